Source: an optimization exercise on an open RTL-to-GDS flow (aim: small area, a short achievable clock period and few clock cycles). Production flows keep margins and buffers that such runs may drop.
Only simulation tests tie the RTL to the original design; equivalence was not proved.
The runs stand in the order in which they began. Some may have run side by side, so a run need not build on the results above it, and the first need not be the original design.
Not every run is shown, and edits may drop behaviour that the tests do not exercise.

==> design.v <==
module JAM (
input CLK,
input RST,
output reg [2:0] W,
output reg [2:0] J,
input [6:0] Cost,
output reg [3:0] MatchCount,
output reg [9:0] MinCost,
output reg Valid );
reg [6:0] C;         
reg [2:0] row, t;    
reg pv;              
wire [7:0] rsel = pv ? (8'd1 << row) : 8'd0;
wire [7:0] tle;      
genvar gi;
generate for (gi=0; gi<8; gi=gi+1) begin : g_tle assign tle[gi] = (t <= gi); end endgenerate
reg [9:0] ac0; reg [3:0] an0;
reg [9:0] ac1; reg [3:0] an1;
reg [9:0] ac2; reg [3:0] an2;
reg [9:0] ac3; reg [3:0] an3;
reg [9:0] ac4; reg [3:0] an4;
reg [9:0] ac5; reg [3:0] an5;
reg [9:0] ac6; reg [3:0] an6;
reg [9:0] ac7; reg [3:0] an7;
reg [8:0] ac8; reg [3:0] an8;
reg [8:0] ac9; reg [3:0] an9;
reg [8:0] ac10; reg [3:0] an10;
reg [8:0] ac11; reg [3:0] an11;
reg [8:0] ac12; reg [3:0] an12;
reg [8:0] ac13; reg [3:0] an13;
reg [8:0] ac14; reg [3:0] an14;
reg [8:0] ac15; reg [3:0] an15;
reg [9:0] ac16; reg [3:0] an16;
reg [9:0] ac17; reg [3:0] an17;
reg [9:0] ac18; reg [3:0] an18;
reg [9:0] ac19; reg [3:0] an19;
reg [9:0] ac20; reg [3:0] an20;
reg [9:0] ac21; reg [3:0] an21;
reg [9:0] ac22; reg [3:0] an22;
reg [9:0] ac23; reg [3:0] an23;
reg [9:0] ac24; reg [3:0] an24;
reg [9:0] ac25; reg [3:0] an25;
reg [9:0] ac26; reg [3:0] an26;
reg [9:0] ac27; reg [3:0] an27;
reg [9:0] ac28; reg [3:0] an28;
reg [9:0] ac29; reg [3:0] an29;
reg [9:0] ac30; reg [3:0] an30;
reg [9:0] ac31; reg [3:0] an31;
reg [8:0] ac32; reg [3:0] an32;
reg [8:0] ac33; reg [3:0] an33;
reg [8:0] ac34; reg [3:0] an34;
reg [8:0] ac35; reg [3:0] an35;
reg [8:0] ac36; reg [3:0] an36;
reg [8:0] ac37; reg [3:0] an37;
reg [8:0] ac38; reg [3:0] an38;
reg [8:0] ac39; reg [3:0] an39;
reg [8:0] ac40; reg [3:0] an40;
reg [8:0] ac41; reg [3:0] an41;
reg [8:0] ac42; reg [3:0] an42;
reg [8:0] ac43; reg [3:0] an43;
reg [8:0] ac44; reg [3:0] an44;
reg [8:0] ac45; reg [3:0] an45;
reg [8:0] ac46; reg [3:0] an46;
reg [8:0] ac47; reg [3:0] an47;
reg [8:0] ac48; reg [3:0] an48;
reg [8:0] ac49; reg [3:0] an49;
reg [8:0] ac50; reg [3:0] an50;
reg [8:0] ac51; reg [3:0] an51;
reg [8:0] ac52; reg [3:0] an52;
reg [8:0] ac53; reg [3:0] an53;
reg [8:0] ac54; reg [3:0] an54;
reg [8:0] ac55; reg [3:0] an55;
reg [8:0] ac56; reg [3:0] an56;
reg [8:0] ac57; reg [3:0] an57;
reg [8:0] ac58; reg [3:0] an58;
reg [8:0] ac59; reg [3:0] an59;
reg [8:0] ac60; reg [3:0] an60;
reg [8:0] ac61; reg [3:0] an61;
reg [8:0] ac62; reg [3:0] an62;
reg [8:0] ac63; reg [3:0] an63;
reg [9:0] ac64; reg [3:0] an64;
reg [9:0] ac65; reg [3:0] an65;
reg [9:0] ac66; reg [3:0] an66;
reg [9:0] ac67; reg [3:0] an67;
reg [8:0] ac68; reg [3:0] an68;
reg [8:0] ac69; reg [3:0] an69;
reg [9:0] bc0; reg [3:0] bn0;
reg [9:0] bc1; reg [3:0] bn1;
reg [9:0] bc2; reg [3:0] bn2;
reg [9:0] bc3; reg [3:0] bn3;
reg [9:0] bc4; reg [3:0] bn4;
reg [9:0] bc5; reg [3:0] bn5;
reg [9:0] bc6; reg [3:0] bn6;
reg [9:0] bc7; reg [3:0] bn7;
reg [9:0] bc8; reg [3:0] bn8;
reg [9:0] bc9; reg [3:0] bn9;
reg [9:0] bc10; reg [3:0] bn10;
reg [9:0] bc11; reg [3:0] bn11;
reg [9:0] bc12; reg [3:0] bn12;
reg [9:0] bc13; reg [3:0] bn13;
reg [9:0] bc14; reg [3:0] bn14;
reg [9:0] bc15; reg [3:0] bn15;
reg [9:0] bc16; reg [3:0] bn16;
reg [9:0] bc17; reg [3:0] bn17;
reg [9:0] bc18; reg [3:0] bn18;
reg [9:0] bc19; reg [3:0] bn19;
reg [9:0] bc20; reg [3:0] bn20;
reg [9:0] bc21; reg [3:0] bn21;
reg [9:0] bc22; reg [3:0] bn22;
reg [9:0] bc23; reg [3:0] bn23;
reg [9:0] bc24; reg [3:0] bn24;
reg [9:0] bc25; reg [3:0] bn25;
reg [9:0] bc26; reg [3:0] bn26;
reg [9:0] bc27; reg [3:0] bn27;
reg [9:0] bc28; reg [3:0] bn28;
reg [9:0] bc29; reg [3:0] bn29;
reg [9:0] bc30; reg [3:0] bn30;
reg [9:0] bc31; reg [3:0] bn31;
reg [9:0] bc32; reg [3:0] bn32;
reg [9:0] bc33; reg [3:0] bn33;
reg [9:0] bc34; reg [3:0] bn34;
reg [9:0] bc35; reg [3:0] bn35;
reg [9:0] bc36; reg [3:0] bn36;
reg [9:0] bc37; reg [3:0] bn37;
reg [9:0] bc38; reg [3:0] bn38;
reg [9:0] bc39; reg [3:0] bn39;
reg [9:0] bc40; reg [3:0] bn40;
reg [9:0] bc41; reg [3:0] bn41;
reg [9:0] bc42; reg [3:0] bn42;
reg [9:0] bc43; reg [3:0] bn43;
reg [9:0] bc44; reg [3:0] bn44;
reg [9:0] bc45; reg [3:0] bn45;
reg [9:0] bc46; reg [3:0] bn46;
reg [9:0] bc47; reg [3:0] bn47;
reg [9:0] bc48; reg [3:0] bn48;
reg [9:0] bc49; reg [3:0] bn49;
reg [9:0] bc50; reg [3:0] bn50;
reg [9:0] bc51; reg [3:0] bn51;
reg [9:0] bc52; reg [3:0] bn52;
reg [9:0] bc53; reg [3:0] bn53;
reg [9:0] bc54; reg [3:0] bn54;
reg [9:0] bc55; reg [3:0] bn55;
reg [9:0] sc_a0; reg [3:0] sn_a0; reg act_a0, fst_a0;
always @* begin
  sc_a0 = 10'd0; sn_a0 = 4'd0; act_a0 = 1'b0; fst_a0 = 1'b0;
  if (rsel[5]) begin sc_a0 = bc21; sn_a0 = bn21; end
  if (rsel[5]) begin act_a0 = 1'b1; fst_a0 = tle[0]; end
end
wire [9:0] sum_a0 = sc_a0 + C;
wire lt_a0 = sum_a0 < ac0;
wire eq_a0 = sum_a0 == ac0;
wire tk_a0 = act_a0 & (fst_a0 | lt_a0);
wire [9:0] nc_a0 = tk_a0 ? sum_a0 : ac0;
wire [3:0] nn_a0 = tk_a0 ? sn_a0 : (act_a0 & eq_a0) ? an0 + sn_a0 : an0;
reg [9:0] sc_a1; reg [3:0] sn_a1; reg act_a1, fst_a1;
always @* begin
  sc_a1 = 10'd0; sn_a1 = 4'd0; act_a1 = 1'b0; fst_a1 = 1'b0;
  if (rsel[1] | rsel[3] | rsel[5]) begin sc_a1 = bc36; sn_a1 = bn36; end
  if (rsel[1]) begin act_a1 = 1'b1; fst_a1 = tle[2]; end
  if (rsel[3]) begin act_a1 = 1'b1; fst_a1 = tle[1]; end
  if (rsel[5]) begin act_a1 = 1'b1; fst_a1 = tle[0]; end
end
wire [9:0] sum_a1 = sc_a1 + C;
wire lt_a1 = sum_a1 < ac1;
wire eq_a1 = sum_a1 == ac1;
wire tk_a1 = act_a1 & (fst_a1 | lt_a1);
wire [9:0] nc_a1 = tk_a1 ? sum_a1 : ac1;
wire [3:0] nn_a1 = tk_a1 ? sn_a1 : (act_a1 & eq_a1) ? an1 + sn_a1 : an1;
reg [9:0] sc_a3; reg [3:0] sn_a3; reg act_a3, fst_a3;
always @* begin
  sc_a3 = 10'd0; sn_a3 = 4'd0; act_a3 = 1'b0; fst_a3 = 1'b0;
  if (rsel[3] | rsel[5]) begin sc_a3 = bc50; sn_a3 = bn50; end
  if (rsel[3]) begin act_a3 = 1'b1; fst_a3 = tle[1]; end
  if (rsel[5]) begin act_a3 = 1'b1; fst_a3 = tle[1]; end
end
wire [9:0] sum_a3 = sc_a3 + C;
wire lt_a3 = sum_a3 < ac3;
wire eq_a3 = sum_a3 == ac3;
wire tk_a3 = act_a3 & (fst_a3 | lt_a3);
wire [9:0] nc_a3 = tk_a3 ? sum_a3 : ac3;
wire [3:0] nn_a3 = tk_a3 ? sn_a3 : (act_a3 & eq_a3) ? an3 + sn_a3 : an3;
reg [9:0] sc_a4; reg [3:0] sn_a4; reg act_a4, fst_a4;
always @* begin
  sc_a4 = 10'd0; sn_a4 = 4'd0; act_a4 = 1'b0; fst_a4 = 1'b0;
  if (rsel[5]) begin sc_a4 = bc1; sn_a4 = bn1; end
  if (rsel[5]) begin act_a4 = 1'b1; fst_a4 = tle[0]; end
end
wire [9:0] sum_a4 = sc_a4 + C;
wire lt_a4 = sum_a4 < ac4;
wire eq_a4 = sum_a4 == ac4;
wire tk_a4 = act_a4 & (fst_a4 | lt_a4);
wire [9:0] nc_a4 = tk_a4 ? sum_a4 : ac4;
wire [3:0] nn_a4 = tk_a4 ? sn_a4 : (act_a4 & eq_a4) ? an4 + sn_a4 : an4;
reg [9:0] sc_a6; reg [3:0] sn_a6; reg act_a6, fst_a6;
always @* begin
  sc_a6 = 10'd0; sn_a6 = 4'd0; act_a6 = 1'b0; fst_a6 = 1'b0;
  if (rsel[1]) begin sc_a6 = bc38; sn_a6 = bn38; end
  if (rsel[3] | rsel[5]) begin sc_a6 = bc9; sn_a6 = bn9; end
  if (rsel[1]) begin act_a6 = 1'b1; fst_a6 = tle[4]; end
  if (rsel[3]) begin act_a6 = 1'b1; fst_a6 = tle[2]; end
  if (rsel[5]) begin act_a6 = 1'b1; fst_a6 = tle[1]; end
end
wire [9:0] sum_a6 = sc_a6 + C;
wire lt_a6 = sum_a6 < ac6;
wire eq_a6 = sum_a6 == ac6;
wire tk_a6 = act_a6 & (fst_a6 | lt_a6);
wire [9:0] nc_a6 = tk_a6 ? sum_a6 : ac6;
wire [3:0] nn_a6 = tk_a6 ? sn_a6 : (act_a6 & eq_a6) ? an6 + sn_a6 : an6;
reg [9:0] sc_a7; reg [3:0] sn_a7; reg act_a7, fst_a7;
always @* begin
  sc_a7 = 10'd0; sn_a7 = 4'd0; act_a7 = 1'b0; fst_a7 = 1'b0;
  if (rsel[3] | rsel[5]) begin sc_a7 = bc23; sn_a7 = bn23; end
  if (rsel[3]) begin act_a7 = 1'b1; fst_a7 = tle[0]; end
  if (rsel[5]) begin act_a7 = 1'b1; fst_a7 = tle[0]; end
end
wire [9:0] sum_a7 = sc_a7 + C;
wire lt_a7 = sum_a7 < ac7;
wire eq_a7 = sum_a7 == ac7;
wire tk_a7 = act_a7 & (fst_a7 | lt_a7);
wire [9:0] nc_a7 = tk_a7 ? sum_a7 : ac7;
wire [3:0] nn_a7 = tk_a7 ? sn_a7 : (act_a7 & eq_a7) ? an7 + sn_a7 : an7;
reg [9:0] sc_a11; reg [3:0] sn_a11; reg act_a11, fst_a11;
always @* begin
  sc_a11 = 10'd0; sn_a11 = 4'd0; act_a11 = 1'b0; fst_a11 = 1'b0;
  if (rsel[3]) begin sc_a11 = bc2; sn_a11 = bn2; end
  if (rsel[3]) begin act_a11 = 1'b1; fst_a11 = tle[3]; end
end
wire [9:0] sum_a11 = sc_a11 + C;
wire lt_a11 = sum_a11 < ac11;
wire eq_a11 = sum_a11 == ac11;
wire tk_a11 = act_a11 & (fst_a11 | lt_a11);
wire [9:0] nc_a11 = tk_a11 ? sum_a11 : ac11;
wire [3:0] nn_a11 = tk_a11 ? sn_a11 : (act_a11 & eq_a11) ? an11 + sn_a11 : an11;
reg [9:0] sc_a12; reg [3:0] sn_a12; reg act_a12, fst_a12;
always @* begin
  sc_a12 = 10'd0; sn_a12 = 4'd0; act_a12 = 1'b0; fst_a12 = 1'b0;
  if (rsel[3]) begin sc_a12 = bc39; sn_a12 = bn39; end
  if (rsel[3]) begin act_a12 = 1'b1; fst_a12 = tle[0]; end
end
wire [9:0] sum_a12 = sc_a12 + C;
wire lt_a12 = sum_a12 < ac12;
wire eq_a12 = sum_a12 == ac12;
wire tk_a12 = act_a12 & (fst_a12 | lt_a12);
wire [9:0] nc_a12 = tk_a12 ? sum_a12 : ac12;
wire [3:0] nn_a12 = tk_a12 ? sn_a12 : (act_a12 & eq_a12) ? an12 + sn_a12 : an12;
reg [9:0] sc_a14; reg [3:0] sn_a14; reg act_a14, fst_a14;
always @* begin
  sc_a14 = 10'd0; sn_a14 = 4'd0; act_a14 = 1'b0; fst_a14 = 1'b0;
  if (rsel[3]) begin sc_a14 = bc44; sn_a14 = bn44; end
  if (rsel[3]) begin act_a14 = 1'b1; fst_a14 = tle[1]; end
end
wire [9:0] sum_a14 = sc_a14 + C;
wire lt_a14 = sum_a14 < ac14;
wire eq_a14 = sum_a14 == ac14;
wire tk_a14 = act_a14 & (fst_a14 | lt_a14);
wire [9:0] nc_a14 = tk_a14 ? sum_a14 : ac14;
wire [3:0] nn_a14 = tk_a14 ? sn_a14 : (act_a14 & eq_a14) ? an14 + sn_a14 : an14;
reg [9:0] sc_a15; reg [3:0] sn_a15; reg act_a15, fst_a15;
always @* begin
  sc_a15 = 10'd0; sn_a15 = 4'd0; act_a15 = 1'b0; fst_a15 = 1'b0;
  if (rsel[3]) begin sc_a15 = bc49; sn_a15 = bn49; end
  if (rsel[3]) begin act_a15 = 1'b1; fst_a15 = tle[0]; end
end
wire [9:0] sum_a15 = sc_a15 + C;
wire lt_a15 = sum_a15 < ac15;
wire eq_a15 = sum_a15 == ac15;
wire tk_a15 = act_a15 & (fst_a15 | lt_a15);
wire [9:0] nc_a15 = tk_a15 ? sum_a15 : ac15;
wire [3:0] nn_a15 = tk_a15 ? sn_a15 : (act_a15 & eq_a15) ? an15 + sn_a15 : an15;
reg [9:0] sc_a16; reg [3:0] sn_a16; reg act_a16, fst_a16;
always @* begin
  sc_a16 = 10'd0; sn_a16 = 4'd0; act_a16 = 1'b0; fst_a16 = 1'b0;
  if (rsel[1]) begin sc_a16 = bc39; sn_a16 = bn39; end
  if (rsel[3] | rsel[5]) begin sc_a16 = bc40; sn_a16 = bn40; end
  if (rsel[1]) begin act_a16 = 1'b1; fst_a16 = tle[5]; end
  if (rsel[3]) begin act_a16 = 1'b1; fst_a16 = tle[2]; end
  if (rsel[5]) begin act_a16 = 1'b1; fst_a16 = tle[0]; end
end
wire [9:0] sum_a16 = sc_a16 + C;
wire lt_a16 = sum_a16 < ac16;
wire eq_a16 = sum_a16 == ac16;
wire tk_a16 = act_a16 & (fst_a16 | lt_a16);
wire [9:0] nc_a16 = tk_a16 ? sum_a16 : ac16;
wire [3:0] nn_a16 = tk_a16 ? sn_a16 : (act_a16 & eq_a16) ? an16 + sn_a16 : an16;
reg [9:0] sc_a17; reg [3:0] sn_a17; reg act_a17, fst_a17;
always @* begin
  sc_a17 = 10'd0; sn_a17 = 4'd0; act_a17 = 1'b0; fst_a17 = 1'b0;
  if (rsel[3] | rsel[5]) begin sc_a17 = bc18; sn_a17 = bn18; end
  if (rsel[3]) begin act_a17 = 1'b1; fst_a17 = tle[0]; end
  if (rsel[5]) begin act_a17 = 1'b1; fst_a17 = tle[0]; end
end
wire [9:0] sum_a17 = sc_a17 + C;
wire lt_a17 = sum_a17 < ac17;
wire eq_a17 = sum_a17 == ac17;
wire tk_a17 = act_a17 & (fst_a17 | lt_a17);
wire [9:0] nc_a17 = tk_a17 ? sum_a17 : ac17;
wire [3:0] nn_a17 = tk_a17 ? sn_a17 : (act_a17 & eq_a17) ? an17 + sn_a17 : an17;
reg [9:0] sc_a18; reg [3:0] sn_a18; reg act_a18, fst_a18;
always @* begin
  sc_a18 = 10'd0; sn_a18 = 4'd0; act_a18 = 1'b0; fst_a18 = 1'b0;
  if (rsel[1] | rsel[3]) begin sc_a18 = bc35; sn_a18 = bn35; end
  if (rsel[5]) begin sc_a18 = bc44; sn_a18 = bn44; end
  if (rsel[1]) begin act_a18 = 1'b1; fst_a18 = tle[1]; end
  if (rsel[3]) begin act_a18 = 1'b1; fst_a18 = tle[0]; end
  if (rsel[5]) begin act_a18 = 1'b1; fst_a18 = tle[0]; end
end
wire [9:0] sum_a18 = sc_a18 + C;
wire lt_a18 = sum_a18 < ac18;
wire eq_a18 = sum_a18 == ac18;
wire tk_a18 = act_a18 & (fst_a18 | lt_a18);
wire [9:0] nc_a18 = tk_a18 ? sum_a18 : ac18;
wire [3:0] nn_a18 = tk_a18 ? sn_a18 : (act_a18 & eq_a18) ? an18 + sn_a18 : an18;
reg [9:0] sc_a19; reg [3:0] sn_a19; reg act_a19, fst_a19;
always @* begin
  sc_a19 = 10'd0; sn_a19 = 4'd0; act_a19 = 1'b0; fst_a19 = 1'b0;
  if (rsel[5]) begin sc_a19 = bc49; sn_a19 = bn49; end
  if (rsel[5]) begin act_a19 = 1'b1; fst_a19 = tle[0]; end
end
wire [9:0] sum_a19 = sc_a19 + C;
wire lt_a19 = sum_a19 < ac19;
wire eq_a19 = sum_a19 == ac19;
wire tk_a19 = act_a19 & (fst_a19 | lt_a19);
wire [9:0] nc_a19 = tk_a19 ? sum_a19 : ac19;
wire [3:0] nn_a19 = tk_a19 ? sn_a19 : (act_a19 & eq_a19) ? an19 + sn_a19 : an19;
reg [9:0] sc_a21; reg [3:0] sn_a21; reg act_a21, fst_a21;
always @* begin
  sc_a21 = 10'd0; sn_a21 = 4'd0; act_a21 = 1'b0; fst_a21 = 1'b0;
  if (rsel[3] | rsel[5]) begin sc_a21 = bc28; sn_a21 = bn28; end
  if (rsel[3]) begin act_a21 = 1'b1; fst_a21 = tle[2]; end
  if (rsel[5]) begin act_a21 = 1'b1; fst_a21 = tle[1]; end
end
wire [9:0] sum_a21 = sc_a21 + C;
wire lt_a21 = sum_a21 < ac21;
wire eq_a21 = sum_a21 == ac21;
wire tk_a21 = act_a21 & (fst_a21 | lt_a21);
wire [9:0] nc_a21 = tk_a21 ? sum_a21 : ac21;
wire [3:0] nn_a21 = tk_a21 ? sn_a21 : (act_a21 & eq_a21) ? an21 + sn_a21 : an21;
reg [9:0] sc_a23; reg [3:0] sn_a23; reg act_a23, fst_a23;
always @* begin
  sc_a23 = 10'd0; sn_a23 = 4'd0; act_a23 = 1'b0; fst_a23 = 1'b0;
  if (rsel[5]) begin sc_a23 = bc2; sn_a23 = bn2; end
  if (rsel[5]) begin act_a23 = 1'b1; fst_a23 = tle[1]; end
end
wire [9:0] sum_a23 = sc_a23 + C;
wire lt_a23 = sum_a23 < ac23;
wire eq_a23 = sum_a23 == ac23;
wire tk_a23 = act_a23 & (fst_a23 | lt_a23);
wire [9:0] nc_a23 = tk_a23 ? sum_a23 : ac23;
wire [3:0] nn_a23 = tk_a23 ? sn_a23 : (act_a23 & eq_a23) ? an23 + sn_a23 : an23;
reg [9:0] sc_a24; reg [3:0] sn_a24; reg act_a24, fst_a24;
always @* begin
  sc_a24 = 10'd0; sn_a24 = 4'd0; act_a24 = 1'b0; fst_a24 = 1'b0;
  if (rsel[3] | rsel[5]) begin sc_a24 = bc7; sn_a24 = bn7; end
  if (rsel[3]) begin act_a24 = 1'b1; fst_a24 = tle[0]; end
  if (rsel[5]) begin act_a24 = 1'b1; fst_a24 = tle[0]; end
end
wire [9:0] sum_a24 = sc_a24 + C;
wire lt_a24 = sum_a24 < ac24;
wire eq_a24 = sum_a24 == ac24;
wire tk_a24 = act_a24 & (fst_a24 | lt_a24);
wire [9:0] nc_a24 = tk_a24 ? sum_a24 : ac24;
wire [3:0] nn_a24 = tk_a24 ? sn_a24 : (act_a24 & eq_a24) ? an24 + sn_a24 : an24;
reg [9:0] sc_a25; reg [3:0] sn_a25; reg act_a25, fst_a25;
always @* begin
  sc_a25 = 10'd0; sn_a25 = 4'd0; act_a25 = 1'b0; fst_a25 = 1'b0;
  if (rsel[5]) begin sc_a25 = bc27; sn_a25 = bn27; end
  if (rsel[5]) begin act_a25 = 1'b1; fst_a25 = tle[0]; end
end
wire [9:0] sum_a25 = sc_a25 + C;
wire lt_a25 = sum_a25 < ac25;
wire eq_a25 = sum_a25 == ac25;
wire tk_a25 = act_a25 & (fst_a25 | lt_a25);
wire [9:0] nc_a25 = tk_a25 ? sum_a25 : ac25;
wire [3:0] nn_a25 = tk_a25 ? sn_a25 : (act_a25 & eq_a25) ? an25 + sn_a25 : an25;
reg [9:0] sc_a28; reg [3:0] sn_a28; reg act_a28, fst_a28;
always @* begin
  sc_a28 = 10'd0; sn_a28 = 4'd0; act_a28 = 1'b0; fst_a28 = 1'b0;
  if (rsel[3] | rsel[5]) begin sc_a28 = bc29; sn_a28 = bn29; end
  if (rsel[3]) begin act_a28 = 1'b1; fst_a28 = tle[3]; end
  if (rsel[5]) begin act_a28 = 1'b1; fst_a28 = tle[2]; end
end
wire [9:0] sum_a28 = sc_a28 + C;
wire lt_a28 = sum_a28 < ac28;
wire eq_a28 = sum_a28 == ac28;
wire tk_a28 = act_a28 & (fst_a28 | lt_a28);
wire [9:0] nc_a28 = tk_a28 ? sum_a28 : ac28;
wire [3:0] nn_a28 = tk_a28 ? sn_a28 : (act_a28 & eq_a28) ? an28 + sn_a28 : an28;
reg [9:0] sc_a29; reg [3:0] sn_a29; reg act_a29, fst_a29;
always @* begin
  sc_a29 = 10'd0; sn_a29 = 4'd0; act_a29 = 1'b0; fst_a29 = 1'b0;
  if (rsel[5]) begin sc_a29 = bc52; sn_a29 = bn52; end
  if (rsel[5]) begin act_a29 = 1'b1; fst_a29 = tle[0]; end
end
wire [9:0] sum_a29 = sc_a29 + C;
wire lt_a29 = sum_a29 < ac29;
wire eq_a29 = sum_a29 == ac29;
wire tk_a29 = act_a29 & (fst_a29 | lt_a29);
wire [9:0] nc_a29 = tk_a29 ? sum_a29 : ac29;
wire [3:0] nn_a29 = tk_a29 ? sn_a29 : (act_a29 & eq_a29) ? an29 + sn_a29 : an29;
reg [9:0] sc_a30; reg [3:0] sn_a30; reg act_a30, fst_a30;
always @* begin
  sc_a30 = 10'd0; sn_a30 = 4'd0; act_a30 = 1'b0; fst_a30 = 1'b0;
  if (rsel[1] | rsel[3] | rsel[5]) begin sc_a30 = bc32; sn_a30 = bn32; end
  if (rsel[1]) begin act_a30 = 1'b1; fst_a30 = tle[6]; end
  if (rsel[3]) begin act_a30 = 1'b1; fst_a30 = tle[1]; end
  if (rsel[5]) begin act_a30 = 1'b1; fst_a30 = tle[0]; end
end
wire [9:0] sum_a30 = sc_a30 + C;
wire lt_a30 = sum_a30 < ac30;
wire eq_a30 = sum_a30 == ac30;
wire tk_a30 = act_a30 & (fst_a30 | lt_a30);
wire [9:0] nc_a30 = tk_a30 ? sum_a30 : ac30;
wire [3:0] nn_a30 = tk_a30 ? sn_a30 : (act_a30 & eq_a30) ? an30 + sn_a30 : an30;
reg [9:0] sc_a31; reg [3:0] sn_a31; reg act_a31, fst_a31;
always @* begin
  sc_a31 = 10'd0; sn_a31 = 4'd0; act_a31 = 1'b0; fst_a31 = 1'b0;
  if (rsel[1]) begin sc_a31 = bc34; sn_a31 = bn34; end
  if (rsel[3] | rsel[5]) begin sc_a31 = bc13; sn_a31 = bn13; end
  if (rsel[1]) begin act_a31 = 1'b1; fst_a31 = tle[0]; end
  if (rsel[3]) begin act_a31 = 1'b1; fst_a31 = tle[0]; end
  if (rsel[5]) begin act_a31 = 1'b1; fst_a31 = tle[0]; end
end
wire [9:0] sum_a31 = sc_a31 + C;
wire lt_a31 = sum_a31 < ac31;
wire eq_a31 = sum_a31 == ac31;
wire tk_a31 = act_a31 & (fst_a31 | lt_a31);
wire [9:0] nc_a31 = tk_a31 ? sum_a31 : ac31;
wire [3:0] nn_a31 = tk_a31 ? sn_a31 : (act_a31 & eq_a31) ? an31 + sn_a31 : an31;
reg [9:0] sc_a32; reg [3:0] sn_a32; reg act_a32, fst_a32;
always @* begin
  sc_a32 = 10'd0; sn_a32 = 4'd0; act_a32 = 1'b0; fst_a32 = 1'b0;
  if (rsel[3]) begin sc_a32 = bc16; sn_a32 = bn16; end
  if (rsel[3]) begin act_a32 = 1'b1; fst_a32 = tle[1]; end
end
wire [9:0] sum_a32 = sc_a32 + C;
wire lt_a32 = sum_a32 < ac32;
wire eq_a32 = sum_a32 == ac32;
wire tk_a32 = act_a32 & (fst_a32 | lt_a32);
wire [9:0] nc_a32 = tk_a32 ? sum_a32 : ac32;
wire [3:0] nn_a32 = tk_a32 ? sn_a32 : (act_a32 & eq_a32) ? an32 + sn_a32 : an32;
reg [9:0] sc_a33; reg [3:0] sn_a33; reg act_a33, fst_a33;
always @* begin
  sc_a33 = 10'd0; sn_a33 = 4'd0; act_a33 = 1'b0; fst_a33 = 1'b0;
  if (rsel[3]) begin sc_a33 = bc20; sn_a33 = bn20; end
  if (rsel[3]) begin act_a33 = 1'b1; fst_a33 = tle[0]; end
end
wire [9:0] sum_a33 = sc_a33 + C;
wire lt_a33 = sum_a33 < ac33;
wire eq_a33 = sum_a33 == ac33;
wire tk_a33 = act_a33 & (fst_a33 | lt_a33);
wire [9:0] nc_a33 = tk_a33 ? sum_a33 : ac33;
wire [3:0] nn_a33 = tk_a33 ? sn_a33 : (act_a33 & eq_a33) ? an33 + sn_a33 : an33;
reg [9:0] sc_a35; reg [3:0] sn_a35; reg act_a35, fst_a35;
always @* begin
  sc_a35 = 10'd0; sn_a35 = 4'd0; act_a35 = 1'b0; fst_a35 = 1'b0;
  if (rsel[3]) begin sc_a35 = bc0; sn_a35 = bn0; end
  if (rsel[3]) begin act_a35 = 1'b1; fst_a35 = tle[1]; end
end
wire [9:0] sum_a35 = sc_a35 + C;
wire lt_a35 = sum_a35 < ac35;
wire eq_a35 = sum_a35 == ac35;
wire tk_a35 = act_a35 & (fst_a35 | lt_a35);
wire [9:0] nc_a35 = tk_a35 ? sum_a35 : ac35;
wire [3:0] nn_a35 = tk_a35 ? sn_a35 : (act_a35 & eq_a35) ? an35 + sn_a35 : an35;
reg [9:0] sc_a38; reg [3:0] sn_a38; reg act_a38, fst_a38;
always @* begin
  sc_a38 = 10'd0; sn_a38 = 4'd0; act_a38 = 1'b0; fst_a38 = 1'b0;
  if (rsel[3]) begin sc_a38 = bc51; sn_a38 = bn51; end
  if (rsel[3]) begin act_a38 = 1'b1; fst_a38 = tle[2]; end
end
wire [9:0] sum_a38 = sc_a38 + C;
wire lt_a38 = sum_a38 < ac38;
wire eq_a38 = sum_a38 == ac38;
wire tk_a38 = act_a38 & (fst_a38 | lt_a38);
wire [9:0] nc_a38 = tk_a38 ? sum_a38 : ac38;
wire [3:0] nn_a38 = tk_a38 ? sn_a38 : (act_a38 & eq_a38) ? an38 + sn_a38 : an38;
reg [9:0] sc_a40; reg [3:0] sn_a40; reg act_a40, fst_a40;
always @* begin
  sc_a40 = 10'd0; sn_a40 = 4'd0; act_a40 = 1'b0; fst_a40 = 1'b0;
  if (rsel[3]) begin sc_a40 = bc26; sn_a40 = bn26; end
  if (rsel[3]) begin act_a40 = 1'b1; fst_a40 = tle[0]; end
end
wire [9:0] sum_a40 = sc_a40 + C;
wire lt_a40 = sum_a40 < ac40;
wire eq_a40 = sum_a40 == ac40;
wire tk_a40 = act_a40 & (fst_a40 | lt_a40);
wire [9:0] nc_a40 = tk_a40 ? sum_a40 : ac40;
wire [3:0] nn_a40 = tk_a40 ? sn_a40 : (act_a40 & eq_a40) ? an40 + sn_a40 : an40;
reg [9:0] sc_a45; reg [3:0] sn_a45; reg act_a45, fst_a45;
always @* begin
  sc_a45 = 10'd0; sn_a45 = 4'd0; act_a45 = 1'b0; fst_a45 = 1'b0;
  if (rsel[3]) begin sc_a45 = bc30; sn_a45 = bn30; end
  if (rsel[3]) begin act_a45 = 1'b1; fst_a45 = tle[4]; end
end
wire [9:0] sum_a45 = sc_a45 + C;
wire lt_a45 = sum_a45 < ac45;
wire eq_a45 = sum_a45 == ac45;
wire tk_a45 = act_a45 & (fst_a45 | lt_a45);
wire [9:0] nc_a45 = tk_a45 ? sum_a45 : ac45;
wire [3:0] nn_a45 = tk_a45 ? sn_a45 : (act_a45 & eq_a45) ? an45 + sn_a45 : an45;
reg [9:0] sc_a46; reg [3:0] sn_a46; reg act_a46, fst_a46;
always @* begin
  sc_a46 = 10'd0; sn_a46 = 4'd0; act_a46 = 1'b0; fst_a46 = 1'b0;
  if (rsel[3]) begin sc_a46 = bc4; sn_a46 = bn4; end
  if (rsel[3]) begin act_a46 = 1'b1; fst_a46 = tle[0]; end
end
wire [9:0] sum_a46 = sc_a46 + C;
wire lt_a46 = sum_a46 < ac46;
wire eq_a46 = sum_a46 == ac46;
wire tk_a46 = act_a46 & (fst_a46 | lt_a46);
wire [9:0] nc_a46 = tk_a46 ? sum_a46 : ac46;
wire [3:0] nn_a46 = tk_a46 ? sn_a46 : (act_a46 & eq_a46) ? an46 + sn_a46 : an46;
reg [9:0] sc_a47; reg [3:0] sn_a47; reg act_a47, fst_a47;
always @* begin
  sc_a47 = 10'd0; sn_a47 = 4'd0; act_a47 = 1'b0; fst_a47 = 1'b0;
  if (rsel[3]) begin sc_a47 = bc55; sn_a47 = bn55; end
  if (rsel[3]) begin act_a47 = 1'b1; fst_a47 = tle[0]; end
end
wire [9:0] sum_a47 = sc_a47 + C;
wire lt_a47 = sum_a47 < ac47;
wire eq_a47 = sum_a47 == ac47;
wire tk_a47 = act_a47 & (fst_a47 | lt_a47);
wire [9:0] nc_a47 = tk_a47 ? sum_a47 : ac47;
wire [3:0] nn_a47 = tk_a47 ? sn_a47 : (act_a47 & eq_a47) ? an47 + sn_a47 : an47;
reg [9:0] sc_a49; reg [3:0] sn_a49; reg act_a49, fst_a49;
always @* begin
  sc_a49 = 10'd0; sn_a49 = 4'd0; act_a49 = 1'b0; fst_a49 = 1'b0;
  if (rsel[3]) begin sc_a49 = bc52; sn_a49 = bn52; end
  if (rsel[3]) begin act_a49 = 1'b1; fst_a49 = tle[3]; end
end
wire [9:0] sum_a49 = sc_a49 + C;
wire lt_a49 = sum_a49 < ac49;
wire eq_a49 = sum_a49 == ac49;
wire tk_a49 = act_a49 & (fst_a49 | lt_a49);
wire [9:0] nc_a49 = tk_a49 ? sum_a49 : ac49;
wire [3:0] nn_a49 = tk_a49 ? sn_a49 : (act_a49 & eq_a49) ? an49 + sn_a49 : an49;
reg [9:0] sc_a50; reg [3:0] sn_a50; reg act_a50, fst_a50;
always @* begin
  sc_a50 = 10'd0; sn_a50 = 4'd0; act_a50 = 1'b0; fst_a50 = 1'b0;
  if (rsel[3]) begin sc_a50 = bc11; sn_a50 = bn11; end
  if (rsel[3]) begin act_a50 = 1'b1; fst_a50 = tle[0]; end
end
wire [9:0] sum_a50 = sc_a50 + C;
wire lt_a50 = sum_a50 < ac50;
wire eq_a50 = sum_a50 == ac50;
wire tk_a50 = act_a50 & (fst_a50 | lt_a50);
wire [9:0] nc_a50 = tk_a50 ? sum_a50 : ac50;
wire [3:0] nn_a50 = tk_a50 ? sn_a50 : (act_a50 & eq_a50) ? an50 + sn_a50 : an50;
reg [9:0] sc_a51; reg [3:0] sn_a51; reg act_a51, fst_a51;
always @* begin
  sc_a51 = 10'd0; sn_a51 = 4'd0; act_a51 = 1'b0; fst_a51 = 1'b0;
  if (rsel[3]) begin sc_a51 = bc43; sn_a51 = bn43; end
  if (rsel[3]) begin act_a51 = 1'b1; fst_a51 = tle[0]; end
end
wire [9:0] sum_a51 = sc_a51 + C;
wire lt_a51 = sum_a51 < ac51;
wire eq_a51 = sum_a51 == ac51;
wire tk_a51 = act_a51 & (fst_a51 | lt_a51);
wire [9:0] nc_a51 = tk_a51 ? sum_a51 : ac51;
wire [3:0] nn_a51 = tk_a51 ? sn_a51 : (act_a51 & eq_a51) ? an51 + sn_a51 : an51;
reg [9:0] sc_a53; reg [3:0] sn_a53; reg act_a53, fst_a53;
always @* begin
  sc_a53 = 10'd0; sn_a53 = 4'd0; act_a53 = 1'b0; fst_a53 = 1'b0;
  if (rsel[3]) begin sc_a53 = bc27; sn_a53 = bn27; end
  if (rsel[3]) begin act_a53 = 1'b1; fst_a53 = tle[1]; end
end
wire [9:0] sum_a53 = sc_a53 + C;
wire lt_a53 = sum_a53 < ac53;
wire eq_a53 = sum_a53 == ac53;
wire tk_a53 = act_a53 & (fst_a53 | lt_a53);
wire [9:0] nc_a53 = tk_a53 ? sum_a53 : ac53;
wire [3:0] nn_a53 = tk_a53 ? sn_a53 : (act_a53 & eq_a53) ? an53 + sn_a53 : an53;
reg [9:0] sc_a57; reg [3:0] sn_a57; reg act_a57, fst_a57;
always @* begin
  sc_a57 = 10'd0; sn_a57 = 4'd0; act_a57 = 1'b0; fst_a57 = 1'b0;
  if (rsel[3]) begin sc_a57 = bc47; sn_a57 = bn47; end
  if (rsel[3]) begin act_a57 = 1'b1; fst_a57 = tle[1]; end
end
wire [9:0] sum_a57 = sc_a57 + C;
wire lt_a57 = sum_a57 < ac57;
wire eq_a57 = sum_a57 == ac57;
wire tk_a57 = act_a57 & (fst_a57 | lt_a57);
wire [9:0] nc_a57 = tk_a57 ? sum_a57 : ac57;
wire [3:0] nn_a57 = tk_a57 ? sn_a57 : (act_a57 & eq_a57) ? an57 + sn_a57 : an57;
reg [9:0] sc_a59; reg [3:0] sn_a59; reg act_a59, fst_a59;
always @* begin
  sc_a59 = 10'd0; sn_a59 = 4'd0; act_a59 = 1'b0; fst_a59 = 1'b0;
  if (rsel[3]) begin sc_a59 = bc21; sn_a59 = bn21; end
  if (rsel[3]) begin act_a59 = 1'b1; fst_a59 = tle[1]; end
end
wire [9:0] sum_a59 = sc_a59 + C;
wire lt_a59 = sum_a59 < ac59;
wire eq_a59 = sum_a59 == ac59;
wire tk_a59 = act_a59 & (fst_a59 | lt_a59);
wire [9:0] nc_a59 = tk_a59 ? sum_a59 : ac59;
wire [3:0] nn_a59 = tk_a59 ? sn_a59 : (act_a59 & eq_a59) ? an59 + sn_a59 : an59;
reg [9:0] sc_a60; reg [3:0] sn_a60; reg act_a60, fst_a60;
always @* begin
  sc_a60 = 10'd0; sn_a60 = 4'd0; act_a60 = 1'b0; fst_a60 = 1'b0;
  if (rsel[3]) begin sc_a60 = bc15; sn_a60 = bn15; end
  if (rsel[3]) begin act_a60 = 1'b1; fst_a60 = tle[0]; end
end
wire [9:0] sum_a60 = sc_a60 + C;
wire lt_a60 = sum_a60 < ac60;
wire eq_a60 = sum_a60 == ac60;
wire tk_a60 = act_a60 & (fst_a60 | lt_a60);
wire [9:0] nc_a60 = tk_a60 ? sum_a60 : ac60;
wire [3:0] nn_a60 = tk_a60 ? sn_a60 : (act_a60 & eq_a60) ? an60 + sn_a60 : an60;
reg [9:0] sc_a63; reg [3:0] sn_a63; reg act_a63, fst_a63;
always @* begin
  sc_a63 = 10'd0; sn_a63 = 4'd0; act_a63 = 1'b0; fst_a63 = 1'b0;
  if (rsel[3]) begin sc_a63 = bc1; sn_a63 = bn1; end
  if (rsel[3]) begin act_a63 = 1'b1; fst_a63 = tle[2]; end
end
wire [9:0] sum_a63 = sc_a63 + C;
wire lt_a63 = sum_a63 < ac63;
wire eq_a63 = sum_a63 == ac63;
wire tk_a63 = act_a63 & (fst_a63 | lt_a63);
wire [9:0] nc_a63 = tk_a63 ? sum_a63 : ac63;
wire [3:0] nn_a63 = tk_a63 ? sn_a63 : (act_a63 & eq_a63) ? an63 + sn_a63 : an63;
reg [9:0] sc_a64; reg [3:0] sn_a64; reg act_a64, fst_a64;
always @* begin
  sc_a64 = 10'd0; sn_a64 = 4'd0; act_a64 = 1'b0; fst_a64 = 1'b0;
  if (rsel[1] | rsel[3] | rsel[5]) begin sc_a64 = bc37; sn_a64 = bn37; end
  if (rsel[1]) begin act_a64 = 1'b1; fst_a64 = tle[3]; end
  if (rsel[3]) begin act_a64 = 1'b1; fst_a64 = tle[2]; end
  if (rsel[5]) begin act_a64 = 1'b1; fst_a64 = tle[1]; end
end
wire [9:0] sum_a64 = sc_a64 + C;
wire lt_a64 = sum_a64 < ac64;
wire eq_a64 = sum_a64 == ac64;
wire tk_a64 = act_a64 & (fst_a64 | lt_a64);
wire [9:0] nc_a64 = tk_a64 ? sum_a64 : ac64;
wire [3:0] nn_a64 = tk_a64 ? sn_a64 : (act_a64 & eq_a64) ? an64 + sn_a64 : an64;
reg [9:0] sc_a65; reg [3:0] sn_a65; reg act_a65, fst_a65;
always @* begin
  sc_a65 = 10'd0; sn_a65 = 4'd0; act_a65 = 1'b0; fst_a65 = 1'b0;
  if (rsel[3] | rsel[5]) begin sc_a65 = bc46; sn_a65 = bn46; end
  if (rsel[3]) begin act_a65 = 1'b1; fst_a65 = tle[0]; end
  if (rsel[5]) begin act_a65 = 1'b1; fst_a65 = tle[0]; end
end
wire [9:0] sum_a65 = sc_a65 + C;
wire lt_a65 = sum_a65 < ac65;
wire eq_a65 = sum_a65 == ac65;
wire tk_a65 = act_a65 & (fst_a65 | lt_a65);
wire [9:0] nc_a65 = tk_a65 ? sum_a65 : ac65;
wire [3:0] nn_a65 = tk_a65 ? sn_a65 : (act_a65 & eq_a65) ? an65 + sn_a65 : an65;
reg [9:0] sc_a66; reg [3:0] sn_a66; reg act_a66, fst_a66;
always @* begin
  sc_a66 = 10'd0; sn_a66 = 4'd0; act_a66 = 1'b0; fst_a66 = 1'b0;
  if (rsel[5]) begin sc_a66 = bc8; sn_a66 = bn8; end
  if (rsel[5]) begin act_a66 = 1'b1; fst_a66 = tle[0]; end
end
wire [9:0] sum_a66 = sc_a66 + C;
wire lt_a66 = sum_a66 < ac66;
wire eq_a66 = sum_a66 == ac66;
wire tk_a66 = act_a66 & (fst_a66 | lt_a66);
wire [9:0] nc_a66 = tk_a66 ? sum_a66 : ac66;
wire [3:0] nn_a66 = tk_a66 ? sn_a66 : (act_a66 & eq_a66) ? an66 + sn_a66 : an66;
reg [9:0] sc_a68; reg [3:0] sn_a68; reg act_a68, fst_a68;
always @* begin
  sc_a68 = 10'd0; sn_a68 = 4'd0; act_a68 = 1'b0; fst_a68 = 1'b0;
  if (rsel[3]) begin sc_a68 = bc8; sn_a68 = bn8; end
  if (rsel[3]) begin act_a68 = 1'b1; fst_a68 = tle[1]; end
end
wire [9:0] sum_a68 = sc_a68 + C;
wire lt_a68 = sum_a68 < ac68;
wire eq_a68 = sum_a68 == ac68;
wire tk_a68 = act_a68 & (fst_a68 | lt_a68);
wire [9:0] nc_a68 = tk_a68 ? sum_a68 : ac68;
wire [3:0] nn_a68 = tk_a68 ? sn_a68 : (act_a68 & eq_a68) ? an68 + sn_a68 : an68;
reg [9:0] sc_b0; reg [3:0] sn_b0; reg act_b0, fst_b0;
always @* begin
  sc_b0 = 10'd0; sn_b0 = 4'd0; act_b0 = 1'b0; fst_b0 = 1'b0;
  if (rsel[4]) begin sc_b0 = {1'd0,ac42}; sn_b0 = an42; end
  if (rsel[4]) begin act_b0 = 1'b1; fst_b0 = tle[1]; end
end
wire [9:0] sum_b0 = sc_b0 + C;
wire lt_b0 = sum_b0 < bc0;
wire eq_b0 = sum_b0 == bc0;
wire tk_b0 = act_b0 & (fst_b0 | lt_b0);
wire [9:0] nc_b0 = tk_b0 ? sum_b0 : bc0;
wire [3:0] nn_b0 = tk_b0 ? sn_b0 : (act_b0 & eq_b0) ? bn0 + sn_b0 : bn0;
reg [9:0] sc_b3; reg [3:0] sn_b3; reg act_b3, fst_b3;
always @* begin
  sc_b3 = 10'd0; sn_b3 = 4'd0; act_b3 = 1'b0; fst_b3 = 1'b0;
  if (rsel[2]) begin sc_b3 = ac28; sn_b3 = an28; end
  if (rsel[4]) begin sc_b3 = {1'd0,ac48}; sn_b3 = an48; end
  if (rsel[2]) begin act_b3 = 1'b1; fst_b3 = tle[4]; end
  if (rsel[4]) begin act_b3 = 1'b1; fst_b3 = tle[2]; end
end
wire [9:0] sum_b3 = sc_b3 + C;
wire lt_b3 = sum_b3 < bc3;
wire eq_b3 = sum_b3 == bc3;
wire tk_b3 = act_b3 & (fst_b3 | lt_b3);
wire [9:0] nc_b3 = tk_b3 ? sum_b3 : bc3;
wire [3:0] nn_b3 = tk_b3 ? sn_b3 : (act_b3 & eq_b3) ? bn3 + sn_b3 : bn3;
reg [9:0] sc_b4; reg [3:0] sn_b4; reg act_b4, fst_b4;
always @* begin
  sc_b4 = 10'd0; sn_b4 = 4'd0; act_b4 = 1'b0; fst_b4 = 1'b0;
  if (rsel[4]) begin sc_b4 = {1'd0,ac39}; sn_b4 = an39; end
  if (rsel[4]) begin act_b4 = 1'b1; fst_b4 = tle[0]; end
end
wire [9:0] sum_b4 = sc_b4 + C;
wire lt_b4 = sum_b4 < bc4;
wire eq_b4 = sum_b4 == bc4;
wire tk_b4 = act_b4 & (fst_b4 | lt_b4);
wire [9:0] nc_b4 = tk_b4 ? sum_b4 : bc4;
wire [3:0] nn_b4 = tk_b4 ? sn_b4 : (act_b4 & eq_b4) ? bn4 + sn_b4 : bn4;
reg [9:0] sc_b5; reg [3:0] sn_b5; reg act_b5, fst_b5;
always @* begin
  sc_b5 = 10'd0; sn_b5 = 4'd0; act_b5 = 1'b0; fst_b5 = 1'b0;
  if (rsel[2] | rsel[4]) begin sc_b5 = ac0; sn_b5 = an0; end
  if (rsel[2]) begin act_b5 = 1'b1; fst_b5 = tle[1]; end
  if (rsel[4]) begin act_b5 = 1'b1; fst_b5 = tle[0]; end
end
wire [9:0] sum_b5 = sc_b5 + C;
wire lt_b5 = sum_b5 < bc5;
wire eq_b5 = sum_b5 == bc5;
wire tk_b5 = act_b5 & (fst_b5 | lt_b5);
wire [9:0] nc_b5 = tk_b5 ? sum_b5 : bc5;
wire [3:0] nn_b5 = tk_b5 ? sn_b5 : (act_b5 & eq_b5) ? bn5 + sn_b5 : bn5;
reg [9:0] sc_b6; reg [3:0] sn_b6; reg act_b6, fst_b6;
always @* begin
  sc_b6 = 10'd0; sn_b6 = 4'd0; act_b6 = 1'b0; fst_b6 = 1'b0;
  if (rsel[2] | rsel[4]) begin sc_b6 = ac19; sn_b6 = an19; end
  if (rsel[2]) begin act_b6 = 1'b1; fst_b6 = tle[0]; end
  if (rsel[4]) begin act_b6 = 1'b1; fst_b6 = tle[0]; end
end
wire [9:0] sum_b6 = sc_b6 + C;
wire lt_b6 = sum_b6 < bc6;
wire eq_b6 = sum_b6 == bc6;
wire tk_b6 = act_b6 & (fst_b6 | lt_b6);
wire [9:0] nc_b6 = tk_b6 ? sum_b6 : bc6;
wire [3:0] nn_b6 = tk_b6 ? sn_b6 : (act_b6 & eq_b6) ? bn6 + sn_b6 : bn6;
reg [9:0] sc_b10; reg [3:0] sn_b10; reg act_b10, fst_b10;
always @* begin
  sc_b10 = 10'd0; sn_b10 = 4'd0; act_b10 = 1'b0; fst_b10 = 1'b0;
  if (rsel[2]) begin sc_b10 = ac22; sn_b10 = an22; end
  if (rsel[4]) begin sc_b10 = {1'd0,ac10}; sn_b10 = an10; end
  if (rsel[2]) begin act_b10 = 1'b1; fst_b10 = tle[3]; end
  if (rsel[4]) begin act_b10 = 1'b1; fst_b10 = tle[2]; end
end
wire [9:0] sum_b10 = sc_b10 + C;
wire lt_b10 = sum_b10 < bc10;
wire eq_b10 = sum_b10 == bc10;
wire tk_b10 = act_b10 & (fst_b10 | lt_b10);
wire [9:0] nc_b10 = tk_b10 ? sum_b10 : bc10;
wire [3:0] nn_b10 = tk_b10 ? sn_b10 : (act_b10 & eq_b10) ? bn10 + sn_b10 : bn10;
reg [9:0] sc_b11; reg [3:0] sn_b11; reg act_b11, fst_b11;
always @* begin
  sc_b11 = 10'd0; sn_b11 = 4'd0; act_b11 = 1'b0; fst_b11 = 1'b0;
  if (rsel[4]) begin sc_b11 = {1'd0,ac56}; sn_b11 = an56; end
  if (rsel[4]) begin act_b11 = 1'b1; fst_b11 = tle[0]; end
end
wire [9:0] sum_b11 = sc_b11 + C;
wire lt_b11 = sum_b11 < bc11;
wire eq_b11 = sum_b11 == bc11;
wire tk_b11 = act_b11 & (fst_b11 | lt_b11);
wire [9:0] nc_b11 = tk_b11 ? sum_b11 : bc11;
wire [3:0] nn_b11 = tk_b11 ? sn_b11 : (act_b11 & eq_b11) ? bn11 + sn_b11 : bn11;
reg [9:0] sc_b12; reg [3:0] sn_b12; reg act_b12, fst_b12;
always @* begin
  sc_b12 = 10'd0; sn_b12 = 4'd0; act_b12 = 1'b0; fst_b12 = 1'b0;
  if (rsel[2] | rsel[4]) begin sc_b12 = ac66; sn_b12 = an66; end
  if (rsel[2]) begin act_b12 = 1'b1; fst_b12 = tle[1]; end
  if (rsel[4]) begin act_b12 = 1'b1; fst_b12 = tle[0]; end
end
wire [9:0] sum_b12 = sc_b12 + C;
wire lt_b12 = sum_b12 < bc12;
wire eq_b12 = sum_b12 == bc12;
wire tk_b12 = act_b12 & (fst_b12 | lt_b12);
wire [9:0] nc_b12 = tk_b12 ? sum_b12 : bc12;
wire [3:0] nn_b12 = tk_b12 ? sn_b12 : (act_b12 & eq_b12) ? bn12 + sn_b12 : bn12;
reg [9:0] sc_b14; reg [3:0] sn_b14; reg act_b14, fst_b14;
always @* begin
  sc_b14 = 10'd0; sn_b14 = 4'd0; act_b14 = 1'b0; fst_b14 = 1'b0;
  if (rsel[2] | rsel[4]) begin sc_b14 = ac20; sn_b14 = an20; end
  if (rsel[2]) begin act_b14 = 1'b1; fst_b14 = tle[1]; end
  if (rsel[4]) begin act_b14 = 1'b1; fst_b14 = tle[1]; end
end
wire [9:0] sum_b14 = sc_b14 + C;
wire lt_b14 = sum_b14 < bc14;
wire eq_b14 = sum_b14 == bc14;
wire tk_b14 = act_b14 & (fst_b14 | lt_b14);
wire [9:0] nc_b14 = tk_b14 ? sum_b14 : bc14;
wire [3:0] nn_b14 = tk_b14 ? sn_b14 : (act_b14 & eq_b14) ? bn14 + sn_b14 : bn14;
reg [9:0] sc_b15; reg [3:0] sn_b15; reg act_b15, fst_b15;
always @* begin
  sc_b15 = 10'd0; sn_b15 = 4'd0; act_b15 = 1'b0; fst_b15 = 1'b0;
  if (rsel[4]) begin sc_b15 = {1'd0,ac54}; sn_b15 = an54; end
  if (rsel[4]) begin act_b15 = 1'b1; fst_b15 = tle[0]; end
end
wire [9:0] sum_b15 = sc_b15 + C;
wire lt_b15 = sum_b15 < bc15;
wire eq_b15 = sum_b15 == bc15;
wire tk_b15 = act_b15 & (fst_b15 | lt_b15);
wire [9:0] nc_b15 = tk_b15 ? sum_b15 : bc15;
wire [3:0] nn_b15 = tk_b15 ? sn_b15 : (act_b15 & eq_b15) ? bn15 + sn_b15 : bn15;
reg [9:0] sc_b16; reg [3:0] sn_b16; reg act_b16, fst_b16;
always @* begin
  sc_b16 = 10'd0; sn_b16 = 4'd0; act_b16 = 1'b0; fst_b16 = 1'b0;
  if (rsel[4]) begin sc_b16 = {1'd0,ac37}; sn_b16 = an37; end
  if (rsel[4]) begin act_b16 = 1'b1; fst_b16 = tle[1]; end
end
wire [9:0] sum_b16 = sc_b16 + C;
wire lt_b16 = sum_b16 < bc16;
wire eq_b16 = sum_b16 == bc16;
wire tk_b16 = act_b16 & (fst_b16 | lt_b16);
wire [9:0] nc_b16 = tk_b16 ? sum_b16 : bc16;
wire [3:0] nn_b16 = tk_b16 ? sn_b16 : (act_b16 & eq_b16) ? bn16 + sn_b16 : bn16;
reg [9:0] sc_b17; reg [3:0] sn_b17; reg act_b17, fst_b17;
always @* begin
  sc_b17 = 10'd0; sn_b17 = 4'd0; act_b17 = 1'b0; fst_b17 = 1'b0;
  if (rsel[2] | rsel[4]) begin sc_b17 = ac4; sn_b17 = an4; end
  if (rsel[2]) begin act_b17 = 1'b1; fst_b17 = tle[2]; end
  if (rsel[4]) begin act_b17 = 1'b1; fst_b17 = tle[0]; end
end
wire [9:0] sum_b17 = sc_b17 + C;
wire lt_b17 = sum_b17 < bc17;
wire eq_b17 = sum_b17 == bc17;
wire tk_b17 = act_b17 & (fst_b17 | lt_b17);
wire [9:0] nc_b17 = tk_b17 ? sum_b17 : bc17;
wire [3:0] nn_b17 = tk_b17 ? sn_b17 : (act_b17 & eq_b17) ? bn17 + sn_b17 : bn17;
reg [9:0] sc_b19; reg [3:0] sn_b19; reg act_b19, fst_b19;
always @* begin
  sc_b19 = 10'd0; sn_b19 = 4'd0; act_b19 = 1'b0; fst_b19 = 1'b0;
  if (rsel[2]) begin sc_b19 = ac3; sn_b19 = an3; end
  if (rsel[4]) begin sc_b19 = {1'd0,ac62}; sn_b19 = an62; end
  if (rsel[2]) begin act_b19 = 1'b1; fst_b19 = tle[1]; end
  if (rsel[4]) begin act_b19 = 1'b1; fst_b19 = tle[1]; end
end
wire [9:0] sum_b19 = sc_b19 + C;
wire lt_b19 = sum_b19 < bc19;
wire eq_b19 = sum_b19 == bc19;
wire tk_b19 = act_b19 & (fst_b19 | lt_b19);
wire [9:0] nc_b19 = tk_b19 ? sum_b19 : bc19;
wire [3:0] nn_b19 = tk_b19 ? sn_b19 : (act_b19 & eq_b19) ? bn19 + sn_b19 : bn19;
reg [9:0] sc_b20; reg [3:0] sn_b20; reg act_b20, fst_b20;
always @* begin
  sc_b20 = 10'd0; sn_b20 = 4'd0; act_b20 = 1'b0; fst_b20 = 1'b0;
  if (rsel[4]) begin sc_b20 = {1'd0,ac36}; sn_b20 = an36; end
  if (rsel[4]) begin act_b20 = 1'b1; fst_b20 = tle[0]; end
end
wire [9:0] sum_b20 = sc_b20 + C;
wire lt_b20 = sum_b20 < bc20;
wire eq_b20 = sum_b20 == bc20;
wire tk_b20 = act_b20 & (fst_b20 | lt_b20);
wire [9:0] nc_b20 = tk_b20 ? sum_b20 : bc20;
wire [3:0] nn_b20 = tk_b20 ? sn_b20 : (act_b20 & eq_b20) ? bn20 + sn_b20 : bn20;
reg [9:0] sc_b22; reg [3:0] sn_b22; reg act_b22, fst_b22;
always @* begin
  sc_b22 = 10'd0; sn_b22 = 4'd0; act_b22 = 1'b0; fst_b22 = 1'b0;
  if (rsel[2]) begin sc_b22 = ac21; sn_b22 = an21; end
  if (rsel[4]) begin sc_b22 = {1'd0,ac9}; sn_b22 = an9; end
  if (rsel[2]) begin act_b22 = 1'b1; fst_b22 = tle[2]; end
  if (rsel[4]) begin act_b22 = 1'b1; fst_b22 = tle[1]; end
end
wire [9:0] sum_b22 = sc_b22 + C;
wire lt_b22 = sum_b22 < bc22;
wire eq_b22 = sum_b22 == bc22;
wire tk_b22 = act_b22 & (fst_b22 | lt_b22);
wire [9:0] nc_b22 = tk_b22 ? sum_b22 : bc22;
wire [3:0] nn_b22 = tk_b22 ? sn_b22 : (act_b22 & eq_b22) ? bn22 + sn_b22 : bn22;
reg [9:0] sc_b24; reg [3:0] sn_b24; reg act_b24, fst_b24;
always @* begin
  sc_b24 = 10'd0; sn_b24 = 4'd0; act_b24 = 1'b0; fst_b24 = 1'b0;
  if (rsel[2]) begin sc_b24 = ac17; sn_b24 = an17; end
  if (rsel[4]) begin sc_b24 = {1'd0,ac13}; sn_b24 = an13; end
  if (rsel[2]) begin act_b24 = 1'b1; fst_b24 = tle[0]; end
  if (rsel[4]) begin act_b24 = 1'b1; fst_b24 = tle[0]; end
end
wire [9:0] sum_b24 = sc_b24 + C;
wire lt_b24 = sum_b24 < bc24;
wire eq_b24 = sum_b24 == bc24;
wire tk_b24 = act_b24 & (fst_b24 | lt_b24);
wire [9:0] nc_b24 = tk_b24 ? sum_b24 : bc24;
wire [3:0] nn_b24 = tk_b24 ? sn_b24 : (act_b24 & eq_b24) ? bn24 + sn_b24 : bn24;
reg [9:0] sc_b25; reg [3:0] sn_b25; reg act_b25, fst_b25;
always @* begin
  sc_b25 = 10'd0; sn_b25 = 4'd0; act_b25 = 1'b0; fst_b25 = 1'b0;
  if (rsel[2]) begin sc_b25 = ac24; sn_b25 = an24; end
  if (rsel[4]) begin sc_b25 = {1'd0,ac52}; sn_b25 = an52; end
  if (rsel[2]) begin act_b25 = 1'b1; fst_b25 = tle[0]; end
  if (rsel[4]) begin act_b25 = 1'b1; fst_b25 = tle[0]; end
end
wire [9:0] sum_b25 = sc_b25 + C;
wire lt_b25 = sum_b25 < bc25;
wire eq_b25 = sum_b25 == bc25;
wire tk_b25 = act_b25 & (fst_b25 | lt_b25);
wire [9:0] nc_b25 = tk_b25 ? sum_b25 : bc25;
wire [3:0] nn_b25 = tk_b25 ? sn_b25 : (act_b25 & eq_b25) ? bn25 + sn_b25 : bn25;
reg [9:0] sc_b26; reg [3:0] sn_b26; reg act_b26, fst_b26;
always @* begin
  sc_b26 = 10'd0; sn_b26 = 4'd0; act_b26 = 1'b0; fst_b26 = 1'b0;
  if (rsel[4]) begin sc_b26 = {1'd0,ac41}; sn_b26 = an41; end
  if (rsel[4]) begin act_b26 = 1'b1; fst_b26 = tle[0]; end
end
wire [9:0] sum_b26 = sc_b26 + C;
wire lt_b26 = sum_b26 < bc26;
wire eq_b26 = sum_b26 == bc26;
wire tk_b26 = act_b26 & (fst_b26 | lt_b26);
wire [9:0] nc_b26 = tk_b26 ? sum_b26 : bc26;
wire [3:0] nn_b26 = tk_b26 ? sn_b26 : (act_b26 & eq_b26) ? bn26 + sn_b26 : bn26;
reg [9:0] sc_b30; reg [3:0] sn_b30; reg act_b30, fst_b30;
always @* begin
  sc_b30 = 10'd0; sn_b30 = 4'd0; act_b30 = 1'b0; fst_b30 = 1'b0;
  if (rsel[4]) begin sc_b30 = {1'd0,ac44}; sn_b30 = an44; end
  if (rsel[4]) begin act_b30 = 1'b1; fst_b30 = tle[3]; end
end
wire [9:0] sum_b30 = sc_b30 + C;
wire lt_b30 = sum_b30 < bc30;
wire eq_b30 = sum_b30 == bc30;
wire tk_b30 = act_b30 & (fst_b30 | lt_b30);
wire [9:0] nc_b30 = tk_b30 ? sum_b30 : bc30;
wire [3:0] nn_b30 = tk_b30 ? sn_b30 : (act_b30 & eq_b30) ? bn30 + sn_b30 : bn30;
reg [9:0] sc_b31; reg [3:0] sn_b31; reg act_b31, fst_b31;
always @* begin
  sc_b31 = 10'd0; sn_b31 = 4'd0; act_b31 = 1'b0; fst_b31 = 1'b0;
  if (rsel[2] | rsel[4]) begin sc_b31 = ac29; sn_b31 = an29; end
  if (rsel[2]) begin act_b31 = 1'b1; fst_b31 = tle[5]; end
  if (rsel[4]) begin act_b31 = 1'b1; fst_b31 = tle[0]; end
end
wire [9:0] sum_b31 = sc_b31 + C;
wire lt_b31 = sum_b31 < bc31;
wire eq_b31 = sum_b31 == bc31;
wire tk_b31 = act_b31 & (fst_b31 | lt_b31);
wire [9:0] nc_b31 = tk_b31 ? sum_b31 : bc31;
wire [3:0] nn_b31 = tk_b31 ? sn_b31 : (act_b31 & eq_b31) ? bn31 + sn_b31 : bn31;
reg [9:0] sc_b32; reg [3:0] sn_b32; reg act_b32, fst_b32;
always @* begin
  sc_b32 = 10'd0; sn_b32 = 4'd0; act_b32 = 1'b0; fst_b32 = 1'b0;
  if (rsel[6]) begin sc_b32 = ac5; sn_b32 = an5; end
  if (rsel[6]) begin act_b32 = 1'b1; fst_b32 = tle[0]; end
end
wire [9:0] sum_b32 = sc_b32 + C;
wire lt_b32 = sum_b32 < bc32;
wire eq_b32 = sum_b32 == bc32;
wire tk_b32 = act_b32 & (fst_b32 | lt_b32);
wire [9:0] nc_b32 = tk_b32 ? sum_b32 : bc32;
wire [3:0] nn_b32 = tk_b32 ? sn_b32 : (act_b32 & eq_b32) ? bn32 + sn_b32 : bn32;
reg [9:0] sc_b33; reg [3:0] sn_b33; reg act_b33, fst_b33;
always @* begin
  sc_b33 = 10'd0; sn_b33 = 4'd0; act_b33 = 1'b0; fst_b33 = 1'b0;
  if (rsel[0]) begin sc_b33 = 10'd0; sn_b33 = 4'd1; end
  if (rsel[2] | rsel[4] | rsel[6]) begin sc_b33 = ac67; sn_b33 = an67; end
  if (rsel[0]) begin act_b33 = 1'b1; fst_b33 = tle[7]; end
  if (rsel[2]) begin act_b33 = 1'b1; fst_b33 = tle[2]; end
  if (rsel[4]) begin act_b33 = 1'b1; fst_b33 = tle[1]; end
  if (rsel[6]) begin act_b33 = 1'b1; fst_b33 = tle[0]; end
end
wire [9:0] sum_b33 = sc_b33 + C;
wire lt_b33 = sum_b33 < bc33;
wire eq_b33 = sum_b33 == bc33;
wire tk_b33 = act_b33 & (fst_b33 | lt_b33);
wire [9:0] nc_b33 = tk_b33 ? sum_b33 : bc33;
wire [3:0] nn_b33 = tk_b33 ? sn_b33 : (act_b33 & eq_b33) ? bn33 + sn_b33 : bn33;
reg [9:0] sc_b34; reg [3:0] sn_b34; reg act_b34, fst_b34;
always @* begin
  sc_b34 = 10'd0; sn_b34 = 4'd0; act_b34 = 1'b0; fst_b34 = 1'b0;
  if (rsel[2] | rsel[4] | rsel[6]) begin sc_b34 = ac2; sn_b34 = an2; end
  if (rsel[2]) begin act_b34 = 1'b1; fst_b34 = tle[0]; end
  if (rsel[4]) begin act_b34 = 1'b1; fst_b34 = tle[0]; end
  if (rsel[6]) begin act_b34 = 1'b1; fst_b34 = tle[0]; end
end
wire [9:0] sum_b34 = sc_b34 + C;
wire lt_b34 = sum_b34 < bc34;
wire eq_b34 = sum_b34 == bc34;
wire tk_b34 = act_b34 & (fst_b34 | lt_b34);
wire [9:0] nc_b34 = tk_b34 ? sum_b34 : bc34;
wire [3:0] nn_b34 = tk_b34 ? sn_b34 : (act_b34 & eq_b34) ? bn34 + sn_b34 : bn34;
reg [9:0] sc_b35; reg [3:0] sn_b35; reg act_b35, fst_b35;
always @* begin
  sc_b35 = 10'd0; sn_b35 = 4'd0; act_b35 = 1'b0; fst_b35 = 1'b0;
  if (rsel[4]) begin sc_b35 = {1'd0,ac8}; sn_b35 = an8; end
  if (rsel[6]) begin sc_b35 = ac20; sn_b35 = an20; end
  if (rsel[4]) begin act_b35 = 1'b1; fst_b35 = tle[0]; end
  if (rsel[6]) begin act_b35 = 1'b1; fst_b35 = tle[0]; end
end
wire [9:0] sum_b35 = sc_b35 + C;
wire lt_b35 = sum_b35 < bc35;
wire eq_b35 = sum_b35 == bc35;
wire tk_b35 = act_b35 & (fst_b35 | lt_b35);
wire [9:0] nc_b35 = tk_b35 ? sum_b35 : bc35;
wire [3:0] nn_b35 = tk_b35 ? sn_b35 : (act_b35 & eq_b35) ? bn35 + sn_b35 : bn35;
reg [9:0] sc_b36; reg [3:0] sn_b36; reg act_b36, fst_b36;
always @* begin
  sc_b36 = 10'd0; sn_b36 = 4'd0; act_b36 = 1'b0; fst_b36 = 1'b0;
  if (rsel[6]) begin sc_b36 = ac26; sn_b36 = an26; end
  if (rsel[6]) begin act_b36 = 1'b1; fst_b36 = tle[0]; end
end
wire [9:0] sum_b36 = sc_b36 + C;
wire lt_b36 = sum_b36 < bc36;
wire eq_b36 = sum_b36 == bc36;
wire tk_b36 = act_b36 & (fst_b36 | lt_b36);
wire [9:0] nc_b36 = tk_b36 ? sum_b36 : bc36;
wire [3:0] nn_b36 = tk_b36 ? sn_b36 : (act_b36 & eq_b36) ? bn36 + sn_b36 : bn36;
reg [9:0] sc_b38; reg [3:0] sn_b38; reg act_b38, fst_b38;
always @* begin
  sc_b38 = 10'd0; sn_b38 = 4'd0; act_b38 = 1'b0; fst_b38 = 1'b0;
  if (rsel[2] | rsel[4] | rsel[6]) begin sc_b38 = ac27; sn_b38 = an27; end
  if (rsel[2]) begin act_b38 = 1'b1; fst_b38 = tle[3]; end
  if (rsel[4]) begin act_b38 = 1'b1; fst_b38 = tle[2]; end
  if (rsel[6]) begin act_b38 = 1'b1; fst_b38 = tle[1]; end
end
wire [9:0] sum_b38 = sc_b38 + C;
wire lt_b38 = sum_b38 < bc38;
wire eq_b38 = sum_b38 == bc38;
wire tk_b38 = act_b38 & (fst_b38 | lt_b38);
wire [9:0] nc_b38 = tk_b38 ? sum_b38 : bc38;
wire [3:0] nn_b38 = tk_b38 ? sn_b38 : (act_b38 & eq_b38) ? bn38 + sn_b38 : bn38;
reg [9:0] sc_b39; reg [3:0] sn_b39; reg act_b39, fst_b39;
always @* begin
  sc_b39 = 10'd0; sn_b39 = 4'd0; act_b39 = 1'b0; fst_b39 = 1'b0;
  if (rsel[4] | rsel[6]) begin sc_b39 = ac22; sn_b39 = an22; end
  if (rsel[4]) begin act_b39 = 1'b1; fst_b39 = tle[0]; end
  if (rsel[6]) begin act_b39 = 1'b1; fst_b39 = tle[0]; end
end
wire [9:0] sum_b39 = sc_b39 + C;
wire lt_b39 = sum_b39 < bc39;
wire eq_b39 = sum_b39 == bc39;
wire tk_b39 = act_b39 & (fst_b39 | lt_b39);
wire [9:0] nc_b39 = tk_b39 ? sum_b39 : bc39;
wire [3:0] nn_b39 = tk_b39 ? sn_b39 : (act_b39 & eq_b39) ? bn39 + sn_b39 : bn39;
reg [9:0] sc_b41; reg [3:0] sn_b41; reg act_b41, fst_b41;
always @* begin
  sc_b41 = 10'd0; sn_b41 = 4'd0; act_b41 = 1'b0; fst_b41 = 1'b0;
  if (rsel[2] | rsel[4]) begin sc_b41 = ac5; sn_b41 = an5; end
  if (rsel[2]) begin act_b41 = 1'b1; fst_b41 = tle[3]; end
  if (rsel[4]) begin act_b41 = 1'b1; fst_b41 = tle[1]; end
end
wire [9:0] sum_b41 = sc_b41 + C;
wire lt_b41 = sum_b41 < bc41;
wire eq_b41 = sum_b41 == bc41;
wire tk_b41 = act_b41 & (fst_b41 | lt_b41);
wire [9:0] nc_b41 = tk_b41 ? sum_b41 : bc41;
wire [3:0] nn_b41 = tk_b41 ? sn_b41 : (act_b41 & eq_b41) ? bn41 + sn_b41 : bn41;
reg [9:0] sc_b42; reg [3:0] sn_b42; reg act_b42, fst_b42;
always @* begin
  sc_b42 = 10'd0; sn_b42 = 4'd0; act_b42 = 1'b0; fst_b42 = 1'b0;
  if (rsel[2]) begin sc_b42 = ac65; sn_b42 = an65; end
  if (rsel[4]) begin sc_b42 = {1'd0,ac69}; sn_b42 = an69; end
  if (rsel[2]) begin act_b42 = 1'b1; fst_b42 = tle[0]; end
  if (rsel[4]) begin act_b42 = 1'b1; fst_b42 = tle[0]; end
end
wire [9:0] sum_b42 = sc_b42 + C;
wire lt_b42 = sum_b42 < bc42;
wire eq_b42 = sum_b42 == bc42;
wire tk_b42 = act_b42 & (fst_b42 | lt_b42);
wire [9:0] nc_b42 = tk_b42 ? sum_b42 : bc42;
wire [3:0] nn_b42 = tk_b42 ? sn_b42 : (act_b42 & eq_b42) ? bn42 + sn_b42 : bn42;
reg [9:0] sc_b43; reg [3:0] sn_b43; reg act_b43, fst_b43;
always @* begin
  sc_b43 = 10'd0; sn_b43 = 4'd0; act_b43 = 1'b0; fst_b43 = 1'b0;
  if (rsel[4]) begin sc_b43 = {1'd0,ac61}; sn_b43 = an61; end
  if (rsel[4]) begin act_b43 = 1'b1; fst_b43 = tle[0]; end
end
wire [9:0] sum_b43 = sc_b43 + C;
wire lt_b43 = sum_b43 < bc43;
wire eq_b43 = sum_b43 == bc43;
wire tk_b43 = act_b43 & (fst_b43 | lt_b43);
wire [9:0] nc_b43 = tk_b43 ? sum_b43 : bc43;
wire [3:0] nn_b43 = tk_b43 ? sn_b43 : (act_b43 & eq_b43) ? bn43 + sn_b43 : bn43;
reg [9:0] sc_b45; reg [3:0] sn_b45; reg act_b45, fst_b45;
always @* begin
  sc_b45 = 10'd0; sn_b45 = 4'd0; act_b45 = 1'b0; fst_b45 = 1'b0;
  if (rsel[2] | rsel[4]) begin sc_b45 = ac26; sn_b45 = an26; end
  if (rsel[2]) begin act_b45 = 1'b1; fst_b45 = tle[2]; end
  if (rsel[4]) begin act_b45 = 1'b1; fst_b45 = tle[1]; end
end
wire [9:0] sum_b45 = sc_b45 + C;
wire lt_b45 = sum_b45 < bc45;
wire eq_b45 = sum_b45 == bc45;
wire tk_b45 = act_b45 & (fst_b45 | lt_b45);
wire [9:0] nc_b45 = tk_b45 ? sum_b45 : bc45;
wire [3:0] nn_b45 = tk_b45 ? sn_b45 : (act_b45 & eq_b45) ? bn45 + sn_b45 : bn45;
reg [9:0] sc_b47; reg [3:0] sn_b47; reg act_b47, fst_b47;
always @* begin
  sc_b47 = 10'd0; sn_b47 = 4'd0; act_b47 = 1'b0; fst_b47 = 1'b0;
  if (rsel[4]) begin sc_b47 = {1'd0,ac55}; sn_b47 = an55; end
  if (rsel[4]) begin act_b47 = 1'b1; fst_b47 = tle[1]; end
end
wire [9:0] sum_b47 = sc_b47 + C;
wire lt_b47 = sum_b47 < bc47;
wire eq_b47 = sum_b47 == bc47;
wire tk_b47 = act_b47 & (fst_b47 | lt_b47);
wire [9:0] nc_b47 = tk_b47 ? sum_b47 : bc47;
wire [3:0] nn_b47 = tk_b47 ? sn_b47 : (act_b47 & eq_b47) ? bn47 + sn_b47 : bn47;
reg [9:0] sc_b48; reg [3:0] sn_b48; reg act_b48, fst_b48;
always @* begin
  sc_b48 = 10'd0; sn_b48 = 4'd0; act_b48 = 1'b0; fst_b48 = 1'b0;
  if (rsel[2] | rsel[4]) begin sc_b48 = ac25; sn_b48 = an25; end
  if (rsel[2]) begin act_b48 = 1'b1; fst_b48 = tle[1]; end
  if (rsel[4]) begin act_b48 = 1'b1; fst_b48 = tle[0]; end
end
wire [9:0] sum_b48 = sc_b48 + C;
wire lt_b48 = sum_b48 < bc48;
wire eq_b48 = sum_b48 == bc48;
wire tk_b48 = act_b48 & (fst_b48 | lt_b48);
wire [9:0] nc_b48 = tk_b48 ? sum_b48 : bc48;
wire [3:0] nn_b48 = tk_b48 ? sn_b48 : (act_b48 & eq_b48) ? bn48 + sn_b48 : bn48;
reg [9:0] sc_b51; reg [3:0] sn_b51; reg act_b51, fst_b51;
always @* begin
  sc_b51 = 10'd0; sn_b51 = 4'd0; act_b51 = 1'b0; fst_b51 = 1'b0;
  if (rsel[4]) begin sc_b51 = {1'd0,ac43}; sn_b51 = an43; end
  if (rsel[4]) begin act_b51 = 1'b1; fst_b51 = tle[2]; end
end
wire [9:0] sum_b51 = sc_b51 + C;
wire lt_b51 = sum_b51 < bc51;
wire eq_b51 = sum_b51 == bc51;
wire tk_b51 = act_b51 & (fst_b51 | lt_b51);
wire [9:0] nc_b51 = tk_b51 ? sum_b51 : bc51;
wire [3:0] nn_b51 = tk_b51 ? sn_b51 : (act_b51 & eq_b51) ? bn51 + sn_b51 : bn51;
reg [9:0] sc_b53; reg [3:0] sn_b53; reg act_b53, fst_b53;
always @* begin
  sc_b53 = 10'd0; sn_b53 = 4'd0; act_b53 = 1'b0; fst_b53 = 1'b0;
  if (rsel[2] | rsel[4]) begin sc_b53 = ac23; sn_b53 = an23; end
  if (rsel[2]) begin act_b53 = 1'b1; fst_b53 = tle[4]; end
  if (rsel[4]) begin act_b53 = 1'b1; fst_b53 = tle[1]; end
end
wire [9:0] sum_b53 = sc_b53 + C;
wire lt_b53 = sum_b53 < bc53;
wire eq_b53 = sum_b53 == bc53;
wire tk_b53 = act_b53 & (fst_b53 | lt_b53);
wire [9:0] nc_b53 = tk_b53 ? sum_b53 : bc53;
wire [3:0] nn_b53 = tk_b53 ? sn_b53 : (act_b53 & eq_b53) ? bn53 + sn_b53 : bn53;
reg [9:0] sc_b54; reg [3:0] sn_b54; reg act_b54, fst_b54;
always @* begin
  sc_b54 = 10'd0; sn_b54 = 4'd0; act_b54 = 1'b0; fst_b54 = 1'b0;
  if (rsel[2]) begin sc_b54 = ac7; sn_b54 = an7; end
  if (rsel[4]) begin sc_b54 = {1'd0,ac58}; sn_b54 = an58; end
  if (rsel[2]) begin act_b54 = 1'b1; fst_b54 = tle[0]; end
  if (rsel[4]) begin act_b54 = 1'b1; fst_b54 = tle[0]; end
end
wire [9:0] sum_b54 = sc_b54 + C;
wire lt_b54 = sum_b54 < bc54;
wire eq_b54 = sum_b54 == bc54;
wire tk_b54 = act_b54 & (fst_b54 | lt_b54);
wire [9:0] nc_b54 = tk_b54 ? sum_b54 : bc54;
wire [3:0] nn_b54 = tk_b54 ? sn_b54 : (act_b54 & eq_b54) ? bn54 + sn_b54 : bn54;
reg [9:0] sc_b55; reg [3:0] sn_b55; reg act_b55, fst_b55;
always @* begin
  sc_b55 = 10'd0; sn_b55 = 4'd0; act_b55 = 1'b0; fst_b55 = 1'b0;
  if (rsel[4]) begin sc_b55 = {1'd0,ac34}; sn_b55 = an34; end
  if (rsel[4]) begin act_b55 = 1'b1; fst_b55 = tle[0]; end
end
wire [9:0] sum_b55 = sc_b55 + C;
wire lt_b55 = sum_b55 < bc55;
wire eq_b55 = sum_b55 == bc55;
wire tk_b55 = act_b55 & (fst_b55 | lt_b55);
wire [9:0] nc_b55 = tk_b55 ? sum_b55 : bc55;
wire [3:0] nn_b55 = tk_b55 ? sn_b55 : (act_b55 & eq_b55) ? bn55 + sn_b55 : bn55;
always @(posedge CLK) begin
  ac1 <= nc_a0; an1 <= nn_a0;
  ac2 <= nc_a1; an2 <= nn_a1;
  ac3 <= ac2; an3 <= an2;
  ac4 <= nc_a3; an4 <= nn_a3;
  ac5 <= nc_a4; an5 <= nn_a4;
  ac6 <= ac5; an6 <= an5;
  ac7 <= nc_a6; an7 <= nn_a6;
  ac0 <= nc_a7; an0 <= nn_a7;
  ac9 <= ac8; an9 <= an8;
  ac10 <= ac9; an10 <= an9;
  ac11 <= ac10; an11 <= an10;
  ac12 <= nc_a11; an12 <= nn_a11;
  ac13 <= nc_a12; an13 <= nn_a12;
  ac14 <= ac13; an14 <= an13;
  ac15 <= nc_a14; an15 <= nn_a14;
  ac8 <= nc_a15; an8 <= nn_a15;
  ac17 <= nc_a16; an17 <= nn_a16;
  ac18 <= nc_a17; an18 <= nn_a17;
  ac19 <= nc_a18; an19 <= nn_a18;
  ac20 <= nc_a19; an20 <= nn_a19;
  ac21 <= ac20; an21 <= an20;
  ac22 <= nc_a21; an22 <= nn_a21;
  ac23 <= ac22; an23 <= an22;
  ac16 <= nc_a23; an16 <= nn_a23;
  ac25 <= nc_a24; an25 <= nn_a24;
  ac26 <= nc_a25; an26 <= nn_a25;
  ac27 <= ac26; an27 <= an26;
  ac28 <= ac27; an28 <= an27;
  ac29 <= nc_a28; an29 <= nn_a28;
  ac30 <= nc_a29; an30 <= nn_a29;
  ac31 <= nc_a30; an31 <= nn_a30;
  ac24 <= nc_a31; an24 <= nn_a31;
  ac33 <= nc_a32; an33 <= nn_a32;
  ac34 <= nc_a33; an34 <= nn_a33;
  ac35 <= ac34; an35 <= an34;
  ac36 <= nc_a35; an36 <= nn_a35;
  ac37 <= ac36; an37 <= an36;
  ac38 <= ac37; an38 <= an37;
  ac39 <= nc_a38; an39 <= nn_a38;
  ac32 <= ac39; an32 <= an39;
  ac41 <= nc_a40; an41 <= nn_a40;
  ac42 <= ac41; an42 <= an41;
  ac43 <= ac42; an43 <= an42;
  ac44 <= ac43; an44 <= an43;
  ac45 <= ac44; an45 <= an44;
  ac46 <= nc_a45; an46 <= nn_a45;
  ac47 <= nc_a46; an47 <= nn_a46;
  ac40 <= nc_a47; an40 <= nn_a47;
  ac49 <= ac48; an49 <= an48;
  ac50 <= nc_a49; an50 <= nn_a49;
  ac51 <= nc_a50; an51 <= nn_a50;
  ac52 <= nc_a51; an52 <= nn_a51;
  ac53 <= ac52; an53 <= an52;
  ac54 <= nc_a53; an54 <= nn_a53;
  ac55 <= ac54; an55 <= an54;
  ac48 <= ac55; an48 <= an55;
  ac57 <= ac56; an57 <= an56;
  ac58 <= nc_a57; an58 <= nn_a57;
  ac59 <= ac58; an59 <= an58;
  ac60 <= nc_a59; an60 <= nn_a59;
  ac61 <= nc_a60; an61 <= nn_a60;
  ac62 <= ac61; an62 <= an61;
  ac63 <= ac62; an63 <= an62;
  ac56 <= nc_a63; an56 <= nn_a63;
  ac65 <= nc_a64; an65 <= nn_a64;
  ac66 <= nc_a65; an66 <= nn_a65;
  ac67 <= nc_a66; an67 <= nn_a66;
  ac64 <= ac67; an64 <= an67;
  ac69 <= nc_a68; an69 <= nn_a68;
  ac68 <= ac69; an68 <= an69;
  bc1 <= nc_b0; bn1 <= nn_b0;
  bc2 <= bc1; bn2 <= bn1;
  bc3 <= bc2; bn3 <= bn2;
  bc4 <= nc_b3; bn4 <= nn_b3;
  bc5 <= nc_b4; bn5 <= nn_b4;
  bc6 <= nc_b5; bn6 <= nn_b5;
  bc7 <= nc_b6; bn7 <= nn_b6;
  bc0 <= bc7; bn0 <= bn7;
  bc9 <= bc8; bn9 <= bn8;
  bc10 <= bc9; bn10 <= bn9;
  bc11 <= nc_b10; bn11 <= nn_b10;
  bc12 <= nc_b11; bn12 <= nn_b11;
  bc13 <= nc_b12; bn13 <= nn_b12;
  bc14 <= bc13; bn14 <= bn13;
  bc15 <= nc_b14; bn15 <= nn_b14;
  bc8 <= nc_b15; bn8 <= nn_b15;
  bc17 <= nc_b16; bn17 <= nn_b16;
  bc18 <= nc_b17; bn18 <= nn_b17;
  bc19 <= bc18; bn19 <= bn18;
  bc20 <= nc_b19; bn20 <= nn_b19;
  bc21 <= nc_b20; bn21 <= nn_b20;
  bc22 <= bc21; bn22 <= bn21;
  bc23 <= nc_b22; bn23 <= nn_b22;
  bc16 <= bc23; bn16 <= bn23;
  bc25 <= nc_b24; bn25 <= nn_b24;
  bc26 <= nc_b25; bn26 <= nn_b25;
  bc27 <= nc_b26; bn27 <= nn_b26;
  bc28 <= bc27; bn28 <= bn27;
  bc29 <= bc28; bn29 <= bn28;
  bc30 <= bc29; bn30 <= bn29;
  bc31 <= nc_b30; bn31 <= nn_b30;
  bc24 <= nc_b31; bn24 <= nn_b31;
  bc33 <= nc_b32; bn33 <= nn_b32;
  bc34 <= nc_b33; bn34 <= nn_b33;
  bc35 <= nc_b34; bn35 <= nn_b34;
  bc36 <= nc_b35; bn36 <= nn_b35;
  bc37 <= nc_b36; bn37 <= nn_b36;
  bc38 <= bc37; bn38 <= bn37;
  bc39 <= nc_b38; bn39 <= nn_b38;
  bc32 <= nc_b39; bn32 <= nn_b39;
  bc41 <= bc40; bn41 <= bn40;
  bc42 <= nc_b41; bn42 <= nn_b41;
  bc43 <= nc_b42; bn43 <= nn_b42;
  bc44 <= nc_b43; bn44 <= nn_b43;
  bc45 <= bc44; bn45 <= bn44;
  bc46 <= nc_b45; bn46 <= nn_b45;
  bc47 <= bc46; bn47 <= bn46;
  bc40 <= nc_b47; bn40 <= nn_b47;
  bc49 <= nc_b48; bn49 <= nn_b48;
  bc50 <= bc49; bn50 <= bn49;
  bc51 <= bc50; bn51 <= bn50;
  bc52 <= nc_b51; bn52 <= nn_b51;
  bc53 <= bc52; bn53 <= bn52;
  bc54 <= nc_b53; bn54 <= nn_b53;
  bc55 <= nc_b54; bn55 <= nn_b54;
  bc48 <= nc_b55; bn48 <= nn_b55;
end
wire [9:0] fsum = bc37 + C;
wire ffirst = (t == 3'd0);
wire flt = fsum < MinCost;
wire feq = fsum == MinCost;
wire fen = rsel[7] & ~Valid;
always @(posedge CLK or posedge RST) begin
  if (RST) begin
    W <= 3'd0; J <= 3'd0; C <= 7'd0; row <= 3'd0; t <= 3'd0; pv <= 1'b0;
    Valid <= 1'b0; MinCost <= 10'd0; MatchCount <= 4'd0;
  end else begin
    C <= Cost;
    {W,J} <= {W,J} + 6'd1;
    {row,t} <= {W,J};
    if ({W,J} == 6'd0) pv <= ~pv & ~Valid;
    if (fen) begin
      if (ffirst | flt) begin MinCost <= fsum; MatchCount <= bn37; end
      else if (feq) MatchCount <= MatchCount + bn37;
      if (t == 3'd7) Valid <= 1'b1;
    end
  end
end
endmodule
==> run.sh <==
#!/bin/bash
# synth_recipe.tcl (not shown) runs the flow's synth.tcl, then flattens the netlist and writes it again
# the make line also repeats each setting of config.mk as NAME=value (left out here)
make -C /OpenROAD-flow-scripts/flow DESIGN_CONFIG=/design/flow/config.mk WORK_HOME=/design/flow/orfs CLKGATE_MAP_FILE= SYNTH_SCRIPT=/design/flow/synth_recipe.tcl finish
==> config.mk <==
export PLATFORM = sky130hd
export DESIGN_NAME = JAM
export DESIGN_NICKNAME = JAM
export VERILOG_FILES = /design/flow/design.v
export SDC_FILE = /design/flow/constraint.sdc
export NUM_CORES = 4
export LEC_CHECK = 0
export CAP_MARGIN = 20
export CORE_MARGIN = 2
export CORE_UTILIZATION = 40
export SLEW_MARGIN = 20
==> constraint.sdc <==
create_clock -name core_clock -period 8.0 [get_ports {CLK}]
set_input_delay 1.6000 -clock core_clock [delete_from_list [all_inputs] [get_ports {CLK}]]
set_output_delay 1.6000 -clock core_clock [all_outputs]
set_load 0.01 [all_outputs]
==> notes.md, run 1 <==
----------------------------------------------------
[Setup path]
  Ordered cell list for the critical path ... buf_4, nand4b_4, nand2_4, nand2_1, o21ai_0, ha_1, a21o_1, a21oi_1, o21ai_0, o41ai_1, nor3_1, xnor2_1, ha_1, and4_1, o21ai_0, o21ai_0, o211ai_1, and2_1, mux2_2
  Critical path endpoint category ... register
  CP arrival ... 7580 ps
  Library cell contributing the largest single delay on the critical path ... sky130_fd_sc_hd__nand2_4
  Critical Path Most Common Cell ... sky130_fd_sc_hd__o21ai_0
  Path type of the worst setup path ... register to register
  Largest incremental delay on the critical path ... 890 ps
  Critical Path Fanout Max ... 49
  CP startpoint kind ... register
  Required time reported for the critical path endpoint ... 8790 ps

[Global route]
  Vias in the first global route ... approximately 85000
  Pin count of the biggest net entering global routing ... 83
  Antenna violations before repair ... 64
  Global router's overall resource usage ... 0.307
  Global route total overflow ... 0
  Wire length of the first global-routing pass ... 615000 um

[Timing]
  Final clock period utilization by the worst path ... 0.849
  Fin crit period ... 6790 ps
  Maximum clock frequency ... 0.147 GHz
  Smallest hold slack ... 319 ps
  Clk_skew ... roughly 81 ps
  Final number of hold-violating endpoints ... 0
  Setup repair after global routing missed its margin ... false
  Final setup violation count ... 0
  Actual slew at the worst max-slew pin ... between 1000 and 1500 ps
  Total negative slack for setup checks ... 0 ps
  Max Slew Vio Count ... 0
  Worst relative slew slack ... 0.123

[Clock tree]
  Clock Pin Slew Worst Setup and Hold Paths ... 70 ps
  Number of buffers added to fix hold violations after cts ... 0
  Master cell of the clock root buffer ... sky130_fd_sc_hd__clkbuf_16
  Number of buffers created by CTS ... 194
  # H-tree levels ... 4
  Sink count of the clock tree ... 1757
  Clock latency reported for the late side of the worst-skew pair ... 930 ps
  Deepest clock path buffer count ... 3
  Post-CTS Repair Setup Buffers ... 0
  Post-CTS resize count ... 0
  Clock tree from TritonCTS ... yes

[Routing]
  Via Count ... 92300
  Antenna Nets Post-Route ... 0
  DRC violation count after routing ... 0
  Count of TritonRoute iterations in the first routing pass ... 9
  Initial DRC count ... 10400
  Routed wire length ... between 400000 and 500000 um
  Average wire per standard cell ... 26.6 um
  Post-DR vias/cell ... 5.54

[Synth]
  Mean Syn Cell Area ... around 8.7 um^2
  Yosys synthesis warning count ... 1
  Post-Synthesis Net Count ... 14500
  Leading register cell type out of synthesis ... sky130_fd_sc_hd__dfxtp_1
  Number of register bits inferred by synthesis ... around 1800
  Post-synthesis cell count ... approximately 13000
  Fraction of synthesis flops using an asynchronous set or reset pin ... 0.0199
  Register area share after synthesis ... 0.319
  Post-synthesis cell area ... 111000 um^2
  Post-synth EDFFs ... 0
  Synth unique cells ... 100

[Die]
  Overall die area ... between 200000 and 300000 um^2
  Core area ... between 200000 and 300000 um^2
  Height of the die ... 531 um
  # rows ... 193
  Horiz. Die Dim ... 531 um
  Number of placed I/O pins ... 30
  Effective utilization at floorplan ... 0.402

[Final layout]
  Share of cells above drive strength 1 ... 0.0778
  Number of filler cells placed in the layout ... approximately 27000
  Area delta synth->final ... 10.9%
  Share of the core filled with cells in the final layout ... 0.445
  Net count reported at finish ... 14500
  Post-route cell area ... 123000 um^2

[Placed design]
  Number of buffers added on ports ... 29
  RePlAce Congestion ... 1.05
  Placed cell areas ... 116000 um^2
  Detailed placer's ending HPWL ... 356000 um

[Min path]
  Type of the worst min-delay path ... register to register

[Job]
  Total of max-cap violations ... 0

[Outcome]
  Status ... timing/DRC/antenna clean

----------------------------------------------------
## metrics by stage
stage               worst slack (ps)  cells
floorplan                        415  12700
global placement                1670  16300
detailed placement              1560  16300
CTS                             1500  16600
global route                     972  16600
finish                          1210  16600
## path summary, 6_finish.rpt
path                         from     end  slack (ps)  depth (start not counted)
max in group asynchronous     RST    C[2]        6440                          3
min in group asynchronous     RST   Valid        1100                          3
hold / removal             ac2[1]  ac3[1]         320                          0
setup / recovery           row[1]  ac7[8]        1210                         19
hold reg to reg            ac2[1]  ac3[1]         320                          0
setup reg to reg           row[1]  ac7[8]        1210                         19
## placed cells by master (no fill, tap or decap), types with 27 or more instances in the layout
master                            count
sky130_fd_sc_hd__fa_1               160
sky130_fd_sc_hd__nor2b_1            241
sky130_fd_sc_hd__mux2i_1            137
sky130_fd_sc_hd__a211oi_1            98
sky130_fd_sc_hd__o21a_1             156
sky130_fd_sc_hd__clkinv_2            31
sky130_fd_sc_hd__clkbuf_16          194
sky130_fd_sc_hd__o21ai_0            980
sky130_fd_sc_hd__a31oi_1             60
sky130_fd_sc_hd__o211ai_1            35
sky130_fd_sc_hd__mux2_2             372
sky130_fd_sc_hd__nand3_1            112
sky130_fd_sc_hd__clkbuf_8            28
sky130_fd_sc_hd__dfrtp_1             27
sky130_fd_sc_hd__xnor2_1            506
sky130_fd_sc_hd__a22oi_1             57
sky130_fd_sc_hd__nand2b_1           125
sky130_fd_sc_hd__xor2_1             172
sky130_fd_sc_hd__clkdlybuf4s50_1     29
sky130_fd_sc_hd__o31ai_1             30
sky130_fd_sc_hd__a22o_1              55
sky130_fd_sc_hd__buf_4              144
sky130_fd_sc_hd__a21oi_1            830
sky130_fd_sc_hd__and3_1              37
sky130_fd_sc_hd__nor2_1             857
sky130_fd_sc_hd__nand2_1            995
sky130_fd_sc_hd__a21o_1             404
sky130_fd_sc_hd__dfxtp_1           1722
sky130_fd_sc_hd__ha_1              1582
sky130_fd_sc_hd__nand4_1            157
sky130_fd_sc_hd__nor3_1             185
sky130_fd_sc_hd__and2_1             421
sky130_fd_sc_hd__inv_1             1339
sky130_fd_sc_hd__a221oi_1            28
## cells by family after synthesis
kind of cell	count (synthesis)	share of synthesized area
fa+ha+maj	1744	0.207
xor+xnor	682	0.0541
buf+inv	1689	0.0588
compound gates	3008	0.166
simple gates	3320	0.145
flops	1757	0.319
mux	510	0.0502
## synthesized netlist by cell type, types with 35 or more instances
| master | instances | area share |
|---|---|---|
| sky130_fd_sc_hd__nand2_1 | 998 | 0.034 |
| sky130_fd_sc_hd__dfxtp_1 | 1722 | 0.31 |
| sky130_fd_sc_hd__a31oi_1 | 63 | 0.0036 |
| sky130_fd_sc_hd__a22oi_1 | 57 | 0.0039 |
| sky130_fd_sc_hd__xor2_1 | 172 | 0.014 |
| sky130_fd_sc_hd__nor2_1 | 861 | 0.029 |
| sky130_fd_sc_hd__and2_1 | 422 | 0.024 |
| sky130_fd_sc_hd__clkbuf_1 | 208 | 0.0070 |
| sky130_fd_sc_hd__and3_1 | 37 | 0.0021 |
| sky130_fd_sc_hd__a21o_1 | 404 | 0.027 |
| sky130_fd_sc_hd__a211oi_1 | 98 | 0.0066 |
| sky130_fd_sc_hd__o211ai_1 | 35 | 0.0024 |
| sky130_fd_sc_hd__nand3_1 | 112 | 0.0051 |
| sky130_fd_sc_hd__inv_1 | 1341 | 0.045 |
| sky130_fd_sc_hd__nor2b_1 | 242 | 0.014 |
| sky130_fd_sc_hd__xnor2_1 | 506 | 0.040 |
| sky130_fd_sc_hd__o21ai_0 | 983 | 0.044 |
| sky130_fd_sc_hd__fa_1 | 160 | 0.029 |
| sky130_fd_sc_hd__a21oi_1 | 834 | 0.038 |
| sky130_fd_sc_hd__mux2_2 | 372 | 0.038 |
| sky130_fd_sc_hd__mux2i_1 | 137 | 0.012 |
| sky130_fd_sc_hd__ha_1 | 1582 | 0.18 |
| sky130_fd_sc_hd__buf_2 | 100 | 0.0045 |
| sky130_fd_sc_hd__nor3_1 | 185 | 0.0083 |
| sky130_fd_sc_hd__nand2b_1 | 125 | 0.0070 |
| sky130_fd_sc_hd__a22o_1 | 55 | 0.0043 |
| sky130_fd_sc_hd__nand4_1 | 157 | 0.0089 |
| sky130_fd_sc_hd__o21a_1 | 156 | 0.011 |
| sky130_fd_sc_hd__dfrtp_1 | 35 | 0.0079 |
## metal layers
metal  track usage  share of wire  up-vias
met1         0.409           0.43    43500
met5             0        0.00016        -
met4         0.196          0.074       10
met3        0.0615          0.090      931
li1              -              -    43800
met2         0.451           0.41     4012
## worst max-delay path: cells and delay by family, from the launching register on
family	cells	cell delay (ps)
compound gates	8	1700
xor+xnor	1	390
fa+ha+maj	2	590
buf+inv	1	370
flops	1	370
mux	1	410
simple gates	6	2800
## cell type report
cell class                 instances  area [um^2]  area share
timing repair buffer             189         1670      0.0135
clock inverter                   121         1710      0.0139
multi-input combinational       9264        69200       0.563
sequential                      1757        35400       0.288
clock buffer                     245         5330      0.0433
inverter                        1341         5040      0.0410
antenna                           22         55.1    0.000448
tap                             3705         4640      0.0377
Testbench counts, summed over its fixed seeds: cycles 3,120.
Power of run 1 is not shown: the default activity estimate is doubtful for this run.
==> run 2: changes to the inputs <==
==> design.v (replaced) <==
module JAM (
input CLK,
input RST,
output reg [2:0] W,
output reg [2:0] J,
input [6:0] Cost,
output reg [3:0] MatchCount,
output reg [9:0] MinCost,
output reg Valid );
reg [6:0] C;         
reg pv;              
reg fin;             
reg [9:0] ac0; reg [3:0] an0;
reg [9:0] ac1; reg [3:0] an1;
reg [9:0] ac2; reg [3:0] an2;
reg [9:0] ac3; reg [3:0] an3;
reg [9:0] ac4; reg [3:0] an4;
reg [9:0] ac5; reg [3:0] an5;
reg [9:0] ac6; reg [3:0] an6;
reg [9:0] ac7; reg [3:0] an7;
reg [8:0] ac8; reg [3:0] an8;
reg [8:0] ac9; reg [3:0] an9;
reg [8:0] ac10; reg [3:0] an10;
reg [8:0] ac11; reg [3:0] an11;
reg [8:0] ac12; reg [3:0] an12;
reg [8:0] ac13; reg [3:0] an13;
reg [8:0] ac14; reg [3:0] an14;
reg [8:0] ac15; reg [3:0] an15;
reg [9:0] ac16; reg [3:0] an16;
reg [9:0] ac17; reg [3:0] an17;
reg [9:0] ac18; reg [3:0] an18;
reg [9:0] ac19; reg [3:0] an19;
reg [9:0] ac20; reg [3:0] an20;
reg [9:0] ac21; reg [3:0] an21;
reg [9:0] ac22; reg [3:0] an22;
reg [9:0] ac23; reg [3:0] an23;
reg [9:0] ac24; reg [3:0] an24;
reg [9:0] ac25; reg [3:0] an25;
reg [9:0] ac26; reg [3:0] an26;
reg [9:0] ac27; reg [3:0] an27;
reg [9:0] ac28; reg [3:0] an28;
reg [9:0] ac29; reg [3:0] an29;
reg [9:0] ac30; reg [3:0] an30;
reg [9:0] ac31; reg [3:0] an31;
reg [8:0] ac32; reg [3:0] an32;
reg [8:0] ac33; reg [3:0] an33;
reg [8:0] ac34; reg [3:0] an34;
reg [8:0] ac35; reg [3:0] an35;
reg [8:0] ac36; reg [3:0] an36;
reg [8:0] ac37; reg [3:0] an37;
reg [8:0] ac38; reg [3:0] an38;
reg [8:0] ac39; reg [3:0] an39;
reg [8:0] ac40; reg [3:0] an40;
reg [8:0] ac41; reg [3:0] an41;
reg [8:0] ac42; reg [3:0] an42;
reg [8:0] ac43; reg [3:0] an43;
reg [8:0] ac44; reg [3:0] an44;
reg [8:0] ac45; reg [3:0] an45;
reg [8:0] ac46; reg [3:0] an46;
reg [8:0] ac47; reg [3:0] an47;
reg [8:0] ac48; reg [3:0] an48;
reg [8:0] ac49; reg [3:0] an49;
reg [8:0] ac50; reg [3:0] an50;
reg [8:0] ac51; reg [3:0] an51;
reg [8:0] ac52; reg [3:0] an52;
reg [8:0] ac53; reg [3:0] an53;
reg [8:0] ac54; reg [3:0] an54;
reg [8:0] ac55; reg [3:0] an55;
reg [8:0] ac56; reg [3:0] an56;
reg [8:0] ac57; reg [3:0] an57;
reg [8:0] ac58; reg [3:0] an58;
reg [8:0] ac59; reg [3:0] an59;
reg [8:0] ac60; reg [3:0] an60;
reg [8:0] ac61; reg [3:0] an61;
reg [8:0] ac62; reg [3:0] an62;
reg [8:0] ac63; reg [3:0] an63;
reg [9:0] ac64; reg [3:0] an64;
reg [9:0] ac65; reg [3:0] an65;
reg [9:0] ac66; reg [3:0] an66;
reg [9:0] ac67; reg [3:0] an67;
reg [8:0] ac68; reg [3:0] an68;
reg [8:0] ac69; reg [3:0] an69;
reg [9:0] bc0; reg [3:0] bn0;
reg [9:0] bc1; reg [3:0] bn1;
reg [9:0] bc2; reg [3:0] bn2;
reg [9:0] bc3; reg [3:0] bn3;
reg [9:0] bc4; reg [3:0] bn4;
reg [9:0] bc5; reg [3:0] bn5;
reg [9:0] bc6; reg [3:0] bn6;
reg [9:0] bc7; reg [3:0] bn7;
reg [9:0] bc8; reg [3:0] bn8;
reg [9:0] bc9; reg [3:0] bn9;
reg [9:0] bc10; reg [3:0] bn10;
reg [9:0] bc11; reg [3:0] bn11;
reg [9:0] bc12; reg [3:0] bn12;
reg [9:0] bc13; reg [3:0] bn13;
reg [9:0] bc14; reg [3:0] bn14;
reg [9:0] bc15; reg [3:0] bn15;
reg [9:0] bc16; reg [3:0] bn16;
reg [9:0] bc17; reg [3:0] bn17;
reg [9:0] bc18; reg [3:0] bn18;
reg [9:0] bc19; reg [3:0] bn19;
reg [9:0] bc20; reg [3:0] bn20;
reg [9:0] bc21; reg [3:0] bn21;
reg [9:0] bc22; reg [3:0] bn22;
reg [9:0] bc23; reg [3:0] bn23;
reg [9:0] bc24; reg [3:0] bn24;
reg [9:0] bc25; reg [3:0] bn25;
reg [9:0] bc26; reg [3:0] bn26;
reg [9:0] bc27; reg [3:0] bn27;
reg [9:0] bc28; reg [3:0] bn28;
reg [9:0] bc29; reg [3:0] bn29;
reg [9:0] bc30; reg [3:0] bn30;
reg [9:0] bc31; reg [3:0] bn31;
reg [9:0] bc32; reg [3:0] bn32;
reg [9:0] bc33; reg [3:0] bn33;
reg [9:0] bc34; reg [3:0] bn34;
reg [9:0] bc35; reg [3:0] bn35;
reg [9:0] bc36; reg [3:0] bn36;
reg [9:0] bc37; reg [3:0] bn37;
reg [9:0] bc38; reg [3:0] bn38;
reg [9:0] bc39; reg [3:0] bn39;
reg [9:0] bc40; reg [3:0] bn40;
reg [9:0] bc41; reg [3:0] bn41;
reg [9:0] bc42; reg [3:0] bn42;
reg [9:0] bc43; reg [3:0] bn43;
reg [9:0] bc44; reg [3:0] bn44;
reg [9:0] bc45; reg [3:0] bn45;
reg [9:0] bc46; reg [3:0] bn46;
reg [9:0] bc47; reg [3:0] bn47;
reg [9:0] bc48; reg [3:0] bn48;
reg [9:0] bc49; reg [3:0] bn49;
reg [9:0] bc50; reg [3:0] bn50;
reg [9:0] bc51; reg [3:0] bn51;
reg [9:0] bc52; reg [3:0] bn52;
reg [9:0] bc53; reg [3:0] bn53;
reg [9:0] bc54; reg [3:0] bn54;
reg [9:0] bc55; reg [3:0] bn55;
wire [5:0] nxt = {W,J} + 6'd1;
wire pv_n = ({W,J} == 6'd0) ? (~pv & ~Valid) : pv;
wire [7:0] rs_n = pv_n ? (8'd1 << W) : 8'd0;    
wire [7:0] tl_n = 8'hff << J;                   
reg [2:0] g_l0;   
reg [3:0] ss_l0;   
reg fst_l0;   
wire [9:0] sc_l0 = ({10{ss_l0[0]}} & bc32) | ({10{ss_l0[1]}} & 10'd0) | ({10{ss_l0[2]}} & ac67) | ({10{ss_l0[3]}} & bc37);
wire [3:0] sn_l0 = ({4{ss_l0[0]}} & bn32) | ({4{ss_l0[1]}} & 4'd1) | ({4{ss_l0[2]}} & an67) | ({4{ss_l0[3]}} & bn37);
wire [9:0] dc_l0 = ({10{g_l0[0]}} & ac30) | ({10{g_l0[1]}} & bc33) | ({10{g_l0[2]}} & MinCost);
wire [3:0] dn_l0 = ({4{g_l0[0]}} & an30) | ({4{g_l0[1]}} & bn33) | ({4{g_l0[2]}} & MatchCount);
wire [9:0] sum_l0 = sc_l0 + C;
wire [9:0] x_l0 = sc_l0 ^ {3'd0,C} ^ ~dc_l0;
wire [9:0] y_l0 = (sc_l0 & {3'd0,C}) | (sc_l0 & ~dc_l0) | ({3'd0,C} & ~dc_l0);
wire [10:0] a_l0 = {1'b0,x_l0} + {y_l0,1'b1};
wire lt_l0 = ~a_l0[10];
wire eq_l0 = &(x_l0 ^ {y_l0[8:0],1'b0}) & ~y_l0[9];
wire tk_l0 = fst_l0 | lt_l0;
wire [3:0] nn_l0 = tk_l0 ? sn_l0 : dn_l0 + sn_l0;
reg [1:0] g_l1;   
reg [2:0] ss_l1;   
reg fst_l1;   
wire [9:0] sc_l1 = ({10{ss_l1[0]}} & bc34) | ({10{ss_l1[1]}} & bc13) | ({10{ss_l1[2]}} & ac2);
wire [3:0] sn_l1 = ({4{ss_l1[0]}} & bn34) | ({4{ss_l1[1]}} & bn13) | ({4{ss_l1[2]}} & an2);
wire [9:0] dc_l1 = ({10{g_l1[0]}} & ac31) | ({10{g_l1[1]}} & bc34);
wire [3:0] dn_l1 = ({4{g_l1[0]}} & an31) | ({4{g_l1[1]}} & bn34);
wire [9:0] sum_l1 = sc_l1 + C;
wire [9:0] x_l1 = sc_l1 ^ {3'd0,C} ^ ~dc_l1;
wire [9:0] y_l1 = (sc_l1 & {3'd0,C}) | (sc_l1 & ~dc_l1) | ({3'd0,C} & ~dc_l1);
wire [10:0] a_l1 = {1'b0,x_l1} + {y_l1,1'b1};
wire lt_l1 = ~a_l1[10];
wire eq_l1 = &(x_l1 ^ {y_l1[8:0],1'b0}) & ~y_l1[9];
wire tk_l1 = fst_l1 | lt_l1;
wire [3:0] nn_l1 = tk_l1 ? sn_l1 : dn_l1 + sn_l1;
reg [1:0] g_l2;   
reg [2:0] ss_l2;   
reg fst_l2;   
wire [9:0] sc_l2 = ({10{ss_l2[0]}} & bc39) | ({10{ss_l2[1]}} & bc40) | ({10{ss_l2[2]}} & ac27);
wire [3:0] sn_l2 = ({4{ss_l2[0]}} & bn39) | ({4{ss_l2[1]}} & bn40) | ({4{ss_l2[2]}} & an27);
wire [9:0] dc_l2 = ({10{g_l2[0]}} & ac16) | ({10{g_l2[1]}} & bc38);
wire [3:0] dn_l2 = ({4{g_l2[0]}} & an16) | ({4{g_l2[1]}} & bn38);
wire [9:0] sum_l2 = sc_l2 + C;
wire [9:0] x_l2 = sc_l2 ^ {3'd0,C} ^ ~dc_l2;
wire [9:0] y_l2 = (sc_l2 & {3'd0,C}) | (sc_l2 & ~dc_l2) | ({3'd0,C} & ~dc_l2);
wire [10:0] a_l2 = {1'b0,x_l2} + {y_l2,1'b1};
wire lt_l2 = ~a_l2[10];
wire eq_l2 = &(x_l2 ^ {y_l2[8:0],1'b0}) & ~y_l2[9];
wire tk_l2 = fst_l2 | lt_l2;
wire [3:0] nn_l2 = tk_l2 ? sn_l2 : dn_l2 + sn_l2;
reg [1:0] g_l3;   
reg [3:0] ss_l3;   
reg fst_l3;   
wire [9:0] sc_l3 = ({10{ss_l3[0]}} & bc35) | ({10{ss_l3[1]}} & bc44) | ({10{ss_l3[2]}} & {1'd0,ac8}) | ({10{ss_l3[3]}} & ac20);
wire [3:0] sn_l3 = ({4{ss_l3[0]}} & bn35) | ({4{ss_l3[1]}} & bn44) | ({4{ss_l3[2]}} & an8) | ({4{ss_l3[3]}} & an20);
wire [9:0] dc_l3 = ({10{g_l3[0]}} & ac18) | ({10{g_l3[1]}} & bc35);
wire [3:0] dn_l3 = ({4{g_l3[0]}} & an18) | ({4{g_l3[1]}} & bn35);
wire [9:0] sum_l3 = sc_l3 + C;
wire [9:0] x_l3 = sc_l3 ^ {3'd0,C} ^ ~dc_l3;
wire [9:0] y_l3 = (sc_l3 & {3'd0,C}) | (sc_l3 & ~dc_l3) | ({3'd0,C} & ~dc_l3);
wire [10:0] a_l3 = {1'b0,x_l3} + {y_l3,1'b1};
wire lt_l3 = ~a_l3[10];
wire eq_l3 = &(x_l3 ^ {y_l3[8:0],1'b0}) & ~y_l3[9];
wire tk_l3 = fst_l3 | lt_l3;
wire [3:0] nn_l3 = tk_l3 ? sn_l3 : dn_l3 + sn_l3;
reg [1:0] g_l4;   
reg [1:0] ss_l4;   
reg fst_l4;   
wire [9:0] sc_l4 = ({10{ss_l4[0]}} & bc36) | ({10{ss_l4[1]}} & ac22);
wire [3:0] sn_l4 = ({4{ss_l4[0]}} & bn36) | ({4{ss_l4[1]}} & an22);
wire [9:0] dc_l4 = ({10{g_l4[0]}} & ac1) | ({10{g_l4[1]}} & bc39);
wire [3:0] dn_l4 = ({4{g_l4[0]}} & an1) | ({4{g_l4[1]}} & bn39);
wire [9:0] sum_l4 = sc_l4 + C;
wire [9:0] x_l4 = sc_l4 ^ {3'd0,C} ^ ~dc_l4;
wire [9:0] y_l4 = (sc_l4 & {3'd0,C}) | (sc_l4 & ~dc_l4) | ({3'd0,C} & ~dc_l4);
wire [10:0] a_l4 = {1'b0,x_l4} + {y_l4,1'b1};
wire lt_l4 = ~a_l4[10];
wire eq_l4 = &(x_l4 ^ {y_l4[8:0],1'b0}) & ~y_l4[9];
wire tk_l4 = fst_l4 | lt_l4;
wire [3:0] nn_l4 = tk_l4 ? sn_l4 : dn_l4 + sn_l4;
reg [1:0] g_l5;   
reg [3:0] ss_l5;   
reg fst_l5;   
wire [9:0] sc_l5 = ({10{ss_l5[0]}} & bc38) | ({10{ss_l5[1]}} & bc9) | ({10{ss_l5[2]}} & ac17) | ({10{ss_l5[3]}} & {1'd0,ac13});
wire [3:0] sn_l5 = ({4{ss_l5[0]}} & bn38) | ({4{ss_l5[1]}} & bn9) | ({4{ss_l5[2]}} & an17) | ({4{ss_l5[3]}} & an13);
wire [9:0] dc_l5 = ({10{g_l5[0]}} & ac6) | ({10{g_l5[1]}} & bc24);
wire [3:0] dn_l5 = ({4{g_l5[0]}} & an6) | ({4{g_l5[1]}} & bn24);
wire [9:0] sum_l5 = sc_l5 + C;
wire [9:0] x_l5 = sc_l5 ^ {3'd0,C} ^ ~dc_l5;
wire [9:0] y_l5 = (sc_l5 & {3'd0,C}) | (sc_l5 & ~dc_l5) | ({3'd0,C} & ~dc_l5);
wire [10:0] a_l5 = {1'b0,x_l5} + {y_l5,1'b1};
wire lt_l5 = ~a_l5[10];
wire eq_l5 = &(x_l5 ^ {y_l5[8:0],1'b0}) & ~y_l5[9];
wire tk_l5 = fst_l5 | lt_l5;
wire [3:0] nn_l5 = tk_l5 ? sn_l5 : dn_l5 + sn_l5;
reg [1:0] g_l6;   
reg [2:0] ss_l6;   
reg fst_l6;   
wire [9:0] sc_l6 = ({10{ss_l6[0]}} & bc37) | ({10{ss_l6[1]}} & ac24) | ({10{ss_l6[2]}} & {1'd0,ac52});
wire [3:0] sn_l6 = ({4{ss_l6[0]}} & bn37) | ({4{ss_l6[1]}} & an24) | ({4{ss_l6[2]}} & an52);
wire [9:0] dc_l6 = ({10{g_l6[0]}} & ac64) | ({10{g_l6[1]}} & bc25);
wire [3:0] dn_l6 = ({4{g_l6[0]}} & an64) | ({4{g_l6[1]}} & bn25);
wire [9:0] sum_l6 = sc_l6 + C;
wire [9:0] x_l6 = sc_l6 ^ {3'd0,C} ^ ~dc_l6;
wire [9:0] y_l6 = (sc_l6 & {3'd0,C}) | (sc_l6 & ~dc_l6) | ({3'd0,C} & ~dc_l6);
wire [10:0] a_l6 = {1'b0,x_l6} + {y_l6,1'b1};
wire lt_l6 = ~a_l6[10];
wire eq_l6 = &(x_l6 ^ {y_l6[8:0],1'b0}) & ~y_l6[9];
wire tk_l6 = fst_l6 | lt_l6;
wire [3:0] nn_l6 = tk_l6 ? sn_l6 : dn_l6 + sn_l6;
reg [1:0] g_l7;   
reg [1:0] ss_l7;   
reg fst_l7;   
wire [9:0] sc_l7 = ({10{ss_l7[0]}} & bc7) | ({10{ss_l7[1]}} & ac29);
wire [3:0] sn_l7 = ({4{ss_l7[0]}} & bn7) | ({4{ss_l7[1]}} & an29);
wire [9:0] dc_l7 = ({10{g_l7[0]}} & ac24) | ({10{g_l7[1]}} & bc31);
wire [3:0] dn_l7 = ({4{g_l7[0]}} & an24) | ({4{g_l7[1]}} & bn31);
wire [9:0] sum_l7 = sc_l7 + C;
wire [9:0] x_l7 = sc_l7 ^ {3'd0,C} ^ ~dc_l7;
wire [9:0] y_l7 = (sc_l7 & {3'd0,C}) | (sc_l7 & ~dc_l7) | ({3'd0,C} & ~dc_l7);
wire [10:0] a_l7 = {1'b0,x_l7} + {y_l7,1'b1};
wire lt_l7 = ~a_l7[10];
wire eq_l7 = &(x_l7 ^ {y_l7[8:0],1'b0}) & ~y_l7[9];
wire tk_l7 = fst_l7 | lt_l7;
wire [3:0] nn_l7 = tk_l7 ? sn_l7 : dn_l7 + sn_l7;
reg [1:0] g_l8;   
reg [1:0] ss_l8;   
reg fst_l8;   
wire [9:0] sc_l8 = ({10{ss_l8[0]}} & bc29) | ({10{ss_l8[1]}} & ac25);
wire [3:0] sn_l8 = ({4{ss_l8[0]}} & bn29) | ({4{ss_l8[1]}} & an25);
wire [9:0] dc_l8 = ({10{g_l8[0]}} & ac28) | ({10{g_l8[1]}} & bc48);
wire [3:0] dn_l8 = ({4{g_l8[0]}} & an28) | ({4{g_l8[1]}} & bn48);
wire [9:0] sum_l8 = sc_l8 + C;
wire [9:0] x_l8 = sc_l8 ^ {3'd0,C} ^ ~dc_l8;
wire [9:0] y_l8 = (sc_l8 & {3'd0,C}) | (sc_l8 & ~dc_l8) | ({3'd0,C} & ~dc_l8);
wire [10:0] a_l8 = {1'b0,x_l8} + {y_l8,1'b1};
wire lt_l8 = ~a_l8[10];
wire eq_l8 = &(x_l8 ^ {y_l8[8:0],1'b0}) & ~y_l8[9];
wire tk_l8 = fst_l8 | lt_l8;
wire [3:0] nn_l8 = tk_l8 ? sn_l8 : dn_l8 + sn_l8;
reg [1:0] g_l9;   
reg [1:0] ss_l9;   
reg fst_l9;   
wire [9:0] sc_l9 = ({10{ss_l9[0]}} & bc18) | ({10{ss_l9[1]}} & ac23);
wire [3:0] sn_l9 = ({4{ss_l9[0]}} & bn18) | ({4{ss_l9[1]}} & an23);
wire [9:0] dc_l9 = ({10{g_l9[0]}} & ac17) | ({10{g_l9[1]}} & bc53);
wire [3:0] dn_l9 = ({4{g_l9[0]}} & an17) | ({4{g_l9[1]}} & bn53);
wire [9:0] sum_l9 = sc_l9 + C;
wire [9:0] x_l9 = sc_l9 ^ {3'd0,C} ^ ~dc_l9;
wire [9:0] y_l9 = (sc_l9 & {3'd0,C}) | (sc_l9 & ~dc_l9) | ({3'd0,C} & ~dc_l9);
wire [10:0] a_l9 = {1'b0,x_l9} + {y_l9,1'b1};
wire lt_l9 = ~a_l9[10];
wire eq_l9 = &(x_l9 ^ {y_l9[8:0],1'b0}) & ~y_l9[9];
wire tk_l9 = fst_l9 | lt_l9;
wire [3:0] nn_l9 = tk_l9 ? sn_l9 : dn_l9 + sn_l9;
reg [1:0] g_l10;   
reg [2:0] ss_l10;   
reg fst_l10;   
wire [9:0] sc_l10 = ({10{ss_l10[0]}} & bc28) | ({10{ss_l10[1]}} & ac7) | ({10{ss_l10[2]}} & {1'd0,ac58});
wire [3:0] sn_l10 = ({4{ss_l10[0]}} & bn28) | ({4{ss_l10[1]}} & an7) | ({4{ss_l10[2]}} & an58);
wire [9:0] dc_l10 = ({10{g_l10[0]}} & ac21) | ({10{g_l10[1]}} & bc54);
wire [3:0] dn_l10 = ({4{g_l10[0]}} & an21) | ({4{g_l10[1]}} & bn54);
wire [9:0] sum_l10 = sc_l10 + C;
wire [9:0] x_l10 = sc_l10 ^ {3'd0,C} ^ ~dc_l10;
wire [9:0] y_l10 = (sc_l10 & {3'd0,C}) | (sc_l10 & ~dc_l10) | ({3'd0,C} & ~dc_l10);
wire [10:0] a_l10 = {1'b0,x_l10} + {y_l10,1'b1};
wire lt_l10 = ~a_l10[10];
wire eq_l10 = &(x_l10 ^ {y_l10[8:0],1'b0}) & ~y_l10[9];
wire tk_l10 = fst_l10 | lt_l10;
wire [3:0] nn_l10 = tk_l10 ? sn_l10 : dn_l10 + sn_l10;
reg [1:0] g_l11;   
reg [2:0] ss_l11;   
reg fst_l11;   
wire [9:0] sc_l11 = ({10{ss_l11[0]}} & bc50) | ({10{ss_l11[1]}} & ac28) | ({10{ss_l11[2]}} & {1'd0,ac48});
wire [3:0] sn_l11 = ({4{ss_l11[0]}} & bn50) | ({4{ss_l11[1]}} & an28) | ({4{ss_l11[2]}} & an48);
wire [9:0] dc_l11 = ({10{g_l11[0]}} & ac3) | ({10{g_l11[1]}} & bc3);
wire [3:0] dn_l11 = ({4{g_l11[0]}} & an3) | ({4{g_l11[1]}} & bn3);
wire [9:0] sum_l11 = sc_l11 + C;
wire [9:0] x_l11 = sc_l11 ^ {3'd0,C} ^ ~dc_l11;
wire [9:0] y_l11 = (sc_l11 & {3'd0,C}) | (sc_l11 & ~dc_l11) | ({3'd0,C} & ~dc_l11);
wire [10:0] a_l11 = {1'b0,x_l11} + {y_l11,1'b1};
wire lt_l11 = ~a_l11[10];
wire eq_l11 = &(x_l11 ^ {y_l11[8:0],1'b0}) & ~y_l11[9];
wire tk_l11 = fst_l11 | lt_l11;
wire [3:0] nn_l11 = tk_l11 ? sn_l11 : dn_l11 + sn_l11;
reg [1:0] g_l12;   
reg [1:0] ss_l12;   
reg fst_l12;   
wire [9:0] sc_l12 = ({10{ss_l12[0]}} & bc23) | ({10{ss_l12[1]}} & ac0);
wire [3:0] sn_l12 = ({4{ss_l12[0]}} & bn23) | ({4{ss_l12[1]}} & an0);
wire [9:0] dc_l12 = ({10{g_l12[0]}} & ac7) | ({10{g_l12[1]}} & bc5);
wire [3:0] dn_l12 = ({4{g_l12[0]}} & an7) | ({4{g_l12[1]}} & bn5);
wire [9:0] sum_l12 = sc_l12 + C;
wire [9:0] x_l12 = sc_l12 ^ {3'd0,C} ^ ~dc_l12;
wire [9:0] y_l12 = (sc_l12 & {3'd0,C}) | (sc_l12 & ~dc_l12) | ({3'd0,C} & ~dc_l12);
wire [10:0] a_l12 = {1'b0,x_l12} + {y_l12,1'b1};
wire lt_l12 = ~a_l12[10];
wire eq_l12 = &(x_l12 ^ {y_l12[8:0],1'b0}) & ~y_l12[9];
wire tk_l12 = fst_l12 | lt_l12;
wire [3:0] nn_l12 = tk_l12 ? sn_l12 : dn_l12 + sn_l12;
reg [1:0] g_l13;   
reg [1:0] ss_l13;   
reg fst_l13;   
wire [9:0] sc_l13 = ({10{ss_l13[0]}} & bc46) | ({10{ss_l13[1]}} & ac19);
wire [3:0] sn_l13 = ({4{ss_l13[0]}} & bn46) | ({4{ss_l13[1]}} & an19);
wire [9:0] dc_l13 = ({10{g_l13[0]}} & ac65) | ({10{g_l13[1]}} & bc6);
wire [3:0] dn_l13 = ({4{g_l13[0]}} & an65) | ({4{g_l13[1]}} & bn6);
wire [9:0] sum_l13 = sc_l13 + C;
wire [9:0] x_l13 = sc_l13 ^ {3'd0,C} ^ ~dc_l13;
wire [9:0] y_l13 = (sc_l13 & {3'd0,C}) | (sc_l13 & ~dc_l13) | ({3'd0,C} & ~dc_l13);
wire [10:0] a_l13 = {1'b0,x_l13} + {y_l13,1'b1};
wire lt_l13 = ~a_l13[10];
wire eq_l13 = &(x_l13 ^ {y_l13[8:0],1'b0}) & ~y_l13[9];
wire tk_l13 = fst_l13 | lt_l13;
wire [3:0] nn_l13 = tk_l13 ? sn_l13 : dn_l13 + sn_l13;
reg [2:0] g_l14;   
reg [2:0] ss_l14;   
reg fst_l14;   
wire [9:0] sc_l14 = ({10{ss_l14[0]}} & bc27) | ({10{ss_l14[1]}} & bc0) | ({10{ss_l14[2]}} & {1'd0,ac34});
wire [3:0] sn_l14 = ({4{ss_l14[0]}} & bn27) | ({4{ss_l14[1]}} & bn0) | ({4{ss_l14[2]}} & an34);
wire [9:0] dc_l14 = ({10{g_l14[0]}} & ac25) | ({10{g_l14[1]}} & {1'd0,ac35}) | ({10{g_l14[2]}} & bc55);
wire [3:0] dn_l14 = ({4{g_l14[0]}} & an25) | ({4{g_l14[1]}} & an35) | ({4{g_l14[2]}} & bn55);
wire [9:0] sum_l14 = sc_l14 + C;
wire [9:0] x_l14 = sc_l14 ^ {3'd0,C} ^ ~dc_l14;
wire [9:0] y_l14 = (sc_l14 & {3'd0,C}) | (sc_l14 & ~dc_l14) | ({3'd0,C} & ~dc_l14);
wire [10:0] a_l14 = {1'b0,x_l14} + {y_l14,1'b1};
wire lt_l14 = ~a_l14[10];
wire eq_l14 = &(x_l14 ^ {y_l14[8:0],1'b0}) & ~y_l14[9];
wire tk_l14 = fst_l14 | lt_l14;
wire [3:0] nn_l14 = tk_l14 ? sn_l14 : dn_l14 + sn_l14;
reg [2:0] g_l15;   
reg [2:0] ss_l15;   
reg fst_l15;   
wire [9:0] sc_l15 = ({10{ss_l15[0]}} & bc52) | ({10{ss_l15[1]}} & bc51) | ({10{ss_l15[2]}} & {1'd0,ac42});
wire [3:0] sn_l15 = ({4{ss_l15[0]}} & bn52) | ({4{ss_l15[1]}} & bn51) | ({4{ss_l15[2]}} & an42);
wire [9:0] dc_l15 = ({10{g_l15[0]}} & ac29) | ({10{g_l15[1]}} & {1'd0,ac38}) | ({10{g_l15[2]}} & bc0);
wire [3:0] dn_l15 = ({4{g_l15[0]}} & an29) | ({4{g_l15[1]}} & an38) | ({4{g_l15[2]}} & bn0);
wire [9:0] sum_l15 = sc_l15 + C;
wire [9:0] x_l15 = sc_l15 ^ {3'd0,C} ^ ~dc_l15;
wire [9:0] y_l15 = (sc_l15 & {3'd0,C}) | (sc_l15 & ~dc_l15) | ({3'd0,C} & ~dc_l15);
wire [10:0] a_l15 = {1'b0,x_l15} + {y_l15,1'b1};
wire lt_l15 = ~a_l15[10];
wire eq_l15 = &(x_l15 ^ {y_l15[8:0],1'b0}) & ~y_l15[9];
wire tk_l15 = fst_l15 | lt_l15;
wire [3:0] nn_l15 = tk_l15 ? sn_l15 : dn_l15 + sn_l15;
reg [2:0] g_l16;   
reg [2:0] ss_l16;   
reg fst_l16;   
wire [9:0] sc_l16 = ({10{ss_l16[0]}} & bc49) | ({10{ss_l16[1]}} & bc47) | ({10{ss_l16[2]}} & {1'd0,ac39});
wire [3:0] sn_l16 = ({4{ss_l16[0]}} & bn49) | ({4{ss_l16[1]}} & bn47) | ({4{ss_l16[2]}} & an39);
wire [9:0] dc_l16 = ({10{g_l16[0]}} & ac19) | ({10{g_l16[1]}} & {1'd0,ac57}) | ({10{g_l16[2]}} & bc4);
wire [3:0] dn_l16 = ({4{g_l16[0]}} & an19) | ({4{g_l16[1]}} & an57) | ({4{g_l16[2]}} & bn4);
wire [9:0] sum_l16 = sc_l16 + C;
wire [9:0] x_l16 = sc_l16 ^ {3'd0,C} ^ ~dc_l16;
wire [9:0] y_l16 = (sc_l16 & {3'd0,C}) | (sc_l16 & ~dc_l16) | ({3'd0,C} & ~dc_l16);
wire [10:0] a_l16 = {1'b0,x_l16} + {y_l16,1'b1};
wire lt_l16 = ~a_l16[10];
wire eq_l16 = &(x_l16 ^ {y_l16[8:0],1'b0}) & ~y_l16[9];
wire tk_l16 = fst_l16 | lt_l16;
wire [3:0] nn_l16 = tk_l16 ? sn_l16 : dn_l16 + sn_l16;
reg [2:0] g_l17;   
reg [2:0] ss_l17;   
reg fst_l17;   
wire [9:0] sc_l17 = ({10{ss_l17[0]}} & bc2) | ({10{ss_l17[1]}} & bc21) | ({10{ss_l17[2]}} & {1'd0,ac61});
wire [3:0] sn_l17 = ({4{ss_l17[0]}} & bn2) | ({4{ss_l17[1]}} & bn21) | ({4{ss_l17[2]}} & an61);
wire [9:0] dc_l17 = ({10{g_l17[0]}} & ac23) | ({10{g_l17[1]}} & {1'd0,ac59}) | ({10{g_l17[2]}} & bc43);
wire [3:0] dn_l17 = ({4{g_l17[0]}} & an23) | ({4{g_l17[1]}} & an59) | ({4{g_l17[2]}} & bn43);
wire [9:0] sum_l17 = sc_l17 + C;
wire [9:0] x_l17 = sc_l17 ^ {3'd0,C} ^ ~dc_l17;
wire [9:0] y_l17 = (sc_l17 & {3'd0,C}) | (sc_l17 & ~dc_l17) | ({3'd0,C} & ~dc_l17);
wire [10:0] a_l17 = {1'b0,x_l17} + {y_l17,1'b1};
wire lt_l17 = ~a_l17[10];
wire eq_l17 = &(x_l17 ^ {y_l17[8:0],1'b0}) & ~y_l17[9];
wire tk_l17 = fst_l17 | lt_l17;
wire [3:0] nn_l17 = tk_l17 ? sn_l17 : dn_l17 + sn_l17;
reg [2:0] g_l18;   
reg [2:0] ss_l18;   
reg fst_l18;   
wire [9:0] sc_l18 = ({10{ss_l18[0]}} & bc21) | ({10{ss_l18[1]}} & bc15) | ({10{ss_l18[2]}} & {1'd0,ac55});
wire [3:0] sn_l18 = ({4{ss_l18[0]}} & bn21) | ({4{ss_l18[1]}} & bn15) | ({4{ss_l18[2]}} & an55);
wire [9:0] dc_l18 = ({10{g_l18[0]}} & ac0) | ({10{g_l18[1]}} & {1'd0,ac60}) | ({10{g_l18[2]}} & bc47);
wire [3:0] dn_l18 = ({4{g_l18[0]}} & an0) | ({4{g_l18[1]}} & an60) | ({4{g_l18[2]}} & bn47);
wire [9:0] sum_l18 = sc_l18 + C;
wire [9:0] x_l18 = sc_l18 ^ {3'd0,C} ^ ~dc_l18;
wire [9:0] y_l18 = (sc_l18 & {3'd0,C}) | (sc_l18 & ~dc_l18) | ({3'd0,C} & ~dc_l18);
wire [10:0] a_l18 = {1'b0,x_l18} + {y_l18,1'b1};
wire lt_l18 = ~a_l18[10];
wire eq_l18 = &(x_l18 ^ {y_l18[8:0],1'b0}) & ~y_l18[9];
wire tk_l18 = fst_l18 | lt_l18;
wire [3:0] nn_l18 = tk_l18 ? sn_l18 : dn_l18 + sn_l18;
reg [2:0] g_l19;   
reg [1:0] ss_l19;   
reg fst_l19;   
wire [9:0] sc_l19 = ({10{ss_l19[0]}} & bc1) | ({10{ss_l19[1]}} & {1'd0,ac56});
wire [3:0] sn_l19 = ({4{ss_l19[0]}} & bn1) | ({4{ss_l19[1]}} & an56);
wire [9:0] dc_l19 = ({10{g_l19[0]}} & ac4) | ({10{g_l19[1]}} & {1'd0,ac63}) | ({10{g_l19[2]}} & bc11);
wire [3:0] dn_l19 = ({4{g_l19[0]}} & an4) | ({4{g_l19[1]}} & an63) | ({4{g_l19[2]}} & bn11);
wire [9:0] sum_l19 = sc_l19 + C;
wire [9:0] x_l19 = sc_l19 ^ {3'd0,C} ^ ~dc_l19;
wire [9:0] y_l19 = (sc_l19 & {3'd0,C}) | (sc_l19 & ~dc_l19) | ({3'd0,C} & ~dc_l19);
wire [10:0] a_l19 = {1'b0,x_l19} + {y_l19,1'b1};
wire lt_l19 = ~a_l19[10];
wire eq_l19 = &(x_l19 ^ {y_l19[8:0],1'b0}) & ~y_l19[9];
wire tk_l19 = fst_l19 | lt_l19;
wire [3:0] nn_l19 = tk_l19 ? sn_l19 : dn_l19 + sn_l19;
reg [2:0] g_l20;   
reg [1:0] ss_l20;   
reg fst_l20;   
wire [9:0] sc_l20 = ({10{ss_l20[0]}} & bc8) | ({10{ss_l20[1]}} & {1'd0,ac54});
wire [3:0] sn_l20 = ({4{ss_l20[0]}} & bn8) | ({4{ss_l20[1]}} & an54);
wire [9:0] dc_l20 = ({10{g_l20[0]}} & ac66) | ({10{g_l20[1]}} & {1'd0,ac68}) | ({10{g_l20[2]}} & bc15);
wire [3:0] dn_l20 = ({4{g_l20[0]}} & an66) | ({4{g_l20[1]}} & an68) | ({4{g_l20[2]}} & bn15);
wire [9:0] sum_l20 = sc_l20 + C;
wire [9:0] x_l20 = sc_l20 ^ {3'd0,C} ^ ~dc_l20;
wire [9:0] y_l20 = (sc_l20 & {3'd0,C}) | (sc_l20 & ~dc_l20) | ({3'd0,C} & ~dc_l20);
wire [10:0] a_l20 = {1'b0,x_l20} + {y_l20,1'b1};
wire lt_l20 = ~a_l20[10];
wire eq_l20 = &(x_l20 ^ {y_l20[8:0],1'b0}) & ~y_l20[9];
wire tk_l20 = fst_l20 | lt_l20;
wire [3:0] nn_l20 = tk_l20 ? sn_l20 : dn_l20 + sn_l20;
reg [1:0] g_l21;   
reg [1:0] ss_l21;   
reg fst_l21;   
wire [9:0] sc_l21 = ({10{ss_l21[0]}} & bc26) | ({10{ss_l21[1]}} & ac5);
wire [3:0] sn_l21 = ({4{ss_l21[0]}} & bn26) | ({4{ss_l21[1]}} & an5);
wire [9:0] dc_l21 = ({10{g_l21[0]}} & {1'd0,ac40}) | ({10{g_l21[1]}} & bc41);
wire [3:0] dn_l21 = ({4{g_l21[0]}} & an40) | ({4{g_l21[1]}} & bn41);
wire [9:0] sum_l21 = sc_l21 + C;
wire [9:0] x_l21 = sc_l21 ^ {3'd0,C} ^ ~dc_l21;
wire [9:0] y_l21 = (sc_l21 & {3'd0,C}) | (sc_l21 & ~dc_l21) | ({3'd0,C} & ~dc_l21);
wire [10:0] a_l21 = {1'b0,x_l21} + {y_l21,1'b1};
wire lt_l21 = ~a_l21[10];
wire eq_l21 = &(x_l21 ^ {y_l21[8:0],1'b0}) & ~y_l21[9];
wire tk_l21 = fst_l21 | lt_l21;
wire [3:0] nn_l21 = tk_l21 ? sn_l21 : dn_l21 + sn_l21;
reg [1:0] g_l22;   
reg [2:0] ss_l22;   
reg fst_l22;   
wire [9:0] sc_l22 = ({10{ss_l22[0]}} & bc30) | ({10{ss_l22[1]}} & ac65) | ({10{ss_l22[2]}} & {1'd0,ac69});
wire [3:0] sn_l22 = ({4{ss_l22[0]}} & bn30) | ({4{ss_l22[1]}} & an65) | ({4{ss_l22[2]}} & an69);
wire [9:0] dc_l22 = ({10{g_l22[0]}} & {1'd0,ac45}) | ({10{g_l22[1]}} & bc42);
wire [3:0] dn_l22 = ({4{g_l22[0]}} & an45) | ({4{g_l22[1]}} & bn42);
wire [9:0] sum_l22 = sc_l22 + C;
wire [9:0] x_l22 = sc_l22 ^ {3'd0,C} ^ ~dc_l22;
wire [9:0] y_l22 = (sc_l22 & {3'd0,C}) | (sc_l22 & ~dc_l22) | ({3'd0,C} & ~dc_l22);
wire [10:0] a_l22 = {1'b0,x_l22} + {y_l22,1'b1};
wire lt_l22 = ~a_l22[10];
wire eq_l22 = &(x_l22 ^ {y_l22[8:0],1'b0}) & ~y_l22[9];
wire tk_l22 = fst_l22 | lt_l22;
wire [3:0] nn_l22 = tk_l22 ? sn_l22 : dn_l22 + sn_l22;
reg [1:0] g_l23;   
reg [1:0] ss_l23;   
reg fst_l23;   
wire [9:0] sc_l23 = ({10{ss_l23[0]}} & bc4) | ({10{ss_l23[1]}} & ac26);
wire [3:0] sn_l23 = ({4{ss_l23[0]}} & bn4) | ({4{ss_l23[1]}} & an26);
wire [9:0] dc_l23 = ({10{g_l23[0]}} & {1'd0,ac46}) | ({10{g_l23[1]}} & bc45);
wire [3:0] dn_l23 = ({4{g_l23[0]}} & an46) | ({4{g_l23[1]}} & bn45);
wire [9:0] sum_l23 = sc_l23 + C;
wire [9:0] x_l23 = sc_l23 ^ {3'd0,C} ^ ~dc_l23;
wire [9:0] y_l23 = (sc_l23 & {3'd0,C}) | (sc_l23 & ~dc_l23) | ({3'd0,C} & ~dc_l23);
wire [10:0] a_l23 = {1'b0,x_l23} + {y_l23,1'b1};
wire lt_l23 = ~a_l23[10];
wire eq_l23 = &(x_l23 ^ {y_l23[8:0],1'b0}) & ~y_l23[9];
wire tk_l23 = fst_l23 | lt_l23;
wire [3:0] nn_l23 = tk_l23 ? sn_l23 : dn_l23 + sn_l23;
reg [1:0] g_l24;   
reg [2:0] ss_l24;   
reg fst_l24;   
wire [9:0] sc_l24 = ({10{ss_l24[0]}} & bc55) | ({10{ss_l24[1]}} & ac22) | ({10{ss_l24[2]}} & {1'd0,ac10});
wire [3:0] sn_l24 = ({4{ss_l24[0]}} & bn55) | ({4{ss_l24[1]}} & an22) | ({4{ss_l24[2]}} & an10);
wire [9:0] dc_l24 = ({10{g_l24[0]}} & {1'd0,ac47}) | ({10{g_l24[1]}} & bc10);
wire [3:0] dn_l24 = ({4{g_l24[0]}} & an47) | ({4{g_l24[1]}} & bn10);
wire [9:0] sum_l24 = sc_l24 + C;
wire [9:0] x_l24 = sc_l24 ^ {3'd0,C} ^ ~dc_l24;
wire [9:0] y_l24 = (sc_l24 & {3'd0,C}) | (sc_l24 & ~dc_l24) | ({3'd0,C} & ~dc_l24);
wire [10:0] a_l24 = {1'b0,x_l24} + {y_l24,1'b1};
wire lt_l24 = ~a_l24[10];
wire eq_l24 = &(x_l24 ^ {y_l24[8:0],1'b0}) & ~y_l24[9];
wire tk_l24 = fst_l24 | lt_l24;
wire [3:0] nn_l24 = tk_l24 ? sn_l24 : dn_l24 + sn_l24;
reg [1:0] g_l25;   
reg [1:0] ss_l25;   
reg fst_l25;   
wire [9:0] sc_l25 = ({10{ss_l25[0]}} & bc52) | ({10{ss_l25[1]}} & ac66);
wire [3:0] sn_l25 = ({4{ss_l25[0]}} & bn52) | ({4{ss_l25[1]}} & an66);
wire [9:0] dc_l25 = ({10{g_l25[0]}} & {1'd0,ac49}) | ({10{g_l25[1]}} & bc12);
wire [3:0] dn_l25 = ({4{g_l25[0]}} & an49) | ({4{g_l25[1]}} & bn12);
wire [9:0] sum_l25 = sc_l25 + C;
wire [9:0] x_l25 = sc_l25 ^ {3'd0,C} ^ ~dc_l25;
wire [9:0] y_l25 = (sc_l25 & {3'd0,C}) | (sc_l25 & ~dc_l25) | ({3'd0,C} & ~dc_l25);
wire [10:0] a_l25 = {1'b0,x_l25} + {y_l25,1'b1};
wire lt_l25 = ~a_l25[10];
wire eq_l25 = &(x_l25 ^ {y_l25[8:0],1'b0}) & ~y_l25[9];
wire tk_l25 = fst_l25 | lt_l25;
wire [3:0] nn_l25 = tk_l25 ? sn_l25 : dn_l25 + sn_l25;
reg [1:0] g_l26;   
reg [1:0] ss_l26;   
reg fst_l26;   
wire [9:0] sc_l26 = ({10{ss_l26[0]}} & bc11) | ({10{ss_l26[1]}} & ac20);
wire [3:0] sn_l26 = ({4{ss_l26[0]}} & bn11) | ({4{ss_l26[1]}} & an20);
wire [9:0] dc_l26 = ({10{g_l26[0]}} & {1'd0,ac50}) | ({10{g_l26[1]}} & bc14);
wire [3:0] dn_l26 = ({4{g_l26[0]}} & an50) | ({4{g_l26[1]}} & bn14);
wire [9:0] sum_l26 = sc_l26 + C;
wire [9:0] x_l26 = sc_l26 ^ {3'd0,C} ^ ~dc_l26;
wire [9:0] y_l26 = (sc_l26 & {3'd0,C}) | (sc_l26 & ~dc_l26) | ({3'd0,C} & ~dc_l26);
wire [10:0] a_l26 = {1'b0,x_l26} + {y_l26,1'b1};
wire lt_l26 = ~a_l26[10];
wire eq_l26 = &(x_l26 ^ {y_l26[8:0],1'b0}) & ~y_l26[9];
wire tk_l26 = fst_l26 | lt_l26;
wire [3:0] nn_l26 = tk_l26 ? sn_l26 : dn_l26 + sn_l26;
reg [1:0] g_l27;   
reg [1:0] ss_l27;   
reg fst_l27;   
wire [9:0] sc_l27 = ({10{ss_l27[0]}} & bc43) | ({10{ss_l27[1]}} & ac4);
wire [3:0] sn_l27 = ({4{ss_l27[0]}} & bn43) | ({4{ss_l27[1]}} & an4);
wire [9:0] dc_l27 = ({10{g_l27[0]}} & {1'd0,ac51}) | ({10{g_l27[1]}} & bc17);
wire [3:0] dn_l27 = ({4{g_l27[0]}} & an51) | ({4{g_l27[1]}} & bn17);
wire [9:0] sum_l27 = sc_l27 + C;
wire [9:0] x_l27 = sc_l27 ^ {3'd0,C} ^ ~dc_l27;
wire [9:0] y_l27 = (sc_l27 & {3'd0,C}) | (sc_l27 & ~dc_l27) | ({3'd0,C} & ~dc_l27);
wire [10:0] a_l27 = {1'b0,x_l27} + {y_l27,1'b1};
wire lt_l27 = ~a_l27[10];
wire eq_l27 = &(x_l27 ^ {y_l27[8:0],1'b0}) & ~y_l27[9];
wire tk_l27 = fst_l27 | lt_l27;
wire [3:0] nn_l27 = tk_l27 ? sn_l27 : dn_l27 + sn_l27;
reg [1:0] g_l28;   
reg [2:0] ss_l28;   
reg fst_l28;   
wire [9:0] sc_l28 = ({10{ss_l28[0]}} & bc27) | ({10{ss_l28[1]}} & ac3) | ({10{ss_l28[2]}} & {1'd0,ac62});
wire [3:0] sn_l28 = ({4{ss_l28[0]}} & bn27) | ({4{ss_l28[1]}} & an3) | ({4{ss_l28[2]}} & an62);
wire [9:0] dc_l28 = ({10{g_l28[0]}} & {1'd0,ac53}) | ({10{g_l28[1]}} & bc19);
wire [3:0] dn_l28 = ({4{g_l28[0]}} & an53) | ({4{g_l28[1]}} & bn19);
wire [9:0] sum_l28 = sc_l28 + C;
wire [9:0] x_l28 = sc_l28 ^ {3'd0,C} ^ ~dc_l28;
wire [9:0] y_l28 = (sc_l28 & {3'd0,C}) | (sc_l28 & ~dc_l28) | ({3'd0,C} & ~dc_l28);
wire [10:0] a_l28 = {1'b0,x_l28} + {y_l28,1'b1};
wire lt_l28 = ~a_l28[10];
wire eq_l28 = &(x_l28 ^ {y_l28[8:0],1'b0}) & ~y_l28[9];
wire tk_l28 = fst_l28 | lt_l28;
wire [3:0] nn_l28 = tk_l28 ? sn_l28 : dn_l28 + sn_l28;
reg [1:0] g_l29;   
reg [2:0] ss_l29;   
reg fst_l29;   
wire [9:0] sc_l29 = ({10{ss_l29[0]}} & bc2) | ({10{ss_l29[1]}} & ac21) | ({10{ss_l29[2]}} & {1'd0,ac9});
wire [3:0] sn_l29 = ({4{ss_l29[0]}} & bn2) | ({4{ss_l29[1]}} & an21) | ({4{ss_l29[2]}} & an9);
wire [9:0] dc_l29 = ({10{g_l29[0]}} & {1'd0,ac11}) | ({10{g_l29[1]}} & bc22);
wire [3:0] dn_l29 = ({4{g_l29[0]}} & an11) | ({4{g_l29[1]}} & bn22);
wire [9:0] sum_l29 = sc_l29 + C;
wire [9:0] x_l29 = sc_l29 ^ {3'd0,C} ^ ~dc_l29;
wire [9:0] y_l29 = (sc_l29 & {3'd0,C}) | (sc_l29 & ~dc_l29) | ({3'd0,C} & ~dc_l29);
wire [10:0] a_l29 = {1'b0,x_l29} + {y_l29,1'b1};
wire lt_l29 = ~a_l29[10];
wire eq_l29 = &(x_l29 ^ {y_l29[8:0],1'b0}) & ~y_l29[9];
wire tk_l29 = fst_l29 | lt_l29;
wire [3:0] nn_l29 = tk_l29 ? sn_l29 : dn_l29 + sn_l29;
reg [2:0] g_l30;   
reg [2:0] ss_l30;   
reg fst_l30;   
wire [9:0] sc_l30 = ({10{ss_l30[0]}} & bc39) | ({10{ss_l30[1]}} & ac5) | ({10{ss_l30[2]}} & {1'd0,ac37});
wire [3:0] sn_l30 = ({4{ss_l30[0]}} & bn39) | ({4{ss_l30[1]}} & an5) | ({4{ss_l30[2]}} & an37);
wire [9:0] dc_l30 = ({10{g_l30[0]}} & {1'd0,ac12}) | ({10{g_l30[1]}} & bc32) | ({10{g_l30[2]}} & bc16);
wire [3:0] dn_l30 = ({4{g_l30[0]}} & an12) | ({4{g_l30[1]}} & bn32) | ({4{g_l30[2]}} & bn16);
wire [9:0] sum_l30 = sc_l30 + C;
wire [9:0] x_l30 = sc_l30 ^ {3'd0,C} ^ ~dc_l30;
wire [9:0] y_l30 = (sc_l30 & {3'd0,C}) | (sc_l30 & ~dc_l30) | ({3'd0,C} & ~dc_l30);
wire [10:0] a_l30 = {1'b0,x_l30} + {y_l30,1'b1};
wire lt_l30 = ~a_l30[10];
wire eq_l30 = &(x_l30 ^ {y_l30[8:0],1'b0}) & ~y_l30[9];
wire tk_l30 = fst_l30 | lt_l30;
wire [3:0] nn_l30 = tk_l30 ? sn_l30 : dn_l30 + sn_l30;
reg [2:0] g_l31;   
reg [2:0] ss_l31;   
reg fst_l31;   
wire [9:0] sc_l31 = ({10{ss_l31[0]}} & bc44) | ({10{ss_l31[1]}} & ac26) | ({10{ss_l31[2]}} & {1'd0,ac36});
wire [3:0] sn_l31 = ({4{ss_l31[0]}} & bn44) | ({4{ss_l31[1]}} & an26) | ({4{ss_l31[2]}} & an36);
wire [9:0] dc_l31 = ({10{g_l31[0]}} & {1'd0,ac14}) | ({10{g_l31[1]}} & bc36) | ({10{g_l31[2]}} & bc20);
wire [3:0] dn_l31 = ({4{g_l31[0]}} & an14) | ({4{g_l31[1]}} & bn36) | ({4{g_l31[2]}} & bn20);
wire [9:0] sum_l31 = sc_l31 + C;
wire [9:0] x_l31 = sc_l31 ^ {3'd0,C} ^ ~dc_l31;
wire [9:0] y_l31 = (sc_l31 & {3'd0,C}) | (sc_l31 & ~dc_l31) | ({3'd0,C} & ~dc_l31);
wire [10:0] a_l31 = {1'b0,x_l31} + {y_l31,1'b1};
wire lt_l31 = ~a_l31[10];
wire eq_l31 = &(x_l31 ^ {y_l31[8:0],1'b0}) & ~y_l31[9];
wire tk_l31 = fst_l31 | lt_l31;
wire [3:0] nn_l31 = tk_l31 ? sn_l31 : dn_l31 + sn_l31;
reg [1:0] g_l32;   
reg [1:0] ss_l32;   
reg fst_l32;   
wire [9:0] sc_l32 = ({10{ss_l32[0]}} & bc49) | ({10{ss_l32[1]}} & {1'd0,ac41});
wire [3:0] sn_l32 = ({4{ss_l32[0]}} & bn49) | ({4{ss_l32[1]}} & an41);
wire [9:0] dc_l32 = ({10{g_l32[0]}} & {1'd0,ac15}) | ({10{g_l32[1]}} & bc26);
wire [3:0] dn_l32 = ({4{g_l32[0]}} & an15) | ({4{g_l32[1]}} & bn26);
wire [9:0] sum_l32 = sc_l32 + C;
wire [9:0] x_l32 = sc_l32 ^ {3'd0,C} ^ ~dc_l32;
wire [9:0] y_l32 = (sc_l32 & {3'd0,C}) | (sc_l32 & ~dc_l32) | ({3'd0,C} & ~dc_l32);
wire [10:0] a_l32 = {1'b0,x_l32} + {y_l32,1'b1};
wire lt_l32 = ~a_l32[10];
wire eq_l32 = &(x_l32 ^ {y_l32[8:0],1'b0}) & ~y_l32[9];
wire tk_l32 = fst_l32 | lt_l32;
wire [3:0] nn_l32 = tk_l32 ? sn_l32 : dn_l32 + sn_l32;
reg [1:0] g_l33;   
reg [1:0] ss_l33;   
reg fst_l33;   
wire [9:0] sc_l33 = ({10{ss_l33[0]}} & bc16) | ({10{ss_l33[1]}} & {1'd0,ac44});
wire [3:0] sn_l33 = ({4{ss_l33[0]}} & bn16) | ({4{ss_l33[1]}} & an44);
wire [9:0] dc_l33 = ({10{g_l33[0]}} & {1'd0,ac32}) | ({10{g_l33[1]}} & bc30);
wire [3:0] dn_l33 = ({4{g_l33[0]}} & an32) | ({4{g_l33[1]}} & bn30);
wire [9:0] sum_l33 = sc_l33 + C;
wire [9:0] x_l33 = sc_l33 ^ {3'd0,C} ^ ~dc_l33;
wire [9:0] y_l33 = (sc_l33 & {3'd0,C}) | (sc_l33 & ~dc_l33) | ({3'd0,C} & ~dc_l33);
wire [10:0] a_l33 = {1'b0,x_l33} + {y_l33,1'b1};
wire lt_l33 = ~a_l33[10];
wire eq_l33 = &(x_l33 ^ {y_l33[8:0],1'b0}) & ~y_l33[9];
wire tk_l33 = fst_l33 | lt_l33;
wire [3:0] nn_l33 = tk_l33 ? sn_l33 : dn_l33 + sn_l33;
reg [1:0] g_l34;   
reg [1:0] ss_l34;   
reg fst_l34;   
wire [9:0] sc_l34 = ({10{ss_l34[0]}} & bc20) | ({10{ss_l34[1]}} & {1'd0,ac43});
wire [3:0] sn_l34 = ({4{ss_l34[0]}} & bn20) | ({4{ss_l34[1]}} & an43);
wire [9:0] dc_l34 = ({10{g_l34[0]}} & {1'd0,ac33}) | ({10{g_l34[1]}} & bc51);
wire [3:0] dn_l34 = ({4{g_l34[0]}} & an33) | ({4{g_l34[1]}} & bn51);
wire [9:0] sum_l34 = sc_l34 + C;
wire [9:0] x_l34 = sc_l34 ^ {3'd0,C} ^ ~dc_l34;
wire [9:0] y_l34 = (sc_l34 & {3'd0,C}) | (sc_l34 & ~dc_l34) | ({3'd0,C} & ~dc_l34);
wire [10:0] a_l34 = {1'b0,x_l34} + {y_l34,1'b1};
wire lt_l34 = ~a_l34[10];
wire eq_l34 = &(x_l34 ^ {y_l34[8:0],1'b0}) & ~y_l34[9];
wire tk_l34 = fst_l34 | lt_l34;
wire [3:0] nn_l34 = tk_l34 ? sn_l34 : dn_l34 + sn_l34;
always @(posedge CLK) begin
  ac1 <= (g_l18[0] & tk_l18) ? sum_l18 : ac0;
  an1 <= (g_l18[0] & (tk_l18 | eq_l18)) ? nn_l18 : an0;
  ac2 <= (g_l4[0] & tk_l4) ? sum_l4 : ac1;
  an2 <= (g_l4[0] & (tk_l4 | eq_l4)) ? nn_l4 : an1;
  ac3 <= ac2; an3 <= an2;
  ac4 <= (g_l11[0] & tk_l11) ? sum_l11 : ac3;
  an4 <= (g_l11[0] & (tk_l11 | eq_l11)) ? nn_l11 : an3;
  ac5 <= (g_l19[0] & tk_l19) ? sum_l19 : ac4;
  an5 <= (g_l19[0] & (tk_l19 | eq_l19)) ? nn_l19 : an4;
  ac6 <= ac5; an6 <= an5;
  ac7 <= (g_l5[0] & tk_l5) ? sum_l5 : ac6;
  an7 <= (g_l5[0] & (tk_l5 | eq_l5)) ? nn_l5 : an6;
  ac0 <= (g_l12[0] & tk_l12) ? sum_l12 : ac7;
  an0 <= (g_l12[0] & (tk_l12 | eq_l12)) ? nn_l12 : an7;
  ac9 <= ac8; an9 <= an8;
  ac10 <= ac9; an10 <= an9;
  ac11 <= ac10; an11 <= an10;
  ac12 <= (g_l29[0] & tk_l29) ? sum_l29 : ac11;
  an12 <= (g_l29[0] & (tk_l29 | eq_l29)) ? nn_l29 : an11;
  ac13 <= (g_l30[0] & tk_l30) ? sum_l30 : ac12;
  an13 <= (g_l30[0] & (tk_l30 | eq_l30)) ? nn_l30 : an12;
  ac14 <= ac13; an14 <= an13;
  ac15 <= (g_l31[0] & tk_l31) ? sum_l31 : ac14;
  an15 <= (g_l31[0] & (tk_l31 | eq_l31)) ? nn_l31 : an14;
  ac8 <= (g_l32[0] & tk_l32) ? sum_l32 : ac15;
  an8 <= (g_l32[0] & (tk_l32 | eq_l32)) ? nn_l32 : an15;
  ac17 <= (g_l2[0] & tk_l2) ? sum_l2 : ac16;
  an17 <= (g_l2[0] & (tk_l2 | eq_l2)) ? nn_l2 : an16;
  ac18 <= (g_l9[0] & tk_l9) ? sum_l9 : ac17;
  an18 <= (g_l9[0] & (tk_l9 | eq_l9)) ? nn_l9 : an17;
  ac19 <= (g_l3[0] & tk_l3) ? sum_l3 : ac18;
  an19 <= (g_l3[0] & (tk_l3 | eq_l3)) ? nn_l3 : an18;
  ac20 <= (g_l16[0] & tk_l16) ? sum_l16 : ac19;
  an20 <= (g_l16[0] & (tk_l16 | eq_l16)) ? nn_l16 : an19;
  ac21 <= ac20; an21 <= an20;
  ac22 <= (g_l10[0] & tk_l10) ? sum_l10 : ac21;
  an22 <= (g_l10[0] & (tk_l10 | eq_l10)) ? nn_l10 : an21;
  ac23 <= ac22; an23 <= an22;
  ac16 <= (g_l17[0] & tk_l17) ? sum_l17 : ac23;
  an16 <= (g_l17[0] & (tk_l17 | eq_l17)) ? nn_l17 : an23;
  ac25 <= (g_l7[0] & tk_l7) ? sum_l7 : ac24;
  an25 <= (g_l7[0] & (tk_l7 | eq_l7)) ? nn_l7 : an24;
  ac26 <= (g_l14[0] & tk_l14) ? sum_l14 : ac25;
  an26 <= (g_l14[0] & (tk_l14 | eq_l14)) ? nn_l14 : an25;
  ac27 <= ac26; an27 <= an26;
  ac28 <= ac27; an28 <= an27;
  ac29 <= (g_l8[0] & tk_l8) ? sum_l8 : ac28;
  an29 <= (g_l8[0] & (tk_l8 | eq_l8)) ? nn_l8 : an28;
  ac30 <= (g_l15[0] & tk_l15) ? sum_l15 : ac29;
  an30 <= (g_l15[0] & (tk_l15 | eq_l15)) ? nn_l15 : an29;
  ac31 <= (g_l0[0] & tk_l0) ? sum_l0 : ac30;
  an31 <= (g_l0[0] & (tk_l0 | eq_l0)) ? nn_l0 : an30;
  ac24 <= (g_l1[0] & tk_l1) ? sum_l1 : ac31;
  an24 <= (g_l1[0] & (tk_l1 | eq_l1)) ? nn_l1 : an31;
  ac33 <= (g_l33[0] & tk_l33) ? sum_l33 : ac32;
  an33 <= (g_l33[0] & (tk_l33 | eq_l33)) ? nn_l33 : an32;
  ac34 <= (g_l34[0] & tk_l34) ? sum_l34 : ac33;
  an34 <= (g_l34[0] & (tk_l34 | eq_l34)) ? nn_l34 : an33;
  ac35 <= ac34; an35 <= an34;
  ac36 <= (g_l14[1] & tk_l14) ? sum_l14 : ac35;
  an36 <= (g_l14[1] & (tk_l14 | eq_l14)) ? nn_l14 : an35;
  ac37 <= ac36; an37 <= an36;
  ac38 <= ac37; an38 <= an37;
  ac39 <= (g_l15[1] & tk_l15) ? sum_l15 : ac38;
  an39 <= (g_l15[1] & (tk_l15 | eq_l15)) ? nn_l15 : an38;
  ac32 <= ac39; an32 <= an39;
  ac41 <= (g_l21[0] & tk_l21) ? sum_l21 : ac40;
  an41 <= (g_l21[0] & (tk_l21 | eq_l21)) ? nn_l21 : an40;
  ac42 <= ac41; an42 <= an41;
  ac43 <= ac42; an43 <= an42;
  ac44 <= ac43; an44 <= an43;
  ac45 <= ac44; an45 <= an44;
  ac46 <= (g_l22[0] & tk_l22) ? sum_l22 : ac45;
  an46 <= (g_l22[0] & (tk_l22 | eq_l22)) ? nn_l22 : an45;
  ac47 <= (g_l23[0] & tk_l23) ? sum_l23 : ac46;
  an47 <= (g_l23[0] & (tk_l23 | eq_l23)) ? nn_l23 : an46;
  ac40 <= (g_l24[0] & tk_l24) ? sum_l24 : ac47;
  an40 <= (g_l24[0] & (tk_l24 | eq_l24)) ? nn_l24 : an47;
  ac49 <= ac48; an49 <= an48;
  ac50 <= (g_l25[0] & tk_l25) ? sum_l25 : ac49;
  an50 <= (g_l25[0] & (tk_l25 | eq_l25)) ? nn_l25 : an49;
  ac51 <= (g_l26[0] & tk_l26) ? sum_l26 : ac50;
  an51 <= (g_l26[0] & (tk_l26 | eq_l26)) ? nn_l26 : an50;
  ac52 <= (g_l27[0] & tk_l27) ? sum_l27 : ac51;
  an52 <= (g_l27[0] & (tk_l27 | eq_l27)) ? nn_l27 : an51;
  ac53 <= ac52; an53 <= an52;
  ac54 <= (g_l28[0] & tk_l28) ? sum_l28 : ac53;
  an54 <= (g_l28[0] & (tk_l28 | eq_l28)) ? nn_l28 : an53;
  ac55 <= ac54; an55 <= an54;
  ac48 <= ac55; an48 <= an55;
  ac57 <= ac56; an57 <= an56;
  ac58 <= (g_l16[1] & tk_l16) ? sum_l16 : ac57;
  an58 <= (g_l16[1] & (tk_l16 | eq_l16)) ? nn_l16 : an57;
  ac59 <= ac58; an59 <= an58;
  ac60 <= (g_l17[1] & tk_l17) ? sum_l17 : ac59;
  an60 <= (g_l17[1] & (tk_l17 | eq_l17)) ? nn_l17 : an59;
  ac61 <= (g_l18[1] & tk_l18) ? sum_l18 : ac60;
  an61 <= (g_l18[1] & (tk_l18 | eq_l18)) ? nn_l18 : an60;
  ac62 <= ac61; an62 <= an61;
  ac63 <= ac62; an63 <= an62;
  ac56 <= (g_l19[1] & tk_l19) ? sum_l19 : ac63;
  an56 <= (g_l19[1] & (tk_l19 | eq_l19)) ? nn_l19 : an63;
  ac65 <= (g_l6[0] & tk_l6) ? sum_l6 : ac64;
  an65 <= (g_l6[0] & (tk_l6 | eq_l6)) ? nn_l6 : an64;
  ac66 <= (g_l13[0] & tk_l13) ? sum_l13 : ac65;
  an66 <= (g_l13[0] & (tk_l13 | eq_l13)) ? nn_l13 : an65;
  ac67 <= (g_l20[0] & tk_l20) ? sum_l20 : ac66;
  an67 <= (g_l20[0] & (tk_l20 | eq_l20)) ? nn_l20 : an66;
  ac64 <= ac67; an64 <= an67;
  ac69 <= (g_l20[1] & tk_l20) ? sum_l20 : ac68;
  an69 <= (g_l20[1] & (tk_l20 | eq_l20)) ? nn_l20 : an68;
  ac68 <= ac69; an68 <= an69;
  bc1 <= (g_l15[2] & tk_l15) ? sum_l15 : bc0;
  bn1 <= (g_l15[2] & (tk_l15 | eq_l15)) ? nn_l15 : bn0;
  bc2 <= bc1; bn2 <= bn1;
  bc3 <= bc2; bn3 <= bn2;
  bc4 <= (g_l11[1] & tk_l11) ? sum_l11 : bc3;
  bn4 <= (g_l11[1] & (tk_l11 | eq_l11)) ? nn_l11 : bn3;
  bc5 <= (g_l16[2] & tk_l16) ? sum_l16 : bc4;
  bn5 <= (g_l16[2] & (tk_l16 | eq_l16)) ? nn_l16 : bn4;
  bc6 <= (g_l12[1] & tk_l12) ? sum_l12 : bc5;
  bn6 <= (g_l12[1] & (tk_l12 | eq_l12)) ? nn_l12 : bn5;
  bc7 <= (g_l13[1] & tk_l13) ? sum_l13 : bc6;
  bn7 <= (g_l13[1] & (tk_l13 | eq_l13)) ? nn_l13 : bn6;
  bc0 <= bc7; bn0 <= bn7;
  bc9 <= bc8; bn9 <= bn8;
  bc10 <= bc9; bn10 <= bn9;
  bc11 <= (g_l24[1] & tk_l24) ? sum_l24 : bc10;
  bn11 <= (g_l24[1] & (tk_l24 | eq_l24)) ? nn_l24 : bn10;
  bc12 <= (g_l19[2] & tk_l19) ? sum_l19 : bc11;
  bn12 <= (g_l19[2] & (tk_l19 | eq_l19)) ? nn_l19 : bn11;
  bc13 <= (g_l25[1] & tk_l25) ? sum_l25 : bc12;
  bn13 <= (g_l25[1] & (tk_l25 | eq_l25)) ? nn_l25 : bn12;
  bc14 <= bc13; bn14 <= bn13;
  bc15 <= (g_l26[1] & tk_l26) ? sum_l26 : bc14;
  bn15 <= (g_l26[1] & (tk_l26 | eq_l26)) ? nn_l26 : bn14;
  bc8 <= (g_l20[2] & tk_l20) ? sum_l20 : bc15;
  bn8 <= (g_l20[2] & (tk_l20 | eq_l20)) ? nn_l20 : bn15;
  bc17 <= (g_l30[2] & tk_l30) ? sum_l30 : bc16;
  bn17 <= (g_l30[2] & (tk_l30 | eq_l30)) ? nn_l30 : bn16;
  bc18 <= (g_l27[1] & tk_l27) ? sum_l27 : bc17;
  bn18 <= (g_l27[1] & (tk_l27 | eq_l27)) ? nn_l27 : bn17;
  bc19 <= bc18; bn19 <= bn18;
  bc20 <= (g_l28[1] & tk_l28) ? sum_l28 : bc19;
  bn20 <= (g_l28[1] & (tk_l28 | eq_l28)) ? nn_l28 : bn19;
  bc21 <= (g_l31[2] & tk_l31) ? sum_l31 : bc20;
  bn21 <= (g_l31[2] & (tk_l31 | eq_l31)) ? nn_l31 : bn20;
  bc22 <= bc21; bn22 <= bn21;
  bc23 <= (g_l29[1] & tk_l29) ? sum_l29 : bc22;
  bn23 <= (g_l29[1] & (tk_l29 | eq_l29)) ? nn_l29 : bn22;
  bc16 <= bc23; bn16 <= bn23;
  bc25 <= (g_l5[1] & tk_l5) ? sum_l5 : bc24;
  bn25 <= (g_l5[1] & (tk_l5 | eq_l5)) ? nn_l5 : bn24;
  bc26 <= (g_l6[1] & tk_l6) ? sum_l6 : bc25;
  bn26 <= (g_l6[1] & (tk_l6 | eq_l6)) ? nn_l6 : bn25;
  bc27 <= (g_l32[1] & tk_l32) ? sum_l32 : bc26;
  bn27 <= (g_l32[1] & (tk_l32 | eq_l32)) ? nn_l32 : bn26;
  bc28 <= bc27; bn28 <= bn27;
  bc29 <= bc28; bn29 <= bn28;
  bc30 <= bc29; bn30 <= bn29;
  bc31 <= (g_l33[1] & tk_l33) ? sum_l33 : bc30;
  bn31 <= (g_l33[1] & (tk_l33 | eq_l33)) ? nn_l33 : bn30;
  bc24 <= (g_l7[1] & tk_l7) ? sum_l7 : bc31;
  bn24 <= (g_l7[1] & (tk_l7 | eq_l7)) ? nn_l7 : bn31;
  bc33 <= (g_l30[1] & tk_l30) ? sum_l30 : bc32;
  bn33 <= (g_l30[1] & (tk_l30 | eq_l30)) ? nn_l30 : bn32;
  bc34 <= (g_l0[1] & tk_l0) ? sum_l0 : bc33;
  bn34 <= (g_l0[1] & (tk_l0 | eq_l0)) ? nn_l0 : bn33;
  bc35 <= (g_l1[1] & tk_l1) ? sum_l1 : bc34;
  bn35 <= (g_l1[1] & (tk_l1 | eq_l1)) ? nn_l1 : bn34;
  bc36 <= (g_l3[1] & tk_l3) ? sum_l3 : bc35;
  bn36 <= (g_l3[1] & (tk_l3 | eq_l3)) ? nn_l3 : bn35;
  bc37 <= (g_l31[1] & tk_l31) ? sum_l31 : bc36;
  bn37 <= (g_l31[1] & (tk_l31 | eq_l31)) ? nn_l31 : bn36;
  bc38 <= bc37; bn38 <= bn37;
  bc39 <= (g_l2[1] & tk_l2) ? sum_l2 : bc38;
  bn39 <= (g_l2[1] & (tk_l2 | eq_l2)) ? nn_l2 : bn38;
  bc32 <= (g_l4[1] & tk_l4) ? sum_l4 : bc39;
  bn32 <= (g_l4[1] & (tk_l4 | eq_l4)) ? nn_l4 : bn39;
  bc41 <= bc40; bn41 <= bn40;
  bc42 <= (g_l21[1] & tk_l21) ? sum_l21 : bc41;
  bn42 <= (g_l21[1] & (tk_l21 | eq_l21)) ? nn_l21 : bn41;
  bc43 <= (g_l22[1] & tk_l22) ? sum_l22 : bc42;
  bn43 <= (g_l22[1] & (tk_l22 | eq_l22)) ? nn_l22 : bn42;
  bc44 <= (g_l17[2] & tk_l17) ? sum_l17 : bc43;
  bn44 <= (g_l17[2] & (tk_l17 | eq_l17)) ? nn_l17 : bn43;
  bc45 <= bc44; bn45 <= bn44;
  bc46 <= (g_l23[1] & tk_l23) ? sum_l23 : bc45;
  bn46 <= (g_l23[1] & (tk_l23 | eq_l23)) ? nn_l23 : bn45;
  bc47 <= bc46; bn47 <= bn46;
  bc40 <= (g_l18[2] & tk_l18) ? sum_l18 : bc47;
  bn40 <= (g_l18[2] & (tk_l18 | eq_l18)) ? nn_l18 : bn47;
  bc49 <= (g_l8[1] & tk_l8) ? sum_l8 : bc48;
  bn49 <= (g_l8[1] & (tk_l8 | eq_l8)) ? nn_l8 : bn48;
  bc50 <= bc49; bn50 <= bn49;
  bc51 <= bc50; bn51 <= bn50;
  bc52 <= (g_l34[1] & tk_l34) ? sum_l34 : bc51;
  bn52 <= (g_l34[1] & (tk_l34 | eq_l34)) ? nn_l34 : bn51;
  bc53 <= bc52; bn53 <= bn52;
  bc54 <= (g_l9[1] & tk_l9) ? sum_l9 : bc53;
  bn54 <= (g_l9[1] & (tk_l9 | eq_l9)) ? nn_l9 : bn53;
  bc55 <= (g_l10[1] & tk_l10) ? sum_l10 : bc54;
  bn55 <= (g_l10[1] & (tk_l10 | eq_l10)) ? nn_l10 : bn54;
  bc48 <= (g_l14[2] & tk_l14) ? sum_l14 : bc55;
  bn48 <= (g_l14[2] & (tk_l14 | eq_l14)) ? nn_l14 : bn55;
end
always @(posedge CLK or posedge RST) begin
  if (RST) begin
    W <= 3'd0; J <= 3'd0; C <= 7'd0; pv <= 1'b0; fin <= 1'b0;
    Valid <= 1'b0; MinCost <= 10'd0; MatchCount <= 4'd0;
    g_l0 <= 0; fst_l0 <= 1'b0; ss_l0 <= 0;
    g_l1 <= 0; fst_l1 <= 1'b0; ss_l1 <= 0;
    g_l2 <= 0; fst_l2 <= 1'b0; ss_l2 <= 0;
    g_l3 <= 0; fst_l3 <= 1'b0; ss_l3 <= 0;
    g_l4 <= 0; fst_l4 <= 1'b0; ss_l4 <= 0;
    g_l5 <= 0; fst_l5 <= 1'b0; ss_l5 <= 0;
    g_l6 <= 0; fst_l6 <= 1'b0; ss_l6 <= 0;
    g_l7 <= 0; fst_l7 <= 1'b0; ss_l7 <= 0;
    g_l8 <= 0; fst_l8 <= 1'b0; ss_l8 <= 0;
    g_l9 <= 0; fst_l9 <= 1'b0; ss_l9 <= 0;
    g_l10 <= 0; fst_l10 <= 1'b0; ss_l10 <= 0;
    g_l11 <= 0; fst_l11 <= 1'b0; ss_l11 <= 0;
    g_l12 <= 0; fst_l12 <= 1'b0; ss_l12 <= 0;
    g_l13 <= 0; fst_l13 <= 1'b0; ss_l13 <= 0;
    g_l14 <= 0; fst_l14 <= 1'b0; ss_l14 <= 0;
    g_l15 <= 0; fst_l15 <= 1'b0; ss_l15 <= 0;
    g_l16 <= 0; fst_l16 <= 1'b0; ss_l16 <= 0;
    g_l17 <= 0; fst_l17 <= 1'b0; ss_l17 <= 0;
    g_l18 <= 0; fst_l18 <= 1'b0; ss_l18 <= 0;
    g_l19 <= 0; fst_l19 <= 1'b0; ss_l19 <= 0;
    g_l20 <= 0; fst_l20 <= 1'b0; ss_l20 <= 0;
    g_l21 <= 0; fst_l21 <= 1'b0; ss_l21 <= 0;
    g_l22 <= 0; fst_l22 <= 1'b0; ss_l22 <= 0;
    g_l23 <= 0; fst_l23 <= 1'b0; ss_l23 <= 0;
    g_l24 <= 0; fst_l24 <= 1'b0; ss_l24 <= 0;
    g_l25 <= 0; fst_l25 <= 1'b0; ss_l25 <= 0;
    g_l26 <= 0; fst_l26 <= 1'b0; ss_l26 <= 0;
    g_l27 <= 0; fst_l27 <= 1'b0; ss_l27 <= 0;
    g_l28 <= 0; fst_l28 <= 1'b0; ss_l28 <= 0;
    g_l29 <= 0; fst_l29 <= 1'b0; ss_l29 <= 0;
    g_l30 <= 0; fst_l30 <= 1'b0; ss_l30 <= 0;
    g_l31 <= 0; fst_l31 <= 1'b0; ss_l31 <= 0;
    g_l32 <= 0; fst_l32 <= 1'b0; ss_l32 <= 0;
    g_l33 <= 0; fst_l33 <= 1'b0; ss_l33 <= 0;
    g_l34 <= 0; fst_l34 <= 1'b0; ss_l34 <= 0;
  end else begin
    C <= Cost;
    {W,J} <= nxt;
    pv <= pv_n;
    fin <= pv_n & ({W,J} == 6'd63);
    g_l0[0] <= rs_n[1] | rs_n[3] | rs_n[5];
    g_l0[1] <= rs_n[0] | rs_n[2] | rs_n[4] | rs_n[6];
    g_l0[2] <= rs_n[7];
    ss_l0[0] <= rs_n[1] | rs_n[3] | rs_n[5];
    ss_l0[1] <= rs_n[0];
    ss_l0[2] <= rs_n[2] | rs_n[4] | rs_n[6];
    ss_l0[3] <= rs_n[7];
    fst_l0 <= (rs_n[1] & tl_n[6]) | (rs_n[3] & tl_n[1]) | (rs_n[5] & tl_n[0]) | (rs_n[0] & tl_n[7]) | (rs_n[2] & tl_n[2]) | (rs_n[4] & tl_n[1]) | (rs_n[6] & tl_n[0]) | (rs_n[7] & (J == 3'd0));
    g_l1[0] <= rs_n[1] | rs_n[3] | rs_n[5];
    g_l1[1] <= rs_n[2] | rs_n[4] | rs_n[6];
    ss_l1[0] <= rs_n[1];
    ss_l1[1] <= rs_n[3] | rs_n[5];
    ss_l1[2] <= rs_n[2] | rs_n[4] | rs_n[6];
    fst_l1 <= (rs_n[1] & tl_n[0]) | (rs_n[3] & tl_n[0]) | (rs_n[5] & tl_n[0]) | (rs_n[2] & tl_n[0]) | (rs_n[4] & tl_n[0]) | (rs_n[6] & tl_n[0]);
    g_l2[0] <= rs_n[1] | rs_n[3] | rs_n[5];
    g_l2[1] <= rs_n[2] | rs_n[4] | rs_n[6];
    ss_l2[0] <= rs_n[1];
    ss_l2[1] <= rs_n[3] | rs_n[5];
    ss_l2[2] <= rs_n[2] | rs_n[4] | rs_n[6];
    fst_l2 <= (rs_n[1] & tl_n[5]) | (rs_n[3] & tl_n[2]) | (rs_n[5] & tl_n[0]) | (rs_n[2] & tl_n[3]) | (rs_n[4] & tl_n[2]) | (rs_n[6] & tl_n[1]);
    g_l3[0] <= rs_n[1] | rs_n[3] | rs_n[5];
    g_l3[1] <= rs_n[4] | rs_n[6];
    ss_l3[0] <= rs_n[1] | rs_n[3];
    ss_l3[1] <= rs_n[5];
    ss_l3[2] <= rs_n[4];
    ss_l3[3] <= rs_n[6];
    fst_l3 <= (rs_n[1] & tl_n[1]) | (rs_n[3] & tl_n[0]) | (rs_n[5] & tl_n[0]) | (rs_n[4] & tl_n[0]) | (rs_n[6] & tl_n[0]);
    g_l4[0] <= rs_n[1] | rs_n[3] | rs_n[5];
    g_l4[1] <= rs_n[4] | rs_n[6];
    ss_l4[0] <= rs_n[1] | rs_n[3] | rs_n[5];
    ss_l4[1] <= rs_n[4] | rs_n[6];
    fst_l4 <= (rs_n[1] & tl_n[2]) | (rs_n[3] & tl_n[1]) | (rs_n[5] & tl_n[0]) | (rs_n[4] & tl_n[0]) | (rs_n[6] & tl_n[0]);
    g_l5[0] <= rs_n[1] | rs_n[3] | rs_n[5];
    g_l5[1] <= rs_n[2] | rs_n[4];
    ss_l5[0] <= rs_n[1];
    ss_l5[1] <= rs_n[3] | rs_n[5];
    ss_l5[2] <= rs_n[2];
    ss_l5[3] <= rs_n[4];
    fst_l5 <= (rs_n[1] & tl_n[4]) | (rs_n[3] & tl_n[2]) | (rs_n[5] & tl_n[1]) | (rs_n[2] & tl_n[0]) | (rs_n[4] & tl_n[0]);
    g_l6[0] <= rs_n[1] | rs_n[3] | rs_n[5];
    g_l6[1] <= rs_n[2] | rs_n[4];
    ss_l6[0] <= rs_n[1] | rs_n[3] | rs_n[5];
    ss_l6[1] <= rs_n[2];
    ss_l6[2] <= rs_n[4];
    fst_l6 <= (rs_n[1] & tl_n[3]) | (rs_n[3] & tl_n[2]) | (rs_n[5] & tl_n[1]) | (rs_n[2] & tl_n[0]) | (rs_n[4] & tl_n[0]);
    g_l7[0] <= rs_n[3] | rs_n[5];
    g_l7[1] <= rs_n[2] | rs_n[4];
    ss_l7[0] <= rs_n[3] | rs_n[5];
    ss_l7[1] <= rs_n[2] | rs_n[4];
    fst_l7 <= (rs_n[3] & tl_n[0]) | (rs_n[5] & tl_n[0]) | (rs_n[2] & tl_n[5]) | (rs_n[4] & tl_n[0]);
    g_l8[0] <= rs_n[3] | rs_n[5];
    g_l8[1] <= rs_n[2] | rs_n[4];
    ss_l8[0] <= rs_n[3] | rs_n[5];
    ss_l8[1] <= rs_n[2] | rs_n[4];
    fst_l8 <= (rs_n[3] & tl_n[3]) | (rs_n[5] & tl_n[2]) | (rs_n[2] & tl_n[1]) | (rs_n[4] & tl_n[0]);
    g_l9[0] <= rs_n[3] | rs_n[5];
    g_l9[1] <= rs_n[2] | rs_n[4];
    ss_l9[0] <= rs_n[3] | rs_n[5];
    ss_l9[1] <= rs_n[2] | rs_n[4];
    fst_l9 <= (rs_n[3] & tl_n[0]) | (rs_n[5] & tl_n[0]) | (rs_n[2] & tl_n[4]) | (rs_n[4] & tl_n[1]);
    g_l10[0] <= rs_n[3] | rs_n[5];
    g_l10[1] <= rs_n[2] | rs_n[4];
    ss_l10[0] <= rs_n[3] | rs_n[5];
    ss_l10[1] <= rs_n[2];
    ss_l10[2] <= rs_n[4];
    fst_l10 <= (rs_n[3] & tl_n[2]) | (rs_n[5] & tl_n[1]) | (rs_n[2] & tl_n[0]) | (rs_n[4] & tl_n[0]);
    g_l11[0] <= rs_n[3] | rs_n[5];
    g_l11[1] <= rs_n[2] | rs_n[4];
    ss_l11[0] <= rs_n[3] | rs_n[5];
    ss_l11[1] <= rs_n[2];
    ss_l11[2] <= rs_n[4];
    fst_l11 <= (rs_n[3] & tl_n[1]) | (rs_n[5] & tl_n[1]) | (rs_n[2] & tl_n[4]) | (rs_n[4] & tl_n[2]);
    g_l12[0] <= rs_n[3] | rs_n[5];
    g_l12[1] <= rs_n[2] | rs_n[4];
    ss_l12[0] <= rs_n[3] | rs_n[5];
    ss_l12[1] <= rs_n[2] | rs_n[4];
    fst_l12 <= (rs_n[3] & tl_n[0]) | (rs_n[5] & tl_n[0]) | (rs_n[2] & tl_n[1]) | (rs_n[4] & tl_n[0]);
    g_l13[0] <= rs_n[3] | rs_n[5];
    g_l13[1] <= rs_n[2] | rs_n[4];
    ss_l13[0] <= rs_n[3] | rs_n[5];
    ss_l13[1] <= rs_n[2] | rs_n[4];
    fst_l13 <= (rs_n[3] & tl_n[0]) | (rs_n[5] & tl_n[0]) | (rs_n[2] & tl_n[0]) | (rs_n[4] & tl_n[0]);
    g_l14[0] <= rs_n[5];
    g_l14[1] <= rs_n[3];
    g_l14[2] <= rs_n[4];
    ss_l14[0] <= rs_n[5];
    ss_l14[1] <= rs_n[3];
    ss_l14[2] <= rs_n[4];
    fst_l14 <= (rs_n[5] & tl_n[0]) | (rs_n[3] & tl_n[1]) | (rs_n[4] & tl_n[0]);
    g_l15[0] <= rs_n[5];
    g_l15[1] <= rs_n[3];
    g_l15[2] <= rs_n[4];
    ss_l15[0] <= rs_n[5];
    ss_l15[1] <= rs_n[3];
    ss_l15[2] <= rs_n[4];
    fst_l15 <= (rs_n[5] & tl_n[0]) | (rs_n[3] & tl_n[2]) | (rs_n[4] & tl_n[1]);
    g_l16[0] <= rs_n[5];
    g_l16[1] <= rs_n[3];
    g_l16[2] <= rs_n[4];
    ss_l16[0] <= rs_n[5];
    ss_l16[1] <= rs_n[3];
    ss_l16[2] <= rs_n[4];
    fst_l16 <= (rs_n[5] & tl_n[0]) | (rs_n[3] & tl_n[1]) | (rs_n[4] & tl_n[0]);
    g_l17[0] <= rs_n[5];
    g_l17[1] <= rs_n[3];
    g_l17[2] <= rs_n[4];
    ss_l17[0] <= rs_n[5];
    ss_l17[1] <= rs_n[3];
    ss_l17[2] <= rs_n[4];
    fst_l17 <= (rs_n[5] & tl_n[1]) | (rs_n[3] & tl_n[1]) | (rs_n[4] & tl_n[0]);
    g_l18[0] <= rs_n[5];
    g_l18[1] <= rs_n[3];
    g_l18[2] <= rs_n[4];
    ss_l18[0] <= rs_n[5];
    ss_l18[1] <= rs_n[3];
    ss_l18[2] <= rs_n[4];
    fst_l18 <= (rs_n[5] & tl_n[0]) | (rs_n[3] & tl_n[0]) | (rs_n[4] & tl_n[1]);
    g_l19[0] <= rs_n[5];
    g_l19[1] <= rs_n[3];
    g_l19[2] <= rs_n[4];
    ss_l19[0] <= rs_n[5] | rs_n[3];
    ss_l19[1] <= rs_n[4];
    fst_l19 <= (rs_n[5] & tl_n[0]) | (rs_n[3] & tl_n[2]) | (rs_n[4] & tl_n[0]);
    g_l20[0] <= rs_n[5];
    g_l20[1] <= rs_n[3];
    g_l20[2] <= rs_n[4];
    ss_l20[0] <= rs_n[5] | rs_n[3];
    ss_l20[1] <= rs_n[4];
    fst_l20 <= (rs_n[5] & tl_n[0]) | (rs_n[3] & tl_n[1]) | (rs_n[4] & tl_n[0]);
    g_l21[0] <= rs_n[3];
    g_l21[1] <= rs_n[2] | rs_n[4];
    ss_l21[0] <= rs_n[3];
    ss_l21[1] <= rs_n[2] | rs_n[4];
    fst_l21 <= (rs_n[3] & tl_n[0]) | (rs_n[2] & tl_n[3]) | (rs_n[4] & tl_n[1]);
    g_l22[0] <= rs_n[3];
    g_l22[1] <= rs_n[2] | rs_n[4];
    ss_l22[0] <= rs_n[3];
    ss_l22[1] <= rs_n[2];
    ss_l22[2] <= rs_n[4];
    fst_l22 <= (rs_n[3] & tl_n[4]) | (rs_n[2] & tl_n[0]) | (rs_n[4] & tl_n[0]);
    g_l23[0] <= rs_n[3];
    g_l23[1] <= rs_n[2] | rs_n[4];
    ss_l23[0] <= rs_n[3];
    ss_l23[1] <= rs_n[2] | rs_n[4];
    fst_l23 <= (rs_n[3] & tl_n[0]) | (rs_n[2] & tl_n[2]) | (rs_n[4] & tl_n[1]);
    g_l24[0] <= rs_n[3];
    g_l24[1] <= rs_n[2] | rs_n[4];
    ss_l24[0] <= rs_n[3];
    ss_l24[1] <= rs_n[2];
    ss_l24[2] <= rs_n[4];
    fst_l24 <= (rs_n[3] & tl_n[0]) | (rs_n[2] & tl_n[3]) | (rs_n[4] & tl_n[2]);
    g_l25[0] <= rs_n[3];
    g_l25[1] <= rs_n[2] | rs_n[4];
    ss_l25[0] <= rs_n[3];
    ss_l25[1] <= rs_n[2] | rs_n[4];
    fst_l25 <= (rs_n[3] & tl_n[3]) | (rs_n[2] & tl_n[1]) | (rs_n[4] & tl_n[0]);
    g_l26[0] <= rs_n[3];
    g_l26[1] <= rs_n[2] | rs_n[4];
    ss_l26[0] <= rs_n[3];
    ss_l26[1] <= rs_n[2] | rs_n[4];
    fst_l26 <= (rs_n[3] & tl_n[0]) | (rs_n[2] & tl_n[1]) | (rs_n[4] & tl_n[1]);
    g_l27[0] <= rs_n[3];
    g_l27[1] <= rs_n[2] | rs_n[4];
    ss_l27[0] <= rs_n[3];
    ss_l27[1] <= rs_n[2] | rs_n[4];
    fst_l27 <= (rs_n[3] & tl_n[0]) | (rs_n[2] & tl_n[2]) | (rs_n[4] & tl_n[0]);
    g_l28[0] <= rs_n[3];
    g_l28[1] <= rs_n[2] | rs_n[4];
    ss_l28[0] <= rs_n[3];
    ss_l28[1] <= rs_n[2];
    ss_l28[2] <= rs_n[4];
    fst_l28 <= (rs_n[3] & tl_n[1]) | (rs_n[2] & tl_n[1]) | (rs_n[4] & tl_n[1]);
    g_l29[0] <= rs_n[3];
    g_l29[1] <= rs_n[2] | rs_n[4];
    ss_l29[0] <= rs_n[3];
    ss_l29[1] <= rs_n[2];
    ss_l29[2] <= rs_n[4];
    fst_l29 <= (rs_n[3] & tl_n[3]) | (rs_n[2] & tl_n[2]) | (rs_n[4] & tl_n[1]);
    g_l30[0] <= rs_n[3];
    g_l30[1] <= rs_n[6];
    g_l30[2] <= rs_n[4];
    ss_l30[0] <= rs_n[3];
    ss_l30[1] <= rs_n[6];
    ss_l30[2] <= rs_n[4];
    fst_l30 <= (rs_n[3] & tl_n[0]) | (rs_n[6] & tl_n[0]) | (rs_n[4] & tl_n[1]);
    g_l31[0] <= rs_n[3];
    g_l31[1] <= rs_n[6];
    g_l31[2] <= rs_n[4];
    ss_l31[0] <= rs_n[3];
    ss_l31[1] <= rs_n[6];
    ss_l31[2] <= rs_n[4];
    fst_l31 <= (rs_n[3] & tl_n[1]) | (rs_n[6] & tl_n[0]) | (rs_n[4] & tl_n[0]);
    g_l32[0] <= rs_n[3];
    g_l32[1] <= rs_n[4];
    ss_l32[0] <= rs_n[3];
    ss_l32[1] <= rs_n[4];
    fst_l32 <= (rs_n[3] & tl_n[0]) | (rs_n[4] & tl_n[0]);
    g_l33[0] <= rs_n[3];
    g_l33[1] <= rs_n[4];
    ss_l33[0] <= rs_n[3];
    ss_l33[1] <= rs_n[4];
    fst_l33 <= (rs_n[3] & tl_n[1]) | (rs_n[4] & tl_n[3]);
    g_l34[0] <= rs_n[3];
    g_l34[1] <= rs_n[4];
    ss_l34[0] <= rs_n[3];
    ss_l34[1] <= rs_n[4];
    fst_l34 <= (rs_n[3] & tl_n[0]) | (rs_n[4] & tl_n[2]);
    if (~Valid) begin
      if (g_l0[2] & tk_l0) MinCost <= sum_l0;
      if (g_l0[2] & (tk_l0 | eq_l0)) MatchCount <= nn_l0;
      if (fin) Valid <= 1'b1;
    end
  end
end
endmodule
==> run 2 against run 1 <==
Net effect: still clean; sequential share of layout area rose by 5.9 points; sequential cell count rose by 43; via count fell by 16%; highest routed layer unchanged.
==> notes.md, run 2 <==
----------------------------------------------------
[Outcome]
  Status ... timing/DRC/antenna clean

[Placed design]
  Detailed placer's ending HPWL ... 436000 um (+23%)
  RePlAce Congestion ... 1.08 (+3.4%)
  Number of buffers added on ports ... 29 (unchanged)

[Setup path]
  Worst Reg2Reg Path Length in Cells ... 12 (-7)
  CP startpoint kind ... register
  End of the worst register-to-register path ... bc1[8]
  Critical path endpoint category ... register
  Path type of the worst setup path ... register to register
  CP arrival ... 7100 ps (-480 ps)
  Critical Path Fanout Max ... 51 (+4.1%)
  Beginning of the worst register-to-register path ... ss_l3[2]
  Start point of the critical path ... ss_l3[2]
  Required time reported for the critical path endpoint ... 8770 ps (-20 ps)
  Flop2flop setup slack ... 1680 ps (+470 ps)

[Synth]
  Post-Synthesis Net Count ... 9970 (-31%)
  Post-synth EDFFs ... 0 (unchanged)
  Number of register bits inferred by synthesis ... 1800 (+2.4%)
  Synth top area cells ... sky130_fd_sc_hd__dfxtp_1 37%, sky130_fd_sc_hd__ha_1 10%, sky130_fd_sc_hd__mux2_2 9.1%
  Post-synthesis cell area ... 93800 um^2 (-15%)
  Yosys synthesis warning count ... 1 (unchanged)
  Leading cell types by count after synthesis ... 1722 x sky130_fd_sc_hd__dfxtp_1, 774 x sky130_fd_sc_hd__ha_1, 759 x sky130_fd_sc_hd__mux2_2
  Dominant cell type by area after synthesis ... sky130_fd_sc_hd__dfxtp_1
  Xor and xnor fraction of the mapped netlist area ... 0.0351 (-0.0190)
  Leading register cell type out of synthesis ... sky130_fd_sc_hd__dfxtp_1
  Combinational family with the most area after synthesis ... compound AO/OA/AOI/OAI gates
  Fraction of synthesis flops using an asynchronous set or reset pin ... 0.0433 (+0.0234)
  Synth unique cells ... 82 (-18%)
  Simple-gate share of the synthesized area ... 0.0775 (-0.0673)
  Register area share after synthesis ... 0.388 (+0.0698)
  Most common cell in the netlist ... sky130_fd_sc_hd__dfxtp_1
  Post-synthesis compound-gate area fraction ... 0.187 (+0.0212)
  Post-synthesis adder-cell area fraction ... 0.171 (-0.0368)
  Yosys top cell area share ... 0.368 (+0.0569)
  Post-synthesis cell count ... 8872 (-30%)
  Mean Syn Cell Area ... 10.6 um^2 (+21%)
  Share of cell area taken by muxes after synthesis ... 0.0969 (+0.0467)

[Global route]
  Global router's overall resource usage ... 0.434 (+0.127)
  Vias in the first global route ... 73300 (-14%)
  Global route total overflow ... 0 (unchanged)
  Antenna violations before repair ... 32 (-50%)
  Wire length of the first global-routing pass ... 687000 um (+12%)
  Pin count of the biggest net entering global routing ... 129 (+55%)

[Clock tree]
  Clock tree from TritonCTS ... yes
  Master cell of the clock root buffer ... sky130_fd_sc_hd__clkbuf_16
  Number of buffers added to fix hold violations after cts ... 0 (unchanged)
  # H-tree levels ... 4 (unchanged)
  Number of buffers created by CTS ... 204 (+5.2%)
  Deepest clock path buffer count ... 3 (unchanged)
  Post-CTS resize count ... 0 (unchanged)
  Post-CTS Repair Setup Buffers ... 0 (unchanged)
  Sink count of the clock tree ... 1800 (+2.4%)
  Clock Pin Slew Worst Setup and Hold Paths ... 60 ps (about the same)
  Clock latency reported for the late side of the worst-skew pair ... 900 ps (-30 ps)

[Die]
  Number of placed I/O pins ... 30 (unchanged)
  Effective utilization at floorplan ... 0.403 (+0.00129)
  Overall die area ... 238000 um^2 (-15%)
  # rows ... 177 (-8.3%)
  Height of the die ... 488 um (-8.0%)
  Horiz. Die Dim ... 488 um (-8.0%)
  Core area ... 233000 um^2 (-16%)

[Timing]
  Final clock period utilization by the worst path ... 0.790 (-0.0590)
  Max Slew Vio Count ... 0 (unchanged)
  Clk_skew ... 42.2 ps (-39.0 ps)
  Worst relative slew slack ... 0.149 (+0.0255)
  Maximum clock frequency ... 0.158 GHz (+7.5%)
  Final setup violation count ... 0 (unchanged)
  Final number of hold-violating endpoints ... 0 (unchanged)
  Total negative slack for setup checks ... 0 ps (unchanged)
  Setup repair after global routing missed its margin ... false
  Fin crit period ... 6320 ps (-472 ps)
  Actual slew at the worst max-slew pin ... 1280 ps (-38.3 ps)

[Min path]
  Worst-case hold path end point ... ac28[9]
  Hold path start ... ac27[9]
  Worst Hold Path Cells ... 0 (unchanged)
  Type of the worst min-delay path ... register to register

[Routing]
  Count of TritonRoute iterations in the first routing pass ... 11 (+2)
  Via Count ... 77400 (-16%)
  Initial DRC count ... 12100 (+16%)
  Post-DR vias/cell ... 6.34 (+14%)
  DRC violation count after routing ... 0 (unchanged)
  Antenna Nets Post-Route ... 0 (unchanged)
  Routed wire length ... 530000 um (+20%)
  Average wire per standard cell ... 43.4 um (+63%)

[Final layout]
  Commonest non-fill, non-tap cell in the layout ... sky130_fd_sc_hd__dfxtp_1
  Share of cells above drive strength 1 ... 0.156 (+0.0780)
  Area delta synth->final ... 12.3%
  Number of filler cells placed in the layout ... 21900 (-20%)
  Net count reported at finish ... 9969 (-31%)
  Commonest cells after routing, fill and taps aside ... 1722 x sky130_fd_sc_hd__dfxtp_1, 774 x sky130_fd_sc_hd__ha_1, 759 x sky130_fd_sc_hd__mux2_2

[Job]
  Total of max-cap violations ... 0 (unchanged)

----------------------------------------------------
[run 2: logic make-up after synthesis]
group / Yosys count
flops: 1800
buf+inv: 1066
xor+xnor: 370
compound gates: 2276
mux: 809
simple gates: 1461
fa+ha+maj: 1090
[run 2: worst max-delay path: stages, from the launching register on]
cell and delay (ps):
sky130_fd_sc_hd__dfrtp_4 770, sky130_fd_sc_hd__buf_12 370, sky130_fd_sc_hd__buf_4 190, sky130_fd_sc_hd__a222oi_1 430, sky130_fd_sc_hd__fa_1 510, sky130_fd_sc_hd__inv_1 80, sky130_fd_sc_hd__ha_1 230, sky130_fd_sc_hd__nand4_1 600
sky130_fd_sc_hd__nor3_1 190, sky130_fd_sc_hd__a2111oi_4 740, sky130_fd_sc_hd__xor2_2 400, sky130_fd_sc_hd__o21ai_2 1040, sky130_fd_sc_hd__mux2_2 430
[run 2: metrics by stage]
step / hold WS, ps / setup WS, ps / util / cells / cell area, um^2
floorplan: 324 / 921 / - / 8872 / 93800
global placement: 336 / 1680 / 0.420 / 11800 / 97800
detailed placement: 336 / 2190 / 0.420 / 11800 / 97900
CTS: 343 / 2130 / 0.452 / 12200 / 105000
global route: 352 / 1820 / 0.452 / 12200 / 105000
finish: 347 / 1680 / 0.453 / 12200 / 105000
[run 2: worst max-delay path by stage]
stage / to / slack, ps
floorplan: MinCost[0] / 920
global placement: MinCost[6] / 1680
detailed placement: bc1[8] / 2190
CTS: bc1[0] / 2130
global route: bc1[0] / 1820
finish: bc1[8] / 1680
[run 2: layout make-up]
cell class	count	area [um^2]	area share
inverter	682	2560	0.0243
tap	3132	3920	0.0372
clock inverter	98	1500	0.0143
multi-input combinational	6006	53300	0.506
clock buffer	281	5860	0.0556
antenna	37	92.6	0.000879
sequential	1800	36500	0.346
timing repair buffer	177	1610	0.0153
[run 2: per-layer routing]
layer	up-vias	global-route usage	share of wire	routed length (um)
met5	-	0	0.000036	19
met4	4	0.413	0.12	61000
met3	1140	0.0865	0.085	45000
met2	4840	0.617	0.41	216000
met1	38600	0.547	0.39	208000
li1	32800	-	-	-
Testbench counts for the RTL of run 2, summed over its fixed seeds: cycles 3,120.
Power of run 2 is not shown: the default activity estimate is doubtful for this run.
==> run 3: changes to the inputs <==
--- a/design.v
+++ b/design.v
@@ -156,3 +156,3 @@
 wire tk_l0 = fst_l0 | lt_l0;
-wire [3:0] nn_l0 = tk_l0 ? sn_l0 : dn_l0 + sn_l0;
+wire [3:0] ns_l0 = dn_l0 + sn_l0;
 reg [1:0] g_l1;   
@@ -171,3 +171,3 @@
 wire tk_l1 = fst_l1 | lt_l1;
-wire [3:0] nn_l1 = tk_l1 ? sn_l1 : dn_l1 + sn_l1;
+wire [3:0] ns_l1 = dn_l1 + sn_l1;
 reg [1:0] g_l2;   
@@ -186,3 +186,3 @@
 wire tk_l2 = fst_l2 | lt_l2;
-wire [3:0] nn_l2 = tk_l2 ? sn_l2 : dn_l2 + sn_l2;
+wire [3:0] ns_l2 = dn_l2 + sn_l2;
 reg [1:0] g_l3;   
@@ -201,3 +201,3 @@
 wire tk_l3 = fst_l3 | lt_l3;
-wire [3:0] nn_l3 = tk_l3 ? sn_l3 : dn_l3 + sn_l3;
+wire [3:0] ns_l3 = dn_l3 + sn_l3;
 reg [1:0] g_l4;   
@@ -216,3 +216,3 @@
 wire tk_l4 = fst_l4 | lt_l4;
-wire [3:0] nn_l4 = tk_l4 ? sn_l4 : dn_l4 + sn_l4;
+wire [3:0] ns_l4 = dn_l4 + sn_l4;
 reg [1:0] g_l5;   
@@ -231,3 +231,3 @@
 wire tk_l5 = fst_l5 | lt_l5;
-wire [3:0] nn_l5 = tk_l5 ? sn_l5 : dn_l5 + sn_l5;
+wire [3:0] ns_l5 = dn_l5 + sn_l5;
 reg [1:0] g_l6;   
@@ -246,3 +246,3 @@
 wire tk_l6 = fst_l6 | lt_l6;
-wire [3:0] nn_l6 = tk_l6 ? sn_l6 : dn_l6 + sn_l6;
+wire [3:0] ns_l6 = dn_l6 + sn_l6;
 reg [1:0] g_l7;   
@@ -261,3 +261,3 @@
 wire tk_l7 = fst_l7 | lt_l7;
-wire [3:0] nn_l7 = tk_l7 ? sn_l7 : dn_l7 + sn_l7;
+wire [3:0] ns_l7 = dn_l7 + sn_l7;
 reg [1:0] g_l8;   
@@ -276,3 +276,3 @@
 wire tk_l8 = fst_l8 | lt_l8;
-wire [3:0] nn_l8 = tk_l8 ? sn_l8 : dn_l8 + sn_l8;
+wire [3:0] ns_l8 = dn_l8 + sn_l8;
 reg [1:0] g_l9;   
@@ -291,3 +291,3 @@
 wire tk_l9 = fst_l9 | lt_l9;
-wire [3:0] nn_l9 = tk_l9 ? sn_l9 : dn_l9 + sn_l9;
+wire [3:0] ns_l9 = dn_l9 + sn_l9;
 reg [1:0] g_l10;   
@@ -306,3 +306,3 @@
 wire tk_l10 = fst_l10 | lt_l10;
-wire [3:0] nn_l10 = tk_l10 ? sn_l10 : dn_l10 + sn_l10;
+wire [3:0] ns_l10 = dn_l10 + sn_l10;
 reg [1:0] g_l11;   
@@ -321,3 +321,3 @@
 wire tk_l11 = fst_l11 | lt_l11;
-wire [3:0] nn_l11 = tk_l11 ? sn_l11 : dn_l11 + sn_l11;
+wire [3:0] ns_l11 = dn_l11 + sn_l11;
 reg [1:0] g_l12;   
@@ -336,3 +336,3 @@
 wire tk_l12 = fst_l12 | lt_l12;
-wire [3:0] nn_l12 = tk_l12 ? sn_l12 : dn_l12 + sn_l12;
+wire [3:0] ns_l12 = dn_l12 + sn_l12;
 reg [1:0] g_l13;   
@@ -351,3 +351,3 @@
 wire tk_l13 = fst_l13 | lt_l13;
-wire [3:0] nn_l13 = tk_l13 ? sn_l13 : dn_l13 + sn_l13;
+wire [3:0] ns_l13 = dn_l13 + sn_l13;
 reg [2:0] g_l14;   
@@ -366,3 +366,3 @@
 wire tk_l14 = fst_l14 | lt_l14;
-wire [3:0] nn_l14 = tk_l14 ? sn_l14 : dn_l14 + sn_l14;
+wire [3:0] ns_l14 = dn_l14 + sn_l14;
 reg [2:0] g_l15;   
@@ -381,3 +381,3 @@
 wire tk_l15 = fst_l15 | lt_l15;
-wire [3:0] nn_l15 = tk_l15 ? sn_l15 : dn_l15 + sn_l15;
+wire [3:0] ns_l15 = dn_l15 + sn_l15;
 reg [2:0] g_l16;   
@@ -396,3 +396,3 @@
 wire tk_l16 = fst_l16 | lt_l16;
-wire [3:0] nn_l16 = tk_l16 ? sn_l16 : dn_l16 + sn_l16;
+wire [3:0] ns_l16 = dn_l16 + sn_l16;
 reg [2:0] g_l17;   
@@ -411,3 +411,3 @@
 wire tk_l17 = fst_l17 | lt_l17;
-wire [3:0] nn_l17 = tk_l17 ? sn_l17 : dn_l17 + sn_l17;
+wire [3:0] ns_l17 = dn_l17 + sn_l17;
 reg [2:0] g_l18;   
@@ -426,3 +426,3 @@
 wire tk_l18 = fst_l18 | lt_l18;
-wire [3:0] nn_l18 = tk_l18 ? sn_l18 : dn_l18 + sn_l18;
+wire [3:0] ns_l18 = dn_l18 + sn_l18;
 reg [2:0] g_l19;   
@@ -441,3 +441,3 @@
 wire tk_l19 = fst_l19 | lt_l19;
-wire [3:0] nn_l19 = tk_l19 ? sn_l19 : dn_l19 + sn_l19;
+wire [3:0] ns_l19 = dn_l19 + sn_l19;
 reg [2:0] g_l20;   
@@ -456,3 +456,3 @@
 wire tk_l20 = fst_l20 | lt_l20;
-wire [3:0] nn_l20 = tk_l20 ? sn_l20 : dn_l20 + sn_l20;
+wire [3:0] ns_l20 = dn_l20 + sn_l20;
 reg [1:0] g_l21;   
@@ -471,3 +471,3 @@
 wire tk_l21 = fst_l21 | lt_l21;
-wire [3:0] nn_l21 = tk_l21 ? sn_l21 : dn_l21 + sn_l21;
+wire [3:0] ns_l21 = dn_l21 + sn_l21;
 reg [1:0] g_l22;   
@@ -486,3 +486,3 @@
 wire tk_l22 = fst_l22 | lt_l22;
-wire [3:0] nn_l22 = tk_l22 ? sn_l22 : dn_l22 + sn_l22;
+wire [3:0] ns_l22 = dn_l22 + sn_l22;
 reg [1:0] g_l23;   
@@ -501,3 +501,3 @@
 wire tk_l23 = fst_l23 | lt_l23;
-wire [3:0] nn_l23 = tk_l23 ? sn_l23 : dn_l23 + sn_l23;
+wire [3:0] ns_l23 = dn_l23 + sn_l23;
 reg [1:0] g_l24;   
@@ -516,3 +516,3 @@
 wire tk_l24 = fst_l24 | lt_l24;
-wire [3:0] nn_l24 = tk_l24 ? sn_l24 : dn_l24 + sn_l24;
+wire [3:0] ns_l24 = dn_l24 + sn_l24;
 reg [1:0] g_l25;   
@@ -531,3 +531,3 @@
 wire tk_l25 = fst_l25 | lt_l25;
-wire [3:0] nn_l25 = tk_l25 ? sn_l25 : dn_l25 + sn_l25;
+wire [3:0] ns_l25 = dn_l25 + sn_l25;
 reg [1:0] g_l26;   
@@ -546,3 +546,3 @@
 wire tk_l26 = fst_l26 | lt_l26;
-wire [3:0] nn_l26 = tk_l26 ? sn_l26 : dn_l26 + sn_l26;
+wire [3:0] ns_l26 = dn_l26 + sn_l26;
 reg [1:0] g_l27;   
@@ -561,3 +561,3 @@
 wire tk_l27 = fst_l27 | lt_l27;
-wire [3:0] nn_l27 = tk_l27 ? sn_l27 : dn_l27 + sn_l27;
+wire [3:0] ns_l27 = dn_l27 + sn_l27;
 reg [1:0] g_l28;   
@@ -576,3 +576,3 @@
 wire tk_l28 = fst_l28 | lt_l28;
-wire [3:0] nn_l28 = tk_l28 ? sn_l28 : dn_l28 + sn_l28;
+wire [3:0] ns_l28 = dn_l28 + sn_l28;
 reg [1:0] g_l29;   
@@ -591,3 +591,3 @@
 wire tk_l29 = fst_l29 | lt_l29;
-wire [3:0] nn_l29 = tk_l29 ? sn_l29 : dn_l29 + sn_l29;
+wire [3:0] ns_l29 = dn_l29 + sn_l29;
 reg [2:0] g_l30;   
@@ -606,3 +606,3 @@
 wire tk_l30 = fst_l30 | lt_l30;
-wire [3:0] nn_l30 = tk_l30 ? sn_l30 : dn_l30 + sn_l30;
+wire [3:0] ns_l30 = dn_l30 + sn_l30;
 reg [2:0] g_l31;   
@@ -621,3 +621,3 @@
 wire tk_l31 = fst_l31 | lt_l31;
-wire [3:0] nn_l31 = tk_l31 ? sn_l31 : dn_l31 + sn_l31;
+wire [3:0] ns_l31 = dn_l31 + sn_l31;
 reg [1:0] g_l32;   
@@ -636,3 +636,3 @@
 wire tk_l32 = fst_l32 | lt_l32;
-wire [3:0] nn_l32 = tk_l32 ? sn_l32 : dn_l32 + sn_l32;
+wire [3:0] ns_l32 = dn_l32 + sn_l32;
 reg [1:0] g_l33;   
@@ -651,3 +651,3 @@
 wire tk_l33 = fst_l33 | lt_l33;
-wire [3:0] nn_l33 = tk_l33 ? sn_l33 : dn_l33 + sn_l33;
+wire [3:0] ns_l33 = dn_l33 + sn_l33;
 reg [1:0] g_l34;   
@@ -666,18 +666,18 @@
 wire tk_l34 = fst_l34 | lt_l34;
-wire [3:0] nn_l34 = tk_l34 ? sn_l34 : dn_l34 + sn_l34;
+wire [3:0] ns_l34 = dn_l34 + sn_l34;
 always @(posedge CLK) begin
   ac1 <= (g_l18[0] & tk_l18) ? sum_l18 : ac0;
-  an1 <= (g_l18[0] & (tk_l18 | eq_l18)) ? nn_l18 : an0;
+  an1 <= (g_l18[0] & tk_l18) ? sn_l18 : (g_l18[0] & eq_l18) ? ns_l18 : an0;
   ac2 <= (g_l4[0] & tk_l4) ? sum_l4 : ac1;
-  an2 <= (g_l4[0] & (tk_l4 | eq_l4)) ? nn_l4 : an1;
+  an2 <= (g_l4[0] & tk_l4) ? sn_l4 : (g_l4[0] & eq_l4) ? ns_l4 : an1;
   ac3 <= ac2; an3 <= an2;
   ac4 <= (g_l11[0] & tk_l11) ? sum_l11 : ac3;
-  an4 <= (g_l11[0] & (tk_l11 | eq_l11)) ? nn_l11 : an3;
+  an4 <= (g_l11[0] & tk_l11) ? sn_l11 : (g_l11[0] & eq_l11) ? ns_l11 : an3;
   ac5 <= (g_l19[0] & tk_l19) ? sum_l19 : ac4;
-  an5 <= (g_l19[0] & (tk_l19 | eq_l19)) ? nn_l19 : an4;
+  an5 <= (g_l19[0] & tk_l19) ? sn_l19 : (g_l19[0] & eq_l19) ? ns_l19 : an4;
   ac6 <= ac5; an6 <= an5;
   ac7 <= (g_l5[0] & tk_l5) ? sum_l5 : ac6;
-  an7 <= (g_l5[0] & (tk_l5 | eq_l5)) ? nn_l5 : an6;
+  an7 <= (g_l5[0] & tk_l5) ? sn_l5 : (g_l5[0] & eq_l5) ? ns_l5 : an6;
   ac0 <= (g_l12[0] & tk_l12) ? sum_l12 : ac7;
-  an0 <= (g_l12[0] & (tk_l12 | eq_l12)) ? nn_l12 : an7;
+  an0 <= (g_l12[0] & tk_l12) ? sn_l12 : (g_l12[0] & eq_l12) ? ns_l12 : an7;
   ac9 <= ac8; an9 <= an8;
@@ -686,28 +686,28 @@
   ac12 <= (g_l29[0] & tk_l29) ? sum_l29 : ac11;
-  an12 <= (g_l29[0] & (tk_l29 | eq_l29)) ? nn_l29 : an11;
+  an12 <= (g_l29[0] & tk_l29) ? sn_l29 : (g_l29[0] & eq_l29) ? ns_l29 : an11;
   ac13 <= (g_l30[0] & tk_l30) ? sum_l30 : ac12;
-  an13 <= (g_l30[0] & (tk_l30 | eq_l30)) ? nn_l30 : an12;
+  an13 <= (g_l30[0] & tk_l30) ? sn_l30 : (g_l30[0] & eq_l30) ? ns_l30 : an12;
   ac14 <= ac13; an14 <= an13;
   ac15 <= (g_l31[0] & tk_l31) ? sum_l31 : ac14;
-  an15 <= (g_l31[0] & (tk_l31 | eq_l31)) ? nn_l31 : an14;
+  an15 <= (g_l31[0] & tk_l31) ? sn_l31 : (g_l31[0] & eq_l31) ? ns_l31 : an14;
   ac8 <= (g_l32[0] & tk_l32) ? sum_l32 : ac15;
-  an8 <= (g_l32[0] & (tk_l32 | eq_l32)) ? nn_l32 : an15;
+  an8 <= (g_l32[0] & tk_l32) ? sn_l32 : (g_l32[0] & eq_l32) ? ns_l32 : an15;
   ac17 <= (g_l2[0] & tk_l2) ? sum_l2 : ac16;
-  an17 <= (g_l2[0] & (tk_l2 | eq_l2)) ? nn_l2 : an16;
+  an17 <= (g_l2[0] & tk_l2) ? sn_l2 : (g_l2[0] & eq_l2) ? ns_l2 : an16;
   ac18 <= (g_l9[0] & tk_l9) ? sum_l9 : ac17;
-  an18 <= (g_l9[0] & (tk_l9 | eq_l9)) ? nn_l9 : an17;
+  an18 <= (g_l9[0] & tk_l9) ? sn_l9 : (g_l9[0] & eq_l9) ? ns_l9 : an17;
   ac19 <= (g_l3[0] & tk_l3) ? sum_l3 : ac18;
-  an19 <= (g_l3[0] & (tk_l3 | eq_l3)) ? nn_l3 : an18;
+  an19 <= (g_l3[0] & tk_l3) ? sn_l3 : (g_l3[0] & eq_l3) ? ns_l3 : an18;
   ac20 <= (g_l16[0] & tk_l16) ? sum_l16 : ac19;
-  an20 <= (g_l16[0] & (tk_l16 | eq_l16)) ? nn_l16 : an19;
+  an20 <= (g_l16[0] & tk_l16) ? sn_l16 : (g_l16[0] & eq_l16) ? ns_l16 : an19;
   ac21 <= ac20; an21 <= an20;
   ac22 <= (g_l10[0] & tk_l10) ? sum_l10 : ac21;
-  an22 <= (g_l10[0] & (tk_l10 | eq_l10)) ? nn_l10 : an21;
+  an22 <= (g_l10[0] & tk_l10) ? sn_l10 : (g_l10[0] & eq_l10) ? ns_l10 : an21;
   ac23 <= ac22; an23 <= an22;
   ac16 <= (g_l17[0] & tk_l17) ? sum_l17 : ac23;
-  an16 <= (g_l17[0] & (tk_l17 | eq_l17)) ? nn_l17 : an23;
+  an16 <= (g_l17[0] & tk_l17) ? sn_l17 : (g_l17[0] & eq_l17) ? ns_l17 : an23;
   ac25 <= (g_l7[0] & tk_l7) ? sum_l7 : ac24;
-  an25 <= (g_l7[0] & (tk_l7 | eq_l7)) ? nn_l7 : an24;
+  an25 <= (g_l7[0] & tk_l7) ? sn_l7 : (g_l7[0] & eq_l7) ? ns_l7 : an24;
   ac26 <= (g_l14[0] & tk_l14) ? sum_l14 : ac25;
-  an26 <= (g_l14[0] & (tk_l14 | eq_l14)) ? nn_l14 : an25;
+  an26 <= (g_l14[0] & tk_l14) ? sn_l14 : (g_l14[0] & eq_l14) ? ns_l14 : an25;
   ac27 <= ac26; an27 <= an26;
@@ -715,16 +715,16 @@
   ac29 <= (g_l8[0] & tk_l8) ? sum_l8 : ac28;
-  an29 <= (g_l8[0] & (tk_l8 | eq_l8)) ? nn_l8 : an28;
+  an29 <= (g_l8[0] & tk_l8) ? sn_l8 : (g_l8[0] & eq_l8) ? ns_l8 : an28;
   ac30 <= (g_l15[0] & tk_l15) ? sum_l15 : ac29;
-  an30 <= (g_l15[0] & (tk_l15 | eq_l15)) ? nn_l15 : an29;
+  an30 <= (g_l15[0] & tk_l15) ? sn_l15 : (g_l15[0] & eq_l15) ? ns_l15 : an29;
   ac31 <= (g_l0[0] & tk_l0) ? sum_l0 : ac30;
-  an31 <= (g_l0[0] & (tk_l0 | eq_l0)) ? nn_l0 : an30;
+  an31 <= (g_l0[0] & tk_l0) ? sn_l0 : (g_l0[0] & eq_l0) ? ns_l0 : an30;
   ac24 <= (g_l1[0] & tk_l1) ? sum_l1 : ac31;
-  an24 <= (g_l1[0] & (tk_l1 | eq_l1)) ? nn_l1 : an31;
+  an24 <= (g_l1[0] & tk_l1) ? sn_l1 : (g_l1[0] & eq_l1) ? ns_l1 : an31;
   ac33 <= (g_l33[0] & tk_l33) ? sum_l33 : ac32;
-  an33 <= (g_l33[0] & (tk_l33 | eq_l33)) ? nn_l33 : an32;
+  an33 <= (g_l33[0] & tk_l33) ? sn_l33 : (g_l33[0] & eq_l33) ? ns_l33 : an32;
   ac34 <= (g_l34[0] & tk_l34) ? sum_l34 : ac33;
-  an34 <= (g_l34[0] & (tk_l34 | eq_l34)) ? nn_l34 : an33;
+  an34 <= (g_l34[0] & tk_l34) ? sn_l34 : (g_l34[0] & eq_l34) ? ns_l34 : an33;
   ac35 <= ac34; an35 <= an34;
   ac36 <= (g_l14[1] & tk_l14) ? sum_l14 : ac35;
-  an36 <= (g_l14[1] & (tk_l14 | eq_l14)) ? nn_l14 : an35;
+  an36 <= (g_l14[1] & tk_l14) ? sn_l14 : (g_l14[1] & eq_l14) ? ns_l14 : an35;
   ac37 <= ac36; an37 <= an36;
@@ -732,6 +732,6 @@
   ac39 <= (g_l15[1] & tk_l15) ? sum_l15 : ac38;
-  an39 <= (g_l15[1] & (tk_l15 | eq_l15)) ? nn_l15 : an38;
+  an39 <= (g_l15[1] & tk_l15) ? sn_l15 : (g_l15[1] & eq_l15) ? ns_l15 : an38;
   ac32 <= ac39; an32 <= an39;
   ac41 <= (g_l21[0] & tk_l21) ? sum_l21 : ac40;
-  an41 <= (g_l21[0] & (tk_l21 | eq_l21)) ? nn_l21 : an40;
+  an41 <= (g_l21[0] & tk_l21) ? sn_l21 : (g_l21[0] & eq_l21) ? ns_l21 : an40;
   ac42 <= ac41; an42 <= an41;
@@ -741,17 +741,17 @@
   ac46 <= (g_l22[0] & tk_l22) ? sum_l22 : ac45;
-  an46 <= (g_l22[0] & (tk_l22 | eq_l22)) ? nn_l22 : an45;
+  an46 <= (g_l22[0] & tk_l22) ? sn_l22 : (g_l22[0] & eq_l22) ? ns_l22 : an45;
   ac47 <= (g_l23[0] & tk_l23) ? sum_l23 : ac46;
-  an47 <= (g_l23[0] & (tk_l23 | eq_l23)) ? nn_l23 : an46;
+  an47 <= (g_l23[0] & tk_l23) ? sn_l23 : (g_l23[0] & eq_l23) ? ns_l23 : an46;
   ac40 <= (g_l24[0] & tk_l24) ? sum_l24 : ac47;
-  an40 <= (g_l24[0] & (tk_l24 | eq_l24)) ? nn_l24 : an47;
+  an40 <= (g_l24[0] & tk_l24) ? sn_l24 : (g_l24[0] & eq_l24) ? ns_l24 : an47;
   ac49 <= ac48; an49 <= an48;
   ac50 <= (g_l25[0] & tk_l25) ? sum_l25 : ac49;
-  an50 <= (g_l25[0] & (tk_l25 | eq_l25)) ? nn_l25 : an49;
+  an50 <= (g_l25[0] & tk_l25) ? sn_l25 : (g_l25[0] & eq_l25) ? ns_l25 : an49;
   ac51 <= (g_l26[0] & tk_l26) ? sum_l26 : ac50;
-  an51 <= (g_l26[0] & (tk_l26 | eq_l26)) ? nn_l26 : an50;
+  an51 <= (g_l26[0] & tk_l26) ? sn_l26 : (g_l26[0] & eq_l26) ? ns_l26 : an50;
   ac52 <= (g_l27[0] & tk_l27) ? sum_l27 : ac51;
-  an52 <= (g_l27[0] & (tk_l27 | eq_l27)) ? nn_l27 : an51;
+  an52 <= (g_l27[0] & tk_l27) ? sn_l27 : (g_l27[0] & eq_l27) ? ns_l27 : an51;
   ac53 <= ac52; an53 <= an52;
   ac54 <= (g_l28[0] & tk_l28) ? sum_l28 : ac53;
-  an54 <= (g_l28[0] & (tk_l28 | eq_l28)) ? nn_l28 : an53;
+  an54 <= (g_l28[0] & tk_l28) ? sn_l28 : (g_l28[0] & eq_l28) ? ns_l28 : an53;
   ac55 <= ac54; an55 <= an54;
@@ -760,8 +760,8 @@
   ac58 <= (g_l16[1] & tk_l16) ? sum_l16 : ac57;
-  an58 <= (g_l16[1] & (tk_l16 | eq_l16)) ? nn_l16 : an57;
+  an58 <= (g_l16[1] & tk_l16) ? sn_l16 : (g_l16[1] & eq_l16) ? ns_l16 : an57;
   ac59 <= ac58; an59 <= an58;
   ac60 <= (g_l17[1] & tk_l17) ? sum_l17 : ac59;
-  an60 <= (g_l17[1] & (tk_l17 | eq_l17)) ? nn_l17 : an59;
+  an60 <= (g_l17[1] & tk_l17) ? sn_l17 : (g_l17[1] & eq_l17) ? ns_l17 : an59;
   ac61 <= (g_l18[1] & tk_l18) ? sum_l18 : ac60;
-  an61 <= (g_l18[1] & (tk_l18 | eq_l18)) ? nn_l18 : an60;
+  an61 <= (g_l18[1] & tk_l18) ? sn_l18 : (g_l18[1] & eq_l18) ? ns_l18 : an60;
   ac62 <= ac61; an62 <= an61;
@@ -769,15 +769,15 @@
   ac56 <= (g_l19[1] & tk_l19) ? sum_l19 : ac63;
-  an56 <= (g_l19[1] & (tk_l19 | eq_l19)) ? nn_l19 : an63;
+  an56 <= (g_l19[1] & tk_l19) ? sn_l19 : (g_l19[1] & eq_l19) ? ns_l19 : an63;
   ac65 <= (g_l6[0] & tk_l6) ? sum_l6 : ac64;
-  an65 <= (g_l6[0] & (tk_l6 | eq_l6)) ? nn_l6 : an64;
+  an65 <= (g_l6[0] & tk_l6) ? sn_l6 : (g_l6[0] & eq_l6) ? ns_l6 : an64;
   ac66 <= (g_l13[0] & tk_l13) ? sum_l13 : ac65;
-  an66 <= (g_l13[0] & (tk_l13 | eq_l13)) ? nn_l13 : an65;
+  an66 <= (g_l13[0] & tk_l13) ? sn_l13 : (g_l13[0] & eq_l13) ? ns_l13 : an65;
   ac67 <= (g_l20[0] & tk_l20) ? sum_l20 : ac66;
-  an67 <= (g_l20[0] & (tk_l20 | eq_l20)) ? nn_l20 : an66;
+  an67 <= (g_l20[0] & tk_l20) ? sn_l20 : (g_l20[0] & eq_l20) ? ns_l20 : an66;
   ac64 <= ac67; an64 <= an67;
   ac69 <= (g_l20[1] & tk_l20) ? sum_l20 : ac68;
-  an69 <= (g_l20[1] & (tk_l20 | eq_l20)) ? nn_l20 : an68;
+  an69 <= (g_l20[1] & tk_l20) ? sn_l20 : (g_l20[1] & eq_l20) ? ns_l20 : an68;
   ac68 <= ac69; an68 <= an69;
   bc1 <= (g_l15[2] & tk_l15) ? sum_l15 : bc0;
-  bn1 <= (g_l15[2] & (tk_l15 | eq_l15)) ? nn_l15 : bn0;
+  bn1 <= (g_l15[2] & tk_l15) ? sn_l15 : (g_l15[2] & eq_l15) ? ns_l15 : bn0;
   bc2 <= bc1; bn2 <= bn1;
@@ -785,9 +785,9 @@
   bc4 <= (g_l11[1] & tk_l11) ? sum_l11 : bc3;
-  bn4 <= (g_l11[1] & (tk_l11 | eq_l11)) ? nn_l11 : bn3;
+  bn4 <= (g_l11[1] & tk_l11) ? sn_l11 : (g_l11[1] & eq_l11) ? ns_l11 : bn3;
   bc5 <= (g_l16[2] & tk_l16) ? sum_l16 : bc4;
-  bn5 <= (g_l16[2] & (tk_l16 | eq_l16)) ? nn_l16 : bn4;
+  bn5 <= (g_l16[2] & tk_l16) ? sn_l16 : (g_l16[2] & eq_l16) ? ns_l16 : bn4;
   bc6 <= (g_l12[1] & tk_l12) ? sum_l12 : bc5;
-  bn6 <= (g_l12[1] & (tk_l12 | eq_l12)) ? nn_l12 : bn5;
+  bn6 <= (g_l12[1] & tk_l12) ? sn_l12 : (g_l12[1] & eq_l12) ? ns_l12 : bn5;
   bc7 <= (g_l13[1] & tk_l13) ? sum_l13 : bc6;
-  bn7 <= (g_l13[1] & (tk_l13 | eq_l13)) ? nn_l13 : bn6;
+  bn7 <= (g_l13[1] & tk_l13) ? sn_l13 : (g_l13[1] & eq_l13) ? ns_l13 : bn6;
   bc0 <= bc7; bn0 <= bn7;
@@ -796,31 +796,31 @@
   bc11 <= (g_l24[1] & tk_l24) ? sum_l24 : bc10;
-  bn11 <= (g_l24[1] & (tk_l24 | eq_l24)) ? nn_l24 : bn10;
+  bn11 <= (g_l24[1] & tk_l24) ? sn_l24 : (g_l24[1] & eq_l24) ? ns_l24 : bn10;
   bc12 <= (g_l19[2] & tk_l19) ? sum_l19 : bc11;
-  bn12 <= (g_l19[2] & (tk_l19 | eq_l19)) ? nn_l19 : bn11;
+  bn12 <= (g_l19[2] & tk_l19) ? sn_l19 : (g_l19[2] & eq_l19) ? ns_l19 : bn11;
   bc13 <= (g_l25[1] & tk_l25) ? sum_l25 : bc12;
-  bn13 <= (g_l25[1] & (tk_l25 | eq_l25)) ? nn_l25 : bn12;
+  bn13 <= (g_l25[1] & tk_l25) ? sn_l25 : (g_l25[1] & eq_l25) ? ns_l25 : bn12;
   bc14 <= bc13; bn14 <= bn13;
   bc15 <= (g_l26[1] & tk_l26) ? sum_l26 : bc14;
-  bn15 <= (g_l26[1] & (tk_l26 | eq_l26)) ? nn_l26 : bn14;
+  bn15 <= (g_l26[1] & tk_l26) ? sn_l26 : (g_l26[1] & eq_l26) ? ns_l26 : bn14;
   bc8 <= (g_l20[2] & tk_l20) ? sum_l20 : bc15;
-  bn8 <= (g_l20[2] & (tk_l20 | eq_l20)) ? nn_l20 : bn15;
+  bn8 <= (g_l20[2] & tk_l20) ? sn_l20 : (g_l20[2] & eq_l20) ? ns_l20 : bn15;
   bc17 <= (g_l30[2] & tk_l30) ? sum_l30 : bc16;
-  bn17 <= (g_l30[2] & (tk_l30 | eq_l30)) ? nn_l30 : bn16;
+  bn17 <= (g_l30[2] & tk_l30) ? sn_l30 : (g_l30[2] & eq_l30) ? ns_l30 : bn16;
   bc18 <= (g_l27[1] & tk_l27) ? sum_l27 : bc17;
-  bn18 <= (g_l27[1] & (tk_l27 | eq_l27)) ? nn_l27 : bn17;
+  bn18 <= (g_l27[1] & tk_l27) ? sn_l27 : (g_l27[1] & eq_l27) ? ns_l27 : bn17;
   bc19 <= bc18; bn19 <= bn18;
   bc20 <= (g_l28[1] & tk_l28) ? sum_l28 : bc19;
-  bn20 <= (g_l28[1] & (tk_l28 | eq_l28)) ? nn_l28 : bn19;
+  bn20 <= (g_l28[1] & tk_l28) ? sn_l28 : (g_l28[1] & eq_l28) ? ns_l28 : bn19;
   bc21 <= (g_l31[2] & tk_l31) ? sum_l31 : bc20;
-  bn21 <= (g_l31[2] & (tk_l31 | eq_l31)) ? nn_l31 : bn20;
+  bn21 <= (g_l31[2] & tk_l31) ? sn_l31 : (g_l31[2] & eq_l31) ? ns_l31 : bn20;
   bc22 <= bc21; bn22 <= bn21;
   bc23 <= (g_l29[1] & tk_l29) ? sum_l29 : bc22;
-  bn23 <= (g_l29[1] & (tk_l29 | eq_l29)) ? nn_l29 : bn22;
+  bn23 <= (g_l29[1] & tk_l29) ? sn_l29 : (g_l29[1] & eq_l29) ? ns_l29 : bn22;
   bc16 <= bc23; bn16 <= bn23;
   bc25 <= (g_l5[1] & tk_l5) ? sum_l5 : bc24;
-  bn25 <= (g_l5[1] & (tk_l5 | eq_l5)) ? nn_l5 : bn24;
+  bn25 <= (g_l5[1] & tk_l5) ? sn_l5 : (g_l5[1] & eq_l5) ? ns_l5 : bn24;
   bc26 <= (g_l6[1] & tk_l6) ? sum_l6 : bc25;
-  bn26 <= (g_l6[1] & (tk_l6 | eq_l6)) ? nn_l6 : bn25;
+  bn26 <= (g_l6[1] & tk_l6) ? sn_l6 : (g_l6[1] & eq_l6) ? ns_l6 : bn25;
   bc27 <= (g_l32[1] & tk_l32) ? sum_l32 : bc26;
-  bn27 <= (g_l32[1] & (tk_l32 | eq_l32)) ? nn_l32 : bn26;
+  bn27 <= (g_l32[1] & tk_l32) ? sn_l32 : (g_l32[1] & eq_l32) ? ns_l32 : bn26;
   bc28 <= bc27; bn28 <= bn27;
@@ -829,35 +829,35 @@
   bc31 <= (g_l33[1] & tk_l33) ? sum_l33 : bc30;
-  bn31 <= (g_l33[1] & (tk_l33 | eq_l33)) ? nn_l33 : bn30;
+  bn31 <= (g_l33[1] & tk_l33) ? sn_l33 : (g_l33[1] & eq_l33) ? ns_l33 : bn30;
   bc24 <= (g_l7[1] & tk_l7) ? sum_l7 : bc31;
-  bn24 <= (g_l7[1] & (tk_l7 | eq_l7)) ? nn_l7 : bn31;
+  bn24 <= (g_l7[1] & tk_l7) ? sn_l7 : (g_l7[1] & eq_l7) ? ns_l7 : bn31;
   bc33 <= (g_l30[1] & tk_l30) ? sum_l30 : bc32;
-  bn33 <= (g_l30[1] & (tk_l30 | eq_l30)) ? nn_l30 : bn32;
+  bn33 <= (g_l30[1] & tk_l30) ? sn_l30 : (g_l30[1] & eq_l30) ? ns_l30 : bn32;
   bc34 <= (g_l0[1] & tk_l0) ? sum_l0 : bc33;
-  bn34 <= (g_l0[1] & (tk_l0 | eq_l0)) ? nn_l0 : bn33;
+  bn34 <= (g_l0[1] & tk_l0) ? sn_l0 : (g_l0[1] & eq_l0) ? ns_l0 : bn33;
   bc35 <= (g_l1[1] & tk_l1) ? sum_l1 : bc34;
-  bn35 <= (g_l1[1] & (tk_l1 | eq_l1)) ? nn_l1 : bn34;
+  bn35 <= (g_l1[1] & tk_l1) ? sn_l1 : (g_l1[1] & eq_l1) ? ns_l1 : bn34;
   bc36 <= (g_l3[1] & tk_l3) ? sum_l3 : bc35;
-  bn36 <= (g_l3[1] & (tk_l3 | eq_l3)) ? nn_l3 : bn35;
+  bn36 <= (g_l3[1] & tk_l3) ? sn_l3 : (g_l3[1] & eq_l3) ? ns_l3 : bn35;
   bc37 <= (g_l31[1] & tk_l31) ? sum_l31 : bc36;
-  bn37 <= (g_l31[1] & (tk_l31 | eq_l31)) ? nn_l31 : bn36;
+  bn37 <= (g_l31[1] & tk_l31) ? sn_l31 : (g_l31[1] & eq_l31) ? ns_l31 : bn36;
   bc38 <= bc37; bn38 <= bn37;
   bc39 <= (g_l2[1] & tk_l2) ? sum_l2 : bc38;
-  bn39 <= (g_l2[1] & (tk_l2 | eq_l2)) ? nn_l2 : bn38;
+  bn39 <= (g_l2[1] & tk_l2) ? sn_l2 : (g_l2[1] & eq_l2) ? ns_l2 : bn38;
   bc32 <= (g_l4[1] & tk_l4) ? sum_l4 : bc39;
-  bn32 <= (g_l4[1] & (tk_l4 | eq_l4)) ? nn_l4 : bn39;
+  bn32 <= (g_l4[1] & tk_l4) ? sn_l4 : (g_l4[1] & eq_l4) ? ns_l4 : bn39;
   bc41 <= bc40; bn41 <= bn40;
   bc42 <= (g_l21[1] & tk_l21) ? sum_l21 : bc41;
-  bn42 <= (g_l21[1] & (tk_l21 | eq_l21)) ? nn_l21 : bn41;
+  bn42 <= (g_l21[1] & tk_l21) ? sn_l21 : (g_l21[1] & eq_l21) ? ns_l21 : bn41;
   bc43 <= (g_l22[1] & tk_l22) ? sum_l22 : bc42;
-  bn43 <= (g_l22[1] & (tk_l22 | eq_l22)) ? nn_l22 : bn42;
+  bn43 <= (g_l22[1] & tk_l22) ? sn_l22 : (g_l22[1] & eq_l22) ? ns_l22 : bn42;
   bc44 <= (g_l17[2] & tk_l17) ? sum_l17 : bc43;
-  bn44 <= (g_l17[2] & (tk_l17 | eq_l17)) ? nn_l17 : bn43;
+  bn44 <= (g_l17[2] & tk_l17) ? sn_l17 : (g_l17[2] & eq_l17) ? ns_l17 : bn43;
   bc45 <= bc44; bn45 <= bn44;
   bc46 <= (g_l23[1] & tk_l23) ? sum_l23 : bc45;
-  bn46 <= (g_l23[1] & (tk_l23 | eq_l23)) ? nn_l23 : bn45;
+  bn46 <= (g_l23[1] & tk_l23) ? sn_l23 : (g_l23[1] & eq_l23) ? ns_l23 : bn45;
   bc47 <= bc46; bn47 <= bn46;
   bc40 <= (g_l18[2] & tk_l18) ? sum_l18 : bc47;
-  bn40 <= (g_l18[2] & (tk_l18 | eq_l18)) ? nn_l18 : bn47;
+  bn40 <= (g_l18[2] & tk_l18) ? sn_l18 : (g_l18[2] & eq_l18) ? ns_l18 : bn47;
   bc49 <= (g_l8[1] & tk_l8) ? sum_l8 : bc48;
-  bn49 <= (g_l8[1] & (tk_l8 | eq_l8)) ? nn_l8 : bn48;
+  bn49 <= (g_l8[1] & tk_l8) ? sn_l8 : (g_l8[1] & eq_l8) ? ns_l8 : bn48;
   bc50 <= bc49; bn50 <= bn49;
@@ -865,10 +865,10 @@
   bc52 <= (g_l34[1] & tk_l34) ? sum_l34 : bc51;
-  bn52 <= (g_l34[1] & (tk_l34 | eq_l34)) ? nn_l34 : bn51;
+  bn52 <= (g_l34[1] & tk_l34) ? sn_l34 : (g_l34[1] & eq_l34) ? ns_l34 : bn51;
   bc53 <= bc52; bn53 <= bn52;
   bc54 <= (g_l9[1] & tk_l9) ? sum_l9 : bc53;
-  bn54 <= (g_l9[1] & (tk_l9 | eq_l9)) ? nn_l9 : bn53;
+  bn54 <= (g_l9[1] & tk_l9) ? sn_l9 : (g_l9[1] & eq_l9) ? ns_l9 : bn53;
   bc55 <= (g_l10[1] & tk_l10) ? sum_l10 : bc54;
-  bn55 <= (g_l10[1] & (tk_l10 | eq_l10)) ? nn_l10 : bn54;
+  bn55 <= (g_l10[1] & tk_l10) ? sn_l10 : (g_l10[1] & eq_l10) ? ns_l10 : bn54;
   bc48 <= (g_l14[2] & tk_l14) ? sum_l14 : bc55;
-  bn48 <= (g_l14[2] & (tk_l14 | eq_l14)) ? nn_l14 : bn55;
+  bn48 <= (g_l14[2] & tk_l14) ? sn_l14 : (g_l14[2] & eq_l14) ? ns_l14 : bn55;
 end
@@ -1127,3 +1127,3 @@
       if (g_l0[2] & tk_l0) MinCost <= sum_l0;
-      if (g_l0[2] & (tk_l0 | eq_l0)) MatchCount <= nn_l0;
+      if (g_l0[2] & tk_l0) MatchCount <= sn_l0; else if (g_l0[2] & eq_l0) MatchCount <= ns_l0;
       if (fin) Valid <= 1'b1;
--- a/config.mk
+++ b/config.mk
@@ -10,2 +10,3 @@
 export CORE_UTILIZATION = 40
+export SETUP_SLACK_MARGIN = 4.5
 export SLEW_MARGIN = 20
==> run 3 against run 2 <==
Net effect: still clean; via count increased by 4.7%; count of clock-buffer cells in the layout shrank 5; worst hold slack got worse by 5.8 ps; final cell count increased by 3.7%; clock skew shrank 3.9 ps; sequential share of layout area decreased by 5.3 points; synthesized cell count shrank 3.5%; core utilization increased by 8.4 points; critical path depth is 3 higher; wire length grew 2.2%; die area decreased by 0.42%; critical endpoint is now bc37[0]; largest cell class unchanged; highest routed layer unchanged.
==> notes.md, run 3 <==
----------------------------------------------------
[Placed design]
  Detailed placer's ending HPWL ... 389000 um (-11%)
  RePlAce Congestion ... 1.09 (+1.0%)
  Number of buffers added on ports ... 29 (unchanged)

[Die]
  Effective utilization at floorplan ... 0.402 (-0.000961)
  Horiz. Die Dim ... 487 um (-0.21%)
  # rows ... 177 (unchanged)
  Height of the die ... 487 um (-0.21%)
  Core area ... 232000 um^2 (-0.19%)
  Number of placed I/O pins ... 30 (unchanged)
  Overall die area ... 237000 um^2 (-0.42%)

[Setup path]
  Path type of the worst setup path ... register to register
  Critical Path Fanout Max ... 50 (-2.0%)
  Library cell contributing the largest single delay on the critical path ... sky130_fd_sc_hd__a222oi_1
  CP startpoint kind ... register
  Ordered cell list for the critical path ... buf_12, buf_12, a222oi_1, inv_1, buf_6, ha_4, ha_4, nand4_1, nor3_2, a211o_1, nor3b_2, mux2_4, nor2_4, buf_12, mux2_2
  Required time reported for the critical path endpoint ... 8760 ps (about the same)
  CP arrival ... 5360 ps (-1740 ps)
  Largest incremental delay on the critical path ... 1100 ps (+60 ps)
  Worst Reg2Reg Path Length in Cells ... 15 (+3)
  Critical path endpoint category ... register
  Critical Path Most Common Cell ... sky130_fd_sc_hd__buf_12

[Global route]
  Global route total overflow ... 0 (unchanged)
  Met2 usage ... 0.609 (-0.00876)
  Pin count of the biggest net entering global routing ... 75 (-42%)
  Wire length of the first global-routing pass ... 704000 um (+2.4%)
  Global routing's busiest layer ... met2
  Fraction of met1 tracks used by global routing ... 0.542 (-0.00518)
  Antenna violations before repair ... 36 (+13%)
  Global router's overall resource usage ... 0.441 (+0.00654)
  Fraction of met3 tracks used by global routing ... 0.122 (+0.0352)
  Vias in the first global route ... 78300 (+6.9%)

[Final layout]
  Commonest non-fill, non-tap cell in the layout ... sky130_fd_sc_hd__dfxtp_1
  Area delta synth->final ... 33.5%
  Share of cells above drive strength 1 ... 0.312 (+0.157)
  Net count reported at finish ... 10500 (+5.4%)
  Commonest cells after routing, fill and taps aside ... 1722 x sky130_fd_sc_hd__dfxtp_1, 669 x sky130_fd_sc_hd__ha_1, 511 x sky130_fd_sc_hd__mux2_4

[Synth]
  Fraction of synthesis flops using an asynchronous set or reset pin ... 0.0433 (unchanged)
  Post-Synthesis Net Count ... 9657 (-3.1%)
  Most common cell in the netlist ... sky130_fd_sc_hd__dfxtp_1
  Yosys top cell area share ... 0.369 (+0.00158)
  Yosys synthesis warning count ... 1 (unchanged)
  Dominant cell type by area after synthesis ... sky130_fd_sc_hd__dfxtp_1
  Synth top area cells ... sky130_fd_sc_hd__dfxtp_1 37%, sky130_fd_sc_hd__ha_1 10%, sky130_fd_sc_hd__mux2_2 8.8%
  Post-synthesis cell count ... 8559 (-3.5%)
  Mean Syn Cell Area ... 10.9 um^2 (+3.2%)
  Post-synthesis cell area ... 93400 um^2 (-0.43%)
  Register area share after synthesis ... 0.390 (+0.00167)
  Number of register bits inferred by synthesis ... 1800 (unchanged)
  Leading register cell type out of synthesis ... sky130_fd_sc_hd__dfxtp_1
  Synth unique cells ... 72 (-12%)
  Post-synth EDFFs ... 0 (unchanged)
  Leading cell types by count after synthesis ... 1722 x sky130_fd_sc_hd__dfxtp_1, 774 x sky130_fd_sc_hd__ha_1, 731 x sky130_fd_sc_hd__mux2_2

[Job]
  Total of max-cap violations ... 0 (unchanged)

[Timing]
  Fin crit period ... 4600 ps (-1720 ps)
  Setup repair after global routing missed its margin ... true
  Clk_skew ... 38.3 ps (-3.86 ps)
  Actual slew at the worst max-slew pin ... 1300 ps (+26.8 ps)
  Final clock period utilization by the worst path ... 0.575 (-0.215)
  Max Slew Vio Count ... 0 (unchanged)
  Maximum clock frequency ... 0.217 GHz (+37%)
  Final number of hold-violating endpoints ... 0 (unchanged)
  Worst relative slew slack ... 0.131 (-0.0179)
  Final setup violation count ... 0 (unchanged)
  Total negative slack for setup checks ... 0 ps (unchanged)

[Clock tree]
  # H-tree levels ... 4 (unchanged)
  Deepest clock path buffer count ... 3 (unchanged)
  Clock tree from TritonCTS ... yes
  Master cell of the clock root buffer ... sky130_fd_sc_hd__clkbuf_16
  Number of buffers created by CTS ... 200 (-2.0%)
  Number of buffers added to fix hold violations after cts ... 0 (unchanged)
  Sink count of the clock tree ... 1800 (unchanged)
  Clock latency reported for the late side of the worst-skew pair ... 880 ps (-20 ps)
  Clock Pin Slew Worst Setup and Hold Paths ... 70 ps (about the same)

[Routing]
  Initial DRC count ... 12300 (+2.0%)
  Routed wire length ... 541000 um (+2.2%)
  Antenna Nets Post-Route ... 0 (unchanged)
  Post-DR vias/cell ... 6.40 (+1.0%)
  Count of TritonRoute iterations in the first routing pass ... 10 (-1)
  Average wire per standard cell ... 42.8 um (-1.4%)
  DRC violation count after routing ... 0 (unchanged)
  Via Count ... 81000 (+4.7%)

[Min path]
  Type of the worst min-delay path ... register to register
  Worst Hold Path Cells ... 0 (unchanged)

[Outcome]
  Status ... timing/DRC/antenna clean

----------------------------------------------------
==> run 3: cell families (layout without fill, tap and decap cells) <==
family,count (synthesis),count (layout),share of synthesized area
simple gates,1169,1180,0.0601
mux,1322,1322,0.152
fa+ha+maj,1090,1090,0.171
buf+inv,931,1933,0.0397
other cells,0,47,0
xor+xnor,366,366,0.0344
flops,1800,1800,0.390
compound gates,1881,1881,0.152
==> run 3: worst max-delay path, delay by kind of cell, from the launching register on <==
family,cells,cell delay (ps)
AOI/OAI and AO/OA,2,1260
adders and majority gates,2,510
buffers and inverters,5,860
DFF,1,540
muxes,2,660
and+or+nand+nor,4,520
==> run 3: final cells by class <==
class / instances / area, um^2
Antenna cell: 47 / 118
Clock buffer: 276 / 5770
Clock inverter: 93 / 1230
Timing Repair Buffer: 1036 / 13900
Inverter: 528 / 2000
Tap cell: 3043 / 3810
Multi-Input combinational cell: 5839 / 61400
Fill cell: 19600 / 108000
Sequential cell: 1800 / 36500
==> run 3: layer usage <==
metal	up-vias	wire, um
li1	33300	-
met1	40500	200000
met2	5694	212000
met3	1565	61100
met4	14	67500
met5	-	79
==> run 3: worst paths after layout <==
kind | slack (ps) | from | to
min in group asynchronous | 1310 | RST | MatchCount[0]
max | 3400 | ss_l3[2] | bc37[0]
max in group asynchronous | 5180 | RST | C[2]
max reg2reg | 3400 | ss_l3[2] | bc37[0]
min | 340 | ac34[7] | ac35[7]
min reg2reg | 340 | ac34[7] | ac35[7]
==> run 3: stage by stage <==
| step | util | hold WS [ps] | area [um^2] | instances | worst slack (ps) |
|---|---|---|---|---|---|
| 5_1_grt | 0.536 | 352 | 125000 | 12600 | 3410 |
| 3_5_place_dp | 0.427 | 337 | 99100 | 11400 | 2460 |
| 2_1_floorplan | - | 324 | 95900 | 8559 | 2980 |
| 6_report | 0.536 | 341 | 125000 | 12700 | 3400 |
| 4_1_cts | 0.521 | 349 | 121000 | 12500 | 3680 |
| 3_3_place_gp | 0.426 | 333 | 99000 | 11400 | 2220 |
==> run 3: timing repair <==
item	4_1_cts	5_1_grt
setup buffers	667	120
gates resized for setup	1088	468
pin swaps	358	274
gates cloned	90	13
setup endpoints to repair	1109	1100
Testbench counts for the RTL of run 3, summed over its fixed seeds: cycles 3,120.
Power of run 3 is not shown: the default activity estimate is doubtful for this run.
==> run 4: changes to the inputs <==
==> design.v (replaced) <==
module JAM (
input CLK,
input RST,
output reg [2:0] W,
output reg [2:0] J,
input [6:0] Cost,
output reg [3:0] MatchCount,
output reg [9:0] MinCost,
output reg Valid );
reg [6:0] C;         
reg [2:0] t;         
reg run;             
reg r0;              
reg fin1, fin2;      
reg [9:0] ac0; reg [3:0] an0;
reg [9:0] ac1; reg [3:0] an1;
reg [9:0] ac2; reg [3:0] an2;
reg [9:0] ac3; reg [3:0] an3;
reg [9:0] ac4; reg [3:0] an4;
reg [9:0] ac5; reg [3:0] an5;
reg [9:0] ac6; reg [3:0] an6;
reg [9:0] ac7; reg [3:0] an7;
reg [8:0] ac8; reg [3:0] an8;
reg [8:0] ac9; reg [3:0] an9;
reg [8:0] ac10; reg [3:0] an10;
reg [8:0] ac11; reg [3:0] an11;
reg [8:0] ac12; reg [3:0] an12;
reg [8:0] ac13; reg [3:0] an13;
reg [8:0] ac14; reg [3:0] an14;
reg [8:0] ac15; reg [3:0] an15;
reg [8:0] ac16; reg [3:0] an16;
reg [8:0] ac17; reg [3:0] an17;
reg [8:0] ac18; reg [3:0] an18;
reg [8:0] ac19; reg [3:0] an19;
reg [8:0] ac20; reg [3:0] an20;
reg [8:0] ac21; reg [3:0] an21;
reg [8:0] ac22; reg [3:0] an22;
reg [8:0] ac23; reg [3:0] an23;
reg [8:0] ac24; reg [3:0] an24;
reg [8:0] ac25; reg [3:0] an25;
reg [8:0] ac26; reg [3:0] an26;
reg [8:0] ac27; reg [3:0] an27;
reg [8:0] ac28; reg [3:0] an28;
reg [8:0] ac29; reg [3:0] an29;
reg [8:0] ac30; reg [3:0] an30;
reg [8:0] ac31; reg [3:0] an31;
reg [8:0] ac32; reg [3:0] an32;
reg [8:0] ac33; reg [3:0] an33;
reg [8:0] ac34; reg [3:0] an34;
reg [8:0] ac35; reg [3:0] an35;
reg [8:0] ac36; reg [3:0] an36;
reg [8:0] ac37; reg [3:0] an37;
reg [8:0] ac38; reg [3:0] an38;
reg [8:0] ac39; reg [3:0] an39;
reg [9:0] ac40; reg [3:0] an40;
reg [9:0] ac41; reg [3:0] an41;
reg [9:0] ac42; reg [3:0] an42;
reg [9:0] ac43; reg [3:0] an43;
reg [9:0] ac44; reg [3:0] an44;
reg [9:0] ac45; reg [3:0] an45;
reg [9:0] ac46; reg [3:0] an46;
reg [9:0] ac47; reg [3:0] an47;
reg [9:0] ac48; reg [3:0] an48;
reg [9:0] ac49; reg [3:0] an49;
reg [9:0] ac50; reg [3:0] an50;
reg [9:0] ac51; reg [3:0] an51;
reg [9:0] ac52; reg [3:0] an52;
reg [9:0] ac53; reg [3:0] an53;
reg [9:0] ac54; reg [3:0] an54;
reg [9:0] ac55; reg [3:0] an55;
reg [8:0] ac56; reg [3:0] an56;
reg [8:0] ac57; reg [3:0] an57;
reg [8:0] ac58; reg [3:0] an58;
reg [8:0] ac59; reg [3:0] an59;
reg [8:0] ac60; reg [3:0] an60;
reg [8:0] ac61; reg [3:0] an61;
reg [8:0] ac62; reg [3:0] an62;
reg [8:0] ac63; reg [3:0] an63;
reg [9:0] ac64; reg [3:0] an64;
reg [9:0] ac65; reg [3:0] an65;
reg [9:0] ac66; reg [3:0] an66;
reg [9:0] ac67; reg [3:0] an67;
reg [8:0] ac68; reg [3:0] an68;
reg [8:0] ac69; reg [3:0] an69;
reg [9:0] bc0; reg [3:0] bn0;
reg [9:0] bc1; reg [3:0] bn1;
reg [9:0] bc2; reg [3:0] bn2;
reg [9:0] bc3; reg [3:0] bn3;
reg [9:0] bc4; reg [3:0] bn4;
reg [9:0] bc5; reg [3:0] bn5;
reg [9:0] bc6; reg [3:0] bn6;
reg [9:0] bc7; reg [3:0] bn7;
reg [9:0] bc8; reg [3:0] bn8;
reg [9:0] bc9; reg [3:0] bn9;
reg [9:0] bc10; reg [3:0] bn10;
reg [9:0] bc11; reg [3:0] bn11;
reg [9:0] bc12; reg [3:0] bn12;
reg [9:0] bc13; reg [3:0] bn13;
reg [9:0] bc14; reg [3:0] bn14;
reg [9:0] bc15; reg [3:0] bn15;
reg [9:0] bc16; reg [3:0] bn16;
reg [9:0] bc17; reg [3:0] bn17;
reg [9:0] bc18; reg [3:0] bn18;
reg [9:0] bc19; reg [3:0] bn19;
reg [9:0] bc20; reg [3:0] bn20;
reg [9:0] bc21; reg [3:0] bn21;
reg [9:0] bc22; reg [3:0] bn22;
reg [9:0] bc23; reg [3:0] bn23;
reg [9:0] bc24; reg [3:0] bn24;
reg [9:0] bc25; reg [3:0] bn25;
reg [9:0] bc26; reg [3:0] bn26;
reg [9:0] bc27; reg [3:0] bn27;
reg [9:0] bc28; reg [3:0] bn28;
reg [9:0] bc29; reg [3:0] bn29;
reg [9:0] bc30; reg [3:0] bn30;
reg [9:0] bc31; reg [3:0] bn31;
reg [9:0] bc32; reg [3:0] bn32;
reg [9:0] bc33; reg [3:0] bn33;
reg [9:0] bc34; reg [3:0] bn34;
reg [9:0] bc35; reg [3:0] bn35;
reg [9:0] bc36; reg [3:0] bn36;
reg [9:0] bc37; reg [3:0] bn37;
reg [9:0] bc38; reg [3:0] bn38;
reg [9:0] bc39; reg [3:0] bn39;
reg [9:0] bc40; reg [3:0] bn40;
reg [9:0] bc41; reg [3:0] bn41;
reg [9:0] bc42; reg [3:0] bn42;
reg [9:0] bc43; reg [3:0] bn43;
reg [9:0] bc44; reg [3:0] bn44;
reg [9:0] bc45; reg [3:0] bn45;
reg [9:0] bc46; reg [3:0] bn46;
reg [9:0] bc47; reg [3:0] bn47;
reg [9:0] bc48; reg [3:0] bn48;
reg [9:0] bc49; reg [3:0] bn49;
reg [9:0] bc50; reg [3:0] bn50;
reg [9:0] bc51; reg [3:0] bn51;
reg [9:0] bc52; reg [3:0] bn52;
reg [9:0] bc53; reg [3:0] bn53;
reg [9:0] bc54; reg [3:0] bn54;
reg [9:0] bc55; reg [3:0] bn55;
wire rd = run;                                   
wire [7:0] rs_n = rd ? (8'd1 << W) : 8'd0;        
wire [7:0] tl_n = 8'hff << t[2:0];               
reg [2:0] g1_l0, g2_l0;   
reg [2:0] ss_l0;   
reg f2_l0;   
reg [9:0] s2_l0;   
reg f1_l0;
wire [9:0] sc_l0 = ({10{ss_l0[0]}} & bc55) | ({10{ss_l0[1]}} & ac51) | ({10{ss_l0[2]}} & bc31);
reg [2:0] ss2_l0;   
wire [3:0] n2_l0 = ({4{ss2_l0[0]}} & bn48) | ({4{ss2_l0[1]}} & an52) | ({4{ss2_l0[2]}} & bn24);   
wire [9:0] dc_l0 = ({10{g2_l0[0]}} & ac41) | ({10{g2_l0[1]}} & bc26) | ({10{g2_l0[2]}} & MinCost) | {10{f2_l0}};
wire [3:0] dn_l0 = ({4{g2_l0[0]}} & an41) | ({4{g2_l0[1]}} & bn26) | ({4{g2_l0[2]}} & MatchCount);
wire lt_l0 = s2_l0 < dc_l0;    
wire eq_l0 = s2_l0 == dc_l0;
wire [3:0] ns_l0 = dn_l0 + n2_l0;
reg [1:0] g1_l1, g2_l1;   
reg [4:0] ss_l1;   
reg f2_l1;   
reg [9:0] s2_l1;   
reg f1_l1;
wire [9:0] sc_l1 = ({10{ss_l1[0]}} & bc49) | ({10{ss_l1[1]}} & bc46) | ({10{ss_l1[2]}} & ac66) | ({10{ss_l1[3]}} & {1'd0,ac69}) | ({10{ss_l1[4]}} & ac64);
reg [4:0] ss2_l1;   
wire [3:0] n2_l1 = ({4{ss2_l1[0]}} & bn50) | ({4{ss2_l1[1]}} & bn47) | ({4{ss2_l1[2]}} & an67) | ({4{ss2_l1[3]}} & an68) | ({4{ss2_l1[4]}} & an65);   
wire [9:0] dc_l1 = ({10{g2_l1[0]}} & ac42) | ({10{g2_l1[1]}} & bc27) | {10{f2_l1}};
wire [3:0] dn_l1 = ({4{g2_l1[0]}} & an42) | ({4{g2_l1[1]}} & bn27);
wire lt_l1 = s2_l1 < dc_l1;    
wire eq_l1 = s2_l1 == dc_l1;
wire [3:0] ns_l1 = dn_l1 + n2_l1;
reg [1:0] g1_l2, g2_l2;   
reg [2:0] ss_l2;   
reg f2_l2;   
reg [9:0] s2_l2;   
reg f1_l2;
wire [9:0] sc_l2 = ({10{ss_l2[0]}} & bc53) | ({10{ss_l2[1]}} & bc42) | ({10{ss_l2[2]}} & ac45);
reg [2:0] ss2_l2;   
wire [3:0] n2_l2 = ({4{ss2_l2[0]}} & bn54) | ({4{ss2_l2[1]}} & bn43) | ({4{ss2_l2[2]}} & an46);   
wire [9:0] dc_l2 = ({10{g2_l2[0]}} & ac52) | ({10{g2_l2[1]}} & bc30) | {10{f2_l2}};
wire [3:0] dn_l2 = ({4{g2_l2[0]}} & an52) | ({4{g2_l2[1]}} & bn30);
wire lt_l2 = s2_l2 < dc_l2;    
wire eq_l2 = s2_l2 == dc_l2;
wire [3:0] ns_l2 = dn_l2 + n2_l2;
reg [1:0] g1_l3, g2_l3;   
reg [2:0] ss_l3;   
reg f2_l3;   
reg [9:0] s2_l3;   
reg f1_l3;
wire [9:0] sc_l3 = ({10{ss_l3[0]}} & bc51) | ({10{ss_l3[1]}} & {1'd0,ac9}) | ({10{ss_l3[2]}} & ac48);
reg [2:0] ss2_l3;   
wire [3:0] n2_l3 = ({4{ss2_l3[0]}} & bn52) | ({4{ss2_l3[1]}} & an10) | ({4{ss2_l3[2]}} & an49);   
wire [9:0] dc_l3 = ({10{g2_l3[0]}} & ac55) | ({10{g2_l3[1]}} & bc28) | {10{f2_l3}};
wire [3:0] dn_l3 = ({4{g2_l3[0]}} & an55) | ({4{g2_l3[1]}} & bn28);
wire lt_l3 = s2_l3 < dc_l3;    
wire eq_l3 = s2_l3 == dc_l3;
wire [3:0] ns_l3 = dn_l3 + n2_l3;
reg [1:0] g1_l4, g2_l4;   
reg [2:0] ss_l4;   
reg f2_l4;   
reg [9:0] s2_l4;   
reg f1_l4;
wire [9:0] sc_l4 = ({10{ss_l4[0]}} & bc52) | ({10{ss_l4[1]}} & {1'd0,ac19}) | ({10{ss_l4[2]}} & ac46);
reg [2:0] ss2_l4;   
wire [3:0] n2_l4 = ({4{ss2_l4[0]}} & bn53) | ({4{ss2_l4[1]}} & an20) | ({4{ss2_l4[2]}} & an47);   
wire [9:0] dc_l4 = ({10{g2_l4[0]}} & ac65) | ({10{g2_l4[1]}} & bc24) | {10{f2_l4}};
wire [3:0] dn_l4 = ({4{g2_l4[0]}} & an65) | ({4{g2_l4[1]}} & bn24);
wire lt_l4 = s2_l4 < dc_l4;    
wire eq_l4 = s2_l4 == dc_l4;
wire [3:0] ns_l4 = dn_l4 + n2_l4;
reg [1:0] g1_l5, g2_l5;   
reg [1:0] ss_l5;   
reg f2_l5;   
reg [9:0] s2_l5;   
reg f1_l5;
wire [9:0] sc_l5 = ({10{ss_l5[0]}} & bc3) | ({10{ss_l5[1]}} & ac48);
reg [1:0] ss2_l5;   
wire [3:0] n2_l5 = ({4{ss2_l5[0]}} & bn4) | ({4{ss2_l5[1]}} & an49);   
wire [9:0] dc_l5 = ({10{g2_l5[0]}} & ac43) | ({10{g2_l5[1]}} & bc49) | {10{f2_l5}};
wire [3:0] dn_l5 = ({4{g2_l5[0]}} & an43) | ({4{g2_l5[1]}} & bn49);
wire lt_l5 = s2_l5 < dc_l5;    
wire eq_l5 = s2_l5 == dc_l5;
wire [3:0] ns_l5 = dn_l5 + n2_l5;
reg [1:0] g1_l6, g2_l6;   
reg [1:0] ss_l6;   
reg f2_l6;   
reg [9:0] s2_l6;   
reg f1_l6;
wire [9:0] sc_l6 = ({10{ss_l6[0]}} & bc21) | ({10{ss_l6[1]}} & ac46);
reg [1:0] ss2_l6;   
wire [3:0] n2_l6 = ({4{ss2_l6[0]}} & bn22) | ({4{ss2_l6[1]}} & an47);   
wire [9:0] dc_l6 = ({10{g2_l6[0]}} & ac47) | ({10{g2_l6[1]}} & bc53) | {10{f2_l6}};
wire [3:0] dn_l6 = ({4{g2_l6[0]}} & an47) | ({4{g2_l6[1]}} & bn53);
wire lt_l6 = s2_l6 < dc_l6;    
wire eq_l6 = s2_l6 == dc_l6;
wire [3:0] ns_l6 = dn_l6 + n2_l6;
reg [1:0] g1_l7, g2_l7;   
reg [1:0] ss_l7;   
reg f2_l7;   
reg [9:0] s2_l7;   
reg f1_l7;
wire [9:0] sc_l7 = ({10{ss_l7[0]}} & bc9) | ({10{ss_l7[1]}} & ac64);
reg [1:0] ss2_l7;   
wire [3:0] n2_l7 = ({4{ss2_l7[0]}} & bn10) | ({4{ss2_l7[1]}} & an65);   
wire [9:0] dc_l7 = ({10{g2_l7[0]}} & ac49) | ({10{g2_l7[1]}} & bc48) | {10{f2_l7}};
wire [3:0] dn_l7 = ({4{g2_l7[0]}} & an49) | ({4{g2_l7[1]}} & bn48);
wire lt_l7 = s2_l7 < dc_l7;    
wire eq_l7 = s2_l7 == dc_l7;
wire [3:0] ns_l7 = dn_l7 + n2_l7;
reg [1:0] g1_l8, g2_l8;   
reg [2:0] ss_l8;   
reg f2_l8;   
reg [9:0] s2_l8;   
reg f1_l8;
wire [9:0] sc_l8 = ({10{ss_l8[0]}} & bc37) | ({10{ss_l8[1]}} & ac43) | ({10{ss_l8[2]}} & {1'd0,ac16});
reg [2:0] ss2_l8;   
wire [3:0] n2_l8 = ({4{ss2_l8[0]}} & bn38) | ({4{ss2_l8[1]}} & an44) | ({4{ss2_l8[2]}} & an17);   
wire [9:0] dc_l8 = ({10{g2_l8[0]}} & ac53) | ({10{g2_l8[1]}} & bc17) | {10{f2_l8}};
wire [3:0] dn_l8 = ({4{g2_l8[0]}} & an53) | ({4{g2_l8[1]}} & bn17);
wire lt_l8 = s2_l8 < dc_l8;    
wire eq_l8 = s2_l8 == dc_l8;
wire [3:0] ns_l8 = dn_l8 + n2_l8;
reg [1:0] g1_l9, g2_l9;   
reg [1:0] ss_l9;   
reg f2_l9;   
reg [9:0] s2_l9;   
reg f1_l9;
wire [9:0] sc_l9 = ({10{ss_l9[0]}} & bc31) | ({10{ss_l9[1]}} & ac40);
reg [1:0] ss2_l9;   
wire [3:0] n2_l9 = ({4{ss2_l9[0]}} & bn24) | ({4{ss2_l9[1]}} & an41);   
wire [9:0] dc_l9 = ({10{g2_l9[0]}} & ac66) | ({10{g2_l9[1]}} & bc23) | {10{f2_l9}};
wire [3:0] dn_l9 = ({4{g2_l9[0]}} & an66) | ({4{g2_l9[1]}} & bn23);
wire lt_l9 = s2_l9 < dc_l9;    
wire eq_l9 = s2_l9 == dc_l9;
wire [3:0] ns_l9 = dn_l9 + n2_l9;
reg [1:0] g1_l10, g2_l10;   
reg [1:0] ss_l10;   
reg f2_l10;   
reg [9:0] s2_l10;   
reg f1_l10;
wire [9:0] sc_l10 = ({10{ss_l10[0]}} & bc20) | ({10{ss_l10[1]}} & {1'd0,ac27});
reg [1:0] ss2_l10;   
wire [3:0] n2_l10 = ({4{ss2_l10[0]}} & bn21) | ({4{ss2_l10[1]}} & an28);   
wire [9:0] dc_l10 = ({10{g2_l10[0]}} & ac3) | ({10{g2_l10[1]}} & bc16) | {10{f2_l10}};
wire [3:0] dn_l10 = ({4{g2_l10[0]}} & an3) | ({4{g2_l10[1]}} & bn16);
wire lt_l10 = s2_l10 < dc_l10;    
wire eq_l10 = s2_l10 == dc_l10;
wire [3:0] ns_l10 = dn_l10 + n2_l10;
reg [1:0] g1_l11, g2_l11;   
reg [2:0] ss_l11;   
reg f2_l11;   
reg [9:0] s2_l11;   
reg f1_l11;
wire [9:0] sc_l11 = ({10{ss_l11[0]}} & bc25) | ({10{ss_l11[1]}} & {1'd0,ac25}) | ({10{ss_l11[2]}} & ac5);
reg [2:0] ss2_l11;   
wire [3:0] n2_l11 = ({4{ss2_l11[0]}} & bn26) | ({4{ss2_l11[1]}} & an26) | ({4{ss2_l11[2]}} & an6);   
wire [9:0] dc_l11 = ({10{g2_l11[0]}} & ac6) | ({10{g2_l11[1]}} & bc12) | {10{f2_l11}};
wire [3:0] dn_l11 = ({4{g2_l11[0]}} & an6) | ({4{g2_l11[1]}} & bn12);
wire lt_l11 = s2_l11 < dc_l11;    
wire eq_l11 = s2_l11 == dc_l11;
wire [3:0] ns_l11 = dn_l11 + n2_l11;
reg [1:0] g1_l12, g2_l12;   
reg [2:0] ss_l12;   
reg f2_l12;   
reg [9:0] s2_l12;   
reg f1_l12;
wire [9:0] sc_l12 = ({10{ss_l12[0]}} & bc32) | ({10{ss_l12[1]}} & ac53) | ({10{ss_l12[2]}} & {1'd0,ac14});
reg [2:0] ss2_l12;   
wire [3:0] n2_l12 = ({4{ss2_l12[0]}} & bn33) | ({4{ss2_l12[1]}} & an54) | ({4{ss2_l12[2]}} & an15);   
wire [9:0] dc_l12 = ({10{g2_l12[0]}} & ac7) | ({10{g2_l12[1]}} & bc13) | {10{f2_l12}};
wire [3:0] dn_l12 = ({4{g2_l12[0]}} & an7) | ({4{g2_l12[1]}} & bn13);
wire lt_l12 = s2_l12 < dc_l12;    
wire eq_l12 = s2_l12 == dc_l12;
wire [3:0] ns_l12 = dn_l12 + n2_l12;
reg [1:0] g1_l13, g2_l13;   
reg [2:0] ss_l13;   
reg f2_l13;   
reg [9:0] s2_l13;   
reg f1_l13;
wire [9:0] sc_l13 = ({10{ss_l13[0]}} & bc50) | ({10{ss_l13[1]}} & bc29) | ({10{ss_l13[2]}} & ac44);
reg [2:0] ss2_l13;   
wire [3:0] n2_l13 = ({4{ss2_l13[0]}} & bn51) | ({4{ss2_l13[1]}} & bn30) | ({4{ss2_l13[2]}} & an45);   
wire [9:0] dc_l13 = ({10{g2_l13[0]}} & ac0) | ({10{g2_l13[1]}} & bc15) | {10{f2_l13}};
wire [3:0] dn_l13 = ({4{g2_l13[0]}} & an0) | ({4{g2_l13[1]}} & bn15);
wire lt_l13 = s2_l13 < dc_l13;    
wire eq_l13 = s2_l13 == dc_l13;
wire [3:0] ns_l13 = dn_l13 + n2_l13;
reg [1:0] g1_l14, g2_l14;   
reg [1:0] ss_l14;   
reg f2_l14;   
reg [9:0] s2_l14;   
reg f1_l14;
wire [9:0] sc_l14 = ({10{ss_l14[0]}} & bc54) | ({10{ss_l14[1]}} & ac54);
reg [1:0] ss2_l14;   
wire [3:0] n2_l14 = ({4{ss2_l14[0]}} & bn55) | ({4{ss2_l14[1]}} & an55);   
wire [9:0] dc_l14 = ({10{g2_l14[0]}} & {1'd0,ac26}) | ({10{g2_l14[1]}} & bc1) | {10{f2_l14}};
wire [3:0] dn_l14 = ({4{g2_l14[0]}} & an26) | ({4{g2_l14[1]}} & bn1);
wire lt_l14 = s2_l14 < dc_l14;    
wire eq_l14 = s2_l14 == dc_l14;
wire [3:0] ns_l14 = dn_l14 + n2_l14;
reg [1:0] g1_l15, g2_l15;   
reg [3:0] ss_l15;   
reg f2_l15;   
reg [9:0] s2_l15;   
reg f1_l15;
wire [9:0] sc_l15 = ({10{ss_l15[0]}} & bc50) | ({10{ss_l15[1]}} & bc29) | ({10{ss_l15[2]}} & {1'd0,ac29}) | ({10{ss_l15[3]}} & ac1);
reg [3:0] ss2_l15;   
wire [3:0] n2_l15 = ({4{ss2_l15[0]}} & bn51) | ({4{ss2_l15[1]}} & bn30) | ({4{ss2_l15[2]}} & an30) | ({4{ss2_l15[3]}} & an2);   
wire [9:0] dc_l15 = ({10{g2_l15[0]}} & {1'd0,ac28}) | ({10{g2_l15[1]}} & bc2) | {10{f2_l15}};
wire [3:0] dn_l15 = ({4{g2_l15[0]}} & an28) | ({4{g2_l15[1]}} & bn2);
wire lt_l15 = s2_l15 < dc_l15;    
wire eq_l15 = s2_l15 == dc_l15;
wire [3:0] ns_l15 = dn_l15 + n2_l15;
reg [2:0] g1_l16, g2_l16;   
reg [2:0] ss_l16;   
reg f2_l16;   
reg [9:0] s2_l16;   
reg f1_l16;
wire [9:0] sc_l16 = ({10{ss_l16[0]}} & bc19) | ({10{ss_l16[1]}} & bc34) | ({10{ss_l16[2]}} & {1'd0,ac59});
reg [2:0] ss2_l16;   
wire [3:0] n2_l16 = ({4{ss2_l16[0]}} & bn20) | ({4{ss2_l16[1]}} & bn35) | ({4{ss2_l16[2]}} & an60);   
wire [9:0] dc_l16 = ({10{g2_l16[0]}} & ac44) | ({10{g2_l16[1]}} & {1'd0,ac36}) | ({10{g2_l16[2]}} & bc22) | {10{f2_l16}};
wire [3:0] dn_l16 = ({4{g2_l16[0]}} & an44) | ({4{g2_l16[1]}} & an36) | ({4{g2_l16[2]}} & bn22);
wire lt_l16 = s2_l16 < dc_l16;    
wire eq_l16 = s2_l16 == dc_l16;
wire [3:0] ns_l16 = dn_l16 + n2_l16;
reg [2:0] g1_l17, g2_l17;   
reg [2:0] ss_l17;   
reg f2_l17;   
reg [9:0] s2_l17;   
reg f1_l17;
wire [9:0] sc_l17 = ({10{ss_l17[0]}} & bc11) | ({10{ss_l17[1]}} & bc4) | ({10{ss_l17[2]}} & {1'd0,ac58});
reg [2:0] ss2_l17;   
wire [3:0] n2_l17 = ({4{ss2_l17[0]}} & bn12) | ({4{ss2_l17[1]}} & bn5) | ({4{ss2_l17[2]}} & an59);   
wire [9:0] dc_l17 = ({10{g2_l17[0]}} & ac40) | ({10{g2_l17[1]}} & {1'd0,ac38}) | ({10{g2_l17[2]}} & bc10) | {10{f2_l17}};
wire [3:0] dn_l17 = ({4{g2_l17[0]}} & an40) | ({4{g2_l17[1]}} & an38) | ({4{g2_l17[2]}} & bn10);
wire lt_l17 = s2_l17 < dc_l17;    
wire eq_l17 = s2_l17 == dc_l17;
wire [3:0] ns_l17 = dn_l17 + n2_l17;
reg [2:0] g1_l18, g2_l18;   
reg [1:0] ss_l18;   
reg f2_l18;   
reg [9:0] s2_l18;   
reg f1_l18;
wire [9:0] sc_l18 = ({10{ss_l18[0]}} & bc5) | ({10{ss_l18[1]}} & {1'd0,ac37});
reg [1:0] ss2_l18;   
wire [3:0] n2_l18 = ({4{ss2_l18[0]}} & bn6) | ({4{ss2_l18[1]}} & an38);   
wire [9:0] dc_l18 = ({10{g2_l18[0]}} & ac50) | ({10{g2_l18[1]}} & {1'd0,ac11}) | ({10{g2_l18[2]}} & bc14) | {10{f2_l18}};
wire [3:0] dn_l18 = ({4{g2_l18[0]}} & an50) | ({4{g2_l18[1]}} & an11) | ({4{g2_l18[2]}} & bn14);
wire lt_l18 = s2_l18 < dc_l18;    
wire eq_l18 = s2_l18 == dc_l18;
wire [3:0] ns_l18 = dn_l18 + n2_l18;
reg [2:0] g1_l19, g2_l19;   
reg [2:0] ss_l19;   
reg f2_l19;   
reg [9:0] s2_l19;   
reg f1_l19;
wire [9:0] sc_l19 = ({10{ss_l19[0]}} & bc35) | ({10{ss_l19[1]}} & bc24) | ({10{ss_l19[2]}} & {1'd0,ac57});
reg [2:0] ss2_l19;   
wire [3:0] n2_l19 = ({4{ss2_l19[0]}} & bn36) | ({4{ss2_l19[1]}} & bn25) | ({4{ss2_l19[2]}} & an58);   
wire [9:0] dc_l19 = ({10{g2_l19[0]}} & ac54) | ({10{g2_l19[1]}} & {1'd0,ac13}) | ({10{g2_l19[2]}} & bc4) | {10{f2_l19}};
wire [3:0] dn_l19 = ({4{g2_l19[0]}} & an54) | ({4{g2_l19[1]}} & an13) | ({4{g2_l19[2]}} & bn4);
wire lt_l19 = s2_l19 < dc_l19;    
wire eq_l19 = s2_l19 == dc_l19;
wire [3:0] ns_l19 = dn_l19 + n2_l19;
reg [2:0] g1_l20, g2_l20;   
reg [2:0] ss_l20;   
reg f2_l20;   
reg [9:0] s2_l20;   
reg f1_l20;
wire [9:0] sc_l20 = ({10{ss_l20[0]}} & bc41) | ({10{ss_l20[1]}} & bc35) | ({10{ss_l20[2]}} & {1'd0,ac34});
reg [2:0] ss2_l20;   
wire [3:0] n2_l20 = ({4{ss2_l20[0]}} & bn42) | ({4{ss2_l20[1]}} & bn36) | ({4{ss2_l20[2]}} & an35);   
wire [9:0] dc_l20 = ({10{g2_l20[0]}} & ac67) | ({10{g2_l20[1]}} & {1'd0,ac15}) | ({10{g2_l20[2]}} & bc0) | {10{f2_l20}};
wire [3:0] dn_l20 = ({4{g2_l20[0]}} & an67) | ({4{g2_l20[1]}} & an15) | ({4{g2_l20[2]}} & bn0);
wire lt_l20 = s2_l20 < dc_l20;    
wire eq_l20 = s2_l20 == dc_l20;
wire [3:0] ns_l20 = dn_l20 + n2_l20;
reg [2:0] g1_l21, g2_l21;   
reg [2:0] ss_l21;   
reg f2_l21;   
reg [9:0] s2_l21;   
reg f1_l21;
wire [9:0] sc_l21 = ({10{ss_l21[0]}} & bc8) | ({10{ss_l21[1]}} & bc40) | ({10{ss_l21[2]}} & {1'd0,ac12});
reg [2:0] ss2_l21;   
wire [3:0] n2_l21 = ({4{ss2_l21[0]}} & bn9) | ({4{ss2_l21[1]}} & bn41) | ({4{ss2_l21[2]}} & an13);   
wire [9:0] dc_l21 = ({10{g2_l21[0]}} & ac1) | ({10{g2_l21[1]}} & {1'd0,ac8}) | ({10{g2_l21[2]}} & bc44) | {10{f2_l21}};
wire [3:0] dn_l21 = ({4{g2_l21[0]}} & an1) | ({4{g2_l21[1]}} & an8) | ({4{g2_l21[2]}} & bn44);
wire lt_l21 = s2_l21 < dc_l21;    
wire eq_l21 = s2_l21 == dc_l21;
wire [3:0] ns_l21 = dn_l21 + n2_l21;
reg [2:0] g1_l22, g2_l22;   
reg [2:0] ss_l22;   
reg f2_l22;   
reg [9:0] s2_l22;   
reg f1_l22;
wire [9:0] sc_l22 = ({10{ss_l22[0]}} & bc6) | ({10{ss_l22[1]}} & bc41) | ({10{ss_l22[2]}} & {1'd0,ac18});
reg [2:0] ss2_l22;   
wire [3:0] n2_l22 = ({4{ss2_l22[0]}} & bn7) | ({4{ss2_l22[1]}} & bn42) | ({4{ss2_l22[2]}} & an19);   
wire [9:0] dc_l22 = ({10{g2_l22[0]}} & ac5) | ({10{g2_l22[1]}} & {1'd0,ac68}) | ({10{g2_l22[2]}} & bc40) | {10{f2_l22}};
wire [3:0] dn_l22 = ({4{g2_l22[0]}} & an5) | ({4{g2_l22[1]}} & an68) | ({4{g2_l22[2]}} & bn40);
wire lt_l22 = s2_l22 < dc_l22;    
wire eq_l22 = s2_l22 == dc_l22;
wire [3:0] ns_l22 = dn_l22 + n2_l22;
reg [1:0] g1_l23, g2_l23;   
reg [2:0] ss_l23;   
reg f2_l23;   
reg [9:0] s2_l23;   
reg f1_l23;
wire [9:0] sc_l23 = ({10{ss_l23[0]}} & bc6) | ({10{ss_l23[1]}} & ac47) | ({10{ss_l23[2]}} & {1'd0,ac20});
reg [2:0] ss2_l23;   
wire [3:0] n2_l23 = ({4{ss2_l23[0]}} & bn7) | ({4{ss2_l23[1]}} & an40) | ({4{ss2_l23[2]}} & an21);   
wire [9:0] dc_l23 = ({10{g2_l23[0]}} & {1'd0,ac25}) | ({10{g2_l23[1]}} & bc7) | {10{f2_l23}};
wire [3:0] dn_l23 = ({4{g2_l23[0]}} & an25) | ({4{g2_l23[1]}} & bn7);
wire lt_l23 = s2_l23 < dc_l23;    
wire eq_l23 = s2_l23 == dc_l23;
wire [3:0] ns_l23 = dn_l23 + n2_l23;
reg [1:0] g1_l24, g2_l24;   
reg [1:0] ss_l24;   
reg f2_l24;   
reg [9:0] s2_l24;   
reg f1_l24;
wire [9:0] sc_l24 = ({10{ss_l24[0]}} & bc8) | ({10{ss_l24[1]}} & {1'd0,ac24});
reg [1:0] ss2_l24;   
wire [3:0] n2_l24 = ({4{ss2_l24[0]}} & bn9) | ({4{ss2_l24[1]}} & an25);   
wire [9:0] dc_l24 = ({10{g2_l24[0]}} & {1'd0,ac29}) | ({10{g2_l24[1]}} & bc43) | {10{f2_l24}};
wire [3:0] dn_l24 = ({4{g2_l24[0]}} & an29) | ({4{g2_l24[1]}} & bn43);
wire lt_l24 = s2_l24 < dc_l24;    
wire eq_l24 = s2_l24 == dc_l24;
wire [3:0] ns_l24 = dn_l24 + n2_l24;
reg [1:0] g1_l25, g2_l25;   
reg [1:0] ss_l25;   
reg f2_l25;   
reg [9:0] s2_l25;   
reg f1_l25;
wire [9:0] sc_l25 = ({10{ss_l25[0]}} & bc22) | ({10{ss_l25[1]}} & ac67);
reg [1:0] ss2_l25;   
wire [3:0] n2_l25 = ({4{ss2_l25[0]}} & bn23) | ({4{ss2_l25[1]}} & an64);   
wire [9:0] dc_l25 = ({10{g2_l25[0]}} & {1'd0,ac60}) | ({10{g2_l25[1]}} & bc45) | {10{f2_l25}};
wire [3:0] dn_l25 = ({4{g2_l25[0]}} & an60) | ({4{g2_l25[1]}} & bn45);
wire lt_l25 = s2_l25 < dc_l25;    
wire eq_l25 = s2_l25 == dc_l25;
wire [3:0] ns_l25 = dn_l25 + n2_l25;
reg [1:0] g1_l26, g2_l26;   
reg [2:0] ss_l26;   
reg f2_l26;   
reg [9:0] s2_l26;   
reg f1_l26;
wire [9:0] sc_l26 = ({10{ss_l26[0]}} & bc0) | ({10{ss_l26[1]}} & {1'd0,ac30}) | ({10{ss_l26[2]}} & ac2);
reg [2:0] ss2_l26;   
wire [3:0] n2_l26 = ({4{ss2_l26[0]}} & bn1) | ({4{ss2_l26[1]}} & an31) | ({4{ss2_l26[2]}} & an3);   
wire [9:0] dc_l26 = ({10{g2_l26[0]}} & {1'd0,ac61}) | ({10{g2_l26[1]}} & bc47) | {10{f2_l26}};
wire [3:0] dn_l26 = ({4{g2_l26[0]}} & an61) | ({4{g2_l26[1]}} & bn47);
wire lt_l26 = s2_l26 < dc_l26;    
wire eq_l26 = s2_l26 == dc_l26;
wire [3:0] ns_l26 = dn_l26 + n2_l26;
reg [1:0] g1_l27, g2_l27;   
reg [2:0] ss_l27;   
reg f2_l27;   
reg [9:0] s2_l27;   
reg f1_l27;
wire [9:0] sc_l27 = ({10{ss_l27[0]}} & bc14) | ({10{ss_l27[1]}} & ac49) | ({10{ss_l27[2]}} & {1'd0,ac10});
reg [2:0] ss2_l27;   
wire [3:0] n2_l27 = ({4{ss2_l27[0]}} & bn15) | ({4{ss2_l27[1]}} & an50) | ({4{ss2_l27[2]}} & an11);   
wire [9:0] dc_l27 = ({10{g2_l27[0]}} & {1'd0,ac62}) | ({10{g2_l27[1]}} & bc33) | {10{f2_l27}};
wire [3:0] dn_l27 = ({4{g2_l27[0]}} & an62) | ({4{g2_l27[1]}} & bn33);
wire lt_l27 = s2_l27 < dc_l27;    
wire eq_l27 = s2_l27 == dc_l27;
wire [3:0] ns_l27 = dn_l27 + n2_l27;
reg [1:0] g1_l28, g2_l28;   
reg [1:0] ss_l28;   
reg f2_l28;   
reg [9:0] s2_l28;   
reg f1_l28;
wire [9:0] sc_l28 = ({10{ss_l28[0]}} & bc18) | ({10{ss_l28[1]}} & {1'd0,ac31});
reg [1:0] ss2_l28;   
wire [3:0] n2_l28 = ({4{ss2_l28[0]}} & bn19) | ({4{ss2_l28[1]}} & an24);   
wire [9:0] dc_l28 = ({10{g2_l28[0]}} & {1'd0,ac63}) | ({10{g2_l28[1]}} & bc36) | {10{f2_l28}};
wire [3:0] dn_l28 = ({4{g2_l28[0]}} & an63) | ({4{g2_l28[1]}} & bn36);
wire lt_l28 = s2_l28 < dc_l28;    
wire eq_l28 = s2_l28 == dc_l28;
wire [3:0] ns_l28 = dn_l28 + n2_l28;
reg [1:0] g1_l29, g2_l29;   
reg [1:0] ss_l29;   
reg f2_l29;   
reg [9:0] s2_l29;   
reg f1_l29;
wire [9:0] sc_l29 = ({10{ss_l29[0]}} & bc19) | ({10{ss_l29[1]}} & ac50);
reg [1:0] ss2_l29;   
wire [3:0] n2_l29 = ({4{ss2_l29[0]}} & bn20) | ({4{ss2_l29[1]}} & an51);   
wire [9:0] dc_l29 = ({10{g2_l29[0]}} & {1'd0,ac17}) | ({10{g2_l29[1]}} & bc39) | {10{f2_l29}};
wire [3:0] dn_l29 = ({4{g2_l29[0]}} & an17) | ({4{g2_l29[1]}} & bn39);
wire lt_l29 = s2_l29 < dc_l29;    
wire eq_l29 = s2_l29 == dc_l29;
wire [3:0] ns_l29 = dn_l29 + n2_l29;
reg [2:0] g1_l30, g2_l30;   
reg [2:0] ss_l30;   
reg f2_l30;   
reg [9:0] s2_l30;   
reg f1_l30;
wire [9:0] sc_l30 = ({10{ss_l30[0]}} & bc11) | ({10{ss_l30[1]}} & ac4) | ({10{ss_l30[2]}} & {1'd0,ac39});
reg [2:0] ss2_l30;   
wire [3:0] n2_l30 = ({4{ss2_l30[0]}} & bn12) | ({4{ss2_l30[1]}} & an5) | ({4{ss2_l30[2]}} & an32);   
wire [9:0] dc_l30 = ({10{g2_l30[0]}} & {1'd0,ac21}) | ({10{g2_l30[1]}} & bc25) | ({10{g2_l30[2]}} & bc34) | {10{f2_l30}};
wire [3:0] dn_l30 = ({4{g2_l30[0]}} & an21) | ({4{g2_l30[1]}} & bn25) | ({4{g2_l30[2]}} & bn34);
wire lt_l30 = s2_l30 < dc_l30;    
wire eq_l30 = s2_l30 == dc_l30;
wire [3:0] ns_l30 = dn_l30 + n2_l30;
reg [2:0] g1_l31, g2_l31;   
reg [2:0] ss_l31;   
reg f2_l31;   
reg [9:0] s2_l31;   
reg f1_l31;
wire [9:0] sc_l31 = ({10{ss_l31[0]}} & bc44) | ({10{ss_l31[1]}} & ac2) | ({10{ss_l31[2]}} & {1'd0,ac32});
reg [2:0] ss2_l31;   
wire [3:0] n2_l31 = ({4{ss2_l31[0]}} & bn45) | ({4{ss2_l31[1]}} & an3) | ({4{ss2_l31[2]}} & an33);   
wire [9:0] dc_l31 = ({10{g2_l31[0]}} & {1'd0,ac22}) | ({10{g2_l31[1]}} & bc29) | ({10{g2_l31[2]}} & bc38) | {10{f2_l31}};
wire [3:0] dn_l31 = ({4{g2_l31[0]}} & an22) | ({4{g2_l31[1]}} & bn29) | ({4{g2_l31[2]}} & bn38);
wire lt_l31 = s2_l31 < dc_l31;    
wire eq_l31 = s2_l31 == dc_l31;
wire [3:0] ns_l31 = dn_l31 + n2_l31;
reg [1:0] g1_l32, g2_l32;   
reg [1:0] ss_l32;   
reg f2_l32;   
reg [9:0] s2_l32;   
reg f1_l32;
wire [9:0] sc_l32 = ({10{ss_l32[0]}} & bc28) | ({10{ss_l32[1]}} & {1'd0,ac30});
reg [1:0] ss2_l32;   
wire [3:0] n2_l32 = ({4{ss2_l32[0]}} & bn29) | ({4{ss2_l32[1]}} & an31);   
wire [9:0] dc_l32 = ({10{g2_l32[0]}} & {1'd0,ac23}) | ({10{g2_l32[1]}} & bc50) | {10{f2_l32}};
wire [3:0] dn_l32 = ({4{g2_l32[0]}} & an23) | ({4{g2_l32[1]}} & bn50);
wire lt_l32 = s2_l32 < dc_l32;    
wire eq_l32 = s2_l32 == dc_l32;
wire [3:0] ns_l32 = dn_l32 + n2_l32;
reg [1:0] g1_l33, g2_l33;   
reg [1:0] ss_l33;   
reg f2_l33;   
reg [9:0] s2_l33;   
reg f1_l33;
wire [9:0] sc_l33 = ({10{ss_l33[0]}} & bc10) | ({10{ss_l33[1]}} & ac4);
reg [1:0] ss2_l33;   
wire [3:0] n2_l33 = ({4{ss2_l33[0]}} & bn11) | ({4{ss2_l33[1]}} & an5);   
wire [9:0] dc_l33 = ({10{g2_l33[0]}} & {1'd0,ac33}) | ({10{g2_l33[1]}} & bc54) | {10{f2_l33}};
wire [3:0] dn_l33 = ({4{g2_l33[0]}} & an33) | ({4{g2_l33[1]}} & bn54);
wire lt_l33 = s2_l33 < dc_l33;    
wire eq_l33 = s2_l33 == dc_l33;
wire [3:0] ns_l33 = dn_l33 + n2_l33;
reg [1:0] g1_l34, g2_l34;   
reg [1:0] ss_l34;   
reg f2_l34;   
reg [9:0] s2_l34;   
reg f1_l34;
wire [9:0] sc_l34 = ({10{ss_l34[0]}} & bc38) | ({10{ss_l34[1]}} & {1'd0,ac56});
reg [1:0] ss2_l34;   
wire [3:0] n2_l34 = ({4{ss2_l34[0]}} & bn39) | ({4{ss2_l34[1]}} & an57);   
wire [9:0] dc_l34 = ({10{g2_l34[0]}} & {1'd0,ac35}) | ({10{g2_l34[1]}} & bc18) | {10{f2_l34}};
wire [3:0] dn_l34 = ({4{g2_l34[0]}} & an35) | ({4{g2_l34[1]}} & bn18);
wire lt_l34 = s2_l34 < dc_l34;    
wire eq_l34 = s2_l34 == dc_l34;
wire [3:0] ns_l34 = dn_l34 + n2_l34;
always @(posedge CLK) begin
  g1_l0[0] <= rs_n[1] | rs_n[3] | rs_n[5];
  g1_l0[1] <= rs_n[2] | rs_n[4] | rs_n[6];
  g1_l0[2] <= rs_n[7];
  g2_l0 <= g1_l0;
  ss_l0[0] <= rs_n[1] | rs_n[3] | rs_n[5];
  ss_l0[1] <= rs_n[2] | rs_n[4] | rs_n[6];
  ss_l0[2] <= rs_n[7];
  f1_l0 <= (rs_n[1] & tl_n[6]) | (rs_n[3] & tl_n[1]) | (rs_n[5] & tl_n[0]) | (rs_n[2] & tl_n[3]) | (rs_n[4] & tl_n[1]) | (rs_n[6] & tl_n[0]) | (rs_n[7] & tl_n[0]);
  f2_l0 <= f1_l0;
  s2_l0 <= sc_l0 + C;
  ss2_l0 <= ss_l0;
  g1_l1[0] <= rs_n[1] | rs_n[3] | rs_n[5];
  g1_l1[1] <= rs_n[2] | rs_n[4] | rs_n[6];
  g2_l1 <= g1_l1;
  ss_l1[0] <= rs_n[1];
  ss_l1[1] <= rs_n[3] | rs_n[5];
  ss_l1[2] <= rs_n[2];
  ss_l1[3] <= rs_n[4];
  ss_l1[4] <= rs_n[6];
  f1_l1 <= (rs_n[1] & tl_n[0]) | (rs_n[3] & tl_n[0]) | (rs_n[5] & tl_n[0]) | (rs_n[2] & tl_n[0]) | (rs_n[4] & tl_n[0]) | (rs_n[6] & tl_n[0]);
  f2_l1 <= f1_l1;
  s2_l1 <= sc_l1 + C;
  ss2_l1 <= ss_l1;
  g1_l2[0] <= rs_n[1] | rs_n[3] | rs_n[5];
  g1_l2[1] <= rs_n[2] | rs_n[4] | rs_n[6];
  g2_l2 <= g1_l2;
  ss_l2[0] <= rs_n[1];
  ss_l2[1] <= rs_n[3] | rs_n[5];
  ss_l2[2] <= rs_n[2] | rs_n[4] | rs_n[6];
  f1_l2 <= (rs_n[1] & tl_n[4]) | (rs_n[3] & tl_n[2]) | (rs_n[5] & tl_n[1]) | (rs_n[2] & tl_n[2]) | (rs_n[4] & tl_n[1]) | (rs_n[6] & tl_n[0]);
  f2_l2 <= f1_l2;
  s2_l2 <= sc_l2 + C;
  ss2_l2 <= ss_l2;
  g1_l3[0] <= rs_n[1] | rs_n[3] | rs_n[5];
  g1_l3[1] <= rs_n[4] | rs_n[6];
  g2_l3 <= g1_l3;
  ss_l3[0] <= rs_n[1] | rs_n[3] | rs_n[5];
  ss_l3[1] <= rs_n[4];
  ss_l3[2] <= rs_n[6];
  f1_l3 <= (rs_n[1] & tl_n[2]) | (rs_n[3] & tl_n[1]) | (rs_n[5] & tl_n[0]) | (rs_n[4] & tl_n[0]) | (rs_n[6] & tl_n[0]);
  f2_l3 <= f1_l3;
  s2_l3 <= sc_l3 + C;
  ss2_l3 <= ss_l3;
  g1_l4[0] <= rs_n[1] | rs_n[3] | rs_n[5];
  g1_l4[1] <= rs_n[4] | rs_n[6];
  g2_l4 <= g1_l4;
  ss_l4[0] <= rs_n[1] | rs_n[3] | rs_n[5];
  ss_l4[1] <= rs_n[4];
  ss_l4[2] <= rs_n[6];
  f1_l4 <= (rs_n[1] & tl_n[3]) | (rs_n[3] & tl_n[2]) | (rs_n[5] & tl_n[1]) | (rs_n[4] & tl_n[1]) | (rs_n[6] & tl_n[1]);
  f2_l4 <= f1_l4;
  s2_l4 <= sc_l4 + C;
  ss2_l4 <= ss_l4;
  g1_l5[0] <= rs_n[3] | rs_n[5];
  g1_l5[1] <= rs_n[2] | rs_n[4];
  g2_l5 <= g1_l5;
  ss_l5[0] <= rs_n[3] | rs_n[5];
  ss_l5[1] <= rs_n[2] | rs_n[4];
  f1_l5 <= (rs_n[3] & tl_n[0]) | (rs_n[5] & tl_n[0]) | (rs_n[2] & tl_n[0]) | (rs_n[4] & tl_n[0]);
  f2_l5 <= f1_l5;
  s2_l5 <= sc_l5 + C;
  ss2_l5 <= ss_l5;
  g1_l6[0] <= rs_n[3] | rs_n[5];
  g1_l6[1] <= rs_n[2] | rs_n[4];
  g2_l6 <= g1_l6;
  ss_l6[0] <= rs_n[3] | rs_n[5];
  ss_l6[1] <= rs_n[2] | rs_n[4];
  f1_l6 <= (rs_n[3] & tl_n[3]) | (rs_n[5] & tl_n[2]) | (rs_n[2] & tl_n[3]) | (rs_n[4] & tl_n[2]);
  f2_l6 <= f1_l6;
  s2_l6 <= sc_l6 + C;
  ss2_l6 <= ss_l6;
  g1_l7[0] <= rs_n[3] | rs_n[5];
  g1_l7[1] <= rs_n[2] | rs_n[4];
  g2_l7 <= g1_l7;
  ss_l7[0] <= rs_n[3] | rs_n[5];
  ss_l7[1] <= rs_n[2] | rs_n[4];
  f1_l7 <= (rs_n[3] & tl_n[1]) | (rs_n[5] & tl_n[1]) | (rs_n[2] & tl_n[2]) | (rs_n[4] & tl_n[1]);
  f2_l7 <= f1_l7;
  s2_l7 <= sc_l7 + C;
  ss2_l7 <= ss_l7;
  g1_l8[0] <= rs_n[3] | rs_n[5];
  g1_l8[1] <= rs_n[2] | rs_n[4];
  g2_l8 <= g1_l8;
  ss_l8[0] <= rs_n[3] | rs_n[5];
  ss_l8[1] <= rs_n[2];
  ss_l8[2] <= rs_n[4];
  f1_l8 <= (rs_n[3] & tl_n[0]) | (rs_n[5] & tl_n[0]) | (rs_n[2] & tl_n[0]) | (rs_n[4] & tl_n[0]);
  f2_l8 <= f1_l8;
  s2_l8 <= sc_l8 + C;
  ss2_l8 <= ss_l8;
  g1_l9[0] <= rs_n[3] | rs_n[5];
  g1_l9[1] <= rs_n[2] | rs_n[4];
  g2_l9 <= g1_l9;
  ss_l9[0] <= rs_n[3] | rs_n[5];
  ss_l9[1] <= rs_n[2] | rs_n[4];
  f1_l9 <= (rs_n[3] & tl_n[0]) | (rs_n[5] & tl_n[0]) | (rs_n[2] & tl_n[5]) | (rs_n[4] & tl_n[0]);
  f2_l9 <= f1_l9;
  s2_l9 <= sc_l9 + C;
  ss2_l9 <= ss_l9;
  g1_l10[0] <= rs_n[3] | rs_n[5];
  g1_l10[1] <= rs_n[2] | rs_n[4];
  g2_l10 <= g1_l10;
  ss_l10[0] <= rs_n[3] | rs_n[5];
  ss_l10[1] <= rs_n[2] | rs_n[4];
  f1_l10 <= (rs_n[3] & tl_n[2]) | (rs_n[5] & tl_n[1]) | (rs_n[2] & tl_n[0]) | (rs_n[4] & tl_n[0]);
  f2_l10 <= f1_l10;
  s2_l10 <= sc_l10 + C;
  ss2_l10 <= ss_l10;
  g1_l11[0] <= rs_n[3] | rs_n[5];
  g1_l11[1] <= rs_n[2] | rs_n[4];
  g2_l11 <= g1_l11;
  ss_l11[0] <= rs_n[3] | rs_n[5];
  ss_l11[1] <= rs_n[2];
  ss_l11[2] <= rs_n[4];
  f1_l11 <= (rs_n[3] & tl_n[2]) | (rs_n[5] & tl_n[0]) | (rs_n[2] & tl_n[4]) | (rs_n[4] & tl_n[1]);
  f2_l11 <= f1_l11;
  s2_l11 <= sc_l11 + C;
  ss2_l11 <= ss_l11;
  g1_l12[0] <= rs_n[3] | rs_n[5];
  g1_l12[1] <= rs_n[2] | rs_n[4];
  g2_l12 <= g1_l12;
  ss_l12[0] <= rs_n[3] | rs_n[5];
  ss_l12[1] <= rs_n[2];
  ss_l12[2] <= rs_n[4];
  f1_l12 <= (rs_n[3] & tl_n[0]) | (rs_n[5] & tl_n[0]) | (rs_n[2] & tl_n[0]) | (rs_n[4] & tl_n[0]);
  f2_l12 <= f1_l12;
  s2_l12 <= sc_l12 + C;
  ss2_l12 <= ss_l12;
  g1_l13[0] <= rs_n[3] | rs_n[5];
  g1_l13[1] <= rs_n[2] | rs_n[4];
  g2_l13 <= g1_l13;
  ss_l13[0] <= rs_n[3];
  ss_l13[1] <= rs_n[5];
  ss_l13[2] <= rs_n[2] | rs_n[4];
  f1_l13 <= (rs_n[3] & tl_n[0]) | (rs_n[5] & tl_n[0]) | (rs_n[2] & tl_n[1]) | (rs_n[4] & tl_n[0]);
  f2_l13 <= f1_l13;
  s2_l13 <= sc_l13 + C;
  ss2_l13 <= ss_l13;
  g1_l14[0] <= rs_n[1] | rs_n[3];
  g1_l14[1] <= rs_n[2] | rs_n[4];
  g2_l14 <= g1_l14;
  ss_l14[0] <= rs_n[1] | rs_n[3];
  ss_l14[1] <= rs_n[2] | rs_n[4];
  f1_l14 <= (rs_n[1] & tl_n[5]) | (rs_n[3] & tl_n[0]) | (rs_n[2] & tl_n[1]) | (rs_n[4] & tl_n[0]);
  f2_l14 <= f1_l14;
  s2_l14 <= sc_l14 + C;
  ss2_l14 <= ss_l14;
  g1_l15[0] <= rs_n[1] | rs_n[3];
  g1_l15[1] <= rs_n[2] | rs_n[4];
  g2_l15 <= g1_l15;
  ss_l15[0] <= rs_n[1];
  ss_l15[1] <= rs_n[3];
  ss_l15[2] <= rs_n[2];
  ss_l15[3] <= rs_n[4];
  f1_l15 <= (rs_n[1] & tl_n[1]) | (rs_n[3] & tl_n[1]) | (rs_n[2] & tl_n[0]) | (rs_n[4] & tl_n[0]);
  f2_l15 <= f1_l15;
  s2_l15 <= sc_l15 + C;
  ss2_l15 <= ss_l15;
  g1_l16[0] <= rs_n[5];
  g1_l16[1] <= rs_n[3];
  g1_l16[2] <= rs_n[4];
  g2_l16 <= g1_l16;
  ss_l16[0] <= rs_n[5];
  ss_l16[1] <= rs_n[3];
  ss_l16[2] <= rs_n[4];
  f1_l16 <= (rs_n[5] & tl_n[0]) | (rs_n[3] & tl_n[0]) | (rs_n[4] & tl_n[3]);
  f2_l16 <= f1_l16;
  s2_l16 <= sc_l16 + C;
  ss2_l16 <= ss_l16;
  g1_l17[0] <= rs_n[5];
  g1_l17[1] <= rs_n[3];
  g1_l17[2] <= rs_n[4];
  g2_l17 <= g1_l17;
  ss_l17[0] <= rs_n[5];
  ss_l17[1] <= rs_n[3];
  ss_l17[2] <= rs_n[4];
  f1_l17 <= (rs_n[5] & tl_n[0]) | (rs_n[3] & tl_n[1]) | (rs_n[4] & tl_n[2]);
  f2_l17 <= f1_l17;
  s2_l17 <= sc_l17 + C;
  ss2_l17 <= ss_l17;
  g1_l18[0] <= rs_n[5];
  g1_l18[1] <= rs_n[3];
  g1_l18[2] <= rs_n[4];
  g2_l18 <= g1_l18;
  ss_l18[0] <= rs_n[5] | rs_n[3];
  ss_l18[1] <= rs_n[4];
  f1_l18 <= (rs_n[5] & tl_n[0]) | (rs_n[3] & tl_n[2]) | (rs_n[4] & tl_n[0]);
  f2_l18 <= f1_l18;
  s2_l18 <= sc_l18 + C;
  ss2_l18 <= ss_l18;
  g1_l19[0] <= rs_n[5];
  g1_l19[1] <= rs_n[3];
  g1_l19[2] <= rs_n[4];
  g2_l19 <= g1_l19;
  ss_l19[0] <= rs_n[5];
  ss_l19[1] <= rs_n[3];
  ss_l19[2] <= rs_n[4];
  f1_l19 <= (rs_n[5] & tl_n[0]) | (rs_n[3] & tl_n[1]) | (rs_n[4] & tl_n[1]);
  f2_l19 <= f1_l19;
  s2_l19 <= sc_l19 + C;
  ss2_l19 <= ss_l19;
  g1_l20[0] <= rs_n[5];
  g1_l20[1] <= rs_n[3];
  g1_l20[2] <= rs_n[4];
  g2_l20 <= g1_l20;
  ss_l20[0] <= rs_n[5];
  ss_l20[1] <= rs_n[3];
  ss_l20[2] <= rs_n[4];
  f1_l20 <= (rs_n[5] & tl_n[0]) | (rs_n[3] & tl_n[1]) | (rs_n[4] & tl_n[0]);
  f2_l20 <= f1_l20;
  s2_l20 <= sc_l20 + C;
  ss2_l20 <= ss_l20;
  g1_l21[0] <= rs_n[5];
  g1_l21[1] <= rs_n[3];
  g1_l21[2] <= rs_n[4];
  g2_l21 <= g1_l21;
  ss_l21[0] <= rs_n[5];
  ss_l21[1] <= rs_n[3];
  ss_l21[2] <= rs_n[4];
  f1_l21 <= (rs_n[5] & tl_n[0]) | (rs_n[3] & tl_n[0]) | (rs_n[4] & tl_n[0]);
  f2_l21 <= f1_l21;
  s2_l21 <= sc_l21 + C;
  ss2_l21 <= ss_l21;
  g1_l22[0] <= rs_n[5];
  g1_l22[1] <= rs_n[3];
  g1_l22[2] <= rs_n[4];
  g2_l22 <= g1_l22;
  ss_l22[0] <= rs_n[5];
  ss_l22[1] <= rs_n[3];
  ss_l22[2] <= rs_n[4];
  f1_l22 <= (rs_n[5] & tl_n[1]) | (rs_n[3] & tl_n[1]) | (rs_n[4] & tl_n[0]);
  f2_l22 <= f1_l22;
  s2_l22 <= sc_l22 + C;
  ss2_l22 <= ss_l22;
  g1_l23[0] <= rs_n[3];
  g1_l23[1] <= rs_n[2] | rs_n[4];
  g2_l23 <= g1_l23;
  ss_l23[0] <= rs_n[3];
  ss_l23[1] <= rs_n[2];
  ss_l23[2] <= rs_n[4];
  f1_l23 <= (rs_n[3] & tl_n[3]) | (rs_n[2] & tl_n[4]) | (rs_n[4] & tl_n[2]);
  f2_l23 <= f1_l23;
  s2_l23 <= sc_l23 + C;
  ss2_l23 <= ss_l23;
  g1_l24[0] <= rs_n[3];
  g1_l24[1] <= rs_n[2] | rs_n[4];
  g2_l24 <= g1_l24;
  ss_l24[0] <= rs_n[3];
  ss_l24[1] <= rs_n[2] | rs_n[4];
  f1_l24 <= (rs_n[3] & tl_n[0]) | (rs_n[2] & tl_n[3]) | (rs_n[4] & tl_n[2]);
  f2_l24 <= f1_l24;
  s2_l24 <= sc_l24 + C;
  ss2_l24 <= ss_l24;
  g1_l25[0] <= rs_n[3];
  g1_l25[1] <= rs_n[2] | rs_n[4];
  g2_l25 <= g1_l25;
  ss_l25[0] <= rs_n[3];
  ss_l25[1] <= rs_n[2] | rs_n[4];
  f1_l25 <= (rs_n[3] & tl_n[4]) | (rs_n[2] & tl_n[1]) | (rs_n[4] & tl_n[0]);
  f2_l25 <= f1_l25;
  s2_l25 <= sc_l25 + C;
  ss2_l25 <= ss_l25;
  g1_l26[0] <= rs_n[3];
  g1_l26[1] <= rs_n[2] | rs_n[4];
  g2_l26 <= g1_l26;
  ss_l26[0] <= rs_n[3];
  ss_l26[1] <= rs_n[2];
  ss_l26[2] <= rs_n[4];
  f1_l26 <= (rs_n[3] & tl_n[0]) | (rs_n[2] & tl_n[1]) | (rs_n[4] & tl_n[1]);
  f2_l26 <= f1_l26;
  s2_l26 <= sc_l26 + C;
  ss2_l26 <= ss_l26;
  g1_l27[0] <= rs_n[3];
  g1_l27[1] <= rs_n[2] | rs_n[4];
  g2_l27 <= g1_l27;
  ss_l27[0] <= rs_n[3];
  ss_l27[1] <= rs_n[2];
  ss_l27[2] <= rs_n[4];
  f1_l27 <= (rs_n[3] & tl_n[0]) | (rs_n[2] & tl_n[1]) | (rs_n[4] & tl_n[1]);
  f2_l27 <= f1_l27;
  s2_l27 <= sc_l27 + C;
  ss2_l27 <= ss_l27;
  g1_l28[0] <= rs_n[3];
  g1_l28[1] <= rs_n[2] | rs_n[4];
  g2_l28 <= g1_l28;
  ss_l28[0] <= rs_n[3];
  ss_l28[1] <= rs_n[2] | rs_n[4];
  f1_l28 <= (rs_n[3] & tl_n[0]) | (rs_n[2] & tl_n[2]) | (rs_n[4] & tl_n[1]);
  f2_l28 <= f1_l28;
  s2_l28 <= sc_l28 + C;
  ss2_l28 <= ss_l28;
  g1_l29[0] <= rs_n[3];
  g1_l29[1] <= rs_n[2] | rs_n[4];
  g2_l29 <= g1_l29;
  ss_l29[0] <= rs_n[3];
  ss_l29[1] <= rs_n[2] | rs_n[4];
  f1_l29 <= (rs_n[3] & tl_n[1]) | (rs_n[2] & tl_n[2]) | (rs_n[4] & tl_n[0]);
  f2_l29 <= f1_l29;
  s2_l29 <= sc_l29 + C;
  ss2_l29 <= ss_l29;
  g1_l30[0] <= rs_n[3];
  g1_l30[1] <= rs_n[6];
  g1_l30[2] <= rs_n[4];
  g2_l30 <= g1_l30;
  ss_l30[0] <= rs_n[3];
  ss_l30[1] <= rs_n[6];
  ss_l30[2] <= rs_n[4];
  f1_l30 <= (rs_n[3] & tl_n[3]) | (rs_n[6] & tl_n[0]) | (rs_n[4] & tl_n[0]);
  f2_l30 <= f1_l30;
  s2_l30 <= sc_l30 + C;
  ss2_l30 <= ss_l30;
  g1_l31[0] <= rs_n[3];
  g1_l31[1] <= rs_n[6];
  g1_l31[2] <= rs_n[4];
  g2_l31 <= g1_l31;
  ss_l31[0] <= rs_n[3];
  ss_l31[1] <= rs_n[6];
  ss_l31[2] <= rs_n[4];
  f1_l31 <= (rs_n[3] & tl_n[0]) | (rs_n[6] & tl_n[0]) | (rs_n[4] & tl_n[1]);
  f2_l31 <= f1_l31;
  s2_l31 <= sc_l31 + C;
  ss2_l31 <= ss_l31;
  g1_l32[0] <= rs_n[3];
  g1_l32[1] <= rs_n[4];
  g2_l32 <= g1_l32;
  ss_l32[0] <= rs_n[3];
  ss_l32[1] <= rs_n[4];
  f1_l32 <= (rs_n[3] & tl_n[0]) | (rs_n[4] & tl_n[0]);
  f2_l32 <= f1_l32;
  s2_l32 <= sc_l32 + C;
  ss2_l32 <= ss_l32;
  g1_l33[0] <= rs_n[3];
  g1_l33[1] <= rs_n[4];
  g2_l33 <= g1_l33;
  ss_l33[0] <= rs_n[3];
  ss_l33[1] <= rs_n[4];
  f1_l33 <= (rs_n[3] & tl_n[2]) | (rs_n[4] & tl_n[0]);
  f2_l33 <= f1_l33;
  s2_l33 <= sc_l33 + C;
  ss2_l33 <= ss_l33;
  g1_l34[0] <= rs_n[3];
  g1_l34[1] <= rs_n[4];
  g2_l34 <= g1_l34;
  ss_l34[0] <= rs_n[3];
  ss_l34[1] <= rs_n[4];
  f1_l34 <= (rs_n[3] & tl_n[1]) | (rs_n[4] & tl_n[0]);
  f2_l34 <= f1_l34;
  s2_l34 <= sc_l34 + C;
  ss2_l34 <= ss_l34;
  ac1 <= (g2_l13[0] & lt_l13) ? s2_l13 : ac0;
  an1 <= (g2_l13[0] & lt_l13) ? n2_l13 : (g2_l13[0] & eq_l13) ? ns_l13 : an0;
  ac2 <= (g2_l21[0] & lt_l21) ? s2_l21 : ac1;
  an2 <= (g2_l21[0] & lt_l21) ? n2_l21 : (g2_l21[0] & eq_l21) ? ns_l21 : an1;
  ac3 <= ac2;
  an3 <= an2;
  ac4 <= (g2_l10[0] & lt_l10) ? s2_l10 : ac3;
  an4 <= (g2_l10[0] & lt_l10) ? n2_l10 : (g2_l10[0] & eq_l10) ? ns_l10 : an3;
  ac5 <= ac4;
  an5 <= an4;
  ac6 <= (g2_l22[0] & lt_l22) ? s2_l22 : ac5;
  an6 <= (g2_l22[0] & lt_l22) ? n2_l22 : (g2_l22[0] & eq_l22) ? ns_l22 : an5;
  ac7 <= (g2_l11[0] & lt_l11) ? s2_l11 : ac6;
  an7 <= (g2_l11[0] & lt_l11) ? n2_l11 : (g2_l11[0] & eq_l11) ? ns_l11 : an6;
  ac0 <= (g2_l12[0] & lt_l12) ? s2_l12 : ac7;
  an0 <= (g2_l12[0] & lt_l12) ? n2_l12 : (g2_l12[0] & eq_l12) ? ns_l12 : an7;
  ac9 <= (g2_l21[1] & lt_l21) ? s2_l21 : ac8;
  an9 <= (g2_l21[1] & lt_l21) ? n2_l21 : (g2_l21[1] & eq_l21) ? ns_l21 : an8;
  ac10 <= ac9;
  an10 <= an9;
  ac11 <= ac10;
  an11 <= an10;
  ac12 <= (g2_l18[1] & lt_l18) ? s2_l18 : ac11;
  an12 <= (g2_l18[1] & lt_l18) ? n2_l18 : (g2_l18[1] & eq_l18) ? ns_l18 : an11;
  ac13 <= ac12;
  an13 <= an12;
  ac14 <= (g2_l19[1] & lt_l19) ? s2_l19 : ac13;
  an14 <= (g2_l19[1] & lt_l19) ? n2_l19 : (g2_l19[1] & eq_l19) ? ns_l19 : an13;
  ac15 <= ac14;
  an15 <= an14;
  ac8 <= (g2_l20[1] & lt_l20) ? s2_l20 : ac15;
  an8 <= (g2_l20[1] & lt_l20) ? n2_l20 : (g2_l20[1] & eq_l20) ? ns_l20 : an15;
  ac17 <= ac16;
  an17 <= an16;
  ac18 <= (g2_l29[0] & lt_l29) ? s2_l29 : ac17;
  an18 <= (g2_l29[0] & lt_l29) ? n2_l29 : (g2_l29[0] & eq_l29) ? ns_l29 : an17;
  ac19 <= ac18;
  an19 <= an18;
  ac20 <= ac19;
  an20 <= an19;
  ac21 <= ac20;
  an21 <= an20;
  ac22 <= (g2_l30[0] & lt_l30) ? s2_l30 : ac21;
  an22 <= (g2_l30[0] & lt_l30) ? n2_l30 : (g2_l30[0] & eq_l30) ? ns_l30 : an21;
  ac23 <= (g2_l31[0] & lt_l31) ? s2_l31 : ac22;
  an23 <= (g2_l31[0] & lt_l31) ? n2_l31 : (g2_l31[0] & eq_l31) ? ns_l31 : an22;
  ac16 <= (g2_l32[0] & lt_l32) ? s2_l32 : ac23;
  an16 <= (g2_l32[0] & lt_l32) ? n2_l32 : (g2_l32[0] & eq_l32) ? ns_l32 : an23;
  ac25 <= ac24;
  an25 <= an24;
  ac26 <= (g2_l23[0] & lt_l23) ? s2_l23 : ac25;
  an26 <= (g2_l23[0] & lt_l23) ? n2_l23 : (g2_l23[0] & eq_l23) ? ns_l23 : an25;
  ac27 <= (g2_l14[0] & lt_l14) ? s2_l14 : ac26;
  an27 <= (g2_l14[0] & lt_l14) ? n2_l14 : (g2_l14[0] & eq_l14) ? ns_l14 : an26;
  ac28 <= ac27;
  an28 <= an27;
  ac29 <= (g2_l15[0] & lt_l15) ? s2_l15 : ac28;
  an29 <= (g2_l15[0] & lt_l15) ? n2_l15 : (g2_l15[0] & eq_l15) ? ns_l15 : an28;
  ac30 <= (g2_l24[0] & lt_l24) ? s2_l24 : ac29;
  an30 <= (g2_l24[0] & lt_l24) ? n2_l24 : (g2_l24[0] & eq_l24) ? ns_l24 : an29;
  ac31 <= ac30;
  an31 <= an30;
  ac24 <= ac31;
  an24 <= an31;
  ac33 <= ac32;
  an33 <= an32;
  ac34 <= (g2_l33[0] & lt_l33) ? s2_l33 : ac33;
  an34 <= (g2_l33[0] & lt_l33) ? n2_l33 : (g2_l33[0] & eq_l33) ? ns_l33 : an33;
  ac35 <= ac34;
  an35 <= an34;
  ac36 <= (g2_l34[0] & lt_l34) ? s2_l34 : ac35;
  an36 <= (g2_l34[0] & lt_l34) ? n2_l34 : (g2_l34[0] & eq_l34) ? ns_l34 : an35;
  ac37 <= (g2_l16[1] & lt_l16) ? s2_l16 : ac36;
  an37 <= (g2_l16[1] & lt_l16) ? n2_l16 : (g2_l16[1] & eq_l16) ? ns_l16 : an36;
  ac38 <= ac37;
  an38 <= an37;
  ac39 <= (g2_l17[1] & lt_l17) ? s2_l17 : ac38;
  an39 <= (g2_l17[1] & lt_l17) ? n2_l17 : (g2_l17[1] & eq_l17) ? ns_l17 : an38;
  ac32 <= ac39;
  an32 <= an39;
  ac41 <= (g2_l17[0] & lt_l17) ? s2_l17 : ac40;
  an41 <= (g2_l17[0] & lt_l17) ? n2_l17 : (g2_l17[0] & eq_l17) ? ns_l17 : an40;
  ac42 <= (g2_l0[0] & lt_l0) ? s2_l0 : ac41;
  an42 <= (g2_l0[0] & lt_l0) ? n2_l0 : (g2_l0[0] & eq_l0) ? ns_l0 : an41;
  ac43 <= (g2_l1[0] & lt_l1) ? s2_l1 : ac42;
  an43 <= (g2_l1[0] & lt_l1) ? n2_l1 : (g2_l1[0] & eq_l1) ? ns_l1 : an42;
  ac44 <= (g2_l5[0] & lt_l5) ? s2_l5 : ac43;
  an44 <= (g2_l5[0] & lt_l5) ? n2_l5 : (g2_l5[0] & eq_l5) ? ns_l5 : an43;
  ac45 <= (g2_l16[0] & lt_l16) ? s2_l16 : ac44;
  an45 <= (g2_l16[0] & lt_l16) ? n2_l16 : (g2_l16[0] & eq_l16) ? ns_l16 : an44;
  ac46 <= ac45;
  an46 <= an45;
  ac47 <= ac46;
  an47 <= an46;
  ac40 <= (g2_l6[0] & lt_l6) ? s2_l6 : ac47;
  an40 <= (g2_l6[0] & lt_l6) ? n2_l6 : (g2_l6[0] & eq_l6) ? ns_l6 : an47;
  ac49 <= ac48;
  an49 <= an48;
  ac50 <= (g2_l7[0] & lt_l7) ? s2_l7 : ac49;
  an50 <= (g2_l7[0] & lt_l7) ? n2_l7 : (g2_l7[0] & eq_l7) ? ns_l7 : an49;
  ac51 <= (g2_l18[0] & lt_l18) ? s2_l18 : ac50;
  an51 <= (g2_l18[0] & lt_l18) ? n2_l18 : (g2_l18[0] & eq_l18) ? ns_l18 : an50;
  ac52 <= ac51;
  an52 <= an51;
  ac53 <= (g2_l2[0] & lt_l2) ? s2_l2 : ac52;
  an53 <= (g2_l2[0] & lt_l2) ? n2_l2 : (g2_l2[0] & eq_l2) ? ns_l2 : an52;
  ac54 <= (g2_l8[0] & lt_l8) ? s2_l8 : ac53;
  an54 <= (g2_l8[0] & lt_l8) ? n2_l8 : (g2_l8[0] & eq_l8) ? ns_l8 : an53;
  ac55 <= (g2_l19[0] & lt_l19) ? s2_l19 : ac54;
  an55 <= (g2_l19[0] & lt_l19) ? n2_l19 : (g2_l19[0] & eq_l19) ? ns_l19 : an54;
  ac48 <= (g2_l3[0] & lt_l3) ? s2_l3 : ac55;
  an48 <= (g2_l3[0] & lt_l3) ? n2_l3 : (g2_l3[0] & eq_l3) ? ns_l3 : an55;
  ac57 <= ac56;
  an57 <= an56;
  ac58 <= ac57;
  an58 <= an57;
  ac59 <= ac58;
  an59 <= an58;
  ac60 <= ac59;
  an60 <= an59;
  ac61 <= (g2_l25[0] & lt_l25) ? s2_l25 : ac60;
  an61 <= (g2_l25[0] & lt_l25) ? n2_l25 : (g2_l25[0] & eq_l25) ? ns_l25 : an60;
  ac62 <= (g2_l26[0] & lt_l26) ? s2_l26 : ac61;
  an62 <= (g2_l26[0] & lt_l26) ? n2_l26 : (g2_l26[0] & eq_l26) ? ns_l26 : an61;
  ac63 <= (g2_l27[0] & lt_l27) ? s2_l27 : ac62;
  an63 <= (g2_l27[0] & lt_l27) ? n2_l27 : (g2_l27[0] & eq_l27) ? ns_l27 : an62;
  ac56 <= (g2_l28[0] & lt_l28) ? s2_l28 : ac63;
  an56 <= (g2_l28[0] & lt_l28) ? n2_l28 : (g2_l28[0] & eq_l28) ? ns_l28 : an63;
  ac65 <= ac64;
  an65 <= an64;
  ac66 <= (g2_l4[0] & lt_l4) ? s2_l4 : ac65;
  an66 <= (g2_l4[0] & lt_l4) ? n2_l4 : (g2_l4[0] & eq_l4) ? ns_l4 : an65;
  ac67 <= (g2_l9[0] & lt_l9) ? s2_l9 : ac66;
  an67 <= (g2_l9[0] & lt_l9) ? n2_l9 : (g2_l9[0] & eq_l9) ? ns_l9 : an66;
  ac64 <= (g2_l20[0] & lt_l20) ? s2_l20 : ac67;
  an64 <= (g2_l20[0] & lt_l20) ? n2_l20 : (g2_l20[0] & eq_l20) ? ns_l20 : an67;
  ac69 <= (g2_l22[1] & lt_l22) ? s2_l22 : ac68;
  an69 <= (g2_l22[1] & lt_l22) ? n2_l22 : (g2_l22[1] & eq_l22) ? ns_l22 : an68;
  ac68 <= ac69;
  an68 <= an69;
  bc1 <= (g2_l20[2] & lt_l20) ? s2_l20 : bc0;
  bn1 <= (g2_l20[2] & lt_l20) ? n2_l20 : (g2_l20[2] & eq_l20) ? ns_l20 : bn0;
  bc2 <= (g2_l14[1] & lt_l14) ? s2_l14 : bc1;
  bn2 <= (g2_l14[1] & lt_l14) ? n2_l14 : (g2_l14[1] & eq_l14) ? ns_l14 : bn1;
  bc3 <= (g2_l15[1] & lt_l15) ? s2_l15 : bc2;
  bn3 <= (g2_l15[1] & lt_l15) ? n2_l15 : (g2_l15[1] & eq_l15) ? ns_l15 : bn2;
  bc4 <= bc3;
  bn4 <= bn3;
  bc5 <= (g2_l19[2] & lt_l19) ? s2_l19 : bc4;
  bn5 <= (g2_l19[2] & lt_l19) ? n2_l19 : (g2_l19[2] & eq_l19) ? ns_l19 : bn4;
  bc6 <= bc5;
  bn6 <= bn5;
  bc7 <= bc6;
  bn7 <= bn6;
  bc0 <= (g2_l23[1] & lt_l23) ? s2_l23 : bc7;
  bn0 <= (g2_l23[1] & lt_l23) ? n2_l23 : (g2_l23[1] & eq_l23) ? ns_l23 : bn7;
  bc9 <= bc8;
  bn9 <= bn8;
  bc10 <= bc9;
  bn10 <= bn9;
  bc11 <= (g2_l17[2] & lt_l17) ? s2_l17 : bc10;
  bn11 <= (g2_l17[2] & lt_l17) ? n2_l17 : (g2_l17[2] & eq_l17) ? ns_l17 : bn10;
  bc12 <= bc11;
  bn12 <= bn11;
  bc13 <= (g2_l11[1] & lt_l11) ? s2_l11 : bc12;
  bn13 <= (g2_l11[1] & lt_l11) ? n2_l11 : (g2_l11[1] & eq_l11) ? ns_l11 : bn12;
  bc14 <= (g2_l12[1] & lt_l12) ? s2_l12 : bc13;
  bn14 <= (g2_l12[1] & lt_l12) ? n2_l12 : (g2_l12[1] & eq_l12) ? ns_l12 : bn13;
  bc15 <= (g2_l18[2] & lt_l18) ? s2_l18 : bc14;
  bn15 <= (g2_l18[2] & lt_l18) ? n2_l18 : (g2_l18[2] & eq_l18) ? ns_l18 : bn14;
  bc8 <= (g2_l13[1] & lt_l13) ? s2_l13 : bc15;
  bn8 <= (g2_l13[1] & lt_l13) ? n2_l13 : (g2_l13[1] & eq_l13) ? ns_l13 : bn15;
  bc17 <= (g2_l10[1] & lt_l10) ? s2_l10 : bc16;
  bn17 <= (g2_l10[1] & lt_l10) ? n2_l10 : (g2_l10[1] & eq_l10) ? ns_l10 : bn16;
  bc18 <= (g2_l8[1] & lt_l8) ? s2_l8 : bc17;
  bn18 <= (g2_l8[1] & lt_l8) ? n2_l8 : (g2_l8[1] & eq_l8) ? ns_l8 : bn17;
  bc19 <= (g2_l34[1] & lt_l34) ? s2_l34 : bc18;
  bn19 <= (g2_l34[1] & lt_l34) ? n2_l34 : (g2_l34[1] & eq_l34) ? ns_l34 : bn18;
  bc20 <= bc19;
  bn20 <= bn19;
  bc21 <= bc20;
  bn21 <= bn20;
  bc22 <= bc21;
  bn22 <= bn21;
  bc23 <= (g2_l16[2] & lt_l16) ? s2_l16 : bc22;
  bn23 <= (g2_l16[2] & lt_l16) ? n2_l16 : (g2_l16[2] & eq_l16) ? ns_l16 : bn22;
  bc16 <= (g2_l9[1] & lt_l9) ? s2_l9 : bc23;
  bn16 <= (g2_l9[1] & lt_l9) ? n2_l9 : (g2_l9[1] & eq_l9) ? ns_l9 : bn23;
  bc25 <= (g2_l4[1] & lt_l4) ? s2_l4 : bc24;
  bn25 <= (g2_l4[1] & lt_l4) ? n2_l4 : (g2_l4[1] & eq_l4) ? ns_l4 : bn24;
  bc26 <= (g2_l30[1] & lt_l30) ? s2_l30 : bc25;
  bn26 <= (g2_l30[1] & lt_l30) ? n2_l30 : (g2_l30[1] & eq_l30) ? ns_l30 : bn25;
  bc27 <= (g2_l0[1] & lt_l0) ? s2_l0 : bc26;
  bn27 <= (g2_l0[1] & lt_l0) ? n2_l0 : (g2_l0[1] & eq_l0) ? ns_l0 : bn26;
  bc28 <= (g2_l1[1] & lt_l1) ? s2_l1 : bc27;
  bn28 <= (g2_l1[1] & lt_l1) ? n2_l1 : (g2_l1[1] & eq_l1) ? ns_l1 : bn27;
  bc29 <= (g2_l3[1] & lt_l3) ? s2_l3 : bc28;
  bn29 <= (g2_l3[1] & lt_l3) ? n2_l3 : (g2_l3[1] & eq_l3) ? ns_l3 : bn28;
  bc30 <= (g2_l31[1] & lt_l31) ? s2_l31 : bc29;
  bn30 <= (g2_l31[1] & lt_l31) ? n2_l31 : (g2_l31[1] & eq_l31) ? ns_l31 : bn29;
  bc31 <= (g2_l2[1] & lt_l2) ? s2_l2 : bc30;
  bn31 <= (g2_l2[1] & lt_l2) ? n2_l2 : (g2_l2[1] & eq_l2) ? ns_l2 : bn30;
  bc24 <= bc31;
  bn24 <= bn31;
  bc33 <= bc32;
  bn33 <= bn32;
  bc34 <= (g2_l27[1] & lt_l27) ? s2_l27 : bc33;
  bn34 <= (g2_l27[1] & lt_l27) ? n2_l27 : (g2_l27[1] & eq_l27) ? ns_l27 : bn33;
  bc35 <= (g2_l30[2] & lt_l30) ? s2_l30 : bc34;
  bn35 <= (g2_l30[2] & lt_l30) ? n2_l30 : (g2_l30[2] & eq_l30) ? ns_l30 : bn34;
  bc36 <= bc35;
  bn36 <= bn35;
  bc37 <= (g2_l28[1] & lt_l28) ? s2_l28 : bc36;
  bn37 <= (g2_l28[1] & lt_l28) ? n2_l28 : (g2_l28[1] & eq_l28) ? ns_l28 : bn36;
  bc38 <= bc37;
  bn38 <= bn37;
  bc39 <= (g2_l31[2] & lt_l31) ? s2_l31 : bc38;
  bn39 <= (g2_l31[2] & lt_l31) ? n2_l31 : (g2_l31[2] & eq_l31) ? ns_l31 : bn38;
  bc32 <= (g2_l29[1] & lt_l29) ? s2_l29 : bc39;
  bn32 <= (g2_l29[1] & lt_l29) ? n2_l29 : (g2_l29[1] & eq_l29) ? ns_l29 : bn39;
  bc41 <= (g2_l22[2] & lt_l22) ? s2_l22 : bc40;
  bn41 <= (g2_l22[2] & lt_l22) ? n2_l22 : (g2_l22[2] & eq_l22) ? ns_l22 : bn40;
  bc42 <= bc41;
  bn42 <= bn41;
  bc43 <= bc42;
  bn43 <= bn42;
  bc44 <= (g2_l24[1] & lt_l24) ? s2_l24 : bc43;
  bn44 <= (g2_l24[1] & lt_l24) ? n2_l24 : (g2_l24[1] & eq_l24) ? ns_l24 : bn43;
  bc45 <= (g2_l21[2] & lt_l21) ? s2_l21 : bc44;
  bn45 <= (g2_l21[2] & lt_l21) ? n2_l21 : (g2_l21[2] & eq_l21) ? ns_l21 : bn44;
  bc46 <= (g2_l25[1] & lt_l25) ? s2_l25 : bc45;
  bn46 <= (g2_l25[1] & lt_l25) ? n2_l25 : (g2_l25[1] & eq_l25) ? ns_l25 : bn45;
  bc47 <= bc46;
  bn47 <= bn46;
  bc40 <= (g2_l26[1] & lt_l26) ? s2_l26 : bc47;
  bn40 <= (g2_l26[1] & lt_l26) ? n2_l26 : (g2_l26[1] & eq_l26) ? ns_l26 : bn47;
  bc49 <= (g2_l7[1] & lt_l7) ? s2_l7 : bc48;
  bn49 <= (g2_l7[1] & lt_l7) ? n2_l7 : (g2_l7[1] & eq_l7) ? ns_l7 : bn48;
  bc50 <= (g2_l5[1] & lt_l5) ? s2_l5 : bc49;
  bn50 <= (g2_l5[1] & lt_l5) ? n2_l5 : (g2_l5[1] & eq_l5) ? ns_l5 : bn49;
  bc51 <= (g2_l32[1] & lt_l32) ? s2_l32 : bc50;
  bn51 <= (g2_l32[1] & lt_l32) ? n2_l32 : (g2_l32[1] & eq_l32) ? ns_l32 : bn50;
  bc52 <= bc51;
  bn52 <= bn51;
  bc53 <= bc52;
  bn53 <= bn52;
  bc54 <= (g2_l6[1] & lt_l6) ? s2_l6 : bc53;
  bn54 <= (g2_l6[1] & lt_l6) ? n2_l6 : (g2_l6[1] & eq_l6) ? ns_l6 : bn53;
  bc55 <= (g2_l33[1] & lt_l33) ? s2_l33 : bc54;
  bn55 <= (g2_l33[1] & lt_l33) ? n2_l33 : (g2_l33[1] & eq_l33) ? ns_l33 : bn54;
  bc48 <= r0 ? {3'd0,C} : bc55;
  bn48 <= r0 ? 4'd1 : bn55;
end
always @(posedge CLK or posedge RST) begin
  if (RST) begin
    W <= 3'd0; J <= 3'd0; t <= 3'd0; run <= 1'b1; C <= 7'd0; r0 <= 1'b0; fin1 <= 1'b0; fin2 <= 1'b0;
    Valid <= 1'b0; MinCost <= 10'd0; MatchCount <= 4'd0;
  end else begin
    C <= Cost;
    if (t != 3'd7) J <= J + 3'd1;
    t <= t + 3'd1;
    if (t == 3'd7) begin W <= W + 3'd1; if (W == 3'd7) run <= 1'b0; end
    r0 <= rd & (W == 3'd0);
    fin1 <= rd & (W == 3'd7) & (t == 3'd7);
    fin2 <= fin1;
    if (~Valid) begin
      if (g2_l0[2] & lt_l0) begin MinCost <= s2_l0; MatchCount <= n2_l0; end
      else if (g2_l0[2] & eq_l0) MatchCount <= ns_l0;
      if (fin2) Valid <= 1'b1;
    end
  end
end
endmodule
==> run 4 against run 3 <==
Net effect: still clean; core utilization fell by 7.1 points; setup slack improved by 1000 ps; count of clock-buffer cells in the layout rose by 23; synthesized cell count rose by 1.2%; final cell count fell by 2.5%; register-to-register slack improved by 1000 ps; wire length rose by 1.3%; die area rose by 2.3%; worst hold slack got worse by 20 ps; via count fell by 2.6%; design area fell by 11%; critical endpoint is now s2_l16[9].
==> notes.md, run 4 <==
----------------------------------------------------
[Setup path]
  Beginning of the worst register-to-register path ... ss_l34[0]
  Path type of the worst setup path ... register to register
  Worst Reg2Reg Path Length in Cells ... 8 (-7)
  Required time reported for the critical path endpoint ... 8800 ps (+40 ps)
  End of the worst register-to-register path ... s2_l16[9]
  Critical Path Fanout Max ... 55 (+10%)
  CP arrival ... 4350 ps (-1010 ps)
  Critical path endpoint category ... register
  Flop2flop setup slack ... 4450 ps (+1050 ps)
  CP startpoint kind ... register

[Final layout]
  Area occupied by multi-input gates ... 48400 um^2 (-21%)
  Share of cells above drive strength 1 ... 0.186 (-0.127)
  Commonest cells after routing, fill and taps aside ... 2145 x sky130_fd_sc_hd__dfxtp_1, 783 x sky130_fd_sc_hd__mux2_2, 711 x sky130_fd_sc_hd__ha_1
  Net count reported at finish ... 9580 (-8.8%)
  Number of filler cells placed in the layout ... 21800 (+11%)
  FF+latch area ... 44200 um^2 (+21%)
  Area delta synth->final ... 15.9%
  Commonest non-fill, non-tap cell in the layout ... sky130_fd_sc_hd__dfxtp_1
  Share of the core filled with cells in the final layout ... 0.466 (-0.0706)

[Clock tree]
  Clock tree from TritonCTS ... yes
  Clock Pin Slew Worst Setup and Hold Paths ... 70 ps (about the same)
  Number of buffers created by CTS ... 235 (+18%)
  Master cell of the clock root buffer ... sky130_fd_sc_hd__clkbuf_16
  # H-tree levels ... 4 (unchanged)
  Deepest clock path buffer count ... 3 (unchanged)
  Sink count of the clock tree ... 2197 (+22%)
  Clock latency reported for the late side of the worst-skew pair ... 930 ps (+50 ps)

[Synth]
  Post-synthesis cell area ... 95500 um^2 (+2.3%)
  Yosys synthesis warning count ... 1 (unchanged)
  Synth top area cells ... sky130_fd_sc_hd__dfxtp_1 45%, sky130_fd_sc_hd__ha_1 9.3%, sky130_fd_sc_hd__mux2_2 9.2%
  Leading register cell type out of synthesis ... sky130_fd_sc_hd__dfxtp_1
  Post-synth EDFFs ... 0 (unchanged)
  Most common cell in the netlist ... sky130_fd_sc_hd__dfxtp_1
  Post-Synthesis Net Count ... 9450 (-2.1%)
  Number of register bits inferred by synthesis ... 2197 (+22%)
  Yosys top cell area share ... 0.453 (+0.0838)
  Register area share after synthesis ... 0.462 (+0.0720)
  Leading cell types by count after synthesis ... 2162 x sky130_fd_sc_hd__dfxtp_1, 783 x sky130_fd_sc_hd__mux2_2, 711 x sky130_fd_sc_hd__ha_1
  Fraction of synthesis flops using an asynchronous set or reset pin ... 0.0159 (-0.0274)
  Post-synthesis cell count ... 8660 (+1.2%)
  Mean Syn Cell Area ... 11.0 um^2 (+1.1%)
  Dominant cell type by area after synthesis ... sky130_fd_sc_hd__dfxtp_1
  Synth unique cells ... 70 (-2.8%)

[Die]
  Height of the die ... 493 um (+1.1%)
  # rows ... 179 (+1.1%)
  Effective utilization at floorplan ... 0.402 (about the same)
  Horiz. Die Dim ... 493 um (+1.1%)
  Core area ... 238000 um^2 (+2.3%)
  Number of placed I/O pins ... 30 (unchanged)
  Overall die area ... 243000 um^2 (+2.3%)

[Timing]
  Fin crit period ... 3550 ps (-1050 ps)
  Final number of hold-violating endpoints ... 0 (unchanged)
  Minimum setup slack in the final design ... 4450 ps (+1050 ps)
  Final clock period utilization by the worst path ... 0.444 (-0.131)
  Total negative slack for setup checks ... 0 ps (unchanged)
  Final setup violation count ... 0 (unchanged)
  Worst relative slew slack ... 0.0914 (-0.0393)
  Max Slew Vio Count ... 0 (unchanged)
  Maximum clock frequency ... 0.282 GHz (+30%)
  Clk_skew ... 41.9 ps (+3.60 ps)
  Actual slew at the worst max-slew pin ... 1360 ps (+58.9 ps)
  Setup repair after global routing missed its margin ... true

[Min path]
  Worst-case hold path end point ... g2_l4[1]
  Worst Hold Path Cells ... 0 (unchanged)
  Hold path start ... g1_l4[1]
  Type of the worst min-delay path ... register to register

[Global route]
  Wire length of the first global-routing pass ... 704000 um (about the same)
  Antenna violations before repair ... 127 (+250%)
  Vias in the first global route ... 73800 (-5.8%)
  Global route total overflow ... 0 (unchanged)
  Global router's overall resource usage ... 0.436 (-0.00463)
  Pin count of the biggest net entering global routing ... 76 (+1.3%)

[Placed design]
  Detailed placer's ending HPWL ... 434000 um (+12%)
  Worst setup timing slack at the placement stage ... 3290 ps (+835 ps)
  Number of buffers added on ports ... 29 (unchanged)
  RePlAce Congestion ... 1.09 (-0.22%)

[Routing]
  Via Count ... 78900 (-2.6%)
  Average wire per standard cell ... 44.4 um (+3.9%)
  Post-DR vias/cell ... 6.39 (-0.15%)
  Initial DRC count ... 13000 (+5.6%)
  DRC violation count after routing ... 0 (unchanged)
  Routed wire length ... 548000 um (+1.3%)
  Count of TritonRoute iterations in the first routing pass ... 12 (+2)
  Antenna Nets Post-Route ... 0 (unchanged)

[Outcome]
  Status ... timing/DRC/antenna clean

[Job]
  Total of max-cap violations ... 0 (unchanged)

----------------------------------------------------
[run 4: repair_timing]
item | in CTS | in global routing
pin swaps | 18 | 14
gates cloned | 6 | 7
setup endpoints to repair | 1028 | 373
hold buffers | 0 | 0
gates resized for setup | 141 | 48
setup buffers | 36 | 31
[run 4: cells by family (layout without fill, tap and decap cells)]
kind of cell | after synthesis | in the layout | share of synthesized area
buffers and inverters | 907 | 1240 | 0.0385
XOR/XNOR | 352 | 352 | 0.0323
AO/OA/AOI/OAI | 1964 | 1964 | 0.157
other | 0 | 183 | 0
multiplexers | 1272 | 1272 | 0.144
adder cells (fa/ha/maj) | 781 | 781 | 0.108
flip-flops | 2197 | 2197 | 0.462
AND/OR/NAND/NOR | 1187 | 1191 | 0.0578
[run 4: area by class of cell]
type / instances / area share
Clock inverter: 145 / 0.0176
Sequential cell: 2197 / 0.399
Timing Repair Buffer: 323 / 0.0307
Antenna cell: 183 / 0.00414
Multi-Input combinational cell: 5560 / 0.437
Clock buffer: 299 / 0.0591
Tap cell: 3167 / 0.0358
Inverter: 473 / 0.0161
[run 4: layer usage]
layer  GRT usage  wire length (um)  share of wire
met4       0.405             59200           0.11
met5     0.00294               118        0.00022
met3       0.117             54300          0.099
met1       0.531            208000           0.38
met2       0.623            227000           0.41
[run 4: metrics by stage]
stage / std cells / hold slack, ps / instance area, um^2
3_3_place_gp: 11600 / 309 / 99800
3_5_place_dp: 11600 / 312 / 99900
4_1_cts: 12100 / 323 / 110000
6_report: 12300 / 321 / 111000
5_1_grt: 12300 / 326 / 111000
2_1_floorplan: 8660 / 310 / 95600
[run 4: critical path: stages (launching register included)]
cell	delay (ps)
sky130_fd_sc_hd__dfxtp_4	460
sky130_fd_sc_hd__buf_12	250
sky130_fd_sc_hd__buf_6	260
sky130_fd_sc_hd__a222oi_1	1180
sky130_fd_sc_hd__inv_1	160
sky130_fd_sc_hd__ha_1	310
sky130_fd_sc_hd__o41ai_2	510
sky130_fd_sc_hd__nor3_2	110
sky130_fd_sc_hd__xnor2_1	140
[run 4: how the worst max path moves through the flow]
stage / from / endpoint / slack [ps]
floorplan: ss2_l34[0] / bc44[3] / 4480
global placement: ss2_l4[1] / ac55[4] / 3250
detailed placement: ss2_l34[0] / bc26[1] / 3290
CTS: ss2_l34[0] / bc26[1] / 4480
global route: ss2_l34[0] / ac69[1] / 4450
finish: ss_l34[0] / s2_l16[9] / 4450
Testbench counts for the RTL of run 4, summed over its fixed seeds: cycles 3,168.
Power of run 4 is not shown: the default activity estimate is doubtful for this run.
--- run 5: outline of the changes from run 4 ---
design.v: 1221 -> 1163 lines; modules unchanged: 0
  JAM: edited, 1221 -> 1163 lines, shown in part
==> module JAM, changes in run 5, first 34 of 1500 lines <==
@@ -143,7 +143,7 @@
 wire [7:0] tl_n = 8'hff << t[2:0];               
-reg [2:0] g1_l0, g2_l0;   
+reg [7:0] rs1, tl1;                              
+reg [2:0] h2_l0;   
+reg [2:0] fg2_l0;  
 reg [2:0] ss_l0;   
-reg f2_l0;   
 reg [9:0] s2_l0;   
-reg f1_l0;
 wire [9:0] sc_l0 = ({10{ss_l0[0]}} & bc55) | ({10{ss_l0[1]}} & ac51) | ({10{ss_l0[2]}} & bc31);
@@ -151,4 +151,4 @@
 wire [3:0] n2_l0 = ({4{ss2_l0[0]}} & bn48) | ({4{ss2_l0[1]}} & an52) | ({4{ss2_l0[2]}} & bn24);   
-wire [9:0] dc_l0 = ({10{g2_l0[0]}} & ac41) | ({10{g2_l0[1]}} & bc26) | ({10{g2_l0[2]}} & MinCost) | {10{f2_l0}};
-wire [3:0] dn_l0 = ({4{g2_l0[0]}} & an41) | ({4{g2_l0[1]}} & bn26) | ({4{g2_l0[2]}} & MatchCount);
+wire [9:0] dc_l0 = ({10{h2_l0[0]}} & ac41) | ({10{h2_l0[1]}} & bc26) | ({10{h2_l0[2]}} & MinCost) | {10{|fg2_l0}};
+wire [3:0] dn_l0 = ({4{h2_l0[0]}} & an41) | ({4{h2_l0[1]}} & bn26) | ({4{h2_l0[2]}} & MatchCount);
 wire lt_l0 = s2_l0 < dc_l0;    
@@ -156,7 +156,6 @@
 wire [3:0] ns_l0 = dn_l0 + n2_l0;
-reg [1:0] g1_l1, g2_l1;   
+reg [1:0] h2_l1;   
+reg [1:0] fg2_l1;  
 reg [4:0] ss_l1;   
-reg f2_l1;   
 reg [9:0] s2_l1;   
-reg f1_l1;
 wire [9:0] sc_l1 = ({10{ss_l1[0]}} & bc49) | ({10{ss_l1[1]}} & bc46) | ({10{ss_l1[2]}} & ac66) | ({10{ss_l1[3]}} & {1'd0,ac69}) | ({10{ss_l1[4]}} & ac64);
@@ -164,4 +163,4 @@
 wire [3:0] n2_l1 = ({4{ss2_l1[0]}} & bn50) | ({4{ss2_l1[1]}} & bn47) | ({4{ss2_l1[2]}} & an67) | ({4{ss2_l1[3]}} & an68) | ({4{ss2_l1[4]}} & an65);   
-wire [9:0] dc_l1 = ({10{g2_l1[0]}} & ac42) | ({10{g2_l1[1]}} & bc27) | {10{f2_l1}};
-wire [3:0] dn_l1 = ({4{g2_l1[0]}} & an42) | ({4{g2_l1[1]}} & bn27);
+wire [9:0] dc_l1 = ({10{h2_l1[0]}} & ac42) | ({10{h2_l1[1]}} & bc27) | {10{|fg2_l1}};
+wire [3:0] dn_l1 = ({4{h2_l1[0]}} & an42) | ({4{h2_l1[1]}} & bn27);
--- a/config.mk
+++ b/config.mk
@@ -10,3 +10,3 @@
 export CORE_UTILIZATION = 40
-export SETUP_SLACK_MARGIN = 4.5
+export SETUP_SLACK_MARGIN = 4.8
 export SLEW_MARGIN = 20
==> run 5 against run 4 <==
Net effect: fmax grew 2.5%; via count rose by 7.2%; clock skew grew 12 ps; first-iteration DRC count rose by 20%; largest cell class unchanged; highest routed layer unchanged; non-clock buffer count increased by 246; sequential share of layout area shrank 1.5 points; wire length grew 5.4%; core utilization grew 1.8 points; count of clock-buffer cells in the layout up 26; synthesized cell count rose by 1.9%.
==> notes.md, run 5 <==
----------------------------------------------------
[Outcome]
  Status ... timing/DRC/antenna clean

[Placed design]
  Placed cell areas ... 101000 um^2 (+0.76%)
  Detailed placer's ending HPWL ... 435000 um (+0.41%)
  Number of buffers added on ports ... 29 (unchanged)
  RePlAce Congestion ... 1.14 (+4.6%)

[Final layout]
  Commonest cells after routing, fill and taps aside ... 2123 x sky130_fd_sc_hd__dfxtp_1, 758 x sky130_fd_sc_hd__mux2_2, 685 x sky130_fd_sc_hd__ha_1
  Number of filler cells placed in the layout ... 21700 (-0.37%)
  Share of cells above drive strength 1 ... 0.234 (+0.0487)
  Area delta synth->final ... 20.3%
  Commonest non-fill, non-tap cell in the layout ... sky130_fd_sc_hd__dfxtp_1
  Post-route cell area ... 116000 um^2 (+5.0%)
  Net count reported at finish ... 10000 (+4.4%)

[Global route]
  Antenna violations before repair ... 135 (+6.3%)
  Global routing's busiest layer ... met2
  Fraction of met1 tracks used by global routing ... 0.547 (+0.0152)
  Wire length of the first global-routing pass ... 732000 um (+3.9%)
  Met2 usage ... 0.610 (-0.0138)
  Global route total overflow ... 0 (unchanged)
  Fraction of met3 tracks used by global routing ... 0.161 (+0.0445)
  Global router's overall resource usage ... 0.452 (+0.0153)
  Pin count of the biggest net entering global routing ... 89 (+17%)
  Vias in the first global route ... 76700 (+3.9%)

[Min path]
  Worst Hold Path Cells ... 0 (unchanged)
  Type of the worst min-delay path ... register to register
  Worst-case hold path end point ... an32[3]
  Hold path start ... an39[3]

[Synth]
  Dominant cell type by area after synthesis ... sky130_fd_sc_hd__dfxtp_1
  Simple-gate share of the synthesized area ... 0.0720 (+0.0142)
  Yosys top cell area share ... 0.452 (-0.000985)
  Synth unique cells ... 77 (+10%)
  Synth top area cells ... sky130_fd_sc_hd__dfxtp_1 45%, sky130_fd_sc_hd__mux2_2 9.4%, sky130_fd_sc_hd__ha_1 9.2%
  Combinational family with the most area after synthesis ... compound AO/OA/AOI/OAI gates
  Post-synthesis adder-cell area fraction ... 0.107 (-0.00117)
  Leading cell types by count after synthesis ... 2181 x sky130_fd_sc_hd__dfxtp_1, 809 x sky130_fd_sc_hd__mux2_2, 711 x sky130_fd_sc_hd__ha_1
  Register area share after synthesis ... 0.461 (-0.00108)
  Post-Synthesis Net Count ... 9615 (+1.7%)
  Post-synthesis cell count ... 8825 (+1.9%)
  Leading register cell type out of synthesis ... sky130_fd_sc_hd__dfxtp_1
  Yosys synthesis warning count ... 1 (unchanged)
  Most common cell in the netlist ... sky130_fd_sc_hd__dfxtp_1
  Share of cell area taken by muxes after synthesis ... 0.133 (-0.0115)
  Post-synthesis compound-gate area fraction ... 0.157 (about the same)
  Post-synthesis cell area ... 96600 um^2 (+1.1%)
  Mean Syn Cell Area ... 10.9 um^2 (-0.79%)
  Fraction of synthesis flops using an asynchronous set or reset pin ... 0.0158 (-0.000137)
  Number of register bits inferred by synthesis ... 2216 (+0.86%)
  Post-synth EDFFs ... 0 (unchanged)
  Xor and xnor fraction of the mapped netlist area ... 0.0308 (-0.00144)

[Setup path]
  Critical path endpoint category ... register
  CP startpoint kind ... register
  Flop2flop setup slack ... 4540 ps (+90 ps)
  Path type of the worst setup path ... register to register
  Required time reported for the critical path endpoint ... 8740 ps (-60 ps)
  Beginning of the worst register-to-register path ... ss_l22[0]
  End of the worst register-to-register path ... s2_l13[9]
  CP arrival ... 4200 ps (-150 ps)
  Critical Path Fanout Max ... 10 (-82%)
  Worst Reg2Reg Path Length in Cells ... 9 (+1)

[Routing]
  Count of TritonRoute iterations in the first routing pass ... 13 (+1)
  Initial DRC count ... 15600 (+20%)
  Via Count ... 84600 (+7.2%)
  Average wire per standard cell ... 45.5 um (+2.4%)
  Routed wire length ... 578000 um (+5.4%)
  DRC violation count after routing ... 0 (unchanged)
  Post-DR vias/cell ... 6.65 (+4.1%)
  Antenna Nets Post-Route ... 0 (unchanged)

[Timing]
  Worst relative slew slack ... 0.0794 (-0.0120)
  Fin crit period ... 3460 ps (-86.2 ps)
  Final setup violation count ... 0 (unchanged)
  Max Slew Vio Count ... 0 (unchanged)
  Total negative slack for setup checks ... 0 ps (unchanged)
  Setup repair after global routing missed its margin ... true
  Final number of hold-violating endpoints ... 0 (unchanged)
  Maximum clock frequency ... 0.289 GHz (+2.5%)
  Final clock period utilization by the worst path ... 0.433 (-0.0108)
  Clk_skew ... 53.8 ps (+11.9 ps)
  Actual slew at the worst max-slew pin ... 1380 ps (+16.1 ps)

[Die]
  Horiz. Die Dim ... 495 um (+0.54%)
  Core area ... 240000 um^2 (+1.1%)
  Overall die area ... 245000 um^2 (+1.1%)
  Effective utilization at floorplan ... 0.402 (about the same)
  Number of placed I/O pins ... 30 (unchanged)
  Height of the die ... 495 um (+0.54%)
  # rows ... 180 (+0.56%)

[Job]
  Total of max-cap violations ... 0 (unchanged)

[Clock tree]
  # H-tree levels ... 4 (unchanged)
  Clock latency reported for the late side of the worst-skew pair ... 950 ps (+20 ps)
  Clock tree from TritonCTS ... yes
  Clock Pin Slew Worst Setup and Hold Paths ... 60 ps (about the same)
  Sink count of the clock tree ... 2216 (+0.86%)
  Deepest clock path buffer count ... 3 (unchanged)
  Number of buffers created by CTS ... 234 (-0.43%)
  Number of buffers added to fix hold violations after cts ... 0 (unchanged)
  Master cell of the clock root buffer ... sky130_fd_sc_hd__clkbuf_16

----------------------------------------------------
## run 5: worst max-delay path by stage
| stage | end | start | cells after the start |
|---|---|---|---|
| 3_3_place_gp | bc45[6] | fg2_l32[0] | 10 |
| 4_1_cts | s2_l8[8] | ss_l4[1] | 13 |
| 6_report | s2_l13[9] | ss_l22[0] | 9 |
| 3_5_place_dp | ac41[0] | h2_l34[0] | 8 |
| 5_1_grt | bc35[5] | h2_l18[2] | 11 |
| 2_1_floorplan | bc3[6] | h2_l10[1] | 12 |
## run 5: timing repair
| action | in CTS | in global routing |
|---|---|---|
| gates cloned | 29 | 20 |
| setup endpoints to repair | 1176 | 786 |
| setup buffers | 208 | 109 |
| pin swaps | 95 | 160 |
| gates resized for setup | 392 | 364 |
## run 5: area by class of cell
class | instances | area [um^2] | area share
Multi-Input combinational cell | 5676 | 50600 | 0.435
Sequential cell | 2216 | 44700 | 0.384
Clock buffer | 325 | 6740 | 0.0580
Timing Repair Buffer | 569 | 6720 | 0.0578
Tap cell | 3185 | 3990 | 0.0343
Inverter | 514 | 1940 | 0.0167
Clock inverter | 112 | 1300 | 0.0112
Antenna cell | 108 | 270 | 0.00233
## run 5: metal layers
metal,vias to the layer above,routed length (um)
met5,-,330
met4,44,68000
met1,41700,210000
li1,33700,-
met2,6987,226000
met3,2145,73800
## run 5: kinds of logic after synthesis
| logic type | count (synthesis) |
|---|---|
| AOI/OAI and AO/OA | 1970 |
| xor gates and xnor gates | 340 |
| adders and majority gates | 781 |
| buffers and inverters | 948 |
| DFF | 2216 |
| muxes | 1178 |
| and+or+nand+nor | 1392 |
## run 5: metrics by stage
step	worst slack, ps	util	hold WS [ps]	instances
2_1_floorplan	4760	-	310	8825
3_3_place_gp	3170	0.419	310	11800
3_5_place_dp	3420	0.419	312	11800
4_1_cts	4670	0.470	309	12500
5_1_grt	4630	0.483	322	12600
6_report	4540	0.484	309	12700
## run 5: worst max-delay path: stages (launching register included)
cell	delay (ps)
sky130_fd_sc_hd__dfxtp_4	380
sky130_fd_sc_hd__buf_12	150
sky130_fd_sc_hd__buf_16	150
sky130_fd_sc_hd__a222oi_1	950
sky130_fd_sc_hd__buf_4	330
sky130_fd_sc_hd__inv_4	50
sky130_fd_sc_hd__ha_4	160
sky130_fd_sc_hd__or3_4	340
sky130_fd_sc_hd__o211ai_1	250
sky130_fd_sc_hd__xor2_2	460
Testbench counts for the RTL of run 5, summed over its fixed seeds: cycles 3,168.
Power of run 5 is not shown: the default activity estimate is doubtful for this run.
==> run 6: changes to the inputs <==
--- a/config.mk
+++ b/config.mk
@@ -9,3 +9,6 @@
 export CORE_MARGIN = 2
-export CORE_UTILIZATION = 40
+export CORE_UTILIZATION = 50
+export CTS_BUF_LIST = sky130_fd_sc_hd__clkbuf_16
+export CTS_CLUSTER_DIAMETER = 82
+export CTS_CLUSTER_SIZE = 20
 export SETUP_SLACK_MARGIN = 4.8
==> run 6 against run 5 <==
Net effect: core utilization increased by 9.4 points; critical path depth increased by 4; via count is 0.28% lower; worst hold slack gained 8.5 ps; non-clock buffer count down 31; die area fell by 20%; highest routed layer unchanged.
==> notes.md, run 6 <==
----------------------------------------------------
[Placed design]
  Detailed placer's ending HPWL ... 416000 um (-4.4%)
  Worst setup timing slack at the placement stage ... 3030 ps (-389 ps)
  RePlAce Congestion ... 1.15 (+0.92%)
  Number of buffers added on ports ... 29 (unchanged)

[Synth]
  Most common cell in the netlist ... sky130_fd_sc_hd__dfxtp_1
  Synth unique cells ... 77 (unchanged)
  Post-synth EDFFs ... 0 (unchanged)
  Leading cell types by count after synthesis ... 2181 x sky130_fd_sc_hd__dfxtp_1, 809 x sky130_fd_sc_hd__mux2_2, 711 x sky130_fd_sc_hd__ha_1
  Post-synthesis cell count ... 8825 (unchanged)
  Number of register bits inferred by synthesis ... 2216 (unchanged)
  Register area share after synthesis ... 0.461 (unchanged)
  Yosys top cell area share ... 0.452 (unchanged)
  Fraction of synthesis flops using an asynchronous set or reset pin ... 0.0158 (unchanged)
  Post-Synthesis Net Count ... 9615 (unchanged)
  Mean Syn Cell Area ... 10.9 um^2 (unchanged)
  Post-synthesis cell area ... 96600 um^2 (unchanged)
  Leading register cell type out of synthesis ... sky130_fd_sc_hd__dfxtp_1
  Dominant cell type by area after synthesis ... sky130_fd_sc_hd__dfxtp_1
  Synth top area cells ... sky130_fd_sc_hd__dfxtp_1 45%, sky130_fd_sc_hd__mux2_2 9.4%, sky130_fd_sc_hd__ha_1 9.2%
  Yosys synthesis warning count ... 1 (unchanged)

[Routing]
  Routed wire length ... 547000 um (-5.3%)
  Average wire per standard cell ... 46.4 um (+2.0%)
  DRC violation count after routing ... 0 (unchanged)
  Antenna Nets Post-Route ... 0 (unchanged)
  Post-DR vias/cell ... 7.15 (+7.5%)
  Count of TritonRoute iterations in the first routing pass ... 17 (+4)
  Initial DRC count ... 16400 (+5.0%)
  Via Count ... 84300 (-0.28%)

[Final layout]
  Area delta synth->final ... 14.8%
  Share of cells above drive strength 1 ... 0.212 (-0.0219)
  Share of the core filled with cells in the final layout ... 0.577 (+0.0935)
  Net count reported at finish ... 9875 (-1.3%)
  Commonest non-fill, non-tap cell in the layout ... sky130_fd_sc_hd__dfxtp_1
  Commonest cells after routing, fill and taps aside ... 2125 x sky130_fd_sc_hd__dfxtp_1, 747 x sky130_fd_sc_hd__mux2_2, 692 x sky130_fd_sc_hd__ha_1

[Die]
  Horiz. Die Dim ... 444 um (-10%)
  Core area ... 192000 um^2 (-20%)
  Height of the die ... 444 um (-10%)
  Number of placed I/O pins ... 30 (unchanged)
  Effective utilization at floorplan ... 0.503 (+0.101)
  # rows ... 161 (-11%)
  Overall die area ... 197000 um^2 (-20%)

[Setup path]
  Required time reported for the critical path endpoint ... 8760 ps (+20 ps)
  Capturing element of the worst setup path ... ac2[4]
  CP startpoint kind ... register
  Critical path endpoint category ... register
  End of the worst register-to-register path ... ac2[4]
  Start point of the critical path ... fg2_l32[0]
  Worst Reg2Reg Path Length in Cells ... 13 (+4)
  CP arrival ... 4280 ps (+80 ps)
  Beginning of the worst register-to-register path ... fg2_l32[0]
  Critical Path Fanout Max ... 6 (-4)
  Path type of the worst setup path ... register to register
  Flop2flop setup slack ... 4490 ps (-50 ps)

[Timing]
  Total negative slack for setup checks ... 0 ps (unchanged)
  Fin crit period ... 3510 ps (+48.5 ps)
  Worst relative slew slack ... 0.111 (+0.0311)
  Maximum clock frequency ... 0.285 GHz (-1.4%)
  Actual slew at the worst max-slew pin ... 1330 ps (-44.8 ps)
  Final setup violation count ... 0 (unchanged)
  Max Slew Vio Count ... 0 (unchanged)
  Setup repair after global routing missed its margin ... true
  Clk_skew ... 42.6 ps (-11.2 ps)
  Final clock period utilization by the worst path ... 0.439 (+0.00606)
  Minimum setup slack in the final design ... 4490 ps (-48.5 ps)
  Final number of hold-violating endpoints ... 0 (unchanged)

[Clock tree]
  Number of buffers added to fix hold violations after cts ... 0 (unchanged)
  Clock latency reported for the late side of the worst-skew pair ... 900 ps (-50 ps)
  Sink count of the clock tree ... 2216 (unchanged)
  # H-tree levels ... 4 (unchanged)
  Clock Pin Slew Worst Setup and Hold Paths ... 80 ps (+20 ps)
  Number of buffers created by CTS ... 139 (-41%)
  Master cell of the clock root buffer ... sky130_fd_sc_hd__clkbuf_16
  Clock tree from TritonCTS ... yes
  Deepest clock path buffer count ... 3 (unchanged)

[Global route]
  Global route total overflow ... 0 (unchanged)
  Pin count of the biggest net entering global routing ... 70 (-21%)
  Antenna violations before repair ... 104 (-23%)
  Wire length of the first global-routing pass ... 699000 um (-4.5%)
  Vias in the first global route ... 76600 (-0.11%)
  Global router's overall resource usage ... 0.531 (+0.0792)

[Outcome]
  Status ... timing/DRC/antenna clean

[Job]
  Total of max-cap violations ... 0 (unchanged)

[Min path]
  Hold path start ... an12[3]
  Type of the worst min-delay path ... register to register

----------------------------------------------------
[run 6: logic make-up (layout without fill, tap and decap cells)]
logic type / after synthesis / count (layout) / synth area share
compound gates: 1970 / 1974 / 0.157
xor+xnor: 340 / 340 / 0.0308
fa+ha+maj: 781 / 781 / 0.107
buf+inv: 948 / 1265 / 0.0394
flops: 2216 / 2216 / 0.461
mux: 1178 / 1178 / 0.133
other cells: 0 / 107 / 0
simple gates: 1392 / 1403 / 0.0720
[run 6: worst min path at each step]
stage	endpoint	slack, ps	cells past startpoint
finish	an13[3]	320	0
detailed placement	an28[3]	310	0
CTS	an13[3]	330	0
floorplan	an10[0]	310	0
global placement	an68[1]	310	0
global route	an13[3]	330	0
[run 6: per-stage QoR]
stage	hold WS (ps)	instances	cell area, um^2
after floorplan	310	8825	96700
after global placement	310	11100	99600
after detailed placement	312	11100	99700
after CTS	325	11500	108000
after global routing	334	11700	111000
final	318	11800	111000
[run 6: what timing repair did]
action                                  4_1_cts  5_1_grt
setup buffers                               189      121
pin swaps                                    84      176
resized for setup                           341      368
endpoints found under the hold margin         0        0
endpoints found under the setup margin     1196      851
cloned                                       18       24
[run 6: area by class of cell]
cell class	instances	area, um^2
timing repair buffer	538	5980
multi-input combinational	5676	50600
clock buffer	146	3650
fill	16300	81300
inverter	514	1940
clock inverter	67	624
tap	2526	3160
sequential	2216	44700
antenna	107	268
[run 6: per-layer routing]
metal	vias up	share of wire	track usage	wire, um
met5	-	0.0015	0.00464	802
met4	22	0.13	0.535	70900
met2	7376	0.38	0.722	211000
met3	2321	0.14	0.235	78400
met1	41300	0.34	0.603	186000
li1	33300	-	-	-
[run 6: critical path, cell delays in order, from the launching register on]
cell	delay, ps
sky130_fd_sc_hd__dfxtp_4	370
sky130_fd_sc_hd__buf_12	130
sky130_fd_sc_hd__or2_4	270
sky130_fd_sc_hd__nor2_4	280
sky130_fd_sc_hd__and2_1	180
sky130_fd_sc_hd__ha_1	240
sky130_fd_sc_hd__and4_1	210
sky130_fd_sc_hd__and2_4	140
sky130_fd_sc_hd__a221o_1	330
sky130_fd_sc_hd__a21oi_4	330
sky130_fd_sc_hd__buf_6	160
sky130_fd_sc_hd__buf_6	90
sky130_fd_sc_hd__and2_4	260
sky130_fd_sc_hd__mux2_2	360
Power of run 6 is not shown: the default activity estimate is doubtful for this run.
==> run 7: changes to the inputs <==
--- a/config.mk
+++ b/config.mk
@@ -13,3 +13,3 @@
 export CTS_CLUSTER_SIZE = 20
-export SETUP_SLACK_MARGIN = 4.8
+export SETUP_SLACK_MARGIN = 4.2
 export SLEW_MARGIN = 20
==> run 7 against run 6 <==
Net effect: largest cell class unchanged; sequential share of layout area grew 2.2 points; highest routed layer unchanged; register-to-register slack lost 380 ps; wire length down 4.7%; critical endpoint is now bc54[9].
==> notes.md, run 7 <==
----------------------------------------------------
[Final layout]
  Commonest non-fill, non-tap cell in the layout ... sky130_fd_sc_hd__dfxtp_1
  Net count reported at finish ... 9563 (-3.2%)
  Number of filler cells placed in the layout ... 16800 (+3.0%)
  Area delta synth->final ... 8.67%
  Commonest cells after routing, fill and taps aside ... 2157 x sky130_fd_sc_hd__dfxtp_1, 809 x sky130_fd_sc_hd__mux2_2, 711 x sky130_fd_sc_hd__ha_1
  Area occupied by multi-input gates ... 48700 um^2 (-3.7%)
  FF+latch area ... 44600 um^2 (-0.18%)
  Share of cells above drive strength 1 ... 0.158 (-0.0539)

[Synth]
  Fraction of synthesis flops using an asynchronous set or reset pin ... 0.0158 (unchanged)
  Yosys synthesis warning count ... 1 (unchanged)
  Most common cell in the netlist ... sky130_fd_sc_hd__dfxtp_1
  Register area share after synthesis ... 0.461 (unchanged)
  Number of register bits inferred by synthesis ... 2216 (unchanged)
  Leading register cell type out of synthesis ... sky130_fd_sc_hd__dfxtp_1
  Synth unique cells ... 77 (unchanged)
  Mean Syn Cell Area ... 10.9 um^2 (unchanged)
  Post-synthesis cell count ... 8825 (unchanged)
  Post-Synthesis Net Count ... 9615 (unchanged)
  Synth top area cells ... sky130_fd_sc_hd__dfxtp_1 45%, sky130_fd_sc_hd__mux2_2 9.4%, sky130_fd_sc_hd__ha_1 9.2%
  Post-synthesis cell area ... 96600 um^2 (unchanged)
  Leading cell types by count after synthesis ... 2181 x sky130_fd_sc_hd__dfxtp_1, 809 x sky130_fd_sc_hd__mux2_2, 711 x sky130_fd_sc_hd__ha_1
  Yosys top cell area share ... 0.452 (unchanged)
  Dominant cell type by area after synthesis ... sky130_fd_sc_hd__dfxtp_1
  Post-synth EDFFs ... 0 (unchanged)

[Clock tree]
  Deepest clock path buffer count ... 3 (unchanged)
  Number of buffers added to fix hold violations after cts ... 0 (unchanged)
  # H-tree levels ... 4 (unchanged)
  Number of buffers created by CTS ... 141 (+1.4%)
  Sink count of the clock tree ... 2216 (unchanged)
  Master cell of the clock root buffer ... sky130_fd_sc_hd__clkbuf_16
  Clock tree from TritonCTS ... yes
  Clock Pin Slew Worst Setup and Hold Paths ... 80 ps (about the same)
  Clock latency reported for the late side of the worst-skew pair ... 890 ps (about the same)

[Global route]
  Global route total overflow ... 0 (unchanged)
  Vias in the first global route ... 73900 (-3.5%)
  Pin count of the biggest net entering global routing ... 98 (+40%)
  Wire length of the first global-routing pass ... 675000 um (-3.4%)
  Antenna violations before repair ... 93 (-11%)
  Global router's overall resource usage ... 0.513 (-0.0180)

[Setup path]
  CP startpoint kind ... register
  End of the worst register-to-register path ... bc54[9]
  Critical path endpoint category ... register
  Flop2flop setup slack ... 4110 ps (-380 ps)
  Required time reported for the critical path endpoint ... 8780 ps (+20 ps)
  Critical Path Fanout Max ... 22 (+16)
  Beginning of the worst register-to-register path ... h2_l6[1]
  CP arrival ... 4670 ps (+390 ps)
  Worst Reg2Reg Path Length in Cells ... 9 (-4)
  Path type of the worst setup path ... register to register

[Die]
  Overall die area ... 197000 um^2 (unchanged)
  Height of the die ... 444 um (unchanged)
  Number of placed I/O pins ... 30 (unchanged)
  Effective utilization at floorplan ... 0.503 (unchanged)
  # rows ... 161 (unchanged)
  Core area ... 192000 um^2 (unchanged)
  Horiz. Die Dim ... 444 um (unchanged)

[Min path]
  Hold path start ... an37[1]
  Worst Hold Path Cells ... 0 (unchanged)
  Type of the worst min-delay path ... register to register
  Worst-case hold path end point ... an38[1]

[Timing]
  Actual slew at the worst max-slew pin ... 1290 ps (-40.2 ps)
  Final clock period utilization by the worst path ... 0.486 (+0.0473)
  Clk_skew ... 32.1 ps (-10.5 ps)
  Worst relative slew slack ... 0.137 (+0.0268)
  Maximum clock frequency ... 0.257 GHz (-9.7%)
  Setup repair after global routing missed its margin ... true
  Final number of hold-violating endpoints ... 0 (unchanged)
  Fin crit period ... 3890 ps (+378 ps)
  Max Slew Vio Count ... 0 (unchanged)
  Total negative slack for setup checks ... 0 ps (unchanged)
  Final setup violation count ... 0 (unchanged)

[Routing]
  Average wire per standard cell ... 45.6 um (-1.6%)
  Post-DR vias/cell ... 7.09 (-0.83%)
  DRC violation count after routing ... 0 (unchanged)
  Count of TritonRoute iterations in the first routing pass ... 21 (+4)
  Antenna Nets Post-Route ... 0 (unchanged)
  Routed wire length ... 521000 um (-4.7%)
  Via Count ... 81000 (-3.9%)
  Initial DRC count ... 15500 (-5.6%)

[Placed design]
  Detailed placer's ending HPWL ... 416000 um (-0.13%)
  RePlAce Congestion ... 1.13 (-1.7%)
  Number of buffers added on ports ... 29 (unchanged)

[Job]
  Total of max-cap violations ... 0 (unchanged)

[Outcome]
  Status ... timing/DRC/antenna clean

----------------------------------------------------
==> run 7: cell counts after synthesis <==
Identical to the previous run, type by type.
==> run 7: cells by family (layout without fill, tap and decap cells) <==
family                     after synthesis  in the layout  synth area share
DFF                                   2216           2216             0.461
AOI/OAI and AO/OA                     1970           1970             0.157
and+or+nand+nor                       1392           1392            0.0720
muxes                                 1178           1178             0.133
buffers and inverters                  948            964            0.0394
adders and majority gates              781            781             0.107
xor gates and xnor gates               340            340            0.0308
other                                    0             56                 0
==> run 7: repair_timing <==
item	4_1_cts	5_1_grt
setup buffers	18	15
pin swaps	2	3
gates resized for setup	45	44
setup endpoints to repair	476	354
hold endpoints to repair	0	0
==> run 7: final cells by class <==
cell class / instances / area share
well taps: 2526 / 0.0301
clock inverters: 67 / 0.00558
repair buffers: 239 / 0.0213
multi-input cells: 5661 / 0.464
diodes: 56 / 0.00133
clock buffers: 144 / 0.0343
flip-flops and latches: 2216 / 0.425
inverters: 514 / 0.0184
==> run 7: stage by stage <==
stage                util  setup WS [ps]  instance area (um^2)  hold WS [ps]  cells
global placement    0.519           3460                 99700           310  11100
finish              0.546           4110                105000           329  11400
CTS                 0.543           4170                104000           325  11300
global route        0.546           4130                105000           332  11400
detailed placement  0.519           3400                 99700           312  11100
floorplan               -           4430                 96600           310   8825
==> run 7: worst max-delay path by stage <==
stage               startpoint      end  slack (ps)
floorplan            h2_l32[0]  bc45[3]        4430
global placement    fg2_l32[0]  bc45[0]        3460
detailed placement  fg2_l32[0]  bc45[7]        3400
CTS                  h2_l19[2]  an55[1]        4170
global route          h2_l6[1]  bc54[5]        4130
finish                h2_l6[1]  bc54[9]        4110
==> run 7: metal layers <==
layer  part of all wire  up-vias  wire [um]  track usage
li1                   -    32600          -            -
met1               0.35    39600     183000        0.605
met2               0.38     6750     200000        0.692
met3               0.14     2034      71200        0.197
met4               0.13       16      67400        0.521
met5            0.00021        -        109      0.00171
==> run 7: critical path, stage by stage (launching register included) <==
cell and delay, ps:
sky130_fd_sc_hd__dfxtp_2 720, sky130_fd_sc_hd__buf_4 590, sky130_fd_sc_hd__a221oi_1 190, sky130_fd_sc_hd__ha_1 350, sky130_fd_sc_hd__nand3_1 150, sky130_fd_sc_hd__or3_1 520, sky130_fd_sc_hd__o221ai_2 470, sky130_fd_sc_hd__nor2_4 230
sky130_fd_sc_hd__buf_4 260, sky130_fd_sc_hd__mux2_2 290
Power of run 7 is not shown: the default activity estimate is doubtful for this run.

afterwards: timing with drivers on the ports:
The results above use ideal ports. As a check the final layouts listed here were re-extracted and re-timed, cells and wires unchanged.
Step 1 assumes that a clkbuf_16 drives the clock port and a buf_2 every other input.
Step 2 times the ports against the registers' clock, not the clock port: input delays grow and output delays shrink by t, the midpoint of the rising clock arrivals with the driver on.
a / b / c = ideal / step 1 / step 2; a / b = the first two.
| run | t (ns) | setup WS [ns] | worst setup path at the end |
|---|---|---|---|
| run 1 | 0.983 | 1.207 / 1.207 / 1.207 | register to register |
| run 2 | 0.998 | 1.679 / 1.679 / 1.679 | register to register |
| run 3 | 0.966 | 3.399 / 3.399 / 3.399 | register to register |
| run 4 | 1.020 | 4.449 / 4.443 / 4.449 | register to register |
| run 5 | 1.030 | 4.536 / 4.536 / 4.536 | register to register |
| run 6 | 0.986 | 4.487 / 4.487 / 4.487 | register to register |
| run 7 | 0.950 | 4.109 / 4.109 / 4.109 | register to register |
After both steps every run listed still meets setup and hold.
